This is an optimization exercise on Yosys and OpenROAD, whose aim is small area, not a production implementation.
The RTL was checked by simulation tests, not by an equivalence proof against the original design.
Runs are listed by start time; runs that overlapped did not see each other's results, and the first one shown may already differ from the original design.
Not every run is shown, and edits may drop behaviour that the tests do not exercise.

==> design/flow/design.v <==
`timescale 1 ns / 1 ps
module jit_mux #
(
  parameter NUM_PORTs = 2
)
(
  output  reg              s1_tready  ,
  input   wire             s1_tvalid  ,
  input   wire  [31 : 0]   s1_tdata   ,
  output  reg              s2_tready  ,
  input   wire             s2_tvalid  ,
  input   wire  [31 : 0]   s2_tdata   ,
  output  reg              s3_tready  ,
  input   wire             s3_tvalid  ,
  input   wire  [31 : 0]   s3_tdata   ,
  output  reg              s4_tready  ,
  input   wire             s4_tvalid  ,
  input   wire  [31 : 0]   s4_tdata   ,
  output  reg              s5_tready  ,
  input   wire             s5_tvalid  ,
  input   wire  [31 : 0]   s5_tdata   ,
  output  reg              s6_tready  ,
  input   wire             s6_tvalid  ,
  input   wire  [31 : 0]   s6_tdata   ,
  output  reg              s7_tready  ,
  input   wire             s7_tvalid  ,
  input   wire  [31 : 0]   s7_tdata   ,
  output  reg              s8_tready  ,
  input   wire             s8_tvalid  ,
  input   wire  [31 : 0]   s8_tdata   ,
  input   wire             mO_tready  ,
  output  reg              mO_tvalid  ,
  output  reg   [31 : 0]   mO_tdata   ,
  input   wire  [ 3 : 0]   CONF       ,
  input   wire             ACLK       ,
  input   wire             ARESETN
);
generate if (NUM_PORTs == 2) begin
  always @(*) begin
    if (!ARESETN) begin
      mO_tvalid =  1'b0     ;
      mO_tdata  = 32'd0     ;
      s1_tready =  1'b0     ;
      s2_tready =  1'b0     ;
      s3_tready =  1'b0     ;
      s4_tready =  1'b0     ;
      s5_tready =  1'b0     ;
      s6_tready =  1'b0     ;
      s7_tready =  1'b0     ;
      s8_tready =  1'b0     ;
    end
    else begin
      case (CONF)
        4'd0: begin
          mO_tvalid =  1'b0     ;
          mO_tdata  = 32'd0     ;
          s1_tready =  1'b0     ;
          s2_tready =  1'b0     ;
          s3_tready =  1'b0     ;
          s4_tready =  1'b0     ;
          s5_tready =  1'b0     ;
          s6_tready =  1'b0     ;
          s7_tready =  1'b0     ;
          s8_tready =  1'b0     ;
        end
        4'd1: begin
          mO_tvalid = s1_tvalid ;
          mO_tdata  = s1_tdata  ;
          s1_tready = mO_tready ;
          s2_tready = 1'b0      ;
          s3_tready = 1'b0      ;
          s4_tready = 1'b0      ;
          s5_tready = 1'b0      ;
          s6_tready = 1'b0      ;
          s7_tready = 1'b0      ;
          s8_tready = 1'b0      ;
        end
        4'd2: begin
          mO_tvalid = s2_tvalid ;
          mO_tdata  = s2_tdata  ;
          s1_tready = 1'b0      ;
          s2_tready = mO_tready ;
          s3_tready = 1'b0      ;
          s4_tready = 1'b0      ;
          s5_tready = 1'b0      ;
          s6_tready = 1'b0      ;
          s7_tready = 1'b0      ;
          s8_tready = 1'b0      ;
        end
        default: begin
          mO_tvalid =  1'b0     ;
          mO_tdata  = 32'd0     ;
          s1_tready =  1'b0     ;
          s2_tready =  1'b0     ;
          s3_tready =  1'b0     ;
          s4_tready =  1'b0     ;
          s5_tready =  1'b0     ;
          s6_tready =  1'b0     ;
          s7_tready =  1'b0     ;
          s8_tready =  1'b0     ;
        end
      endcase
    end
  end
end
endgenerate
generate if (NUM_PORTs == 3) begin
  always @(*) begin
    if (!ARESETN) begin
      mO_tvalid =  1'b0     ;
      mO_tdata  = 32'd0     ;
      s1_tready =  1'b0     ;
      s2_tready =  1'b0     ;
      s3_tready =  1'b0     ;
      s4_tready =  1'b0     ;
      s5_tready =  1'b0     ;
      s6_tready =  1'b0     ;
      s7_tready =  1'b0     ;
      s8_tready =  1'b0     ;
    end
    else begin
      case (CONF)
        4'd0: begin
          mO_tvalid =  1'b0     ;
          mO_tdata  = 32'd0     ;
          s1_tready =  1'b0     ;
          s2_tready =  1'b0     ;
          s3_tready =  1'b0     ;
          s4_tready =  1'b0     ;
          s5_tready =  1'b0     ;
          s6_tready =  1'b0     ;
          s7_tready =  1'b0     ;
          s8_tready =  1'b0     ;
        end
        4'd1: begin
          mO_tvalid = s1_tvalid ;
          mO_tdata  = s1_tdata  ;
          s1_tready = mO_tready ;
          s2_tready = 1'b0      ;
          s3_tready = 1'b0      ;
          s4_tready = 1'b0      ;
          s5_tready = 1'b0      ;
          s6_tready = 1'b0      ;
          s7_tready = 1'b0      ;
          s8_tready = 1'b0      ;
        end
        4'd2: begin
          mO_tvalid = s2_tvalid ;
          mO_tdata  = s2_tdata  ;
          s1_tready = 1'b0      ;
          s2_tready = mO_tready ;
          s3_tready = 1'b0      ;
          s4_tready = 1'b0      ;
          s5_tready = 1'b0      ;
          s6_tready = 1'b0      ;
          s7_tready = 1'b0      ;
          s8_tready = 1'b0      ;
        end
        4'd3: begin
          mO_tvalid = s3_tvalid ;
          mO_tdata  = s3_tdata  ;
          s1_tready = 1'b0      ;
          s2_tready = 1'b0      ;
          s3_tready = mO_tready ;
          s4_tready = 1'b0      ;
          s5_tready = 1'b0      ;
          s6_tready = 1'b0      ;
          s7_tready = 1'b0      ;
          s8_tready = 1'b0      ;
        end
        default: begin
          mO_tvalid =  1'b0     ;
          mO_tdata  = 32'd0     ;
          s1_tready =  1'b0     ;
          s2_tready =  1'b0     ;
          s3_tready =  1'b0     ;
          s4_tready =  1'b0     ;
          s5_tready =  1'b0     ;
          s6_tready =  1'b0     ;
          s7_tready =  1'b0     ;
          s8_tready =  1'b0     ;
        end
      endcase
    end
  end
end
endgenerate
generate if (NUM_PORTs == 4) begin
  always @(*) begin
    if (!ARESETN) begin
      mO_tvalid =  1'b0     ;
      mO_tdata  = 32'd0     ;
      s1_tready =  1'b0     ;
      s2_tready =  1'b0     ;
      s3_tready =  1'b0     ;
      s4_tready =  1'b0     ;
      s5_tready =  1'b0     ;
      s6_tready =  1'b0     ;
      s7_tready =  1'b0     ;
      s8_tready =  1'b0     ;
    end
    else begin
      case (CONF)
        4'd0: begin
          mO_tvalid =  1'b0     ;
          mO_tdata  = 32'd0     ;
          s1_tready =  1'b0     ;
          s2_tready =  1'b0     ;
          s3_tready =  1'b0     ;
          s4_tready =  1'b0     ;
          s5_tready =  1'b0     ;
          s6_tready =  1'b0     ;
          s7_tready =  1'b0     ;
          s8_tready =  1'b0     ;
        end
        4'd1: begin
          mO_tvalid = s1_tvalid ;
          mO_tdata  = s1_tdata  ;
          s1_tready = mO_tready ;
          s2_tready = 1'b0      ;
          s3_tready = 1'b0      ;
          s4_tready = 1'b0      ;
          s5_tready = 1'b0      ;
          s6_tready = 1'b0      ;
          s7_tready = 1'b0      ;
          s8_tready = 1'b0      ;
        end
        4'd2: begin
          mO_tvalid = s2_tvalid ;
          mO_tdata  = s2_tdata  ;
          s1_tready = 1'b0      ;
          s2_tready = mO_tready ;
          s3_tready = 1'b0      ;
          s4_tready = 1'b0      ;
          s5_tready = 1'b0      ;
          s6_tready = 1'b0      ;
          s7_tready = 1'b0      ;
          s8_tready = 1'b0      ;
        end
        4'd3: begin
          mO_tvalid = s3_tvalid ;
          mO_tdata  = s3_tdata  ;
          s1_tready = 1'b0      ;
          s2_tready = 1'b0      ;
          s3_tready = mO_tready ;
          s4_tready = 1'b0      ;
          s5_tready = 1'b0      ;
          s6_tready = 1'b0      ;
          s7_tready = 1'b0      ;
          s8_tready = 1'b0      ;
        end
        4'd4: begin
          mO_tvalid = s4_tvalid ;
          mO_tdata  = s4_tdata  ;
          s1_tready = 1'b0      ;
          s2_tready = 1'b0      ;
          s3_tready = 1'b0      ;
          s4_tready = mO_tready ;
          s5_tready = 1'b0      ;
          s6_tready = 1'b0      ;
          s7_tready = 1'b0      ;
          s8_tready = 1'b0      ;
        end
        default: begin
          mO_tvalid =  1'b0     ;
          mO_tdata  = 32'd0     ;
          s1_tready =  1'b0     ;
          s2_tready =  1'b0     ;
          s3_tready =  1'b0     ;
          s4_tready =  1'b0     ;
          s5_tready =  1'b0     ;
          s6_tready =  1'b0     ;
          s7_tready =  1'b0     ;
          s8_tready =  1'b0     ;
        end
      endcase
    end
  end
end
endgenerate
generate if (NUM_PORTs == 5) begin
  always @(*) begin
    if (!ARESETN) begin
      mO_tvalid =  1'b0     ;
      mO_tdata  = 32'd0     ;
      s1_tready =  1'b0     ;
      s2_tready =  1'b0     ;
      s3_tready =  1'b0     ;
      s4_tready =  1'b0     ;
      s5_tready =  1'b0     ;
      s6_tready =  1'b0     ;
      s7_tready =  1'b0     ;
      s8_tready =  1'b0     ;
    end
    else begin
      case (CONF)
        4'd0: begin
          mO_tvalid =  1'b0     ;
          mO_tdata  = 32'd0     ;
          s1_tready =  1'b0     ;
          s2_tready =  1'b0     ;
          s3_tready =  1'b0     ;
          s4_tready =  1'b0     ;
          s5_tready =  1'b0     ;
          s6_tready =  1'b0     ;
          s7_tready =  1'b0     ;
          s8_tready =  1'b0     ;
        end
        4'd1: begin
          mO_tvalid = s1_tvalid ;
          mO_tdata  = s1_tdata  ;
          s1_tready = mO_tready ;
          s2_tready = 1'b0      ;
          s3_tready = 1'b0      ;
          s4_tready = 1'b0      ;
          s5_tready = 1'b0      ;
          s6_tready = 1'b0      ;
          s7_tready = 1'b0      ;
          s8_tready = 1'b0      ;
        end
        4'd2: begin
          mO_tvalid = s2_tvalid ;
          mO_tdata  = s2_tdata  ;
          s1_tready = 1'b0      ;
          s2_tready = mO_tready ;
          s3_tready = 1'b0      ;
          s4_tready = 1'b0      ;
          s5_tready = 1'b0      ;
          s6_tready = 1'b0      ;
          s7_tready = 1'b0      ;
          s8_tready = 1'b0      ;
        end
        4'd3: begin
          mO_tvalid = s3_tvalid ;
          mO_tdata  = s3_tdata  ;
          s1_tready = 1'b0      ;
          s2_tready = 1'b0      ;
          s3_tready = mO_tready ;
          s4_tready = 1'b0      ;
          s5_tready = 1'b0      ;
          s6_tready = 1'b0      ;
          s7_tready = 1'b0      ;
          s8_tready = 1'b0      ;
        end
        4'd4: begin
          mO_tvalid = s4_tvalid ;
          mO_tdata  = s4_tdata  ;
          s1_tready = 1'b0      ;
          s2_tready = 1'b0      ;
          s3_tready = 1'b0      ;
          s4_tready = mO_tready ;
          s5_tready = 1'b0      ;
          s6_tready = 1'b0      ;
          s7_tready = 1'b0      ;
          s8_tready = 1'b0      ;
        end
        4'd5: begin
          mO_tvalid = s5_tvalid ;
          mO_tdata  = s5_tdata  ;
          s1_tready = 1'b0      ;
          s2_tready = 1'b0      ;
          s3_tready = 1'b0      ;
          s4_tready = 1'b0      ;
          s5_tready = mO_tready ;
          s6_tready = 1'b0      ;
          s7_tready = 1'b0      ;
          s8_tready = 1'b0      ;
        end
        default: begin
          mO_tvalid =  1'b0     ;
          mO_tdata  = 32'd0     ;
          s1_tready =  1'b0     ;
          s2_tready =  1'b0     ;
          s3_tready =  1'b0     ;
          s4_tready =  1'b0     ;
          s5_tready =  1'b0     ;
          s6_tready =  1'b0     ;
          s7_tready =  1'b0     ;
          s8_tready =  1'b0     ;
        end
      endcase
    end
  end
end
endgenerate
generate if (NUM_PORTs == 6) begin
  always @(*) begin
    if (!ARESETN) begin
      mO_tvalid =  1'b0     ;
      mO_tdata  = 32'd0     ;
      s1_tready =  1'b0     ;
      s2_tready =  1'b0     ;
      s3_tready =  1'b0     ;
      s4_tready =  1'b0     ;
      s5_tready =  1'b0     ;
      s6_tready =  1'b0     ;
      s7_tready =  1'b0     ;
      s8_tready =  1'b0     ;
    end
    else begin
      case (CONF)
        4'd0: begin
          mO_tvalid =  1'b0     ;
          mO_tdata  = 32'd0     ;
          s1_tready =  1'b0     ;
          s2_tready =  1'b0     ;
          s3_tready =  1'b0     ;
          s4_tready =  1'b0     ;
          s5_tready =  1'b0     ;
          s6_tready =  1'b0     ;
          s7_tready =  1'b0     ;
          s8_tready =  1'b0     ;
        end
        4'd1: begin
          mO_tvalid = s1_tvalid ;
          mO_tdata  = s1_tdata  ;
          s1_tready = mO_tready ;
          s2_tready = 1'b0      ;
          s3_tready = 1'b0      ;
          s4_tready = 1'b0      ;
          s5_tready = 1'b0      ;
          s6_tready = 1'b0      ;
          s7_tready = 1'b0      ;
          s8_tready = 1'b0      ;
        end
        4'd2: begin
          mO_tvalid = s2_tvalid ;
          mO_tdata  = s2_tdata  ;
          s1_tready = 1'b0      ;
          s2_tready = mO_tready ;
          s3_tready = 1'b0      ;
          s4_tready = 1'b0      ;
          s5_tready = 1'b0      ;
          s6_tready = 1'b0      ;
          s7_tready = 1'b0      ;
          s8_tready = 1'b0      ;
        end
        4'd3: begin
          mO_tvalid = s3_tvalid ;
          mO_tdata  = s3_tdata  ;
          s1_tready = 1'b0      ;
          s2_tready = 1'b0      ;
          s3_tready = mO_tready ;
          s4_tready = 1'b0      ;
          s5_tready = 1'b0      ;
          s6_tready = 1'b0      ;
          s7_tready = 1'b0      ;
          s8_tready = 1'b0      ;
        end
        4'd4: begin
          mO_tvalid = s4_tvalid ;
          mO_tdata  = s4_tdata  ;
          s1_tready = 1'b0      ;
          s2_tready = 1'b0      ;
          s3_tready = 1'b0      ;
          s4_tready = mO_tready ;
          s5_tready = 1'b0      ;
          s6_tready = 1'b0      ;
          s7_tready = 1'b0      ;
          s8_tready = 1'b0      ;
        end
        4'd5: begin
          mO_tvalid = s5_tvalid ;
          mO_tdata  = s5_tdata  ;
          s1_tready = 1'b0      ;
          s2_tready = 1'b0      ;
          s3_tready = 1'b0      ;
          s4_tready = 1'b0      ;
          s5_tready = mO_tready ;
          s6_tready = 1'b0      ;
          s7_tready = 1'b0      ;
          s8_tready = 1'b0      ;
        end
        4'd6: begin
          mO_tvalid = s6_tvalid ;
          mO_tdata  = s6_tdata  ;
          s1_tready = 1'b0      ;
          s2_tready = 1'b0      ;
          s3_tready = 1'b0      ;
          s4_tready = 1'b0      ;
          s5_tready = 1'b0      ;
          s6_tready = mO_tready ;
          s7_tready = 1'b0      ;
          s8_tready = 1'b0      ;
        end
        default: begin
          mO_tvalid =  1'b0     ;
          mO_tdata  = 32'd0     ;
          s1_tready =  1'b0     ;
          s2_tready =  1'b0     ;
          s3_tready =  1'b0     ;
          s4_tready =  1'b0     ;
          s5_tready =  1'b0     ;
          s6_tready =  1'b0     ;
          s7_tready =  1'b0     ;
          s8_tready =  1'b0     ;
        end
      endcase
    end
  end
end
endgenerate
generate if (NUM_PORTs == 7) begin
  always @(*) begin
    if (!ARESETN) begin
      mO_tvalid =  1'b0     ;
      mO_tdata  = 32'd0     ;
      s1_tready =  1'b0     ;
      s2_tready =  1'b0     ;
      s3_tready =  1'b0     ;
      s4_tready =  1'b0     ;
      s5_tready =  1'b0     ;
      s6_tready =  1'b0     ;
      s7_tready =  1'b0     ;
      s8_tready =  1'b0     ;
    end
    else begin
      case (CONF)
        4'd0: begin
          mO_tvalid =  1'b0     ;
          mO_tdata  = 32'd0     ;
          s1_tready =  1'b0     ;
          s2_tready =  1'b0     ;
          s3_tready =  1'b0     ;
          s4_tready =  1'b0     ;
          s5_tready =  1'b0     ;
          s6_tready =  1'b0     ;
          s7_tready =  1'b0     ;
          s8_tready =  1'b0     ;
        end
        4'd1: begin
          mO_tvalid = s1_tvalid ;
          mO_tdata  = s1_tdata  ;
          s1_tready = mO_tready ;
          s2_tready = 1'b0      ;
          s3_tready = 1'b0      ;
          s4_tready = 1'b0      ;
          s5_tready = 1'b0      ;
          s6_tready = 1'b0      ;
          s7_tready = 1'b0      ;
          s8_tready = 1'b0      ;
        end
        4'd2: begin
          mO_tvalid = s2_tvalid ;
          mO_tdata  = s2_tdata  ;
          s1_tready = 1'b0      ;
          s2_tready = mO_tready ;
          s3_tready = 1'b0      ;
          s4_tready = 1'b0      ;
          s5_tready = 1'b0      ;
          s6_tready = 1'b0      ;
          s7_tready = 1'b0      ;
          s8_tready = 1'b0      ;
        end
        4'd3: begin
          mO_tvalid = s3_tvalid ;
          mO_tdata  = s3_tdata  ;
          s1_tready = 1'b0      ;
          s2_tready = 1'b0      ;
          s3_tready = mO_tready ;
          s4_tready = 1'b0      ;
          s5_tready = 1'b0      ;
          s6_tready = 1'b0      ;
          s7_tready = 1'b0      ;
          s8_tready = 1'b0      ;
        end
        4'd4: begin
          mO_tvalid = s4_tvalid ;
          mO_tdata  = s4_tdata  ;
          s1_tready = 1'b0      ;
          s2_tready = 1'b0      ;
          s3_tready = 1'b0      ;
          s4_tready = mO_tready ;
          s5_tready = 1'b0      ;
          s6_tready = 1'b0      ;
          s7_tready = 1'b0      ;
          s8_tready = 1'b0      ;
        end
        4'd5: begin
          mO_tvalid = s5_tvalid ;
          mO_tdata  = s5_tdata  ;
          s1_tready = 1'b0      ;
          s2_tready = 1'b0      ;
          s3_tready = 1'b0      ;
          s4_tready = 1'b0      ;
          s5_tready = mO_tready ;
          s6_tready = 1'b0      ;
          s7_tready = 1'b0      ;
          s8_tready = 1'b0      ;
        end
        4'd6: begin
          mO_tvalid = s6_tvalid ;
          mO_tdata  = s6_tdata  ;
          s1_tready = 1'b0      ;
          s2_tready = 1'b0      ;
          s3_tready = 1'b0      ;
          s4_tready = 1'b0      ;
          s5_tready = 1'b0      ;
          s6_tready = mO_tready ;
          s7_tready = 1'b0      ;
          s8_tready = 1'b0      ;
        end
        4'd7: begin
          mO_tvalid = s7_tvalid ;
          mO_tdata  = s7_tdata  ;
          s1_tready = 1'b0      ;
          s2_tready = 1'b0      ;
          s3_tready = 1'b0      ;
          s4_tready = 1'b0      ;
          s5_tready = 1'b0      ;
          s6_tready = 1'b0      ;
          s7_tready = mO_tready ;
          s8_tready = 1'b0      ;
        end
        default: begin
          mO_tvalid =  1'b0     ;
          mO_tdata  = 32'd0     ;
          s1_tready =  1'b0     ;
          s2_tready =  1'b0     ;
          s3_tready =  1'b0     ;
          s4_tready =  1'b0     ;
          s5_tready =  1'b0     ;
          s6_tready =  1'b0     ;
          s7_tready =  1'b0     ;
          s8_tready =  1'b0     ;
        end
      endcase
    end
  end
end
endgenerate
generate if (NUM_PORTs == 8) begin
  always @(*) begin
    if (!ARESETN) begin
      mO_tvalid =  1'b0     ;
      mO_tdata  = 32'd0     ;
      s1_tready =  1'b0     ;
      s2_tready =  1'b0     ;
      s3_tready =  1'b0     ;
      s4_tready =  1'b0     ;
      s5_tready =  1'b0     ;
      s6_tready =  1'b0     ;
      s7_tready =  1'b0     ;
      s8_tready =  1'b0     ;
    end
    else begin
      case (CONF)
        4'd0: begin
          mO_tvalid =  1'b0     ;
          mO_tdata  = 32'd0     ;
          s1_tready =  1'b0     ;
          s2_tready =  1'b0     ;
          s3_tready =  1'b0     ;
          s4_tready =  1'b0     ;
          s5_tready =  1'b0     ;
          s6_tready =  1'b0     ;
          s7_tready =  1'b0     ;
          s8_tready =  1'b0     ;
        end
        4'd1: begin
          mO_tvalid = s1_tvalid ;
          mO_tdata  = s1_tdata  ;
          s1_tready = mO_tready ;
          s2_tready = 1'b0      ;
          s3_tready = 1'b0      ;
          s4_tready = 1'b0      ;
          s5_tready = 1'b0      ;
          s6_tready = 1'b0      ;
          s7_tready = 1'b0      ;
          s8_tready = 1'b0      ;
        end
        4'd2: begin
          mO_tvalid = s2_tvalid ;
          mO_tdata  = s2_tdata  ;
          s1_tready = 1'b0      ;
          s2_tready = mO_tready ;
          s3_tready = 1'b0      ;
          s4_tready = 1'b0      ;
          s5_tready = 1'b0      ;
          s6_tready = 1'b0      ;
          s7_tready = 1'b0      ;
          s8_tready = 1'b0      ;
        end
        4'd3: begin
          mO_tvalid = s3_tvalid ;
          mO_tdata  = s3_tdata  ;
          s1_tready = 1'b0      ;
          s2_tready = 1'b0      ;
          s3_tready = mO_tready ;
          s4_tready = 1'b0      ;
          s5_tready = 1'b0      ;
          s6_tready = 1'b0      ;
          s7_tready = 1'b0      ;
          s8_tready = 1'b0      ;
        end
        4'd4: begin
          mO_tvalid = s4_tvalid ;
          mO_tdata  = s4_tdata  ;
          s1_tready = 1'b0      ;
          s2_tready = 1'b0      ;
          s3_tready = 1'b0      ;
          s4_tready = mO_tready ;
          s5_tready = 1'b0      ;
          s6_tready = 1'b0      ;
          s7_tready = 1'b0      ;
          s8_tready = 1'b0      ;
        end
        4'd5: begin
          mO_tvalid = s5_tvalid ;
          mO_tdata  = s5_tdata  ;
          s1_tready = 1'b0      ;
          s2_tready = 1'b0      ;
          s3_tready = 1'b0      ;
          s4_tready = 1'b0      ;
          s5_tready = mO_tready ;
          s6_tready = 1'b0      ;
          s7_tready = 1'b0      ;
          s8_tready = 1'b0      ;
        end
        4'd6: begin
          mO_tvalid = s6_tvalid ;
          mO_tdata  = s6_tdata  ;
          s1_tready = 1'b0      ;
          s2_tready = 1'b0      ;
          s3_tready = 1'b0      ;
          s4_tready = 1'b0      ;
          s5_tready = 1'b0      ;
          s6_tready = mO_tready ;
          s7_tready = 1'b0      ;
          s8_tready = 1'b0      ;
        end
        4'd7: begin
          mO_tvalid = s7_tvalid ;
          mO_tdata  = s7_tdata  ;
          s1_tready = 1'b0      ;
          s2_tready = 1'b0      ;
          s3_tready = 1'b0      ;
          s4_tready = 1'b0      ;
          s5_tready = 1'b0      ;
          s6_tready = 1'b0      ;
          s7_tready = mO_tready ;
          s8_tready = 1'b0      ;
        end
        4'd8: begin
          mO_tvalid = s8_tvalid ;
          mO_tdata  = s8_tdata  ;
          s1_tready = 1'b0      ;
          s2_tready = 1'b0      ;
          s3_tready = 1'b0      ;
          s4_tready = 1'b0      ;
          s5_tready = 1'b0      ;
          s6_tready = 1'b0      ;
          s7_tready = 1'b0      ;
          s8_tready = mO_tready ;
        end
        default: begin
          mO_tvalid =  1'b0     ;
          mO_tdata  = 32'd0     ;
          s1_tready =  1'b0     ;
          s2_tready =  1'b0     ;
          s3_tready =  1'b0     ;
          s4_tready =  1'b0     ;
          s5_tready =  1'b0     ;
          s6_tready =  1'b0     ;
          s7_tready =  1'b0     ;
          s8_tready =  1'b0     ;
        end
      endcase
    end
  end
end
endgenerate
endmodule
`timescale 1ns / 1ps
module jit_couple
(
  output  wire             sInA_tready     ,
  input   wire             sInA_tvalid     ,
  input   wire  [31 : 0]   sInA_tdata      ,
  output  wire             sInB_tready     ,
  input   wire             sInB_tvalid     ,
  input   wire  [31 : 0]   sInB_tdata      ,
  input   wire             mOutC_tready    ,
  output  wire             mOutC_tvalid    ,
  output  wire  [31 : 0]   mOutC_tdata     ,
  output  wire             sInAT_tready    ,
  input   wire             sInAT_tvalid    ,
  input   wire  [31 : 0]   sInAT_tdata     ,
  output  wire             sInBT_tready    ,
  input   wire             sInBT_tvalid    ,
  input   wire  [31 : 0]   sInBT_tdata     ,
  input   wire             mOutCT_tready   ,
  output  wire             mOutCT_tvalid   ,
  output  wire  [31 : 0]   mOutCT_tdata    ,
  output  wire             scInA_tready    ,
  input   wire             scInA_tvalid    ,
  input   wire  [31 : 0]   scInA_tdata     ,
  output  wire             scInB_tready    ,
  input   wire             scInB_tvalid    ,
  input   wire  [31 : 0]   scInB_tdata     ,
  input   wire             mcOutC_tready   ,
  output  wire             mcOutC_tvalid   ,
  output  wire  [31 : 0]   mcOutC_tdata    ,
  output  wire             sAccInC_tready  ,
  input   wire             sAccInC_tvalid  ,
  input   wire  [31 : 0]   sAccInC_tdata   ,
  input   wire             mAccOutA_tready ,
  output  wire             mAccOutA_tvalid ,
  output  wire  [31 : 0]   mAccOutA_tdata  ,
  input   wire             mAccOutB_tready ,
  output  wire             mAccOutB_tvalid ,
  output  wire  [31 : 0]   mAccOutB_tdata  ,
  input   wire  [ 5 : 0]   CONF            ,
  input   wire             ACLK            ,
  input   wire             ARESETN
);
  assign mOutC_tvalid    =  (CONF[1:0] == 2'd1 ? sAccInC_tvalid : 1'b0) ;
  assign mOutC_tdata     =  (CONF[1:0] == 2'd1 ? sAccInC_tdata  :32'b0) ;
  assign mcOutC_tvalid   =  (CONF[1:0] == 2'd2 ? sAccInC_tvalid : 1'b0) ;
  assign mcOutC_tdata    =  (CONF[1:0] == 2'd2 ? sAccInC_tdata  :32'b0) ;
  assign mOutCT_tvalid   =  (CONF[1:0] == 2'd3 ? sAccInC_tvalid : 1'b0) ;
  assign mOutCT_tdata    =  (CONF[1:0] == 2'd3 ? sAccInC_tdata  :32'b0) ;
  assign sAccInC_tready  =  mOutC_tready | mcOutC_tready | mOutCT_tready;
  jit_mux #(3) u_AccOutA_mux(
    .s1_tready  (sInA_tready     ),
    .s1_tvalid  (sInA_tvalid     ),
    .s1_tdata   (sInA_tdata      ),
    .s2_tready  (scInA_tready    ),
    .s2_tvalid  (scInA_tvalid    ),
    .s2_tdata   (scInA_tdata     ),
    .s3_tready  (sInAT_tready    ),
    .s3_tvalid  (sInAT_tvalid    ),
    .s3_tdata   (sInAT_tdata     ),
    .s4_tready  (                ),
    .s4_tvalid  ( 1'd0           ),
    .s4_tdata   (32'd0           ),
    .s5_tready  (                ),
    .s5_tvalid  ( 1'd0           ),
    .s5_tdata   (32'd0           ),
    .s6_tready  (                ),
    .s6_tvalid  ( 1'd0           ),
    .s6_tdata   (32'd0           ),
    .s7_tready  (                ),
    .s7_tvalid  ( 1'd0           ),
    .s7_tdata   (32'd0           ),
    .s8_tready  (                ),
    .s8_tvalid  ( 1'd0           ),
    .s8_tdata   (32'd0           ),
    .mO_tready  (mAccOutA_tready ),
    .mO_tvalid  (mAccOutA_tvalid ),
    .mO_tdata   (mAccOutA_tdata  ),
    .CONF       ({2'd0,CONF[5:4]}),
    .ACLK       (ACLK            ),
    .ARESETN    (ARESETN         )
  );
  jit_mux #(3) u_AccOutB_mux(
    .s1_tready  (sInB_tready     ),
    .s1_tvalid  (sInB_tvalid     ),
    .s1_tdata   (sInB_tdata      ),
    .s2_tready  (scInB_tready    ),
    .s2_tvalid  (scInB_tvalid    ),
    .s2_tdata   (scInB_tdata     ),
    .s3_tready  (sInBT_tready    ),
    .s3_tvalid  (sInBT_tvalid    ),
    .s3_tdata   (sInBT_tdata     ),
    .s4_tready  (                ),
    .s4_tvalid  ( 1'd0           ),
    .s4_tdata   (32'd0           ),
    .s5_tready  (                ),
    .s5_tvalid  ( 1'd0           ),
    .s5_tdata   (32'd0           ),
    .s6_tready  (                ),
    .s6_tvalid  ( 1'd0           ),
    .s6_tdata   (32'd0           ),
    .s7_tready  (                ),
    .s7_tvalid  ( 1'd0           ),
    .s7_tdata   (32'd0           ),
    .s8_tready  (                ),
    .s8_tvalid  ( 1'd0           ),
    .s8_tdata   (32'd0           ),
    .mO_tready  (mAccOutB_tready ),
    .mO_tvalid  (mAccOutB_tvalid ),
    .mO_tdata   (mAccOutB_tdata  ),
    .CONF       ({2'd0,CONF[3:2]}),
    .ACLK       (ACLK            ),
    .ARESETN    (ARESETN         )
  );
endmodule
`timescale 1ns / 1ps
module jit_crossbar#
(
  parameter integer NUM_ACCs = 2
)
(
  input   wire  [ 3 : 0]   CONF1_A     ,
  input   wire  [ 3 : 0]   CONF1_B     ,
  output  wire             sC1_tready  ,
  input   wire             sC1_tvalid  ,
  input   wire  [31 : 0]   sC1_tdata   ,
  input   wire             mA1_tready  ,
  output  wire             mA1_tvalid  ,
  output  wire  [31 : 0]   mA1_tdata   ,
  input   wire             mB1_tready  ,
  output  wire             mB1_tvalid  ,
  output  wire  [31 : 0]   mB1_tdata   ,
  input   wire  [ 3 : 0]   CONF2_A     ,
  input   wire  [ 3 : 0]   CONF2_B     ,
  output  wire             sC2_tready  ,
  input   wire             sC2_tvalid  ,
  input   wire  [31 : 0]   sC2_tdata   ,
  input   wire             mA2_tready  ,
  output  wire             mA2_tvalid  ,
  output  wire  [31 : 0]   mA2_tdata   ,
  input   wire             mB2_tready  ,
  output  wire             mB2_tvalid  ,
  output  wire  [31 : 0]   mB2_tdata   ,
  input   wire  [ 3 : 0]   CONF3_A     ,
  input   wire  [ 3 : 0]   CONF3_B     ,
  output  wire             sC3_tready  ,
  input   wire             sC3_tvalid  ,
  input   wire  [31 : 0]   sC3_tdata   ,
  input   wire             mA3_tready  ,
  output  wire             mA3_tvalid  ,
  output  wire  [31 : 0]   mA3_tdata   ,
  input   wire             mB3_tready  ,
  output  wire             mB3_tvalid  ,
  output  wire  [31 : 0]   mB3_tdata   ,
  input   wire  [ 3 : 0]   CONF4_A     ,
  input   wire  [ 3 : 0]   CONF4_B     ,
  output  wire             sC4_tready  ,
  input   wire             sC4_tvalid  ,
  input   wire  [31 : 0]   sC4_tdata   ,
  input   wire             mA4_tready  ,
  output  wire             mA4_tvalid  ,
  output  wire  [31 : 0]   mA4_tdata   ,
  input   wire             mB4_tready  ,
  output  wire             mB4_tvalid  ,
  output  wire  [31 : 0]   mB4_tdata   ,
  input   wire  [ 3 : 0]   CONF5_A     ,
  input   wire  [ 3 : 0]   CONF5_B     ,
  output  wire             sC5_tready  ,
  input   wire             sC5_tvalid  ,
  input   wire  [31 : 0]   sC5_tdata   ,
  input   wire             mA5_tready  ,
  output  wire             mA5_tvalid  ,
  output  wire  [31 : 0]   mA5_tdata   ,
  input   wire             mB5_tready  ,
  output  wire             mB5_tvalid  ,
  output  wire  [31 : 0]   mB5_tdata   ,
  input   wire  [ 3 : 0]   CONF6_A     ,
  input   wire  [ 3 : 0]   CONF6_B     ,
  output  wire             sC6_tready  ,
  input   wire             sC6_tvalid  ,
  input   wire  [31 : 0]   sC6_tdata   ,
  input   wire             mA6_tready  ,
  output  wire             mA6_tvalid  ,
  output  wire  [31 : 0]   mA6_tdata   ,
  input   wire             mB6_tready  ,
  output  wire             mB6_tvalid  ,
  output  wire  [31 : 0]   mB6_tdata   ,
  input   wire  [ 3 : 0]   CONF7_A     ,
  input   wire  [ 3 : 0]   CONF7_B     ,
  output  wire             sC7_tready  ,
  input   wire             sC7_tvalid  ,
  input   wire  [31 : 0]   sC7_tdata   ,
  input   wire             mA7_tready  ,
  output  wire             mA7_tvalid  ,
  output  wire  [31 : 0]   mA7_tdata   ,
  input   wire             mB7_tready  ,
  output  wire             mB7_tvalid  ,
  output  wire  [31 : 0]   mB7_tdata   ,
  input   wire  [ 3 : 0]   CONF8_A     ,
  input   wire  [ 3 : 0]   CONF8_B     ,
  output  wire             sC8_tready  ,
  input   wire             sC8_tvalid  ,
  input   wire  [31 : 0]   sC8_tdata   ,
  input   wire             mA8_tready  ,
  output  wire             mA8_tvalid  ,
  output  wire  [31 : 0]   mA8_tdata   ,
  input   wire             mB8_tready  ,
  output  wire             mB8_tvalid  ,
  output  wire  [31 : 0]   mB8_tdata   ,
  input   wire             ACLK        ,
  input   wire             ARESETN
);
generate if (NUM_ACCs == 2) begin
  wire              w111_tready;
  wire              w112_tready;
  wire              w121_tready;
  wire              w122_tready;
  assign            sC1_tready = w111_tready | w112_tready | w121_tready | w122_tready;
  wire              w211_tready;
  wire              w212_tready;
  wire              w221_tready;
  wire              w222_tready;
  assign            sC2_tready = w211_tready | w212_tready | w221_tready | w222_tready;
  jit_mux #(NUM_ACCs) u_acc1_mA_mux(
    .s1_tready  (w111_tready),
    .s1_tvalid  (sC1_tvalid ),
    .s1_tdata   (sC1_tdata  ),
    .s2_tready  (w211_tready),
    .s2_tvalid  (sC2_tvalid ),
    .s2_tdata   (sC2_tdata  ),
    .s3_tready  (sC3_tready ),
    .s3_tvalid  ( 1'd0      ),
    .s3_tdata   (32'd0      ),
    .s4_tready  (sC4_tready ),
    .s4_tvalid  ( 1'd0      ),
    .s4_tdata   (32'd0      ),
    .s5_tready  (sC5_tready ),
    .s5_tvalid  ( 1'd0      ),
    .s5_tdata   (32'd0      ),
    .s6_tready  (sC6_tready ),
    .s6_tvalid  ( 1'd0      ),
    .s6_tdata   (32'd0      ),
    .s7_tready  (sC7_tready ),
    .s7_tvalid  ( 1'd0      ),
    .s7_tdata   (32'd0      ),
    .s8_tready  (sC8_tready ),
    .s8_tvalid  ( 1'd0      ),
    .s8_tdata   (32'd0      ),
    .mO_tready  (mA1_tready ),
    .mO_tvalid  (mA1_tvalid ),
    .mO_tdata   (mA1_tdata  ),
    .CONF       (CONF1_A    ),
    .ACLK       (ACLK       ),
    .ARESETN    (ARESETN    )
  );
  jit_mux #(NUM_ACCs) u_acc1_mB_mux(
    .s1_tready  (w112_tready),
    .s1_tvalid  (sC1_tvalid ),
    .s1_tdata   (sC1_tdata  ),
    .s2_tready  (w212_tready),
    .s2_tvalid  (sC2_tvalid ),
    .s2_tdata   (sC2_tdata  ),
    .s3_tready  (sC3_tready ),
    .s3_tvalid  ( 1'd0      ),
    .s3_tdata   (32'd0      ),
    .s4_tready  (sC4_tready ),
    .s4_tvalid  ( 1'd0      ),
    .s4_tdata   (32'd0      ),
    .s5_tready  (sC5_tready ),
    .s5_tvalid  ( 1'd0      ),
    .s5_tdata   (32'd0      ),
    .s6_tready  (sC6_tready ),
    .s6_tvalid  ( 1'd0      ),
    .s6_tdata   (32'd0      ),
    .s7_tready  (sC7_tready ),
    .s7_tvalid  ( 1'd0      ),
    .s7_tdata   (32'd0      ),
    .s8_tready  (sC8_tready ),
    .s8_tvalid  ( 1'd0      ),
    .s8_tdata   (32'd0      ),
    .mO_tready  (mB1_tready ),
    .mO_tvalid  (mB1_tvalid ),
    .mO_tdata   (mB1_tdata  ),
    .CONF       (CONF1_B    ),
    .ACLK       (ACLK       ),
    .ARESETN    (ARESETN    )
  );
  jit_mux #(NUM_ACCs) u_acc2_mA_mux(
    .s1_tready  (w121_tready),
    .s1_tvalid  (sC1_tvalid ),
    .s1_tdata   (sC1_tdata  ),
    .s2_tready  (w221_tready),
    .s2_tvalid  (sC2_tvalid ),
    .s2_tdata   (sC2_tdata  ),
    .s3_tready  (sC3_tready ),
    .s3_tvalid  ( 1'd0      ),
    .s3_tdata   (32'd0      ),
    .s4_tready  (sC4_tready ),
    .s4_tvalid  ( 1'd0      ),
    .s4_tdata   (32'd0      ),
    .s5_tready  (sC5_tready ),
    .s5_tvalid  ( 1'd0      ),
    .s5_tdata   (32'd0      ),
    .s6_tready  (sC6_tready ),
    .s6_tvalid  ( 1'd0      ),
    .s6_tdata   (32'd0      ),
    .s7_tready  (sC7_tready ),
    .s7_tvalid  ( 1'd0      ),
    .s7_tdata   (32'd0      ),
    .s8_tready  (sC8_tready ),
    .s8_tvalid  ( 1'd0      ),
    .s8_tdata   (32'd0      ),
    .mO_tready  (mA2_tready ),
    .mO_tvalid  (mA2_tvalid ),
    .mO_tdata   (mA2_tdata  ),
    .CONF       (CONF2_A    ),
    .ACLK       (ACLK       ),
    .ARESETN    (ARESETN    )
  );
  jit_mux #(NUM_ACCs) u_acc2_mB_mux(
    .s1_tready  (w122_tready),
    .s1_tvalid  (sC1_tvalid ),
    .s1_tdata   (sC1_tdata  ),
    .s2_tready  (w222_tready),
    .s2_tvalid  (sC2_tvalid ),
    .s2_tdata   (sC2_tdata  ),
    .s3_tready  (sC3_tready ),
    .s3_tvalid  ( 1'd0      ),
    .s3_tdata   (32'd0      ),
    .s4_tready  (sC4_tready ),
    .s4_tvalid  ( 1'd0      ),
    .s4_tdata   (32'd0      ),
    .s5_tready  (sC5_tready ),
    .s5_tvalid  ( 1'd0      ),
    .s5_tdata   (32'd0      ),
    .s6_tready  (sC6_tready ),
    .s6_tvalid  ( 1'd0      ),
    .s6_tdata   (32'd0      ),
    .s7_tready  (sC7_tready ),
    .s7_tvalid  ( 1'd0      ),
    .s7_tdata   (32'd0      ),
    .s8_tready  (sC8_tready ),
    .s8_tvalid  ( 1'd0      ),
    .s8_tdata   (32'd0      ),
    .mO_tready  (mB2_tready ),
    .mO_tvalid  (mB2_tvalid ),
    .mO_tdata   (mB2_tdata  ),
    .CONF       (CONF2_B    ),
    .ACLK       (ACLK       ),
    .ARESETN    (ARESETN    )
  );
end  
endgenerate
generate if (NUM_ACCs == 4) begin
  wire              w111_tready;
  wire              w112_tready;
  wire              w121_tready;
  wire              w122_tready;
  wire              w131_tready;
  wire              w132_tready;
  wire              w141_tready;
  wire              w142_tready;
  assign            sC1_tready = w111_tready | w112_tready | w121_tready | w122_tready | w131_tready | w132_tready | w141_tready | w142_tready;
  wire              w211_tready;
  wire              w212_tready;
  wire              w221_tready;
  wire              w222_tready;
  wire              w231_tready;
  wire              w232_tready;
  wire              w241_tready;
  wire              w242_tready;
  assign            sC2_tready = w211_tready | w212_tready | w221_tready | w222_tready | w231_tready | w232_tready | w241_tready | w242_tready;
  wire              w311_tready;
  wire              w312_tready;
  wire              w321_tready;
  wire              w322_tready;
  wire              w331_tready;
  wire              w332_tready;
  wire              w341_tready;
  wire              w342_tready;
  assign            sC3_tready = w311_tready | w312_tready | w321_tready | w322_tready | w331_tready | w332_tready | w341_tready | w342_tready;
  wire              w411_tready;
  wire              w412_tready;
  wire              w421_tready;
  wire              w422_tready;
  wire              w431_tready;
  wire              w432_tready;
  wire              w441_tready;
  wire              w442_tready;
  assign            sC4_tready = w411_tready | w412_tready | w421_tready | w422_tready | w431_tready | w432_tready | w441_tready | w442_tready;
  jit_mux #(NUM_ACCs) u_acc1_mA_mux(
    .s1_tready  (w111_tready),
    .s1_tvalid  (sC1_tvalid ),
    .s1_tdata   (sC1_tdata  ),
    .s2_tready  (w211_tready),
    .s2_tvalid  (sC2_tvalid ),
    .s2_tdata   (sC2_tdata  ),
    .s3_tready  (w311_tready),
    .s3_tvalid  (sC3_tvalid ),
    .s3_tdata   (sC3_tdata  ),
    .s4_tready  (w411_tready),
    .s4_tvalid  (sC4_tvalid ),
    .s4_tdata   (sC4_tdata  ),
    .s5_tready  (sC5_tready ),
    .s5_tvalid  ( 1'd0      ),
    .s5_tdata   (32'd0      ),
    .s6_tready  (sC6_tready ),
    .s6_tvalid  ( 1'd0      ),
    .s6_tdata   (32'd0      ),
    .s7_tready  (sC7_tready ),
    .s7_tvalid  ( 1'd0      ),
    .s7_tdata   (32'd0      ),
    .s8_tready  (sC8_tready ),
    .s8_tvalid  ( 1'd0      ),
    .s8_tdata   (32'd0      ),
    .mO_tready  (mA1_tready ),
    .mO_tvalid  (mA1_tvalid ),
    .mO_tdata   (mA1_tdata  ),
    .CONF       (CONF1_A    ),
    .ACLK       (ACLK       ),
    .ARESETN    (ARESETN    )
  );
  jit_mux #(NUM_ACCs) u_acc1_mB_mux(
    .s1_tready  (w112_tready),
    .s1_tvalid  (sC1_tvalid ),
    .s1_tdata   (sC1_tdata  ),
    .s2_tready  (w212_tready),
    .s2_tvalid  (sC2_tvalid ),
    .s2_tdata   (sC2_tdata  ),
    .s3_tready  (w312_tready),
    .s3_tvalid  (sC3_tvalid ),
    .s3_tdata   (sC3_tdata  ),
    .s4_tready  (w412_tready),
    .s4_tvalid  (sC4_tvalid ),
    .s4_tdata   (sC4_tdata  ),
    .s5_tready  (sC5_tready ),
    .s5_tvalid  ( 1'd0      ),
    .s5_tdata   (32'd0      ),
    .s6_tready  (sC6_tready ),
    .s6_tvalid  ( 1'd0      ),
    .s6_tdata   (32'd0      ),
    .s7_tready  (sC7_tready ),
    .s7_tvalid  ( 1'd0      ),
    .s7_tdata   (32'd0      ),
    .s8_tready  (sC8_tready ),
    .s8_tvalid  ( 1'd0      ),
    .s8_tdata   (32'd0      ),
    .mO_tready  (mB1_tready ),
    .mO_tvalid  (mB1_tvalid ),
    .mO_tdata   (mB1_tdata  ),
    .CONF       (CONF1_B    ),
    .ACLK       (ACLK       ),
    .ARESETN    (ARESETN    )
  );
  jit_mux #(NUM_ACCs) u_acc2_mA_mux(
    .s1_tready  (w121_tready),
    .s1_tvalid  (sC1_tvalid ),
    .s1_tdata   (sC1_tdata  ),
    .s2_tready  (w221_tready),
    .s2_tvalid  (sC2_tvalid ),
    .s2_tdata   (sC2_tdata  ),
    .s3_tready  (w321_tready),
    .s3_tvalid  (sC3_tvalid ),
    .s3_tdata   (sC3_tdata  ),
    .s4_tready  (w421_tready),
    .s4_tvalid  (sC4_tvalid ),
    .s4_tdata   (sC4_tdata  ),
    .s5_tready  (sC5_tready ),
    .s5_tvalid  ( 1'd0      ),
    .s5_tdata   (32'd0      ),
    .s6_tready  (sC6_tready ),
    .s6_tvalid  ( 1'd0      ),
    .s6_tdata   (32'd0      ),
    .s7_tready  (sC7_tready ),
    .s7_tvalid  ( 1'd0      ),
    .s7_tdata   (32'd0      ),
    .s8_tready  (sC8_tready ),
    .s8_tvalid  ( 1'd0      ),
    .s8_tdata   (32'd0      ),
    .mO_tready  (mA2_tready ),
    .mO_tvalid  (mA2_tvalid ),
    .mO_tdata   (mA2_tdata  ),
    .CONF       (CONF2_A    ),
    .ACLK       (ACLK       ),
    .ARESETN    (ARESETN    )
  );
  jit_mux #(NUM_ACCs) u_acc2_mB_mux(
    .s1_tready  (w122_tready),
    .s1_tvalid  (sC1_tvalid ),
    .s1_tdata   (sC1_tdata  ),
    .s2_tready  (w222_tready),
    .s2_tvalid  (sC2_tvalid ),
    .s2_tdata   (sC2_tdata  ),
    .s3_tready  (w322_tready),
    .s3_tvalid  (sC3_tvalid ),
    .s3_tdata   (sC3_tdata  ),
    .s4_tready  (w422_tready),
    .s4_tvalid  (sC4_tvalid ),
    .s4_tdata   (sC4_tdata  ),
    .s5_tready  (sC5_tready ),
    .s5_tvalid  ( 1'd0      ),
    .s5_tdata   (32'd0      ),
    .s6_tready  (sC6_tready ),
    .s6_tvalid  ( 1'd0      ),
    .s6_tdata   (32'd0      ),
    .s7_tready  (sC7_tready ),
    .s7_tvalid  ( 1'd0      ),
    .s7_tdata   (32'd0      ),
    .s8_tready  (sC8_tready ),
    .s8_tvalid  ( 1'd0      ),
    .s8_tdata   (32'd0      ),
    .mO_tready  (mB2_tready ),
    .mO_tvalid  (mB2_tvalid ),
    .mO_tdata   (mB2_tdata  ),
    .CONF       (CONF2_B    ),
    .ACLK       (ACLK       ),
    .ARESETN    (ARESETN    )
  );
  jit_mux #(NUM_ACCs) u_acc3_mA_mux(
    .s1_tready  (w131_tready),
    .s1_tvalid  (sC1_tvalid ),
    .s1_tdata   (sC1_tdata  ),
    .s2_tready  (w231_tready),
    .s2_tvalid  (sC2_tvalid ),
    .s2_tdata   (sC2_tdata  ),
    .s3_tready  (w331_tready),
    .s3_tvalid  (sC3_tvalid ),
    .s3_tdata   (sC3_tdata  ),
    .s4_tready  (w431_tready),
    .s4_tvalid  (sC4_tvalid ),
    .s4_tdata   (sC4_tdata  ),
    .s5_tready  (sC5_tready ),
    .s5_tvalid  ( 1'd0      ),
    .s5_tdata   (32'd0      ),
    .s6_tready  (sC6_tready ),
    .s6_tvalid  ( 1'd0      ),
    .s6_tdata   (32'd0      ),
    .s7_tready  (sC7_tready ),
    .s7_tvalid  ( 1'd0      ),
    .s7_tdata   (32'd0      ),
    .s8_tready  (sC8_tready ),
    .s8_tvalid  ( 1'd0      ),
    .s8_tdata   (32'd0      ),
    .mO_tready  (mA3_tready ),
    .mO_tvalid  (mA3_tvalid ),
    .mO_tdata   (mA3_tdata  ),
    .CONF       (CONF3_A    ),
    .ACLK       (ACLK       ),
    .ARESETN    (ARESETN    )
  );
  jit_mux #(NUM_ACCs) u_acc3_mB_mux(
    .s1_tready  (w132_tready),
    .s1_tvalid  (sC1_tvalid ),
    .s1_tdata   (sC1_tdata  ),
    .s2_tready  (w232_tready),
    .s2_tvalid  (sC2_tvalid ),
    .s2_tdata   (sC2_tdata  ),
    .s3_tready  (w332_tready),
    .s3_tvalid  (sC3_tvalid ),
    .s3_tdata   (sC3_tdata  ),
    .s4_tready  (w432_tready),
    .s4_tvalid  (sC4_tvalid ),
    .s4_tdata   (sC4_tdata  ),
    .s5_tready  (sC5_tready ),
    .s5_tvalid  ( 1'd0      ),
    .s5_tdata   (32'd0      ),
    .s6_tready  (sC6_tready ),
    .s6_tvalid  ( 1'd0      ),
    .s6_tdata   (32'd0      ),
    .s7_tready  (sC7_tready ),
    .s7_tvalid  ( 1'd0      ),
    .s7_tdata   (32'd0      ),
    .s8_tready  (sC8_tready ),
    .s8_tvalid  ( 1'd0      ),
    .s8_tdata   (32'd0      ),
    .mO_tready  (mB3_tready ),
    .mO_tvalid  (mB3_tvalid ),
    .mO_tdata   (mB3_tdata  ),
    .CONF       (CONF3_B    ),
    .ACLK       (ACLK       ),
    .ARESETN    (ARESETN    )
  );
  jit_mux #(NUM_ACCs) u_acc4_mA_mux(
    .s1_tready  (w141_tready),
    .s1_tvalid  (sC1_tvalid ),
    .s1_tdata   (sC1_tdata  ),
    .s2_tready  (w241_tready),
    .s2_tvalid  (sC2_tvalid ),
    .s2_tdata   (sC2_tdata  ),
    .s3_tready  (w341_tready),
    .s3_tvalid  (sC3_tvalid ),
    .s3_tdata   (sC3_tdata  ),
    .s4_tready  (w441_tready),
    .s4_tvalid  (sC4_tvalid ),
    .s4_tdata   (sC4_tdata  ),
    .s5_tready  (sC5_tready ),
    .s5_tvalid  ( 1'd0      ),
    .s5_tdata   (32'd0      ),
    .s6_tready  (sC6_tready ),
    .s6_tvalid  ( 1'd0      ),
    .s6_tdata   (32'd0      ),
    .s7_tready  (sC7_tready ),
    .s7_tvalid  ( 1'd0      ),
    .s7_tdata   (32'd0      ),
    .s8_tready  (sC8_tready ),
    .s8_tvalid  ( 1'd0      ),
    .s8_tdata   (32'd0      ),
    .mO_tready  (mA4_tready ),
    .mO_tvalid  (mA4_tvalid ),
    .mO_tdata   (mA4_tdata  ),
    .CONF       (CONF4_A    ),
    .ACLK       (ACLK       ),
    .ARESETN    (ARESETN    )
  );
  jit_mux #(NUM_ACCs) u_acc4_mB_mux(
    .s1_tready  (w142_tready),
    .s1_tvalid  (sC1_tvalid ),
    .s1_tdata   (sC1_tdata  ),
    .s2_tready  (w242_tready),
    .s2_tvalid  (sC2_tvalid ),
    .s2_tdata   (sC2_tdata  ),
    .s3_tready  (w342_tready),
    .s3_tvalid  (sC3_tvalid ),
    .s3_tdata   (sC3_tdata  ),
    .s4_tready  (w442_tready),
    .s4_tvalid  (sC4_tvalid ),
    .s4_tdata   (sC4_tdata  ),
    .s5_tready  (sC5_tready ),
    .s5_tvalid  ( 1'd0      ),
    .s5_tdata   (32'd0      ),
    .s6_tready  (sC6_tready ),
    .s6_tvalid  ( 1'd0      ),
    .s6_tdata   (32'd0      ),
    .s7_tready  (sC7_tready ),
    .s7_tvalid  ( 1'd0      ),
    .s7_tdata   (32'd0      ),
    .s8_tready  (sC8_tready ),
    .s8_tvalid  ( 1'd0      ),
    .s8_tdata   (32'd0      ),
    .mO_tready  (mB4_tready ),
    .mO_tvalid  (mB4_tvalid ),
    .mO_tdata   (mB4_tdata  ),
    .CONF       (CONF4_B    ),
    .ACLK       (ACLK       ),
    .ARESETN    (ARESETN    )
  );
end  
endgenerate
generate if (NUM_ACCs == 8) begin
  wire              w111_tready;
  wire              w112_tready;
  wire              w121_tready;
  wire              w122_tready;
  wire              w131_tready;
  wire              w132_tready;
  wire              w141_tready;
  wire              w142_tready;
  wire              w151_tready;
  wire              w152_tready;
  wire              w161_tready;
  wire              w162_tready;
  wire              w171_tready;
  wire              w172_tready;
  wire              w181_tready;
  wire              w182_tready;
  assign            sC1_tready = w111_tready | w112_tready | w121_tready | w122_tready | w131_tready | w132_tready | w141_tready | w142_tready | w151_tready | w152_tready | w161_tready | w162_tready | w171_tready | w172_tready | w181_tready | w182_tready;
  wire              w211_tready;
  wire              w212_tready;
  wire              w221_tready;
  wire              w222_tready;
  wire              w231_tready;
  wire              w232_tready;
  wire              w241_tready;
  wire              w242_tready;
  wire              w251_tready;
  wire              w252_tready;
  wire              w261_tready;
  wire              w262_tready;
  wire              w271_tready;
  wire              w272_tready;
  wire              w281_tready;
  wire              w282_tready;
  assign            sC2_tready = w211_tready | w212_tready | w221_tready | w222_tready | w231_tready | w232_tready | w241_tready | w242_tready | w251_tready | w252_tready | w261_tready | w262_tready | w271_tready | w272_tready | w281_tready | w282_tready;
  wire              w311_tready;
  wire              w312_tready;
  wire              w321_tready;
  wire              w322_tready;
  wire              w331_tready;
  wire              w332_tready;
  wire              w341_tready;
  wire              w342_tready;
  wire              w351_tready;
  wire              w352_tready;
  wire              w361_tready;
  wire              w362_tready;
  wire              w371_tready;
  wire              w372_tready;
  wire              w381_tready;
  wire              w382_tready;
  assign            sC3_tready = w311_tready | w312_tready | w321_tready | w322_tready | w331_tready | w332_tready | w341_tready | w342_tready | w351_tready | w352_tready | w361_tready | w362_tready | w371_tready | w372_tready | w381_tready | w382_tready;
  wire              w411_tready;
  wire              w412_tready;
  wire              w421_tready;
  wire              w422_tready;
  wire              w431_tready;
  wire              w432_tready;
  wire              w441_tready;
  wire              w442_tready;
  wire              w451_tready;
  wire              w452_tready;
  wire              w461_tready;
  wire              w462_tready;
  wire              w471_tready;
  wire              w472_tready;
  wire              w481_tready;
  wire              w482_tready;
  assign            sC4_tready = w411_tready | w412_tready | w421_tready | w422_tready | w431_tready | w432_tready | w441_tready | w442_tready | w451_tready | w452_tready | w461_tready | w462_tready | w471_tready | w472_tready | w481_tready | w482_tready;
  wire              w511_tready;
  wire              w512_tready;
  wire              w521_tready;
  wire              w522_tready;
  wire              w531_tready;
  wire              w532_tready;
  wire              w541_tready;
  wire              w542_tready;
  wire              w551_tready;
  wire              w552_tready;
  wire              w561_tready;
  wire              w562_tready;
  wire              w571_tready;
  wire              w572_tready;
  wire              w581_tready;
  wire              w582_tready;
  assign            sC5_tready = w511_tready | w512_tready | w521_tready | w522_tready | w531_tready | w532_tready | w541_tready | w542_tready | w551_tready | w552_tready | w561_tready | w562_tready | w571_tready | w572_tready | w581_tready | w582_tready;
  wire              w611_tready;
  wire              w612_tready;
  wire              w621_tready;
  wire              w622_tready;
  wire              w631_tready;
  wire              w632_tready;
  wire              w641_tready;
  wire              w642_tready;
  wire              w651_tready;
  wire              w652_tready;
  wire              w661_tready;
  wire              w662_tready;
  wire              w671_tready;
  wire              w672_tready;
  wire              w681_tready;
  wire              w682_tready;
  assign            sC6_tready = w611_tready | w612_tready | w621_tready | w622_tready | w631_tready | w632_tready | w641_tready | w642_tready | w651_tready | w652_tready | w661_tready | w662_tready | w671_tready | w672_tready | w681_tready | w682_tready;
  wire              w711_tready;
  wire              w712_tready;
  wire              w721_tready;
  wire              w722_tready;
  wire              w731_tready;
  wire              w732_tready;
  wire              w741_tready;
  wire              w742_tready;
  wire              w751_tready;
  wire              w752_tready;
  wire              w761_tready;
  wire              w762_tready;
  wire              w771_tready;
  wire              w772_tready;
  wire              w781_tready;
  wire              w782_tready;
  assign            sC7_tready = w711_tready | w712_tready | w721_tready | w722_tready | w731_tready | w732_tready | w741_tready | w742_tready | w751_tready | w752_tready | w761_tready | w762_tready | w771_tready | w772_tready | w781_tready | w782_tready;
  wire              w811_tready;
  wire              w812_tready;
  wire              w821_tready;
  wire              w822_tready;
  wire              w831_tready;
  wire              w832_tready;
  wire              w841_tready;
  wire              w842_tready;
  wire              w851_tready;
  wire              w852_tready;
  wire              w861_tready;
  wire              w862_tready;
  wire              w871_tready;
  wire              w872_tready;
  wire              w881_tready;
  wire              w882_tready;
  assign            sC8_tready = w811_tready | w812_tready | w821_tready | w822_tready | w831_tready | w832_tready | w841_tready | w842_tready | w851_tready | w852_tready | w861_tready | w862_tready | w871_tready | w872_tready | w881_tready | w882_tready;
  jit_mux #(NUM_ACCs) u_acc1_mA_mux(
    .s1_tready  (w111_tready),
    .s1_tvalid  (sC1_tvalid ),
    .s1_tdata   (sC1_tdata  ),
    .s2_tready  (w211_tready),
    .s2_tvalid  (sC2_tvalid ),
    .s2_tdata   (sC2_tdata  ),
    .s3_tready  (w311_tready),
    .s3_tvalid  (sC3_tvalid ),
    .s3_tdata   (sC3_tdata  ),
    .s4_tready  (w411_tready),
    .s4_tvalid  (sC4_tvalid ),
    .s4_tdata   (sC4_tdata  ),
    .s5_tready  (w511_tready),
    .s5_tvalid  (sC5_tvalid ),
    .s5_tdata   (sC5_tdata  ),
    .s6_tready  (w611_tready),
    .s6_tvalid  (sC6_tvalid ),
    .s6_tdata   (sC6_tdata  ),
    .s7_tready  (w711_tready),
    .s7_tvalid  (sC7_tvalid ),
    .s7_tdata   (sC7_tdata  ),
    .s8_tready  (w811_tready),
    .s8_tvalid  (sC8_tvalid ),
    .s8_tdata   (sC8_tdata  ),
    .mO_tready  (mA1_tready ),
    .mO_tvalid  (mA1_tvalid ),
    .mO_tdata   (mA1_tdata  ),
    .CONF       (CONF1_A    ),
    .ACLK       (ACLK       ),
    .ARESETN    (ARESETN    )
  );
  jit_mux #(NUM_ACCs) u_acc1_mB_mux(
    .s1_tready  (w112_tready),
    .s1_tvalid  (sC1_tvalid ),
    .s1_tdata   (sC1_tdata  ),
    .s2_tready  (w212_tready),
    .s2_tvalid  (sC2_tvalid ),
    .s2_tdata   (sC2_tdata  ),
    .s3_tready  (w312_tready),
    .s3_tvalid  (sC3_tvalid ),
    .s3_tdata   (sC3_tdata  ),
    .s4_tready  (w412_tready),
    .s4_tvalid  (sC4_tvalid ),
    .s4_tdata   (sC4_tdata  ),
    .s5_tready  (w512_tready),
    .s5_tvalid  (sC5_tvalid ),
    .s5_tdata   (sC5_tdata  ),
    .s6_tready  (w612_tready),
    .s6_tvalid  (sC6_tvalid ),
    .s6_tdata   (sC6_tdata  ),
    .s7_tready  (w712_tready),
    .s7_tvalid  (sC7_tvalid ),
    .s7_tdata   (sC7_tdata  ),
    .s8_tready  (w812_tready),
    .s8_tvalid  (sC8_tvalid ),
    .s8_tdata   (sC8_tdata  ),
    .mO_tready  (mB1_tready ),
    .mO_tvalid  (mB1_tvalid ),
    .mO_tdata   (mB1_tdata  ),
    .CONF       (CONF1_B    ),
    .ACLK       (ACLK       ),
    .ARESETN    (ARESETN    )
  );
  jit_mux #(NUM_ACCs) u_acc2_mA_mux(
    .s1_tready  (w121_tready),
    .s1_tvalid  (sC1_tvalid ),
    .s1_tdata   (sC1_tdata  ),
    .s2_tready  (w221_tready),
    .s2_tvalid  (sC2_tvalid ),
    .s2_tdata   (sC2_tdata  ),
    .s3_tready  (w321_tready),
    .s3_tvalid  (sC3_tvalid ),
    .s3_tdata   (sC3_tdata  ),
    .s4_tready  (w421_tready),
    .s4_tvalid  (sC4_tvalid ),
    .s4_tdata   (sC4_tdata  ),
    .s5_tready  (w521_tready),
    .s5_tvalid  (sC5_tvalid ),
    .s5_tdata   (sC5_tdata  ),
    .s6_tready  (w621_tready),
    .s6_tvalid  (sC6_tvalid ),
    .s6_tdata   (sC6_tdata  ),
    .s7_tready  (w721_tready),
    .s7_tvalid  (sC7_tvalid ),
    .s7_tdata   (sC7_tdata  ),
    .s8_tready  (w821_tready),
    .s8_tvalid  (sC8_tvalid ),
    .s8_tdata   (sC8_tdata  ),
    .mO_tready  (mA2_tready ),
    .mO_tvalid  (mA2_tvalid ),
    .mO_tdata   (mA2_tdata  ),
    .CONF       (CONF2_A    ),
    .ACLK       (ACLK       ),
    .ARESETN    (ARESETN    )
  );
  jit_mux #(NUM_ACCs) u_acc2_mB_mux(
    .s1_tready  (w122_tready),
    .s1_tvalid  (sC1_tvalid ),
    .s1_tdata   (sC1_tdata  ),
    .s2_tready  (w222_tready),
    .s2_tvalid  (sC2_tvalid ),
    .s2_tdata   (sC2_tdata  ),
    .s3_tready  (w322_tready),
    .s3_tvalid  (sC3_tvalid ),
    .s3_tdata   (sC3_tdata  ),
    .s4_tready  (w422_tready),
    .s4_tvalid  (sC4_tvalid ),
    .s4_tdata   (sC4_tdata  ),
    .s5_tready  (w522_tready),
    .s5_tvalid  (sC5_tvalid ),
    .s5_tdata   (sC5_tdata  ),
    .s6_tready  (w622_tready),
    .s6_tvalid  (sC6_tvalid ),
    .s6_tdata   (sC6_tdata  ),
    .s7_tready  (w722_tready),
    .s7_tvalid  (sC7_tvalid ),
    .s7_tdata   (sC7_tdata  ),
    .s8_tready  (w822_tready),
    .s8_tvalid  (sC8_tvalid ),
    .s8_tdata   (sC8_tdata  ),
    .mO_tready  (mB2_tready ),
    .mO_tvalid  (mB2_tvalid ),
    .mO_tdata   (mB2_tdata  ),
    .CONF       (CONF2_B    ),
    .ACLK       (ACLK       ),
    .ARESETN    (ARESETN    )
  );
  jit_mux #(NUM_ACCs) u_acc3_mA_mux(
    .s1_tready  (w131_tready),
    .s1_tvalid  (sC1_tvalid ),
    .s1_tdata   (sC1_tdata  ),
    .s2_tready  (w231_tready),
    .s2_tvalid  (sC2_tvalid ),
    .s2_tdata   (sC2_tdata  ),
    .s3_tready  (w331_tready),
    .s3_tvalid  (sC3_tvalid ),
    .s3_tdata   (sC3_tdata  ),
    .s4_tready  (w431_tready),
    .s4_tvalid  (sC4_tvalid ),
    .s4_tdata   (sC4_tdata  ),
    .s5_tready  (w531_tready),
    .s5_tvalid  (sC5_tvalid ),
    .s5_tdata   (sC5_tdata  ),
    .s6_tready  (w631_tready),
    .s6_tvalid  (sC6_tvalid ),
    .s6_tdata   (sC6_tdata  ),
    .s7_tready  (w731_tready),
    .s7_tvalid  (sC7_tvalid ),
    .s7_tdata   (sC7_tdata  ),
    .s8_tready  (w831_tready),
    .s8_tvalid  (sC8_tvalid ),
    .s8_tdata   (sC8_tdata  ),
    .mO_tready  (mA3_tready ),
    .mO_tvalid  (mA3_tvalid ),
    .mO_tdata   (mA3_tdata  ),
    .CONF       (CONF3_A    ),
    .ACLK       (ACLK       ),
    .ARESETN    (ARESETN    )
  );
  jit_mux #(NUM_ACCs) u_acc3_mB_mux(
    .s1_tready  (w132_tready),
    .s1_tvalid  (sC1_tvalid ),
    .s1_tdata   (sC1_tdata  ),
    .s2_tready  (w232_tready),
    .s2_tvalid  (sC2_tvalid ),
    .s2_tdata   (sC2_tdata  ),
    .s3_tready  (w332_tready),
    .s3_tvalid  (sC3_tvalid ),
    .s3_tdata   (sC3_tdata  ),
    .s4_tready  (w432_tready),
    .s4_tvalid  (sC4_tvalid ),
    .s4_tdata   (sC4_tdata  ),
    .s5_tready  (w532_tready),
    .s5_tvalid  (sC5_tvalid ),
    .s5_tdata   (sC5_tdata  ),
    .s6_tready  (w632_tready),
    .s6_tvalid  (sC6_tvalid ),
    .s6_tdata   (sC6_tdata  ),
    .s7_tready  (w732_tready),
    .s7_tvalid  (sC7_tvalid ),
    .s7_tdata   (sC7_tdata  ),
    .s8_tready  (w832_tready),
    .s8_tvalid  (sC8_tvalid ),
    .s8_tdata   (sC8_tdata  ),
    .mO_tready  (mB3_tready ),
    .mO_tvalid  (mB3_tvalid ),
    .mO_tdata   (mB3_tdata  ),
    .CONF       (CONF3_B    ),
    .ACLK       (ACLK       ),
    .ARESETN    (ARESETN    )
  );
  jit_mux #(NUM_ACCs) u_acc4_mA_mux(
    .s1_tready  (w141_tready),
    .s1_tvalid  (sC1_tvalid ),
    .s1_tdata   (sC1_tdata  ),
    .s2_tready  (w241_tready),
    .s2_tvalid  (sC2_tvalid ),
    .s2_tdata   (sC2_tdata  ),
    .s3_tready  (w341_tready),
    .s3_tvalid  (sC3_tvalid ),
    .s3_tdata   (sC3_tdata  ),
    .s4_tready  (w441_tready),
    .s4_tvalid  (sC4_tvalid ),
    .s4_tdata   (sC4_tdata  ),
    .s5_tready  (w541_tready),
    .s5_tvalid  (sC5_tvalid ),
    .s5_tdata   (sC5_tdata  ),
    .s6_tready  (w641_tready),
    .s6_tvalid  (sC6_tvalid ),
    .s6_tdata   (sC6_tdata  ),
    .s7_tready  (w741_tready),
    .s7_tvalid  (sC7_tvalid ),
    .s7_tdata   (sC7_tdata  ),
    .s8_tready  (w841_tready),
    .s8_tvalid  (sC8_tvalid ),
    .s8_tdata   (sC8_tdata  ),
    .mO_tready  (mA4_tready ),
    .mO_tvalid  (mA4_tvalid ),
    .mO_tdata   (mA4_tdata  ),
    .CONF       (CONF4_A    ),
    .ACLK       (ACLK       ),
    .ARESETN    (ARESETN    )
  );
  jit_mux #(NUM_ACCs) u_acc4_mB_mux(
    .s1_tready  (w142_tready),
    .s1_tvalid  (sC1_tvalid ),
    .s1_tdata   (sC1_tdata  ),
    .s2_tready  (w242_tready),
    .s2_tvalid  (sC2_tvalid ),
    .s2_tdata   (sC2_tdata  ),
    .s3_tready  (w342_tready),
    .s3_tvalid  (sC3_tvalid ),
    .s3_tdata   (sC3_tdata  ),
    .s4_tready  (w442_tready),
    .s4_tvalid  (sC4_tvalid ),
    .s4_tdata   (sC4_tdata  ),
    .s5_tready  (w542_tready),
    .s5_tvalid  (sC5_tvalid ),
    .s5_tdata   (sC5_tdata  ),
    .s6_tready  (w642_tready),
    .s6_tvalid  (sC6_tvalid ),
    .s6_tdata   (sC6_tdata  ),
    .s7_tready  (w742_tready),
    .s7_tvalid  (sC7_tvalid ),
    .s7_tdata   (sC7_tdata  ),
    .s8_tready  (w842_tready),
    .s8_tvalid  (sC8_tvalid ),
    .s8_tdata   (sC8_tdata  ),
    .mO_tready  (mB4_tready ),
    .mO_tvalid  (mB4_tvalid ),
    .mO_tdata   (mB4_tdata  ),
    .CONF       (CONF4_B    ),
    .ACLK       (ACLK       ),
    .ARESETN    (ARESETN    )
  );
  jit_mux #(NUM_ACCs) u_acc5_mA_mux(
    .s1_tready  (w151_tready),
    .s1_tvalid  (sC1_tvalid ),
    .s1_tdata   (sC1_tdata  ),
    .s2_tready  (w251_tready),
    .s2_tvalid  (sC2_tvalid ),
    .s2_tdata   (sC2_tdata  ),
    .s3_tready  (w351_tready),
    .s3_tvalid  (sC3_tvalid ),
    .s3_tdata   (sC3_tdata  ),
    .s4_tready  (w451_tready),
    .s4_tvalid  (sC4_tvalid ),
    .s4_tdata   (sC4_tdata  ),
    .s5_tready  (w551_tready),
    .s5_tvalid  (sC5_tvalid ),
    .s5_tdata   (sC5_tdata  ),
    .s6_tready  (w651_tready),
    .s6_tvalid  (sC6_tvalid ),
    .s6_tdata   (sC6_tdata  ),
    .s7_tready  (w751_tready),
    .s7_tvalid  (sC7_tvalid ),
    .s7_tdata   (sC7_tdata  ),
    .s8_tready  (w851_tready),
    .s8_tvalid  (sC8_tvalid ),
    .s8_tdata   (sC8_tdata  ),
    .mO_tready  (mA5_tready ),
    .mO_tvalid  (mA5_tvalid ),
    .mO_tdata   (mA5_tdata  ),
    .CONF       (CONF5_A    ),
    .ACLK       (ACLK       ),
    .ARESETN    (ARESETN    )
  );
  jit_mux #(NUM_ACCs) u_acc5_mB_mux(
    .s1_tready  (w152_tready),
    .s1_tvalid  (sC1_tvalid ),
    .s1_tdata   (sC1_tdata  ),
    .s2_tready  (w252_tready),
    .s2_tvalid  (sC2_tvalid ),
    .s2_tdata   (sC2_tdata  ),
    .s3_tready  (w352_tready),
    .s3_tvalid  (sC3_tvalid ),
    .s3_tdata   (sC3_tdata  ),
    .s4_tready  (w452_tready),
    .s4_tvalid  (sC4_tvalid ),
    .s4_tdata   (sC4_tdata  ),
    .s5_tready  (w552_tready),
    .s5_tvalid  (sC5_tvalid ),
    .s5_tdata   (sC5_tdata  ),
    .s6_tready  (w652_tready),
    .s6_tvalid  (sC6_tvalid ),
    .s6_tdata   (sC6_tdata  ),
    .s7_tready  (w752_tready),
    .s7_tvalid  (sC7_tvalid ),
    .s7_tdata   (sC7_tdata  ),
    .s8_tready  (w852_tready),
    .s8_tvalid  (sC8_tvalid ),
    .s8_tdata   (sC8_tdata  ),
    .mO_tready  (mB5_tready ),
    .mO_tvalid  (mB5_tvalid ),
    .mO_tdata   (mB5_tdata  ),
    .CONF       (CONF5_B    ),
    .ACLK       (ACLK       ),
    .ARESETN    (ARESETN    )
  );
  jit_mux #(NUM_ACCs) u_acc6_mA_mux(
    .s1_tready  (w161_tready),
    .s1_tvalid  (sC1_tvalid ),
    .s1_tdata   (sC1_tdata  ),
    .s2_tready  (w261_tready),
    .s2_tvalid  (sC2_tvalid ),
    .s2_tdata   (sC2_tdata  ),
    .s3_tready  (w361_tready),
    .s3_tvalid  (sC3_tvalid ),
    .s3_tdata   (sC3_tdata  ),
    .s4_tready  (w461_tready),
    .s4_tvalid  (sC4_tvalid ),
    .s4_tdata   (sC4_tdata  ),
    .s5_tready  (w561_tready),
    .s5_tvalid  (sC5_tvalid ),
    .s5_tdata   (sC5_tdata  ),
    .s6_tready  (w661_tready),
    .s6_tvalid  (sC6_tvalid ),
    .s6_tdata   (sC6_tdata  ),
    .s7_tready  (w761_tready),
    .s7_tvalid  (sC7_tvalid ),
    .s7_tdata   (sC7_tdata  ),
    .s8_tready  (w861_tready),
    .s8_tvalid  (sC8_tvalid ),
    .s8_tdata   (sC8_tdata  ),
    .mO_tready  (mA6_tready ),
    .mO_tvalid  (mA6_tvalid ),
    .mO_tdata   (mA6_tdata  ),
    .CONF       (CONF6_A    ),
    .ACLK       (ACLK       ),
    .ARESETN    (ARESETN    )
  );
  jit_mux #(NUM_ACCs) u_acc6_mB_mux(
    .s1_tready  (w162_tready),
    .s1_tvalid  (sC1_tvalid ),
    .s1_tdata   (sC1_tdata  ),
    .s2_tready  (w262_tready),
    .s2_tvalid  (sC2_tvalid ),
    .s2_tdata   (sC2_tdata  ),
    .s3_tready  (w362_tready),
    .s3_tvalid  (sC3_tvalid ),
    .s3_tdata   (sC3_tdata  ),
    .s4_tready  (w462_tready),
    .s4_tvalid  (sC4_tvalid ),
    .s4_tdata   (sC4_tdata  ),
    .s5_tready  (w562_tready),
    .s5_tvalid  (sC5_tvalid ),
    .s5_tdata   (sC5_tdata  ),
    .s6_tready  (w662_tready),
    .s6_tvalid  (sC6_tvalid ),
    .s6_tdata   (sC6_tdata  ),
    .s7_tready  (w762_tready),
    .s7_tvalid  (sC7_tvalid ),
    .s7_tdata   (sC7_tdata  ),
    .s8_tready  (w862_tready),
    .s8_tvalid  (sC8_tvalid ),
    .s8_tdata   (sC8_tdata  ),
    .mO_tready  (mB6_tready ),
    .mO_tvalid  (mB6_tvalid ),
    .mO_tdata   (mB6_tdata  ),
    .CONF       (CONF6_B    ),
    .ACLK       (ACLK       ),
    .ARESETN    (ARESETN    )
  );
  jit_mux #(NUM_ACCs) u_acc7_mA_mux(
    .s1_tready  (w171_tready),
    .s1_tvalid  (sC1_tvalid ),
    .s1_tdata   (sC1_tdata  ),
    .s2_tready  (w271_tready),
    .s2_tvalid  (sC2_tvalid ),
    .s2_tdata   (sC2_tdata  ),
    .s3_tready  (w371_tready),
    .s3_tvalid  (sC3_tvalid ),
    .s3_tdata   (sC3_tdata  ),
    .s4_tready  (w471_tready),
    .s4_tvalid  (sC4_tvalid ),
    .s4_tdata   (sC4_tdata  ),
    .s5_tready  (w571_tready),
    .s5_tvalid  (sC5_tvalid ),
    .s5_tdata   (sC5_tdata  ),
    .s6_tready  (w671_tready),
    .s6_tvalid  (sC6_tvalid ),
    .s6_tdata   (sC6_tdata  ),
    .s7_tready  (w771_tready),
    .s7_tvalid  (sC7_tvalid ),
    .s7_tdata   (sC7_tdata  ),
    .s8_tready  (w871_tready),
    .s8_tvalid  (sC8_tvalid ),
    .s8_tdata   (sC8_tdata  ),
    .mO_tready  (mA7_tready ),
    .mO_tvalid  (mA7_tvalid ),
    .mO_tdata   (mA7_tdata  ),
    .CONF       (CONF7_A    ),
    .ACLK       (ACLK       ),
    .ARESETN    (ARESETN    )
  );
  jit_mux #(NUM_ACCs) u_acc7_mB_mux(
    .s1_tready  (w172_tready),
    .s1_tvalid  (sC1_tvalid ),
    .s1_tdata   (sC1_tdata  ),
    .s2_tready  (w272_tready),
    .s2_tvalid  (sC2_tvalid ),
    .s2_tdata   (sC2_tdata  ),
    .s3_tready  (w372_tready),
    .s3_tvalid  (sC3_tvalid ),
    .s3_tdata   (sC3_tdata  ),
    .s4_tready  (w472_tready),
    .s4_tvalid  (sC4_tvalid ),
    .s4_tdata   (sC4_tdata  ),
    .s5_tready  (w572_tready),
    .s5_tvalid  (sC5_tvalid ),
    .s5_tdata   (sC5_tdata  ),
    .s6_tready  (w672_tready),
    .s6_tvalid  (sC6_tvalid ),
    .s6_tdata   (sC6_tdata  ),
    .s7_tready  (w772_tready),
    .s7_tvalid  (sC7_tvalid ),
    .s7_tdata   (sC7_tdata  ),
    .s8_tready  (w872_tready),
    .s8_tvalid  (sC8_tvalid ),
    .s8_tdata   (sC8_tdata  ),
    .mO_tready  (mB7_tready ),
    .mO_tvalid  (mB7_tvalid ),
    .mO_tdata   (mB7_tdata  ),
    .CONF       (CONF7_B    ),
    .ACLK       (ACLK       ),
    .ARESETN    (ARESETN    )
  );
  jit_mux #(NUM_ACCs) u_acc8_mA_mux(
    .s1_tready  (w181_tready),
    .s1_tvalid  (sC1_tvalid ),
    .s1_tdata   (sC1_tdata  ),
    .s2_tready  (w281_tready),
    .s2_tvalid  (sC2_tvalid ),
    .s2_tdata   (sC2_tdata  ),
    .s3_tready  (w381_tready),
    .s3_tvalid  (sC3_tvalid ),
    .s3_tdata   (sC3_tdata  ),
    .s4_tready  (w481_tready),
    .s4_tvalid  (sC4_tvalid ),
    .s4_tdata   (sC4_tdata  ),
    .s5_tready  (w581_tready),
    .s5_tvalid  (sC5_tvalid ),
    .s5_tdata   (sC5_tdata  ),
    .s6_tready  (w681_tready),
    .s6_tvalid  (sC6_tvalid ),
    .s6_tdata   (sC6_tdata  ),
    .s7_tready  (w781_tready),
    .s7_tvalid  (sC7_tvalid ),
    .s7_tdata   (sC7_tdata  ),
    .s8_tready  (w881_tready),
    .s8_tvalid  (sC8_tvalid ),
    .s8_tdata   (sC8_tdata  ),
    .mO_tready  (mA8_tready ),
    .mO_tvalid  (mA8_tvalid ),
    .mO_tdata   (mA8_tdata  ),
    .CONF       (CONF8_A    ),
    .ACLK       (ACLK       ),
    .ARESETN    (ARESETN    )
  );
  jit_mux #(NUM_ACCs) u_acc8_mB_mux(
    .s1_tready  (w182_tready),
    .s1_tvalid  (sC1_tvalid ),
    .s1_tdata   (sC1_tdata  ),
    .s2_tready  (w282_tready),
    .s2_tvalid  (sC2_tvalid ),
    .s2_tdata   (sC2_tdata  ),
    .s3_tready  (w382_tready),
    .s3_tvalid  (sC3_tvalid ),
    .s3_tdata   (sC3_tdata  ),
    .s4_tready  (w482_tready),
    .s4_tvalid  (sC4_tvalid ),
    .s4_tdata   (sC4_tdata  ),
    .s5_tready  (w582_tready),
    .s5_tvalid  (sC5_tvalid ),
    .s5_tdata   (sC5_tdata  ),
    .s6_tready  (w682_tready),
    .s6_tvalid  (sC6_tvalid ),
    .s6_tdata   (sC6_tdata  ),
    .s7_tready  (w782_tready),
    .s7_tvalid  (sC7_tvalid ),
    .s7_tdata   (sC7_tdata  ),
    .s8_tready  (w882_tready),
    .s8_tvalid  (sC8_tvalid ),
    .s8_tdata   (sC8_tdata  ),
    .mO_tready  (mB8_tready ),
    .mO_tvalid  (mB8_tvalid ),
    .mO_tdata   (mB8_tdata  ),
    .CONF       (CONF8_B    ),
    .ACLK       (ACLK       ),
    .ARESETN    (ARESETN    )
  );
end  
endgenerate
endmodule
`timescale 1ns / 1ps
module jit_dispatch #(
  parameter integer NUM_ACCs = 2
)
(
  output  wire            sR_tready   ,
  input   wire            sR_tvalid   ,
  input   wire  [31 : 0]  sR_tdata    ,
  output  wire  [ 3 : 0]  acc1_A1     ,
  output  wire  [ 3 : 0]  acc1_B1     ,
  output  wire  [ 5 : 0]  acc1_C1     ,
  output  wire  [15 : 0]  acc1_R1     ,
  output  wire  [15 : 0]  acc1_R2     ,
  output  wire  [15 : 0]  acc1_R3     ,
  output  wire  [ 3 : 0]  acc2_A1     ,
  output  wire  [ 3 : 0]  acc2_B1     ,
  output  wire  [ 5 : 0]  acc2_C1     ,
  output  wire  [15 : 0]  acc2_R1     ,
  output  wire  [15 : 0]  acc2_R2     ,
  output  wire  [15 : 0]  acc2_R3     ,
  output  wire  [ 3 : 0]  acc3_A1     ,
  output  wire  [ 3 : 0]  acc3_B1     ,
  output  wire  [ 5 : 0]  acc3_C1     ,
  output  wire  [15 : 0]  acc3_R1     ,
  output  wire  [15 : 0]  acc3_R2     ,
  output  wire  [15 : 0]  acc3_R3     ,
  output  wire  [ 3 : 0]  acc4_A1     ,
  output  wire  [ 3 : 0]  acc4_B1     ,
  output  wire  [ 5 : 0]  acc4_C1     ,
  output  wire  [15 : 0]  acc4_R1     ,
  output  wire  [15 : 0]  acc4_R2     ,
  output  wire  [15 : 0]  acc4_R3     ,
  output  wire  [ 3 : 0]  acc5_A1     ,
  output  wire  [ 3 : 0]  acc5_B1     ,
  output  wire  [ 5 : 0]  acc5_C1     ,
  output  wire  [15 : 0]  acc5_R1     ,
  output  wire  [15 : 0]  acc5_R2     ,
  output  wire  [15 : 0]  acc5_R3     ,
  output  wire  [ 3 : 0]  acc6_A1     ,
  output  wire  [ 3 : 0]  acc6_B1     ,
  output  wire  [ 5 : 0]  acc6_C1     ,
  output  wire  [15 : 0]  acc6_R1     ,
  output  wire  [15 : 0]  acc6_R2     ,
  output  wire  [15 : 0]  acc6_R3     ,
  output  wire  [ 3 : 0]  acc7_A1     ,
  output  wire  [ 3 : 0]  acc7_B1     ,
  output  wire  [ 5 : 0]  acc7_C1     ,
  output  wire  [15 : 0]  acc7_R1     ,
  output  wire  [15 : 0]  acc7_R2     ,
  output  wire  [15 : 0]  acc7_R3     ,
  output  wire  [ 3 : 0]  acc8_A1     ,
  output  wire  [ 3 : 0]  acc8_B1     ,
  output  wire  [ 5 : 0]  acc8_C1     ,
  output  wire  [15 : 0]  acc8_R1     ,
  output  wire  [15 : 0]  acc8_R2     ,
  output  wire  [15 : 0]  acc8_R3     ,
  input   wire            ACLK        ,
  input   wire            ARESETN
);
generate if (NUM_ACCs == 2) begin
  reg    [ 3 : 0]    racc1_A1   ;
  reg    [ 3 : 0]    racc1_B1   ;
  reg    [ 5 : 0]    racc1_C1   ;
  reg    [15 : 0]    racc1_R1   ;
  reg    [15 : 0]    racc1_R2   ;
  reg    [15 : 0]    racc1_R3   ;
  reg                racc1_done ;
  reg    [ 3 : 0]    racc2_A1   ;
  reg    [ 3 : 0]    racc2_B1   ;
  reg    [ 5 : 0]    racc2_C1   ;
  reg    [15 : 0]    racc2_R1   ;
  reg    [15 : 0]    racc2_R2   ;
  reg    [15 : 0]    racc2_R3   ;
  reg                racc2_done ;
  parameter [5:0]    FETCH  = 0,  
                     DECODE = 1,  
                     TYPEA  = 2,  
                     TYPEB  = 3,  
                     TYPEC  = 4,  
                     START  = 5;  
  reg       [5:0]    state, next;
  parameter [39:0]   ACC1  = 0,  
                     ACC2  = 1,  
                     ACC3  = 2,  
                     ACC4  = 3,  
                     ACC5  = 4,  
                     ACC6  = 5,  
                     ACC7  = 6,  
                     ACC8  = 7,  
                     DONE1 = 8,
                     DONE2 = 9,
                     DONE3 = 10,
                     DONE4 = 11,
                     DONE5 = 12,
                     DONE6 = 13,
                     DONE7 = 14,
                     DONE8 = 15,
                     DONE11= 16,
                     DONE12= 17,
                     DONE13= 18,
                     DONE21= 19,
                     DONE22= 20,
                     DONE23= 21,
                     DONE31= 22,
                     DONE32= 23,
                     DONE33= 24,
                     DONE41= 25,
                     DONE42= 26,
                     DONE43= 27,
                     DONE51= 28,
                     DONE52= 29,
                     DONE53= 30,
                     DONE61= 31,
                     DONE62= 32,
                     DONE63= 33,
                     DONE71= 34,
                     DONE72= 35,
                     DONE73= 36,
                     DONE81= 37,
                     DONE82= 38,
                     DONE83= 39;
  reg    [39:0]      state_acc, next_acc;
  reg    [31 : 0]    rcmd       ;
  reg                rmR_tvalid ;
  reg    [31 : 0]    rmR_tdata  ;
  wire   [ 3 : 0]    wOP        ;
  wire   [ 3 : 0]    wACCn      ;
  wire   [ 3 : 0]    wREGn      ;
  wire   [15 : 0]    wVALUE     ;
  wire   [ 3 : 0]    wVA        ;
  wire   [ 3 : 0]    wVB        ;
  wire   [ 5 : 0]    wVC        ;
  wire               w_tvalid   ;
  wire               w_tready   ;
  wire   [31 : 0]    w_tdata    ;
  assign sR_tready = (state[FETCH] == 1);
  assign wOP       = rcmd[31:28] ;
  assign wACCn     = rcmd[27:24] ;
  assign wREGn     = rcmd[23:20] ;
  assign wVALUE    = rcmd[15: 0] ;
  assign wVA       = rcmd[23:20] ;
  assign wVB       = rcmd[19:16] ;
  assign wVC       = {rcmd[9: 8], rcmd[ 5: 4], rcmd[ 1: 0]};
  assign acc1_A1 = racc1_A1 ;
  assign acc1_B1 = racc1_B1 ;
  assign acc1_C1 = racc1_C1 ;
  always @(posedge ACLK) begin
    if (!ARESETN) begin
      racc1_A1 <= 4'd0;
      racc1_B1 <= 4'd0;
      racc1_C1 <= 5'd0;
    end
    else begin
      if (state[TYPEB] == 1'b1 && wACCn == 4'd1) begin
        racc1_A1 <= wVA;
        racc1_B1 <= wVB;
        racc1_C1 <= wVC;
      end
    end
  end
  assign acc2_A1 = racc2_A1 ;
  assign acc2_B1 = racc2_B1 ;
  assign acc2_C1 = racc2_C1 ;
  always @(posedge ACLK) begin
    if (!ARESETN) begin
      racc2_A1 <= 4'd0;
      racc2_B1 <= 4'd0;
      racc2_C1 <= 5'd0;
    end
    else begin
      if (state[TYPEB] == 1'b1 && wACCn == 4'd2) begin
        racc2_A1 <= wVA;
        racc2_B1 <= wVB;
        racc2_C1 <= wVC;
      end
    end
  end
  assign acc1_R1   = racc1_R1    ;
  always @(posedge ACLK) begin
    if (!ARESETN) begin
      racc1_R1 <= 16'd0;
    end
    else begin
      if (state[TYPEC] == 1'b1 && wACCn == 4'd1 && wREGn == 4'd1)
        racc1_R1 <= wVALUE;
    end
  end
  assign acc1_R2   = racc1_R2    ;
  always @(posedge ACLK) begin
    if (!ARESETN) begin
      racc1_R2 <= 16'd0;
    end
    else begin
      if (state[TYPEC] == 1'b1 && wACCn == 4'd1 && wREGn == 4'd2)
        racc1_R2 <= wVALUE;
    end
  end
  assign acc1_R3   = racc1_R3    ;
  always @(posedge ACLK) begin
    if (!ARESETN) begin
      racc1_R3 <= 16'd0;
    end
    else begin
      if (state[TYPEC] == 1'b1 && wACCn == 4'd1 && wREGn == 4'd3)
        racc1_R3 <= wVALUE;
    end
  end
  assign acc2_R1   = racc2_R1    ;
  always @(posedge ACLK) begin
    if (!ARESETN) begin
      racc2_R1 <= 16'd0;
    end
    else begin
      if (state[TYPEC] == 1'b1 && wACCn == 4'd2 && wREGn == 4'd1)
        racc2_R1 <= wVALUE;
    end
  end
  assign acc2_R2   = racc2_R2    ;
  always @(posedge ACLK) begin
    if (!ARESETN) begin
      racc2_R2 <= 16'd0;
    end
    else begin
      if (state[TYPEC] == 1'b1 && wACCn == 4'd2 && wREGn == 4'd2)
        racc2_R2 <= wVALUE;
    end
  end
  assign acc2_R3   = racc2_R3    ;
  always @(posedge ACLK) begin
    if (!ARESETN) begin
      racc2_R3 <= 16'd0;
    end
    else begin
      if (state[TYPEC] == 1'b1 && wACCn == 4'd2 && wREGn == 4'd3)
        racc2_R3 <= wVALUE;
    end
  end
  always @(posedge ACLK) begin
    if (!ARESETN) begin
        rcmd <= 15'd0;
    end
    else begin
      if (state[FETCH] == 1 && sR_tvalid == 1)
        rcmd <= sR_tdata;
    end
  end
  always @(posedge ACLK) begin
    if (!ARESETN) begin
      state        <=  7'b0;
      state[FETCH] <=  1'b1;
    end
    else state     <= next;
  end
  always @(*) begin
    next = 6'b0;
    case (1'b1)
      state[FETCH] : begin
        if (sR_tvalid == 1) next[DECODE] = 1'b1;
        else                next[FETCH]  = 1'b1;
      end
      state[DECODE] : begin
        case(wOP)
          4'hA : begin
            next[TYPEA] = 1'b1;
          end
          4'hB : begin
            next[TYPEB] = 1'b1;
          end
          4'hC : begin
            next[TYPEC] = 1'b1;
          end
          default : begin
            next[FETCH] = 1'b1;
          end
        endcase
      end
      state[TYPEA] : begin
        next[FETCH] = 1'b1;
      end
      state[TYPEB] : begin
        next[FETCH] = 1'b1;
      end
      state[TYPEC] : begin
        next[FETCH] = 1'b1;
      end
    endcase
  end  
end  
endgenerate
generate if (NUM_ACCs == 4) begin
  reg    [ 3 : 0]    racc1_A1   ;
  reg    [ 3 : 0]    racc1_B1   ;
  reg    [ 5 : 0]    racc1_C1   ;
  reg    [15 : 0]    racc1_R1   ;
  reg    [15 : 0]    racc1_R2   ;
  reg    [15 : 0]    racc1_R3   ;
  reg                racc1_done ;
  reg    [ 3 : 0]    racc2_A1   ;
  reg    [ 3 : 0]    racc2_B1   ;
  reg    [ 5 : 0]    racc2_C1   ;
  reg    [15 : 0]    racc2_R1   ;
  reg    [15 : 0]    racc2_R2   ;
  reg    [15 : 0]    racc2_R3   ;
  reg                racc2_done ;
  reg    [ 3 : 0]    racc3_A1   ;
  reg    [ 3 : 0]    racc3_B1   ;
  reg    [ 5 : 0]    racc3_C1   ;
  reg    [15 : 0]    racc3_R1   ;
  reg    [15 : 0]    racc3_R2   ;
  reg    [15 : 0]    racc3_R3   ;
  reg                racc3_done ;
  reg    [ 3 : 0]    racc4_A1   ;
  reg    [ 3 : 0]    racc4_B1   ;
  reg    [ 5 : 0]    racc4_C1   ;
  reg    [15 : 0]    racc4_R1   ;
  reg    [15 : 0]    racc4_R2   ;
  reg    [15 : 0]    racc4_R3   ;
  reg                racc4_done ;
  parameter [5:0]    FETCH  = 0,  
                     DECODE = 1,  
                     TYPEA  = 2,  
                     TYPEB  = 3,  
                     TYPEC  = 4,  
                     START  = 5;  
  reg       [5:0]    state, next;
  parameter [39:0]   ACC1  = 0,  
                     ACC2  = 1,  
                     ACC3  = 2,  
                     ACC4  = 3,  
                     ACC5  = 4,  
                     ACC6  = 5,  
                     ACC7  = 6,  
                     ACC8  = 7,  
                     DONE1 = 8,
                     DONE2 = 9,
                     DONE3 = 10,
                     DONE4 = 11,
                     DONE5 = 12,
                     DONE6 = 13,
                     DONE7 = 14,
                     DONE8 = 15,
                     DONE11= 16,
                     DONE12= 17,
                     DONE13= 18,
                     DONE21= 19,
                     DONE22= 20,
                     DONE23= 21,
                     DONE31= 22,
                     DONE32= 23,
                     DONE33= 24,
                     DONE41= 25,
                     DONE42= 26,
                     DONE43= 27,
                     DONE51= 28,
                     DONE52= 29,
                     DONE53= 30,
                     DONE61= 31,
                     DONE62= 32,
                     DONE63= 33,
                     DONE71= 34,
                     DONE72= 35,
                     DONE73= 36,
                     DONE81= 37,
                     DONE82= 38,
                     DONE83= 39;
  reg    [39:0]      state_acc, next_acc;
  reg    [31 : 0]    rcmd       ;
  reg                rmR_tvalid ;
  reg    [31 : 0]    rmR_tdata  ;
  wire   [ 3 : 0]    wOP        ;
  wire   [ 3 : 0]    wACCn      ;
  wire   [ 3 : 0]    wREGn      ;
  wire   [15 : 0]    wVALUE     ;
  wire   [ 3 : 0]    wVA        ;
  wire   [ 3 : 0]    wVB        ;
  wire   [ 5 : 0]    wVC        ;
  wire               w_tvalid   ;
  wire               w_tready   ;
  wire   [31 : 0]    w_tdata    ;
  assign sR_tready = (state[FETCH] == 1);
  assign wOP       = rcmd[31:28] ;
  assign wACCn     = rcmd[27:24] ;
  assign wREGn     = rcmd[23:20] ;
  assign wVALUE    = rcmd[15: 0] ;
  assign wVA       = rcmd[23:20] ;
  assign wVB       = rcmd[19:16] ;
  assign wVC       = {rcmd[9: 8], rcmd[ 5: 4], rcmd[ 1: 0]};
  assign acc1_A1 = racc1_A1 ;
  assign acc1_B1 = racc1_B1 ;
  assign acc1_C1 = racc1_C1 ;
  always @(posedge ACLK) begin
    if (!ARESETN) begin
      racc1_A1 <= 4'd0;
      racc1_B1 <= 4'd0;
      racc1_C1 <= 5'd0;
    end
    else begin
      if (state[TYPEB] == 1'b1 && wACCn == 4'd1) begin
        racc1_A1 <= wVA;
        racc1_B1 <= wVB;
        racc1_C1 <= wVC;
      end
    end
  end
  assign acc2_A1 = racc2_A1 ;
  assign acc2_B1 = racc2_B1 ;
  assign acc2_C1 = racc2_C1 ;
  always @(posedge ACLK) begin
    if (!ARESETN) begin
      racc2_A1 <= 4'd0;
      racc2_B1 <= 4'd0;
      racc2_C1 <= 5'd0;
    end
    else begin
      if (state[TYPEB] == 1'b1 && wACCn == 4'd2) begin
        racc2_A1 <= wVA;
        racc2_B1 <= wVB;
        racc2_C1 <= wVC;
      end
    end
  end
  assign acc3_A1 = racc3_A1 ;
  assign acc3_B1 = racc3_B1 ;
  assign acc3_C1 = racc3_C1 ;
  always @(posedge ACLK) begin
    if (!ARESETN) begin
      racc3_A1 <= 4'd0;
      racc3_B1 <= 4'd0;
      racc3_C1 <= 5'd0;
    end
    else begin
      if (state[TYPEB] == 1'b1 && wACCn == 4'd3) begin
        racc3_A1 <= wVA;
        racc3_B1 <= wVB;
        racc3_C1 <= wVC;
      end
    end
  end
  assign acc4_A1 = racc4_A1 ;
  assign acc4_B1 = racc4_B1 ;
  assign acc4_C1 = racc4_C1 ;
  always @(posedge ACLK) begin
    if (!ARESETN) begin
      racc4_A1 <= 4'd0;
      racc4_B1 <= 4'd0;
      racc4_C1 <= 5'd0;
    end
    else begin
      if (state[TYPEB] == 1'b1 && wACCn == 4'd4) begin
        racc4_A1 <= wVA;
        racc4_B1 <= wVB;
        racc4_C1 <= wVC;
      end
    end
  end
  assign acc1_R1   = racc1_R1    ;
  always @(posedge ACLK) begin
    if (!ARESETN) begin
      racc1_R1 <= 16'd0;
    end
    else begin
      if (state[TYPEC] == 1'b1 && wACCn == 4'd1 && wREGn == 4'd1)
        racc1_R1 <= wVALUE;
    end
  end
  assign acc1_R2   = racc1_R2    ;
  always @(posedge ACLK) begin
    if (!ARESETN) begin
      racc1_R2 <= 16'd0;
    end
    else begin
      if (state[TYPEC] == 1'b1 && wACCn == 4'd1 && wREGn == 4'd2)
        racc1_R2 <= wVALUE;
    end
  end
  assign acc1_R3   = racc1_R3    ;
  always @(posedge ACLK) begin
    if (!ARESETN) begin
      racc1_R3 <= 16'd0;
    end
    else begin
      if (state[TYPEC] == 1'b1 && wACCn == 4'd1 && wREGn == 4'd3)
        racc1_R3 <= wVALUE;
    end
  end
  assign acc2_R1   = racc2_R1    ;
  always @(posedge ACLK) begin
    if (!ARESETN) begin
      racc2_R1 <= 16'd0;
    end
    else begin
      if (state[TYPEC] == 1'b1 && wACCn == 4'd2 && wREGn == 4'd1)
        racc2_R1 <= wVALUE;
    end
  end
  assign acc2_R2   = racc2_R2    ;
  always @(posedge ACLK) begin
    if (!ARESETN) begin
      racc2_R2 <= 16'd0;
    end
    else begin
      if (state[TYPEC] == 1'b1 && wACCn == 4'd2 && wREGn == 4'd2)
        racc2_R2 <= wVALUE;
    end
  end
  assign acc2_R3   = racc2_R3    ;
  always @(posedge ACLK) begin
    if (!ARESETN) begin
      racc2_R3 <= 16'd0;
    end
    else begin
      if (state[TYPEC] == 1'b1 && wACCn == 4'd2 && wREGn == 4'd3)
        racc2_R3 <= wVALUE;
    end
  end
  assign acc3_R1   = racc3_R1    ;
  always @(posedge ACLK) begin
    if (!ARESETN) begin
      racc3_R1 <= 16'd0;
    end
    else begin
      if (state[TYPEC] == 1'b1 && wACCn == 4'd3 && wREGn == 4'd1)
        racc3_R1 <= wVALUE;
    end
  end
  assign acc3_R2   = racc3_R2    ;
  always @(posedge ACLK) begin
    if (!ARESETN) begin
      racc3_R2 <= 16'd0;
    end
    else begin
      if (state[TYPEC] == 1'b1 && wACCn == 4'd3 && wREGn == 4'd2)
        racc3_R2 <= wVALUE;
    end
  end
  assign acc3_R3   = racc3_R3    ;
  always @(posedge ACLK) begin
    if (!ARESETN) begin
      racc3_R3 <= 16'd0;
    end
    else begin
      if (state[TYPEC] == 1'b1 && wACCn == 4'd3 && wREGn == 4'd3)
        racc3_R3 <= wVALUE;
    end
  end
  assign acc4_R1   = racc4_R1    ;
  always @(posedge ACLK) begin
    if (!ARESETN) begin
      racc4_R1 <= 16'd0;
    end
    else begin
      if (state[TYPEC] == 1'b1 && wACCn == 4'd4 && wREGn == 4'd1)
        racc4_R1 <= wVALUE;
    end
  end
  assign acc4_R2   = racc4_R2    ;
  always @(posedge ACLK) begin
    if (!ARESETN) begin
      racc4_R2 <= 16'd0;
    end
    else begin
      if (state[TYPEC] == 1'b1 && wACCn == 4'd4 && wREGn == 4'd2)
        racc4_R2 <= wVALUE;
    end
  end
  assign acc4_R3   = racc4_R3    ;
  always @(posedge ACLK) begin
    if (!ARESETN) begin
      racc4_R3 <= 16'd0;
    end
    else begin
      if (state[TYPEC] == 1'b1 && wACCn == 4'd4 && wREGn == 4'd3)
        racc4_R3 <= wVALUE;
    end
  end
  always @(posedge ACLK) begin
    if (!ARESETN) begin
        rcmd <= 15'd0;
    end
    else begin
      if (state[FETCH] == 1 && sR_tvalid == 1)
        rcmd <= sR_tdata;
    end
  end
  always @(posedge ACLK) begin
    if (!ARESETN) begin
      state        <=  7'b0;
      state[FETCH] <=  1'b1;
    end
    else state     <= next;
  end
  always @(*) begin
    next = 6'b0;
    case (1'b1)
      state[FETCH] : begin
        if (sR_tvalid == 1) next[DECODE] = 1'b1;
        else                next[FETCH]  = 1'b1;
      end
      state[DECODE] : begin
        case(wOP)
          4'hA : begin
            next[TYPEA] = 1'b1;
          end
          4'hB : begin
            next[TYPEB] = 1'b1;
          end
          4'hC : begin
            next[TYPEC] = 1'b1;
          end
          default : begin
            next[FETCH] = 1'b1;
          end
        endcase
      end
      state[TYPEA] : begin
        next[FETCH] = 1'b1;
      end
      state[TYPEB] : begin
        next[FETCH] = 1'b1;
      end
      state[TYPEC] : begin
        next[FETCH] = 1'b1;
      end
    endcase
  end  
end  
endgenerate
generate if (NUM_ACCs == 8) begin
  reg    [ 3 : 0]    racc1_A1   ;
  reg    [ 3 : 0]    racc1_B1   ;
  reg    [ 5 : 0]    racc1_C1   ;
  reg    [15 : 0]    racc1_R1   ;
  reg    [15 : 0]    racc1_R2   ;
  reg    [15 : 0]    racc1_R3   ;
  reg                racc1_done ;
  reg    [ 3 : 0]    racc2_A1   ;
  reg    [ 3 : 0]    racc2_B1   ;
  reg    [ 5 : 0]    racc2_C1   ;
  reg    [15 : 0]    racc2_R1   ;
  reg    [15 : 0]    racc2_R2   ;
  reg    [15 : 0]    racc2_R3   ;
  reg                racc2_done ;
  reg    [ 3 : 0]    racc3_A1   ;
  reg    [ 3 : 0]    racc3_B1   ;
  reg    [ 5 : 0]    racc3_C1   ;
  reg    [15 : 0]    racc3_R1   ;
  reg    [15 : 0]    racc3_R2   ;
  reg    [15 : 0]    racc3_R3   ;
  reg                racc3_done ;
  reg    [ 3 : 0]    racc4_A1   ;
  reg    [ 3 : 0]    racc4_B1   ;
  reg    [ 5 : 0]    racc4_C1   ;
  reg    [15 : 0]    racc4_R1   ;
  reg    [15 : 0]    racc4_R2   ;
  reg    [15 : 0]    racc4_R3   ;
  reg                racc4_done ;
  reg    [ 3 : 0]    racc5_A1   ;
  reg    [ 3 : 0]    racc5_B1   ;
  reg    [ 5 : 0]    racc5_C1   ;
  reg    [15 : 0]    racc5_R1   ;
  reg    [15 : 0]    racc5_R2   ;
  reg    [15 : 0]    racc5_R3   ;
  reg                racc5_done ;
  reg    [ 3 : 0]    racc6_A1   ;
  reg    [ 3 : 0]    racc6_B1   ;
  reg    [ 5 : 0]    racc6_C1   ;
  reg    [15 : 0]    racc6_R1   ;
  reg    [15 : 0]    racc6_R2   ;
  reg    [15 : 0]    racc6_R3   ;
  reg                racc6_done ;
  reg    [ 3 : 0]    racc7_A1   ;
  reg    [ 3 : 0]    racc7_B1   ;
  reg    [ 5 : 0]    racc7_C1   ;
  reg    [15 : 0]    racc7_R1   ;
  reg    [15 : 0]    racc7_R2   ;
  reg    [15 : 0]    racc7_R3   ;
  reg                racc7_done ;
  reg    [ 3 : 0]    racc8_A1   ;
  reg    [ 3 : 0]    racc8_B1   ;
  reg    [ 5 : 0]    racc8_C1   ;
  reg    [15 : 0]    racc8_R1   ;
  reg    [15 : 0]    racc8_R2   ;
  reg    [15 : 0]    racc8_R3   ;
  reg                racc8_done ;
  parameter [5:0]    FETCH  = 0,  
                     DECODE = 1,  
                     TYPEA  = 2,  
                     TYPEB  = 3,  
                     TYPEC  = 4,  
                     START  = 5;  
  reg       [5:0]    state, next;
  parameter [39:0]   ACC1  = 0,  
                     ACC2  = 1,  
                     ACC3  = 2,  
                     ACC4  = 3,  
                     ACC5  = 4,  
                     ACC6  = 5,  
                     ACC7  = 6,  
                     ACC8  = 7,  
                     DONE1 = 8,
                     DONE2 = 9,
                     DONE3 = 10,
                     DONE4 = 11,
                     DONE5 = 12,
                     DONE6 = 13,
                     DONE7 = 14,
                     DONE8 = 15,
                     DONE11= 16,
                     DONE12= 17,
                     DONE13= 18,
                     DONE21= 19,
                     DONE22= 20,
                     DONE23= 21,
                     DONE31= 22,
                     DONE32= 23,
                     DONE33= 24,
                     DONE41= 25,
                     DONE42= 26,
                     DONE43= 27,
                     DONE51= 28,
                     DONE52= 29,
                     DONE53= 30,
                     DONE61= 31,
                     DONE62= 32,
                     DONE63= 33,
                     DONE71= 34,
                     DONE72= 35,
                     DONE73= 36,
                     DONE81= 37,
                     DONE82= 38,
                     DONE83= 39;
  reg    [39:0]      state_acc, next_acc;
  reg    [31 : 0]    rcmd       ;
  reg                rmR_tvalid ;
  reg    [31 : 0]    rmR_tdata  ;
  wire   [ 3 : 0]    wOP        ;
  wire   [ 3 : 0]    wACCn      ;
  wire   [ 3 : 0]    wREGn      ;
  wire   [15 : 0]    wVALUE     ;
  wire   [ 3 : 0]    wVA        ;
  wire   [ 3 : 0]    wVB        ;
  wire   [ 5 : 0]    wVC        ;
  wire               w_tvalid   ;
  wire               w_tready   ;
  wire   [31 : 0]    w_tdata    ;
  assign sR_tready = (state[FETCH] == 1);
  assign wOP       = rcmd[31:28] ;
  assign wACCn     = rcmd[27:24] ;
  assign wREGn     = rcmd[23:20] ;
  assign wVALUE    = rcmd[15: 0] ;
  assign wVA       = rcmd[23:20] ;
  assign wVB       = rcmd[19:16] ;
  assign wVC       = {rcmd[9: 8], rcmd[ 5: 4], rcmd[ 1: 0]};
  assign acc1_A1 = racc1_A1 ;
  assign acc1_B1 = racc1_B1 ;
  assign acc1_C1 = racc1_C1 ;
  always @(posedge ACLK) begin
    if (!ARESETN) begin
      racc1_A1 <= 4'd0;
      racc1_B1 <= 4'd0;
      racc1_C1 <= 5'd0;
    end
    else begin
      if (state[TYPEB] == 1'b1 && wACCn == 4'd1) begin
        racc1_A1 <= wVA;
        racc1_B1 <= wVB;
        racc1_C1 <= wVC;
      end
    end
  end
  assign acc2_A1 = racc2_A1 ;
  assign acc2_B1 = racc2_B1 ;
  assign acc2_C1 = racc2_C1 ;
  always @(posedge ACLK) begin
    if (!ARESETN) begin
      racc2_A1 <= 4'd0;
      racc2_B1 <= 4'd0;
      racc2_C1 <= 5'd0;
    end
    else begin
      if (state[TYPEB] == 1'b1 && wACCn == 4'd2) begin
        racc2_A1 <= wVA;
        racc2_B1 <= wVB;
        racc2_C1 <= wVC;
      end
    end
  end
  assign acc3_A1 = racc3_A1 ;
  assign acc3_B1 = racc3_B1 ;
  assign acc3_C1 = racc3_C1 ;
  always @(posedge ACLK) begin
    if (!ARESETN) begin
      racc3_A1 <= 4'd0;
      racc3_B1 <= 4'd0;
      racc3_C1 <= 5'd0;
    end
    else begin
      if (state[TYPEB] == 1'b1 && wACCn == 4'd3) begin
        racc3_A1 <= wVA;
        racc3_B1 <= wVB;
        racc3_C1 <= wVC;
      end
    end
  end
  assign acc4_A1 = racc4_A1 ;
  assign acc4_B1 = racc4_B1 ;
  assign acc4_C1 = racc4_C1 ;
  always @(posedge ACLK) begin
    if (!ARESETN) begin
      racc4_A1 <= 4'd0;
      racc4_B1 <= 4'd0;
      racc4_C1 <= 5'd0;
    end
    else begin
      if (state[TYPEB] == 1'b1 && wACCn == 4'd4) begin
        racc4_A1 <= wVA;
        racc4_B1 <= wVB;
        racc4_C1 <= wVC;
      end
    end
  end
  assign acc5_A1 = racc5_A1 ;
  assign acc5_B1 = racc5_B1 ;
  assign acc5_C1 = racc5_C1 ;
  always @(posedge ACLK) begin
    if (!ARESETN) begin
      racc5_A1 <= 4'd0;
      racc5_B1 <= 4'd0;
      racc5_C1 <= 5'd0;
    end
    else begin
      if (state[TYPEB] == 1'b1 && wACCn == 4'd5) begin
        racc5_A1 <= wVA;
        racc5_B1 <= wVB;
        racc5_C1 <= wVC;
      end
    end
  end
  assign acc6_A1 = racc6_A1 ;
  assign acc6_B1 = racc6_B1 ;
  assign acc6_C1 = racc6_C1 ;
  always @(posedge ACLK) begin
    if (!ARESETN) begin
      racc6_A1 <= 4'd0;
      racc6_B1 <= 4'd0;
      racc6_C1 <= 5'd0;
    end
    else begin
      if (state[TYPEB] == 1'b1 && wACCn == 4'd6) begin
        racc6_A1 <= wVA;
        racc6_B1 <= wVB;
        racc6_C1 <= wVC;
      end
    end
  end
  assign acc7_A1 = racc7_A1 ;
  assign acc7_B1 = racc7_B1 ;
  assign acc7_C1 = racc7_C1 ;
  always @(posedge ACLK) begin
    if (!ARESETN) begin
      racc7_A1 <= 4'd0;
      racc7_B1 <= 4'd0;
      racc7_C1 <= 5'd0;
    end
    else begin
      if (state[TYPEB] == 1'b1 && wACCn == 4'd7) begin
        racc7_A1 <= wVA;
        racc7_B1 <= wVB;
        racc7_C1 <= wVC;
      end
    end
  end
  assign acc8_A1 = racc8_A1 ;
  assign acc8_B1 = racc8_B1 ;
  assign acc8_C1 = racc8_C1 ;
  always @(posedge ACLK) begin
    if (!ARESETN) begin
      racc8_A1 <= 4'd0;
      racc8_B1 <= 4'd0;
      racc8_C1 <= 5'd0;
    end
    else begin
      if (state[TYPEB] == 1'b1 && wACCn == 4'd8) begin
        racc8_A1 <= wVA;
        racc8_B1 <= wVB;
        racc8_C1 <= wVC;
      end
    end
  end
  assign acc1_R1   = racc1_R1    ;
  always @(posedge ACLK) begin
    if (!ARESETN) begin
      racc1_R1 <= 16'd0;
    end
    else begin
      if (state[TYPEC] == 1'b1 && wACCn == 4'd1 && wREGn == 4'd1)
        racc1_R1 <= wVALUE;
    end
  end
  assign acc1_R2   = racc1_R2    ;
  always @(posedge ACLK) begin
    if (!ARESETN) begin
      racc1_R2 <= 16'd0;
    end
    else begin
      if (state[TYPEC] == 1'b1 && wACCn == 4'd1 && wREGn == 4'd2)
        racc1_R2 <= wVALUE;
    end
  end
  assign acc1_R3   = racc1_R3    ;
  always @(posedge ACLK) begin
    if (!ARESETN) begin
      racc1_R3 <= 16'd0;
    end
    else begin
      if (state[TYPEC] == 1'b1 && wACCn == 4'd1 && wREGn == 4'd3)
        racc1_R3 <= wVALUE;
    end
  end
  assign acc2_R1   = racc2_R1    ;
  always @(posedge ACLK) begin
    if (!ARESETN) begin
      racc2_R1 <= 16'd0;
    end
    else begin
      if (state[TYPEC] == 1'b1 && wACCn == 4'd2 && wREGn == 4'd1)
        racc2_R1 <= wVALUE;
    end
  end
  assign acc2_R2   = racc2_R2    ;
  always @(posedge ACLK) begin
    if (!ARESETN) begin
      racc2_R2 <= 16'd0;
    end
    else begin
      if (state[TYPEC] == 1'b1 && wACCn == 4'd2 && wREGn == 4'd2)
        racc2_R2 <= wVALUE;
    end
  end
  assign acc2_R3   = racc2_R3    ;
  always @(posedge ACLK) begin
    if (!ARESETN) begin
      racc2_R3 <= 16'd0;
    end
    else begin
      if (state[TYPEC] == 1'b1 && wACCn == 4'd2 && wREGn == 4'd3)
        racc2_R3 <= wVALUE;
    end
  end
  assign acc3_R1   = racc3_R1    ;
  always @(posedge ACLK) begin
    if (!ARESETN) begin
      racc3_R1 <= 16'd0;
    end
    else begin
      if (state[TYPEC] == 1'b1 && wACCn == 4'd3 && wREGn == 4'd1)
        racc3_R1 <= wVALUE;
    end
  end
  assign acc3_R2   = racc3_R2    ;
  always @(posedge ACLK) begin
    if (!ARESETN) begin
      racc3_R2 <= 16'd0;
    end
    else begin
      if (state[TYPEC] == 1'b1 && wACCn == 4'd3 && wREGn == 4'd2)
        racc3_R2 <= wVALUE;
    end
  end
  assign acc3_R3   = racc3_R3    ;
  always @(posedge ACLK) begin
    if (!ARESETN) begin
      racc3_R3 <= 16'd0;
    end
    else begin
      if (state[TYPEC] == 1'b1 && wACCn == 4'd3 && wREGn == 4'd3)
        racc3_R3 <= wVALUE;
    end
  end
  assign acc4_R1   = racc4_R1    ;
  always @(posedge ACLK) begin
    if (!ARESETN) begin
      racc4_R1 <= 16'd0;
    end
    else begin
      if (state[TYPEC] == 1'b1 && wACCn == 4'd4 && wREGn == 4'd1)
        racc4_R1 <= wVALUE;
    end
  end
  assign acc4_R2   = racc4_R2    ;
  always @(posedge ACLK) begin
    if (!ARESETN) begin
      racc4_R2 <= 16'd0;
    end
    else begin
      if (state[TYPEC] == 1'b1 && wACCn == 4'd4 && wREGn == 4'd2)
        racc4_R2 <= wVALUE;
    end
  end
  assign acc4_R3   = racc4_R3    ;
  always @(posedge ACLK) begin
    if (!ARESETN) begin
      racc4_R3 <= 16'd0;
    end
    else begin
      if (state[TYPEC] == 1'b1 && wACCn == 4'd4 && wREGn == 4'd3)
        racc4_R3 <= wVALUE;
    end
  end
  assign acc5_R1   = racc5_R1    ;
  always @(posedge ACLK) begin
    if (!ARESETN) begin
      racc5_R1 <= 16'd0;
    end
    else begin
      if (state[TYPEC] == 1'b1 && wACCn == 4'd5 && wREGn == 4'd1)
        racc5_R1 <= wVALUE;
    end
  end
  assign acc5_R2   = racc5_R2    ;
  always @(posedge ACLK) begin
    if (!ARESETN) begin
      racc5_R2 <= 16'd0;
    end
    else begin
      if (state[TYPEC] == 1'b1 && wACCn == 4'd5 && wREGn == 4'd2)
        racc5_R2 <= wVALUE;
    end
  end
  assign acc5_R3   = racc5_R3    ;
  always @(posedge ACLK) begin
    if (!ARESETN) begin
      racc5_R3 <= 16'd0;
    end
    else begin
      if (state[TYPEC] == 1'b1 && wACCn == 4'd5 && wREGn == 4'd3)
        racc5_R3 <= wVALUE;
    end
  end
  assign acc6_R1   = racc6_R1    ;
  always @(posedge ACLK) begin
    if (!ARESETN) begin
      racc6_R1 <= 16'd0;
    end
    else begin
      if (state[TYPEC] == 1'b1 && wACCn == 4'd6 && wREGn == 4'd1)
        racc6_R1 <= wVALUE;
    end
  end
  assign acc6_R2   = racc6_R2    ;
  always @(posedge ACLK) begin
    if (!ARESETN) begin
      racc6_R2 <= 16'd0;
    end
    else begin
      if (state[TYPEC] == 1'b1 && wACCn == 4'd6 && wREGn == 4'd2)
        racc6_R2 <= wVALUE;
    end
  end
  assign acc6_R3   = racc6_R3    ;
  always @(posedge ACLK) begin
    if (!ARESETN) begin
      racc6_R3 <= 16'd0;
    end
    else begin
      if (state[TYPEC] == 1'b1 && wACCn == 4'd6 && wREGn == 4'd3)
        racc6_R3 <= wVALUE;
    end
  end
  assign acc7_R1   = racc7_R1    ;
  always @(posedge ACLK) begin
    if (!ARESETN) begin
      racc7_R1 <= 16'd0;
    end
    else begin
      if (state[TYPEC] == 1'b1 && wACCn == 4'd7 && wREGn == 4'd1)
        racc7_R1 <= wVALUE;
    end
  end
  assign acc7_R2   = racc7_R2    ;
  always @(posedge ACLK) begin
    if (!ARESETN) begin
      racc7_R2 <= 16'd0;
    end
    else begin
      if (state[TYPEC] == 1'b1 && wACCn == 4'd7 && wREGn == 4'd2)
        racc7_R2 <= wVALUE;
    end
  end
  assign acc7_R3   = racc7_R3    ;
  always @(posedge ACLK) begin
    if (!ARESETN) begin
      racc7_R3 <= 16'd0;
    end
    else begin
      if (state[TYPEC] == 1'b1 && wACCn == 4'd7 && wREGn == 4'd3)
        racc7_R3 <= wVALUE;
    end
  end
  assign acc8_R1   = racc8_R1    ;
  always @(posedge ACLK) begin
    if (!ARESETN) begin
      racc8_R1 <= 16'd0;
    end
    else begin
      if (state[TYPEC] == 1'b1 && wACCn == 4'd8 && wREGn == 4'd1)
        racc8_R1 <= wVALUE;
    end
  end
  assign acc8_R2   = racc8_R2    ;
  always @(posedge ACLK) begin
    if (!ARESETN) begin
      racc8_R2 <= 16'd0;
    end
    else begin
      if (state[TYPEC] == 1'b1 && wACCn == 4'd8 && wREGn == 4'd2)
        racc8_R2 <= wVALUE;
    end
  end
  assign acc8_R3   = racc8_R3    ;
  always @(posedge ACLK) begin
    if (!ARESETN) begin
      racc8_R3 <= 16'd0;
    end
    else begin
      if (state[TYPEC] == 1'b1 && wACCn == 4'd8 && wREGn == 4'd3)
        racc8_R3 <= wVALUE;
    end
  end
  always @(posedge ACLK) begin
    if (!ARESETN) begin
        rcmd <= 15'd0;
    end
    else begin
      if (state[FETCH] == 1 && sR_tvalid == 1)
        rcmd <= sR_tdata;
    end
  end
  always @(posedge ACLK) begin
    if (!ARESETN) begin
      state        <=  7'b0;
      state[FETCH] <=  1'b1;
    end
    else state     <= next;
  end
  always @(*) begin
    next = 6'b0;
    case (1'b1)
      state[FETCH] : begin
        if (sR_tvalid == 1) next[DECODE] = 1'b1;
        else                next[FETCH]  = 1'b1;
      end
      state[DECODE] : begin
        case(wOP)
          4'hA : begin
            next[TYPEA] = 1'b1;
          end
          4'hB : begin
            next[TYPEB] = 1'b1;
          end
          4'hC : begin
            next[TYPEC] = 1'b1;
          end
          default : begin
            next[FETCH] = 1'b1;
          end
        endcase
      end
      state[TYPEA] : begin
        next[FETCH] = 1'b1;
      end
      state[TYPEB] : begin
        next[FETCH] = 1'b1;
      end
      state[TYPEC] : begin
        next[FETCH] = 1'b1;
      end
    endcase
  end  
end  
endgenerate
endmodule
`timescale 1ns / 1ps
module jit_switch #(
  parameter integer NUM_ACCs = 8
)
(
  output  wire             sCMD_tready ,
  input   wire             sCMD_tvalid ,
  input   wire  [31 : 0]   sCMD_tdata  ,
  output  wire             s1A_tready  ,
  input   wire             s1A_tvalid  ,
  input   wire  [31 : 0]   s1A_tdata   ,
  output  wire             s1B_tready  ,
  input   wire             s1B_tvalid  ,
  input   wire  [31 : 0]   s1B_tdata   ,
  input   wire             m1C_tready  ,
  output  wire             m1C_tvalid  ,
  output  wire  [31 : 0]   m1C_tdata   ,
  output  wire             s1AT_tready ,
  input   wire             s1AT_tvalid ,
  input   wire  [31 : 0]   s1AT_tdata  ,
  output  wire             s1BT_tready ,
  input   wire             s1BT_tvalid ,
  input   wire  [31 : 0]   s1BT_tdata  ,
  input   wire             m1CT_tready ,
  output  wire             m1CT_tvalid ,
  output  wire  [31 : 0]   m1CT_tdata  ,
  output  wire             s1C_tready  ,
  input   wire             s1C_tvalid  ,
  input   wire  [31 : 0]   s1C_tdata   ,
  input   wire             m1A_tready  ,
  output  wire             m1A_tvalid  ,
  output  wire  [31 : 0]   m1A_tdata   ,
  input   wire             m1B_tready  ,
  output  wire             m1B_tvalid  ,
  output  wire  [31 : 0]   m1B_tdata   ,
  output  wire             s2A_tready  ,
  input   wire             s2A_tvalid  ,
  input   wire  [31 : 0]   s2A_tdata   ,
  output  wire             s2B_tready  ,
  input   wire             s2B_tvalid  ,
  input   wire  [31 : 0]   s2B_tdata   ,
  input   wire             m2C_tready  ,
  output  wire             m2C_tvalid  ,
  output  wire  [31 : 0]   m2C_tdata   ,
  output  wire             s2AT_tready ,
  input   wire             s2AT_tvalid ,
  input   wire  [31 : 0]   s2AT_tdata  ,
  output  wire             s2BT_tready ,
  input   wire             s2BT_tvalid ,
  input   wire  [31 : 0]   s2BT_tdata  ,
  input   wire             m2CT_tready ,
  output  wire             m2CT_tvalid ,
  output  wire  [31 : 0]   m2CT_tdata  ,
  output  wire             s2C_tready  ,
  input   wire             s2C_tvalid  ,
  input   wire  [31 : 0]   s2C_tdata   ,
  input   wire             m2A_tready  ,
  output  wire             m2A_tvalid  ,
  output  wire  [31 : 0]   m2A_tdata   ,
  input   wire             m2B_tready  ,
  output  wire             m2B_tvalid  ,
  output  wire  [31 : 0]   m2B_tdata   ,
  output  wire             s3A_tready  ,
  input   wire             s3A_tvalid  ,
  input   wire  [31 : 0]   s3A_tdata   ,
  output  wire             s3B_tready  ,
  input   wire             s3B_tvalid  ,
  input   wire  [31 : 0]   s3B_tdata   ,
  input   wire             m3C_tready  ,
  output  wire             m3C_tvalid  ,
  output  wire  [31 : 0]   m3C_tdata   ,
  output  wire             s3AT_tready ,
  input   wire             s3AT_tvalid ,
  input   wire  [31 : 0]   s3AT_tdata  ,
  output  wire             s3BT_tready ,
  input   wire             s3BT_tvalid ,
  input   wire  [31 : 0]   s3BT_tdata  ,
  input   wire             m3CT_tready ,
  output  wire             m3CT_tvalid ,
  output  wire  [31 : 0]   m3CT_tdata  ,
  output  wire             s3C_tready  ,
  input   wire             s3C_tvalid  ,
  input   wire  [31 : 0]   s3C_tdata   ,
  input   wire             m3A_tready  ,
  output  wire             m3A_tvalid  ,
  output  wire  [31 : 0]   m3A_tdata   ,
  input   wire             m3B_tready  ,
  output  wire             m3B_tvalid  ,
  output  wire  [31 : 0]   m3B_tdata   ,
  output  wire             s4A_tready  ,
  input   wire             s4A_tvalid  ,
  input   wire  [31 : 0]   s4A_tdata   ,
  output  wire             s4B_tready  ,
  input   wire             s4B_tvalid  ,
  input   wire  [31 : 0]   s4B_tdata   ,
  input   wire             m4C_tready  ,
  output  wire             m4C_tvalid  ,
  output  wire  [31 : 0]   m4C_tdata   ,
  output  wire             s4AT_tready ,
  input   wire             s4AT_tvalid ,
  input   wire  [31 : 0]   s4AT_tdata  ,
  output  wire             s4BT_tready ,
  input   wire             s4BT_tvalid ,
  input   wire  [31 : 0]   s4BT_tdata  ,
  input   wire             m4CT_tready ,
  output  wire             m4CT_tvalid ,
  output  wire  [31 : 0]   m4CT_tdata  ,
  output  wire             s4C_tready  ,
  input   wire             s4C_tvalid  ,
  input   wire  [31 : 0]   s4C_tdata   ,
  input   wire             m4A_tready  ,
  output  wire             m4A_tvalid  ,
  output  wire  [31 : 0]   m4A_tdata   ,
  input   wire             m4B_tready  ,
  output  wire             m4B_tvalid  ,
  output  wire  [31 : 0]   m4B_tdata   ,
  output  wire             s5A_tready  ,
  input   wire             s5A_tvalid  ,
  input   wire  [31 : 0]   s5A_tdata   ,
  output  wire             s5B_tready  ,
  input   wire             s5B_tvalid  ,
  input   wire  [31 : 0]   s5B_tdata   ,
  input   wire             m5C_tready  ,
  output  wire             m5C_tvalid  ,
  output  wire  [31 : 0]   m5C_tdata   ,
  output  wire             s5AT_tready ,
  input   wire             s5AT_tvalid ,
  input   wire  [31 : 0]   s5AT_tdata  ,
  output  wire             s5BT_tready ,
  input   wire             s5BT_tvalid ,
  input   wire  [31 : 0]   s5BT_tdata  ,
  input   wire             m5CT_tready ,
  output  wire             m5CT_tvalid ,
  output  wire  [31 : 0]   m5CT_tdata  ,
  output  wire             s5C_tready  ,
  input   wire             s5C_tvalid  ,
  input   wire  [31 : 0]   s5C_tdata   ,
  input   wire             m5A_tready  ,
  output  wire             m5A_tvalid  ,
  output  wire  [31 : 0]   m5A_tdata   ,
  input   wire             m5B_tready  ,
  output  wire             m5B_tvalid  ,
  output  wire  [31 : 0]   m5B_tdata   ,
  output  wire             s6A_tready  ,
  input   wire             s6A_tvalid  ,
  input   wire  [31 : 0]   s6A_tdata   ,
  output  wire             s6B_tready  ,
  input   wire             s6B_tvalid  ,
  input   wire  [31 : 0]   s6B_tdata   ,
  input   wire             m6C_tready  ,
  output  wire             m6C_tvalid  ,
  output  wire  [31 : 0]   m6C_tdata   ,
  output  wire             s6AT_tready ,
  input   wire             s6AT_tvalid ,
  input   wire  [31 : 0]   s6AT_tdata  ,
  output  wire             s6BT_tready ,
  input   wire             s6BT_tvalid ,
  input   wire  [31 : 0]   s6BT_tdata  ,
  input   wire             m6CT_tready ,
  output  wire             m6CT_tvalid ,
  output  wire  [31 : 0]   m6CT_tdata  ,
  output  wire             s6C_tready  ,
  input   wire             s6C_tvalid  ,
  input   wire  [31 : 0]   s6C_tdata   ,
  input   wire             m6A_tready  ,
  output  wire             m6A_tvalid  ,
  output  wire  [31 : 0]   m6A_tdata   ,
  input   wire             m6B_tready  ,
  output  wire             m6B_tvalid  ,
  output  wire  [31 : 0]   m6B_tdata   ,
  output  wire             s7A_tready  ,
  input   wire             s7A_tvalid  ,
  input   wire  [31 : 0]   s7A_tdata   ,
  output  wire             s7B_tready  ,
  input   wire             s7B_tvalid  ,
  input   wire  [31 : 0]   s7B_tdata   ,
  input   wire             m7C_tready  ,
  output  wire             m7C_tvalid  ,
  output  wire  [31 : 0]   m7C_tdata   ,
  output  wire             s7AT_tready ,
  input   wire             s7AT_tvalid ,
  input   wire  [31 : 0]   s7AT_tdata  ,
  output  wire             s7BT_tready ,
  input   wire             s7BT_tvalid ,
  input   wire  [31 : 0]   s7BT_tdata  ,
  input   wire             m7CT_tready ,
  output  wire             m7CT_tvalid ,
  output  wire  [31 : 0]   m7CT_tdata  ,
  output  wire             s7C_tready  ,
  input   wire             s7C_tvalid  ,
  input   wire  [31 : 0]   s7C_tdata   ,
  input   wire             m7A_tready  ,
  output  wire             m7A_tvalid  ,
  output  wire  [31 : 0]   m7A_tdata   ,
  input   wire             m7B_tready  ,
  output  wire             m7B_tvalid  ,
  output  wire  [31 : 0]   m7B_tdata   ,
  output  wire             s8A_tready  ,
  input   wire             s8A_tvalid  ,
  input   wire  [31 : 0]   s8A_tdata   ,
  output  wire             s8B_tready  ,
  input   wire             s8B_tvalid  ,
  input   wire  [31 : 0]   s8B_tdata   ,
  input   wire             m8C_tready  ,
  output  wire             m8C_tvalid  ,
  output  wire  [31 : 0]   m8C_tdata   ,
  output  wire             s8AT_tready ,
  input   wire             s8AT_tvalid ,
  input   wire  [31 : 0]   s8AT_tdata  ,
  output  wire             s8BT_tready ,
  input   wire             s8BT_tvalid ,
  input   wire  [31 : 0]   s8BT_tdata  ,
  input   wire             m8CT_tready ,
  output  wire             m8CT_tvalid ,
  output  wire  [31 : 0]   m8CT_tdata  ,
  output  wire             s8C_tready  ,
  input   wire             s8C_tvalid  ,
  input   wire  [31 : 0]   s8C_tdata   ,
  input   wire             m8A_tready  ,
  output  wire             m8A_tvalid  ,
  output  wire  [31 : 0]   m8A_tdata   ,
  input   wire             m8B_tready  ,
  output  wire             m8B_tvalid  ,
  output  wire  [31 : 0]   m8B_tdata   ,
  output  wire  [15 : 0]   ap1_arg1_V  ,
  output  wire  [15 : 0]   ap1_arg2_V  ,
  output  wire  [15 : 0]   ap1_arg3_V  ,
  output  wire  [15 : 0]   ap2_arg1_V  ,
  output  wire  [15 : 0]   ap2_arg2_V  ,
  output  wire  [15 : 0]   ap2_arg3_V  ,
  output  wire  [15 : 0]   ap3_arg1_V  ,
  output  wire  [15 : 0]   ap3_arg2_V  ,
  output  wire  [15 : 0]   ap3_arg3_V  ,
  output  wire  [15 : 0]   ap4_arg1_V  ,
  output  wire  [15 : 0]   ap4_arg2_V  ,
  output  wire  [15 : 0]   ap4_arg3_V  ,
  output  wire  [15 : 0]   ap5_arg1_V  ,
  output  wire  [15 : 0]   ap5_arg2_V  ,
  output  wire  [15 : 0]   ap5_arg3_V  ,
  output  wire  [15 : 0]   ap6_arg1_V  ,
  output  wire  [15 : 0]   ap6_arg2_V  ,
  output  wire  [15 : 0]   ap6_arg3_V  ,
  output  wire  [15 : 0]   ap7_arg1_V  ,
  output  wire  [15 : 0]   ap7_arg2_V  ,
  output  wire  [15 : 0]   ap7_arg3_V  ,
  output  wire  [15 : 0]   ap8_arg1_V  ,
  output  wire  [15 : 0]   ap8_arg2_V  ,
  output  wire  [15 : 0]   ap8_arg3_V  ,
  input   wire             ACLK        ,
  input   wire             ARESETN
);
  wire             w1cA_tready  ;
  wire             w1cA_tvalid  ;
  wire  [31 : 0]   w1cA_tdata   ;
  wire             w1cB_tready  ;
  wire             w1cB_tvalid  ;
  wire  [31 : 0]   w1cB_tdata   ;
  wire             w1cC_tready  ;
  wire             w1cC_tvalid  ;
  wire  [31 : 0]   w1cC_tdata   ;
  wire             w2cA_tready  ;
  wire             w2cA_tvalid  ;
  wire  [31 : 0]   w2cA_tdata   ;
  wire             w2cB_tready  ;
  wire             w2cB_tvalid  ;
  wire  [31 : 0]   w2cB_tdata   ;
  wire             w2cC_tready  ;
  wire             w2cC_tvalid  ;
  wire  [31 : 0]   w2cC_tdata   ;
  wire             w3cA_tready  ;
  wire             w3cA_tvalid  ;
  wire  [31 : 0]   w3cA_tdata   ;
  wire             w3cB_tready  ;
  wire             w3cB_tvalid  ;
  wire  [31 : 0]   w3cB_tdata   ;
  wire             w3cC_tready  ;
  wire             w3cC_tvalid  ;
  wire  [31 : 0]   w3cC_tdata   ;
  wire             w4cA_tready  ;
  wire             w4cA_tvalid  ;
  wire  [31 : 0]   w4cA_tdata   ;
  wire             w4cB_tready  ;
  wire             w4cB_tvalid  ;
  wire  [31 : 0]   w4cB_tdata   ;
  wire             w4cC_tready  ;
  wire             w4cC_tvalid  ;
  wire  [31 : 0]   w4cC_tdata   ;
  wire             w5cA_tready  ;
  wire             w5cA_tvalid  ;
  wire  [31 : 0]   w5cA_tdata   ;
  wire             w5cB_tready  ;
  wire             w5cB_tvalid  ;
  wire  [31 : 0]   w5cB_tdata   ;
  wire             w5cC_tready  ;
  wire             w5cC_tvalid  ;
  wire  [31 : 0]   w5cC_tdata   ;
  wire             w6cA_tready  ;
  wire             w6cA_tvalid  ;
  wire  [31 : 0]   w6cA_tdata   ;
  wire             w6cB_tready  ;
  wire             w6cB_tvalid  ;
  wire  [31 : 0]   w6cB_tdata   ;
  wire             w6cC_tready  ;
  wire             w6cC_tvalid  ;
  wire  [31 : 0]   w6cC_tdata   ;
  wire             w7cA_tready  ;
  wire             w7cA_tvalid  ;
  wire  [31 : 0]   w7cA_tdata   ;
  wire             w7cB_tready  ;
  wire             w7cB_tvalid  ;
  wire  [31 : 0]   w7cB_tdata   ;
  wire             w7cC_tready  ;
  wire             w7cC_tvalid  ;
  wire  [31 : 0]   w7cC_tdata   ;
  wire             w8cA_tready  ;
  wire             w8cA_tvalid  ;
  wire  [31 : 0]   w8cA_tdata   ;
  wire             w8cB_tready  ;
  wire             w8cB_tvalid  ;
  wire  [31 : 0]   w8cB_tdata   ;
  wire             w8cC_tready  ;
  wire             w8cC_tvalid  ;
  wire  [31 : 0]   w8cC_tdata   ;
  wire  [ 3 : 0]   acc1_A1      ;
  wire  [ 3 : 0]   acc1_B1      ;
  wire  [ 5 : 0]   acc1_C1      ;
  wire  [ 3 : 0]   acc2_A1      ;
  wire  [ 3 : 0]   acc2_B1      ;
  wire  [ 5 : 0]   acc2_C1      ;
  wire  [ 3 : 0]   acc3_A1      ;
  wire  [ 3 : 0]   acc3_B1      ;
  wire  [ 5 : 0]   acc3_C1      ;
  wire  [ 3 : 0]   acc4_A1      ;
  wire  [ 3 : 0]   acc4_B1      ;
  wire  [ 5 : 0]   acc4_C1      ;
  wire  [ 3 : 0]   acc5_A1      ;
  wire  [ 3 : 0]   acc5_B1      ;
  wire  [ 5 : 0]   acc5_C1      ;
  wire  [ 3 : 0]   acc6_A1      ;
  wire  [ 3 : 0]   acc6_B1      ;
  wire  [ 5 : 0]   acc6_C1      ;
  wire  [ 3 : 0]   acc7_A1      ;
  wire  [ 3 : 0]   acc7_B1      ;
  wire  [ 5 : 0]   acc7_C1      ;
  wire  [ 3 : 0]   acc8_A1      ;
  wire  [ 3 : 0]   acc8_B1      ;
  wire  [ 5 : 0]   acc8_C1      ;
generate if (NUM_ACCs == 2) begin
  jit_couple u_acc1_couple (
    .sInA_tready      (s1A_tready   ),
    .sInA_tvalid      (s1A_tvalid   ),
    .sInA_tdata       (s1A_tdata    ),
    .sInB_tready      (s1B_tready   ),
    .sInB_tvalid      (s1B_tvalid   ),
    .sInB_tdata       (s1B_tdata    ),
    .mOutC_tready     (m1C_tready   ),
    .mOutC_tvalid     (m1C_tvalid   ),
    .mOutC_tdata      (m1C_tdata    ),
    .sInAT_tready     (s1AT_tready  ),
    .sInAT_tvalid     (s1AT_tvalid  ),
    .sInAT_tdata      (s1AT_tdata   ),
    .sInBT_tready     (s1BT_tready  ),
    .sInBT_tvalid     (s1BT_tvalid  ),
    .sInBT_tdata      (s1BT_tdata   ),
    .mOutCT_tready    (m1CT_tready  ),
    .mOutCT_tvalid    (m1CT_tvalid  ),
    .mOutCT_tdata     (m1CT_tdata   ),
    .scInA_tready     (w1cA_tready  ),
    .scInA_tvalid     (w1cA_tvalid  ),
    .scInA_tdata      (w1cA_tdata   ),
    .scInB_tready     (w1cB_tready  ),
    .scInB_tvalid     (w1cB_tvalid  ),
    .scInB_tdata      (w1cB_tdata   ),
    .mcOutC_tready    (w1cC_tready  ),
    .mcOutC_tvalid    (w1cC_tvalid  ),
    .mcOutC_tdata     (w1cC_tdata   ),
    .sAccInC_tready   (s1C_tready   ),
    .sAccInC_tvalid   (s1C_tvalid   ),
    .sAccInC_tdata    (s1C_tdata    ),
    .mAccOutA_tready  (m1A_tready   ),
    .mAccOutA_tvalid  (m1A_tvalid   ),
    .mAccOutA_tdata   (m1A_tdata    ),
    .mAccOutB_tready  (m1B_tready   ),
    .mAccOutB_tvalid  (m1B_tvalid   ),
    .mAccOutB_tdata   (m1B_tdata    ),
    .CONF             (acc1_C1      ),
    .ACLK             (ACLK         ),
    .ARESETN          (ARESETN      )
  );
  jit_couple u_acc2_couple (
    .sInA_tready      (s2A_tready   ),
    .sInA_tvalid      (s2A_tvalid   ),
    .sInA_tdata       (s2A_tdata    ),
    .sInB_tready      (s2B_tready   ),
    .sInB_tvalid      (s2B_tvalid   ),
    .sInB_tdata       (s2B_tdata    ),
    .mOutC_tready     (m2C_tready   ),
    .mOutC_tvalid     (m2C_tvalid   ),
    .mOutC_tdata      (m2C_tdata    ),
    .sInAT_tready     (s2AT_tready  ),
    .sInAT_tvalid     (s2AT_tvalid  ),
    .sInAT_tdata      (s2AT_tdata   ),
    .sInBT_tready     (s2BT_tready  ),
    .sInBT_tvalid     (s2BT_tvalid  ),
    .sInBT_tdata      (s2BT_tdata   ),
    .mOutCT_tready    (m2CT_tready  ),
    .mOutCT_tvalid    (m2CT_tvalid  ),
    .mOutCT_tdata     (m2CT_tdata   ),
    .scInA_tready     (w2cA_tready  ),
    .scInA_tvalid     (w2cA_tvalid  ),
    .scInA_tdata      (w2cA_tdata   ),
    .scInB_tready     (w2cB_tready  ),
    .scInB_tvalid     (w2cB_tvalid  ),
    .scInB_tdata      (w2cB_tdata   ),
    .mcOutC_tready    (w2cC_tready  ),
    .mcOutC_tvalid    (w2cC_tvalid  ),
    .mcOutC_tdata     (w2cC_tdata   ),
    .sAccInC_tready   (s2C_tready   ),
    .sAccInC_tvalid   (s2C_tvalid   ),
    .sAccInC_tdata    (s2C_tdata    ),
    .mAccOutA_tready  (m2A_tready   ),
    .mAccOutA_tvalid  (m2A_tvalid   ),
    .mAccOutA_tdata   (m2A_tdata    ),
    .mAccOutB_tready  (m2B_tready   ),
    .mAccOutB_tvalid  (m2B_tvalid   ),
    .mAccOutB_tdata   (m2B_tdata    ),
    .CONF             (acc2_C1      ),
    .ACLK             (ACLK         ),
    .ARESETN          (ARESETN      )
  );
  jit_crossbar #(NUM_ACCs) u_crossbar (
    .CONF1_A       (acc1_A1         ),
    .CONF1_B       (acc1_B1         ),
    .sC1_tready    (w1cC_tready     ),
    .sC1_tvalid    (w1cC_tvalid     ),
    .sC1_tdata     (w1cC_tdata      ),
    .mA1_tready    (w1cA_tready     ),
    .mA1_tvalid    (w1cA_tvalid     ),
    .mA1_tdata     (w1cA_tdata      ),
    .mB1_tready    (w1cB_tready     ),
    .mB1_tvalid    (w1cB_tvalid     ),
    .mB1_tdata     (w1cB_tdata      ),
    .CONF2_A       (acc2_A1         ),
    .CONF2_B       (acc2_B1         ),
    .sC2_tready    (w2cC_tready     ),
    .sC2_tvalid    (w2cC_tvalid     ),
    .sC2_tdata     (w2cC_tdata      ),
    .mA2_tready    (w2cA_tready     ),
    .mA2_tvalid    (w2cA_tvalid     ),
    .mA2_tdata     (w2cA_tdata      ),
    .mB2_tready    (w2cB_tready     ),
    .mB2_tvalid    (w2cB_tvalid     ),
    .mB2_tdata     (w2cB_tdata      ),
    .CONF3_A       (acc3_A1         ),
    .CONF3_B       (acc3_B1         ),
    .sC3_tready    (w3cC_tready     ),
    .sC3_tvalid    ( 1'd0           ),
    .sC3_tdata     (32'd0           ),
    .mA3_tready    ( 1'd0           ),
    .mA3_tvalid    (w3cA_tvalid     ),
    .mA3_tdata     (w3cA_tdata      ),
    .mB3_tready    ( 1'd0           ),
    .mB3_tvalid    (w3cB_tvalid     ),
    .mB3_tdata     (w3cB_tdata      ),
    .CONF4_A       (acc4_A1         ),
    .CONF4_B       (acc4_B1         ),
    .sC4_tready    (w4cC_tready     ),
    .sC4_tvalid    ( 1'd0           ),
    .sC4_tdata     (32'd0           ),
    .mA4_tready    ( 1'd0           ),
    .mA4_tvalid    (w4cA_tvalid     ),
    .mA4_tdata     (w4cA_tdata      ),
    .mB4_tready    ( 1'd0           ),
    .mB4_tvalid    (w4cB_tvalid     ),
    .mB4_tdata     (w4cB_tdata      ),
    .CONF5_A       (acc5_A1         ),
    .CONF5_B       (acc5_B1         ),
    .sC5_tready    (w5cC_tready     ),
    .sC5_tvalid    ( 1'd0           ),
    .sC5_tdata     (32'd0           ),
    .mA5_tready    ( 1'd0           ),
    .mA5_tvalid    (w5cA_tvalid     ),
    .mA5_tdata     (w5cA_tdata      ),
    .mB5_tready    ( 1'd0           ),
    .mB5_tvalid    (w5cB_tvalid     ),
    .mB5_tdata     (w5cB_tdata      ),
    .CONF6_A       (acc6_A1         ),
    .CONF6_B       (acc6_B1         ),
    .sC6_tready    (w6cC_tready     ),
    .sC6_tvalid    ( 1'd0           ),
    .sC6_tdata     (32'd0           ),
    .mA6_tready    ( 1'd0           ),
    .mA6_tvalid    (w6cA_tvalid     ),
    .mA6_tdata     (w6cA_tdata      ),
    .mB6_tready    ( 1'd0           ),
    .mB6_tvalid    (w6cB_tvalid     ),
    .mB6_tdata     (w6cB_tdata      ),
    .CONF7_A       (acc7_A1         ),
    .CONF7_B       (acc7_B1         ),
    .sC7_tready    (w7cC_tready     ),
    .sC7_tvalid    ( 1'd0           ),
    .sC7_tdata     (32'd0           ),
    .mA7_tready    ( 1'd0           ),
    .mA7_tvalid    (w7cA_tvalid     ),
    .mA7_tdata     (w7cA_tdata      ),
    .mB7_tready    ( 1'd0           ),
    .mB7_tvalid    (w7cB_tvalid     ),
    .mB7_tdata     (w7cB_tdata      ),
    .CONF8_A       (acc8_A1         ),
    .CONF8_B       (acc8_B1         ),
    .sC8_tready    (w8cC_tready     ),
    .sC8_tvalid    ( 1'd0           ),
    .sC8_tdata     (32'd0           ),
    .mA8_tready    ( 1'd0           ),
    .mA8_tvalid    (w8cA_tvalid     ),
    .mA8_tdata     (w8cA_tdata      ),
    .mB8_tready    ( 1'd0           ),
    .mB8_tvalid    (w8cB_tvalid     ),
    .mB8_tdata     (w8cB_tdata      ),
    .ACLK          (ACLK            ),
    .ARESETN       (ARESETN         )
  );
  jit_dispatch #(NUM_ACCs) u_dispatch(
    .sR_tready     (sCMD_tready     ),
    .sR_tvalid     (sCMD_tvalid     ),
    .sR_tdata      (sCMD_tdata      ),
    .acc1_A1       (acc1_A1         ),
    .acc1_B1       (acc1_B1         ),
    .acc1_C1       (acc1_C1         ),
    .acc1_R1       (ap1_arg1_V      ),
    .acc1_R2       (ap1_arg2_V      ),
    .acc1_R3       (ap1_arg3_V      ),
    .acc2_A1       (acc2_A1         ),
    .acc2_B1       (acc2_B1         ),
    .acc2_C1       (acc2_C1         ),
    .acc2_R1       (ap2_arg1_V      ),
    .acc2_R2       (ap2_arg2_V      ),
    .acc2_R3       (ap2_arg3_V      ),
    .acc3_A1       (acc3_A1         ),
    .acc3_B1       (acc3_B1         ),
    .acc3_C1       (acc3_C1         ),
    .acc3_R1       (ap3_arg1_V      ),
    .acc3_R2       (ap3_arg2_V      ),
    .acc3_R3       (ap3_arg3_V      ),
    .acc4_A1       (acc4_A1         ),
    .acc4_B1       (acc4_B1         ),
    .acc4_C1       (acc4_C1         ),
    .acc4_R1       (ap4_arg1_V      ),
    .acc4_R2       (ap4_arg2_V      ),
    .acc4_R3       (ap4_arg3_V      ),
    .acc5_A1       (acc5_A1         ),
    .acc5_B1       (acc5_B1         ),
    .acc5_C1       (acc5_C1         ),
    .acc5_R1       (ap5_arg1_V      ),
    .acc5_R2       (ap5_arg2_V      ),
    .acc5_R3       (ap5_arg3_V      ),
    .acc6_A1       (acc6_A1         ),
    .acc6_B1       (acc6_B1         ),
    .acc6_C1       (acc6_C1         ),
    .acc6_R1       (ap6_arg1_V      ),
    .acc6_R2       (ap6_arg2_V      ),
    .acc6_R3       (ap6_arg3_V      ),
    .acc7_A1       (acc7_A1         ),
    .acc7_B1       (acc7_B1         ),
    .acc7_C1       (acc7_C1         ),
    .acc7_R1       (ap7_arg1_V      ),
    .acc7_R2       (ap7_arg2_V      ),
    .acc7_R3       (ap7_arg3_V      ),
    .acc8_A1       (acc8_A1         ),
    .acc8_B1       (acc8_B1         ),
    .acc8_C1       (acc8_C1         ),
    .acc8_R1       (ap8_arg1_V      ),
    .acc8_R2       (ap8_arg2_V      ),
    .acc8_R3       (ap8_arg3_V      ),
    .ACLK          (ACLK            ),
    .ARESETN       (ARESETN         )
  );
end
endgenerate  
generate if (NUM_ACCs == 4) begin
  jit_couple u_acc1_couple (
    .sInA_tready      (s1A_tready   ),
    .sInA_tvalid      (s1A_tvalid   ),
    .sInA_tdata       (s1A_tdata    ),
    .sInB_tready      (s1B_tready   ),
    .sInB_tvalid      (s1B_tvalid   ),
    .sInB_tdata       (s1B_tdata    ),
    .mOutC_tready     (m1C_tready   ),
    .mOutC_tvalid     (m1C_tvalid   ),
    .mOutC_tdata      (m1C_tdata    ),
    .sInAT_tready     (s1AT_tready  ),
    .sInAT_tvalid     (s1AT_tvalid  ),
    .sInAT_tdata      (s1AT_tdata   ),
    .sInBT_tready     (s1BT_tready  ),
    .sInBT_tvalid     (s1BT_tvalid  ),
    .sInBT_tdata      (s1BT_tdata   ),
    .mOutCT_tready    (m1CT_tready  ),
    .mOutCT_tvalid    (m1CT_tvalid  ),
    .mOutCT_tdata     (m1CT_tdata   ),
    .scInA_tready     (w1cA_tready  ),
    .scInA_tvalid     (w1cA_tvalid  ),
    .scInA_tdata      (w1cA_tdata   ),
    .scInB_tready     (w1cB_tready  ),
    .scInB_tvalid     (w1cB_tvalid  ),
    .scInB_tdata      (w1cB_tdata   ),
    .mcOutC_tready    (w1cC_tready  ),
    .mcOutC_tvalid    (w1cC_tvalid  ),
    .mcOutC_tdata     (w1cC_tdata   ),
    .sAccInC_tready   (s1C_tready   ),
    .sAccInC_tvalid   (s1C_tvalid   ),
    .sAccInC_tdata    (s1C_tdata    ),
    .mAccOutA_tready  (m1A_tready   ),
    .mAccOutA_tvalid  (m1A_tvalid   ),
    .mAccOutA_tdata   (m1A_tdata    ),
    .mAccOutB_tready  (m1B_tready   ),
    .mAccOutB_tvalid  (m1B_tvalid   ),
    .mAccOutB_tdata   (m1B_tdata    ),
    .CONF             (acc1_C1      ),
    .ACLK             (ACLK         ),
    .ARESETN          (ARESETN      )
  );
  jit_couple u_acc2_couple (
    .sInA_tready      (s2A_tready   ),
    .sInA_tvalid      (s2A_tvalid   ),
    .sInA_tdata       (s2A_tdata    ),
    .sInB_tready      (s2B_tready   ),
    .sInB_tvalid      (s2B_tvalid   ),
    .sInB_tdata       (s2B_tdata    ),
    .mOutC_tready     (m2C_tready   ),
    .mOutC_tvalid     (m2C_tvalid   ),
    .mOutC_tdata      (m2C_tdata    ),
    .sInAT_tready     (s2AT_tready  ),
    .sInAT_tvalid     (s2AT_tvalid  ),
    .sInAT_tdata      (s2AT_tdata   ),
    .sInBT_tready     (s2BT_tready  ),
    .sInBT_tvalid     (s2BT_tvalid  ),
    .sInBT_tdata      (s2BT_tdata   ),
    .mOutCT_tready    (m2CT_tready  ),
    .mOutCT_tvalid    (m2CT_tvalid  ),
    .mOutCT_tdata     (m2CT_tdata   ),
    .scInA_tready     (w2cA_tready  ),
    .scInA_tvalid     (w2cA_tvalid  ),
    .scInA_tdata      (w2cA_tdata   ),
    .scInB_tready     (w2cB_tready  ),
    .scInB_tvalid     (w2cB_tvalid  ),
    .scInB_tdata      (w2cB_tdata   ),
    .mcOutC_tready    (w2cC_tready  ),
    .mcOutC_tvalid    (w2cC_tvalid  ),
    .mcOutC_tdata     (w2cC_tdata   ),
    .sAccInC_tready   (s2C_tready   ),
    .sAccInC_tvalid   (s2C_tvalid   ),
    .sAccInC_tdata    (s2C_tdata    ),
    .mAccOutA_tready  (m2A_tready   ),
    .mAccOutA_tvalid  (m2A_tvalid   ),
    .mAccOutA_tdata   (m2A_tdata    ),
    .mAccOutB_tready  (m2B_tready   ),
    .mAccOutB_tvalid  (m2B_tvalid   ),
    .mAccOutB_tdata   (m2B_tdata    ),
    .CONF             (acc2_C1      ),
    .ACLK             (ACLK         ),
    .ARESETN          (ARESETN      )
  );
  jit_couple u_acc3_couple (
    .sInA_tready      (s3A_tready   ),
    .sInA_tvalid      (s3A_tvalid   ),
    .sInA_tdata       (s3A_tdata    ),
    .sInB_tready      (s3B_tready   ),
    .sInB_tvalid      (s3B_tvalid   ),
    .sInB_tdata       (s3B_tdata    ),
    .mOutC_tready     (m3C_tready   ),
    .mOutC_tvalid     (m3C_tvalid   ),
    .mOutC_tdata      (m3C_tdata    ),
    .sInAT_tready     (s3AT_tready  ),
    .sInAT_tvalid     (s3AT_tvalid  ),
    .sInAT_tdata      (s3AT_tdata   ),
    .sInBT_tready     (s3BT_tready  ),
    .sInBT_tvalid     (s3BT_tvalid  ),
    .sInBT_tdata      (s3BT_tdata   ),
    .mOutCT_tready    (m3CT_tready  ),
    .mOutCT_tvalid    (m3CT_tvalid  ),
    .mOutCT_tdata     (m3CT_tdata   ),
    .scInA_tready     (w3cA_tready  ),
    .scInA_tvalid     (w3cA_tvalid  ),
    .scInA_tdata      (w3cA_tdata   ),
    .scInB_tready     (w3cB_tready  ),
    .scInB_tvalid     (w3cB_tvalid  ),
    .scInB_tdata      (w3cB_tdata   ),
    .mcOutC_tready    (w3cC_tready  ),
    .mcOutC_tvalid    (w3cC_tvalid  ),
    .mcOutC_tdata     (w3cC_tdata   ),
    .sAccInC_tready   (s3C_tready   ),
    .sAccInC_tvalid   (s3C_tvalid   ),
    .sAccInC_tdata    (s3C_tdata    ),
    .mAccOutA_tready  (m3A_tready   ),
    .mAccOutA_tvalid  (m3A_tvalid   ),
    .mAccOutA_tdata   (m3A_tdata    ),
    .mAccOutB_tready  (m3B_tready   ),
    .mAccOutB_tvalid  (m3B_tvalid   ),
    .mAccOutB_tdata   (m3B_tdata    ),
    .CONF             (acc3_C1      ),
    .ACLK             (ACLK         ),
    .ARESETN          (ARESETN      )
  );
  jit_couple u_acc4_couple (
    .sInA_tready      (s4A_tready   ),
    .sInA_tvalid      (s4A_tvalid   ),
    .sInA_tdata       (s4A_tdata    ),
    .sInB_tready      (s4B_tready   ),
    .sInB_tvalid      (s4B_tvalid   ),
    .sInB_tdata       (s4B_tdata    ),
    .mOutC_tready     (m4C_tready   ),
    .mOutC_tvalid     (m4C_tvalid   ),
    .mOutC_tdata      (m4C_tdata    ),
    .sInAT_tready     (s4AT_tready  ),
    .sInAT_tvalid     (s4AT_tvalid  ),
    .sInAT_tdata      (s4AT_tdata   ),
    .sInBT_tready     (s4BT_tready  ),
    .sInBT_tvalid     (s4BT_tvalid  ),
    .sInBT_tdata      (s4BT_tdata   ),
    .mOutCT_tready    (m4CT_tready  ),
    .mOutCT_tvalid    (m4CT_tvalid  ),
    .mOutCT_tdata     (m4CT_tdata   ),
    .scInA_tready     (w4cA_tready  ),
    .scInA_tvalid     (w4cA_tvalid  ),
    .scInA_tdata      (w4cA_tdata   ),
    .scInB_tready     (w4cB_tready  ),
    .scInB_tvalid     (w4cB_tvalid  ),
    .scInB_tdata      (w4cB_tdata   ),
    .mcOutC_tready    (w4cC_tready  ),
    .mcOutC_tvalid    (w4cC_tvalid  ),
    .mcOutC_tdata     (w4cC_tdata   ),
    .sAccInC_tready   (s4C_tready   ),
    .sAccInC_tvalid   (s4C_tvalid   ),
    .sAccInC_tdata    (s4C_tdata    ),
    .mAccOutA_tready  (m4A_tready   ),
    .mAccOutA_tvalid  (m4A_tvalid   ),
    .mAccOutA_tdata   (m4A_tdata    ),
    .mAccOutB_tready  (m4B_tready   ),
    .mAccOutB_tvalid  (m4B_tvalid   ),
    .mAccOutB_tdata   (m4B_tdata    ),
    .CONF             (acc4_C1      ),
    .ACLK             (ACLK         ),
    .ARESETN          (ARESETN      )
  );
  jit_crossbar #(NUM_ACCs) u_crossbar (
    .CONF1_A       (acc1_A1         ),
    .CONF1_B       (acc1_B1         ),
    .sC1_tready    (w1cC_tready     ),
    .sC1_tvalid    (w1cC_tvalid     ),
    .sC1_tdata     (w1cC_tdata      ),
    .mA1_tready    (w1cA_tready     ),
    .mA1_tvalid    (w1cA_tvalid     ),
    .mA1_tdata     (w1cA_tdata      ),
    .mB1_tready    (w1cB_tready     ),
    .mB1_tvalid    (w1cB_tvalid     ),
    .mB1_tdata     (w1cB_tdata      ),
    .CONF2_A       (acc2_A1         ),
    .CONF2_B       (acc2_B1         ),
    .sC2_tready    (w2cC_tready     ),
    .sC2_tvalid    (w2cC_tvalid     ),
    .sC2_tdata     (w2cC_tdata      ),
    .mA2_tready    (w2cA_tready     ),
    .mA2_tvalid    (w2cA_tvalid     ),
    .mA2_tdata     (w2cA_tdata      ),
    .mB2_tready    (w2cB_tready     ),
    .mB2_tvalid    (w2cB_tvalid     ),
    .mB2_tdata     (w2cB_tdata      ),
    .CONF3_A       (acc3_A1         ),
    .CONF3_B       (acc3_B1         ),
    .sC3_tready    (w3cC_tready     ),
    .sC3_tvalid    (w3cC_tvalid     ),
    .sC3_tdata     (w3cC_tdata      ),
    .mA3_tready    (w3cA_tready     ),
    .mA3_tvalid    (w3cA_tvalid     ),
    .mA3_tdata     (w3cA_tdata      ),
    .mB3_tready    (w3cB_tready     ),
    .mB3_tvalid    (w3cB_tvalid     ),
    .mB3_tdata     (w3cB_tdata      ),
    .CONF4_A       (acc4_A1         ),
    .CONF4_B       (acc4_B1         ),
    .sC4_tready    (w4cC_tready     ),
    .sC4_tvalid    (w4cC_tvalid     ),
    .sC4_tdata     (w4cC_tdata      ),
    .mA4_tready    (w4cA_tready     ),
    .mA4_tvalid    (w4cA_tvalid     ),
    .mA4_tdata     (w4cA_tdata      ),
    .mB4_tready    (w4cB_tready     ),
    .mB4_tvalid    (w4cB_tvalid     ),
    .mB4_tdata     (w4cB_tdata      ),
    .CONF5_A       (acc5_A1         ),
    .CONF5_B       (acc5_B1         ),
    .sC5_tready    (w5cC_tready     ),
    .sC5_tvalid    ( 1'd0           ),
    .sC5_tdata     (32'd0           ),
    .mA5_tready    ( 1'd0           ),
    .mA5_tvalid    (w5cA_tvalid     ),
    .mA5_tdata     (w5cA_tdata      ),
    .mB5_tready    ( 1'd0           ),
    .mB5_tvalid    (w5cB_tvalid     ),
    .mB5_tdata     (w5cB_tdata      ),
    .CONF6_A       (acc6_A1         ),
    .CONF6_B       (acc6_B1         ),
    .sC6_tready    (w6cC_tready     ),
    .sC6_tvalid    ( 1'd0           ),
    .sC6_tdata     (32'd0           ),
    .mA6_tready    ( 1'd0           ),
    .mA6_tvalid    (w6cA_tvalid     ),
    .mA6_tdata     (w6cA_tdata      ),
    .mB6_tready    ( 1'd0           ),
    .mB6_tvalid    (w6cB_tvalid     ),
    .mB6_tdata     (w6cB_tdata      ),
    .CONF7_A       (acc7_A1         ),
    .CONF7_B       (acc7_B1         ),
    .sC7_tready    (w7cC_tready     ),
    .sC7_tvalid    ( 1'd0           ),
    .sC7_tdata     (32'd0           ),
    .mA7_tready    ( 1'd0           ),
    .mA7_tvalid    (w7cA_tvalid     ),
    .mA7_tdata     (w7cA_tdata      ),
    .mB7_tready    ( 1'd0           ),
    .mB7_tvalid    (w7cB_tvalid     ),
    .mB7_tdata     (w7cB_tdata      ),
    .CONF8_A       (acc8_A1         ),
    .CONF8_B       (acc8_B1         ),
    .sC8_tready    (w8cC_tready     ),
    .sC8_tvalid    ( 1'd0           ),
    .sC8_tdata     (32'd0           ),
    .mA8_tready    ( 1'd0           ),
    .mA8_tvalid    (w8cA_tvalid     ),
    .mA8_tdata     (w8cA_tdata      ),
    .mB8_tready    ( 1'd0           ),
    .mB8_tvalid    (w8cB_tvalid     ),
    .mB8_tdata     (w8cB_tdata      ),
    .ACLK          (ACLK            ),
    .ARESETN       (ARESETN         )
  );
  jit_dispatch #(NUM_ACCs) u_dispatch(
    .sR_tready     (sCMD_tready     ),
    .sR_tvalid     (sCMD_tvalid     ),
    .sR_tdata      (sCMD_tdata      ),
    .acc1_A1       (acc1_A1         ),
    .acc1_B1       (acc1_B1         ),
    .acc1_C1       (acc1_C1         ),
    .acc1_R1       (ap1_arg1_V      ),
    .acc1_R2       (ap1_arg2_V      ),
    .acc1_R3       (ap1_arg3_V      ),
    .acc2_A1       (acc2_A1         ),
    .acc2_B1       (acc2_B1         ),
    .acc2_C1       (acc2_C1         ),
    .acc2_R1       (ap2_arg1_V      ),
    .acc2_R2       (ap2_arg2_V      ),
    .acc2_R3       (ap2_arg3_V      ),
    .acc3_A1       (acc3_A1         ),
    .acc3_B1       (acc3_B1         ),
    .acc3_C1       (acc3_C1         ),
    .acc3_R1       (ap3_arg1_V      ),
    .acc3_R2       (ap3_arg2_V      ),
    .acc3_R3       (ap3_arg3_V      ),
    .acc4_A1       (acc4_A1         ),
    .acc4_B1       (acc4_B1         ),
    .acc4_C1       (acc4_C1         ),
    .acc4_R1       (ap4_arg1_V      ),
    .acc4_R2       (ap4_arg2_V      ),
    .acc4_R3       (ap4_arg3_V      ),
    .acc5_A1       (acc5_A1         ),
    .acc5_B1       (acc5_B1         ),
    .acc5_C1       (acc5_C1         ),
    .acc5_R1       (ap5_arg1_V      ),
    .acc5_R2       (ap5_arg2_V      ),
    .acc5_R3       (ap5_arg3_V      ),
    .acc6_A1       (acc6_A1         ),
    .acc6_B1       (acc6_B1         ),
    .acc6_C1       (acc6_C1         ),
    .acc6_R1       (ap6_arg1_V      ),
    .acc6_R2       (ap6_arg2_V      ),
    .acc6_R3       (ap6_arg3_V      ),
    .acc7_A1       (acc7_A1         ),
    .acc7_B1       (acc7_B1         ),
    .acc7_C1       (acc7_C1         ),
    .acc7_R1       (ap7_arg1_V      ),
    .acc7_R2       (ap7_arg2_V      ),
    .acc7_R3       (ap7_arg3_V      ),
    .acc8_A1       (acc8_A1         ),
    .acc8_B1       (acc8_B1         ),
    .acc8_C1       (acc8_C1         ),
    .acc8_R1       (ap8_arg1_V      ),
    .acc8_R2       (ap8_arg2_V      ),
    .acc8_R3       (ap8_arg3_V      ),
    .ACLK          (ACLK            ),
    .ARESETN       (ARESETN         )
  );
end
endgenerate  
generate if (NUM_ACCs == 8) begin
  jit_couple u_acc1_couple (
    .sInA_tready      (s1A_tready   ),
    .sInA_tvalid      (s1A_tvalid   ),
    .sInA_tdata       (s1A_tdata    ),
    .sInB_tready      (s1B_tready   ),
    .sInB_tvalid      (s1B_tvalid   ),
    .sInB_tdata       (s1B_tdata    ),
    .mOutC_tready     (m1C_tready   ),
    .mOutC_tvalid     (m1C_tvalid   ),
    .mOutC_tdata      (m1C_tdata    ),
    .sInAT_tready     (s1AT_tready  ),
    .sInAT_tvalid     (s1AT_tvalid  ),
    .sInAT_tdata      (s1AT_tdata   ),
    .sInBT_tready     (s1BT_tready  ),
    .sInBT_tvalid     (s1BT_tvalid  ),
    .sInBT_tdata      (s1BT_tdata   ),
    .mOutCT_tready    (m1CT_tready  ),
    .mOutCT_tvalid    (m1CT_tvalid  ),
    .mOutCT_tdata     (m1CT_tdata   ),
    .scInA_tready     (w1cA_tready  ),
    .scInA_tvalid     (w1cA_tvalid  ),
    .scInA_tdata      (w1cA_tdata   ),
    .scInB_tready     (w1cB_tready  ),
    .scInB_tvalid     (w1cB_tvalid  ),
    .scInB_tdata      (w1cB_tdata   ),
    .mcOutC_tready    (w1cC_tready  ),
    .mcOutC_tvalid    (w1cC_tvalid  ),
    .mcOutC_tdata     (w1cC_tdata   ),
    .sAccInC_tready   (s1C_tready   ),
    .sAccInC_tvalid   (s1C_tvalid   ),
    .sAccInC_tdata    (s1C_tdata    ),
    .mAccOutA_tready  (m1A_tready   ),
    .mAccOutA_tvalid  (m1A_tvalid   ),
    .mAccOutA_tdata   (m1A_tdata    ),
    .mAccOutB_tready  (m1B_tready   ),
    .mAccOutB_tvalid  (m1B_tvalid   ),
    .mAccOutB_tdata   (m1B_tdata    ),
    .CONF             (acc1_C1      ),
    .ACLK             (ACLK         ),
    .ARESETN          (ARESETN      )
  );
  jit_couple u_acc2_couple (
    .sInA_tready      (s2A_tready   ),
    .sInA_tvalid      (s2A_tvalid   ),
    .sInA_tdata       (s2A_tdata    ),
    .sInB_tready      (s2B_tready   ),
    .sInB_tvalid      (s2B_tvalid   ),
    .sInB_tdata       (s2B_tdata    ),
    .mOutC_tready     (m2C_tready   ),
    .mOutC_tvalid     (m2C_tvalid   ),
    .mOutC_tdata      (m2C_tdata    ),
    .sInAT_tready     (s2AT_tready  ),
    .sInAT_tvalid     (s2AT_tvalid  ),
    .sInAT_tdata      (s2AT_tdata   ),
    .sInBT_tready     (s2BT_tready  ),
    .sInBT_tvalid     (s2BT_tvalid  ),
    .sInBT_tdata      (s2BT_tdata   ),
    .mOutCT_tready    (m2CT_tready  ),
    .mOutCT_tvalid    (m2CT_tvalid  ),
    .mOutCT_tdata     (m2CT_tdata   ),
    .scInA_tready     (w2cA_tready  ),
    .scInA_tvalid     (w2cA_tvalid  ),
    .scInA_tdata      (w2cA_tdata   ),
    .scInB_tready     (w2cB_tready  ),
    .scInB_tvalid     (w2cB_tvalid  ),
    .scInB_tdata      (w2cB_tdata   ),
    .mcOutC_tready    (w2cC_tready  ),
    .mcOutC_tvalid    (w2cC_tvalid  ),
    .mcOutC_tdata     (w2cC_tdata   ),
    .sAccInC_tready   (s2C_tready   ),
    .sAccInC_tvalid   (s2C_tvalid   ),
    .sAccInC_tdata    (s2C_tdata    ),
    .mAccOutA_tready  (m2A_tready   ),
    .mAccOutA_tvalid  (m2A_tvalid   ),
    .mAccOutA_tdata   (m2A_tdata    ),
    .mAccOutB_tready  (m2B_tready   ),
    .mAccOutB_tvalid  (m2B_tvalid   ),
    .mAccOutB_tdata   (m2B_tdata    ),
    .CONF             (acc2_C1      ),
    .ACLK             (ACLK         ),
    .ARESETN          (ARESETN      )
  );
  jit_couple u_acc3_couple (
    .sInA_tready      (s3A_tready   ),
    .sInA_tvalid      (s3A_tvalid   ),
    .sInA_tdata       (s3A_tdata    ),
    .sInB_tready      (s3B_tready   ),
    .sInB_tvalid      (s3B_tvalid   ),
    .sInB_tdata       (s3B_tdata    ),
    .mOutC_tready     (m3C_tready   ),
    .mOutC_tvalid     (m3C_tvalid   ),
    .mOutC_tdata      (m3C_tdata    ),
    .sInAT_tready     (s3AT_tready  ),
    .sInAT_tvalid     (s3AT_tvalid  ),
    .sInAT_tdata      (s3AT_tdata   ),
    .sInBT_tready     (s3BT_tready  ),
    .sInBT_tvalid     (s3BT_tvalid  ),
    .sInBT_tdata      (s3BT_tdata   ),
    .mOutCT_tready    (m3CT_tready  ),
    .mOutCT_tvalid    (m3CT_tvalid  ),
    .mOutCT_tdata     (m3CT_tdata   ),
    .scInA_tready     (w3cA_tready  ),
    .scInA_tvalid     (w3cA_tvalid  ),
    .scInA_tdata      (w3cA_tdata   ),
    .scInB_tready     (w3cB_tready  ),
    .scInB_tvalid     (w3cB_tvalid  ),
    .scInB_tdata      (w3cB_tdata   ),
    .mcOutC_tready    (w3cC_tready  ),
    .mcOutC_tvalid    (w3cC_tvalid  ),
    .mcOutC_tdata     (w3cC_tdata   ),
    .sAccInC_tready   (s3C_tready   ),
    .sAccInC_tvalid   (s3C_tvalid   ),
    .sAccInC_tdata    (s3C_tdata    ),
    .mAccOutA_tready  (m3A_tready   ),
    .mAccOutA_tvalid  (m3A_tvalid   ),
    .mAccOutA_tdata   (m3A_tdata    ),
    .mAccOutB_tready  (m3B_tready   ),
    .mAccOutB_tvalid  (m3B_tvalid   ),
    .mAccOutB_tdata   (m3B_tdata    ),
    .CONF             (acc3_C1      ),
    .ACLK             (ACLK         ),
    .ARESETN          (ARESETN      )
  );
  jit_couple u_acc4_couple (
    .sInA_tready      (s4A_tready   ),
    .sInA_tvalid      (s4A_tvalid   ),
    .sInA_tdata       (s4A_tdata    ),
    .sInB_tready      (s4B_tready   ),
    .sInB_tvalid      (s4B_tvalid   ),
    .sInB_tdata       (s4B_tdata    ),
    .mOutC_tready     (m4C_tready   ),
    .mOutC_tvalid     (m4C_tvalid   ),
    .mOutC_tdata      (m4C_tdata    ),
    .sInAT_tready     (s4AT_tready  ),
    .sInAT_tvalid     (s4AT_tvalid  ),
    .sInAT_tdata      (s4AT_tdata   ),
    .sInBT_tready     (s4BT_tready  ),
    .sInBT_tvalid     (s4BT_tvalid  ),
    .sInBT_tdata      (s4BT_tdata   ),
    .mOutCT_tready    (m4CT_tready  ),
    .mOutCT_tvalid    (m4CT_tvalid  ),
    .mOutCT_tdata     (m4CT_tdata   ),
    .scInA_tready     (w4cA_tready  ),
    .scInA_tvalid     (w4cA_tvalid  ),
    .scInA_tdata      (w4cA_tdata   ),
    .scInB_tready     (w4cB_tready  ),
    .scInB_tvalid     (w4cB_tvalid  ),
    .scInB_tdata      (w4cB_tdata   ),
    .mcOutC_tready    (w4cC_tready  ),
    .mcOutC_tvalid    (w4cC_tvalid  ),
    .mcOutC_tdata     (w4cC_tdata   ),
    .sAccInC_tready   (s4C_tready   ),
    .sAccInC_tvalid   (s4C_tvalid   ),
    .sAccInC_tdata    (s4C_tdata    ),
    .mAccOutA_tready  (m4A_tready   ),
    .mAccOutA_tvalid  (m4A_tvalid   ),
    .mAccOutA_tdata   (m4A_tdata    ),
    .mAccOutB_tready  (m4B_tready   ),
    .mAccOutB_tvalid  (m4B_tvalid   ),
    .mAccOutB_tdata   (m4B_tdata    ),
    .CONF             (acc4_C1      ),
    .ACLK             (ACLK         ),
    .ARESETN          (ARESETN      )
  );
  jit_couple u_acc5_couple (
    .sInA_tready      (s5A_tready   ),
    .sInA_tvalid      (s5A_tvalid   ),
    .sInA_tdata       (s5A_tdata    ),
    .sInB_tready      (s5B_tready   ),
    .sInB_tvalid      (s5B_tvalid   ),
    .sInB_tdata       (s5B_tdata    ),
    .mOutC_tready     (m5C_tready   ),
    .mOutC_tvalid     (m5C_tvalid   ),
    .mOutC_tdata      (m5C_tdata    ),
    .sInAT_tready     (s5AT_tready  ),
    .sInAT_tvalid     (s5AT_tvalid  ),
    .sInAT_tdata      (s5AT_tdata   ),
    .sInBT_tready     (s5BT_tready  ),
    .sInBT_tvalid     (s5BT_tvalid  ),
    .sInBT_tdata      (s5BT_tdata   ),
    .mOutCT_tready    (m5CT_tready  ),
    .mOutCT_tvalid    (m5CT_tvalid  ),
    .mOutCT_tdata     (m5CT_tdata   ),
    .scInA_tready     (w5cA_tready  ),
    .scInA_tvalid     (w5cA_tvalid  ),
    .scInA_tdata      (w5cA_tdata   ),
    .scInB_tready     (w5cB_tready  ),
    .scInB_tvalid     (w5cB_tvalid  ),
    .scInB_tdata      (w5cB_tdata   ),
    .mcOutC_tready    (w5cC_tready  ),
    .mcOutC_tvalid    (w5cC_tvalid  ),
    .mcOutC_tdata     (w5cC_tdata   ),
    .sAccInC_tready   (s5C_tready   ),
    .sAccInC_tvalid   (s5C_tvalid   ),
    .sAccInC_tdata    (s5C_tdata    ),
    .mAccOutA_tready  (m5A_tready   ),
    .mAccOutA_tvalid  (m5A_tvalid   ),
    .mAccOutA_tdata   (m5A_tdata    ),
    .mAccOutB_tready  (m5B_tready   ),
    .mAccOutB_tvalid  (m5B_tvalid   ),
    .mAccOutB_tdata   (m5B_tdata    ),
    .CONF             (acc5_C1      ),
    .ACLK             (ACLK         ),
    .ARESETN          (ARESETN      )
  );
  jit_couple       u_acc6_couple (
    .sInA_tready      (s6A_tready   ),
    .sInA_tvalid      (s6A_tvalid   ),
    .sInA_tdata       (s6A_tdata    ),
    .sInB_tready      (s6B_tready   ),
    .sInB_tvalid      (s6B_tvalid   ),
    .sInB_tdata       (s6B_tdata    ),
    .mOutC_tready     (m6C_tready   ),
    .mOutC_tvalid     (m6C_tvalid   ),
    .mOutC_tdata      (m6C_tdata    ),
    .sInAT_tready     (s6AT_tready  ),
    .sInAT_tvalid     (s6AT_tvalid  ),
    .sInAT_tdata      (s6AT_tdata   ),
    .sInBT_tready     (s6BT_tready  ),
    .sInBT_tvalid     (s6BT_tvalid  ),
    .sInBT_tdata      (s6BT_tdata   ),
    .mOutCT_tready    (m6CT_tready  ),
    .mOutCT_tvalid    (m6CT_tvalid  ),
    .mOutCT_tdata     (m6CT_tdata   ),
    .scInA_tready     (w6cA_tready  ),
    .scInA_tvalid     (w6cA_tvalid  ),
    .scInA_tdata      (w6cA_tdata   ),
    .scInB_tready     (w6cB_tready  ),
    .scInB_tvalid     (w6cB_tvalid  ),
    .scInB_tdata      (w6cB_tdata   ),
    .mcOutC_tready    (w6cC_tready  ),
    .mcOutC_tvalid    (w6cC_tvalid  ),
    .mcOutC_tdata     (w6cC_tdata   ),
    .sAccInC_tready   (s6C_tready   ),
    .sAccInC_tvalid   (s6C_tvalid   ),
    .sAccInC_tdata    (s6C_tdata    ),
    .mAccOutA_tready  (m6A_tready   ),
    .mAccOutA_tvalid  (m6A_tvalid   ),
    .mAccOutA_tdata   (m6A_tdata    ),
    .mAccOutB_tready  (m6B_tready   ),
    .mAccOutB_tvalid  (m6B_tvalid   ),
    .mAccOutB_tdata   (m6B_tdata    ),
    .CONF             (acc6_C1      ),
    .ACLK             (ACLK         ),
    .ARESETN          (ARESETN      )
  );
  jit_couple u_acc7_couple (
    .sInA_tready      (s7A_tready   ),
    .sInA_tvalid      (s7A_tvalid   ),
    .sInA_tdata       (s7A_tdata    ),
    .sInB_tready      (s7B_tready   ),
    .sInB_tvalid      (s7B_tvalid   ),
    .sInB_tdata       (s7B_tdata    ),
    .mOutC_tready     (m7C_tready   ),
    .mOutC_tvalid     (m7C_tvalid   ),
    .mOutC_tdata      (m7C_tdata    ),
    .sInAT_tready     (s7AT_tready  ),
    .sInAT_tvalid     (s7AT_tvalid  ),
    .sInAT_tdata      (s7AT_tdata   ),
    .sInBT_tready     (s7BT_tready  ),
    .sInBT_tvalid     (s7BT_tvalid  ),
    .sInBT_tdata      (s7BT_tdata   ),
    .mOutCT_tready    (m7CT_tready  ),
    .mOutCT_tvalid    (m7CT_tvalid  ),
    .mOutCT_tdata     (m7CT_tdata   ),
    .scInA_tready     (w7cA_tready  ),
    .scInA_tvalid     (w7cA_tvalid  ),
    .scInA_tdata      (w7cA_tdata   ),
    .scInB_tready     (w7cB_tready  ),
    .scInB_tvalid     (w7cB_tvalid  ),
    .scInB_tdata      (w7cB_tdata   ),
    .mcOutC_tready    (w7cC_tready  ),
    .mcOutC_tvalid    (w7cC_tvalid  ),
    .mcOutC_tdata     (w7cC_tdata   ),
    .sAccInC_tready   (s7C_tready   ),
    .sAccInC_tvalid   (s7C_tvalid   ),
    .sAccInC_tdata    (s7C_tdata    ),
    .mAccOutA_tready  (m7A_tready   ),
    .mAccOutA_tvalid  (m7A_tvalid   ),
    .mAccOutA_tdata   (m7A_tdata    ),
    .mAccOutB_tready  (m7B_tready   ),
    .mAccOutB_tvalid  (m7B_tvalid   ),
    .mAccOutB_tdata   (m7B_tdata    ),
    .CONF             (acc7_C1      ),
    .ACLK             (ACLK         ),
    .ARESETN          (ARESETN      )
  );
  jit_couple u_acc8_couple (
    .sInA_tready      (s8A_tready   ),
    .sInA_tvalid      (s8A_tvalid   ),
    .sInA_tdata       (s8A_tdata    ),
    .sInB_tready      (s8B_tready   ),
    .sInB_tvalid      (s8B_tvalid   ),
    .sInB_tdata       (s8B_tdata    ),
    .mOutC_tready     (m8C_tready   ),
    .mOutC_tvalid     (m8C_tvalid   ),
    .mOutC_tdata      (m8C_tdata    ),
    .sInAT_tready     (s8AT_tready  ),
    .sInAT_tvalid     (s8AT_tvalid  ),
    .sInAT_tdata      (s8AT_tdata   ),
    .sInBT_tready     (s8BT_tready  ),
    .sInBT_tvalid     (s8BT_tvalid  ),
    .sInBT_tdata      (s8BT_tdata   ),
    .mOutCT_tready    (m8CT_tready  ),
    .mOutCT_tvalid    (m8CT_tvalid  ),
    .mOutCT_tdata     (m8CT_tdata   ),
    .scInA_tready     (w8cA_tready  ),
    .scInA_tvalid     (w8cA_tvalid  ),
    .scInA_tdata      (w8cA_tdata   ),
    .scInB_tready     (w8cB_tready  ),
    .scInB_tvalid     (w8cB_tvalid  ),
    .scInB_tdata      (w8cB_tdata   ),
    .mcOutC_tready    (w8cC_tready  ),
    .mcOutC_tvalid    (w8cC_tvalid  ),
    .mcOutC_tdata     (w8cC_tdata   ),
    .sAccInC_tready   (s8C_tready   ),
    .sAccInC_tvalid   (s8C_tvalid   ),
    .sAccInC_tdata    (s8C_tdata    ),
    .mAccOutA_tready  (m8A_tready   ),
    .mAccOutA_tvalid  (m8A_tvalid   ),
    .mAccOutA_tdata   (m8A_tdata    ),
    .mAccOutB_tready  (m8B_tready   ),
    .mAccOutB_tvalid  (m8B_tvalid   ),
    .mAccOutB_tdata   (m8B_tdata    ),
    .CONF             (acc8_C1      ),
    .ACLK             (ACLK         ),
    .ARESETN          (ARESETN      )
  );
  jit_crossbar #(NUM_ACCs) u_crossbar (
    .CONF1_A       (acc1_A1         ),
    .CONF1_B       (acc1_B1         ),
    .sC1_tready    (w1cC_tready     ),
    .sC1_tvalid    (w1cC_tvalid     ),
    .sC1_tdata     (w1cC_tdata      ),
    .mA1_tready    (w1cA_tready     ),
    .mA1_tvalid    (w1cA_tvalid     ),
    .mA1_tdata     (w1cA_tdata      ),
    .mB1_tready    (w1cB_tready     ),
    .mB1_tvalid    (w1cB_tvalid     ),
    .mB1_tdata     (w1cB_tdata      ),
    .CONF2_A       (acc2_A1         ),
    .CONF2_B       (acc2_B1         ),
    .sC2_tready    (w2cC_tready     ),
    .sC2_tvalid    (w2cC_tvalid     ),
    .sC2_tdata     (w2cC_tdata      ),
    .mA2_tready    (w2cA_tready     ),
    .mA2_tvalid    (w2cA_tvalid     ),
    .mA2_tdata     (w2cA_tdata      ),
    .mB2_tready    (w2cB_tready     ),
    .mB2_tvalid    (w2cB_tvalid     ),
    .mB2_tdata     (w2cB_tdata      ),
    .CONF3_A       (acc3_A1         ),
    .CONF3_B       (acc3_B1         ),
    .sC3_tready    (w3cC_tready     ),
    .sC3_tvalid    (w3cC_tvalid     ),
    .sC3_tdata     (w3cC_tdata      ),
    .mA3_tready    (w3cA_tready     ),
    .mA3_tvalid    (w3cA_tvalid     ),
    .mA3_tdata     (w3cA_tdata      ),
    .mB3_tready    (w3cB_tready     ),
    .mB3_tvalid    (w3cB_tvalid     ),
    .mB3_tdata     (w3cB_tdata      ),
    .CONF4_A       (acc4_A1         ),
    .CONF4_B       (acc4_B1         ),
    .sC4_tready    (w4cC_tready     ),
    .sC4_tvalid    (w4cC_tvalid     ),
    .sC4_tdata     (w4cC_tdata      ),
    .mA4_tready    (w4cA_tready     ),
    .mA4_tvalid    (w4cA_tvalid     ),
    .mA4_tdata     (w4cA_tdata      ),
    .mB4_tready    (w4cB_tready     ),
    .mB4_tvalid    (w4cB_tvalid     ),
    .mB4_tdata     (w4cB_tdata      ),
    .CONF5_A       (acc5_A1         ),
    .CONF5_B       (acc5_B1         ),
    .sC5_tready    (w5cC_tready     ),
    .sC5_tvalid    (w5cC_tvalid     ),
    .sC5_tdata     (w5cC_tdata      ),
    .mA5_tready    (w5cA_tready     ),
    .mA5_tvalid    (w5cA_tvalid     ),
    .mA5_tdata     (w5cA_tdata      ),
    .mB5_tready    (w5cB_tready     ),
    .mB5_tvalid    (w5cB_tvalid     ),
    .mB5_tdata     (w5cB_tdata      ),
    .CONF6_A       (acc6_A1         ),
    .CONF6_B       (acc6_B1         ),
    .sC6_tready    (w6cC_tready     ),
    .sC6_tvalid    (w6cC_tvalid     ),
    .sC6_tdata     (w6cC_tdata      ),
    .mA6_tready    (w6cA_tready     ),
    .mA6_tvalid    (w6cA_tvalid     ),
    .mA6_tdata     (w6cA_tdata      ),
    .mB6_tready    (w6cB_tready     ),
    .mB6_tvalid    (w6cB_tvalid     ),
    .mB6_tdata     (w6cB_tdata      ),
    .CONF7_A       (acc7_A1         ),
    .CONF7_B       (acc7_B1         ),
    .sC7_tready    (w7cC_tready     ),
    .sC7_tvalid    (w7cC_tvalid     ),
    .sC7_tdata     (w7cC_tdata      ),
    .mA7_tready    (w7cA_tready     ),
    .mA7_tvalid    (w7cA_tvalid     ),
    .mA7_tdata     (w7cA_tdata      ),
    .mB7_tready    (w7cB_tready     ),
    .mB7_tvalid    (w7cB_tvalid     ),
    .mB7_tdata     (w7cB_tdata      ),
    .CONF8_A       (acc8_A1         ),
    .CONF8_B       (acc8_B1         ),
    .sC8_tready    (w8cC_tready     ),
    .sC8_tvalid    (w8cC_tvalid     ),
    .sC8_tdata     (w8cC_tdata      ),
    .mA8_tready    (w8cA_tready     ),
    .mA8_tvalid    (w8cA_tvalid     ),
    .mA8_tdata     (w8cA_tdata      ),
    .mB8_tready    (w8cB_tready     ),
    .mB8_tvalid    (w8cB_tvalid     ),
    .mB8_tdata     (w8cB_tdata      ),
    .ACLK          (ACLK            ),
    .ARESETN       (ARESETN         )
  );
  jit_dispatch #(NUM_ACCs) u_dispatch(
    .sR_tready     (sCMD_tready     ),
    .sR_tvalid     (sCMD_tvalid     ),
    .sR_tdata      (sCMD_tdata      ),
    .acc1_A1       (acc1_A1         ),
    .acc1_B1       (acc1_B1         ),
    .acc1_C1       (acc1_C1         ),
    .acc1_R1       (ap1_arg1_V      ),
    .acc1_R2       (ap1_arg2_V      ),
    .acc1_R3       (ap1_arg3_V      ),
    .acc2_A1       (acc2_A1         ),
    .acc2_B1       (acc2_B1         ),
    .acc2_C1       (acc2_C1         ),
    .acc2_R1       (ap2_arg1_V      ),
    .acc2_R2       (ap2_arg2_V      ),
    .acc2_R3       (ap2_arg3_V      ),
    .acc3_A1       (acc3_A1         ),
    .acc3_B1       (acc3_B1         ),
    .acc3_C1       (acc3_C1         ),
    .acc3_R1       (ap3_arg1_V      ),
    .acc3_R2       (ap3_arg2_V      ),
    .acc3_R3       (ap3_arg3_V      ),
    .acc4_A1       (acc4_A1         ),
    .acc4_B1       (acc4_B1         ),
    .acc4_C1       (acc4_C1         ),
    .acc4_R1       (ap4_arg1_V      ),
    .acc4_R2       (ap4_arg2_V      ),
    .acc4_R3       (ap4_arg3_V      ),
    .acc5_A1       (acc5_A1         ),
    .acc5_B1       (acc5_B1         ),
    .acc5_C1       (acc5_C1         ),
    .acc5_R1       (ap5_arg1_V      ),
    .acc5_R2       (ap5_arg2_V      ),
    .acc5_R3       (ap5_arg3_V      ),
    .acc6_A1       (acc6_A1         ),
    .acc6_B1       (acc6_B1         ),
    .acc6_C1       (acc6_C1         ),
    .acc6_R1       (ap6_arg1_V      ),
    .acc6_R2       (ap6_arg2_V      ),
    .acc6_R3       (ap6_arg3_V      ),
    .acc7_A1       (acc7_A1         ),
    .acc7_B1       (acc7_B1         ),
    .acc7_C1       (acc7_C1         ),
    .acc7_R1       (ap7_arg1_V      ),
    .acc7_R2       (ap7_arg2_V      ),
    .acc7_R3       (ap7_arg3_V      ),
    .acc8_A1       (acc8_A1         ),
    .acc8_B1       (acc8_B1         ),
    .acc8_C1       (acc8_C1         ),
    .acc8_R1       (ap8_arg1_V      ),
    .acc8_R2       (ap8_arg2_V      ),
    .acc8_R3       (ap8_arg3_V      ),
    .ACLK          (ACLK            ),
    .ARESETN       (ARESETN         )
  );
end
endgenerate  
endmodule
==> design/flow/run.sh <==
#!/bin/bash
# synth_recipe.tcl (not shown) runs the flow's synth.tcl, then flattens the netlist and writes it again
# the make line also repeats each setting of config.mk as NAME=value (left out here)
make -C /OpenROAD-flow-scripts/flow DESIGN_CONFIG=/design/flow/config.mk WORK_HOME=/design/flow/orfs CLKGATE_MAP_FILE= SYNTH_SCRIPT=/design/flow/synth_recipe.tcl finish
==> design/flow/config.mk <==
export PLATFORM = sky130hd
export DESIGN_NAME = jit_switch
export DESIGN_NICKNAME = jit_switch
export VERILOG_FILES = /design/flow/design.v
export SDC_FILE = /design/flow/constraint.sdc
export NUM_CORES = 4
export LEC_CHECK = 0
export CAP_MARGIN = 30
export CELL_PAD_IN_SITES_DETAIL_PLACEMENT = 2
export CELL_PAD_IN_SITES_GLOBAL_PLACEMENT = 4
export CORE_AREA = 10 10 990 990
export DIE_AREA = 0 0 1000 1000
export PLACE_DENSITY = 0.2
export SLEW_MARGIN = 40
==> design/flow/constraint.sdc <==
create_clock -name core_clock -period 10.0 [get_ports {ACLK}]
set_input_delay 2.0000 -clock core_clock [delete_from_list [all_inputs] [get_ports {ACLK}]]
set_output_delay 2.0000 -clock core_clock [all_outputs]
set_load 0.01 [all_outputs]
==> results.sh, run 1 <==
export IMPL_status="complete, no violations"
export IMPL_path_clk_slew_ns=0.06
export IMPL_die_h_um=1000
export IMPL_cts_resized=0
export IMPL_cpMaxStageDelayCell="clkdlybuf4s50_1"
export IMPL_required_ns=8.00
export IMPL_post_route_period_util=0.815
export IMPL_seq_area_frac_synth=0.170
export IMPL_crit_type="in2out"
export IMPL_drive_gt1_frac=0.130
export IMPL_regToRegSetupSlack_ns=7.09
export IMPL_core_mm2=0.957
export IMPL_wl_um=1410000
export IMPL_async_flop_share=0
export IMPL_fin_nets=13000
export IMPL_cp_num_buf_inv=2
export IMPL_synthesis_nets=10600
export IMPL_cts_root_buffer="clkbuf_16"
export IMPL_fin_setup_tns_ns=0
export IMPL_syn_area_per_cell_um2=6.82
export IMPL_grt_setup_unrepaired="false"
export IMPL_grt_pass1_vias=102000
export IMPL_firstDrtPassIters=10
export IMPL_tritoncts="yes"
export IMPL_antenna_left=0
export IMPL_cp_start_kind="input port"
export IMPL_cp_end_kind="output port"
export IMPL_critPathTopFamily="compound AO/OA/AOI/OAI gates"
export IMPL_cp_depth=7
export IMPL_clk_latency_ns=0.76
export IMPL_cts_htree_levels=3
export IMPL_cts_hold_buf=0
export IMPL_finClkSkew_ns=0.0630
export IMPL_final_hold_viol_count=0
export IMPL_dpl_hpwl_um=1150000
export IMPL_worst_slew_pin_slew_ns=1.02
export IMPL_ios=2868
export IMPL_drv_slew=0
export IMPL_maxCapViolCount=0
export IMPL_die_w_um=1000
export IMPL_cts_buffer_depth=3
export IMPL_hold_depth=2
export IMPL_overflow=0
export IMPL_dieArea_mm2=1.00
export IMPL_gp_congestion=0.863
export IMPL_maxSlewHeadroom=0.319
export IMPL_rows=359
export IMPL_initial_core_util=0.0655
export IMPL_drt_iter0_drc=11400
export IMPL_io_buffer_count=2867
export IMPL_synth_cells=9188
export IMPL_critPathMaxFanout=12
export IMPL_synthFlopType="dfxtp_1"
export IMPL_synth_seq_cells=533
export IMPL_path_cells="clkdlybuf4s50_1, nand3b_1, o22ai_1, a211oi_1, a21oi_1, o21a_1, clkdlybuf4s50_1"
export IMPL_avgRoutedWirePerCell_um=57.1
export IMPL_yosysWarnings=3
export IMPL_min_to="genblk3.u_dispatch.genblk3.racc5_R3[9]"
export IMPL_synth_edf_count=0
export IMPL_cts_sinks=533
export IMPL_min_path_type="reg2reg"
export IMPL_cpPeakStageDelay_ns=0.89
export IMPL_reg2reg_from="genblk3.u_dispatch.genblk3.rcmd[24]"
export IMPL_track_usage=0.267
export IMPL_synth_cell_type_count=62
export IMPL_synth_area_mm2=0.0627
export IMPL_rr_endpoint="genblk3.u_dispatch.genblk3.racc1_R3[8]"
export IMPL_grt_max_degree=108
export IMPL_achievable_frequency_mhz=123
export IMPL_vias=104000
export IMPL_viasPerCell=4.21
export IMPL_fin_crit_ns=8.15
export IMPL_largest_reg_flops=32
export IMPL_cts_buffers=78
export IMPL_syn_to_final_growth_pct=83.4
export IMPL_critPathMostFrequentCell="clkdlybuf4s50_1"
export IMPL_worstPathArrival_ns=6.15
export IMPL_finalSetupViolCount=0
export IMPL_ff2ff_path_depth=5
export IMPL_antenna_found_initial=664
export IMPL_min_from="genblk3.u_dispatch.genblk3.racc5_R3[9]"
export IMPL_cts_setup_buffers=0
export IMPL_grt_pass1_wl_um=1660000
export IMPL_drc=0
export IMPL_regMostFlops="genblk3.u_dispatch.genblk3.rcmd"
## area by class of cell
type,count,area [um2]
clock inverter,24,370
multi-input combinational,7245,48400
fill,112000,842000
timing repair buffer,3755,36600
tap,12600,15800
sequential,533,10800
inverter,9,33.8
clock buffer,115,2230
antenna,281,703
## how the worst max path moves through the flow
stage / start / endpoint / slack (ns)
finish: s4C_tdata[11] / m5B_tdata[11] / 1.85
global route: s4C_tdata[11] / m5B_tdata[11] / 1.87
CTS: s1C_tvalid / m5A_tvalid / 1.81
global placement: s5C_tdata[30] / m8A_tdata[30] / 0.98
floorplan: ARESETN / m8B_tdata[10] / 4.72
detailed placement: s1C_tvalid / m5A_tvalid / 1.85
## worst reg2reg max path, stage by stage (launching register included)
cell and delay [ns]:
dfxtp_2 0.57, nor2b_2 0.71, nand2_1 0.54, nor2_4 0.66, nand2_1 0.17, a21boi_1 0.15
## per-stage QoR
| step | std cells | hold slack [ns] | cell area (um2) | setup WS, ns | utilization |
|---|---|---|---|---|---|
| global placement | 24100 | 0.444 | 109000 | 0.981 | 0.114 |
| CTS | 24300 | 0.460 | 114000 | 1.81 | 0.119 |
| floorplan | 9188 | 0.452 | 62700 | 4.72 | - |
| finish | 24600 | 0.456 | 115000 | 1.85 | 0.120 |
| global route | 24400 | 0.477 | 115000 | 1.87 | 0.120 |
| detailed placement | 24200 | 0.452 | 112000 | 1.85 | 0.117 |
## metal layers
layer	vias to the layer above	global-route usage	part of all wire
met5	-	0	0.00060
met4	126	0.0604	0.028
met3	1153	0.0615	0.070
met2	6094	0.468	0.49
met1	56100	0.329	0.41
li1	40100	-	-
## cell usage after synthesis, drive strengths merged (2+ instances only)
cell type | instances | share of area
a221o | 297 | 0.047
dfxtp | 533 | 0.17
mux2i | 251 | 0.040
o21a | 231 | 0.028
nand3 | 37 | 0.0030
o2111ai | 2 | 0.00028
a311oi | 2 | 0.00028
and4b | 2 | 0.00032
nor3b | 2 | 0.00024
o22ai | 1433 | 0.14
inv | 9 | 0.00054
nor4bb | 7 | 0.0011
nand4 | 7 | 0.00070
a222oi | 90 | 0.014
nor3 | 25 | 0.0020
o221a | 2 | 0.00036
nor2b | 271 | 0.027
a21oi | 745 | 0.059
a211oi | 452 | 0.054
clkbuf | 878 | 0.053
nor2 | 335 | 0.020
o21ai | 15 | 0.0014
and3b | 3 | 0.00042
a31oi | 157 | 0.016
nor4b | 28 | 0.0054
nand2 | 1093 | 0.065
or3 | 2 | 0.00020
or4b | 56 | 0.0089
buf | 523 | 0.044
a21boi | 508 | 0.061
nand2b | 6 | 0.00060
a221oi | 92 | 0.013
a211o | 7 | 0.00098
nand3b | 249 | 0.030
and3 | 275 | 0.027
o22a | 2 | 0.00028
nand4bb | 41 | 0.0074
nor4 | 3 | 0.00030
and2 | 489 | 0.049
nand4b | 19 | 0.0027
o211ai | 2 | 0.00024
## cell families after synthesis
family	count (synthesis)	synth area share
compound gates	4040	0.440
simple gates	2954	0.253
buf+inv	1410	0.0970
flops	533	0.170
mux	251	0.0401
## cells in the final DEF (no fill, tap or decap), types with 266 or more instances in the layout
cell | Yosys | routed
buf_4 | 14 | 753
a21boi_0 | 354 | 354
a221o_1 | 297 | 297
o22ai_1 | 1433 | 1433
a211oi_1 | 452 | 451
and3_1 | 275 | 266
diode_2 | 0 | 281
nor2_1 | 329 | 302
a21oi_1 | 745 | 634
and2_1 | 483 | 445
clkdlybuf4s50_1 | 0 | 2847
dfxtp_1 | 533 | 475
nand2_1 | 1093 | 1072
Power of run 1 is not shown: the default activity estimate is doubtful for this run.
==> run 2: changes to the inputs <==
==> design/flow/design.v (replaced) <==
`timescale 1ns / 1ps
module jit_ao222n (
  input  wire a0, b0, a1, b1, a2, b2,
  output wire y
);
  assign y = ~((a0 & b0) | (a1 & b1) | (a2 & b2));
endmodule
module jit_mux (
  input  wire [9:0] sel,
  input  wire [9:0] d,
  output wire       y
);
  wire n0, n1, n2;
  jit_ao222n u0 (.a0(sel[0]), .b0(d[0]), .a1(sel[1]), .b1(d[1]), .a2(sel[2]), .b2(d[2]), .y(n0));
  jit_ao222n u1 (.a0(sel[3]), .b0(d[3]), .a1(sel[4]), .b1(d[4]), .a2(sel[5]), .b2(d[5]), .y(n1));
  jit_ao222n u2 (.a0(sel[6]), .b0(d[6]), .a1(sel[7]), .b1(d[7]), .a2(sel[8]), .b2(d[8]), .y(n2));
  assign y = ~(n0 & n1 & n2 & ~(sel[9] & d[9]));
endmodule
module jit_hold (
  input  wire we, hold, d, q,
  output wire y
);
  assign y = (we & d) | (hold & q);
endmodule
`timescale 1ns / 1ps
module jit_switch #(
  parameter integer NUM_ACCs = 8
)
(
  output  wire             sCMD_tready ,
  input   wire             sCMD_tvalid ,
  input   wire  [31 : 0]   sCMD_tdata  ,
  output  wire             s1A_tready  ,
  input   wire             s1A_tvalid  ,
  input   wire  [31 : 0]   s1A_tdata   ,
  output  wire             s1B_tready  ,
  input   wire             s1B_tvalid  ,
  input   wire  [31 : 0]   s1B_tdata   ,
  input   wire             m1C_tready  ,
  output  wire             m1C_tvalid  ,
  output  wire  [31 : 0]   m1C_tdata   ,
  output  wire             s1AT_tready ,
  input   wire             s1AT_tvalid ,
  input   wire  [31 : 0]   s1AT_tdata  ,
  output  wire             s1BT_tready ,
  input   wire             s1BT_tvalid ,
  input   wire  [31 : 0]   s1BT_tdata  ,
  input   wire             m1CT_tready ,
  output  wire             m1CT_tvalid ,
  output  wire  [31 : 0]   m1CT_tdata  ,
  output  wire             s1C_tready  ,
  input   wire             s1C_tvalid  ,
  input   wire  [31 : 0]   s1C_tdata   ,
  input   wire             m1A_tready  ,
  output  wire             m1A_tvalid  ,
  output  wire  [31 : 0]   m1A_tdata   ,
  input   wire             m1B_tready  ,
  output  wire             m1B_tvalid  ,
  output  wire  [31 : 0]   m1B_tdata   ,
  output  wire             s2A_tready  ,
  input   wire             s2A_tvalid  ,
  input   wire  [31 : 0]   s2A_tdata   ,
  output  wire             s2B_tready  ,
  input   wire             s2B_tvalid  ,
  input   wire  [31 : 0]   s2B_tdata   ,
  input   wire             m2C_tready  ,
  output  wire             m2C_tvalid  ,
  output  wire  [31 : 0]   m2C_tdata   ,
  output  wire             s2AT_tready ,
  input   wire             s2AT_tvalid ,
  input   wire  [31 : 0]   s2AT_tdata  ,
  output  wire             s2BT_tready ,
  input   wire             s2BT_tvalid ,
  input   wire  [31 : 0]   s2BT_tdata  ,
  input   wire             m2CT_tready ,
  output  wire             m2CT_tvalid ,
  output  wire  [31 : 0]   m2CT_tdata  ,
  output  wire             s2C_tready  ,
  input   wire             s2C_tvalid  ,
  input   wire  [31 : 0]   s2C_tdata   ,
  input   wire             m2A_tready  ,
  output  wire             m2A_tvalid  ,
  output  wire  [31 : 0]   m2A_tdata   ,
  input   wire             m2B_tready  ,
  output  wire             m2B_tvalid  ,
  output  wire  [31 : 0]   m2B_tdata   ,
  output  wire             s3A_tready  ,
  input   wire             s3A_tvalid  ,
  input   wire  [31 : 0]   s3A_tdata   ,
  output  wire             s3B_tready  ,
  input   wire             s3B_tvalid  ,
  input   wire  [31 : 0]   s3B_tdata   ,
  input   wire             m3C_tready  ,
  output  wire             m3C_tvalid  ,
  output  wire  [31 : 0]   m3C_tdata   ,
  output  wire             s3AT_tready ,
  input   wire             s3AT_tvalid ,
  input   wire  [31 : 0]   s3AT_tdata  ,
  output  wire             s3BT_tready ,
  input   wire             s3BT_tvalid ,
  input   wire  [31 : 0]   s3BT_tdata  ,
  input   wire             m3CT_tready ,
  output  wire             m3CT_tvalid ,
  output  wire  [31 : 0]   m3CT_tdata  ,
  output  wire             s3C_tready  ,
  input   wire             s3C_tvalid  ,
  input   wire  [31 : 0]   s3C_tdata   ,
  input   wire             m3A_tready  ,
  output  wire             m3A_tvalid  ,
  output  wire  [31 : 0]   m3A_tdata   ,
  input   wire             m3B_tready  ,
  output  wire             m3B_tvalid  ,
  output  wire  [31 : 0]   m3B_tdata   ,
  output  wire             s4A_tready  ,
  input   wire             s4A_tvalid  ,
  input   wire  [31 : 0]   s4A_tdata   ,
  output  wire             s4B_tready  ,
  input   wire             s4B_tvalid  ,
  input   wire  [31 : 0]   s4B_tdata   ,
  input   wire             m4C_tready  ,
  output  wire             m4C_tvalid  ,
  output  wire  [31 : 0]   m4C_tdata   ,
  output  wire             s4AT_tready ,
  input   wire             s4AT_tvalid ,
  input   wire  [31 : 0]   s4AT_tdata  ,
  output  wire             s4BT_tready ,
  input   wire             s4BT_tvalid ,
  input   wire  [31 : 0]   s4BT_tdata  ,
  input   wire             m4CT_tready ,
  output  wire             m4CT_tvalid ,
  output  wire  [31 : 0]   m4CT_tdata  ,
  output  wire             s4C_tready  ,
  input   wire             s4C_tvalid  ,
  input   wire  [31 : 0]   s4C_tdata   ,
  input   wire             m4A_tready  ,
  output  wire             m4A_tvalid  ,
  output  wire  [31 : 0]   m4A_tdata   ,
  input   wire             m4B_tready  ,
  output  wire             m4B_tvalid  ,
  output  wire  [31 : 0]   m4B_tdata   ,
  output  wire             s5A_tready  ,
  input   wire             s5A_tvalid  ,
  input   wire  [31 : 0]   s5A_tdata   ,
  output  wire             s5B_tready  ,
  input   wire             s5B_tvalid  ,
  input   wire  [31 : 0]   s5B_tdata   ,
  input   wire             m5C_tready  ,
  output  wire             m5C_tvalid  ,
  output  wire  [31 : 0]   m5C_tdata   ,
  output  wire             s5AT_tready ,
  input   wire             s5AT_tvalid ,
  input   wire  [31 : 0]   s5AT_tdata  ,
  output  wire             s5BT_tready ,
  input   wire             s5BT_tvalid ,
  input   wire  [31 : 0]   s5BT_tdata  ,
  input   wire             m5CT_tready ,
  output  wire             m5CT_tvalid ,
  output  wire  [31 : 0]   m5CT_tdata  ,
  output  wire             s5C_tready  ,
  input   wire             s5C_tvalid  ,
  input   wire  [31 : 0]   s5C_tdata   ,
  input   wire             m5A_tready  ,
  output  wire             m5A_tvalid  ,
  output  wire  [31 : 0]   m5A_tdata   ,
  input   wire             m5B_tready  ,
  output  wire             m5B_tvalid  ,
  output  wire  [31 : 0]   m5B_tdata   ,
  output  wire             s6A_tready  ,
  input   wire             s6A_tvalid  ,
  input   wire  [31 : 0]   s6A_tdata   ,
  output  wire             s6B_tready  ,
  input   wire             s6B_tvalid  ,
  input   wire  [31 : 0]   s6B_tdata   ,
  input   wire             m6C_tready  ,
  output  wire             m6C_tvalid  ,
  output  wire  [31 : 0]   m6C_tdata   ,
  output  wire             s6AT_tready ,
  input   wire             s6AT_tvalid ,
  input   wire  [31 : 0]   s6AT_tdata  ,
  output  wire             s6BT_tready ,
  input   wire             s6BT_tvalid ,
  input   wire  [31 : 0]   s6BT_tdata  ,
  input   wire             m6CT_tready ,
  output  wire             m6CT_tvalid ,
  output  wire  [31 : 0]   m6CT_tdata  ,
  output  wire             s6C_tready  ,
  input   wire             s6C_tvalid  ,
  input   wire  [31 : 0]   s6C_tdata   ,
  input   wire             m6A_tready  ,
  output  wire             m6A_tvalid  ,
  output  wire  [31 : 0]   m6A_tdata   ,
  input   wire             m6B_tready  ,
  output  wire             m6B_tvalid  ,
  output  wire  [31 : 0]   m6B_tdata   ,
  output  wire             s7A_tready  ,
  input   wire             s7A_tvalid  ,
  input   wire  [31 : 0]   s7A_tdata   ,
  output  wire             s7B_tready  ,
  input   wire             s7B_tvalid  ,
  input   wire  [31 : 0]   s7B_tdata   ,
  input   wire             m7C_tready  ,
  output  wire             m7C_tvalid  ,
  output  wire  [31 : 0]   m7C_tdata   ,
  output  wire             s7AT_tready ,
  input   wire             s7AT_tvalid ,
  input   wire  [31 : 0]   s7AT_tdata  ,
  output  wire             s7BT_tready ,
  input   wire             s7BT_tvalid ,
  input   wire  [31 : 0]   s7BT_tdata  ,
  input   wire             m7CT_tready ,
  output  wire             m7CT_tvalid ,
  output  wire  [31 : 0]   m7CT_tdata  ,
  output  wire             s7C_tready  ,
  input   wire             s7C_tvalid  ,
  input   wire  [31 : 0]   s7C_tdata   ,
  input   wire             m7A_tready  ,
  output  wire             m7A_tvalid  ,
  output  wire  [31 : 0]   m7A_tdata   ,
  input   wire             m7B_tready  ,
  output  wire             m7B_tvalid  ,
  output  wire  [31 : 0]   m7B_tdata   ,
  output  wire             s8A_tready  ,
  input   wire             s8A_tvalid  ,
  input   wire  [31 : 0]   s8A_tdata   ,
  output  wire             s8B_tready  ,
  input   wire             s8B_tvalid  ,
  input   wire  [31 : 0]   s8B_tdata   ,
  input   wire             m8C_tready  ,
  output  wire             m8C_tvalid  ,
  output  wire  [31 : 0]   m8C_tdata   ,
  output  wire             s8AT_tready ,
  input   wire             s8AT_tvalid ,
  input   wire  [31 : 0]   s8AT_tdata  ,
  output  wire             s8BT_tready ,
  input   wire             s8BT_tvalid ,
  input   wire  [31 : 0]   s8BT_tdata  ,
  input   wire             m8CT_tready ,
  output  wire             m8CT_tvalid ,
  output  wire  [31 : 0]   m8CT_tdata  ,
  output  wire             s8C_tready  ,
  input   wire             s8C_tvalid  ,
  input   wire  [31 : 0]   s8C_tdata   ,
  input   wire             m8A_tready  ,
  output  wire             m8A_tvalid  ,
  output  wire  [31 : 0]   m8A_tdata   ,
  input   wire             m8B_tready  ,
  output  wire             m8B_tvalid  ,
  output  wire  [31 : 0]   m8B_tdata   ,
  output  wire  [15 : 0]   ap1_arg1_V  ,
  output  wire  [15 : 0]   ap1_arg2_V  ,
  output  wire  [15 : 0]   ap1_arg3_V  ,
  output  wire  [15 : 0]   ap2_arg1_V  ,
  output  wire  [15 : 0]   ap2_arg2_V  ,
  output  wire  [15 : 0]   ap2_arg3_V  ,
  output  wire  [15 : 0]   ap3_arg1_V  ,
  output  wire  [15 : 0]   ap3_arg2_V  ,
  output  wire  [15 : 0]   ap3_arg3_V  ,
  output  wire  [15 : 0]   ap4_arg1_V  ,
  output  wire  [15 : 0]   ap4_arg2_V  ,
  output  wire  [15 : 0]   ap4_arg3_V  ,
  output  wire  [15 : 0]   ap5_arg1_V  ,
  output  wire  [15 : 0]   ap5_arg2_V  ,
  output  wire  [15 : 0]   ap5_arg3_V  ,
  output  wire  [15 : 0]   ap6_arg1_V  ,
  output  wire  [15 : 0]   ap6_arg2_V  ,
  output  wire  [15 : 0]   ap6_arg3_V  ,
  output  wire  [15 : 0]   ap7_arg1_V  ,
  output  wire  [15 : 0]   ap7_arg2_V  ,
  output  wire  [15 : 0]   ap7_arg3_V  ,
  output  wire  [15 : 0]   ap8_arg1_V  ,
  output  wire  [15 : 0]   ap8_arg2_V  ,
  output  wire  [15 : 0]   ap8_arg3_V  ,
  input   wire             ACLK        ,
  input   wire             ARESETN
);
  genvar gh;
  reg  [1:0]  st;
  reg  [2:0]  cslot;    
  reg         cb;       
  reg  [1:0]  cr;       
  reg  [15:0] cpay;     
  wire [31:0] w = sCMD_tdata;
  wire        fetch  = ~st[1] & ~st[0];
  wire        accept = fetch & sCMD_tvalid;
  wire        nval   = (w[27:24] >= 4'd1) && (w[27:24] <= 4'd8);
  wire        isA    = w[31:28] == 4'hA;
  wire        isB    = w[31:28] == 4'hB;
  wire        isC    = w[31:28] == 4'hC;
  wire [3:0]  nm1    = w[27:24] - 4'd1;
  wire [3:0]  encA   = (w[9:8] == 2'd1) ? 4'b0001 :
                       (w[9:8] == 2'd3) ? 4'b0010 :
                       (w[9:8] == 2'd2 && w[23:20] >= 4'd1 && w[23:20] <= 4'd8) ? {1'b1, w[22:20] - 3'd1} : 4'b0000;
  wire [3:0]  encB   = (w[5:4] == 2'd1) ? 4'b0001 :
                       (w[5:4] == 2'd3) ? 4'b0010 :
                       (w[5:4] == 2'd2 && w[19:16] >= 4'd1 && w[19:16] <= 4'd8) ? {1'b1, w[18:16] - 3'd1} : 4'b0000;
  assign sCMD_tready = fetch;
  always @(posedge ACLK) begin
    if (!ARESETN) st <= 2'b00;
    else begin
      st[0] <= accept;
      st[1] <= (accept & (isA | isB | isC)) | (st[1] & st[0]);
    end
  end
  wire [21:0] cap_d = {nm1[2:0], isB & nval, (isC & nval & (w[23:20] >= 4'd1) & (w[23:20] <= 4'd3)) ? w[21:20] : 2'd0,
                        w[28] ? {6'd0, w[1:0], encB, encA} : w[15:0]};
  wire [21:0] cap_q = {cslot, cb, cr, cpay};
  wire we_cap = accept;
  wire hd_cap = ~we_cap;
  wire [21:0] d_cap = cap_d;
  wire [21:0] q_cap = cap_q;
  wire [21:0] nx_cap;
  generate for (gh = 0; gh < 22; gh = gh + 1) begin : g_h_cap
    jit_hold u_h (.we(we_cap), .hold(hd_cap), .d(d_cap[gh]), .q(q_cap[gh]), .y(nx_cap[gh]));
  end endgenerate
  always @(posedge ACLK) {cslot, cb, cr, cpay} <= nx_cap;
  wire        ex  = st[1] & ~st[0];
  wire [15:0] pd  = cpay & {16{ARESETN}};
  reg [3:0] eA1, eB1; reg [1:0] c1; reg [15:0] r1_1, r1_2, r1_3;
  reg [3:0] eA2, eB2; reg [1:0] c2; reg [15:0] r2_1, r2_2, r2_3;
  reg [3:0] eA3, eB3; reg [1:0] c3; reg [15:0] r3_1, r3_2, r3_3;
  reg [3:0] eA4, eB4; reg [1:0] c4; reg [15:0] r4_1, r4_2, r4_3;
  reg [3:0] eA5, eB5; reg [1:0] c5; reg [15:0] r5_1, r5_2, r5_3;
  reg [3:0] eA6, eB6; reg [1:0] c6; reg [15:0] r6_1, r6_2, r6_3;
  reg [3:0] eA7, eB7; reg [1:0] c7; reg [15:0] r7_1, r7_2, r7_3;
  reg [3:0] eA8, eB8; reg [1:0] c8; reg [15:0] r8_1, r8_2, r8_3;
  wire hit1 = ex & (cslot == 3'd0);
  wire weB1 = (hit1 & cb) | ~ARESETN;
  wire weR1_1 = (hit1 & (cr == 2'd1)) | ~ARESETN;
  wire weR1_2 = (hit1 & (cr == 2'd2)) | ~ARESETN;
  wire weR1_3 = (hit1 & (cr == 2'd3)) | ~ARESETN;
  wire we_b1 = weB1;
  wire hd_b1 = ~we_b1;
  wire [9:0] d_b1 = pd[9:0];
  wire [9:0] q_b1 = {c1, eB1, eA1};
  wire [9:0] nx_b1;
  generate for (gh = 0; gh < 10; gh = gh + 1) begin : g_h_b1
    jit_hold u_h (.we(we_b1), .hold(hd_b1), .d(d_b1[gh]), .q(q_b1[gh]), .y(nx_b1[gh]));
  end endgenerate
  always @(posedge ACLK) {c1, eB1, eA1} <= nx_b1;
  wire we_r1_1 = weR1_1;
  wire hd_r1_1 = ~we_r1_1;
  wire [15:0] d_r1_1 = pd;
  wire [15:0] q_r1_1 = r1_1;
  wire [15:0] nx_r1_1;
  generate for (gh = 0; gh < 16; gh = gh + 1) begin : g_h_r1_1
    jit_hold u_h (.we(we_r1_1), .hold(hd_r1_1), .d(d_r1_1[gh]), .q(q_r1_1[gh]), .y(nx_r1_1[gh]));
  end endgenerate
  always @(posedge ACLK) r1_1 <= nx_r1_1;
  wire we_r1_2 = weR1_2;
  wire hd_r1_2 = ~we_r1_2;
  wire [15:0] d_r1_2 = pd;
  wire [15:0] q_r1_2 = r1_2;
  wire [15:0] nx_r1_2;
  generate for (gh = 0; gh < 16; gh = gh + 1) begin : g_h_r1_2
    jit_hold u_h (.we(we_r1_2), .hold(hd_r1_2), .d(d_r1_2[gh]), .q(q_r1_2[gh]), .y(nx_r1_2[gh]));
  end endgenerate
  always @(posedge ACLK) r1_2 <= nx_r1_2;
  wire we_r1_3 = weR1_3;
  wire hd_r1_3 = ~we_r1_3;
  wire [15:0] d_r1_3 = pd;
  wire [15:0] q_r1_3 = r1_3;
  wire [15:0] nx_r1_3;
  generate for (gh = 0; gh < 16; gh = gh + 1) begin : g_h_r1_3
    jit_hold u_h (.we(we_r1_3), .hold(hd_r1_3), .d(d_r1_3[gh]), .q(q_r1_3[gh]), .y(nx_r1_3[gh]));
  end endgenerate
  always @(posedge ACLK) r1_3 <= nx_r1_3;
  assign ap1_arg1_V = r1_1;
  assign ap1_arg2_V = r1_2;
  assign ap1_arg3_V = r1_3;
  wire hit2 = ex & (cslot == 3'd1);
  wire weB2 = (hit2 & cb) | ~ARESETN;
  wire weR2_1 = (hit2 & (cr == 2'd1)) | ~ARESETN;
  wire weR2_2 = (hit2 & (cr == 2'd2)) | ~ARESETN;
  wire weR2_3 = (hit2 & (cr == 2'd3)) | ~ARESETN;
  wire we_b2 = weB2;
  wire hd_b2 = ~we_b2;
  wire [9:0] d_b2 = pd[9:0];
  wire [9:0] q_b2 = {c2, eB2, eA2};
  wire [9:0] nx_b2;
  generate for (gh = 0; gh < 10; gh = gh + 1) begin : g_h_b2
    jit_hold u_h (.we(we_b2), .hold(hd_b2), .d(d_b2[gh]), .q(q_b2[gh]), .y(nx_b2[gh]));
  end endgenerate
  always @(posedge ACLK) {c2, eB2, eA2} <= nx_b2;
  wire we_r2_1 = weR2_1;
  wire hd_r2_1 = ~we_r2_1;
  wire [15:0] d_r2_1 = pd;
  wire [15:0] q_r2_1 = r2_1;
  wire [15:0] nx_r2_1;
  generate for (gh = 0; gh < 16; gh = gh + 1) begin : g_h_r2_1
    jit_hold u_h (.we(we_r2_1), .hold(hd_r2_1), .d(d_r2_1[gh]), .q(q_r2_1[gh]), .y(nx_r2_1[gh]));
  end endgenerate
  always @(posedge ACLK) r2_1 <= nx_r2_1;
  wire we_r2_2 = weR2_2;
  wire hd_r2_2 = ~we_r2_2;
  wire [15:0] d_r2_2 = pd;
  wire [15:0] q_r2_2 = r2_2;
  wire [15:0] nx_r2_2;
  generate for (gh = 0; gh < 16; gh = gh + 1) begin : g_h_r2_2
    jit_hold u_h (.we(we_r2_2), .hold(hd_r2_2), .d(d_r2_2[gh]), .q(q_r2_2[gh]), .y(nx_r2_2[gh]));
  end endgenerate
  always @(posedge ACLK) r2_2 <= nx_r2_2;
  wire we_r2_3 = weR2_3;
  wire hd_r2_3 = ~we_r2_3;
  wire [15:0] d_r2_3 = pd;
  wire [15:0] q_r2_3 = r2_3;
  wire [15:0] nx_r2_3;
  generate for (gh = 0; gh < 16; gh = gh + 1) begin : g_h_r2_3
    jit_hold u_h (.we(we_r2_3), .hold(hd_r2_3), .d(d_r2_3[gh]), .q(q_r2_3[gh]), .y(nx_r2_3[gh]));
  end endgenerate
  always @(posedge ACLK) r2_3 <= nx_r2_3;
  assign ap2_arg1_V = r2_1;
  assign ap2_arg2_V = r2_2;
  assign ap2_arg3_V = r2_3;
  wire hit3 = ex & (cslot == 3'd2);
  wire weB3 = (hit3 & cb) | ~ARESETN;
  wire weR3_1 = (hit3 & (cr == 2'd1)) | ~ARESETN;
  wire weR3_2 = (hit3 & (cr == 2'd2)) | ~ARESETN;
  wire weR3_3 = (hit3 & (cr == 2'd3)) | ~ARESETN;
  wire we_b3 = weB3;
  wire hd_b3 = ~we_b3;
  wire [9:0] d_b3 = pd[9:0];
  wire [9:0] q_b3 = {c3, eB3, eA3};
  wire [9:0] nx_b3;
  generate for (gh = 0; gh < 10; gh = gh + 1) begin : g_h_b3
    jit_hold u_h (.we(we_b3), .hold(hd_b3), .d(d_b3[gh]), .q(q_b3[gh]), .y(nx_b3[gh]));
  end endgenerate
  always @(posedge ACLK) {c3, eB3, eA3} <= nx_b3;
  wire we_r3_1 = weR3_1;
  wire hd_r3_1 = ~we_r3_1;
  wire [15:0] d_r3_1 = pd;
  wire [15:0] q_r3_1 = r3_1;
  wire [15:0] nx_r3_1;
  generate for (gh = 0; gh < 16; gh = gh + 1) begin : g_h_r3_1
    jit_hold u_h (.we(we_r3_1), .hold(hd_r3_1), .d(d_r3_1[gh]), .q(q_r3_1[gh]), .y(nx_r3_1[gh]));
  end endgenerate
  always @(posedge ACLK) r3_1 <= nx_r3_1;
  wire we_r3_2 = weR3_2;
  wire hd_r3_2 = ~we_r3_2;
  wire [15:0] d_r3_2 = pd;
  wire [15:0] q_r3_2 = r3_2;
  wire [15:0] nx_r3_2;
  generate for (gh = 0; gh < 16; gh = gh + 1) begin : g_h_r3_2
    jit_hold u_h (.we(we_r3_2), .hold(hd_r3_2), .d(d_r3_2[gh]), .q(q_r3_2[gh]), .y(nx_r3_2[gh]));
  end endgenerate
  always @(posedge ACLK) r3_2 <= nx_r3_2;
  wire we_r3_3 = weR3_3;
  wire hd_r3_3 = ~we_r3_3;
  wire [15:0] d_r3_3 = pd;
  wire [15:0] q_r3_3 = r3_3;
  wire [15:0] nx_r3_3;
  generate for (gh = 0; gh < 16; gh = gh + 1) begin : g_h_r3_3
    jit_hold u_h (.we(we_r3_3), .hold(hd_r3_3), .d(d_r3_3[gh]), .q(q_r3_3[gh]), .y(nx_r3_3[gh]));
  end endgenerate
  always @(posedge ACLK) r3_3 <= nx_r3_3;
  assign ap3_arg1_V = r3_1;
  assign ap3_arg2_V = r3_2;
  assign ap3_arg3_V = r3_3;
  wire hit4 = ex & (cslot == 3'd3);
  wire weB4 = (hit4 & cb) | ~ARESETN;
  wire weR4_1 = (hit4 & (cr == 2'd1)) | ~ARESETN;
  wire weR4_2 = (hit4 & (cr == 2'd2)) | ~ARESETN;
  wire weR4_3 = (hit4 & (cr == 2'd3)) | ~ARESETN;
  wire we_b4 = weB4;
  wire hd_b4 = ~we_b4;
  wire [9:0] d_b4 = pd[9:0];
  wire [9:0] q_b4 = {c4, eB4, eA4};
  wire [9:0] nx_b4;
  generate for (gh = 0; gh < 10; gh = gh + 1) begin : g_h_b4
    jit_hold u_h (.we(we_b4), .hold(hd_b4), .d(d_b4[gh]), .q(q_b4[gh]), .y(nx_b4[gh]));
  end endgenerate
  always @(posedge ACLK) {c4, eB4, eA4} <= nx_b4;
  wire we_r4_1 = weR4_1;
  wire hd_r4_1 = ~we_r4_1;
  wire [15:0] d_r4_1 = pd;
  wire [15:0] q_r4_1 = r4_1;
  wire [15:0] nx_r4_1;
  generate for (gh = 0; gh < 16; gh = gh + 1) begin : g_h_r4_1
    jit_hold u_h (.we(we_r4_1), .hold(hd_r4_1), .d(d_r4_1[gh]), .q(q_r4_1[gh]), .y(nx_r4_1[gh]));
  end endgenerate
  always @(posedge ACLK) r4_1 <= nx_r4_1;
  wire we_r4_2 = weR4_2;
  wire hd_r4_2 = ~we_r4_2;
  wire [15:0] d_r4_2 = pd;
  wire [15:0] q_r4_2 = r4_2;
  wire [15:0] nx_r4_2;
  generate for (gh = 0; gh < 16; gh = gh + 1) begin : g_h_r4_2
    jit_hold u_h (.we(we_r4_2), .hold(hd_r4_2), .d(d_r4_2[gh]), .q(q_r4_2[gh]), .y(nx_r4_2[gh]));
  end endgenerate
  always @(posedge ACLK) r4_2 <= nx_r4_2;
  wire we_r4_3 = weR4_3;
  wire hd_r4_3 = ~we_r4_3;
  wire [15:0] d_r4_3 = pd;
  wire [15:0] q_r4_3 = r4_3;
  wire [15:0] nx_r4_3;
  generate for (gh = 0; gh < 16; gh = gh + 1) begin : g_h_r4_3
    jit_hold u_h (.we(we_r4_3), .hold(hd_r4_3), .d(d_r4_3[gh]), .q(q_r4_3[gh]), .y(nx_r4_3[gh]));
  end endgenerate
  always @(posedge ACLK) r4_3 <= nx_r4_3;
  assign ap4_arg1_V = r4_1;
  assign ap4_arg2_V = r4_2;
  assign ap4_arg3_V = r4_3;
  wire hit5 = ex & (cslot == 3'd4);
  wire weB5 = (hit5 & cb) | ~ARESETN;
  wire weR5_1 = (hit5 & (cr == 2'd1)) | ~ARESETN;
  wire weR5_2 = (hit5 & (cr == 2'd2)) | ~ARESETN;
  wire weR5_3 = (hit5 & (cr == 2'd3)) | ~ARESETN;
  wire we_b5 = weB5;
  wire hd_b5 = ~we_b5;
  wire [9:0] d_b5 = pd[9:0];
  wire [9:0] q_b5 = {c5, eB5, eA5};
  wire [9:0] nx_b5;
  generate for (gh = 0; gh < 10; gh = gh + 1) begin : g_h_b5
    jit_hold u_h (.we(we_b5), .hold(hd_b5), .d(d_b5[gh]), .q(q_b5[gh]), .y(nx_b5[gh]));
  end endgenerate
  always @(posedge ACLK) {c5, eB5, eA5} <= nx_b5;
  wire we_r5_1 = weR5_1;
  wire hd_r5_1 = ~we_r5_1;
  wire [15:0] d_r5_1 = pd;
  wire [15:0] q_r5_1 = r5_1;
  wire [15:0] nx_r5_1;
  generate for (gh = 0; gh < 16; gh = gh + 1) begin : g_h_r5_1
    jit_hold u_h (.we(we_r5_1), .hold(hd_r5_1), .d(d_r5_1[gh]), .q(q_r5_1[gh]), .y(nx_r5_1[gh]));
  end endgenerate
  always @(posedge ACLK) r5_1 <= nx_r5_1;
  wire we_r5_2 = weR5_2;
  wire hd_r5_2 = ~we_r5_2;
  wire [15:0] d_r5_2 = pd;
  wire [15:0] q_r5_2 = r5_2;
  wire [15:0] nx_r5_2;
  generate for (gh = 0; gh < 16; gh = gh + 1) begin : g_h_r5_2
    jit_hold u_h (.we(we_r5_2), .hold(hd_r5_2), .d(d_r5_2[gh]), .q(q_r5_2[gh]), .y(nx_r5_2[gh]));
  end endgenerate
  always @(posedge ACLK) r5_2 <= nx_r5_2;
  wire we_r5_3 = weR5_3;
  wire hd_r5_3 = ~we_r5_3;
  wire [15:0] d_r5_3 = pd;
  wire [15:0] q_r5_3 = r5_3;
  wire [15:0] nx_r5_3;
  generate for (gh = 0; gh < 16; gh = gh + 1) begin : g_h_r5_3
    jit_hold u_h (.we(we_r5_3), .hold(hd_r5_3), .d(d_r5_3[gh]), .q(q_r5_3[gh]), .y(nx_r5_3[gh]));
  end endgenerate
  always @(posedge ACLK) r5_3 <= nx_r5_3;
  assign ap5_arg1_V = r5_1;
  assign ap5_arg2_V = r5_2;
  assign ap5_arg3_V = r5_3;
  wire hit6 = ex & (cslot == 3'd5);
  wire weB6 = (hit6 & cb) | ~ARESETN;
  wire weR6_1 = (hit6 & (cr == 2'd1)) | ~ARESETN;
  wire weR6_2 = (hit6 & (cr == 2'd2)) | ~ARESETN;
  wire weR6_3 = (hit6 & (cr == 2'd3)) | ~ARESETN;
  wire we_b6 = weB6;
  wire hd_b6 = ~we_b6;
  wire [9:0] d_b6 = pd[9:0];
  wire [9:0] q_b6 = {c6, eB6, eA6};
  wire [9:0] nx_b6;
  generate for (gh = 0; gh < 10; gh = gh + 1) begin : g_h_b6
    jit_hold u_h (.we(we_b6), .hold(hd_b6), .d(d_b6[gh]), .q(q_b6[gh]), .y(nx_b6[gh]));
  end endgenerate
  always @(posedge ACLK) {c6, eB6, eA6} <= nx_b6;
  wire we_r6_1 = weR6_1;
  wire hd_r6_1 = ~we_r6_1;
  wire [15:0] d_r6_1 = pd;
  wire [15:0] q_r6_1 = r6_1;
  wire [15:0] nx_r6_1;
  generate for (gh = 0; gh < 16; gh = gh + 1) begin : g_h_r6_1
    jit_hold u_h (.we(we_r6_1), .hold(hd_r6_1), .d(d_r6_1[gh]), .q(q_r6_1[gh]), .y(nx_r6_1[gh]));
  end endgenerate
  always @(posedge ACLK) r6_1 <= nx_r6_1;
  wire we_r6_2 = weR6_2;
  wire hd_r6_2 = ~we_r6_2;
  wire [15:0] d_r6_2 = pd;
  wire [15:0] q_r6_2 = r6_2;
  wire [15:0] nx_r6_2;
  generate for (gh = 0; gh < 16; gh = gh + 1) begin : g_h_r6_2
    jit_hold u_h (.we(we_r6_2), .hold(hd_r6_2), .d(d_r6_2[gh]), .q(q_r6_2[gh]), .y(nx_r6_2[gh]));
  end endgenerate
  always @(posedge ACLK) r6_2 <= nx_r6_2;
  wire we_r6_3 = weR6_3;
  wire hd_r6_3 = ~we_r6_3;
  wire [15:0] d_r6_3 = pd;
  wire [15:0] q_r6_3 = r6_3;
  wire [15:0] nx_r6_3;
  generate for (gh = 0; gh < 16; gh = gh + 1) begin : g_h_r6_3
    jit_hold u_h (.we(we_r6_3), .hold(hd_r6_3), .d(d_r6_3[gh]), .q(q_r6_3[gh]), .y(nx_r6_3[gh]));
  end endgenerate
  always @(posedge ACLK) r6_3 <= nx_r6_3;
  assign ap6_arg1_V = r6_1;
  assign ap6_arg2_V = r6_2;
  assign ap6_arg3_V = r6_3;
  wire hit7 = ex & (cslot == 3'd6);
  wire weB7 = (hit7 & cb) | ~ARESETN;
  wire weR7_1 = (hit7 & (cr == 2'd1)) | ~ARESETN;
  wire weR7_2 = (hit7 & (cr == 2'd2)) | ~ARESETN;
  wire weR7_3 = (hit7 & (cr == 2'd3)) | ~ARESETN;
  wire we_b7 = weB7;
  wire hd_b7 = ~we_b7;
  wire [9:0] d_b7 = pd[9:0];
  wire [9:0] q_b7 = {c7, eB7, eA7};
  wire [9:0] nx_b7;
  generate for (gh = 0; gh < 10; gh = gh + 1) begin : g_h_b7
    jit_hold u_h (.we(we_b7), .hold(hd_b7), .d(d_b7[gh]), .q(q_b7[gh]), .y(nx_b7[gh]));
  end endgenerate
  always @(posedge ACLK) {c7, eB7, eA7} <= nx_b7;
  wire we_r7_1 = weR7_1;
  wire hd_r7_1 = ~we_r7_1;
  wire [15:0] d_r7_1 = pd;
  wire [15:0] q_r7_1 = r7_1;
  wire [15:0] nx_r7_1;
  generate for (gh = 0; gh < 16; gh = gh + 1) begin : g_h_r7_1
    jit_hold u_h (.we(we_r7_1), .hold(hd_r7_1), .d(d_r7_1[gh]), .q(q_r7_1[gh]), .y(nx_r7_1[gh]));
  end endgenerate
  always @(posedge ACLK) r7_1 <= nx_r7_1;
  wire we_r7_2 = weR7_2;
  wire hd_r7_2 = ~we_r7_2;
  wire [15:0] d_r7_2 = pd;
  wire [15:0] q_r7_2 = r7_2;
  wire [15:0] nx_r7_2;
  generate for (gh = 0; gh < 16; gh = gh + 1) begin : g_h_r7_2
    jit_hold u_h (.we(we_r7_2), .hold(hd_r7_2), .d(d_r7_2[gh]), .q(q_r7_2[gh]), .y(nx_r7_2[gh]));
  end endgenerate
  always @(posedge ACLK) r7_2 <= nx_r7_2;
  wire we_r7_3 = weR7_3;
  wire hd_r7_3 = ~we_r7_3;
  wire [15:0] d_r7_3 = pd;
  wire [15:0] q_r7_3 = r7_3;
  wire [15:0] nx_r7_3;
  generate for (gh = 0; gh < 16; gh = gh + 1) begin : g_h_r7_3
    jit_hold u_h (.we(we_r7_3), .hold(hd_r7_3), .d(d_r7_3[gh]), .q(q_r7_3[gh]), .y(nx_r7_3[gh]));
  end endgenerate
  always @(posedge ACLK) r7_3 <= nx_r7_3;
  assign ap7_arg1_V = r7_1;
  assign ap7_arg2_V = r7_2;
  assign ap7_arg3_V = r7_3;
  wire hit8 = ex & (cslot == 3'd7);
  wire weB8 = (hit8 & cb) | ~ARESETN;
  wire weR8_1 = (hit8 & (cr == 2'd1)) | ~ARESETN;
  wire weR8_2 = (hit8 & (cr == 2'd2)) | ~ARESETN;
  wire weR8_3 = (hit8 & (cr == 2'd3)) | ~ARESETN;
  wire we_b8 = weB8;
  wire hd_b8 = ~we_b8;
  wire [9:0] d_b8 = pd[9:0];
  wire [9:0] q_b8 = {c8, eB8, eA8};
  wire [9:0] nx_b8;
  generate for (gh = 0; gh < 10; gh = gh + 1) begin : g_h_b8
    jit_hold u_h (.we(we_b8), .hold(hd_b8), .d(d_b8[gh]), .q(q_b8[gh]), .y(nx_b8[gh]));
  end endgenerate
  always @(posedge ACLK) {c8, eB8, eA8} <= nx_b8;
  wire we_r8_1 = weR8_1;
  wire hd_r8_1 = ~we_r8_1;
  wire [15:0] d_r8_1 = pd;
  wire [15:0] q_r8_1 = r8_1;
  wire [15:0] nx_r8_1;
  generate for (gh = 0; gh < 16; gh = gh + 1) begin : g_h_r8_1
    jit_hold u_h (.we(we_r8_1), .hold(hd_r8_1), .d(d_r8_1[gh]), .q(q_r8_1[gh]), .y(nx_r8_1[gh]));
  end endgenerate
  always @(posedge ACLK) r8_1 <= nx_r8_1;
  wire we_r8_2 = weR8_2;
  wire hd_r8_2 = ~we_r8_2;
  wire [15:0] d_r8_2 = pd;
  wire [15:0] q_r8_2 = r8_2;
  wire [15:0] nx_r8_2;
  generate for (gh = 0; gh < 16; gh = gh + 1) begin : g_h_r8_2
    jit_hold u_h (.we(we_r8_2), .hold(hd_r8_2), .d(d_r8_2[gh]), .q(q_r8_2[gh]), .y(nx_r8_2[gh]));
  end endgenerate
  always @(posedge ACLK) r8_2 <= nx_r8_2;
  wire we_r8_3 = weR8_3;
  wire hd_r8_3 = ~we_r8_3;
  wire [15:0] d_r8_3 = pd;
  wire [15:0] q_r8_3 = r8_3;
  wire [15:0] nx_r8_3;
  generate for (gh = 0; gh < 16; gh = gh + 1) begin : g_h_r8_3
    jit_hold u_h (.we(we_r8_3), .hold(hd_r8_3), .d(d_r8_3[gh]), .q(q_r8_3[gh]), .y(nx_r8_3[gh]));
  end endgenerate
  always @(posedge ACLK) r8_3 <= nx_r8_3;
  assign ap8_arg1_V = r8_1;
  assign ap8_arg2_V = r8_2;
  assign ap8_arg3_V = r8_3;
  genvar gb;
  wire cx1 = c1 == 2'd2;
  wire cx2 = c2 == 2'd2;
  wire cx3 = c3 == 2'd2;
  wire cx4 = c4 == 2'd2;
  wire cx5 = c5 == 2'd2;
  wire cx6 = c6 == 2'd2;
  wire cx7 = c7 == 2'd2;
  wire cx8 = c8 == 2'd2;
  wire sA1_1 = ARESETN & (eA1 == 4'b0001);
  wire sA3_1 = ARESETN & (eA1 == 4'b0010);
  wire xA_1  = ARESETN & eA1[3];
  wire rA1_1 = xA_1 & (eA1[2:0] == 3'd0);
  wire dA1_1 = rA1_1 & cx1;
  wire rA1_2 = xA_1 & (eA1[2:0] == 3'd1);
  wire dA1_2 = rA1_2 & cx2;
  wire rA1_3 = xA_1 & (eA1[2:0] == 3'd2);
  wire dA1_3 = rA1_3 & cx3;
  wire rA1_4 = xA_1 & (eA1[2:0] == 3'd3);
  wire dA1_4 = rA1_4 & cx4;
  wire rA1_5 = xA_1 & (eA1[2:0] == 3'd4);
  wire dA1_5 = rA1_5 & cx5;
  wire rA1_6 = xA_1 & (eA1[2:0] == 3'd5);
  wire dA1_6 = rA1_6 & cx6;
  wire rA1_7 = xA_1 & (eA1[2:0] == 3'd6);
  wire dA1_7 = rA1_7 & cx7;
  wire rA1_8 = xA_1 & (eA1[2:0] == 3'd7);
  wire dA1_8 = rA1_8 & cx8;
  wire sB1_1 = ARESETN & (eB1 == 4'b0001);
  wire sB3_1 = ARESETN & (eB1 == 4'b0010);
  wire xB_1  = ARESETN & eB1[3];
  wire rB1_1 = xB_1 & (eB1[2:0] == 3'd0);
  wire dB1_1 = rB1_1 & cx1;
  wire rB1_2 = xB_1 & (eB1[2:0] == 3'd1);
  wire dB1_2 = rB1_2 & cx2;
  wire rB1_3 = xB_1 & (eB1[2:0] == 3'd2);
  wire dB1_3 = rB1_3 & cx3;
  wire rB1_4 = xB_1 & (eB1[2:0] == 3'd3);
  wire dB1_4 = rB1_4 & cx4;
  wire rB1_5 = xB_1 & (eB1[2:0] == 3'd4);
  wire dB1_5 = rB1_5 & cx5;
  wire rB1_6 = xB_1 & (eB1[2:0] == 3'd5);
  wire dB1_6 = rB1_6 & cx6;
  wire rB1_7 = xB_1 & (eB1[2:0] == 3'd6);
  wire dB1_7 = rB1_7 & cx7;
  wire rB1_8 = xB_1 & (eB1[2:0] == 3'd7);
  wire dB1_8 = rB1_8 & cx8;
  wire sA1_2 = ARESETN & (eA2 == 4'b0001);
  wire sA3_2 = ARESETN & (eA2 == 4'b0010);
  wire xA_2  = ARESETN & eA2[3];
  wire rA2_1 = xA_2 & (eA2[2:0] == 3'd0);
  wire dA2_1 = rA2_1 & cx1;
  wire rA2_2 = xA_2 & (eA2[2:0] == 3'd1);
  wire dA2_2 = rA2_2 & cx2;
  wire rA2_3 = xA_2 & (eA2[2:0] == 3'd2);
  wire dA2_3 = rA2_3 & cx3;
  wire rA2_4 = xA_2 & (eA2[2:0] == 3'd3);
  wire dA2_4 = rA2_4 & cx4;
  wire rA2_5 = xA_2 & (eA2[2:0] == 3'd4);
  wire dA2_5 = rA2_5 & cx5;
  wire rA2_6 = xA_2 & (eA2[2:0] == 3'd5);
  wire dA2_6 = rA2_6 & cx6;
  wire rA2_7 = xA_2 & (eA2[2:0] == 3'd6);
  wire dA2_7 = rA2_7 & cx7;
  wire rA2_8 = xA_2 & (eA2[2:0] == 3'd7);
  wire dA2_8 = rA2_8 & cx8;
  wire sB1_2 = ARESETN & (eB2 == 4'b0001);
  wire sB3_2 = ARESETN & (eB2 == 4'b0010);
  wire xB_2  = ARESETN & eB2[3];
  wire rB2_1 = xB_2 & (eB2[2:0] == 3'd0);
  wire dB2_1 = rB2_1 & cx1;
  wire rB2_2 = xB_2 & (eB2[2:0] == 3'd1);
  wire dB2_2 = rB2_2 & cx2;
  wire rB2_3 = xB_2 & (eB2[2:0] == 3'd2);
  wire dB2_3 = rB2_3 & cx3;
  wire rB2_4 = xB_2 & (eB2[2:0] == 3'd3);
  wire dB2_4 = rB2_4 & cx4;
  wire rB2_5 = xB_2 & (eB2[2:0] == 3'd4);
  wire dB2_5 = rB2_5 & cx5;
  wire rB2_6 = xB_2 & (eB2[2:0] == 3'd5);
  wire dB2_6 = rB2_6 & cx6;
  wire rB2_7 = xB_2 & (eB2[2:0] == 3'd6);
  wire dB2_7 = rB2_7 & cx7;
  wire rB2_8 = xB_2 & (eB2[2:0] == 3'd7);
  wire dB2_8 = rB2_8 & cx8;
  wire sA1_3 = ARESETN & (eA3 == 4'b0001);
  wire sA3_3 = ARESETN & (eA3 == 4'b0010);
  wire xA_3  = ARESETN & eA3[3];
  wire rA3_1 = xA_3 & (eA3[2:0] == 3'd0);
  wire dA3_1 = rA3_1 & cx1;
  wire rA3_2 = xA_3 & (eA3[2:0] == 3'd1);
  wire dA3_2 = rA3_2 & cx2;
  wire rA3_3 = xA_3 & (eA3[2:0] == 3'd2);
  wire dA3_3 = rA3_3 & cx3;
  wire rA3_4 = xA_3 & (eA3[2:0] == 3'd3);
  wire dA3_4 = rA3_4 & cx4;
  wire rA3_5 = xA_3 & (eA3[2:0] == 3'd4);
  wire dA3_5 = rA3_5 & cx5;
  wire rA3_6 = xA_3 & (eA3[2:0] == 3'd5);
  wire dA3_6 = rA3_6 & cx6;
  wire rA3_7 = xA_3 & (eA3[2:0] == 3'd6);
  wire dA3_7 = rA3_7 & cx7;
  wire rA3_8 = xA_3 & (eA3[2:0] == 3'd7);
  wire dA3_8 = rA3_8 & cx8;
  wire sB1_3 = ARESETN & (eB3 == 4'b0001);
  wire sB3_3 = ARESETN & (eB3 == 4'b0010);
  wire xB_3  = ARESETN & eB3[3];
  wire rB3_1 = xB_3 & (eB3[2:0] == 3'd0);
  wire dB3_1 = rB3_1 & cx1;
  wire rB3_2 = xB_3 & (eB3[2:0] == 3'd1);
  wire dB3_2 = rB3_2 & cx2;
  wire rB3_3 = xB_3 & (eB3[2:0] == 3'd2);
  wire dB3_3 = rB3_3 & cx3;
  wire rB3_4 = xB_3 & (eB3[2:0] == 3'd3);
  wire dB3_4 = rB3_4 & cx4;
  wire rB3_5 = xB_3 & (eB3[2:0] == 3'd4);
  wire dB3_5 = rB3_5 & cx5;
  wire rB3_6 = xB_3 & (eB3[2:0] == 3'd5);
  wire dB3_6 = rB3_6 & cx6;
  wire rB3_7 = xB_3 & (eB3[2:0] == 3'd6);
  wire dB3_7 = rB3_7 & cx7;
  wire rB3_8 = xB_3 & (eB3[2:0] == 3'd7);
  wire dB3_8 = rB3_8 & cx8;
  wire sA1_4 = ARESETN & (eA4 == 4'b0001);
  wire sA3_4 = ARESETN & (eA4 == 4'b0010);
  wire xA_4  = ARESETN & eA4[3];
  wire rA4_1 = xA_4 & (eA4[2:0] == 3'd0);
  wire dA4_1 = rA4_1 & cx1;
  wire rA4_2 = xA_4 & (eA4[2:0] == 3'd1);
  wire dA4_2 = rA4_2 & cx2;
  wire rA4_3 = xA_4 & (eA4[2:0] == 3'd2);
  wire dA4_3 = rA4_3 & cx3;
  wire rA4_4 = xA_4 & (eA4[2:0] == 3'd3);
  wire dA4_4 = rA4_4 & cx4;
  wire rA4_5 = xA_4 & (eA4[2:0] == 3'd4);
  wire dA4_5 = rA4_5 & cx5;
  wire rA4_6 = xA_4 & (eA4[2:0] == 3'd5);
  wire dA4_6 = rA4_6 & cx6;
  wire rA4_7 = xA_4 & (eA4[2:0] == 3'd6);
  wire dA4_7 = rA4_7 & cx7;
  wire rA4_8 = xA_4 & (eA4[2:0] == 3'd7);
  wire dA4_8 = rA4_8 & cx8;
  wire sB1_4 = ARESETN & (eB4 == 4'b0001);
  wire sB3_4 = ARESETN & (eB4 == 4'b0010);
  wire xB_4  = ARESETN & eB4[3];
  wire rB4_1 = xB_4 & (eB4[2:0] == 3'd0);
  wire dB4_1 = rB4_1 & cx1;
  wire rB4_2 = xB_4 & (eB4[2:0] == 3'd1);
  wire dB4_2 = rB4_2 & cx2;
  wire rB4_3 = xB_4 & (eB4[2:0] == 3'd2);
  wire dB4_3 = rB4_3 & cx3;
  wire rB4_4 = xB_4 & (eB4[2:0] == 3'd3);
  wire dB4_4 = rB4_4 & cx4;
  wire rB4_5 = xB_4 & (eB4[2:0] == 3'd4);
  wire dB4_5 = rB4_5 & cx5;
  wire rB4_6 = xB_4 & (eB4[2:0] == 3'd5);
  wire dB4_6 = rB4_6 & cx6;
  wire rB4_7 = xB_4 & (eB4[2:0] == 3'd6);
  wire dB4_7 = rB4_7 & cx7;
  wire rB4_8 = xB_4 & (eB4[2:0] == 3'd7);
  wire dB4_8 = rB4_8 & cx8;
  wire sA1_5 = ARESETN & (eA5 == 4'b0001);
  wire sA3_5 = ARESETN & (eA5 == 4'b0010);
  wire xA_5  = ARESETN & eA5[3];
  wire rA5_1 = xA_5 & (eA5[2:0] == 3'd0);
  wire dA5_1 = rA5_1 & cx1;
  wire rA5_2 = xA_5 & (eA5[2:0] == 3'd1);
  wire dA5_2 = rA5_2 & cx2;
  wire rA5_3 = xA_5 & (eA5[2:0] == 3'd2);
  wire dA5_3 = rA5_3 & cx3;
  wire rA5_4 = xA_5 & (eA5[2:0] == 3'd3);
  wire dA5_4 = rA5_4 & cx4;
  wire rA5_5 = xA_5 & (eA5[2:0] == 3'd4);
  wire dA5_5 = rA5_5 & cx5;
  wire rA5_6 = xA_5 & (eA5[2:0] == 3'd5);
  wire dA5_6 = rA5_6 & cx6;
  wire rA5_7 = xA_5 & (eA5[2:0] == 3'd6);
  wire dA5_7 = rA5_7 & cx7;
  wire rA5_8 = xA_5 & (eA5[2:0] == 3'd7);
  wire dA5_8 = rA5_8 & cx8;
  wire sB1_5 = ARESETN & (eB5 == 4'b0001);
  wire sB3_5 = ARESETN & (eB5 == 4'b0010);
  wire xB_5  = ARESETN & eB5[3];
  wire rB5_1 = xB_5 & (eB5[2:0] == 3'd0);
  wire dB5_1 = rB5_1 & cx1;
  wire rB5_2 = xB_5 & (eB5[2:0] == 3'd1);
  wire dB5_2 = rB5_2 & cx2;
  wire rB5_3 = xB_5 & (eB5[2:0] == 3'd2);
  wire dB5_3 = rB5_3 & cx3;
  wire rB5_4 = xB_5 & (eB5[2:0] == 3'd3);
  wire dB5_4 = rB5_4 & cx4;
  wire rB5_5 = xB_5 & (eB5[2:0] == 3'd4);
  wire dB5_5 = rB5_5 & cx5;
  wire rB5_6 = xB_5 & (eB5[2:0] == 3'd5);
  wire dB5_6 = rB5_6 & cx6;
  wire rB5_7 = xB_5 & (eB5[2:0] == 3'd6);
  wire dB5_7 = rB5_7 & cx7;
  wire rB5_8 = xB_5 & (eB5[2:0] == 3'd7);
  wire dB5_8 = rB5_8 & cx8;
  wire sA1_6 = ARESETN & (eA6 == 4'b0001);
  wire sA3_6 = ARESETN & (eA6 == 4'b0010);
  wire xA_6  = ARESETN & eA6[3];
  wire rA6_1 = xA_6 & (eA6[2:0] == 3'd0);
  wire dA6_1 = rA6_1 & cx1;
  wire rA6_2 = xA_6 & (eA6[2:0] == 3'd1);
  wire dA6_2 = rA6_2 & cx2;
  wire rA6_3 = xA_6 & (eA6[2:0] == 3'd2);
  wire dA6_3 = rA6_3 & cx3;
  wire rA6_4 = xA_6 & (eA6[2:0] == 3'd3);
  wire dA6_4 = rA6_4 & cx4;
  wire rA6_5 = xA_6 & (eA6[2:0] == 3'd4);
  wire dA6_5 = rA6_5 & cx5;
  wire rA6_6 = xA_6 & (eA6[2:0] == 3'd5);
  wire dA6_6 = rA6_6 & cx6;
  wire rA6_7 = xA_6 & (eA6[2:0] == 3'd6);
  wire dA6_7 = rA6_7 & cx7;
  wire rA6_8 = xA_6 & (eA6[2:0] == 3'd7);
  wire dA6_8 = rA6_8 & cx8;
  wire sB1_6 = ARESETN & (eB6 == 4'b0001);
  wire sB3_6 = ARESETN & (eB6 == 4'b0010);
  wire xB_6  = ARESETN & eB6[3];
  wire rB6_1 = xB_6 & (eB6[2:0] == 3'd0);
  wire dB6_1 = rB6_1 & cx1;
  wire rB6_2 = xB_6 & (eB6[2:0] == 3'd1);
  wire dB6_2 = rB6_2 & cx2;
  wire rB6_3 = xB_6 & (eB6[2:0] == 3'd2);
  wire dB6_3 = rB6_3 & cx3;
  wire rB6_4 = xB_6 & (eB6[2:0] == 3'd3);
  wire dB6_4 = rB6_4 & cx4;
  wire rB6_5 = xB_6 & (eB6[2:0] == 3'd4);
  wire dB6_5 = rB6_5 & cx5;
  wire rB6_6 = xB_6 & (eB6[2:0] == 3'd5);
  wire dB6_6 = rB6_6 & cx6;
  wire rB6_7 = xB_6 & (eB6[2:0] == 3'd6);
  wire dB6_7 = rB6_7 & cx7;
  wire rB6_8 = xB_6 & (eB6[2:0] == 3'd7);
  wire dB6_8 = rB6_8 & cx8;
  wire sA1_7 = ARESETN & (eA7 == 4'b0001);
  wire sA3_7 = ARESETN & (eA7 == 4'b0010);
  wire xA_7  = ARESETN & eA7[3];
  wire rA7_1 = xA_7 & (eA7[2:0] == 3'd0);
  wire dA7_1 = rA7_1 & cx1;
  wire rA7_2 = xA_7 & (eA7[2:0] == 3'd1);
  wire dA7_2 = rA7_2 & cx2;
  wire rA7_3 = xA_7 & (eA7[2:0] == 3'd2);
  wire dA7_3 = rA7_3 & cx3;
  wire rA7_4 = xA_7 & (eA7[2:0] == 3'd3);
  wire dA7_4 = rA7_4 & cx4;
  wire rA7_5 = xA_7 & (eA7[2:0] == 3'd4);
  wire dA7_5 = rA7_5 & cx5;
  wire rA7_6 = xA_7 & (eA7[2:0] == 3'd5);
  wire dA7_6 = rA7_6 & cx6;
  wire rA7_7 = xA_7 & (eA7[2:0] == 3'd6);
  wire dA7_7 = rA7_7 & cx7;
  wire rA7_8 = xA_7 & (eA7[2:0] == 3'd7);
  wire dA7_8 = rA7_8 & cx8;
  wire sB1_7 = ARESETN & (eB7 == 4'b0001);
  wire sB3_7 = ARESETN & (eB7 == 4'b0010);
  wire xB_7  = ARESETN & eB7[3];
  wire rB7_1 = xB_7 & (eB7[2:0] == 3'd0);
  wire dB7_1 = rB7_1 & cx1;
  wire rB7_2 = xB_7 & (eB7[2:0] == 3'd1);
  wire dB7_2 = rB7_2 & cx2;
  wire rB7_3 = xB_7 & (eB7[2:0] == 3'd2);
  wire dB7_3 = rB7_3 & cx3;
  wire rB7_4 = xB_7 & (eB7[2:0] == 3'd3);
  wire dB7_4 = rB7_4 & cx4;
  wire rB7_5 = xB_7 & (eB7[2:0] == 3'd4);
  wire dB7_5 = rB7_5 & cx5;
  wire rB7_6 = xB_7 & (eB7[2:0] == 3'd5);
  wire dB7_6 = rB7_6 & cx6;
  wire rB7_7 = xB_7 & (eB7[2:0] == 3'd6);
  wire dB7_7 = rB7_7 & cx7;
  wire rB7_8 = xB_7 & (eB7[2:0] == 3'd7);
  wire dB7_8 = rB7_8 & cx8;
  wire sA1_8 = ARESETN & (eA8 == 4'b0001);
  wire sA3_8 = ARESETN & (eA8 == 4'b0010);
  wire xA_8  = ARESETN & eA8[3];
  wire rA8_1 = xA_8 & (eA8[2:0] == 3'd0);
  wire dA8_1 = rA8_1 & cx1;
  wire rA8_2 = xA_8 & (eA8[2:0] == 3'd1);
  wire dA8_2 = rA8_2 & cx2;
  wire rA8_3 = xA_8 & (eA8[2:0] == 3'd2);
  wire dA8_3 = rA8_3 & cx3;
  wire rA8_4 = xA_8 & (eA8[2:0] == 3'd3);
  wire dA8_4 = rA8_4 & cx4;
  wire rA8_5 = xA_8 & (eA8[2:0] == 3'd4);
  wire dA8_5 = rA8_5 & cx5;
  wire rA8_6 = xA_8 & (eA8[2:0] == 3'd5);
  wire dA8_6 = rA8_6 & cx6;
  wire rA8_7 = xA_8 & (eA8[2:0] == 3'd6);
  wire dA8_7 = rA8_7 & cx7;
  wire rA8_8 = xA_8 & (eA8[2:0] == 3'd7);
  wire dA8_8 = rA8_8 & cx8;
  wire sB1_8 = ARESETN & (eB8 == 4'b0001);
  wire sB3_8 = ARESETN & (eB8 == 4'b0010);
  wire xB_8  = ARESETN & eB8[3];
  wire rB8_1 = xB_8 & (eB8[2:0] == 3'd0);
  wire dB8_1 = rB8_1 & cx1;
  wire rB8_2 = xB_8 & (eB8[2:0] == 3'd1);
  wire dB8_2 = rB8_2 & cx2;
  wire rB8_3 = xB_8 & (eB8[2:0] == 3'd2);
  wire dB8_3 = rB8_3 & cx3;
  wire rB8_4 = xB_8 & (eB8[2:0] == 3'd3);
  wire dB8_4 = rB8_4 & cx4;
  wire rB8_5 = xB_8 & (eB8[2:0] == 3'd4);
  wire dB8_5 = rB8_5 & cx5;
  wire rB8_6 = xB_8 & (eB8[2:0] == 3'd5);
  wire dB8_6 = rB8_6 & cx6;
  wire rB8_7 = xB_8 & (eB8[2:0] == 3'd6);
  wire dB8_7 = rB8_7 & cx7;
  wire rB8_8 = xB_8 & (eB8[2:0] == 3'd7);
  wire dB8_8 = rB8_8 & cx8;
  wire [329:0] din1A = {{s8C_tvalid, s8C_tdata}, {s7C_tvalid, s7C_tdata}, {s6C_tvalid, s6C_tdata}, {s5C_tvalid, s5C_tdata}, {s4C_tvalid, s4C_tdata}, {s3C_tvalid, s3C_tdata}, {s2C_tvalid, s2C_tdata}, {s1C_tvalid, s1C_tdata}, {s1AT_tvalid, s1AT_tdata}, {s1A_tvalid, s1A_tdata}};
  wire [9:0] sel1A = {dA1_8, dA1_7, dA1_6, dA1_5, dA1_4, dA1_3, dA1_2, dA1_1, sA3_1, sA1_1};
  wire [32:0] dout1A;
  generate for (gb = 0; gb < 33; gb = gb + 1) begin : g_m1A
    jit_mux u_m (.sel(sel1A), .d({din1A[297+gb], din1A[264+gb], din1A[231+gb], din1A[198+gb], din1A[165+gb], din1A[132+gb], din1A[99+gb], din1A[66+gb], din1A[33+gb], din1A[gb]}), .y(dout1A[gb]));
  end endgenerate
  assign {m1A_tvalid, m1A_tdata} = dout1A;
  assign s1A_tready  = sA1_1 & m1A_tready;
  assign s1AT_tready = sA3_1 & m1A_tready;
  wire [329:0] din1B = {{s8C_tvalid, s8C_tdata}, {s7C_tvalid, s7C_tdata}, {s6C_tvalid, s6C_tdata}, {s5C_tvalid, s5C_tdata}, {s4C_tvalid, s4C_tdata}, {s3C_tvalid, s3C_tdata}, {s2C_tvalid, s2C_tdata}, {s1C_tvalid, s1C_tdata}, {s1BT_tvalid, s1BT_tdata}, {s1B_tvalid, s1B_tdata}};
  wire [9:0] sel1B = {dB1_8, dB1_7, dB1_6, dB1_5, dB1_4, dB1_3, dB1_2, dB1_1, sB3_1, sB1_1};
  wire [32:0] dout1B;
  generate for (gb = 0; gb < 33; gb = gb + 1) begin : g_m1B
    jit_mux u_m (.sel(sel1B), .d({din1B[297+gb], din1B[264+gb], din1B[231+gb], din1B[198+gb], din1B[165+gb], din1B[132+gb], din1B[99+gb], din1B[66+gb], din1B[33+gb], din1B[gb]}), .y(dout1B[gb]));
  end endgenerate
  assign {m1B_tvalid, m1B_tdata} = dout1B;
  assign s1B_tready  = sB1_1 & m1B_tready;
  assign s1BT_tready = sB3_1 & m1B_tready;
  wire [329:0] din2A = {{s8C_tvalid, s8C_tdata}, {s7C_tvalid, s7C_tdata}, {s6C_tvalid, s6C_tdata}, {s5C_tvalid, s5C_tdata}, {s4C_tvalid, s4C_tdata}, {s3C_tvalid, s3C_tdata}, {s2C_tvalid, s2C_tdata}, {s1C_tvalid, s1C_tdata}, {s2AT_tvalid, s2AT_tdata}, {s2A_tvalid, s2A_tdata}};
  wire [9:0] sel2A = {dA2_8, dA2_7, dA2_6, dA2_5, dA2_4, dA2_3, dA2_2, dA2_1, sA3_2, sA1_2};
  wire [32:0] dout2A;
  generate for (gb = 0; gb < 33; gb = gb + 1) begin : g_m2A
    jit_mux u_m (.sel(sel2A), .d({din2A[297+gb], din2A[264+gb], din2A[231+gb], din2A[198+gb], din2A[165+gb], din2A[132+gb], din2A[99+gb], din2A[66+gb], din2A[33+gb], din2A[gb]}), .y(dout2A[gb]));
  end endgenerate
  assign {m2A_tvalid, m2A_tdata} = dout2A;
  assign s2A_tready  = sA1_2 & m2A_tready;
  assign s2AT_tready = sA3_2 & m2A_tready;
  wire [329:0] din2B = {{s8C_tvalid, s8C_tdata}, {s7C_tvalid, s7C_tdata}, {s6C_tvalid, s6C_tdata}, {s5C_tvalid, s5C_tdata}, {s4C_tvalid, s4C_tdata}, {s3C_tvalid, s3C_tdata}, {s2C_tvalid, s2C_tdata}, {s1C_tvalid, s1C_tdata}, {s2BT_tvalid, s2BT_tdata}, {s2B_tvalid, s2B_tdata}};
  wire [9:0] sel2B = {dB2_8, dB2_7, dB2_6, dB2_5, dB2_4, dB2_3, dB2_2, dB2_1, sB3_2, sB1_2};
  wire [32:0] dout2B;
  generate for (gb = 0; gb < 33; gb = gb + 1) begin : g_m2B
    jit_mux u_m (.sel(sel2B), .d({din2B[297+gb], din2B[264+gb], din2B[231+gb], din2B[198+gb], din2B[165+gb], din2B[132+gb], din2B[99+gb], din2B[66+gb], din2B[33+gb], din2B[gb]}), .y(dout2B[gb]));
  end endgenerate
  assign {m2B_tvalid, m2B_tdata} = dout2B;
  assign s2B_tready  = sB1_2 & m2B_tready;
  assign s2BT_tready = sB3_2 & m2B_tready;
  wire [329:0] din3A = {{s8C_tvalid, s8C_tdata}, {s7C_tvalid, s7C_tdata}, {s6C_tvalid, s6C_tdata}, {s5C_tvalid, s5C_tdata}, {s4C_tvalid, s4C_tdata}, {s3C_tvalid, s3C_tdata}, {s2C_tvalid, s2C_tdata}, {s1C_tvalid, s1C_tdata}, {s3AT_tvalid, s3AT_tdata}, {s3A_tvalid, s3A_tdata}};
  wire [9:0] sel3A = {dA3_8, dA3_7, dA3_6, dA3_5, dA3_4, dA3_3, dA3_2, dA3_1, sA3_3, sA1_3};
  wire [32:0] dout3A;
  generate for (gb = 0; gb < 33; gb = gb + 1) begin : g_m3A
    jit_mux u_m (.sel(sel3A), .d({din3A[297+gb], din3A[264+gb], din3A[231+gb], din3A[198+gb], din3A[165+gb], din3A[132+gb], din3A[99+gb], din3A[66+gb], din3A[33+gb], din3A[gb]}), .y(dout3A[gb]));
  end endgenerate
  assign {m3A_tvalid, m3A_tdata} = dout3A;
  assign s3A_tready  = sA1_3 & m3A_tready;
  assign s3AT_tready = sA3_3 & m3A_tready;
  wire [329:0] din3B = {{s8C_tvalid, s8C_tdata}, {s7C_tvalid, s7C_tdata}, {s6C_tvalid, s6C_tdata}, {s5C_tvalid, s5C_tdata}, {s4C_tvalid, s4C_tdata}, {s3C_tvalid, s3C_tdata}, {s2C_tvalid, s2C_tdata}, {s1C_tvalid, s1C_tdata}, {s3BT_tvalid, s3BT_tdata}, {s3B_tvalid, s3B_tdata}};
  wire [9:0] sel3B = {dB3_8, dB3_7, dB3_6, dB3_5, dB3_4, dB3_3, dB3_2, dB3_1, sB3_3, sB1_3};
  wire [32:0] dout3B;
  generate for (gb = 0; gb < 33; gb = gb + 1) begin : g_m3B
    jit_mux u_m (.sel(sel3B), .d({din3B[297+gb], din3B[264+gb], din3B[231+gb], din3B[198+gb], din3B[165+gb], din3B[132+gb], din3B[99+gb], din3B[66+gb], din3B[33+gb], din3B[gb]}), .y(dout3B[gb]));
  end endgenerate
  assign {m3B_tvalid, m3B_tdata} = dout3B;
  assign s3B_tready  = sB1_3 & m3B_tready;
  assign s3BT_tready = sB3_3 & m3B_tready;
  wire [329:0] din4A = {{s8C_tvalid, s8C_tdata}, {s7C_tvalid, s7C_tdata}, {s6C_tvalid, s6C_tdata}, {s5C_tvalid, s5C_tdata}, {s4C_tvalid, s4C_tdata}, {s3C_tvalid, s3C_tdata}, {s2C_tvalid, s2C_tdata}, {s1C_tvalid, s1C_tdata}, {s4AT_tvalid, s4AT_tdata}, {s4A_tvalid, s4A_tdata}};
  wire [9:0] sel4A = {dA4_8, dA4_7, dA4_6, dA4_5, dA4_4, dA4_3, dA4_2, dA4_1, sA3_4, sA1_4};
  wire [32:0] dout4A;
  generate for (gb = 0; gb < 33; gb = gb + 1) begin : g_m4A
    jit_mux u_m (.sel(sel4A), .d({din4A[297+gb], din4A[264+gb], din4A[231+gb], din4A[198+gb], din4A[165+gb], din4A[132+gb], din4A[99+gb], din4A[66+gb], din4A[33+gb], din4A[gb]}), .y(dout4A[gb]));
  end endgenerate
  assign {m4A_tvalid, m4A_tdata} = dout4A;
  assign s4A_tready  = sA1_4 & m4A_tready;
  assign s4AT_tready = sA3_4 & m4A_tready;
  wire [329:0] din4B = {{s8C_tvalid, s8C_tdata}, {s7C_tvalid, s7C_tdata}, {s6C_tvalid, s6C_tdata}, {s5C_tvalid, s5C_tdata}, {s4C_tvalid, s4C_tdata}, {s3C_tvalid, s3C_tdata}, {s2C_tvalid, s2C_tdata}, {s1C_tvalid, s1C_tdata}, {s4BT_tvalid, s4BT_tdata}, {s4B_tvalid, s4B_tdata}};
  wire [9:0] sel4B = {dB4_8, dB4_7, dB4_6, dB4_5, dB4_4, dB4_3, dB4_2, dB4_1, sB3_4, sB1_4};
  wire [32:0] dout4B;
  generate for (gb = 0; gb < 33; gb = gb + 1) begin : g_m4B
    jit_mux u_m (.sel(sel4B), .d({din4B[297+gb], din4B[264+gb], din4B[231+gb], din4B[198+gb], din4B[165+gb], din4B[132+gb], din4B[99+gb], din4B[66+gb], din4B[33+gb], din4B[gb]}), .y(dout4B[gb]));
  end endgenerate
  assign {m4B_tvalid, m4B_tdata} = dout4B;
  assign s4B_tready  = sB1_4 & m4B_tready;
  assign s4BT_tready = sB3_4 & m4B_tready;
  wire [329:0] din5A = {{s8C_tvalid, s8C_tdata}, {s7C_tvalid, s7C_tdata}, {s6C_tvalid, s6C_tdata}, {s5C_tvalid, s5C_tdata}, {s4C_tvalid, s4C_tdata}, {s3C_tvalid, s3C_tdata}, {s2C_tvalid, s2C_tdata}, {s1C_tvalid, s1C_tdata}, {s5AT_tvalid, s5AT_tdata}, {s5A_tvalid, s5A_tdata}};
  wire [9:0] sel5A = {dA5_8, dA5_7, dA5_6, dA5_5, dA5_4, dA5_3, dA5_2, dA5_1, sA3_5, sA1_5};
  wire [32:0] dout5A;
  generate for (gb = 0; gb < 33; gb = gb + 1) begin : g_m5A
    jit_mux u_m (.sel(sel5A), .d({din5A[297+gb], din5A[264+gb], din5A[231+gb], din5A[198+gb], din5A[165+gb], din5A[132+gb], din5A[99+gb], din5A[66+gb], din5A[33+gb], din5A[gb]}), .y(dout5A[gb]));
  end endgenerate
  assign {m5A_tvalid, m5A_tdata} = dout5A;
  assign s5A_tready  = sA1_5 & m5A_tready;
  assign s5AT_tready = sA3_5 & m5A_tready;
  wire [329:0] din5B = {{s8C_tvalid, s8C_tdata}, {s7C_tvalid, s7C_tdata}, {s6C_tvalid, s6C_tdata}, {s5C_tvalid, s5C_tdata}, {s4C_tvalid, s4C_tdata}, {s3C_tvalid, s3C_tdata}, {s2C_tvalid, s2C_tdata}, {s1C_tvalid, s1C_tdata}, {s5BT_tvalid, s5BT_tdata}, {s5B_tvalid, s5B_tdata}};
  wire [9:0] sel5B = {dB5_8, dB5_7, dB5_6, dB5_5, dB5_4, dB5_3, dB5_2, dB5_1, sB3_5, sB1_5};
  wire [32:0] dout5B;
  generate for (gb = 0; gb < 33; gb = gb + 1) begin : g_m5B
    jit_mux u_m (.sel(sel5B), .d({din5B[297+gb], din5B[264+gb], din5B[231+gb], din5B[198+gb], din5B[165+gb], din5B[132+gb], din5B[99+gb], din5B[66+gb], din5B[33+gb], din5B[gb]}), .y(dout5B[gb]));
  end endgenerate
  assign {m5B_tvalid, m5B_tdata} = dout5B;
  assign s5B_tready  = sB1_5 & m5B_tready;
  assign s5BT_tready = sB3_5 & m5B_tready;
  wire [329:0] din6A = {{s8C_tvalid, s8C_tdata}, {s7C_tvalid, s7C_tdata}, {s6C_tvalid, s6C_tdata}, {s5C_tvalid, s5C_tdata}, {s4C_tvalid, s4C_tdata}, {s3C_tvalid, s3C_tdata}, {s2C_tvalid, s2C_tdata}, {s1C_tvalid, s1C_tdata}, {s6AT_tvalid, s6AT_tdata}, {s6A_tvalid, s6A_tdata}};
  wire [9:0] sel6A = {dA6_8, dA6_7, dA6_6, dA6_5, dA6_4, dA6_3, dA6_2, dA6_1, sA3_6, sA1_6};
  wire [32:0] dout6A;
  generate for (gb = 0; gb < 33; gb = gb + 1) begin : g_m6A
    jit_mux u_m (.sel(sel6A), .d({din6A[297+gb], din6A[264+gb], din6A[231+gb], din6A[198+gb], din6A[165+gb], din6A[132+gb], din6A[99+gb], din6A[66+gb], din6A[33+gb], din6A[gb]}), .y(dout6A[gb]));
  end endgenerate
  assign {m6A_tvalid, m6A_tdata} = dout6A;
  assign s6A_tready  = sA1_6 & m6A_tready;
  assign s6AT_tready = sA3_6 & m6A_tready;
  wire [329:0] din6B = {{s8C_tvalid, s8C_tdata}, {s7C_tvalid, s7C_tdata}, {s6C_tvalid, s6C_tdata}, {s5C_tvalid, s5C_tdata}, {s4C_tvalid, s4C_tdata}, {s3C_tvalid, s3C_tdata}, {s2C_tvalid, s2C_tdata}, {s1C_tvalid, s1C_tdata}, {s6BT_tvalid, s6BT_tdata}, {s6B_tvalid, s6B_tdata}};
  wire [9:0] sel6B = {dB6_8, dB6_7, dB6_6, dB6_5, dB6_4, dB6_3, dB6_2, dB6_1, sB3_6, sB1_6};
  wire [32:0] dout6B;
  generate for (gb = 0; gb < 33; gb = gb + 1) begin : g_m6B
    jit_mux u_m (.sel(sel6B), .d({din6B[297+gb], din6B[264+gb], din6B[231+gb], din6B[198+gb], din6B[165+gb], din6B[132+gb], din6B[99+gb], din6B[66+gb], din6B[33+gb], din6B[gb]}), .y(dout6B[gb]));
  end endgenerate
  assign {m6B_tvalid, m6B_tdata} = dout6B;
  assign s6B_tready  = sB1_6 & m6B_tready;
  assign s6BT_tready = sB3_6 & m6B_tready;
  wire [329:0] din7A = {{s8C_tvalid, s8C_tdata}, {s7C_tvalid, s7C_tdata}, {s6C_tvalid, s6C_tdata}, {s5C_tvalid, s5C_tdata}, {s4C_tvalid, s4C_tdata}, {s3C_tvalid, s3C_tdata}, {s2C_tvalid, s2C_tdata}, {s1C_tvalid, s1C_tdata}, {s7AT_tvalid, s7AT_tdata}, {s7A_tvalid, s7A_tdata}};
  wire [9:0] sel7A = {dA7_8, dA7_7, dA7_6, dA7_5, dA7_4, dA7_3, dA7_2, dA7_1, sA3_7, sA1_7};
  wire [32:0] dout7A;
  generate for (gb = 0; gb < 33; gb = gb + 1) begin : g_m7A
    jit_mux u_m (.sel(sel7A), .d({din7A[297+gb], din7A[264+gb], din7A[231+gb], din7A[198+gb], din7A[165+gb], din7A[132+gb], din7A[99+gb], din7A[66+gb], din7A[33+gb], din7A[gb]}), .y(dout7A[gb]));
  end endgenerate
  assign {m7A_tvalid, m7A_tdata} = dout7A;
  assign s7A_tready  = sA1_7 & m7A_tready;
  assign s7AT_tready = sA3_7 & m7A_tready;
  wire [329:0] din7B = {{s8C_tvalid, s8C_tdata}, {s7C_tvalid, s7C_tdata}, {s6C_tvalid, s6C_tdata}, {s5C_tvalid, s5C_tdata}, {s4C_tvalid, s4C_tdata}, {s3C_tvalid, s3C_tdata}, {s2C_tvalid, s2C_tdata}, {s1C_tvalid, s1C_tdata}, {s7BT_tvalid, s7BT_tdata}, {s7B_tvalid, s7B_tdata}};
  wire [9:0] sel7B = {dB7_8, dB7_7, dB7_6, dB7_5, dB7_4, dB7_3, dB7_2, dB7_1, sB3_7, sB1_7};
  wire [32:0] dout7B;
  generate for (gb = 0; gb < 33; gb = gb + 1) begin : g_m7B
    jit_mux u_m (.sel(sel7B), .d({din7B[297+gb], din7B[264+gb], din7B[231+gb], din7B[198+gb], din7B[165+gb], din7B[132+gb], din7B[99+gb], din7B[66+gb], din7B[33+gb], din7B[gb]}), .y(dout7B[gb]));
  end endgenerate
  assign {m7B_tvalid, m7B_tdata} = dout7B;
  assign s7B_tready  = sB1_7 & m7B_tready;
  assign s7BT_tready = sB3_7 & m7B_tready;
  wire [329:0] din8A = {{s8C_tvalid, s8C_tdata}, {s7C_tvalid, s7C_tdata}, {s6C_tvalid, s6C_tdata}, {s5C_tvalid, s5C_tdata}, {s4C_tvalid, s4C_tdata}, {s3C_tvalid, s3C_tdata}, {s2C_tvalid, s2C_tdata}, {s1C_tvalid, s1C_tdata}, {s8AT_tvalid, s8AT_tdata}, {s8A_tvalid, s8A_tdata}};
  wire [9:0] sel8A = {dA8_8, dA8_7, dA8_6, dA8_5, dA8_4, dA8_3, dA8_2, dA8_1, sA3_8, sA1_8};
  wire [32:0] dout8A;
  generate for (gb = 0; gb < 33; gb = gb + 1) begin : g_m8A
    jit_mux u_m (.sel(sel8A), .d({din8A[297+gb], din8A[264+gb], din8A[231+gb], din8A[198+gb], din8A[165+gb], din8A[132+gb], din8A[99+gb], din8A[66+gb], din8A[33+gb], din8A[gb]}), .y(dout8A[gb]));
  end endgenerate
  assign {m8A_tvalid, m8A_tdata} = dout8A;
  assign s8A_tready  = sA1_8 & m8A_tready;
  assign s8AT_tready = sA3_8 & m8A_tready;
  wire [329:0] din8B = {{s8C_tvalid, s8C_tdata}, {s7C_tvalid, s7C_tdata}, {s6C_tvalid, s6C_tdata}, {s5C_tvalid, s5C_tdata}, {s4C_tvalid, s4C_tdata}, {s3C_tvalid, s3C_tdata}, {s2C_tvalid, s2C_tdata}, {s1C_tvalid, s1C_tdata}, {s8BT_tvalid, s8BT_tdata}, {s8B_tvalid, s8B_tdata}};
  wire [9:0] sel8B = {dB8_8, dB8_7, dB8_6, dB8_5, dB8_4, dB8_3, dB8_2, dB8_1, sB3_8, sB1_8};
  wire [32:0] dout8B;
  generate for (gb = 0; gb < 33; gb = gb + 1) begin : g_m8B
    jit_mux u_m (.sel(sel8B), .d({din8B[297+gb], din8B[264+gb], din8B[231+gb], din8B[198+gb], din8B[165+gb], din8B[132+gb], din8B[99+gb], din8B[66+gb], din8B[33+gb], din8B[gb]}), .y(dout8B[gb]));
  end endgenerate
  assign {m8B_tvalid, m8B_tdata} = dout8B;
  assign s8B_tready  = sB1_8 & m8B_tready;
  assign s8BT_tready = sB3_8 & m8B_tready;
  assign m1C_tvalid  = (c1 == 2'd1) & s1C_tvalid;
  assign m1C_tdata   = {32{c1 == 2'd1}} & s1C_tdata;
  assign m1CT_tvalid = (c1 == 2'd3) & s1C_tvalid;
  assign m1CT_tdata  = {32{c1 == 2'd3}} & s1C_tdata;
  assign s1C_tready = m1C_tready | m1CT_tready
    | (rA1_1 & m1A_tready)
    | (rB1_1 & m1B_tready)
    | (rA2_1 & m2A_tready)
    | (rB2_1 & m2B_tready)
    | (rA3_1 & m3A_tready)
    | (rB3_1 & m3B_tready)
    | (rA4_1 & m4A_tready)
    | (rB4_1 & m4B_tready)
    | (rA5_1 & m5A_tready)
    | (rB5_1 & m5B_tready)
    | (rA6_1 & m6A_tready)
    | (rB6_1 & m6B_tready)
    | (rA7_1 & m7A_tready)
    | (rB7_1 & m7B_tready)
    | (rA8_1 & m8A_tready)
    | (rB8_1 & m8B_tready);
  assign m2C_tvalid  = (c2 == 2'd1) & s2C_tvalid;
  assign m2C_tdata   = {32{c2 == 2'd1}} & s2C_tdata;
  assign m2CT_tvalid = (c2 == 2'd3) & s2C_tvalid;
  assign m2CT_tdata  = {32{c2 == 2'd3}} & s2C_tdata;
  assign s2C_tready = m2C_tready | m2CT_tready
    | (rA1_2 & m1A_tready)
    | (rB1_2 & m1B_tready)
    | (rA2_2 & m2A_tready)
    | (rB2_2 & m2B_tready)
    | (rA3_2 & m3A_tready)
    | (rB3_2 & m3B_tready)
    | (rA4_2 & m4A_tready)
    | (rB4_2 & m4B_tready)
    | (rA5_2 & m5A_tready)
    | (rB5_2 & m5B_tready)
    | (rA6_2 & m6A_tready)
    | (rB6_2 & m6B_tready)
    | (rA7_2 & m7A_tready)
    | (rB7_2 & m7B_tready)
    | (rA8_2 & m8A_tready)
    | (rB8_2 & m8B_tready);
  assign m3C_tvalid  = (c3 == 2'd1) & s3C_tvalid;
  assign m3C_tdata   = {32{c3 == 2'd1}} & s3C_tdata;
  assign m3CT_tvalid = (c3 == 2'd3) & s3C_tvalid;
  assign m3CT_tdata  = {32{c3 == 2'd3}} & s3C_tdata;
  assign s3C_tready = m3C_tready | m3CT_tready
    | (rA1_3 & m1A_tready)
    | (rB1_3 & m1B_tready)
    | (rA2_3 & m2A_tready)
    | (rB2_3 & m2B_tready)
    | (rA3_3 & m3A_tready)
    | (rB3_3 & m3B_tready)
    | (rA4_3 & m4A_tready)
    | (rB4_3 & m4B_tready)
    | (rA5_3 & m5A_tready)
    | (rB5_3 & m5B_tready)
    | (rA6_3 & m6A_tready)
    | (rB6_3 & m6B_tready)
    | (rA7_3 & m7A_tready)
    | (rB7_3 & m7B_tready)
    | (rA8_3 & m8A_tready)
    | (rB8_3 & m8B_tready);
  assign m4C_tvalid  = (c4 == 2'd1) & s4C_tvalid;
  assign m4C_tdata   = {32{c4 == 2'd1}} & s4C_tdata;
  assign m4CT_tvalid = (c4 == 2'd3) & s4C_tvalid;
  assign m4CT_tdata  = {32{c4 == 2'd3}} & s4C_tdata;
  assign s4C_tready = m4C_tready | m4CT_tready
    | (rA1_4 & m1A_tready)
    | (rB1_4 & m1B_tready)
    | (rA2_4 & m2A_tready)
    | (rB2_4 & m2B_tready)
    | (rA3_4 & m3A_tready)
    | (rB3_4 & m3B_tready)
    | (rA4_4 & m4A_tready)
    | (rB4_4 & m4B_tready)
    | (rA5_4 & m5A_tready)
    | (rB5_4 & m5B_tready)
    | (rA6_4 & m6A_tready)
    | (rB6_4 & m6B_tready)
    | (rA7_4 & m7A_tready)
    | (rB7_4 & m7B_tready)
    | (rA8_4 & m8A_tready)
    | (rB8_4 & m8B_tready);
  assign m5C_tvalid  = (c5 == 2'd1) & s5C_tvalid;
  assign m5C_tdata   = {32{c5 == 2'd1}} & s5C_tdata;
  assign m5CT_tvalid = (c5 == 2'd3) & s5C_tvalid;
  assign m5CT_tdata  = {32{c5 == 2'd3}} & s5C_tdata;
  assign s5C_tready = m5C_tready | m5CT_tready
    | (rA1_5 & m1A_tready)
    | (rB1_5 & m1B_tready)
    | (rA2_5 & m2A_tready)
    | (rB2_5 & m2B_tready)
    | (rA3_5 & m3A_tready)
    | (rB3_5 & m3B_tready)
    | (rA4_5 & m4A_tready)
    | (rB4_5 & m4B_tready)
    | (rA5_5 & m5A_tready)
    | (rB5_5 & m5B_tready)
    | (rA6_5 & m6A_tready)
    | (rB6_5 & m6B_tready)
    | (rA7_5 & m7A_tready)
    | (rB7_5 & m7B_tready)
    | (rA8_5 & m8A_tready)
    | (rB8_5 & m8B_tready);
  assign m6C_tvalid  = (c6 == 2'd1) & s6C_tvalid;
  assign m6C_tdata   = {32{c6 == 2'd1}} & s6C_tdata;
  assign m6CT_tvalid = (c6 == 2'd3) & s6C_tvalid;
  assign m6CT_tdata  = {32{c6 == 2'd3}} & s6C_tdata;
  assign s6C_tready = m6C_tready | m6CT_tready
    | (rA1_6 & m1A_tready)
    | (rB1_6 & m1B_tready)
    | (rA2_6 & m2A_tready)
    | (rB2_6 & m2B_tready)
    | (rA3_6 & m3A_tready)
    | (rB3_6 & m3B_tready)
    | (rA4_6 & m4A_tready)
    | (rB4_6 & m4B_tready)
    | (rA5_6 & m5A_tready)
    | (rB5_6 & m5B_tready)
    | (rA6_6 & m6A_tready)
    | (rB6_6 & m6B_tready)
    | (rA7_6 & m7A_tready)
    | (rB7_6 & m7B_tready)
    | (rA8_6 & m8A_tready)
    | (rB8_6 & m8B_tready);
  assign m7C_tvalid  = (c7 == 2'd1) & s7C_tvalid;
  assign m7C_tdata   = {32{c7 == 2'd1}} & s7C_tdata;
  assign m7CT_tvalid = (c7 == 2'd3) & s7C_tvalid;
  assign m7CT_tdata  = {32{c7 == 2'd3}} & s7C_tdata;
  assign s7C_tready = m7C_tready | m7CT_tready
    | (rA1_7 & m1A_tready)
    | (rB1_7 & m1B_tready)
    | (rA2_7 & m2A_tready)
    | (rB2_7 & m2B_tready)
    | (rA3_7 & m3A_tready)
    | (rB3_7 & m3B_tready)
    | (rA4_7 & m4A_tready)
    | (rB4_7 & m4B_tready)
    | (rA5_7 & m5A_tready)
    | (rB5_7 & m5B_tready)
    | (rA6_7 & m6A_tready)
    | (rB6_7 & m6B_tready)
    | (rA7_7 & m7A_tready)
    | (rB7_7 & m7B_tready)
    | (rA8_7 & m8A_tready)
    | (rB8_7 & m8B_tready);
  assign m8C_tvalid  = (c8 == 2'd1) & s8C_tvalid;
  assign m8C_tdata   = {32{c8 == 2'd1}} & s8C_tdata;
  assign m8CT_tvalid = (c8 == 2'd3) & s8C_tvalid;
  assign m8CT_tdata  = {32{c8 == 2'd3}} & s8C_tdata;
  assign s8C_tready = m8C_tready | m8CT_tready
    | (rA1_8 & m1A_tready)
    | (rB1_8 & m1B_tready)
    | (rA2_8 & m2A_tready)
    | (rB2_8 & m2B_tready)
    | (rA3_8 & m3A_tready)
    | (rB3_8 & m3B_tready)
    | (rA4_8 & m4A_tready)
    | (rB4_8 & m4B_tready)
    | (rA5_8 & m5A_tready)
    | (rB5_8 & m5B_tready)
    | (rA6_8 & m6A_tready)
    | (rB6_8 & m6B_tready)
    | (rA7_8 & m7A_tready)
    | (rB7_8 & m7B_tready)
    | (rA8_8 & m8A_tready)
    | (rB8_8 & m8B_tready);
endmodule
==> design/flow/flow/run.sh (new file) <==
#!/bin/bash
# The standard layout (standard.sh: unchanged synthesis, floorplan, power grid and tap
# cells), with these ORFS options changed:
#  - every input and output port is still buffered, with the smallest buffer (buf_1) instead of
#    the delay buffer that buffer_ports picks by default;
#  - after global routing, gates on paths with positive slack are downsized (RECOVER_POWER);
#  - the global router is offered less of met1/met2 (flow/fastroute.tcl).
# make's own output goes to flow_make.log; each ORFS step writes its full log under orfs/logs/.
set -euo pipefail
bash standard.sh finish \
  "BUFFER_PORTS_ARGS=-buffer_cell sky130_fd_sc_hd__buf_1" \
  "RECOVER_POWER=100" \
  "FASTROUTE_TCL=$(pwd)/flow/fastroute.tcl" \
  > flow_make.log 2>&1
==> design/flow/flow/fastroute.tcl (new file) <==
# Global routing layers as the platform's fastroute.tcl, but with less of met1 and met2 offered
# to the global router, so that it leaves more room on them for pin access in detailed routing.
set_global_routing_layer_adjustment $::env(MIN_ROUTING_LAYER)-$::env(MAX_ROUTING_LAYER) 0.2
set_global_routing_layer_adjustment met1 0.45
set_global_routing_layer_adjustment met2 0.35

set_routing_layers -clock $::env(MIN_CLK_ROUTING_LAYER)-$::env(MAX_ROUTING_LAYER)
set_routing_layers -signal $::env(MIN_ROUTING_LAYER)-$::env(MAX_ROUTING_LAYER)
==> design/flow/standard.sh (new file) <==
#!/bin/bash
# synth_recipe.tcl (not shown) runs the flow's synth.tcl, then flattens the netlist and writes it again
# the make line also repeats each setting of config.mk as NAME=value (left out here)
make -C /OpenROAD-flow-scripts/flow DESIGN_CONFIG=/design/flow/config.mk WORK_HOME=/design/flow/orfs CLKGATE_MAP_FILE= SYNTH_SCRIPT=/design/flow/synth_recipe.tcl "${@:-finish}"
==> design/flow/config.mk (replaced) <==
export PLATFORM = sky130hd
export DESIGN_NAME = jit_switch
export DESIGN_NICKNAME = jit_switch
export VERILOG_FILES = /design/flow/design.v
export SDC_FILE = /design/flow/constraint.sdc
export NUM_CORES = 4
export LEC_CHECK = 0
export CAP_MARGIN = 20
export CELL_PAD_IN_SITES_DETAIL_PLACEMENT = 2
export CELL_PAD_IN_SITES_GLOBAL_PLACEMENT = 4
export CORE_AREA = 10 10 790 790
export CTS_CLUSTER_DIAMETER = 70
export CTS_CLUSTER_SIZE = 22
export DIE_AREA = 0 0 800 800
export PLACE_DENSITY = 0.3
export SLEW_MARGIN = 20
export SYNTH_HIERARCHICAL = 1
removed: design/flow/run.sh
==> results.sh, run 2 <==
export IMPL_critPathTopFamily="flip-flops"
export IMPL_antenna_left=0
export IMPL_io_buffer_count=2867
export IMPL_cp_num_buf_inv=4
export IMPL_crit_end="m1B_tdata[3]"
export IMPL_firstDrtPassIters=12
export IMPL_core_mm2=0.607
export IMPL_drv_slew=4100
export IMPL_grt_setup_unrepaired="false"
export IMPL_cts_sinks=488
export IMPL_cp_end_kind="output port"
export IMPL_seq_area_mm2=0.00981
export IMPL_drive_gt1_frac=0.141
export IMPL_yosysTopAreaCellShare=0.368
export IMPL_syn_to_final_growth_pct=76.7
export IMPL_cp_depth=8
export IMPL_gp_congestion=1.09
export IMPL_achievable_frequency_mhz=110
export IMPL_regToRegSetupSlack_ns=3.67
export IMPL_drt_iter0_drc=17000
export IMPL_cts_htree_levels=3
export IMPL_cts_buffers=73
export IMPL_synthFlopType="dfxtp_1"
export IMPL_cts_resized=0
export IMPL_synthTopCellsByCount="1584 x a222oi_1, 575 x nand2_1, 536 x nand4_1"
export IMPL_hold_depth=1
export IMPL_multiInputGateArea_mm2=0.0333
export IMPL_cts_buffer_depth=3
export IMPL_avgRoutedWirePerCell_um=76.1
export IMPL_track_usage=0.477
export IMPL_min_to="cpay[8]"
export IMPL_maxSlewHeadroom=-2.28
export IMPL_critPathMostFrequentCell="buf_4"
export IMPL_cp_start_kind="register"
export IMPL_min_path_type="reg2reg"
export IMPL_rows=286
export IMPL_ff2ff_path_depth=5
export IMPL_synth_seq_cells=488
export IMPL_synth_cells=4981
export IMPL_tritoncts="yes"
export IMPL_path_clk_slew_ns=0.06
export IMPL_cp_startpoint="c2[0]"
export IMPL_fin_setup_tns_ns=0
export IMPL_cts_hold_buf=0
export IMPL_rr_endpoint="r8_1[0]"
export IMPL_cts_setup_buffers=0
export IMPL_synth_area_mm2=0.0430
export IMPL_crit_type="reg2out"
export IMPL_worstPathArrival_ns=7.06
export IMPL_min_from="cpay[8]"
export IMPL_clk_latency_ns=0.72
export IMPL_drc=0
export IMPL_synth_edf_count=0
export IMPL_finalSetupViolCount=0
export IMPL_fin_nets=10200
export IMPL_grt_max_degree=47
export IMPL_worst_slew_pin_slew_ns=4.91
export IMPL_grt_pass1_wl_um=1560000
export IMPL_final_cell_mix="2052 x buf_1, 1584 x a222oi_1, 877 x clkbuf_1"
export IMPL_initial_core_util=0.0710
export IMPL_overflow=0
export IMPL_maxCapViolCount=216
export IMPL_layout_commonest_cell="buf_1"
export IMPL_synth_most_common_cell="a222oi_1"
export IMPL_wl_um=1340000
export IMPL_syn_area_per_cell_um2=8.64
export IMPL_required_ns=8.00
export IMPL_yosysWarnings=7
export IMPL_ios=2868
export IMPL_final_hold_viol_count=0
export IMPL_cts_root_buffer="clkbuf_16"
export IMPL_cpPeakStageDelay_ns=2.76
export IMPL_dieArea_mm2=0.640
export IMPL_synthTopCellsByArea="a222oi_1 37%, dfxtp_1 23%, a22o_1 9.9%"
export IMPL_reg2reg_from="st[1]"
export IMPL_fin_crit_ns=9.06
export IMPL_seq_area_frac_synth=0.227
export IMPL_async_flop_share=0
export IMPL_viasPerCell=5.37
export IMPL_synth_cell_type_count=53
export IMPL_synth_top_area_cell="a222oi_1"
export IMPL_grt_pass1_vias=93000
export IMPL_vias=94700
export IMPL_dpl_hpwl_um=1030000
export IMPL_failed_checks="max-capacitance violations, max-slew violations"
export IMPL_nFillCells=72200
export IMPL_antenna_found_initial=785
export IMPL_finClkSkew_ns=0.0498
export IMPL_status="finished with violations"
export IMPL_die_w_um=800
export IMPL_cpMaxStageDelayCell="dfxtp_1"
export IMPL_post_route_period_util=0.906
export IMPL_die_h_um=800
export IMPL_path_cells="nand2b_1, buf_4, nor3_1, buf_4, clkbuf_2, a222oi_1, nand4_1, buf_1"
export IMPL_synthesis_nets=6374
export IMPL_critPathMaxFanout=41
==> run 2: cell count changes in the layout (fill, tap and decap cells not counted), moves of 448 or more <==
| cell | change |
|---|---|
| a211oi_1 | -448 |
| a21oi_1 | -633 |
| a222oi_1 | +1494 |
| a22o_1 | +488 |
| buf_1 | +2052 |
| clkbuf_1 | +854 |
| clkdlybuf4s50_1 | -2847 |
| nand2_1 | -497 |
| nand4_1 | +529 |
| o22ai_1 | -1389 |
==> run 2: cell type report <==
| cell class | count | area share |
|---|---|---|
| Timing Repair Buffer | 3872 | 0.241 |
| Antenna cell | 705 | 0.0232 |
| Clock buffer | 85 | 0.0254 |
| Tap cell | 8064 | 0.133 |
| Inverter | 47 | 0.00232 |
| Multi-Input combinational cell | 4308 | 0.438 |
| Sequential cell | 488 | 0.129 |
| Clock inverter | 49 | 0.00844 |
==> run 2: routing by layer <==
metal,up-vias,wire (um),GRT usage
met1,49000,451000,0.541
met4,255,145000,0.385
met2,9476,534000,0.676
li1,32600,-,-
met3,3277,207000,0.314
met5,-,2700,0.0227
==> run 2: logic make-up (layout without fill, tap and decap cells) <==
group           Yosys count  count (layout)  share of synthesized area
fa+ha+maj                 6               6                    0.00174
simple gates           2119            2119                      0.269
mux                       3               3                   0.000785
compound gates         2177            2177                      0.483
buf+inv                 185            4053                     0.0179
other cells               0             705                          0
xor+xnor                  3               3                   0.000611
flops                   488             488                      0.227
==> run 2: worst max-delay path by stage <==
stage | cells after the start | end
after floorplan | 6 | m8B_tdata[0]
after global placement | 7 | m6B_tdata[28]
after detailed placement | 11 | m6B_tdata[22]
after CTS | 11 | m6B_tdata[22]
==> run 2: Yosys stat by module, one instance, submodules excluded <==
module      flops+latches  area [um2]  cells  copies in the design
jit_mux                 0        10.0      2                   528
jit_hold                0        8.76      1                   486
jit_switch            488       17600   1855                     1
jit_ao222n              0        10.0      1                  1584
==> run 2: per-stage QoR <==
| stage | instance area, um2 | cells | setup WS, ns | utilization | hold slack [ns] |
|---|---|---|---|---|---|
| after global placement | 71700 | 16700 | 0.266 | 0.118 | 0.448 |
| after CTS | 75300 | 16900 | 1.99 | 0.124 | 0.467 |
| after global routing | 75100 | 17300 | 1.03 | 0.124 | 0.486 |
| final | 76000 | 17600 | 0.941 | 0.125 | 0.464 |
| after floorplan | 43000 | 4981 | 2.44 | - | 0.432 |
| after detailed placement | 72700 | 16800 | 1.96 | 0.120 | 0.449 |
Power of run 2 is not shown: the default activity estimate is doubtful for this run.
==> run 3: changes to the inputs <==
--- a/design/flow/flow/run.sh
+++ b/design/flow/flow/run.sh
@@ -2,4 +2,5 @@
 # The standard layout (standard.sh: unchanged synthesis, floorplan, power grid and tap
 # cells), with these ORFS options changed:
+#  - I/O pins may sit one routing track apart (the default is two), so the die can be smaller;
 #  - every input and output port is still buffered, with the smallest buffer (buf_1) instead of
 #    the delay buffer that buffer_ports picks by default;
@@ -9,4 +10,5 @@
 set -euo pipefail
 bash standard.sh finish \
+  "PLACE_PINS_ARGS=-min_distance 1 -min_distance_in_tracks" \
   "BUFFER_PORTS_ARGS=-buffer_cell sky130_fd_sc_hd__buf_1" \
   "RECOVER_POWER=100" \
--- a/design/flow/config.mk
+++ b/design/flow/config.mk
@@ -9,8 +9,8 @@
 export CELL_PAD_IN_SITES_DETAIL_PLACEMENT = 2
 export CELL_PAD_IN_SITES_GLOBAL_PLACEMENT = 4
-export CORE_AREA = 10 10 790 790
+export CORE_AREA = 10 10 610 610
 export CTS_CLUSTER_DIAMETER = 70
 export CTS_CLUSTER_SIZE = 22
-export DIE_AREA = 0 0 800 800
+export DIE_AREA = 0 0 620 620
 export PLACE_DENSITY = 0.3
 export SLEW_MARGIN = 20
==> results.sh, run 3 <==
export IMPL_status="aborted with a tool error"
export IMPL_haltStage="5_1_grt"
export IMPL_error_message="[ERROR GRT-0116] Global routing finished with congestion. Check the congestion regions in the DRC Viewer."
export IMPL_io_buffer_count=2867
export IMPL_synth_most_common_cell="a222oi_1"
export IMPL_cts_sinks=488
export IMPL_die_h_um=620
export IMPL_async_flop_share=0
export IMPL_grt_pass1_wl_um=1320000
export IMPL_synthFlopType="dfxtp_1"
export IMPL_synth_area_mm2=0.0430
export IMPL_synthTopCellsByArea="a222oi_1 37%, dfxtp_1 23%, a22o_1 9.9%"
export IMPL_grt_pass1_vias=103000
export IMPL_cts_root_buffer="clkbuf_16"
export IMPL_initial_core_util=0.120
export IMPL_syn_area_per_cell_um2=8.64
export IMPL_yosysWarnings=7
export IMPL_cts_htree_levels=1
export IMPL_dpl_hpwl_um=693000
export IMPL_ios=2868
export IMPL_placed_cells=13100
export IMPL_rows=220
export IMPL_grt_max_degree=58
export IMPL_overflow=193
export IMPL_cts_hold_buf=0
export IMPL_seq_area_frac_synth=0.227
export IMPL_gp_congestion=1.04
export IMPL_cts_resized=0
export IMPL_synth_seq_cells=488
export IMPL_synth_cells=4981
export IMPL_die_w_um=620
export IMPL_synth_edf_count=0
export IMPL_cts_setup_buffers=0
export IMPL_yosysTopAreaCellShare=0.368
export IMPL_cts_buffer_depth=3
export IMPL_synthesis_nets=6374
export IMPL_synth_cell_type_count=53
export IMPL_cts_buffers=26
export IMPL_synth_top_area_cell="a222oi_1"
export IMPL_synthTopCellsByCount="1584 x a222oi_1, 575 x nand2_1, 536 x nand4_1"
export IMPL_track_usage=0.633
run 3: per-module statistics from Yosys (local to each module, per instance):
module,area (um2),copies in the design,cells inside,flops+latches
jit_ao222n,10.0,1584,1,0
jit_switch,17600,1,1855,488
jit_mux,10.0,528,2,0
jit_hold,8.76,486,1,0
run 3: logic make-up after synthesis:
| logic type | share of synthesized area |
|---|---|
| compound gates | 0.483 |
| xor+xnor | 0.000611 |
| fa+ha+maj | 0.00174 |
| buf+inv | 0.0179 |
| flops | 0.227 |
| mux | 0.000785 |
| simple gates | 0.269 |
run 3: per-stage QoR:
step | area (um2) | worst slack [ns] | hold WS, ns
global placement | 65100 | 1.95 | 0.448
floorplan | 43000 | 2.44 | 0.432
CTS | 66000 | 2.19 | 0.478
detailed placement | 65300 | 2.17 | 0.449
run 3: metal layers:
metal,track usage,overflow
met1,0.703,3
met2,0.810,120
met3,0.532,3
met4,0.481,66
met5,0.123,1
run 3: worst min-delay path by stage:
stage | from | to | slack (ns) | cells past startpoint
floorplan | cpay[0] | cpay[0] | 0.43 | 1
global placement | cpay[12] | cpay[12] | 0.45 | 1
detailed placement | cpay[15] | cpay[15] | 0.45 | 1
CTS | cpay[14] | cpay[14] | 0.48 | 1
==> run 4: changes to the inputs <==
--- a/design/flow/design.v
+++ b/design/flow/design.v
@@ -23,4 +23,19 @@
   assign y = (we & d) | (hold & q);
 endmodule
+module jit_cgate (
+  input  wire ncen, ncent, d,
+  output wire yc, yct
+);
+  wire nd;
+  jit_inv  u_i (.a(d), .y(nd));
+  jit_nor2 u_c (.a(ncen), .b(nd), .y(yc));
+  jit_nor2 u_t (.a(ncent), .b(nd), .y(yct));
+endmodule
+module jit_inv (input wire a, output wire y);
+  assign y = ~a;
+endmodule
+module jit_nor2 (input wire a, b, output wire y);
+  assign y = ~(a | b);
+endmodule
 `timescale 1ns / 1ps
 module jit_switch #(
@@ -1133,8 +1148,13 @@
   assign s8B_tready  = sB1_8 & m8B_tready;
   assign s8BT_tready = sB3_8 & m8B_tready;
-  assign m1C_tvalid  = (c1 == 2'd1) & s1C_tvalid;
-  assign m1C_tdata   = {32{c1 == 2'd1}} & s1C_tdata;
-  assign m1CT_tvalid = (c1 == 2'd3) & s1C_tvalid;
-  assign m1CT_tdata  = {32{c1 == 2'd3}} & s1C_tdata;
+  wire nce1  = ~(c1 == 2'd1);
+  wire ncte1 = ~(c1 == 2'd3);
+  wire [32:0] cin1 = {s1C_tvalid, s1C_tdata};
+  wire [32:0] co1, cto1;
+  generate for (gb = 0; gb < 33; gb = gb + 1) begin : g_c1
+    jit_cgate u_g (.ncen(nce1), .ncent(ncte1), .d(cin1[gb]), .yc(co1[gb]), .yct(cto1[gb]));
+  end endgenerate
+  assign {m1C_tvalid, m1C_tdata} = co1;
+  assign {m1CT_tvalid, m1CT_tdata} = cto1;
   assign s1C_tready = m1C_tready | m1CT_tready
     | (rA1_1 & m1A_tready)
@@ -1154,8 +1174,13 @@
     | (rA8_1 & m8A_tready)
     | (rB8_1 & m8B_tready);
-  assign m2C_tvalid  = (c2 == 2'd1) & s2C_tvalid;
-  assign m2C_tdata   = {32{c2 == 2'd1}} & s2C_tdata;
-  assign m2CT_tvalid = (c2 == 2'd3) & s2C_tvalid;
-  assign m2CT_tdata  = {32{c2 == 2'd3}} & s2C_tdata;
+  wire nce2  = ~(c2 == 2'd1);
+  wire ncte2 = ~(c2 == 2'd3);
+  wire [32:0] cin2 = {s2C_tvalid, s2C_tdata};
+  wire [32:0] co2, cto2;
+  generate for (gb = 0; gb < 33; gb = gb + 1) begin : g_c2
+    jit_cgate u_g (.ncen(nce2), .ncent(ncte2), .d(cin2[gb]), .yc(co2[gb]), .yct(cto2[gb]));
+  end endgenerate
+  assign {m2C_tvalid, m2C_tdata} = co2;
+  assign {m2CT_tvalid, m2CT_tdata} = cto2;
   assign s2C_tready = m2C_tready | m2CT_tready
     | (rA1_2 & m1A_tready)
@@ -1175,8 +1200,13 @@
     | (rA8_2 & m8A_tready)
     | (rB8_2 & m8B_tready);
-  assign m3C_tvalid  = (c3 == 2'd1) & s3C_tvalid;
-  assign m3C_tdata   = {32{c3 == 2'd1}} & s3C_tdata;
-  assign m3CT_tvalid = (c3 == 2'd3) & s3C_tvalid;
-  assign m3CT_tdata  = {32{c3 == 2'd3}} & s3C_tdata;
+  wire nce3  = ~(c3 == 2'd1);
+  wire ncte3 = ~(c3 == 2'd3);
+  wire [32:0] cin3 = {s3C_tvalid, s3C_tdata};
+  wire [32:0] co3, cto3;
+  generate for (gb = 0; gb < 33; gb = gb + 1) begin : g_c3
+    jit_cgate u_g (.ncen(nce3), .ncent(ncte3), .d(cin3[gb]), .yc(co3[gb]), .yct(cto3[gb]));
+  end endgenerate
+  assign {m3C_tvalid, m3C_tdata} = co3;
+  assign {m3CT_tvalid, m3CT_tdata} = cto3;
   assign s3C_tready = m3C_tready | m3CT_tready
     | (rA1_3 & m1A_tready)
@@ -1196,8 +1226,13 @@
     | (rA8_3 & m8A_tready)
     | (rB8_3 & m8B_tready);
-  assign m4C_tvalid  = (c4 == 2'd1) & s4C_tvalid;
-  assign m4C_tdata   = {32{c4 == 2'd1}} & s4C_tdata;
-  assign m4CT_tvalid = (c4 == 2'd3) & s4C_tvalid;
-  assign m4CT_tdata  = {32{c4 == 2'd3}} & s4C_tdata;
+  wire nce4  = ~(c4 == 2'd1);
+  wire ncte4 = ~(c4 == 2'd3);
+  wire [32:0] cin4 = {s4C_tvalid, s4C_tdata};
+  wire [32:0] co4, cto4;
+  generate for (gb = 0; gb < 33; gb = gb + 1) begin : g_c4
+    jit_cgate u_g (.ncen(nce4), .ncent(ncte4), .d(cin4[gb]), .yc(co4[gb]), .yct(cto4[gb]));
+  end endgenerate
+  assign {m4C_tvalid, m4C_tdata} = co4;
+  assign {m4CT_tvalid, m4CT_tdata} = cto4;
   assign s4C_tready = m4C_tready | m4CT_tready
     | (rA1_4 & m1A_tready)
@@ -1217,8 +1252,13 @@
     | (rA8_4 & m8A_tready)
     | (rB8_4 & m8B_tready);
-  assign m5C_tvalid  = (c5 == 2'd1) & s5C_tvalid;
-  assign m5C_tdata   = {32{c5 == 2'd1}} & s5C_tdata;
-  assign m5CT_tvalid = (c5 == 2'd3) & s5C_tvalid;
-  assign m5CT_tdata  = {32{c5 == 2'd3}} & s5C_tdata;
+  wire nce5  = ~(c5 == 2'd1);
+  wire ncte5 = ~(c5 == 2'd3);
+  wire [32:0] cin5 = {s5C_tvalid, s5C_tdata};
+  wire [32:0] co5, cto5;
+  generate for (gb = 0; gb < 33; gb = gb + 1) begin : g_c5
+    jit_cgate u_g (.ncen(nce5), .ncent(ncte5), .d(cin5[gb]), .yc(co5[gb]), .yct(cto5[gb]));
+  end endgenerate
+  assign {m5C_tvalid, m5C_tdata} = co5;
+  assign {m5CT_tvalid, m5CT_tdata} = cto5;
   assign s5C_tready = m5C_tready | m5CT_tready
     | (rA1_5 & m1A_tready)
@@ -1238,8 +1278,13 @@
     | (rA8_5 & m8A_tready)
     | (rB8_5 & m8B_tready);
-  assign m6C_tvalid  = (c6 == 2'd1) & s6C_tvalid;
-  assign m6C_tdata   = {32{c6 == 2'd1}} & s6C_tdata;
-  assign m6CT_tvalid = (c6 == 2'd3) & s6C_tvalid;
-  assign m6CT_tdata  = {32{c6 == 2'd3}} & s6C_tdata;
+  wire nce6  = ~(c6 == 2'd1);
+  wire ncte6 = ~(c6 == 2'd3);
+  wire [32:0] cin6 = {s6C_tvalid, s6C_tdata};
+  wire [32:0] co6, cto6;
+  generate for (gb = 0; gb < 33; gb = gb + 1) begin : g_c6
+    jit_cgate u_g (.ncen(nce6), .ncent(ncte6), .d(cin6[gb]), .yc(co6[gb]), .yct(cto6[gb]));
+  end endgenerate
+  assign {m6C_tvalid, m6C_tdata} = co6;
+  assign {m6CT_tvalid, m6CT_tdata} = cto6;
   assign s6C_tready = m6C_tready | m6CT_tready
     | (rA1_6 & m1A_tready)
@@ -1259,8 +1304,13 @@
     | (rA8_6 & m8A_tready)
     | (rB8_6 & m8B_tready);
-  assign m7C_tvalid  = (c7 == 2'd1) & s7C_tvalid;
-  assign m7C_tdata   = {32{c7 == 2'd1}} & s7C_tdata;
-  assign m7CT_tvalid = (c7 == 2'd3) & s7C_tvalid;
-  assign m7CT_tdata  = {32{c7 == 2'd3}} & s7C_tdata;
+  wire nce7  = ~(c7 == 2'd1);
+  wire ncte7 = ~(c7 == 2'd3);
+  wire [32:0] cin7 = {s7C_tvalid, s7C_tdata};
+  wire [32:0] co7, cto7;
+  generate for (gb = 0; gb < 33; gb = gb + 1) begin : g_c7
+    jit_cgate u_g (.ncen(nce7), .ncent(ncte7), .d(cin7[gb]), .yc(co7[gb]), .yct(cto7[gb]));
+  end endgenerate
+  assign {m7C_tvalid, m7C_tdata} = co7;
+  assign {m7CT_tvalid, m7CT_tdata} = cto7;
   assign s7C_tready = m7C_tready | m7CT_tready
     | (rA1_7 & m1A_tready)
@@ -1280,8 +1330,13 @@
     | (rA8_7 & m8A_tready)
     | (rB8_7 & m8B_tready);
-  assign m8C_tvalid  = (c8 == 2'd1) & s8C_tvalid;
-  assign m8C_tdata   = {32{c8 == 2'd1}} & s8C_tdata;
-  assign m8CT_tvalid = (c8 == 2'd3) & s8C_tvalid;
-  assign m8CT_tdata  = {32{c8 == 2'd3}} & s8C_tdata;
+  wire nce8  = ~(c8 == 2'd1);
+  wire ncte8 = ~(c8 == 2'd3);
+  wire [32:0] cin8 = {s8C_tvalid, s8C_tdata};
+  wire [32:0] co8, cto8;
+  generate for (gb = 0; gb < 33; gb = gb + 1) begin : g_c8
+    jit_cgate u_g (.ncen(nce8), .ncent(ncte8), .d(cin8[gb]), .yc(co8[gb]), .yct(cto8[gb]));
+  end endgenerate
+  assign {m8C_tvalid, m8C_tdata} = co8;
+  assign {m8CT_tvalid, m8CT_tdata} = cto8;
   assign s8C_tready = m8C_tready | m8CT_tready
     | (rA1_8 & m1A_tready)
==> design/flow/flow/run.sh (replaced) <==
#!/bin/bash
# The standard layout (standard.sh: unchanged synthesis, floorplan, power grid and tap
# cells), with these ORFS options changed:
#  - I/O pins may sit one routing track apart (the default is two), so the die can be smaller;
#  - every input and output port is still buffered, with the smallest buffer (buf_1) instead of
#    the delay buffer that buffer_ports picks by default;
# make's own output goes to flow_make.log; each ORFS step writes its full log under orfs/logs/.
set -euo pipefail
bash standard.sh finish \
  "PLACE_PINS_ARGS=-min_distance 1 -min_distance_in_tracks" \
  "BUFFER_PORTS_ARGS=-buffer_cell sky130_fd_sc_hd__buf_1" \
  > flow_make.log 2>&1
--- a/design/flow/config.mk
+++ b/design/flow/config.mk
@@ -9,8 +9,8 @@
 export CELL_PAD_IN_SITES_DETAIL_PLACEMENT = 2
 export CELL_PAD_IN_SITES_GLOBAL_PLACEMENT = 4
-export CORE_AREA = 10 10 610 610
+export CORE_AREA = 10 10 570 570
 export CTS_CLUSTER_DIAMETER = 70
 export CTS_CLUSTER_SIZE = 22
-export DIE_AREA = 0 0 620 620
+export DIE_AREA = 0 0 580 580
 export PLACE_DENSITY = 0.3
 export SLEW_MARGIN = 20
removed: design/flow/flow/fastroute.tcl
==> results.sh, run 4 <==
export IMPL_antenna_left=0
export IMPL_seq_area_frac_synth=0.231
export IMPL_final_cell_mix="2799 x buf_1, 1584 x a222oi_1, 589 x nor2_1"
export IMPL_wl_met2_um=357000
export IMPL_cp_end_kind="output port"
export IMPL_synth_seq_cells=488
export IMPL_topRoutingLayerUsed="met5"
export IMPL_synthesis_nets=6570
export IMPL_cts_buffers=26
export IMPL_crit_type="in2out"
export IMPL_dr_wl_met3_um=116000
export IMPL_cpPeakStageDelay_ns=0.95
export IMPL_dpl_hpwl_um=634000
export IMPL_avgRoutedWirePerCell_um=66.8
export IMPL_cpMaxStageDelayCell="buf_1"
export IMPL_grt_max_degree=46
export IMPL_cts_hold_buf=0
export IMPL_worstPathArrival_ns=6.30
export IMPL_final_hold_viol_count=0
export IMPL_finalSetupViolCount=0
export IMPL_achievable_frequency_mhz=121
export IMPL_synthTopCellsByArea="a222oi_1 37%, dfxtp_1 23%, a22o_1 10%"
export IMPL_overflow=0
export IMPL_die_w_um=580
export IMPL_cts_sinks=488
export IMPL_cts_htree_levels=1
export IMPL_drc=0
export IMPL_gp_congestion=0.990
export IMPL_fin_crit_ns=8.30
export IMPL_cp_start_kind="input port"
export IMPL_synth_area_mm2=0.0424
export IMPL_drv_slew=0
export IMPL_synthTopCellsByCount="1584 x a222oi_1, 591 x nor2_1, 578 x nand2_1"
export IMPL_vias=91900
export IMPL_min_path_type="reg2reg"
export IMPL_firstDrtPassIters=15
export IMPL_cp_num_buf_inv=4
export IMPL_grt_pass1_vias=84600
export IMPL_status="complete, no violations"
export IMPL_synth_cell_type_count=52
export IMPL_async_flop_share=0
export IMPL_tritoncts="yes"
export IMPL_cts_buffer_depth=3
export IMPL_finClkSkew_ns=0.0261
export IMPL_synth_most_common_cell="a222oi_1"
export IMPL_fin_nets=9979
export IMPL_maxSlewHeadroom=0.111
export IMPL_critPathMaxFanout=45
export IMPL_dieArea_mm2=0.336
export IMPL_syn_area_per_cell_um2=8.18
export IMPL_grt_pass1_wl_um=1080000
export IMPL_clk_latency_ns=0.65
export IMPL_fin_setup_tns_ns=0
export IMPL_io_buffer_count=2867
export IMPL_path_cells="clkbuf_4, inv_1, or2_2, nor3_2, buf_4, a222oi_1, nand4_1, buf_1"
export IMPL_maxCapViolCount=0
export IMPL_synth_top_area_cell="a222oi_1"
export IMPL_cts_resized=0
export IMPL_drive_gt1_frac=0.104
export IMPL_core_mm2=0.312
export IMPL_antenna_found_initial=568
export IMPL_ios=2868
export IMPL_cts_setup_buffers=0
export IMPL_yosysTopAreaCellShare=0.374
export IMPL_rows=205
export IMPL_track_usage=0.485
export IMPL_drt_iter0_drc=24600
export IMPL_wl_um=879000
export IMPL_synth_edf_count=0
export IMPL_synth_cells=5177
export IMPL_yosysWarnings=7
export IMPL_required_ns=8.00
export IMPL_synthFlopType="dfxtp_1"
export IMPL_path_clk_slew_ns=0.10
export IMPL_viasPerCell=6.99
export IMPL_die_h_um=580
export IMPL_layout_commonest_cell="buf_1"
export IMPL_critPathTopFamily="buffers and inverters"
export IMPL_wl_met1_um=303000
export IMPL_post_route_period_util=0.830
export IMPL_cts_root_buffer="clkbuf_16"
export IMPL_syn_to_final_growth_pct=54.6
export IMPL_worst_slew_pin_slew_ns=1.34
export IMPL_grt_setup_unrepaired="false"
export IMPL_initial_core_util=0.136
export IMPL_timing_hold_ws_ns=0.473
run 4: changes by cell type after synthesis, moves of 7 or more:
| cell | delta |
|---|---|
| buf_2 | +15 |
| nor2b_1 | -7 |
| nor3_1 | +13 |
| and2_1 | -268 |
| clkbuf_1 | -75 |
| nor4_1 | +11 |
| nor2_1 | +528 |
| and3_1 | -265 |
| or3b_1 | -7 |
| inv_1 | +267 |
| or4_1 | +9 |
| o22ai_1 | -11 |
run 4: worst paths after layout:
| kind | startpoint | to | slack [ns] | depth (start not counted) |
|---|---|---|---|---|
| hold reg to reg | cpay[12] | cpay[12] | 0.47 | 1 |
| setup / recovery | ARESETN | m5B_tdata[29] | 1.70 | 8 |
| hold / removal | cpay[12] | cpay[12] | 0.47 | 1 |
| setup reg to reg | st[1] | r6_1[1] | 6.62 | 7 |
run 4: metrics by stage:
stage / setup slack (ns) / cell area (um2) / util / cells
after floorplan: 2.11 / 42400 / - / 5177
after global placement: 2.32 / 63500 / 0.203 / 12700
after detailed placement: 2.24 / 63600 / 0.204 / 12700
after CTS: 2.23 / 64300 / 0.206 / 12700
after global routing: 1.88 / 65100 / 0.209 / 13000
final: 1.70 / 65500 / 0.210 / 13200
run 4: per-layer routing:
| layer | vias up | track usage |
|---|---|---|
| met5 | - | 0.0153 |
| met4 | 146 | 0.437 |
| met3 | 2934 | 0.222 |
| met2 | 9660 | 0.708 |
| met1 | 47700 | 0.521 |
| li1 | 31500 | - |
run 4: final cells by class:
class,count,area (um2)
Clock inverter,3,37.5
Multi-Input combinational cell,4307,32200
Sequential cell,488,9770
Clock buffer,27,654
Timing Repair Buffer,3449,15400
Inverter,314,1180
Tap cell,4140,5180
Antenna cell,422,1060
Fill cell,37500,247000
run 4: kinds of logic (layout without fill, tap and decap cells):
group                    Yosys count  in the layout  share of synthesized area
multiplexers                       4              4                    0.00100
adder cells (fa/ha/maj)            6              6                    0.00177
AND/OR/NAND/NOR                 2132           2132                      0.243
other                              0            422                          0
AO/OA/AOI/OAI                   2162           2162                      0.488
flip-flops                       488            488                      0.231
XOR/XNOR                           3              3                   0.000620
buffers and inverters            382           3793                     0.0349
run 4: per-module statistics from Yosys, one instance, submodules excluded, excerpt:
module | flip-flops and latches | area, um2
jit_mux | 0 | 10.0
jit_nor2 | 0 | 3.75
jit_inv | 0 | 3.75
jit_switch | 488 | 14000
jit_ao222n | 0 | 10.0
jit_hold | 0 | 8.76
Power of run 4 is not shown: the default activity estimate is doubtful for this run.
==> run 5: changes to the inputs <==
==> design/flow/flow/run.sh (replaced) <==
#!/bin/bash
# The standard layout (standard.sh: unchanged synthesis, floorplan, power grid and tap
# cells), with these ORFS options changed:
#  - every input and output port is still buffered, with the smallest buffer (buf_1) instead of
#    the delay buffer that buffer_ports picks by default;
#  - the global router is offered less of met1/met2 (flow/fastroute.tcl).
# make's own output goes to flow_make.log; each ORFS step writes its full log under orfs/logs/.
set -euo pipefail
bash standard.sh finish \
  "BUFFER_PORTS_ARGS=-buffer_cell sky130_fd_sc_hd__buf_1" \
  "FASTROUTE_TCL=$(pwd)/flow/fastroute.tcl" \
  > flow_make.log 2>&1
==> design/flow/flow/fastroute.tcl (new file) <==
# Global routing layers as the platform's fastroute.tcl, but with less of met1 and met2 offered
# to the global router, so that it leaves more room on them for pin access in detailed routing.
set_global_routing_layer_adjustment $::env(MIN_ROUTING_LAYER)-$::env(MAX_ROUTING_LAYER) 0.2
set_global_routing_layer_adjustment met1 0.45
set_global_routing_layer_adjustment met2 0.35

set_routing_layers -clock $::env(MIN_CLK_ROUTING_LAYER)-$::env(MAX_ROUTING_LAYER)
set_routing_layers -signal $::env(MIN_ROUTING_LAYER)-$::env(MAX_ROUTING_LAYER)
--- a/design/flow/config.mk
+++ b/design/flow/config.mk
@@ -9,8 +9,8 @@
 export CELL_PAD_IN_SITES_DETAIL_PLACEMENT = 2
 export CELL_PAD_IN_SITES_GLOBAL_PLACEMENT = 4
-export CORE_AREA = 10 10 570 570
+export CORE_AREA = 10 10 790 790
 export CTS_CLUSTER_DIAMETER = 70
 export CTS_CLUSTER_SIZE = 22
-export DIE_AREA = 0 0 580 580
+export DIE_AREA = 0 0 800 800
 export PLACE_DENSITY = 0.3
 export SLEW_MARGIN = 20
==> results.sh, run 5 <==
export IMPL_status="finished with violations"
export IMPL_failed_checks="max-capacitance violations, max-slew violations"
export IMPL_avgRoutedWirePerCell_um=74.5
export IMPL_gp_congestion=1.02
export IMPL_hold_depth=1
export IMPL_cts_htree_levels=2
export IMPL_drt_iter0_drc=16400
export IMPL_cts_hold_buf=0
export IMPL_synthFlopType="dfxtp_1"
export IMPL_timing_hold_ws_ns=0.472
export IMPL_synth_cell_type_count=52
export IMPL_grt_pass1_vias=91900
export IMPL_worstPathArrival_ns=5.88
export IMPL_finClkSkew_ns=0.0250
export IMPL_drc=0
export IMPL_path_clk_slew_ns=0.07
export IMPL_synthesis_nets=6570
export IMPL_antenna_found_initial=668
export IMPL_antenna_left=0
export IMPL_path_cells="clkbuf_4, buf_4, nor2b_1, nand3b_1, nor3_2, buf_4, a222oi_1, buf_4, buf_4, nand4_1, buf_1"
export IMPL_reg2reg_from="st[1]"
export IMPL_synth_most_common_cell="a222oi_1"
export IMPL_cp_num_buf_inv=6
export IMPL_critPathTopFamily="buffers and inverters"
export IMPL_dieArea_mm2=0.640
export IMPL_regToRegSetupSlack_ns=6.82
export IMPL_synth_area_mm2=0.0424
export IMPL_io_buffer_count=2867
export IMPL_drv_slew=4
export IMPL_worst_slew_pin_slew_ns=1.77
export IMPL_maxCapViolCount=1
export IMPL_required_ns=8.00
export IMPL_synth_edf_count=0
export IMPL_maxSlewHeadroom=-0.179
export IMPL_cts_root_buffer="clkbuf_16"
export IMPL_initial_core_util=0.0698
export IMPL_drive_gt1_frac=0.158
export IMPL_cts_resized=0
export IMPL_ff2ff_path_depth=5
export IMPL_clk_latency_ns=0.70
export IMPL_firstDrtPassIters=13
export IMPL_synth_cells=5177
export IMPL_cpMaxStageDelayCell="buf_4"
export IMPL_cp_end_kind="output port"
export IMPL_cts_buffers=57
export IMPL_grt_setup_unrepaired="false"
export IMPL_grt_pass1_wl_um=1540000
export IMPL_cpPeakStageDelay_ns=0.67
export IMPL_fin_ws_ns=2.12
export IMPL_finalSetupViolCount=0
export IMPL_min_path_type="reg2reg"
export IMPL_track_usage=0.472
export IMPL_tritoncts="yes"
export IMPL_rows=286
export IMPL_crit_type="in2out"
export IMPL_synthTopCellsByCount="1584 x a222oi_1, 591 x nor2_1, 578 x nand2_1"
export IMPL_achievable_frequency_mhz=127
export IMPL_critPathMostFrequentCell="buf_4"
export IMPL_die_h_um=800
export IMPL_layout_commonest_cell="buf_1"
export IMPL_dpl_hpwl_um=1030000
export IMPL_overflow=0
export IMPL_async_flop_share=0
export IMPL_synth_top_area_cell="a222oi_1"
export IMPL_fin_setup_tns_ns=0
export IMPL_critPathMaxFanout=33
export IMPL_viasPerCell=5.22
export IMPL_final_hold_viol_count=0
export IMPL_wl_um=1320000
export IMPL_core_mm2=0.607
export IMPL_fin_nets=10300
export IMPL_syn_to_final_growth_pct=78.2
export IMPL_fin_crit_ns=7.88
export IMPL_yosysWarnings=7
export IMPL_syn_area_per_cell_um2=8.18
export IMPL_final_core_util=0.124
export IMPL_synthTopCellsByArea="a222oi_1 37%, dfxtp_1 23%, a22o_1 10%"
export IMPL_cts_buffer_depth=3
export IMPL_cp_start_kind="input port"
export IMPL_synth_seq_cells=488
export IMPL_ios=2868
export IMPL_min_to="r8_3[1]"
export IMPL_yosysTopAreaCellShare=0.374
export IMPL_final_cell_mix="2672 x buf_1, 1584 x a222oi_1, 806 x buf_4"
export IMPL_cts_setup_buffers=0
export IMPL_die_w_um=800
export IMPL_vias=92600
export IMPL_cts_sinks=488
export IMPL_min_from="r8_3[1]"
export IMPL_rr_endpoint="r4_3[10]"
export IMPL_pre_cts_ws_ns=1.97
export IMPL_post_route_period_util=0.788
export IMPL_grt_max_degree=36
export IMPL_seq_area_frac_synth=0.231
## run 5: cell counts after synthesis
Identical to the previous run, type by type.
## run 5: metal layers
| metal | GRT usage | up-vias | part of all wire |
|---|---|---|---|
| li1 | - | 32600 | - |
| met1 | 0.538 | 47900 | 0.34 |
| met2 | 0.669 | 8791 | 0.40 |
| met3 | 0.290 | 3027 | 0.15 |
| met4 | 0.407 | 224 | 0.12 |
| met5 | 0.0184 | - | 0.0017 |
## run 5: final cells by class
type	instances	area, um2
multi-input cells	4307	32200
clock buffers	68	1520
well taps	8064	10100
flip-flops and latches	488	9770
diodes	687	1720
inverters	314	1180
repair buffers	3774	18600
fillers	72200	531000
clock inverters	39	450
## run 5: stage by stage
| stage | cells | instance area [um2] |
|---|---|---|
| 2_1_floorplan | 5177 | 42400 |
| 3_3_place_gp | 16800 | 70600 |
| 3_5_place_dp | 16900 | 71700 |
| 4_1_cts | 17000 | 73600 |
| 5_1_grt | 17500 | 74900 |
| 6_report | 17700 | 75500 |
## run 5: worst register-to-register path, delay by kind of cell (launching register included)
| family | cells | cell delay (ns) |
|---|---|---|
| and+or+nand+nor | 2 | 0.81 |
| buffers and inverters | 1 | 0.63 |
| DFF | 1 | 0.36 |
| AOI/OAI and AO/OA | 2 | 1.28 |
## run 5: worst max path at each step
stage,start,slack (ns),end,depth (start not counted)
after global routing,ARESETN,2.08,m7B_tdata[27],11
final,ARESETN,2.12,m7B_tdata[27],11
after global placement,ARESETN,0.28,m5B_tdata[1],9
after floorplan,ARESETN,2.11,m3A_tdata[0],9
after CTS,ARESETN,1.97,m8A_tdata[13],9
after detailed placement,ARESETN,1.97,m8A_tdata[13],9
## run 5: cells by family after synthesis
kind of cell             Yosys count  share of synthesized area
flip-flops                       488                      0.231
adder cells (fa/ha/maj)            6                    0.00177
multiplexers                       4                    0.00100
buffers and inverters            382                     0.0349
AND/OR/NAND/NOR                 2132                      0.243
AO/OA/AOI/OAI                   2162                      0.488
XOR/XNOR                           3                   0.000620
## run 5: per-module statistics from Yosys, one instance, submodules excluded, a selection
module      copies in the design  area (um2)  cells inside  flip-flops and latches
jit_mux                      528        10.0             2                       0
jit_nor2                     528        3.75             1                       0
jit_ao222n                  1584        10.0             1                       0
jit_hold                     486        8.76             1                       0
jit_switch                     1       14000          1259                     488
jit_inv                      264        3.75             1                       0
Power of run 5 is not shown: the default activity estimate is doubtful for this run.

-- static timing again, ports no longer ideal --
Ports are ideal in the flow. The routed layouts listed here were re-timed in OpenROAD. Step 1 sets driving cells, clkbuf_16 on the clock port and buf_2 on the other inputs (assumed; they add their load-dependent delay and slew). Step 2 times the ports against the registers' clock, not the clock port: input delays grow and output delays shrink by t, the midpoint of the rising clock arrivals with the driver on. a / b / c = ideal ports / drivers / drivers and shift; a / b = the first two.
run	t, ns	slack for setup (ns)	worst setup path at the end	worst data-port slew with drivers (ns)
run 1	0.861	1.852 / 1.520 / 1.520	input to output	0.56
run 2	0.790	0.941 / 0.847 / 0.935	input to output	0.79
run 4	0.713	1.702 / 1.664 / 1.664	input to output	0.56
run 5	0.768	2.118 / 1.945 / 1.945	input to output	0.95
The setup slack of run 1, which loses most, moves by -0.332 ns with the drivers and by -0.332 ns with both steps.
